This design comes from an exercise in tuning for small area and a short achievable clock period on the open sky130 flow, not from production work. RTL that was checked went through simulation tests only; none was proved equivalent to the original. Runs are listed by start time; runs that overlapped did not see each other's results, and the first one shown may already differ from the original design. Some runs may be left out. An edit can pass the tests and still lose a function that they never use. The RTL of runs 1 to 7, 12 to 14, 18 to 20 and 23 was laid out without a check of its function. The clock port is modelled as an ideal driver, which makes a skipped or thinned clock tree look cheaper than it is; a real chip needs a root buffer or a tree. Power figures rest on the tool's default switching activity, not on a simulated workload.

$ cat design/flow/run.sh
#!/bin/bash
# synth_recipe.tcl (not shown) runs the flow's synth.tcl, then flattens the netlist and writes it again
# the make line also repeats each setting of config.mk as NAME=value (left out here)
make -C /OpenROAD-flow-scripts/flow DESIGN_CONFIG=/design/flow/config.mk WORK_HOME=/design/flow/orfs CLKGATE_MAP_FILE= SYNTH_SCRIPT=/design/flow/synth_recipe.tcl finish
$ cat design/flow/config.mk
export PLATFORM = sky130hd
export DESIGN_NAME = Convolution
export DESIGN_NICKNAME = Convolution
export VERILOG_FILES = /design/flow/design.v
export SDC_FILE = /design/flow/constraint.sdc
export NUM_CORES = 4
export LEC_CHECK = 0
export CAP_MARGIN = 20
export CORE_MARGIN = 2
export CORE_UTILIZATION = 40
export SLEW_MARGIN = 20
export SYNTH_HIERARCHICAL = 1
export SYNTH_MINIMUM_KEEP_SIZE = 0
$ cat design/flow/constraint.sdc
create_clock -name core_clock -period 5.5 [get_ports {clk}]
set_input_delay 1.1000 -clock core_clock [delete_from_list [all_inputs] [get_ports {clk}]]
set_output_delay 1.1000 -clock core_clock [all_outputs]
set_load 0.01 [all_outputs]
$ cat design/flow/design.v
module Convolution(
    input clk,
    input rst_n,
    input in_valid,
    input weight_valid,
    input [7:0] In_IFM_1,
    input [7:0] In_IFM_2,
    input [7:0] In_IFM_3,
    input [7:0] In_IFM_4,
    input [7:0] In_IFM_5,
    input [7:0] In_IFM_6,
    input [7:0] In_IFM_7,
    input [7:0] In_IFM_8,
    input [7:0] In_IFM_9,
    input [7:0] In_Weight_1,
    input [7:0] In_Weight_2,
    input [7:0] In_Weight_3,
    input [7:0] In_Weight_4,
    input [7:0] In_Weight_5,
    input [7:0] In_Weight_6,
    input [7:0] In_Weight_7,
    input [7:0] In_Weight_8,
    input [7:0] In_Weight_9,
    output reg out_valid,
    output reg [20:0] Out_OFM
);
reg [7:0] xn1, wn1;
reg [7:0] xn2, wn2;
reg [7:0] xn3, wn3;
reg [7:0] xn4, wn4;
reg [7:0] xn5, wn5;
reg [7:0] xn6, wn6;
reg [7:0] xn7, wn7;
reg [7:0] xn8, wn8;
reg [7:0] xn9, wn9;
always @(posedge clk) begin
    xn1 <= ~In_IFM_1;
    xn2 <= ~In_IFM_2;
    xn3 <= ~In_IFM_3;
    xn4 <= ~In_IFM_4;
    xn5 <= ~In_IFM_5;
    xn6 <= ~In_IFM_6;
    xn7 <= ~In_IFM_7;
    xn8 <= ~In_IFM_8;
    xn9 <= ~In_IFM_9;
    if (weight_valid) begin
        wn1 <= ~In_Weight_1;
        wn2 <= ~In_Weight_2;
        wn3 <= ~In_Weight_3;
        wn4 <= ~In_Weight_4;
        wn5 <= ~In_Weight_5;
        wn6 <= ~In_Weight_6;
        wn7 <= ~In_Weight_7;
        wn8 <= ~In_Weight_8;
        wn9 <= ~In_Weight_9;
    end
end
reg [4:0] vpipe;
always @(posedge clk or negedge rst_n) begin
    if (!rst_n) begin
        vpipe <= 0;
        out_valid <= 1'b0;
    end else begin
        vpipe <= {vpipe[3:0], in_valid};
        out_valid <= vpipe[4];
    end
end
reg r0_0;
reg r0_1;
reg r0_2;
reg r0_3;
reg r0_4;
reg r0_5;
reg r0_6;
reg r0_7;
reg r0_8;
reg r0_9;
reg r0_10;
reg r0_11;
reg r0_12;
reg r0_13;
reg r0_14;
reg r0_15;
reg r0_16;
reg r0_17;
reg r0_18;
reg r0_19;
reg r0_20;
reg r0_21;
reg r0_22;
reg r0_23;
reg r0_24;
reg r0_25;
reg r0_26;
reg r0_27;
reg r0_28;
reg r0_29;
reg r0_30;
reg r0_31;
reg r0_32;
reg r0_33;
reg r0_34;
reg r0_35;
reg r0_36;
reg r0_37;
reg r0_38;
reg r0_39;
reg r0_40;
reg r0_41;
reg r0_42;
reg r0_43;
reg r0_44;
reg r0_45;
reg r0_46;
reg r0_47;
reg r0_48;
reg r0_49;
reg r0_50;
reg r0_51;
reg r0_52;
reg r0_53;
reg r0_54;
reg r0_55;
reg r0_56;
reg r0_57;
reg r0_58;
reg r0_59;
reg r0_60;
reg r0_61;
reg r0_62;
reg r0_63;
reg r0_64;
reg r0_65;
reg r0_66;
reg r0_67;
reg r0_68;
reg r0_69;
reg r0_70;
reg r0_71;
reg r0_72;
reg r0_73;
reg r0_74;
reg r0_75;
reg r0_76;
reg r0_77;
reg r0_78;
reg r0_79;
reg r0_80;
reg r0_81;
reg r0_82;
reg r0_83;
reg r0_84;
reg r0_85;
reg r0_86;
reg r0_87;
reg r0_88;
reg r0_89;
reg r0_90;
reg r0_91;
reg r0_92;
reg r0_93;
reg r0_94;
reg r0_95;
reg r0_96;
reg r0_97;
reg r0_98;
reg r0_99;
reg r0_100;
reg r0_101;
reg r0_102;
reg r0_103;
reg r0_104;
reg r0_105;
reg r0_106;
reg r0_107;
reg r0_108;
reg r0_109;
reg r0_110;
reg r0_111;
reg r0_112;
reg r0_113;
reg r0_114;
reg r0_115;
reg r0_116;
reg r0_117;
reg r0_118;
reg r0_119;
reg r0_120;
reg r0_121;
reg r0_122;
reg r0_123;
reg r0_124;
reg r0_125;
reg r0_126;
reg r0_127;
reg r0_128;
reg r0_129;
reg r0_130;
reg r0_131;
reg r0_132;
reg r0_133;
reg r0_134;
reg r0_135;
reg r0_136;
reg r0_137;
reg r0_138;
reg r0_139;
reg r0_140;
reg r0_141;
reg r0_142;
reg r0_143;
reg r0_144;
reg r0_145;
reg r0_146;
reg r0_147;
reg r0_148;
reg r0_149;
reg r0_150;
reg r0_151;
reg r0_152;
reg r0_153;
reg r0_154;
reg r0_155;
reg r0_156;
reg r0_157;
reg r0_158;
reg r0_159;
reg r0_160;
reg r0_161;
reg r0_162;
reg r0_163;
reg r0_164;
reg r0_165;
reg r0_166;
reg r0_167;
reg r0_168;
reg r0_169;
reg r0_170;
reg r0_171;
reg r0_172;
reg r0_173;
reg r0_174;
reg r0_175;
reg r0_176;
reg r0_177;
reg r0_178;
reg r0_179;
reg r0_180;
reg r0_181;
reg r0_182;
reg r0_183;
reg r0_184;
reg r0_185;
reg r0_186;
reg r0_187;
reg r0_188;
reg r0_189;
reg r0_190;
reg r0_191;
reg r0_192;
reg r0_193;
reg r0_194;
reg r0_195;
reg r0_196;
reg r0_197;
reg r0_198;
reg r0_199;
reg r1_0;
reg r1_1;
reg r1_2;
reg r1_3;
reg r1_4;
reg r1_5;
reg r1_6;
reg r1_7;
reg r1_8;
reg r1_9;
reg r1_10;
reg r1_11;
reg r1_12;
reg r1_13;
reg r1_14;
reg r1_15;
reg r1_16;
reg r1_17;
reg r1_18;
reg r1_19;
reg r1_20;
reg r1_21;
reg r1_22;
reg r1_23;
reg r1_24;
reg r1_25;
reg r1_26;
reg r1_27;
reg r1_28;
reg r1_29;
reg r1_30;
reg r1_31;
reg r1_32;
reg r1_33;
reg r1_34;
reg r1_35;
reg r1_36;
reg r1_37;
reg r1_38;
reg r1_39;
reg r1_40;
reg r1_41;
reg r1_42;
reg r1_43;
reg r1_44;
reg r1_45;
reg r1_46;
reg r1_47;
reg r1_48;
reg r1_49;
reg r1_50;
reg r1_51;
reg r1_52;
reg r1_53;
reg r1_54;
reg r1_55;
reg r1_56;
reg r1_57;
reg r1_58;
reg r1_59;
reg r1_60;
reg r1_61;
reg r1_62;
reg r1_63;
reg r1_64;
reg r1_65;
reg r1_66;
reg r1_67;
reg r1_68;
reg r1_69;
reg r1_70;
reg r1_71;
reg r1_72;
reg r2_0;
reg r2_1;
reg r2_2;
reg r2_3;
reg r2_4;
reg r2_5;
reg r2_6;
reg r2_7;
reg r2_8;
reg r2_9;
reg r2_10;
reg r2_11;
reg r2_12;
reg r2_13;
reg r2_14;
reg r2_15;
reg r2_16;
reg r2_17;
reg r2_18;
reg r2_19;
reg r2_20;
reg r2_21;
reg r2_22;
reg r2_23;
reg r2_24;
reg r2_25;
reg r2_26;
reg r2_27;
reg r2_28;
reg r2_29;
reg r2_30;
reg r2_31;
reg r2_32;
reg r2_33;
reg r2_34;
reg r2_35;
reg r2_36;
reg r3_0;
reg r3_1;
reg r3_2;
reg r3_3;
reg r3_4;
reg r3_5;
reg r3_6;
reg r3_7;
reg r3_8;
reg r3_9;
reg r3_10;
reg r3_11;
reg r3_12;
reg r3_13;
reg r3_14;
reg r3_15;
reg r3_16;
reg r3_17;
reg r3_18;
reg r3_19;
reg r3_20;
reg r3_21;
reg r3_22;
reg r3_23;
reg r3_24;
reg r3_25;
reg r3_26;
wire n1, n2, n3, n4, n5, n6, n7, n8, n9, n10, n11, n12, n13, n14, n15, n16, n17, n18, n19, n20, n21, n22, n23, n24, n25, n26, n27, n28, n29, n30, n31, n32, n33, n34, n35, n36, n37, n38, n39, n40, n41, n42, n43, n44, n45, n46, n47, n48, n49, n50, n51, n52, n53, n54, n55, n56, n57, n58, n59, n60, n61, n62, n63, n64, n65, n66, n67, n68, n69, n70, n71, n72, n73, n74, n75, n76, n77, n78, n79, n80, n81, n82, n83, n84, n85, n86, n87, n88, n89, n90, n91, n92, n93, n94, n95, n96, n97, n98, n99, n100, n101, n102, n103, n104, n105, n106, n107, n108, n109, n110, n111, n112, n113, n114, n115, n116, n117, n118, n119, n120, n121, n122, n123, n124, n125, n126, n127, n128, n129, n130, n131, n132, n133, n134, n135, n136, n137, n138, n139, n140, n141, n142, n143, n144, n145, n146, n147, n148, n149, n150, n151, n152, n153, n154, n155, n156, n157, n158, n159, n160, n161, n162, n163, n164, n165, n166, n167, n168, n169, n170, n171, n172, n173, n174, n175, n176, n177, n178, n179, n180, n181, n182, n183, n184, n185, n186, n187, n188, n189, n190, n191, n192, n193, n194, n195, n196, n197, n198, n199, n200, n201, n202, n203, n204, n205, n206, n207, n208, n209, n210, n211, n212, n213, n214, n215, n216, n217, n218, n219, n220, n221, n222, n223, n224, n225, n226, n227, n228, n229, n230, n231, n232, n233, n234, n235, n236, n237, n238, n239, n240, n241, n242, n243, n244, n245, n246, n247, n248, n249, n250, n251, n252, n253, n254, n255, n256, n257, n258, n259, n260, n261, n262, n263, n264, n265, n266, n267, n268, n269, n270, n271, n272, n273, n274, n275, n276, n277, n278, n279, n280, n281, n282, n283, n284, n285, n286, n287, n288, n289, n290, n291, n292, n293, n294, n295, n296, n297, n298, n299, n300, n301, n302, n303, n304, n305, n306, n307, n308, n309, n310, n311, n312, n313, n314, n315, n316, n317, n318, n319, n320, n321, n322, n323, n324, n325, n326, n327, n328, n329, n330, n331, n332, n333, n334, n335, n336, n337, n338, n339, n340, n341, n342, n343, n344, n345, n346, n347, n348, n349, n350, n351, n352, n353, n354, n355, n356, n357, n358, n359, n360, n361, n362, n363, n364, n365, n366, n367, n368, n369, n370, n371, n372, n373, n374, n375, n376, n377, n378, n379, n380, n381, n382, n383, n384, n385, n386, n387, n388, n389, n390, n391, n392, n393, n394, n395, n396, n397, n398, n399, n400, n401, n402, n403, n404, n405, n406, n407, n408, n409, n410, n411, n412, n413, n414, n415, n416, n417, n418, n419, n420, n421, n422, n423, n424, n425, n426, n427, n428, n429, n430, n431, n432, n433, n434, n435, n436, n437, n438, n439, n440, n441, n442, n443, n444, n445, n446, n447, n448, n449, n450, n451, n452, n453, n454, n455, n456, n457, n458, n459, n460, n461, n462, n463, n464, n465, n466, n467, n468, n469, n470, n471, n472, n473, n474, n475, n476, n477, n478, n479, n480, n481, n482, n483, n484, n485, n486, n487, n488, n489, n490, n491, n492, n493, n494, n495, n496, n497, n498, n499, n500, n501, n502, n503, n504, n505, n506, n507, n508, n509, n510, n511, n512, n513, n514, n515, n516, n517, n518, n519, n520, n521, n522, n523, n524, n525, n526, n527, n528, n529, n530, n531, n532, n533, n534, n535, n536, n537, n538, n539, n540, n541, n542, n543, n544, n545, n546, n547, n548, n549, n550, n551, n552, n553, n554, n555, n556, n557, n558, n559, n560, n561, n562, n563, n564, n565, n566, n567, n568, n569, n570, n571, n572, n573, n574, n575, n576, n577, n578, n579, n580, n581, n582, n583, n584, n585, n586, n587, n588, n589, n590, n591, n592, n593, n594, n595, n596, n597, n598, n599, n600, n601, n602, n603, n604, n605, n606, n607, n608, n609, n610, n611, n612, n613, n614, n615, n616, n617, n618, n619, n620, n621, n622, n623, n624, n625, n626, n627, n628, n629, n630, n631, n632, n633, n634, n635, n636, n637, n638, n639, n640, n641, n642, n643, n644, n645, n646, n647, n648, n649, n650, n651, n652, n653, n654, n655, n656, n657, n658, n659, n660, n661, n662, n663, n664, n665, n666, n667, n668, n669, n670, n671, n672, n673, n674, n675, n676, n677, n678, n679, n680, n681, n682, n683, n684, n685, n686, n687, n688, n689, n690, n691, n692, n693, n694, n695, n696, n697, n698, n699, n700, n701, n702, n703, n704, n705, n706, n707, n708, n709, n710, n711, n712, n713, n714, n715, n716, n717, n718, n719, n720, n721, n722, n723, n724, n725, n726, n727, n728, n729, n730, n731, n732, n733, n734, n735, n736, n737, n738, n739, n740, n741, n742, n743, n744, n745, n746, n747, n748, n749, n750, n751, n752, n753, n754, n755, n756, n757, n758, n759, n760, n761, n762, n763, n764, n765, n766, n767, n768, n769, n770, n771, n772, n773, n774, n775, n776, n777, n778, n779, n780, n781, n782, n783, n784, n785, n786, n787, n788, n789, n790, n791, n792, n793, n794, n795, n796, n797, n798, n799, n800, n801, n802, n803, n804, n805, n806, n807, n808, n809, n810, n811, n812, n813, n814, n815, n816, n817, n818, n819, n820, n821, n822, n823, n824, n825, n826, n827, n828, n829, n830, n831, n832, n833, n834, n835, n836, n837, n838, n839, n840, n841, n842, n843, n844, n845, n846, n847, n848, n849, n850, n851, n852, n853, n854, n855, n856, n857, n858, n859, n860, n861, n862, n863, n864, n865, n866, n867, n868, n869, n870, n871, n872, n873, n874, n875, n876, n877, n878, n879, n880, n881, n882, n883, n884, n885, n886, n887, n888, n889, n890, n891, n892, n893, n894, n895, n896, n897, n898, n899, n900, n901, n902, n903, n904, n905, n906, n907, n908, n909, n910, n911, n912, n913, n914, n915, n916, n917, n918, n919, n920, n921, n922, n923, n924, n925, n926, n927, n928, n929, n930, n931, n932, n933, n934, n935, n936, n937, n938, n939, n940, n941, n942, n943, n944, n945, n946, n947, n948, n949, n950, n951, n952, n953, n954, n955, n956, n957, n958, n959, n960, n961, n962, n963, n964, n965, n966, n967, n968, n969, n970, n971, n972, n973, n974, n975, n976, n977, n978, n979, n980, n981, n982, n983, n984, n985, n986, n987, n988, n989, n990, n991, n992, n993, n994, n995, n996, n997, n998, n999, n1000, n1001, n1002, n1003, n1004, n1005, n1006, n1007, n1008, n1009, n1010, n1011, n1012, n1013, n1014, n1015, n1016, n1017, n1018, n1019, n1020, n1021, n1022, n1023, n1024, n1025, n1026, n1027, n1028, n1029, n1030, n1031, n1032, n1033, n1034, n1035, n1036, n1037, n1038, n1039, n1040, n1041, n1042, n1043, n1044, n1045, n1046, n1047, n1048, n1049, n1050, n1051, n1052, n1053, n1054, n1055, n1056, n1057, n1058, n1059, n1060, n1061, n1062, n1063, n1064, n1065, n1066, n1067, n1068, n1069, n1070, n1071, n1072, n1073, n1074, n1075, n1076, n1077, n1078, n1079, n1080, n1081, n1082, n1083, n1084, n1085, n1086, n1087, n1088, n1089, n1090, n1091, n1092, n1093, n1094, n1095, n1096, n1097, n1098, n1099, n1100, n1101, n1102, n1103, n1104, n1105, n1106, n1107, n1108, n1109, n1110, n1111, n1112, n1113, n1114, n1115, n1116, n1117, n1118, n1119, n1120, n1121, n1122, n1123, n1124, n1125, n1126, n1127, n1128, n1129, n1130, n1131, n1132, n1133, n1134, n1135, n1136, n1137, n1138, n1139, n1140, n1141, n1142, n1143, n1144, n1145, n1146, n1147, n1148, n1149, n1150, n1151, n1152, n1153, n1154, n1155, n1156, n1157, n1158, n1159, n1160, n1161, n1162, n1163, n1164, n1165, n1166, n1167, n1168, n1169, n1170, n1171, n1172, n1173, n1174, n1175, n1176, n1177, n1178, n1179, n1180, n1181, n1182, n1183, n1184, n1185, n1186, n1187, n1188, n1189, n1190, n1191, n1192, n1193, n1194, n1195, n1196, n1197, n1198, n1199, n1200, n1201, n1202, n1203, n1204, n1205, n1206, n1207, n1208, n1209, n1210, n1211, n1212, n1213, n1214, n1215, n1216, n1217, n1218, n1219, n1220, n1221, n1222, n1223, n1224, n1225, n1226, n1227, n1228, n1229, n1230, n1231, n1232, n1233, n1234, n1235, n1236, n1237, n1238, n1239, n1240, n1241, n1242, n1243, n1244, n1245, n1246, n1247, n1248, n1249, n1250, n1251, n1252, n1253, n1254, n1255, n1256, n1257, n1258, n1259, n1260, n1261, n1262, n1263, n1264, n1265, n1266, n1267, n1268, n1269, n1270, n1271, n1272, n1273, n1274, n1275, n1276, n1277, n1278, n1279, n1280, n1281, n1282, n1283, n1284, n1285, n1286, n1287, n1288, n1289, n1290, n1291, n1292, n1293, n1294, n1295, n1296, n1297, n1298, n1299, n1300, n1301, n1302, n1303, n1304, n1305, n1306, n1307, n1308, n1309, n1310, n1311, n1312, n1313, n1314, n1315, n1316, n1317, n1318, n1319, n1320, n1321, n1322, n1323, n1324, n1325, n1326, n1327, n1328, n1329, n1330, n1331, n1332, n1333, n1334, n1335, n1336, n1337, n1338, n1339, n1340, n1341, n1342, n1343, n1344, n1345, n1346, n1347, n1348, n1349, n1350, n1351, n1352, n1353, n1354, n1355, n1356, n1357, n1358, n1359, n1360, n1361, n1362, n1363, n1364, n1365, n1366, n1367, n1368, n1369, n1370, n1371, n1372, n1373, n1374, n1375, n1376, n1377, n1378, n1379, n1380, n1381, n1382, n1383, n1384, n1385, n1386, n1387, n1388, n1389, n1390, n1391, n1392, n1393, n1394, n1395, n1396, n1397, n1398, n1399, n1400, n1401, n1402, n1403, n1404, n1405, n1406, n1407, n1408, n1409, n1410, n1411, n1412, n1413, n1414, n1415, n1416, n1417, n1418, n1419, n1420, n1421, n1422, n1423, n1424, n1425, n1426, n1427, n1428, n1429, n1430, n1431, n1432, n1433, n1434, n1435, n1436, n1437, n1438, n1439, n1440, n1441, n1442, n1443, n1444, n1445, n1446, n1447, n1448, n1449, n1450, n1451, n1452, n1453, n1454, n1455, n1456, n1457, n1458, n1459, n1460, n1461, n1462, n1463, n1464, n1465, n1466, n1467, n1468, n1469, n1470, n1471, n1472, n1473, n1474, n1475, n1476, n1477, n1478, n1479, n1480, n1481, n1482, n1483, n1484, n1485, n1486, n1487, n1488, n1489, n1490, n1491, n1492, n1493, n1494, n1495, n1496, n1497, n1498, n1499, n1500, n1501, n1502, n1503, n1504, n1505, n1506, n1507, n1508, n1509, n1510, n1511, n1512, n1513, n1514, n1515, n1516, n1517, n1518, n1519, n1520, n1521, n1522, n1523, n1524, n1525, n1526, n1527, n1528, n1529, n1530, n1531, n1532, n1533, n1534, n1535, n1536, n1537, n1538, n1539, n1540, n1541, n1542, n1543, n1544, n1545, n1546, n1547, n1548, n1549, n1550, n1551, n1552, n1553, n1554, n1555, n1556, n1557, n1558, n1559, n1560, n1561, n1562, n1563, n1564, n1565, n1566, n1567, n1568, n1569, n1570, n1571, n1572, n1573, n1574, n1575, n1576, n1577, n1578, n1579, n1580, n1581, n1582, n1583, n1584, n1585, n1586, n1587, n1588, n1589, n1590, n1591, n1592, n1593, n1594, n1595, n1596, n1597, n1598, n1599, n1600, n1601, n1602, n1603, n1604, n1605, n1606, n1607, n1608, n1609, n1610, n1611, n1612, n1613, n1614, n1615, n1616, n1617, n1618, n1619, n1620, n1621, n1622, n1623, n1624, n1625, n1626, n1627, n1628, n1629, n1630, n1631, n1632, n1633, n1634, n1635, n1636, n1637, n1638, n1639, n1640, n1641, n1642, n1643, n1644, n1645, n1646, n1647, n1648, n1649, n1650, n1651, n1652, n1653, n1654, n1655, n1656, n1657, n1658, n1659, n1660, n1661, n1662, n1663, n1664, n1665, n1666, n1667, n1668, n1669, n1670, n1671, n1672, n1673, n1674;
assign n1 = ~(xn1[0] | wn1[0]);
assign n2 = ~(xn1[0] | wn1[1]);
assign n3 = ~(xn1[0] | wn1[2]);
assign n4 = ~(xn1[0] | wn1[3]);
assign n5 = ~(xn1[0] | wn1[4]);
assign n6 = ~(xn1[0] | wn1[5]);
assign n7 = ~(xn1[0] | wn1[6]);
assign n8 = ~(xn1[0] | wn1[7]);
assign n9 = ~(xn1[1] | wn1[0]);
assign n10 = ~(xn1[1] | wn1[1]);
assign n11 = ~(xn1[1] | wn1[2]);
assign n12 = ~(xn1[1] | wn1[3]);
assign n13 = ~(xn1[1] | wn1[4]);
assign n14 = ~(xn1[1] | wn1[5]);
assign n15 = ~(xn1[1] | wn1[6]);
assign n16 = ~(xn1[1] | wn1[7]);
assign n17 = ~(xn1[2] | wn1[0]);
assign n18 = ~(xn1[2] | wn1[1]);
assign n19 = ~(xn1[2] | wn1[2]);
assign n20 = ~(xn1[2] | wn1[3]);
assign n21 = ~(xn1[2] | wn1[4]);
assign n22 = ~(xn1[2] | wn1[5]);
assign n23 = ~(xn1[2] | wn1[6]);
assign n24 = ~(xn1[2] | wn1[7]);
assign n25 = ~(xn1[3] | wn1[0]);
assign n26 = ~(xn1[3] | wn1[1]);
assign n27 = ~(xn1[3] | wn1[2]);
assign n28 = ~(xn1[3] | wn1[3]);
assign n29 = ~(xn1[3] | wn1[4]);
assign n30 = ~(xn1[3] | wn1[5]);
assign n31 = ~(xn1[3] | wn1[6]);
assign n32 = ~(xn1[3] | wn1[7]);
assign n33 = ~(xn1[4] | wn1[0]);
assign n34 = ~(xn1[4] | wn1[1]);
assign n35 = ~(xn1[4] | wn1[2]);
assign n36 = ~(xn1[4] | wn1[3]);
assign n37 = ~(xn1[4] | wn1[4]);
assign n38 = ~(xn1[4] | wn1[5]);
assign n39 = ~(xn1[4] | wn1[6]);
assign n40 = ~(xn1[4] | wn1[7]);
assign n41 = ~(xn1[5] | wn1[0]);
assign n42 = ~(xn1[5] | wn1[1]);
assign n43 = ~(xn1[5] | wn1[2]);
assign n44 = ~(xn1[5] | wn1[3]);
assign n45 = ~(xn1[5] | wn1[4]);
assign n46 = ~(xn1[5] | wn1[5]);
assign n47 = ~(xn1[5] | wn1[6]);
assign n48 = ~(xn1[5] | wn1[7]);
assign n49 = ~(xn1[6] | wn1[0]);
assign n50 = ~(xn1[6] | wn1[1]);
assign n51 = ~(xn1[6] | wn1[2]);
assign n52 = ~(xn1[6] | wn1[3]);
assign n53 = ~(xn1[6] | wn1[4]);
assign n54 = ~(xn1[6] | wn1[5]);
assign n55 = ~(xn1[6] | wn1[6]);
assign n56 = ~(xn1[6] | wn1[7]);
assign n57 = ~(xn1[7] | wn1[0]);
assign n58 = ~(xn1[7] | wn1[1]);
assign n59 = ~(xn1[7] | wn1[2]);
assign n60 = ~(xn1[7] | wn1[3]);
assign n61 = ~(xn1[7] | wn1[4]);
assign n62 = ~(xn1[7] | wn1[5]);
assign n63 = ~(xn1[7] | wn1[6]);
assign n64 = ~(xn1[7] | wn1[7]);
assign n65 = ~(xn2[0] | wn2[0]);
assign n66 = ~(xn2[0] | wn2[1]);
assign n67 = ~(xn2[0] | wn2[2]);
assign n68 = ~(xn2[0] | wn2[3]);
assign n69 = ~(xn2[0] | wn2[4]);
assign n70 = ~(xn2[0] | wn2[5]);
assign n71 = ~(xn2[0] | wn2[6]);
assign n72 = ~(xn2[0] | wn2[7]);
assign n73 = ~(xn2[1] | wn2[0]);
assign n74 = ~(xn2[1] | wn2[1]);
assign n75 = ~(xn2[1] | wn2[2]);
assign n76 = ~(xn2[1] | wn2[3]);
assign n77 = ~(xn2[1] | wn2[4]);
assign n78 = ~(xn2[1] | wn2[5]);
assign n79 = ~(xn2[1] | wn2[6]);
assign n80 = ~(xn2[1] | wn2[7]);
assign n81 = ~(xn2[2] | wn2[0]);
assign n82 = ~(xn2[2] | wn2[1]);
assign n83 = ~(xn2[2] | wn2[2]);
assign n84 = ~(xn2[2] | wn2[3]);
assign n85 = ~(xn2[2] | wn2[4]);
assign n86 = ~(xn2[2] | wn2[5]);
assign n87 = ~(xn2[2] | wn2[6]);
assign n88 = ~(xn2[2] | wn2[7]);
assign n89 = ~(xn2[3] | wn2[0]);
assign n90 = ~(xn2[3] | wn2[1]);
assign n91 = ~(xn2[3] | wn2[2]);
assign n92 = ~(xn2[3] | wn2[3]);
assign n93 = ~(xn2[3] | wn2[4]);
assign n94 = ~(xn2[3] | wn2[5]);
assign n95 = ~(xn2[3] | wn2[6]);
assign n96 = ~(xn2[3] | wn2[7]);
assign n97 = ~(xn2[4] | wn2[0]);
assign n98 = ~(xn2[4] | wn2[1]);
assign n99 = ~(xn2[4] | wn2[2]);
assign n100 = ~(xn2[4] | wn2[3]);
assign n101 = ~(xn2[4] | wn2[4]);
assign n102 = ~(xn2[4] | wn2[5]);
assign n103 = ~(xn2[4] | wn2[6]);
assign n104 = ~(xn2[4] | wn2[7]);
assign n105 = ~(xn2[5] | wn2[0]);
assign n106 = ~(xn2[5] | wn2[1]);
assign n107 = ~(xn2[5] | wn2[2]);
assign n108 = ~(xn2[5] | wn2[3]);
assign n109 = ~(xn2[5] | wn2[4]);
assign n110 = ~(xn2[5] | wn2[5]);
assign n111 = ~(xn2[5] | wn2[6]);
assign n112 = ~(xn2[5] | wn2[7]);
assign n113 = ~(xn2[6] | wn2[0]);
assign n114 = ~(xn2[6] | wn2[1]);
assign n115 = ~(xn2[6] | wn2[2]);
assign n116 = ~(xn2[6] | wn2[3]);
assign n117 = ~(xn2[6] | wn2[4]);
assign n118 = ~(xn2[6] | wn2[5]);
assign n119 = ~(xn2[6] | wn2[6]);
assign n120 = ~(xn2[6] | wn2[7]);
assign n121 = ~(xn2[7] | wn2[0]);
assign n122 = ~(xn2[7] | wn2[1]);
assign n123 = ~(xn2[7] | wn2[2]);
assign n124 = ~(xn2[7] | wn2[3]);
assign n125 = ~(xn2[7] | wn2[4]);
assign n126 = ~(xn2[7] | wn2[5]);
assign n127 = ~(xn2[7] | wn2[6]);
assign n128 = ~(xn2[7] | wn2[7]);
assign n129 = ~(xn3[0] | wn3[0]);
assign n130 = ~(xn3[0] | wn3[1]);
assign n131 = ~(xn3[0] | wn3[2]);
assign n132 = ~(xn3[0] | wn3[3]);
assign n133 = ~(xn3[0] | wn3[4]);
assign n134 = ~(xn3[0] | wn3[5]);
assign n135 = ~(xn3[0] | wn3[6]);
assign n136 = ~(xn3[0] | wn3[7]);
assign n137 = ~(xn3[1] | wn3[0]);
assign n138 = ~(xn3[1] | wn3[1]);
assign n139 = ~(xn3[1] | wn3[2]);
assign n140 = ~(xn3[1] | wn3[3]);
assign n141 = ~(xn3[1] | wn3[4]);
assign n142 = ~(xn3[1] | wn3[5]);
assign n143 = ~(xn3[1] | wn3[6]);
assign n144 = ~(xn3[1] | wn3[7]);
assign n145 = ~(xn3[2] | wn3[0]);
assign n146 = ~(xn3[2] | wn3[1]);
assign n147 = ~(xn3[2] | wn3[2]);
assign n148 = ~(xn3[2] | wn3[3]);
assign n149 = ~(xn3[2] | wn3[4]);
assign n150 = ~(xn3[2] | wn3[5]);
assign n151 = ~(xn3[2] | wn3[6]);
assign n152 = ~(xn3[2] | wn3[7]);
assign n153 = ~(xn3[3] | wn3[0]);
assign n154 = ~(xn3[3] | wn3[1]);
assign n155 = ~(xn3[3] | wn3[2]);
assign n156 = ~(xn3[3] | wn3[3]);
assign n157 = ~(xn3[3] | wn3[4]);
assign n158 = ~(xn3[3] | wn3[5]);
assign n159 = ~(xn3[3] | wn3[6]);
assign n160 = ~(xn3[3] | wn3[7]);
assign n161 = ~(xn3[4] | wn3[0]);
assign n162 = ~(xn3[4] | wn3[1]);
assign n163 = ~(xn3[4] | wn3[2]);
assign n164 = ~(xn3[4] | wn3[3]);
assign n165 = ~(xn3[4] | wn3[4]);
assign n166 = ~(xn3[4] | wn3[5]);
assign n167 = ~(xn3[4] | wn3[6]);
assign n168 = ~(xn3[4] | wn3[7]);
assign n169 = ~(xn3[5] | wn3[0]);
assign n170 = ~(xn3[5] | wn3[1]);
assign n171 = ~(xn3[5] | wn3[2]);
assign n172 = ~(xn3[5] | wn3[3]);
assign n173 = ~(xn3[5] | wn3[4]);
assign n174 = ~(xn3[5] | wn3[5]);
assign n175 = ~(xn3[5] | wn3[6]);
assign n176 = ~(xn3[5] | wn3[7]);
assign n177 = ~(xn3[6] | wn3[0]);
assign n178 = ~(xn3[6] | wn3[1]);
assign n179 = ~(xn3[6] | wn3[2]);
assign n180 = ~(xn3[6] | wn3[3]);
assign n181 = ~(xn3[6] | wn3[4]);
assign n182 = ~(xn3[6] | wn3[5]);
assign n183 = ~(xn3[6] | wn3[6]);
assign n184 = ~(xn3[6] | wn3[7]);
assign n185 = ~(xn3[7] | wn3[0]);
assign n186 = ~(xn3[7] | wn3[1]);
assign n187 = ~(xn3[7] | wn3[2]);
assign n188 = ~(xn3[7] | wn3[3]);
assign n189 = ~(xn3[7] | wn3[4]);
assign n190 = ~(xn3[7] | wn3[5]);
assign n191 = ~(xn3[7] | wn3[6]);
assign n192 = ~(xn3[7] | wn3[7]);
assign n193 = ~(xn4[0] | wn4[0]);
assign n194 = ~(xn4[0] | wn4[1]);
assign n195 = ~(xn4[0] | wn4[2]);
assign n196 = ~(xn4[0] | wn4[3]);
assign n197 = ~(xn4[0] | wn4[4]);
assign n198 = ~(xn4[0] | wn4[5]);
assign n199 = ~(xn4[0] | wn4[6]);
assign n200 = ~(xn4[0] | wn4[7]);
assign n201 = ~(xn4[1] | wn4[0]);
assign n202 = ~(xn4[1] | wn4[1]);
assign n203 = ~(xn4[1] | wn4[2]);
assign n204 = ~(xn4[1] | wn4[3]);
assign n205 = ~(xn4[1] | wn4[4]);
assign n206 = ~(xn4[1] | wn4[5]);
assign n207 = ~(xn4[1] | wn4[6]);
assign n208 = ~(xn4[1] | wn4[7]);
assign n209 = ~(xn4[2] | wn4[0]);
assign n210 = ~(xn4[2] | wn4[1]);
assign n211 = ~(xn4[2] | wn4[2]);
assign n212 = ~(xn4[2] | wn4[3]);
assign n213 = ~(xn4[2] | wn4[4]);
assign n214 = ~(xn4[2] | wn4[5]);
assign n215 = ~(xn4[2] | wn4[6]);
assign n216 = ~(xn4[2] | wn4[7]);
assign n217 = ~(xn4[3] | wn4[0]);
assign n218 = ~(xn4[3] | wn4[1]);
assign n219 = ~(xn4[3] | wn4[2]);
assign n220 = ~(xn4[3] | wn4[3]);
assign n221 = ~(xn4[3] | wn4[4]);
assign n222 = ~(xn4[3] | wn4[5]);
assign n223 = ~(xn4[3] | wn4[6]);
assign n224 = ~(xn4[3] | wn4[7]);
assign n225 = ~(xn4[4] | wn4[0]);
assign n226 = ~(xn4[4] | wn4[1]);
assign n227 = ~(xn4[4] | wn4[2]);
assign n228 = ~(xn4[4] | wn4[3]);
assign n229 = ~(xn4[4] | wn4[4]);
assign n230 = ~(xn4[4] | wn4[5]);
assign n231 = ~(xn4[4] | wn4[6]);
assign n232 = ~(xn4[4] | wn4[7]);
assign n233 = ~(xn4[5] | wn4[0]);
assign n234 = ~(xn4[5] | wn4[1]);
assign n235 = ~(xn4[5] | wn4[2]);
assign n236 = ~(xn4[5] | wn4[3]);
assign n237 = ~(xn4[5] | wn4[4]);
assign n238 = ~(xn4[5] | wn4[5]);
assign n239 = ~(xn4[5] | wn4[6]);
assign n240 = ~(xn4[5] | wn4[7]);
assign n241 = ~(xn4[6] | wn4[0]);
assign n242 = ~(xn4[6] | wn4[1]);
assign n243 = ~(xn4[6] | wn4[2]);
assign n244 = ~(xn4[6] | wn4[3]);
assign n245 = ~(xn4[6] | wn4[4]);
assign n246 = ~(xn4[6] | wn4[5]);
assign n247 = ~(xn4[6] | wn4[6]);
assign n248 = ~(xn4[6] | wn4[7]);
assign n249 = ~(xn4[7] | wn4[0]);
assign n250 = ~(xn4[7] | wn4[1]);
assign n251 = ~(xn4[7] | wn4[2]);
assign n252 = ~(xn4[7] | wn4[3]);
assign n253 = ~(xn4[7] | wn4[4]);
assign n254 = ~(xn4[7] | wn4[5]);
assign n255 = ~(xn4[7] | wn4[6]);
assign n256 = ~(xn4[7] | wn4[7]);
assign n257 = ~(xn5[0] | wn5[0]);
assign n258 = ~(xn5[0] | wn5[1]);
assign n259 = ~(xn5[0] | wn5[2]);
assign n260 = ~(xn5[0] | wn5[3]);
assign n261 = ~(xn5[0] | wn5[4]);
assign n262 = ~(xn5[0] | wn5[5]);
assign n263 = ~(xn5[0] | wn5[6]);
assign n264 = ~(xn5[0] | wn5[7]);
assign n265 = ~(xn5[1] | wn5[0]);
assign n266 = ~(xn5[1] | wn5[1]);
assign n267 = ~(xn5[1] | wn5[2]);
assign n268 = ~(xn5[1] | wn5[3]);
assign n269 = ~(xn5[1] | wn5[4]);
assign n270 = ~(xn5[1] | wn5[5]);
assign n271 = ~(xn5[1] | wn5[6]);
assign n272 = ~(xn5[1] | wn5[7]);
assign n273 = ~(xn5[2] | wn5[0]);
assign n274 = ~(xn5[2] | wn5[1]);
assign n275 = ~(xn5[2] | wn5[2]);
assign n276 = ~(xn5[2] | wn5[3]);
assign n277 = ~(xn5[2] | wn5[4]);
assign n278 = ~(xn5[2] | wn5[5]);
assign n279 = ~(xn5[2] | wn5[6]);
assign n280 = ~(xn5[2] | wn5[7]);
assign n281 = ~(xn5[3] | wn5[0]);
assign n282 = ~(xn5[3] | wn5[1]);
assign n283 = ~(xn5[3] | wn5[2]);
assign n284 = ~(xn5[3] | wn5[3]);
assign n285 = ~(xn5[3] | wn5[4]);
assign n286 = ~(xn5[3] | wn5[5]);
assign n287 = ~(xn5[3] | wn5[6]);
assign n288 = ~(xn5[3] | wn5[7]);
assign n289 = ~(xn5[4] | wn5[0]);
assign n290 = ~(xn5[4] | wn5[1]);
assign n291 = ~(xn5[4] | wn5[2]);
assign n292 = ~(xn5[4] | wn5[3]);
assign n293 = ~(xn5[4] | wn5[4]);
assign n294 = ~(xn5[4] | wn5[5]);
assign n295 = ~(xn5[4] | wn5[6]);
assign n296 = ~(xn5[4] | wn5[7]);
assign n297 = ~(xn5[5] | wn5[0]);
assign n298 = ~(xn5[5] | wn5[1]);
assign n299 = ~(xn5[5] | wn5[2]);
assign n300 = ~(xn5[5] | wn5[3]);
assign n301 = ~(xn5[5] | wn5[4]);
assign n302 = ~(xn5[5] | wn5[5]);
assign n303 = ~(xn5[5] | wn5[6]);
assign n304 = ~(xn5[5] | wn5[7]);
assign n305 = ~(xn5[6] | wn5[0]);
assign n306 = ~(xn5[6] | wn5[1]);
assign n307 = ~(xn5[6] | wn5[2]);
assign n308 = ~(xn5[6] | wn5[3]);
assign n309 = ~(xn5[6] | wn5[4]);
assign n310 = ~(xn5[6] | wn5[5]);
assign n311 = ~(xn5[6] | wn5[6]);
assign n312 = ~(xn5[6] | wn5[7]);
assign n313 = ~(xn5[7] | wn5[0]);
assign n314 = ~(xn5[7] | wn5[1]);
assign n315 = ~(xn5[7] | wn5[2]);
assign n316 = ~(xn5[7] | wn5[3]);
assign n317 = ~(xn5[7] | wn5[4]);
assign n318 = ~(xn5[7] | wn5[5]);
assign n319 = ~(xn5[7] | wn5[6]);
assign n320 = ~(xn5[7] | wn5[7]);
assign n321 = ~(xn6[0] | wn6[0]);
assign n322 = ~(xn6[0] | wn6[1]);
assign n323 = ~(xn6[0] | wn6[2]);
assign n324 = ~(xn6[0] | wn6[3]);
assign n325 = ~(xn6[0] | wn6[4]);
assign n326 = ~(xn6[0] | wn6[5]);
assign n327 = ~(xn6[0] | wn6[6]);
assign n328 = ~(xn6[0] | wn6[7]);
assign n329 = ~(xn6[1] | wn6[0]);
assign n330 = ~(xn6[1] | wn6[1]);
assign n331 = ~(xn6[1] | wn6[2]);
assign n332 = ~(xn6[1] | wn6[3]);
assign n333 = ~(xn6[1] | wn6[4]);
assign n334 = ~(xn6[1] | wn6[5]);
assign n335 = ~(xn6[1] | wn6[6]);
assign n336 = ~(xn6[1] | wn6[7]);
assign n337 = ~(xn6[2] | wn6[0]);
assign n338 = ~(xn6[2] | wn6[1]);
assign n339 = ~(xn6[2] | wn6[2]);
assign n340 = ~(xn6[2] | wn6[3]);
assign n341 = ~(xn6[2] | wn6[4]);
assign n342 = ~(xn6[2] | wn6[5]);
assign n343 = ~(xn6[2] | wn6[6]);
assign n344 = ~(xn6[2] | wn6[7]);
assign n345 = ~(xn6[3] | wn6[0]);
assign n346 = ~(xn6[3] | wn6[1]);
assign n347 = ~(xn6[3] | wn6[2]);
assign n348 = ~(xn6[3] | wn6[3]);
assign n349 = ~(xn6[3] | wn6[4]);
assign n350 = ~(xn6[3] | wn6[5]);
assign n351 = ~(xn6[3] | wn6[6]);
assign n352 = ~(xn6[3] | wn6[7]);
assign n353 = ~(xn6[4] | wn6[0]);
assign n354 = ~(xn6[4] | wn6[1]);
assign n355 = ~(xn6[4] | wn6[2]);
assign n356 = ~(xn6[4] | wn6[3]);
assign n357 = ~(xn6[4] | wn6[4]);
assign n358 = ~(xn6[4] | wn6[5]);
assign n359 = ~(xn6[4] | wn6[6]);
assign n360 = ~(xn6[4] | wn6[7]);
assign n361 = ~(xn6[5] | wn6[0]);
assign n362 = ~(xn6[5] | wn6[1]);
assign n363 = ~(xn6[5] | wn6[2]);
assign n364 = ~(xn6[5] | wn6[3]);
assign n365 = ~(xn6[5] | wn6[4]);
assign n366 = ~(xn6[5] | wn6[5]);
assign n367 = ~(xn6[5] | wn6[6]);
assign n368 = ~(xn6[5] | wn6[7]);
assign n369 = ~(xn6[6] | wn6[0]);
assign n370 = ~(xn6[6] | wn6[1]);
assign n371 = ~(xn6[6] | wn6[2]);
assign n372 = ~(xn6[6] | wn6[3]);
assign n373 = ~(xn6[6] | wn6[4]);
assign n374 = ~(xn6[6] | wn6[5]);
assign n375 = ~(xn6[6] | wn6[6]);
assign n376 = ~(xn6[6] | wn6[7]);
assign n377 = ~(xn6[7] | wn6[0]);
assign n378 = ~(xn6[7] | wn6[1]);
assign n379 = ~(xn6[7] | wn6[2]);
assign n380 = ~(xn6[7] | wn6[3]);
assign n381 = ~(xn6[7] | wn6[4]);
assign n382 = ~(xn6[7] | wn6[5]);
assign n383 = ~(xn6[7] | wn6[6]);
assign n384 = ~(xn6[7] | wn6[7]);
assign n385 = ~(xn7[0] | wn7[0]);
assign n386 = ~(xn7[0] | wn7[1]);
assign n387 = ~(xn7[0] | wn7[2]);
assign n388 = ~(xn7[0] | wn7[3]);
assign n389 = ~(xn7[0] | wn7[4]);
assign n390 = ~(xn7[0] | wn7[5]);
assign n391 = ~(xn7[0] | wn7[6]);
assign n392 = ~(xn7[0] | wn7[7]);
assign n393 = ~(xn7[1] | wn7[0]);
assign n394 = ~(xn7[1] | wn7[1]);
assign n395 = ~(xn7[1] | wn7[2]);
assign n396 = ~(xn7[1] | wn7[3]);
assign n397 = ~(xn7[1] | wn7[4]);
assign n398 = ~(xn7[1] | wn7[5]);
assign n399 = ~(xn7[1] | wn7[6]);
assign n400 = ~(xn7[1] | wn7[7]);
assign n401 = ~(xn7[2] | wn7[0]);
assign n402 = ~(xn7[2] | wn7[1]);
assign n403 = ~(xn7[2] | wn7[2]);
assign n404 = ~(xn7[2] | wn7[3]);
assign n405 = ~(xn7[2] | wn7[4]);
assign n406 = ~(xn7[2] | wn7[5]);
assign n407 = ~(xn7[2] | wn7[6]);
assign n408 = ~(xn7[2] | wn7[7]);
assign n409 = ~(xn7[3] | wn7[0]);
assign n410 = ~(xn7[3] | wn7[1]);
assign n411 = ~(xn7[3] | wn7[2]);
assign n412 = ~(xn7[3] | wn7[3]);
assign n413 = ~(xn7[3] | wn7[4]);
assign n414 = ~(xn7[3] | wn7[5]);
assign n415 = ~(xn7[3] | wn7[6]);
assign n416 = ~(xn7[3] | wn7[7]);
assign n417 = ~(xn7[4] | wn7[0]);
assign n418 = ~(xn7[4] | wn7[1]);
assign n419 = ~(xn7[4] | wn7[2]);
assign n420 = ~(xn7[4] | wn7[3]);
assign n421 = ~(xn7[4] | wn7[4]);
assign n422 = ~(xn7[4] | wn7[5]);
assign n423 = ~(xn7[4] | wn7[6]);
assign n424 = ~(xn7[4] | wn7[7]);
assign n425 = ~(xn7[5] | wn7[0]);
assign n426 = ~(xn7[5] | wn7[1]);
assign n427 = ~(xn7[5] | wn7[2]);
assign n428 = ~(xn7[5] | wn7[3]);
assign n429 = ~(xn7[5] | wn7[4]);
assign n430 = ~(xn7[5] | wn7[5]);
assign n431 = ~(xn7[5] | wn7[6]);
assign n432 = ~(xn7[5] | wn7[7]);
assign n433 = ~(xn7[6] | wn7[0]);
assign n434 = ~(xn7[6] | wn7[1]);
assign n435 = ~(xn7[6] | wn7[2]);
assign n436 = ~(xn7[6] | wn7[3]);
assign n437 = ~(xn7[6] | wn7[4]);
assign n438 = ~(xn7[6] | wn7[5]);
assign n439 = ~(xn7[6] | wn7[6]);
assign n440 = ~(xn7[6] | wn7[7]);
assign n441 = ~(xn7[7] | wn7[0]);
assign n442 = ~(xn7[7] | wn7[1]);
assign n443 = ~(xn7[7] | wn7[2]);
assign n444 = ~(xn7[7] | wn7[3]);
assign n445 = ~(xn7[7] | wn7[4]);
assign n446 = ~(xn7[7] | wn7[5]);
assign n447 = ~(xn7[7] | wn7[6]);
assign n448 = ~(xn7[7] | wn7[7]);
assign n449 = ~(xn8[0] | wn8[0]);
assign n450 = ~(xn8[0] | wn8[1]);
assign n451 = ~(xn8[0] | wn8[2]);
assign n452 = ~(xn8[0] | wn8[3]);
assign n453 = ~(xn8[0] | wn8[4]);
assign n454 = ~(xn8[0] | wn8[5]);
assign n455 = ~(xn8[0] | wn8[6]);
assign n456 = ~(xn8[0] | wn8[7]);
assign n457 = ~(xn8[1] | wn8[0]);
assign n458 = ~(xn8[1] | wn8[1]);
assign n459 = ~(xn8[1] | wn8[2]);
assign n460 = ~(xn8[1] | wn8[3]);
assign n461 = ~(xn8[1] | wn8[4]);
assign n462 = ~(xn8[1] | wn8[5]);
assign n463 = ~(xn8[1] | wn8[6]);
assign n464 = ~(xn8[1] | wn8[7]);
assign n465 = ~(xn8[2] | wn8[0]);
assign n466 = ~(xn8[2] | wn8[1]);
assign n467 = ~(xn8[2] | wn8[2]);
assign n468 = ~(xn8[2] | wn8[3]);
assign n469 = ~(xn8[2] | wn8[4]);
assign n470 = ~(xn8[2] | wn8[5]);
assign n471 = ~(xn8[2] | wn8[6]);
assign n472 = ~(xn8[2] | wn8[7]);
assign n473 = ~(xn8[3] | wn8[0]);
assign n474 = ~(xn8[3] | wn8[1]);
assign n475 = ~(xn8[3] | wn8[2]);
assign n476 = ~(xn8[3] | wn8[3]);
assign n477 = ~(xn8[3] | wn8[4]);
assign n478 = ~(xn8[3] | wn8[5]);
assign n479 = ~(xn8[3] | wn8[6]);
assign n480 = ~(xn8[3] | wn8[7]);
assign n481 = ~(xn8[4] | wn8[0]);
assign n482 = ~(xn8[4] | wn8[1]);
assign n483 = ~(xn8[4] | wn8[2]);
assign n484 = ~(xn8[4] | wn8[3]);
assign n485 = ~(xn8[4] | wn8[4]);
assign n486 = ~(xn8[4] | wn8[5]);
assign n487 = ~(xn8[4] | wn8[6]);
assign n488 = ~(xn8[4] | wn8[7]);
assign n489 = ~(xn8[5] | wn8[0]);
assign n490 = ~(xn8[5] | wn8[1]);
assign n491 = ~(xn8[5] | wn8[2]);
assign n492 = ~(xn8[5] | wn8[3]);
assign n493 = ~(xn8[5] | wn8[4]);
assign n494 = ~(xn8[5] | wn8[5]);
assign n495 = ~(xn8[5] | wn8[6]);
assign n496 = ~(xn8[5] | wn8[7]);
assign n497 = ~(xn8[6] | wn8[0]);
assign n498 = ~(xn8[6] | wn8[1]);
assign n499 = ~(xn8[6] | wn8[2]);
assign n500 = ~(xn8[6] | wn8[3]);
assign n501 = ~(xn8[6] | wn8[4]);
assign n502 = ~(xn8[6] | wn8[5]);
assign n503 = ~(xn8[6] | wn8[6]);
assign n504 = ~(xn8[6] | wn8[7]);
assign n505 = ~(xn8[7] | wn8[0]);
assign n506 = ~(xn8[7] | wn8[1]);
assign n507 = ~(xn8[7] | wn8[2]);
assign n508 = ~(xn8[7] | wn8[3]);
assign n509 = ~(xn8[7] | wn8[4]);
assign n510 = ~(xn8[7] | wn8[5]);
assign n511 = ~(xn8[7] | wn8[6]);
assign n512 = ~(xn8[7] | wn8[7]);
assign n513 = ~(xn9[0] | wn9[0]);
assign n514 = ~(xn9[0] | wn9[1]);
assign n515 = ~(xn9[0] | wn9[2]);
assign n516 = ~(xn9[0] | wn9[3]);
assign n517 = ~(xn9[0] | wn9[4]);
assign n518 = ~(xn9[0] | wn9[5]);
assign n519 = ~(xn9[0] | wn9[6]);
assign n520 = ~(xn9[0] | wn9[7]);
assign n521 = ~(xn9[1] | wn9[0]);
assign n522 = ~(xn9[1] | wn9[1]);
assign n523 = ~(xn9[1] | wn9[2]);
assign n524 = ~(xn9[1] | wn9[3]);
assign n525 = ~(xn9[1] | wn9[4]);
assign n526 = ~(xn9[1] | wn9[5]);
assign n527 = ~(xn9[1] | wn9[6]);
assign n528 = ~(xn9[1] | wn9[7]);
assign n529 = ~(xn9[2] | wn9[0]);
assign n530 = ~(xn9[2] | wn9[1]);
assign n531 = ~(xn9[2] | wn9[2]);
assign n532 = ~(xn9[2] | wn9[3]);
assign n533 = ~(xn9[2] | wn9[4]);
assign n534 = ~(xn9[2] | wn9[5]);
assign n535 = ~(xn9[2] | wn9[6]);
assign n536 = ~(xn9[2] | wn9[7]);
assign n537 = ~(xn9[3] | wn9[0]);
assign n538 = ~(xn9[3] | wn9[1]);
assign n539 = ~(xn9[3] | wn9[2]);
assign n540 = ~(xn9[3] | wn9[3]);
assign n541 = ~(xn9[3] | wn9[4]);
assign n542 = ~(xn9[3] | wn9[5]);
assign n543 = ~(xn9[3] | wn9[6]);
assign n544 = ~(xn9[3] | wn9[7]);
assign n545 = ~(xn9[4] | wn9[0]);
assign n546 = ~(xn9[4] | wn9[1]);
assign n547 = ~(xn9[4] | wn9[2]);
assign n548 = ~(xn9[4] | wn9[3]);
assign n549 = ~(xn9[4] | wn9[4]);
assign n550 = ~(xn9[4] | wn9[5]);
assign n551 = ~(xn9[4] | wn9[6]);
assign n552 = ~(xn9[4] | wn9[7]);
assign n553 = ~(xn9[5] | wn9[0]);
assign n554 = ~(xn9[5] | wn9[1]);
assign n555 = ~(xn9[5] | wn9[2]);
assign n556 = ~(xn9[5] | wn9[3]);
assign n557 = ~(xn9[5] | wn9[4]);
assign n558 = ~(xn9[5] | wn9[5]);
assign n559 = ~(xn9[5] | wn9[6]);
assign n560 = ~(xn9[5] | wn9[7]);
assign n561 = ~(xn9[6] | wn9[0]);
assign n562 = ~(xn9[6] | wn9[1]);
assign n563 = ~(xn9[6] | wn9[2]);
assign n564 = ~(xn9[6] | wn9[3]);
assign n565 = ~(xn9[6] | wn9[4]);
assign n566 = ~(xn9[6] | wn9[5]);
assign n567 = ~(xn9[6] | wn9[6]);
assign n568 = ~(xn9[6] | wn9[7]);
assign n569 = ~(xn9[7] | wn9[0]);
assign n570 = ~(xn9[7] | wn9[1]);
assign n571 = ~(xn9[7] | wn9[2]);
assign n572 = ~(xn9[7] | wn9[3]);
assign n573 = ~(xn9[7] | wn9[4]);
assign n574 = ~(xn9[7] | wn9[5]);
assign n575 = ~(xn9[7] | wn9[6]);
assign n576 = ~(xn9[7] | wn9[7]);
fa un577 (.a(n1), .b(n129), .c(n193), .s(n577), .co(n578));
fa un579 (.a(n257), .b(n321), .c(n385), .s(n579), .co(n580));
fa un581 (.a(n449), .b(n513), .c(n65), .s(n581), .co(n582));
fa un583 (.a(n577), .b(n579), .c(n581), .s(n583), .co(n584));
fa un585 (.a(n130), .b(n137), .c(n194), .s(n585), .co(n586));
fa un587 (.a(n2), .b(n201), .c(n258), .s(n587), .co(n588));
fa un589 (.a(n265), .b(n322), .c(n329), .s(n589), .co(n590));
fa un591 (.a(n386), .b(n393), .c(n450), .s(n591), .co(n592));
fa un593 (.a(n457), .b(n514), .c(n521), .s(n593), .co(n594));
fa un595 (.a(n66), .b(n73), .c(n9), .s(n595), .co(n596));
fa un597 (.a(n578), .b(n580), .c(n582), .s(n597), .co(n598));
fa un599 (.a(n585), .b(n587), .c(n589), .s(n599), .co(n600));
fa un601 (.a(n591), .b(n593), .c(n595), .s(n601), .co(n602));
fa un603 (.a(n10), .b(n131), .c(n138), .s(n603), .co(n604));
fa un605 (.a(n145), .b(n17), .c(n195), .s(n605), .co(n606));
fa un607 (.a(n202), .b(n209), .c(n259), .s(n607), .co(n608));
fa un609 (.a(n266), .b(n273), .c(n3), .s(n609), .co(n610));
fa un611 (.a(n323), .b(n330), .c(n337), .s(n611), .co(n612));
fa un613 (.a(n387), .b(n394), .c(n401), .s(n613), .co(n614));
fa un615 (.a(n451), .b(n458), .c(n465), .s(n615), .co(n616));
fa un617 (.a(n515), .b(n522), .c(n529), .s(n617), .co(n618));
fa un619 (.a(n67), .b(n74), .c(n81), .s(n619), .co(n620));
fa un621 (.a(n586), .b(n588), .c(n590), .s(n621), .co(n622));
fa un623 (.a(n592), .b(n594), .c(n596), .s(n623), .co(n624));
fa un625 (.a(n603), .b(n605), .c(n607), .s(n625), .co(n626));
fa un627 (.a(n609), .b(n611), .c(n613), .s(n627), .co(n628));
fa un629 (.a(n615), .b(n617), .c(n619), .s(n629), .co(n630));
fa un631 (.a(n598), .b(n600), .c(n602), .s(n631), .co(n632));
fa un633 (.a(n11), .b(n132), .c(n139), .s(n633), .co(n634));
fa un635 (.a(n146), .b(n153), .c(n18), .s(n635), .co(n636));
fa un637 (.a(n196), .b(n203), .c(n210), .s(n637), .co(n638));
fa un639 (.a(n217), .b(n25), .c(n260), .s(n639), .co(n640));
fa un641 (.a(n267), .b(n274), .c(n281), .s(n641), .co(n642));
fa un643 (.a(n324), .b(n331), .c(n338), .s(n643), .co(n644));
fa un645 (.a(n345), .b(n388), .c(n395), .s(n645), .co(n646));
fa un647 (.a(n4), .b(n402), .c(n409), .s(n647), .co(n648));
fa un649 (.a(n452), .b(n459), .c(n466), .s(n649), .co(n650));
fa un651 (.a(n473), .b(n516), .c(n523), .s(n651), .co(n652));
fa un653 (.a(n530), .b(n537), .c(n68), .s(n653), .co(n654));
fa un655 (.a(n75), .b(n82), .c(n89), .s(n655), .co(n656));
fa un657 (.a(n604), .b(n606), .c(n608), .s(n657), .co(n658));
fa un659 (.a(n610), .b(n612), .c(n614), .s(n659), .co(n660));
fa un661 (.a(n616), .b(n618), .c(n620), .s(n661), .co(n662));
fa un663 (.a(n633), .b(n635), .c(n637), .s(n663), .co(n664));
fa un665 (.a(n639), .b(n641), .c(n643), .s(n665), .co(n666));
fa un667 (.a(n645), .b(n647), .c(n649), .s(n667), .co(n668));
fa un669 (.a(n651), .b(n653), .c(n655), .s(n669), .co(n670));
fa un671 (.a(n622), .b(n624), .c(n626), .s(n671), .co(n672));
fa un673 (.a(n628), .b(n630), .c(n657), .s(n673), .co(n674));
fa un675 (.a(n12), .b(n133), .c(n140), .s(n675), .co(n676));
fa un677 (.a(n147), .b(n154), .c(n161), .s(n677), .co(n678));
fa un679 (.a(n19), .b(n197), .c(n204), .s(n679), .co(n680));
fa un681 (.a(n211), .b(n218), .c(n225), .s(n681), .co(n682));
fa un683 (.a(n26), .b(n261), .c(n268), .s(n683), .co(n684));
fa un685 (.a(n275), .b(n282), .c(n289), .s(n685), .co(n686));
fa un687 (.a(n325), .b(n33), .c(n332), .s(n687), .co(n688));
fa un689 (.a(n339), .b(n346), .c(n353), .s(n689), .co(n690));
fa un691 (.a(n389), .b(n396), .c(n403), .s(n691), .co(n692));
fa un693 (.a(n410), .b(n417), .c(n453), .s(n693), .co(n694));
fa un695 (.a(n460), .b(n467), .c(n474), .s(n695), .co(n696));
fa un697 (.a(n481), .b(n5), .c(n517), .s(n697), .co(n698));
fa un699 (.a(n524), .b(n531), .c(n538), .s(n699), .co(n700));
fa un701 (.a(n545), .b(n69), .c(n76), .s(n701), .co(n702));
fa un703 (.a(n83), .b(n90), .c(n97), .s(n703), .co(n704));
fa un705 (.a(n634), .b(n636), .c(n638), .s(n705), .co(n706));
fa un707 (.a(n640), .b(n642), .c(n644), .s(n707), .co(n708));
fa un709 (.a(n646), .b(n648), .c(n650), .s(n709), .co(n710));
fa un711 (.a(n652), .b(n654), .c(n656), .s(n711), .co(n712));
fa un713 (.a(n675), .b(n677), .c(n679), .s(n713), .co(n714));
fa un715 (.a(n681), .b(n683), .c(n685), .s(n715), .co(n716));
fa un717 (.a(n687), .b(n689), .c(n691), .s(n717), .co(n718));
fa un719 (.a(n693), .b(n695), .c(n697), .s(n719), .co(n720));
fa un721 (.a(n699), .b(n701), .c(n703), .s(n721), .co(n722));
fa un723 (.a(n658), .b(n660), .c(n662), .s(n723), .co(n724));
fa un725 (.a(n664), .b(n666), .c(n668), .s(n725), .co(n726));
fa un727 (.a(n670), .b(n705), .c(n707), .s(n727), .co(n728));
fa un729 (.a(n105), .b(n13), .c(n134), .s(n729), .co(n730));
fa un731 (.a(n141), .b(n148), .c(n155), .s(n731), .co(n732));
fa un733 (.a(n162), .b(n169), .c(n198), .s(n733), .co(n734));
fa un735 (.a(n20), .b(n205), .c(n212), .s(n735), .co(n736));
fa un737 (.a(n219), .b(n226), .c(n233), .s(n737), .co(n738));
fa un739 (.a(n262), .b(n269), .c(n27), .s(n739), .co(n740));
fa un741 (.a(n276), .b(n283), .c(n290), .s(n741), .co(n742));
fa un743 (.a(n297), .b(n326), .c(n333), .s(n743), .co(n744));
fa un745 (.a(n34), .b(n340), .c(n347), .s(n745), .co(n746));
fa un747 (.a(n354), .b(n361), .c(n390), .s(n747), .co(n748));
fa un749 (.a(n397), .b(n404), .c(n41), .s(n749), .co(n750));
fa un751 (.a(n411), .b(n418), .c(n425), .s(n751), .co(n752));
fa un753 (.a(n454), .b(n461), .c(n468), .s(n753), .co(n754));
fa un755 (.a(n475), .b(n482), .c(n489), .s(n755), .co(n756));
fa un757 (.a(n518), .b(n525), .c(n532), .s(n757), .co(n758));
fa un759 (.a(n539), .b(n546), .c(n553), .s(n759), .co(n760));
fa un761 (.a(n6), .b(n70), .c(n77), .s(n761), .co(n762));
fa un763 (.a(n84), .b(n91), .c(n98), .s(n763), .co(n764));
fa un765 (.a(n676), .b(n678), .c(n680), .s(n765), .co(n766));
fa un767 (.a(n682), .b(n684), .c(n686), .s(n767), .co(n768));
fa un769 (.a(n688), .b(n690), .c(n692), .s(n769), .co(n770));
fa un771 (.a(n694), .b(n696), .c(n698), .s(n771), .co(n772));
fa un773 (.a(n700), .b(n702), .c(n704), .s(n773), .co(n774));
fa un775 (.a(n729), .b(n731), .c(n733), .s(n775), .co(n776));
fa un777 (.a(n735), .b(n737), .c(n739), .s(n777), .co(n778));
fa un779 (.a(n741), .b(n743), .c(n745), .s(n779), .co(n780));
fa un781 (.a(n747), .b(n749), .c(n751), .s(n781), .co(n782));
fa un783 (.a(n753), .b(n755), .c(n757), .s(n783), .co(n784));
fa un785 (.a(n759), .b(n761), .c(n763), .s(n785), .co(n786));
fa un787 (.a(n706), .b(n708), .c(n710), .s(n787), .co(n788));
fa un789 (.a(n712), .b(n714), .c(n716), .s(n789), .co(n790));
fa un791 (.a(n718), .b(n720), .c(n722), .s(n791), .co(n792));
fa un793 (.a(n765), .b(n767), .c(n769), .s(n793), .co(n794));
fa un795 (.a(n106), .b(n113), .c(n135), .s(n795), .co(n796));
fa un797 (.a(n14), .b(n142), .c(n149), .s(n797), .co(n798));
fa un799 (.a(n156), .b(n163), .c(n170), .s(n799), .co(n800));
fa un801 (.a(n177), .b(n199), .c(n206), .s(n801), .co(n802));
fa un803 (.a(n21), .b(n213), .c(n220), .s(n803), .co(n804));
fa un805 (.a(n227), .b(n234), .c(n241), .s(n805), .co(n806));
fa un807 (.a(n263), .b(n270), .c(n277), .s(n807), .co(n808));
fa un809 (.a(n28), .b(n284), .c(n291), .s(n809), .co(n810));
fa un811 (.a(n298), .b(n305), .c(n327), .s(n811), .co(n812));
fa un813 (.a(n334), .b(n341), .c(n348), .s(n813), .co(n814));
fa un815 (.a(n35), .b(n355), .c(n362), .s(n815), .co(n816));
fa un817 (.a(n369), .b(n391), .c(n398), .s(n817), .co(n818));
fa un819 (.a(n405), .b(n412), .c(n419), .s(n819), .co(n820));
fa un821 (.a(n42), .b(n426), .c(n433), .s(n821), .co(n822));
fa un823 (.a(n455), .b(n462), .c(n469), .s(n823), .co(n824));
fa un825 (.a(n476), .b(n483), .c(n49), .s(n825), .co(n826));
fa un827 (.a(n490), .b(n497), .c(n519), .s(n827), .co(n828));
fa un829 (.a(n526), .b(n533), .c(n540), .s(n829), .co(n830));
fa un831 (.a(n547), .b(n554), .c(n561), .s(n831), .co(n832));
fa un833 (.a(n7), .b(n71), .c(n78), .s(n833), .co(n834));
fa un835 (.a(n85), .b(n92), .c(n99), .s(n835), .co(n836));
fa un837 (.a(n730), .b(n732), .c(n734), .s(n837), .co(n838));
fa un839 (.a(n736), .b(n738), .c(n740), .s(n839), .co(n840));
fa un841 (.a(n742), .b(n744), .c(n746), .s(n841), .co(n842));
fa un843 (.a(n748), .b(n750), .c(n752), .s(n843), .co(n844));
fa un845 (.a(n754), .b(n756), .c(n758), .s(n845), .co(n846));
fa un847 (.a(n760), .b(n762), .c(n764), .s(n847), .co(n848));
fa un849 (.a(n795), .b(n797), .c(n799), .s(n849), .co(n850));
fa un851 (.a(n801), .b(n803), .c(n805), .s(n851), .co(n852));
fa un853 (.a(n807), .b(n809), .c(n811), .s(n853), .co(n854));
fa un855 (.a(n813), .b(n815), .c(n817), .s(n855), .co(n856));
fa un857 (.a(n819), .b(n821), .c(n823), .s(n857), .co(n858));
fa un859 (.a(n825), .b(n827), .c(n829), .s(n859), .co(n860));
fa un861 (.a(n831), .b(n833), .c(n835), .s(n861), .co(n862));
fa un863 (.a(n766), .b(n768), .c(n770), .s(n863), .co(n864));
fa un865 (.a(n772), .b(n774), .c(n776), .s(n865), .co(n866));
fa un867 (.a(n778), .b(n780), .c(n782), .s(n867), .co(n868));
fa un869 (.a(n784), .b(n786), .c(n837), .s(n869), .co(n870));
fa un871 (.a(n839), .b(n841), .c(n843), .s(n871), .co(n872));
fa un873 (.a(n100), .b(n107), .c(n114), .s(n873), .co(n874));
fa un875 (.a(n121), .b(n136), .c(n143), .s(n875), .co(n876));
fa un877 (.a(n15), .b(n150), .c(n157), .s(n877), .co(n878));
fa un879 (.a(n164), .b(n171), .c(n178), .s(n879), .co(n880));
fa un881 (.a(n185), .b(n200), .c(n207), .s(n881), .co(n882));
fa un883 (.a(n214), .b(n22), .c(n221), .s(n883), .co(n884));
fa un885 (.a(n228), .b(n235), .c(n242), .s(n885), .co(n886));
fa un887 (.a(n249), .b(n264), .c(n271), .s(n887), .co(n888));
fa un889 (.a(n278), .b(n285), .c(n29), .s(n889), .co(n890));
fa un891 (.a(n292), .b(n299), .c(n306), .s(n891), .co(n892));
fa un893 (.a(n313), .b(n328), .c(n335), .s(n893), .co(n894));
fa un895 (.a(n342), .b(n349), .c(n356), .s(n895), .co(n896));
fa un897 (.a(n36), .b(n363), .c(n370), .s(n897), .co(n898));
fa un899 (.a(n377), .b(n392), .c(n399), .s(n899), .co(n900));
fa un901 (.a(n406), .b(n413), .c(n420), .s(n901), .co(n902));
fa un903 (.a(n427), .b(n43), .c(n434), .s(n903), .co(n904));
fa un905 (.a(n441), .b(n456), .c(n463), .s(n905), .co(n906));
fa un907 (.a(n470), .b(n477), .c(n484), .s(n907), .co(n908));
fa un909 (.a(n491), .b(n498), .c(n50), .s(n909), .co(n910));
fa un911 (.a(n505), .b(n520), .c(n527), .s(n911), .co(n912));
fa un913 (.a(n534), .b(n541), .c(n548), .s(n913), .co(n914));
fa un915 (.a(n555), .b(n562), .c(n569), .s(n915), .co(n916));
fa un917 (.a(n57), .b(n72), .c(n79), .s(n917), .co(n918));
fa un919 (.a(n8), .b(n86), .c(n93), .s(n919), .co(n920));
fa un921 (.a(n796), .b(n798), .c(n800), .s(n921), .co(n922));
fa un923 (.a(n802), .b(n804), .c(n806), .s(n923), .co(n924));
fa un925 (.a(n808), .b(n810), .c(n812), .s(n925), .co(n926));
fa un927 (.a(n814), .b(n816), .c(n818), .s(n927), .co(n928));
fa un929 (.a(n820), .b(n822), .c(n824), .s(n929), .co(n930));
fa un931 (.a(n826), .b(n828), .c(n830), .s(n931), .co(n932));
fa un933 (.a(n832), .b(n834), .c(n836), .s(n933), .co(n934));
fa un935 (.a(n873), .b(n875), .c(n877), .s(n935), .co(n936));
fa un937 (.a(n879), .b(n881), .c(n883), .s(n937), .co(n938));
fa un939 (.a(n885), .b(n887), .c(n889), .s(n939), .co(n940));
fa un941 (.a(n891), .b(n893), .c(n895), .s(n941), .co(n942));
fa un943 (.a(n897), .b(n899), .c(n901), .s(n943), .co(n944));
fa un945 (.a(n903), .b(n905), .c(n907), .s(n945), .co(n946));
fa un947 (.a(n909), .b(n911), .c(n913), .s(n947), .co(n948));
fa un949 (.a(n915), .b(n917), .c(n919), .s(n949), .co(n950));
fa un951 (.a(n838), .b(n840), .c(n842), .s(n951), .co(n952));
fa un953 (.a(n844), .b(n846), .c(n848), .s(n953), .co(n954));
fa un955 (.a(n850), .b(n852), .c(n854), .s(n955), .co(n956));
fa un957 (.a(n856), .b(n858), .c(n860), .s(n957), .co(n958));
fa un959 (.a(n862), .b(n921), .c(n923), .s(n959), .co(n960));
fa un961 (.a(n925), .b(n927), .c(n929), .s(n961), .co(n962));
fa un963 (.a(n101), .b(n108), .c(n115), .s(n963), .co(n964));
fa un965 (.a(n122), .b(n144), .c(n151), .s(n965), .co(n966));
fa un967 (.a(n158), .b(n16), .c(n165), .s(n967), .co(n968));
fa un969 (.a(n172), .b(n179), .c(n186), .s(n969), .co(n970));
fa un971 (.a(n208), .b(n215), .c(n222), .s(n971), .co(n972));
fa un973 (.a(n229), .b(n23), .c(n236), .s(n973), .co(n974));
fa un975 (.a(n243), .b(n250), .c(n272), .s(n975), .co(n976));
fa un977 (.a(n279), .b(n286), .c(n293), .s(n977), .co(n978));
fa un979 (.a(n30), .b(n300), .c(n307), .s(n979), .co(n980));
fa un981 (.a(n314), .b(n336), .c(n343), .s(n981), .co(n982));
fa un983 (.a(n350), .b(n357), .c(n364), .s(n983), .co(n984));
fa un985 (.a(n37), .b(n371), .c(n378), .s(n985), .co(n986));
fa un987 (.a(n400), .b(n407), .c(n414), .s(n987), .co(n988));
fa un989 (.a(n421), .b(n428), .c(n435), .s(n989), .co(n990));
fa un991 (.a(n44), .b(n442), .c(n464), .s(n991), .co(n992));
fa un993 (.a(n471), .b(n478), .c(n485), .s(n993), .co(n994));
fa un995 (.a(n492), .b(n499), .c(n506), .s(n995), .co(n996));
fa un997 (.a(n51), .b(n528), .c(n535), .s(n997), .co(n998));
fa un999 (.a(n542), .b(n549), .c(n556), .s(n999), .co(n1000));
fa un1001 (.a(n563), .b(n570), .c(n58), .s(n1001), .co(n1002));
fa un1003 (.a(n80), .b(n87), .c(n94), .s(n1003), .co(n1004));
fa un1005 (.a(n874), .b(n876), .c(n878), .s(n1005), .co(n1006));
fa un1007 (.a(n880), .b(n882), .c(n884), .s(n1007), .co(n1008));
fa un1009 (.a(n886), .b(n888), .c(n890), .s(n1009), .co(n1010));
fa un1011 (.a(n892), .b(n894), .c(n896), .s(n1011), .co(n1012));
fa un1013 (.a(n898), .b(n900), .c(n902), .s(n1013), .co(n1014));
fa un1015 (.a(n904), .b(n906), .c(n908), .s(n1015), .co(n1016));
fa un1017 (.a(n910), .b(n912), .c(n914), .s(n1017), .co(n1018));
fa un1019 (.a(n916), .b(n918), .c(n920), .s(n1019), .co(n1020));
fa un1021 (.a(n1001), .b(n1003), .c(n963), .s(n1021), .co(n1022));
fa un1023 (.a(n965), .b(n967), .c(n969), .s(n1023), .co(n1024));
fa un1025 (.a(n971), .b(n973), .c(n975), .s(n1025), .co(n1026));
fa un1027 (.a(n977), .b(n979), .c(n981), .s(n1027), .co(n1028));
fa un1029 (.a(n983), .b(n985), .c(n987), .s(n1029), .co(n1030));
fa un1031 (.a(n989), .b(n991), .c(n993), .s(n1031), .co(n1032));
fa un1033 (.a(n995), .b(n997), .c(n999), .s(n1033), .co(n1034));
fa un1035 (.a(n922), .b(n924), .c(n926), .s(n1035), .co(n1036));
fa un1037 (.a(n928), .b(n930), .c(n932), .s(n1037), .co(n1038));
fa un1039 (.a(n934), .b(n936), .c(n938), .s(n1039), .co(n1040));
fa un1041 (.a(n940), .b(n942), .c(n944), .s(n1041), .co(n1042));
fa un1043 (.a(n946), .b(n948), .c(n950), .s(n1043), .co(n1044));
fa un1045 (.a(n1005), .b(n1007), .c(n1009), .s(n1045), .co(n1046));
fa un1047 (.a(n1011), .b(n1013), .c(n1015), .s(n1047), .co(n1048));
fa un1049 (.a(n102), .b(n109), .c(n116), .s(n1049), .co(n1050));
fa un1051 (.a(n123), .b(n152), .c(n159), .s(n1051), .co(n1052));
fa un1053 (.a(n166), .b(n173), .c(n180), .s(n1053), .co(n1054));
fa un1055 (.a(n187), .b(n216), .c(n223), .s(n1055), .co(n1056));
fa un1057 (.a(n230), .b(n237), .c(n24), .s(n1057), .co(n1058));
fa un1059 (.a(n244), .b(n251), .c(n280), .s(n1059), .co(n1060));
fa un1061 (.a(n287), .b(n294), .c(n301), .s(n1061), .co(n1062));
fa un1063 (.a(n308), .b(n31), .c(n315), .s(n1063), .co(n1064));
fa un1065 (.a(n344), .b(n351), .c(n358), .s(n1065), .co(n1066));
fa un1067 (.a(n365), .b(n372), .c(n379), .s(n1067), .co(n1068));
fa un1069 (.a(n38), .b(n408), .c(n415), .s(n1069), .co(n1070));
fa un1071 (.a(n422), .b(n429), .c(n436), .s(n1071), .co(n1072));
fa un1073 (.a(n443), .b(n45), .c(n472), .s(n1073), .co(n1074));
fa un1075 (.a(n479), .b(n486), .c(n493), .s(n1075), .co(n1076));
fa un1077 (.a(n500), .b(n507), .c(n52), .s(n1077), .co(n1078));
fa un1079 (.a(n536), .b(n543), .c(n550), .s(n1079), .co(n1080));
fa un1081 (.a(n557), .b(n564), .c(n571), .s(n1081), .co(n1082));
fa un1083 (.a(n59), .b(n88), .c(n95), .s(n1083), .co(n1084));
fa un1085 (.a(n1000), .b(n1002), .c(n1004), .s(n1085), .co(n1086));
fa un1087 (.a(n964), .b(n966), .c(n968), .s(n1087), .co(n1088));
fa un1089 (.a(n970), .b(n972), .c(n974), .s(n1089), .co(n1090));
fa un1091 (.a(n976), .b(n978), .c(n980), .s(n1091), .co(n1092));
fa un1093 (.a(n982), .b(n984), .c(n986), .s(n1093), .co(n1094));
fa un1095 (.a(n988), .b(n990), .c(n992), .s(n1095), .co(n1096));
fa un1097 (.a(n994), .b(n996), .c(n998), .s(n1097), .co(n1098));
fa un1099 (.a(n1049), .b(n1051), .c(n1053), .s(n1099), .co(n1100));
fa un1101 (.a(n1055), .b(n1057), .c(n1059), .s(n1101), .co(n1102));
fa un1103 (.a(n1061), .b(n1063), .c(n1065), .s(n1103), .co(n1104));
fa un1105 (.a(n1067), .b(n1069), .c(n1071), .s(n1105), .co(n1106));
fa un1107 (.a(n1073), .b(n1075), .c(n1077), .s(n1107), .co(n1108));
fa un1109 (.a(n1079), .b(n1081), .c(n1083), .s(n1109), .co(n1110));
fa un1111 (.a(n1006), .b(n1008), .c(n1010), .s(n1111), .co(n1112));
fa un1113 (.a(n1012), .b(n1014), .c(n1016), .s(n1113), .co(n1114));
fa un1115 (.a(n1018), .b(n1020), .c(n1022), .s(n1115), .co(n1116));
fa un1117 (.a(n1024), .b(n1026), .c(n1028), .s(n1117), .co(n1118));
fa un1119 (.a(n1030), .b(n1032), .c(n1034), .s(n1119), .co(n1120));
fa un1121 (.a(n1085), .b(n1087), .c(n1089), .s(n1121), .co(n1122));
fa un1123 (.a(n1091), .b(n1093), .c(n1095), .s(n1123), .co(n1124));
fa un1125 (.a(n103), .b(n110), .c(n117), .s(n1125), .co(n1126));
fa un1127 (.a(n124), .b(n160), .c(n167), .s(n1127), .co(n1128));
fa un1129 (.a(n174), .b(n181), .c(n188), .s(n1129), .co(n1130));
fa un1131 (.a(n224), .b(n231), .c(n238), .s(n1131), .co(n1132));
fa un1133 (.a(n245), .b(n252), .c(n288), .s(n1133), .co(n1134));
fa un1135 (.a(n295), .b(n302), .c(n309), .s(n1135), .co(n1136));
fa un1137 (.a(n316), .b(n32), .c(n352), .s(n1137), .co(n1138));
fa un1139 (.a(n359), .b(n366), .c(n373), .s(n1139), .co(n1140));
fa un1141 (.a(n380), .b(n39), .c(n416), .s(n1141), .co(n1142));
fa un1143 (.a(n423), .b(n430), .c(n437), .s(n1143), .co(n1144));
fa un1145 (.a(n444), .b(n46), .c(n480), .s(n1145), .co(n1146));
fa un1147 (.a(n487), .b(n494), .c(n501), .s(n1147), .co(n1148));
fa un1149 (.a(n508), .b(n53), .c(n544), .s(n1149), .co(n1150));
fa un1151 (.a(n551), .b(n558), .c(n565), .s(n1151), .co(n1152));
fa un1153 (.a(n572), .b(n60), .c(n96), .s(n1153), .co(n1154));
fa un1155 (.a(n1050), .b(n1052), .c(n1054), .s(n1155), .co(n1156));
fa un1157 (.a(n1056), .b(n1058), .c(n1060), .s(n1157), .co(n1158));
fa un1159 (.a(n1062), .b(n1064), .c(n1066), .s(n1159), .co(n1160));
fa un1161 (.a(n1068), .b(n1070), .c(n1072), .s(n1161), .co(n1162));
fa un1163 (.a(n1074), .b(n1076), .c(n1078), .s(n1163), .co(n1164));
fa un1165 (.a(n1080), .b(n1082), .c(n1084), .s(n1165), .co(n1166));
fa un1167 (.a(n1125), .b(n1127), .c(n1129), .s(n1167), .co(n1168));
fa un1169 (.a(n1131), .b(n1133), .c(n1135), .s(n1169), .co(n1170));
fa un1171 (.a(n1137), .b(n1139), .c(n1141), .s(n1171), .co(n1172));
fa un1173 (.a(n1143), .b(n1145), .c(n1147), .s(n1173), .co(n1174));
fa un1175 (.a(n1149), .b(n1151), .c(n1153), .s(n1175), .co(n1176));
fa un1177 (.a(n1086), .b(n1088), .c(n1090), .s(n1177), .co(n1178));
fa un1179 (.a(n1092), .b(n1094), .c(n1096), .s(n1179), .co(n1180));
fa un1181 (.a(n1098), .b(n1100), .c(n1102), .s(n1181), .co(n1182));
fa un1183 (.a(n1104), .b(n1106), .c(n1108), .s(n1183), .co(n1184));
fa un1185 (.a(n1110), .b(n1155), .c(n1157), .s(n1185), .co(n1186));
fa un1187 (.a(n1159), .b(n1161), .c(n1163), .s(n1187), .co(n1188));
fa un1189 (.a(n104), .b(n111), .c(n118), .s(n1189), .co(n1190));
fa un1191 (.a(n125), .b(n168), .c(n175), .s(n1191), .co(n1192));
fa un1193 (.a(n182), .b(n189), .c(n232), .s(n1193), .co(n1194));
fa un1195 (.a(n239), .b(n246), .c(n253), .s(n1195), .co(n1196));
fa un1197 (.a(n296), .b(n303), .c(n310), .s(n1197), .co(n1198));
fa un1199 (.a(n317), .b(n360), .c(n367), .s(n1199), .co(n1200));
fa un1201 (.a(n374), .b(n381), .c(n40), .s(n1201), .co(n1202));
fa un1203 (.a(n424), .b(n431), .c(n438), .s(n1203), .co(n1204));
fa un1205 (.a(n445), .b(n47), .c(n488), .s(n1205), .co(n1206));
fa un1207 (.a(n495), .b(n502), .c(n509), .s(n1207), .co(n1208));
fa un1209 (.a(n54), .b(n552), .c(n559), .s(n1209), .co(n1210));
fa un1211 (.a(n566), .b(n573), .c(n61), .s(n1211), .co(n1212));
fa un1213 (.a(n1126), .b(n1128), .c(n1130), .s(n1213), .co(n1214));
fa un1215 (.a(n1132), .b(n1134), .c(n1136), .s(n1215), .co(n1216));
fa un1217 (.a(n1138), .b(n1140), .c(n1142), .s(n1217), .co(n1218));
fa un1219 (.a(n1144), .b(n1146), .c(n1148), .s(n1219), .co(n1220));
fa un1221 (.a(n1150), .b(n1152), .c(n1154), .s(n1221), .co(n1222));
fa un1223 (.a(n1189), .b(n1191), .c(n1193), .s(n1223), .co(n1224));
fa un1225 (.a(n1195), .b(n1197), .c(n1199), .s(n1225), .co(n1226));
fa un1227 (.a(n1201), .b(n1203), .c(n1205), .s(n1227), .co(n1228));
fa un1229 (.a(n1207), .b(n1209), .c(n1211), .s(n1229), .co(n1230));
fa un1231 (.a(n1156), .b(n1158), .c(n1160), .s(n1231), .co(n1232));
fa un1233 (.a(n1162), .b(n1164), .c(n1166), .s(n1233), .co(n1234));
fa un1235 (.a(n1168), .b(n1170), .c(n1172), .s(n1235), .co(n1236));
fa un1237 (.a(n1174), .b(n1176), .c(n1213), .s(n1237), .co(n1238));
fa un1239 (.a(n1215), .b(n1217), .c(n1219), .s(n1239), .co(n1240));
fa un1241 (.a(n112), .b(n119), .c(n126), .s(n1241), .co(n1242));
fa un1243 (.a(n176), .b(n183), .c(n190), .s(n1243), .co(n1244));
fa un1245 (.a(n240), .b(n247), .c(n254), .s(n1245), .co(n1246));
fa un1247 (.a(n304), .b(n311), .c(n318), .s(n1247), .co(n1248));
fa un1249 (.a(n368), .b(n375), .c(n382), .s(n1249), .co(n1250));
fa un1251 (.a(n432), .b(n439), .c(n446), .s(n1251), .co(n1252));
fa un1253 (.a(n48), .b(n496), .c(n503), .s(n1253), .co(n1254));
fa un1255 (.a(n510), .b(n55), .c(n560), .s(n1255), .co(n1256));
fa un1257 (.a(n567), .b(n574), .c(n62), .s(n1257), .co(n1258));
fa un1259 (.a(n1190), .b(n1192), .c(n1194), .s(n1259), .co(n1260));
fa un1261 (.a(n1196), .b(n1198), .c(n1200), .s(n1261), .co(n1262));
fa un1263 (.a(n1202), .b(n1204), .c(n1206), .s(n1263), .co(n1264));
fa un1265 (.a(n1208), .b(n1210), .c(n1212), .s(n1265), .co(n1266));
fa un1267 (.a(n1241), .b(n1243), .c(n1245), .s(n1267), .co(n1268));
fa un1269 (.a(n1247), .b(n1249), .c(n1251), .s(n1269), .co(n1270));
fa un1271 (.a(n1253), .b(n1255), .c(n1257), .s(n1271), .co(n1272));
fa un1273 (.a(n1214), .b(n1216), .c(n1218), .s(n1273), .co(n1274));
fa un1275 (.a(n1220), .b(n1222), .c(n1224), .s(n1275), .co(n1276));
fa un1277 (.a(n1226), .b(n1228), .c(n1230), .s(n1277), .co(n1278));
fa un1279 (.a(n1259), .b(n1261), .c(n1263), .s(n1279), .co(n1280));
fa un1281 (.a(n120), .b(n127), .c(n184), .s(n1281), .co(n1282));
fa un1283 (.a(n191), .b(n248), .c(n255), .s(n1283), .co(n1284));
fa un1285 (.a(n312), .b(n319), .c(n376), .s(n1285), .co(n1286));
fa un1287 (.a(n383), .b(n440), .c(n447), .s(n1287), .co(n1288));
fa un1289 (.a(n504), .b(n511), .c(n56), .s(n1289), .co(n1290));
fa un1291 (.a(n568), .b(n575), .c(n63), .s(n1291), .co(n1292));
fa un1293 (.a(n1242), .b(n1244), .c(n1246), .s(n1293), .co(n1294));
fa un1295 (.a(n1248), .b(n1250), .c(n1252), .s(n1295), .co(n1296));
fa un1297 (.a(n1254), .b(n1256), .c(n1258), .s(n1297), .co(n1298));
fa un1299 (.a(n1281), .b(n1283), .c(n1285), .s(n1299), .co(n1300));
fa un1301 (.a(n1287), .b(n1289), .c(n1291), .s(n1301), .co(n1302));
fa un1303 (.a(n1260), .b(n1262), .c(n1264), .s(n1303), .co(n1304));
fa un1305 (.a(n1266), .b(n1268), .c(n1270), .s(n1305), .co(n1306));
fa un1307 (.a(n1272), .b(n1293), .c(n1295), .s(n1307), .co(n1308));
fa un1309 (.a(n128), .b(n192), .c(n256), .s(n1309), .co(n1310));
fa un1311 (.a(n320), .b(n384), .c(n448), .s(n1311), .co(n1312));
fa un1313 (.a(n512), .b(n576), .c(n64), .s(n1313), .co(n1314));
fa un1315 (.a(n1282), .b(n1284), .c(n1286), .s(n1315), .co(n1316));
fa un1317 (.a(n1288), .b(n1290), .c(n1292), .s(n1317), .co(n1318));
fa un1319 (.a(n1309), .b(n1311), .c(n1313), .s(n1319), .co(n1320));
fa un1321 (.a(n1294), .b(n1296), .c(n1298), .s(n1321), .co(n1322));
fa un1323 (.a(n1300), .b(n1302), .c(n1315), .s(n1323), .co(n1324));
fa un1325 (.a(n1310), .b(n1312), .c(n1314), .s(n1325), .co(n1326));
fa un1327 (.a(n1316), .b(n1318), .c(n1320), .s(n1327), .co(n1328));
fa un1329 (.a(r0_1), .b(r0_2), .c(r0_3), .s(n1329), .co(n1330));
fa un1331 (.a(r0_10), .b(r0_5), .c(r0_6), .s(n1331), .co(n1332));
fa un1333 (.a(r0_7), .b(r0_8), .c(r0_9), .s(n1333), .co(n1334));
fa un1335 (.a(n1330), .b(n1331), .c(n1333), .s(n1335), .co(n1336));
fa un1337 (.a(r0_11), .b(r0_12), .c(r0_13), .s(n1337), .co(n1338));
fa un1339 (.a(r0_14), .b(r0_15), .c(r0_16), .s(n1339), .co(n1340));
fa un1341 (.a(r0_17), .b(r0_18), .c(r0_19), .s(n1341), .co(n1342));
fa un1343 (.a(n1332), .b(n1334), .c(n1337), .s(n1343), .co(n1344));
fa un1345 (.a(n1339), .b(n1341), .c(n1336), .s(n1345), .co(n1346));
fa un1347 (.a(r0_20), .b(r0_21), .c(r0_22), .s(n1347), .co(n1348));
fa un1349 (.a(r0_23), .b(r0_24), .c(r0_25), .s(n1349), .co(n1350));
fa un1351 (.a(r0_26), .b(r0_27), .c(r0_28), .s(n1351), .co(n1352));
fa un1353 (.a(r0_29), .b(r0_30), .c(r0_31), .s(n1353), .co(n1354));
fa un1355 (.a(n1338), .b(n1340), .c(n1342), .s(n1355), .co(n1356));
fa un1357 (.a(n1347), .b(n1349), .c(n1351), .s(n1357), .co(n1358));
fa un1359 (.a(n1353), .b(n1344), .c(n1355), .s(n1359), .co(n1360));
fa un1361 (.a(r0_32), .b(r0_33), .c(r0_34), .s(n1361), .co(n1362));
fa un1363 (.a(r0_35), .b(r0_36), .c(r0_37), .s(n1363), .co(n1364));
fa un1365 (.a(r0_38), .b(r0_39), .c(r0_40), .s(n1365), .co(n1366));
fa un1367 (.a(r0_41), .b(r0_42), .c(r0_43), .s(n1367), .co(n1368));
fa un1369 (.a(r0_44), .b(r0_45), .c(r0_46), .s(n1369), .co(n1370));
fa un1371 (.a(n1348), .b(n1350), .c(n1352), .s(n1371), .co(n1372));
fa un1373 (.a(n1354), .b(n1361), .c(n1363), .s(n1373), .co(n1374));
fa un1375 (.a(n1365), .b(n1367), .c(n1369), .s(n1375), .co(n1376));
fa un1377 (.a(n1356), .b(n1358), .c(n1371), .s(n1377), .co(n1378));
fa un1379 (.a(r0_47), .b(r0_48), .c(r0_49), .s(n1379), .co(n1380));
fa un1381 (.a(r0_50), .b(r0_51), .c(r0_52), .s(n1381), .co(n1382));
fa un1383 (.a(r0_53), .b(r0_54), .c(r0_55), .s(n1383), .co(n1384));
fa un1385 (.a(r0_56), .b(r0_57), .c(r0_58), .s(n1385), .co(n1386));
fa un1387 (.a(r0_59), .b(r0_60), .c(r0_61), .s(n1387), .co(n1388));
fa un1389 (.a(r0_62), .b(r0_63), .c(r0_64), .s(n1389), .co(n1390));
fa un1391 (.a(n1362), .b(n1364), .c(n1366), .s(n1391), .co(n1392));
fa un1393 (.a(n1368), .b(n1370), .c(n1379), .s(n1393), .co(n1394));
fa un1395 (.a(n1381), .b(n1383), .c(n1385), .s(n1395), .co(n1396));
fa un1397 (.a(n1387), .b(n1389), .c(n1372), .s(n1397), .co(n1398));
fa un1399 (.a(n1374), .b(n1376), .c(n1391), .s(n1399), .co(n1400));
fa un1401 (.a(r0_65), .b(r0_66), .c(r0_67), .s(n1401), .co(n1402));
fa un1403 (.a(r0_68), .b(r0_69), .c(r0_70), .s(n1403), .co(n1404));
fa un1405 (.a(r0_71), .b(r0_72), .c(r0_73), .s(n1405), .co(n1406));
fa un1407 (.a(r0_74), .b(r0_75), .c(r0_76), .s(n1407), .co(n1408));
fa un1409 (.a(r0_77), .b(r0_78), .c(r0_79), .s(n1409), .co(n1410));
fa un1411 (.a(r0_80), .b(r0_81), .c(r0_82), .s(n1411), .co(n1412));
fa un1413 (.a(r0_83), .b(r0_84), .c(r0_85), .s(n1413), .co(n1414));
fa un1415 (.a(n1380), .b(n1382), .c(n1384), .s(n1415), .co(n1416));
fa un1417 (.a(n1386), .b(n1388), .c(n1390), .s(n1417), .co(n1418));
fa un1419 (.a(n1401), .b(n1403), .c(n1405), .s(n1419), .co(n1420));
fa un1421 (.a(n1407), .b(n1409), .c(n1411), .s(n1421), .co(n1422));
fa un1423 (.a(n1413), .b(n1392), .c(n1394), .s(n1423), .co(n1424));
fa un1425 (.a(n1396), .b(n1415), .c(n1417), .s(n1425), .co(n1426));
fa un1427 (.a(r0_100), .b(r0_101), .c(r0_102), .s(n1427), .co(n1428));
fa un1429 (.a(r0_103), .b(r0_104), .c(r0_105), .s(n1429), .co(n1430));
fa un1431 (.a(r0_106), .b(r0_107), .c(r0_86), .s(n1431), .co(n1432));
fa un1433 (.a(r0_87), .b(r0_88), .c(r0_89), .s(n1433), .co(n1434));
fa un1435 (.a(r0_90), .b(r0_91), .c(r0_92), .s(n1435), .co(n1436));
fa un1437 (.a(r0_93), .b(r0_94), .c(r0_95), .s(n1437), .co(n1438));
fa un1439 (.a(r0_96), .b(r0_97), .c(r0_98), .s(n1439), .co(n1440));
fa un1441 (.a(r0_99), .b(n1402), .c(n1404), .s(n1441), .co(n1442));
fa un1443 (.a(n1406), .b(n1408), .c(n1410), .s(n1443), .co(n1444));
fa un1445 (.a(n1412), .b(n1414), .c(n1427), .s(n1445), .co(n1446));
fa un1447 (.a(n1429), .b(n1431), .c(n1433), .s(n1447), .co(n1448));
fa un1449 (.a(n1435), .b(n1437), .c(n1439), .s(n1449), .co(n1450));
fa un1451 (.a(n1416), .b(n1418), .c(n1420), .s(n1451), .co(n1452));
fa un1453 (.a(n1422), .b(n1441), .c(n1443), .s(n1453), .co(n1454));
fa un1455 (.a(n1445), .b(n1447), .c(n1449), .s(n1455), .co(n1456));
fa un1457 (.a(r0_108), .b(r0_109), .c(r0_110), .s(n1457), .co(n1458));
fa un1459 (.a(r0_111), .b(r0_112), .c(r0_113), .s(n1459), .co(n1460));
fa un1461 (.a(r0_114), .b(r0_115), .c(r0_116), .s(n1461), .co(n1462));
fa un1463 (.a(r0_117), .b(r0_118), .c(r0_119), .s(n1463), .co(n1464));
fa un1465 (.a(r0_120), .b(r0_121), .c(r0_122), .s(n1465), .co(n1466));
fa un1467 (.a(r0_123), .b(r0_124), .c(r0_125), .s(n1467), .co(n1468));
fa un1469 (.a(r0_126), .b(r0_127), .c(r0_128), .s(n1469), .co(n1470));
fa un1471 (.a(n1428), .b(n1430), .c(n1432), .s(n1471), .co(n1472));
fa un1473 (.a(n1434), .b(n1436), .c(n1438), .s(n1473), .co(n1474));
fa un1475 (.a(n1440), .b(n1457), .c(n1459), .s(n1475), .co(n1476));
fa un1477 (.a(n1461), .b(n1463), .c(n1465), .s(n1477), .co(n1478));
fa un1479 (.a(n1467), .b(n1469), .c(n1442), .s(n1479), .co(n1480));
fa un1481 (.a(n1444), .b(n1446), .c(n1448), .s(n1481), .co(n1482));
fa un1483 (.a(n1450), .b(n1471), .c(n1473), .s(n1483), .co(n1484));
fa un1485 (.a(r0_129), .b(r0_130), .c(r0_131), .s(n1485), .co(n1486));
fa un1487 (.a(r0_132), .b(r0_133), .c(r0_134), .s(n1487), .co(n1488));
fa un1489 (.a(r0_135), .b(r0_136), .c(r0_137), .s(n1489), .co(n1490));
fa un1491 (.a(r0_138), .b(r0_139), .c(r0_140), .s(n1491), .co(n1492));
fa un1493 (.a(r0_141), .b(r0_142), .c(r0_143), .s(n1493), .co(n1494));
fa un1495 (.a(r0_144), .b(r0_145), .c(r0_146), .s(n1495), .co(n1496));
fa un1497 (.a(r0_147), .b(n1458), .c(n1460), .s(n1497), .co(n1498));
fa un1499 (.a(n1462), .b(n1464), .c(n1466), .s(n1499), .co(n1500));
fa un1501 (.a(n1468), .b(n1470), .c(n1485), .s(n1501), .co(n1502));
fa un1503 (.a(n1487), .b(n1489), .c(n1491), .s(n1503), .co(n1504));
fa un1505 (.a(n1493), .b(n1495), .c(n1472), .s(n1505), .co(n1506));
fa un1507 (.a(n1474), .b(n1476), .c(n1478), .s(n1507), .co(n1508));
fa un1509 (.a(n1497), .b(n1499), .c(n1501), .s(n1509), .co(n1510));
fa un1511 (.a(r0_148), .b(r0_149), .c(r0_150), .s(n1511), .co(n1512));
fa un1513 (.a(r0_151), .b(r0_152), .c(r0_153), .s(n1513), .co(n1514));
fa un1515 (.a(r0_154), .b(r0_155), .c(r0_156), .s(n1515), .co(n1516));
fa un1517 (.a(r0_157), .b(r0_158), .c(r0_159), .s(n1517), .co(n1518));
fa un1519 (.a(r0_160), .b(r0_161), .c(r0_162), .s(n1519), .co(n1520));
fa un1521 (.a(r0_163), .b(n1486), .c(n1488), .s(n1521), .co(n1522));
fa un1523 (.a(n1490), .b(n1492), .c(n1494), .s(n1523), .co(n1524));
fa un1525 (.a(n1496), .b(n1511), .c(n1513), .s(n1525), .co(n1526));
fa un1527 (.a(n1515), .b(n1517), .c(n1519), .s(n1527), .co(n1528));
fa un1529 (.a(n1498), .b(n1500), .c(n1502), .s(n1529), .co(n1530));
fa un1531 (.a(n1504), .b(n1521), .c(n1523), .s(n1531), .co(n1532));
fa un1533 (.a(r0_164), .b(r0_165), .c(r0_166), .s(n1533), .co(n1534));
fa un1535 (.a(r0_167), .b(r0_168), .c(r0_169), .s(n1535), .co(n1536));
fa un1537 (.a(r0_170), .b(r0_171), .c(r0_172), .s(n1537), .co(n1538));
fa un1539 (.a(r0_173), .b(r0_174), .c(r0_175), .s(n1539), .co(n1540));
fa un1541 (.a(r0_176), .b(n1512), .c(n1514), .s(n1541), .co(n1542));
fa un1543 (.a(n1516), .b(n1518), .c(n1520), .s(n1543), .co(n1544));
fa un1545 (.a(n1533), .b(n1535), .c(n1537), .s(n1545), .co(n1546));
fa un1547 (.a(n1539), .b(n1522), .c(n1524), .s(n1547), .co(n1548));
fa un1549 (.a(n1526), .b(n1528), .c(n1541), .s(n1549), .co(n1550));
fa un1551 (.a(r0_177), .b(r0_178), .c(r0_179), .s(n1551), .co(n1552));
fa un1553 (.a(r0_180), .b(r0_181), .c(r0_182), .s(n1553), .co(n1554));
fa un1555 (.a(r0_183), .b(r0_184), .c(r0_185), .s(n1555), .co(n1556));
fa un1557 (.a(r0_186), .b(n1534), .c(n1536), .s(n1557), .co(n1558));
fa un1559 (.a(n1538), .b(n1540), .c(n1551), .s(n1559), .co(n1560));
fa un1561 (.a(n1553), .b(n1555), .c(n1542), .s(n1561), .co(n1562));
fa un1563 (.a(n1544), .b(n1546), .c(n1557), .s(n1563), .co(n1564));
fa un1565 (.a(r0_187), .b(r0_188), .c(r0_189), .s(n1565), .co(n1566));
fa un1567 (.a(r0_190), .b(r0_191), .c(r0_192), .s(n1567), .co(n1568));
fa un1569 (.a(r0_193), .b(n1552), .c(n1554), .s(n1569), .co(n1570));
fa un1571 (.a(n1556), .b(n1565), .c(n1567), .s(n1571), .co(n1572));
fa un1573 (.a(n1558), .b(n1560), .c(n1569), .s(n1573), .co(n1574));
fa un1575 (.a(r0_194), .b(r0_195), .c(r0_196), .s(n1575), .co(n1576));
fa un1577 (.a(r0_197), .b(n1566), .c(n1568), .s(n1577), .co(n1578));
fa un1579 (.a(n1575), .b(n1570), .c(n1572), .s(n1579), .co(n1580));
fa un1581 (.a(r0_198), .b(r0_199), .c(n1576), .s(n1581), .co(n1582));
fa un1583 (.a(r1_6), .b(r1_7), .c(r1_8), .s(n1583), .co(n1584));
fa un1585 (.a(r1_10), .b(r1_11), .c(r1_12), .s(n1585), .co(n1586));
fa un1587 (.a(r1_9), .b(n1584), .c(n1585), .s(n1587), .co(n1588));
fa un1589 (.a(r1_13), .b(r1_14), .c(r1_15), .s(n1589), .co(n1590));
fa un1591 (.a(r1_16), .b(r1_17), .c(n1586), .s(n1591), .co(n1592));
fa un1593 (.a(n1589), .b(n1588), .c(n1591), .s(n1593), .co(n1594));
fa un1595 (.a(r1_18), .b(r1_19), .c(r1_20), .s(n1595), .co(n1596));
fa un1597 (.a(r1_21), .b(r1_22), .c(r1_23), .s(n1597), .co(n1598));
fa un1599 (.a(n1590), .b(n1595), .c(n1597), .s(n1599), .co(n1600));
fa un1601 (.a(r1_24), .b(r1_25), .c(r1_26), .s(n1601), .co(n1602));
fa un1603 (.a(r1_27), .b(r1_28), .c(n1596), .s(n1603), .co(n1604));
fa un1605 (.a(n1598), .b(n1601), .c(n1600), .s(n1605), .co(n1606));
fa un1607 (.a(r1_29), .b(r1_30), .c(r1_31), .s(n1607), .co(n1608));
fa un1609 (.a(r1_32), .b(r1_33), .c(r1_34), .s(n1609), .co(n1610));
fa un1611 (.a(r1_35), .b(r1_36), .c(n1602), .s(n1611), .co(n1612));
fa un1613 (.a(n1607), .b(n1609), .c(n1604), .s(n1613), .co(n1614));
fa un1615 (.a(r1_37), .b(r1_38), .c(r1_39), .s(n1615), .co(n1616));
fa un1617 (.a(r1_40), .b(r1_41), .c(r1_42), .s(n1617), .co(n1618));
fa un1619 (.a(r1_43), .b(n1608), .c(n1610), .s(n1619), .co(n1620));
fa un1621 (.a(n1615), .b(n1617), .c(n1612), .s(n1621), .co(n1622));
fa un1623 (.a(r1_44), .b(r1_45), .c(r1_46), .s(n1623), .co(n1624));
fa un1625 (.a(r1_47), .b(r1_48), .c(r1_49), .s(n1625), .co(n1626));
fa un1627 (.a(r1_50), .b(n1616), .c(n1618), .s(n1627), .co(n1628));
fa un1629 (.a(n1623), .b(n1625), .c(n1620), .s(n1629), .co(n1630));
fa un1631 (.a(r1_51), .b(r1_52), .c(r1_53), .s(n1631), .co(n1632));
fa un1633 (.a(r1_54), .b(r1_55), .c(r1_56), .s(n1633), .co(n1634));
fa un1635 (.a(n1624), .b(n1626), .c(n1631), .s(n1635), .co(n1636));
fa un1637 (.a(n1633), .b(n1628), .c(n1635), .s(n1637), .co(n1638));
fa un1639 (.a(r1_57), .b(r1_58), .c(r1_59), .s(n1639), .co(n1640));
fa un1641 (.a(r1_60), .b(r1_61), .c(n1632), .s(n1641), .co(n1642));
fa un1643 (.a(n1634), .b(n1639), .c(n1636), .s(n1643), .co(n1644));
fa un1645 (.a(r1_62), .b(r1_63), .c(r1_64), .s(n1645), .co(n1646));
fa un1647 (.a(r1_65), .b(n1640), .c(n1645), .s(n1647), .co(n1648));
fa un1649 (.a(r1_66), .b(r1_67), .c(r1_68), .s(n1649), .co(n1650));
fa un1651 (.a(n1646), .b(n1649), .c(n1648), .s(n1651), .co(n1652));
fa un1653 (.a(r1_69), .b(r1_70), .c(r1_71), .s(n1653), .co(n1654));
fa un1655 (.a(r2_10), .b(r2_11), .c(r2_9), .s(n1655), .co(n1656));
fa un1657 (.a(r2_12), .b(r2_13), .c(n1656), .s(n1657), .co(n1658));
fa un1659 (.a(r2_14), .b(r2_15), .c(r2_16), .s(n1659), .co(n1660));
fa un1661 (.a(r2_17), .b(r2_18), .c(r2_19), .s(n1661), .co(n1662));
fa un1663 (.a(r2_20), .b(r2_21), .c(r2_22), .s(n1663), .co(n1664));
fa un1665 (.a(r2_23), .b(r2_24), .c(n1664), .s(n1665), .co(n1666));
fa un1667 (.a(r2_25), .b(r2_26), .c(r2_27), .s(n1667), .co(n1668));
fa un1669 (.a(r2_28), .b(r2_29), .c(r2_30), .s(n1669), .co(n1670));
fa un1671 (.a(r2_32), .b(r2_33), .c(r2_34), .s(n1671), .co(n1672));
fa un1673 (.a(r2_35), .b(r2_36), .c(n1672), .s(n1673), .co(n1674));
always @(posedge clk) begin
    r0_0 <= n583;
    r0_1 <= n584;
    r0_2 <= n597;
    r0_3 <= n599;
    r0_4 <= n601;
    r0_5 <= n621;
    r0_6 <= n623;
    r0_7 <= n625;
    r0_8 <= n627;
    r0_9 <= n629;
    r0_10 <= n631;
    r0_11 <= n659;
    r0_12 <= n661;
    r0_13 <= n663;
    r0_14 <= n665;
    r0_15 <= n667;
    r0_16 <= n669;
    r0_17 <= n632;
    r0_18 <= n671;
    r0_19 <= n673;
    r0_20 <= n709;
    r0_21 <= n711;
    r0_22 <= n713;
    r0_23 <= n715;
    r0_24 <= n717;
    r0_25 <= n719;
    r0_26 <= n721;
    r0_27 <= n672;
    r0_28 <= n674;
    r0_29 <= n723;
    r0_30 <= n725;
    r0_31 <= n727;
    r0_32 <= n771;
    r0_33 <= n773;
    r0_34 <= n775;
    r0_35 <= n777;
    r0_36 <= n779;
    r0_37 <= n781;
    r0_38 <= n783;
    r0_39 <= n785;
    r0_40 <= n724;
    r0_41 <= n726;
    r0_42 <= n728;
    r0_43 <= n787;
    r0_44 <= n789;
    r0_45 <= n791;
    r0_46 <= n793;
    r0_47 <= n845;
    r0_48 <= n847;
    r0_49 <= n849;
    r0_50 <= n851;
    r0_51 <= n853;
    r0_52 <= n855;
    r0_53 <= n857;
    r0_54 <= n859;
    r0_55 <= n861;
    r0_56 <= n788;
    r0_57 <= n790;
    r0_58 <= n792;
    r0_59 <= n794;
    r0_60 <= n863;
    r0_61 <= n865;
    r0_62 <= n867;
    r0_63 <= n869;
    r0_64 <= n871;
    r0_65 <= n931;
    r0_66 <= n933;
    r0_67 <= n935;
    r0_68 <= n937;
    r0_69 <= n939;
    r0_70 <= n941;
    r0_71 <= n943;
    r0_72 <= n945;
    r0_73 <= n947;
    r0_74 <= n949;
    r0_75 <= n864;
    r0_76 <= n866;
    r0_77 <= n868;
    r0_78 <= n870;
    r0_79 <= n872;
    r0_80 <= n951;
    r0_81 <= n953;
    r0_82 <= n955;
    r0_83 <= n957;
    r0_84 <= n959;
    r0_85 <= n961;
    r0_86 <= n1017;
    r0_87 <= n1019;
    r0_88 <= n1021;
    r0_89 <= n1023;
    r0_90 <= n1025;
    r0_91 <= n1027;
    r0_92 <= n1029;
    r0_93 <= n1031;
    r0_94 <= n1033;
    r0_95 <= n952;
    r0_96 <= n954;
    r0_97 <= n956;
    r0_98 <= n958;
    r0_99 <= n1035;
    r0_100 <= n1037;
    r0_101 <= n960;
    r0_102 <= n962;
    r0_103 <= n1039;
    r0_104 <= n1041;
    r0_105 <= n1043;
    r0_106 <= n1045;
    r0_107 <= n1047;
    r0_108 <= n1097;
    r0_109 <= n1099;
    r0_110 <= n1101;
    r0_111 <= n1103;
    r0_112 <= n1105;
    r0_113 <= n1107;
    r0_114 <= n1109;
    r0_115 <= n1036;
    r0_116 <= n1038;
    r0_117 <= n1040;
    r0_118 <= n1042;
    r0_119 <= n1044;
    r0_120 <= n1046;
    r0_121 <= n1048;
    r0_122 <= n1111;
    r0_123 <= n1113;
    r0_124 <= n1115;
    r0_125 <= n1117;
    r0_126 <= n1119;
    r0_127 <= n1121;
    r0_128 <= n1123;
    r0_129 <= n1165;
    r0_130 <= n1167;
    r0_131 <= n1169;
    r0_132 <= n1171;
    r0_133 <= n1173;
    r0_134 <= n1175;
    r0_135 <= n1112;
    r0_136 <= n1114;
    r0_137 <= n1116;
    r0_138 <= n1118;
    r0_139 <= n1120;
    r0_140 <= n1122;
    r0_141 <= n1124;
    r0_142 <= n1177;
    r0_143 <= n1179;
    r0_144 <= n1181;
    r0_145 <= n1183;
    r0_146 <= n1185;
    r0_147 <= n1187;
    r0_148 <= n1221;
    r0_149 <= n1223;
    r0_150 <= n1225;
    r0_151 <= n1227;
    r0_152 <= n1229;
    r0_153 <= n1178;
    r0_154 <= n1180;
    r0_155 <= n1182;
    r0_156 <= n1184;
    r0_157 <= n1186;
    r0_158 <= n1188;
    r0_159 <= n1231;
    r0_160 <= n1233;
    r0_161 <= n1235;
    r0_162 <= n1237;
    r0_163 <= n1239;
    r0_164 <= n1265;
    r0_165 <= n1267;
    r0_166 <= n1269;
    r0_167 <= n1271;
    r0_168 <= n1232;
    r0_169 <= n1234;
    r0_170 <= n1236;
    r0_171 <= n1238;
    r0_172 <= n1240;
    r0_173 <= n1273;
    r0_174 <= n1275;
    r0_175 <= n1277;
    r0_176 <= n1279;
    r0_177 <= n1297;
    r0_178 <= n1299;
    r0_179 <= n1301;
    r0_180 <= n1274;
    r0_181 <= n1276;
    r0_182 <= n1278;
    r0_183 <= n1280;
    r0_184 <= n1303;
    r0_185 <= n1305;
    r0_186 <= n1307;
    r0_187 <= n1317;
    r0_188 <= n1319;
    r0_189 <= n1304;
    r0_190 <= n1306;
    r0_191 <= n1308;
    r0_192 <= n1321;
    r0_193 <= n1323;
    r0_194 <= n1325;
    r0_195 <= n1322;
    r0_196 <= n1324;
    r0_197 <= n1327;
    r0_198 <= n1326;
    r0_199 <= n1328;
    r1_0 <= r0_0;
    r1_1 <= r0_4;
    r1_2 <= n1329;
    r1_3 <= n1335;
    r1_4 <= n1343;
    r1_5 <= n1345;
    r1_6 <= n1357;
    r1_7 <= n1346;
    r1_8 <= n1359;
    r1_9 <= n1373;
    r1_10 <= n1375;
    r1_11 <= n1360;
    r1_12 <= n1377;
    r1_13 <= n1393;
    r1_14 <= n1395;
    r1_15 <= n1378;
    r1_16 <= n1397;
    r1_17 <= n1399;
    r1_18 <= n1419;
    r1_19 <= n1421;
    r1_20 <= n1398;
    r1_21 <= n1400;
    r1_22 <= n1423;
    r1_23 <= n1425;
    r1_24 <= n1424;
    r1_25 <= n1426;
    r1_26 <= n1451;
    r1_27 <= n1453;
    r1_28 <= n1455;
    r1_29 <= n1475;
    r1_30 <= n1477;
    r1_31 <= n1452;
    r1_32 <= n1454;
    r1_33 <= n1479;
    r1_34 <= n1456;
    r1_35 <= n1481;
    r1_36 <= n1483;
    r1_37 <= n1503;
    r1_38 <= n1480;
    r1_39 <= n1482;
    r1_40 <= n1484;
    r1_41 <= n1505;
    r1_42 <= n1507;
    r1_43 <= n1509;
    r1_44 <= n1525;
    r1_45 <= n1527;
    r1_46 <= n1506;
    r1_47 <= n1508;
    r1_48 <= n1510;
    r1_49 <= n1529;
    r1_50 <= n1531;
    r1_51 <= n1543;
    r1_52 <= n1545;
    r1_53 <= n1530;
    r1_54 <= n1532;
    r1_55 <= n1547;
    r1_56 <= n1549;
    r1_57 <= n1559;
    r1_58 <= n1548;
    r1_59 <= n1550;
    r1_60 <= n1561;
    r1_61 <= n1563;
    r1_62 <= n1571;
    r1_63 <= n1562;
    r1_64 <= n1564;
    r1_65 <= n1573;
    r1_66 <= n1577;
    r1_67 <= n1574;
    r1_68 <= n1579;
    r1_69 <= n1578;
    r1_70 <= n1581;
    r1_71 <= n1580;
    r1_72 <= n1582;
    r2_0 <= r1_0;
    r2_1 <= r1_1;
    r2_2 <= r1_2;
    r2_3 <= r1_3;
    r2_4 <= r1_4;
    r2_5 <= r1_5;
    r2_6 <= n1583;
    r2_7 <= n1587;
    r2_8 <= n1593;
    r2_9 <= n1592;
    r2_10 <= n1599;
    r2_11 <= n1594;
    r2_12 <= n1603;
    r2_13 <= n1605;
    r2_14 <= n1611;
    r2_15 <= n1606;
    r2_16 <= n1613;
    r2_17 <= n1619;
    r2_18 <= n1614;
    r2_19 <= n1621;
    r2_20 <= n1627;
    r2_21 <= n1622;
    r2_22 <= n1629;
    r2_23 <= n1630;
    r2_24 <= n1637;
    r2_25 <= n1641;
    r2_26 <= n1638;
    r2_27 <= n1643;
    r2_28 <= n1642;
    r2_29 <= n1647;
    r2_30 <= n1644;
    r2_31 <= n1651;
    r2_32 <= n1650;
    r2_33 <= n1653;
    r2_34 <= n1652;
    r2_35 <= r1_72;
    r2_36 <= n1654;
    r3_0 <= r2_0;
    r3_1 <= r2_1;
    r3_2 <= r2_2;
    r3_3 <= r2_3;
    r3_4 <= r2_4;
    r3_5 <= r2_5;
    r3_6 <= r2_6;
    r3_7 <= r2_7;
    r3_8 <= r2_8;
    r3_9 <= n1655;
    r3_10 <= n1657;
    r3_11 <= n1659;
    r3_12 <= n1658;
    r3_13 <= n1660;
    r3_14 <= n1661;
    r3_15 <= n1662;
    r3_16 <= n1663;
    r3_17 <= n1665;
    r3_18 <= n1667;
    r3_19 <= n1666;
    r3_20 <= n1668;
    r3_21 <= n1669;
    r3_22 <= r2_31;
    r3_23 <= n1670;
    r3_24 <= n1671;
    r3_25 <= n1673;
    r3_26 <= n1674;
end
wire [20:0] row_a = {1'b0, 1'b0, r3_26, r3_25, r3_24, r3_22, r3_20, r3_18, r3_17, r3_15, r3_13, r3_11, r3_10, r3_9, r3_8, r3_7, r3_6, r3_4, r3_3, r3_1, r3_0};
wire [20:0] row_b = {1'b0, 1'b0, 1'b0, 1'b0, 1'b0, r3_23, r3_21, r3_19, 1'b0, r3_16, r3_14, r3_12, 1'b0, 1'b0, 1'b0, 1'b0, 1'b0, r3_5, 1'b0, r3_2, 1'b0};
always @(posedge clk) Out_OFM <= row_a + row_b;
endmodule
module fa(input a, input b, input c, output s, output co);
assign s = a ^ b ^ c;
assign co = (a & b) | (a & c) | (b & c);
endmodule
==> flow_summary.toml, run 1 <==
[layout]
syn_to_final_growth_pct = 16.1
final_cells = 2968
regArea_um2 = 10900
top_register = "Out_OFM"
largest_reg_flops = 20
multiInputGateArea_um2 = 13700
fin_nets = 2782
n_antenna_cell = 0
nFillCells = 5599
drive_gt1_share_pct = 4.85

[setup_path]
critPathBufInv = 0
r2r_start = "xn9[4]"
worstPathMaxFanout = 8
cpMostUsedCell = "fa_1"
cp.required_ns = 6.00
worstPathCellList = "nor2_1 > fa_1 > fa_1 > fa_1"
crit_start = "xn9[4]"
crit_family = "adder cells"
slowest_stage = "dfxtp_1"
rrSetupSlack_ns = 2.66
max_stage_delay_ns = 0.91
cp.arrival_ns = 3.34
critPathKind = "register to register"
end_kind = "register"
cp-start-kind = "register"

[worst_hold_path]
holdCritPathClass = "register to register"
min_from = "r1_4"

[power_and_ir_drop]
p_leak_nw = 13.0
p_per_area_nw_per_um2 = 537
total_power_mw = 16.0
max-vdd-ir-drop_uv = 260

[sta]
slew_viol_final = 0
grt_setup_unrepaired = "no"
setup_tns_ns = 0
layout_min_cycle_time_ns = 2.84
whs_ns = 0.326
finalHoldViolations = 0
setup_viol = 0
max_freq_ghz = 0.352
slew_headroom_pct = 39.2
skew_ns = 0.0369
fin_ws_ns = 2.66
worst_pin_slew_ns = 0.910
fin_crit_sh_pct = 51.6

[die]
dieWidth_um = 257
die_y_um = 257
start_util_pct = 40.6
rows = 92
ioPinCount = 170
fp.coreArea_um2 = 63300
dieArea_um2 = 66300

[route]
ant_nets = 0
drt-met1-wl_um = 31400
wirelength_um = 77300
drtIter0Drc = 1429
wl_per_cell_um = 26.0
via_per_inst = 4.99
dr_wl_met2_um = 36900
wl_met3_um = 6410
vias = 14800
top_layer = "met5"
dr.pass1.iters = 6
post-route-drc-count = 0

[global_route]
antenna_found_initial = 4
grt_overflow = 0
grt_pass1_wl_um = 113000
track_usage_pct = 24.2
grt_pass1_vias = 16800
grt_max_degree = 50

[clock_network]
path_clk_slew_ns = 0.06
postCtsSetupBuffers = 0
cts-htree-levels = 2
cts_buffer_depth = 3
tritoncts = "built"
hold_buffers = 0
clk_latency_ns = 0.64
clock-root-buffer = "clkbuf_16"
cts_inserted_buffers = 56
postCtsResizedCells = 0
cts.sinks = 507

[synthesis]
synth_top_area_share_pct = 42.8
syn_area_um2 = 25700
syn_inst = 1994
synthesis.nets = 2700
async_flop_share_pct = 1.18
ys_ff_latch = 507
ys.flop_type = "dfxtp_1"
seq_area_frac_synth_pct = 42.4
synth_edf_count = 72
avgSynthCellArea_um2 = 12.9
yosysWarnings = 7
synth_area_leader_cell = "fa_1"
ys_types = 35
synthTopCellsByArea = "fa_1 (43%), dfxtp_1 (33%), nor2_1 (8.5%)"

[place]
pre_cts_ws_ns = 2.76
port_buffers = 168
dp_hpwl_um = 62800
place.gp.congestion = 0.975
dp.cells = 2864

[job]
maxCapViolCount = 0

[run_status]
status = "no timing/DRC/antenna violations"
## layout by cell type (no fill, tap or decap), drive strengths merged, types with 3 or more instances in the layout
cell           instances
a21oi                  5
ha                     9
o21ai                  3
a31oi                  4
inv                  152
nor2                 583
fa                   549
clkinvlp               5
dfrtp                  6
clkbuf                76
nand2                  5
xor2                   6
nand3                  5
buf                    3
xnor2                  8
edfxtp                72
clkdlybuf4s50        167
clkinv                12
dfxtp                429
bufinv                 6
## path summary, 6_finish.rpt
check	depth (start not counted)	end
max in group asynchronous	1	vpipe[3]
max	4	r0_127
min in group asynchronous	1	vpipe[1]
min reg2reg	0	r2_4
min	0	r2_4
max reg2reg	4	r0_127
## metrics by stage
stage	area (um^2)	util, %
after global placement	27900	44.0
after CTS	29800	47.1
final	29800	47.1
after detailed placement	27900	44.0
after floorplan	25700	-
after global routing	29800	47.1
## routing by layer
layer | GRT usage [%] | vias to the layer above
li1 | - | 6048
met1 | 31.8 | 7871
met2 | 39.9 | 712
met3 | 5.67 | 171
met4 | 7.72 | 4
met5 | 0 | -
## cell type report
type,instances,area share [%]
clock buffers,76,5.36
clock inverters,28,1.15
inverters,147,1.85
multi-input cells,1194,45.9
flip-flops and latches,507,36.5
well taps,846,3.55
repair buffers,170,5.68
## power breakdown
part	switching [mW]	internal, mW
registers	1.01	5.21
logic	3.10	2.78
clock network	1.60	2.33
## kinds of logic (layout without fill, tap and decap cells)
family                     Yosys count  count (layout)  share of synthesized area (%)
and+or+nand+nor                    601             601                           8.97
adders and majority gates          558             558                           43.2
DFF                                507             507                           42.4
buffers and inverters              293             421                           4.31
AOI/OAI and AO/OA                   20              20                          0.560
xor gates and xnor gates            14              14                          0.477
other                                1               1                         0.0146
## synthesized netlist by cell type (all sizes together) (2+ instances only)
cell / count
edfxtp: 72
a31oi: 4
buf: 2
dfrtp: 6
nor2: 583
xnor2: 8
xor2: 6
fa: 549
inv: 147
nand2: 5
clkbuf: 144
dfxtp: 429
nand3: 5
o21ai: 3
a21oi: 5
ha: 9
## modules after synthesis, one instance, submodules excluded
| module | area (um^2) | flops+latches |
|---|---|---|
| fa | 20.0 | 0 |
| Convolution | 14700 | 507 |
==> run 2, diff against run 1 <==
--- a/design/flow/config.mk
+++ b/design/flow/config.mk
@@ -9,4 +9,5 @@
 export CORE_MARGIN = 2
 export CORE_UTILIZATION = 40
+export SETUP_SLACK_MARGIN = 3.3
 export SLEW_MARGIN = 20
 export SYNTH_HIERARCHICAL = 1
==> flow_summary.toml, run 2 <==
[route]
wirelength_um = 79900
vias = 15300
post-route-drc-count = 0
wl_per_cell_um = 25.8
dr.pass1.iters = 8
ant_nets = 0
via_per_inst = 4.95
drtIter0Drc = 1201

[synthesis]
synthesis.nets = 2700
syn_inst = 1994
yosysWarnings = 7
yosys.cell_count.top_type = "nor2_1"
async_flop_share_pct = 1.18
synth_area_leader_cell = "fa_1"
synth_top_area_share_pct = 42.8
ys_types = 35
synthTopCellsByArea = "fa_1 (43%), dfxtp_1 (33%), nor2_1 (8.5%)"
ys_ff_latch = 507
synthTopCellsByCount = "nor2_1 (583), fa_1 (549), dfxtp_1 (429)"
seq_area_frac_synth_pct = 42.4
synth_edf_count = 72
syn_area_um2 = 25700
ys.flop_type = "dfxtp_1"
avgSynthCellArea_um2 = 12.9

[sta]
layout_min_cycle_time_ns = 2.35
setup_tns_ns = 0
slew_viol_final = 0
fin_crit_sh_pct = 42.8
grt_setup_unrepaired = "yes"
max_freq_ghz = 0.425
worst_pin_slew_ns = 0.744
setup_viol = 0
slew_headroom_pct = 50.4
finalHoldViolations = 0
skew_ns = 0.0359

[die]
dieWidth_um = 257
ioPinCount = 170
rows = 92
dieArea_um2 = 66300
die_y_um = 257
start_util_pct = 40.6
fp.coreArea_um2 = 63300

[global_route]
grt_pass1_vias = 17500
grt_pass1_wl_um = 117000
grt_overflow = 0
grt_max_degree = 50
track_usage_pct = 25.0
antenna_found_initial = 0

[clock_network]
cts-htree-levels = 2
cts.sinks = 507
cts_buffer_depth = 3
cts_inserted_buffers = 56
path_clk_slew_ns = 0.06
clk_latency_ns = 0.64
tritoncts = "built"
hold_buffers = 0
clock-root-buffer = "clkbuf_16"

[layout]
mostFrequentLayoutCells = "fa_1 (364), dfxtp_1 (354), nor2_1 (319)"
syn_to_final_growth_pct = 28.5
layout_commonest_cell = "fa_1"
fin_nets = 2915
largest_reg_flops = 20
drive_gt1_share_pct = 34.6
nFillCells = 5298
final_core_util_pct = 52.1
n_antenna_cell = 0
top_register = "Out_OFM"

[setup_path]
cp.required_ns = 6.07
r2r_start = "wn4[0]"
cp.arrival_ns = 2.92
critPathKind = "register to register"
reg2reg_to = "r0_44"
cp-start-kind = "register"
worst_r2r_path_depth = 5
rrSetupSlack_ns = 3.15
worstPathMaxFanout = 4
end_kind = "register"

[job]
maxCapViolCount = 0

[place]
dp_hpwl_um = 62800
port_buffers = 168
place.gp.congestion = 0.975

[worst_hold_path]
holdPathEnd = "r3_2"
min_from = "r2_2"
holdCritPathClass = "register to register"
whs_path_depth = 0

[run_status]
status = "no timing/DRC/antenna violations"

[power_and_ir_drop]
max-vdd-ir-drop_uv = 271
p_leak_nw = 13.7
p_per_area_nw_per_um2 = 498
## run 2: cell counts after synthesis
Identical to the previous run, type by type.
## run 2: worst max-delay path by stage
stage | start | to | slack [ns] | cells after the start
6_report | wn4[0] | r0_44 | 3.15 | 5
5_1_grt | wn3[0] | r0_44 | 3.14 | 5
2_1_floorplan | wn2[3] | r0_106 | 3.33 | 5
3_3_place_gp | xn9[4] | r0_127 | 2.81 | 4
4_1_cts | wn4[2] | r0_30 | 3.19 | 4
3_5_place_dp | xn9[4] | r0_127 | 2.76 | 4
## run 2: stage by stage
step | std cells | hold slack (ns) | total power [mW] | cell area (um^2) | worst slack (ns)
global route | 3101 | 0.327 | 17.7 | 33000 | 3.14
floorplan | 1994 | 0.310 | 9.41 | 25700 | 3.33
detailed placement | 2864 | 0.313 | 12.3 | 27900 | 2.76
global placement | 2864 | 0.312 | 12.2 | 27900 | 2.81
CTS | 3096 | 0.326 | 16.5 | 31900 | 3.19
finish | 3101 | 0.326 | 16.4 | 33000 | 3.15
## run 2: routing by layer
metal / up-vias / part of all wire, % / GRT usage, %
met5: - / 0 / 0
met4: 0 / 3.4 / 7.47
met3: 185 / 7.9 / 5.36
met2: 686 / 49 / 41.9
met1: 8134 / 40 / 32.7
li1: 6330 / - / -
## run 2: worst max-delay path, cell delays in order, from the launching register on
cell and delay, ns:
edfxtp_1 0.41, buf_4 0.18, nor2_1 0.17, fa_2 0.51, fa_2 0.45, fa_2 0.56
## run 2: power by group
part	internal, mW	switching, mW
Sequential	5.20	0.902
Clock	2.33	1.61
Combinational	3.02	3.38
## run 2: logic make-up after synthesis
kind of cell             Yosys count  share of synthesized area (%)
flip-flops                       507                           42.4
buffers and inverters            293                           4.31
other                              1                         0.0146
adder cells (fa/ha/maj)          558                           43.2
AND/OR/NAND/NOR                  601                           8.97
XOR/XNOR                          14                          0.477
AO/OA/AOI/OAI                     20                          0.560
## run 2: per-module statistics from Yosys (local to each module, per instance)
module,copies in the design,flops+latches
Convolution,1,507
fa,549,0
## run 2: area by class of cell
class,count,area (um^2),share of cell area [%]
repair buffers,303,3120,9.45
clock buffers,76,1600,4.84
flip-flops and latches,507,11100,33.7
well taps,846,1060,3.21
multi-input cells,1194,15200,46.1
inverters,147,552,1.67
clock inverters,28,343,1.04
## run 2: timing repair
action / in CTS / in global routing
pin swaps: 133 / 174
setup endpoints to repair: 135 / 97
setup buffers: 128 / 5
gates resized for setup: 452 / 356
==> run 3, diff against run 2 <==
--- a/design/flow/config.mk
+++ b/design/flow/config.mk
@@ -9,5 +9,5 @@
 export CORE_MARGIN = 2
 export CORE_UTILIZATION = 40
-export SETUP_SLACK_MARGIN = 3.3
+export SETUP_SLACK_MARGIN = 3.6
 export SLEW_MARGIN = 20
 export SYNTH_HIERARCHICAL = 1
==> flow_summary.toml, run 3 <==
[run_status]
status = "no timing/DRC/antenna violations"

[die]
dieArea_um2 = 66300
rows = 92
ioPinCount = 170
start_util_pct = 40.6
dieWidth_um = 257
fp.coreArea_um2 = 63300
die_y_um = 257

[route]
via_per_inst = 4.89
wirelength_um = 79000
ant_nets = 0
post-route-drc-count = 0
wl_per_cell_um = 25.4
vias = 15200
dr.pass1.iters = 5
drtIter0Drc = 965

[power_and_ir_drop]
p_leak_nw = 13.7
max-vdd-ir-drop_uv = 281
p_per_area_nw_per_um2 = 476
total_power_mw = 16.9

[synthesis]
synth_top_area_share_pct = 42.8
synthesis.nets = 2700
async_flop_share_pct = 1.18
synth_edf_count = 72
ys.flop_type = "dfxtp_1"
seq_area_frac_synth_pct = 42.4
ys_types = 35
yosysWarnings = 7
yosys.cell_count.top_type = "nor2_1"
syn_inst = 1994
synthTopCellsByCount = "nor2_1 (583), fa_1 (549), dfxtp_1 (429)"
ys_ff_latch = 507
synthTopCellsByArea = "fa_1 (43%), dfxtp_1 (33%), nor2_1 (8.5%)"
avgSynthCellArea_um2 = 12.9
syn_area_um2 = 25700
synth_area_leader_cell = "fa_1"

[setup_path]
end_kind = "register"
cp-start-kind = "register"
max_stage_delay_ns = 0.58
worstPathCellList = "buf_12 > buf_8 > nor2_4 > fa_2 > fa_2 > fa_2"
crit_start = "wn3[3]"
slowest_stage = "fa_2"
r2r_start = "wn3[3]"
critPathKind = "register to register"
cp.required_ns = 6.04
cpMostUsedCell = "fa_2"
cp.arrival_ns = 2.84
worstPathMaxFanout = 6

[clock_network]
hold_buffers = 0
tritoncts = "built"
path_clk_slew_ns = 0.06
cts-htree-levels = 2
cts_buffer_depth = 3
cts_inserted_buffers = 55
clock-root-buffer = "clkbuf_16"
clk_latency_ns = 0.62
cts.sinks = 507

[sta]
grt_setup_unrepaired = "yes"
slew_viol_final = 0
fin_crit_sh_pct = 41.9
finalHoldViolations = 0
slew_headroom_pct = 62.5
setup_viol = 0
setup_tns_ns = 0
max_freq_ghz = 0.434
skew_ns = 0.0194
layout_min_cycle_time_ns = 2.30
worst_pin_slew_ns = 0.557

[global_route]
track_usage_pct = 24.6
grt_overflow = 0
grt_pass1_wl_um = 116000
grt_max_degree = 38
grt_pass1_vias = 17400
antenna_found_initial = 3

[place]
port_buffers = 168
dp_hpwl_um = 63000
place.gp.congestion = 0.937

[layout]
largest_reg_flops = 20
n_antenna_cell = 0
syn_to_final_growth_pct = 37.8
nFillCells = 5040
drive_gt1_share_pct = 53.5
fin_nets = 2927
layout_commonest_cell = "fa_2"
top_register = "Out_OFM"
final_core_util_pct = 55.9
multiInputGateArea_um2 = 16900
mostFrequentLayoutCells = "fa_2 (353), dfxtp_1 (314), nor2_2 (263)"
regArea_um2 = 11200

[worst_hold_path]
holdCritPathClass = "register to register"
min_from = "r2_7"

[job]
maxCapViolCount = 0
## run 3: cell count changes in the layout (fill, tap and decap cells not counted), sizes merged
cell    before  now
clkinv      12   13
bufinv       6    8
inv        152  151
buf        157  170
clkbuf      76   71
## run 3: cells by family (layout without fill, tap and decap cells)
logic type,count (synthesis),after routing,share of synthesized area [%]
AOI/OAI and AO/OA,20,20,0.560
xor gates and xnor gates,14,14,0.477
adders and majority gates,558,558,43.2
buffers and inverters,293,564,4.31
DFF,507,507,42.4
other,1,1,0.0146
and+or+nand+nor,601,601,8.97
## run 3: final timing paths
check                      slack (ns)       end  cells after the start
min in group asynchronous        0.72  vpipe[1]                      1
max                              3.20     r0_44                      6
min reg2reg                      0.32      r3_7                      0
max reg2reg                      3.20     r0_44                      6
max in group asynchronous        4.58  vpipe[3]                      1
min                              0.32      r3_7                      0
## run 3: power by group
part	total (mW)	leakage (nW)	internal, mW	switching, mW
combinational	6.74	8.41	3.31	3.43
sequential	6.23	4.41	5.24	0.995
clock	3.89	0.917	2.32	1.57
## run 3: worst max-delay path: cells and delay by family, from the launching register on
| kind | cells | cell delay, ns |
|---|---|---|
| adders and majority gates | 3 | 1.44 |
| DFF | 1 | 0.42 |
| buffers and inverters | 2 | 0.29 |
| and+or+nand+nor | 1 | 0.08 |
## run 3: timing repair
item                                    CTS  global route
cloned                                    0             0
pin swaps                               230           159
gates resized for setup                 605           249
buffers inserted                        125            21
endpoints found under the setup margin  250           227
## run 3: metal layers
layer,part of all wire [%],vias to the layer above,global-route usage [%]
met4,2.5,0,5.59
li1,-,6360,-
met3,6.3,131,5.35
met2,50,512,41.7
met1,41,8207,32.4
met5,0,-,0
## run 3: stage by stage
stage	cell area (um^2)	hold WS, ns	worst slack [ns]	cells
after detailed placement	29300	0.312	2.78	2864
final	35400	0.325	3.20	3111
after CTS	34300	0.325	3.18	3090
after global routing	35400	0.332	3.17	3111
after global placement	29300	0.311	2.79	2864
after floorplan	28200	0.310	3.45	1994
## run 3: cell type report
type | count | area share [%]
Timing Repair Buffer | 316 | 10.6
Clock buffer | 71 | 4.26
Tap cell | 846 | 2.99
Multi-Input combinational cell | 1194 | 47.8
Clock inverter | 30 | 1.12
Sequential cell | 507 | 31.7
Inverter | 147 | 1.56
## run 3: per-module statistics from Yosys (local to each module, per instance)
module,cells inside,flip-flops and latches,times used,area (um^2)
fa,1,0,549,20.0
Convolution,1445,507,1,14700
==> run 4: too many edits to list; what changed since run 3 <==
design/flow/design.v: 1877 -> 1743 lines; modules unchanged: 1
  Convolution: edited, 1873 -> 1739 lines, shown in part
==> module Convolution as of run 4, first 86 of 1739 lines <==
module Convolution(
    input clk,
    input rst_n,
    input in_valid,
    input weight_valid,
    input [7:0] In_IFM_1,
    input [7:0] In_IFM_2,
    input [7:0] In_IFM_3,
    input [7:0] In_IFM_4,
    input [7:0] In_IFM_5,
    input [7:0] In_IFM_6,
    input [7:0] In_IFM_7,
    input [7:0] In_IFM_8,
    input [7:0] In_IFM_9,
    input [7:0] In_Weight_1,
    input [7:0] In_Weight_2,
    input [7:0] In_Weight_3,
    input [7:0] In_Weight_4,
    input [7:0] In_Weight_5,
    input [7:0] In_Weight_6,
    input [7:0] In_Weight_7,
    input [7:0] In_Weight_8,
    input [7:0] In_Weight_9,
    output reg out_valid,
    output reg [20:0] Out_OFM
);
reg [7:0] xn1, wn1;
reg [7:0] xn2, wn2;
reg [7:0] xn3, wn3;
reg [7:0] xn4, wn4;
reg [7:0] xn5, wn5;
reg [7:0] xn6, wn6;
reg [7:0] xn7, wn7;
reg [7:0] xn8, wn8;
reg [7:0] xn9, wn9;
always @(posedge clk) begin
    xn1 <= ~In_IFM_1;
    xn2 <= ~In_IFM_2;
    xn3 <= ~In_IFM_3;
    xn4 <= ~In_IFM_4;
    xn5 <= ~In_IFM_5;
    xn6 <= ~In_IFM_6;
    xn7 <= ~In_IFM_7;
    xn8 <= ~In_IFM_8;
    xn9 <= ~In_IFM_9;
    if (weight_valid) begin
        wn1 <= ~In_Weight_1;
        wn2 <= ~In_Weight_2;
        wn3 <= ~In_Weight_3;
        wn4 <= ~In_Weight_4;
        wn5 <= ~In_Weight_5;
        wn6 <= ~In_Weight_6;
        wn7 <= ~In_Weight_7;
        wn8 <= ~In_Weight_8;
        wn9 <= ~In_Weight_9;
    end
end
reg [3:0] vpipe;
always @(posedge clk or negedge rst_n) begin
    if (!rst_n) begin
        vpipe <= 0;
        out_valid <= 1'b0;
    end else begin
        vpipe <= {vpipe[2:0], in_valid};
        out_valid <= vpipe[3];
    end
end
reg r0_0;
reg r0_1;
reg r0_2;
reg r0_3;
reg r0_4;
reg r0_5;
reg r0_6;
reg r0_7;
reg r0_8;
reg r0_9;
reg r0_10;
reg r0_11;
reg r0_12;
reg r0_13;
reg r0_14;
reg r0_15;
reg r0_16;
reg r0_17;
reg r0_18;
--- a/design/flow/config.mk
+++ b/design/flow/config.mk
@@ -9,5 +9,5 @@
 export CORE_MARGIN = 2
 export CORE_UTILIZATION = 40
-export SETUP_SLACK_MARGIN = 3.6
+export SETUP_SLACK_MARGIN = 3.05
 export SLEW_MARGIN = 20
 export SYNTH_HIERARCHICAL = 1
==> flow_summary.toml, run 4 <==
[run_status]
status = "no timing/DRC/antenna violations"

[clock_network]
cts_buffer_depth = 3
clock-root-buffer = "clkbuf_16"
cts_inserted_buffers = 49
cts.sinks = 439
hold_buffers = 0
tritoncts = "built"
cts-htree-levels = 2
clk_latency_ns = 0.61
path_clk_slew_ns = 0.06

[layout]
top_register = "Out_OFM"
multiInputGateArea_um2 = 14000
fin_nets = 2819
syn_to_final_growth_pct = 21.3
layout_commonest_cell = "fa_1"
regArea_um2 = 9610
mostFrequentLayoutCells = "fa_1 (530), nor2_1 (512), dfxtp_1 (304)"
drive_gt1_share_pct = 15.2
nFillCells = 5272
largest_reg_flops = 20

[global_route]
grt_max_degree = 38
antenna_found_initial = 3
track_usage_pct = 25.0
grt_pass1_vias = 16900
grt_pass1_wl_um = 112000
grt_overflow = 0

[route]
post-route-drc-count = 0
vias = 14900
via_per_inst = 5.06
drtIter0Drc = 1365
ant_nets = 0
wl_per_cell_um = 25.8
dr.pass1.iters = 5
wirelength_um = 75600

[worst_hold_path]
holdCritPathClass = "register to register"

[synthesis]
syn_area_um2 = 24400
synth_top_area_share_pct = 45.0
synthesis.nets = 2652
synthTopCellsByArea = "fa_1 (45%), dfxtp_1 (30%), nor2_1 (9.0%)"
ys_types = 40
synthTopCellsByCount = "nor2_1 (583), fa_1 (549), dfxtp_1 (362)"
async_flop_share_pct = 1.14
ys.flop_type = "dfxtp_1"
yosysWarnings = 7
synth_area_leader_cell = "fa_1"
ys_ff_latch = 439
yosys.cell_count.top_type = "nor2_1"
syn_inst = 1946
seq_area_frac_synth_pct = 39.0
synth_edf_count = 72
avgSynthCellArea_um2 = 12.6

[sta]
setup_viol = 0
slew_viol_final = 0
fin_ws_ns = 3.01
worst_pin_slew_ns = 0.808
finalHoldViolations = 0
fin_crit_sh_pct = 45.4
grt_setup_unrepaired = "yes"
slew_headroom_pct = 46.2
skew_ns = 0.0255
layout_min_cycle_time_ns = 2.49
max_freq_ghz = 0.401
setup_tns_ns = 0

[die]
dieWidth_um = 251
rows = 90
dieArea_um2 = 63100
fp.coreArea_um2 = 60400
ioPinCount = 170
die_y_um = 251
start_util_pct = 40.5

[setup_path]
worstPathCellList = "nor2_2 > fa_1 > fa_1 > fa_1"
cp-start-kind = "register"
crit_family = "adder cells"
max_stage_delay_ns = 0.63
cpMostUsedCell = "fa_1"
critPathBufInv = 0
slowest_stage = "edfxtp_1"
end_kind = "register"
worstPathMaxFanout = 8
critPathKind = "register to register"
cp.required_ns = 5.96
cp.arrival_ns = 2.95

[place]
dp_hpwl_um = 61600
pre_cts_ws_ns = 2.75
port_buffers = 168
place.gp.congestion = 0.976

[power_and_ir_drop]
p_int_mw = 9.77
switchingPower_mw = 5.77
p_per_area_nw_per_um2 = 525
seq_power_share_pct = 33.8
p_leak_nw = 12.9
clkPwrFrac_pct = 23.0
p_sw_share_pct = 37.1
combinationalPowerShare_pct = 43.2
max-vdd-ir-drop_uv = 320

[job]
maxCapViolCount = 0
run 4: final timing paths:
path / endpoint / cells after the start / slack (ns) / from
setup reg to reg: r0_36 / 4 / 3.01 / wn5[0]
max in group asynchronous: vpipe[2] / 1 / 4.60 / rst_n
hold / removal: r2_5 / 0 / 0.32 / r1_5
min in group asynchronous: vpipe[1] / 1 / 0.71 / rst_n
setup / recovery: r0_36 / 4 / 3.01 / wn5[0]
hold reg to reg: r2_5 / 0 / 0.32 / r1_5
run 4: layout make-up:
cell class / instances / area share (%)
multi-input cells: 1214 / 47.4
flip-flops and latches: 439 / 32.4
repair buffers: 261 / 9.01
clock buffers: 63 / 4.48
well taps: 782 / 3.30
inverters: 148 / 1.87
clock inverters: 27 / 1.52
diodes: 1 / 0.00845
run 4: per-layer routing:
layer / share of wire [%] / GRT usage, % / vias to the layer above / wire (um)
met5: 0 / 0 / - / 0
met1: 39 / 32.1 / 7813 / 29300
met3: 9.6 / 6.19 / 190 / 7220
met4: 3.7 / 8.95 / 0 / 2800
met2: 48 / 41.2 / 770 / 36300
li1: - / - / 6090 / -
run 4: logic make-up (layout without fill, tap and decap cells):
group                    count (synthesis)  in the layout  synth area share, %
other                                    1              2               0.0154
adder cells (fa/ha/maj)                558            558                 45.5
flip-flops                             439            439                 39.0
AO/OA/AOI/OAI                           31             31                0.856
AND/OR/NAND/NOR                        611            611                 9.65
buffers and inverters                  293            499                 4.52
XOR/XNOR                                13             13                0.466
run 4: power groups by stage:
stage / logic [mW] / clock network (mW) / registers (mW)
2_1_floorplan: 4.05 / 0 / 5.01
6_report: 6.71 / 3.58 / 5.25
5_1_grt: 7.66 / 3.78 / 5.36
3_3_place_gp: 6.35 / 0 / 5.42
3_5_place_dp: 6.52 / 0 / 5.44
4_1_cts: 6.71 / 3.66 / 5.27
run 4: per-stage QoR:
stage	area (um^2)	hold WS, ns	power (mW)	cells	utilization (%)
after floorplan	24400	0.310	9.06	1946	-
after global placement	26500	0.310	11.8	2752	44.0
after detailed placement	26500	0.312	12.0	2752	44.0
after CTS	29200	0.323	15.6	2913	48.4
after global routing	29600	0.329	16.8	2934	49.1
final	29600	0.323	15.5	2935	49.1
run 4: timing repair:
action,4_1_cts,5_1_grt
gates resized for setup,85,97
setup buffers,71,21
setup endpoints to repair,146,60
pin swaps,19,46
run 4: modules after synthesis (local to each module, per instance):
module	flip-flops and latches	cell area [um^2]	copies in the design
Convolution	439	13400	1
fa	0	20.0	549
--- run 5: outline of the changes from run 4 ---
design/flow/design.v: 1743 -> 2023 lines; modules unchanged: 1
  Convolution: edited, 1739 -> 2019 lines, shown in part
==> module Convolution, changes in run 5, first 127 of 1923 lines <==
@@ -56,5 +56,5 @@
     end
 end
-reg [3:0] vpipe;
+reg [4:0] vpipe;
 always @(posedge clk or negedge rst_n) begin
     if (!rst_n) begin
@@ -62,6 +62,6 @@
         out_valid <= 1'b0;
     end else begin
-        vpipe <= {vpipe[2:0], in_valid};
-        out_valid <= vpipe[3];
+        vpipe <= {vpipe[3:0], in_valid};
+        out_valid <= vpipe[4];
     end
 end
@@ -242,4 +242,84 @@
 reg r0_174;
 reg r0_175;
+reg r0_176;
+reg r0_177;
+reg r0_178;
+reg r0_179;
+reg r0_180;
+reg r0_181;
+reg r0_182;
+reg r0_183;
+reg r0_184;
+reg r0_185;
+reg r0_186;
+reg r0_187;
+reg r0_188;
+reg r0_189;
+reg r0_190;
+reg r0_191;
+reg r0_192;
+reg r0_193;
+reg r0_194;
+reg r0_195;
+reg r0_196;
+reg r0_197;
+reg r0_198;
+reg r0_199;
+reg r0_200;
+reg r0_201;
+reg r0_202;
+reg r0_203;
+reg r0_204;
+reg r0_205;
+reg r0_206;
+reg r0_207;
+reg r0_208;
+reg r0_209;
+reg r0_210;
+reg r0_211;
+reg r0_212;
+reg r0_213;
+reg r0_214;
+reg r0_215;
+reg r0_216;
+reg r0_217;
+reg r0_218;
+reg r0_219;
+reg r0_220;
+reg r0_221;
+reg r0_222;
+reg r0_223;
+reg r0_224;
+reg r0_225;
+reg r0_226;
+reg r0_227;
+reg r0_228;
+reg r0_229;
+reg r0_230;
+reg r0_231;
+reg r0_232;
+reg r0_233;
+reg r0_234;
+reg r0_235;
+reg r0_236;
+reg r0_237;
+reg r0_238;
+reg r0_239;
+reg r0_240;
+reg r0_241;
+reg r0_242;
+reg r0_243;
+reg r0_244;
+reg r0_245;
+reg r0_246;
+reg r0_247;
+reg r0_248;
+reg r0_249;
+reg r0_250;
+reg r0_251;
+reg r0_252;
+reg r0_253;
+reg r0_254;
+reg r0_255;
 reg r1_0;
 reg r1_1;
@@ -305,4 +385,29 @@
 reg r1_61;
 reg r1_62;
+reg r1_63;
+reg r1_64;
+reg r1_65;
+reg r1_66;
+reg r1_67;
+reg r1_68;
+reg r1_69;
+reg r1_70;
+reg r1_71;
+reg r1_72;
+reg r1_73;
+reg r1_74;
+reg r1_75;
+reg r1_76;
+reg r1_77;
+reg r1_78;
+reg r1_79;
+reg r1_80;
+reg r1_81;
+reg r1_82;
+reg r1_83;
+reg r1_84;
+reg r1_85;
--- a/design/flow/config.mk
+++ b/design/flow/config.mk
@@ -9,5 +9,5 @@
 export CORE_MARGIN = 2
 export CORE_UTILIZATION = 40
-export SETUP_SLACK_MARGIN = 3.05
+export SETUP_SLACK_MARGIN = 3.25
 export SLEW_MARGIN = 20
 export SYNTH_HIERARCHICAL = 1
==> flow_summary.toml, run 5 <==
[place]
pre_cts_ws_ns = 3.14
place_area_um2 = 29400
dp.cells = 2958
port_buffers = 168
dp_hpwl_um = 60800
place.gp.congestion = 0.912

[route]
dr.pass1.iters = 5
post-route-drc-count = 0
wirelength_um = 74800
wl_per_cell_um = 24.3
drtIter0Drc = 1030
vias = 14900
via_per_inst = 4.84
ant_nets = 0

[layout]
drive_gt1_share_pct = 5.94
mostFrequentLayoutCells = "nor2_1 (581), fa_1 (549), dfxtp_1 (501)"
n_antenna_cell = 0
multiInputGateArea_um2 = 13700
syn_to_final_growth_pct = 16.0
nFillCells = 5871
fin_area_um2 = 31500
top_register = "Out_OFM"
fin_nets = 2859
largest_reg_flops = 20
layout_commonest_cell = "nor2_1"
regArea_um2 = 12400
final_cells = 3078

[global_route]
grt_overflow = 0
grt_max_degree = 73
grt_pass1_vias = 17400
track_usage_pct = 22.4
antenna_found_initial = 3
grt_pass1_wl_um = 112000

[setup_path]
end_kind = "output port"
cp-start-kind = "register"
crit_family = "flip-flops"
critPathKind = "register to output port"
critPathBufInv = 1
max_stage_delay_ns = 0.31
cp.required_ns = 4.40
cp.arrival_ns = 1.11
worstPathCellList = "clkdlybuf4s15_2"
slowest_stage = "dfxtp_1"
worstPathMaxFanout = 1

[sta]
layout_min_cycle_time_ns = 2.21
skew_ns = 0.0228
setup_viol = 0
fin_ws_ns = 3.29
setup_tns_ns = 0
fin_crit_sh_pct = 40.2
grt_setup_unrepaired = "no"
slew_viol_final = 0
slew_headroom_pct = 29.1
max_freq_ghz = 0.453
worst_pin_slew_ns = 1.06
finalHoldViolations = 0

[synthesis]
async_flop_share_pct = 1.03
synth_edf_count = 72
synthTopCellsByArea = "fa_1 (40%), dfxtp_1 (37%), nor2_1 (8.0%)"
avgSynthCellArea_um2 = 13.2
synthesis.nets = 2768
yosysWarnings = 7
synthTopCellsByCount = "nor2_1 (581), fa_1 (549), dfxtp_1 (502)"
synth_area_leader_cell = "fa_1"
syn_inst = 2062
synth_top_area_share_pct = 40.5
yosys.cell_count.top_type = "nor2_1"
syn_area_um2 = 27200
ys.flop_type = "dfxtp_1"
ys_ff_latch = 580
seq_area_frac_synth_pct = 45.5
ys_types = 35

[die]
start_util_pct = 40.4
rows = 95
fp.coreArea_um2 = 67200
die_y_um = 265
ioPinCount = 170
dieWidth_um = 265
dieArea_um2 = 70000

[power_and_ir_drop]
p_leak_nw = 13.7
p_per_area_nw_per_um2 = 543
max-vdd-ir-drop_uv = 237
total_power_mw = 17.1

[clock_network]
cts.sinks = 580
clk_latency_ns = 0.60
path_clk_slew_ns = 0.06
tritoncts = "built"
clock-root-buffer = "clkbuf_16"
cts-htree-levels = 3
postCtsSetupBuffers = 0
cts_inserted_buffers = 66
cts_buffer_depth = 3

[job]
maxCapViolCount = 0

[run_status]
status = "no timing/DRC/antenna violations"

[worst_hold_path]
holdCritPathClass = "register to register"
-- run 5: worst paths after layout --
check,startpoint,endpoint,slack [ns],depth (start not counted)
worst min register to register,r2_2,r3_2,0.32,0
min in group asynchronous,rst_n,vpipe[0],0.75,1
worst max register to register,wn1[5],r0_91,3.38,3
max in group asynchronous,rst_n,vpipe[4],4.54,1
worst max-delay path,Out_OFM[8],Out_OFM[8],3.29,1
worst min-delay path,r2_2,r3_2,0.32,0
-- run 5: Yosys stat by module (local to each module, per instance) --
module,flops+latches,cell area (um^2)
fa,0,20.0
Convolution,580,16200
-- run 5: worst register-to-register path: cells and delay by family (launching register included) --
kind | cells | cell delay, ns
adders and majority gates | 2 | 1.03
and+or+nand+nor | 1 | 0.16
DFF | 1 | 0.77
-- run 5: power breakdown --
part           switching (mW)  leakage, nW  internal [mW]
sequential               1.03         4.98           5.77
clock                    1.76         1.08           2.66
combinational            3.13         7.68           2.77
-- run 5: repair_timing --
action	in CTS	in global routing
gates resized for setup	75	5
hold buffers	0	0
cloned	0	0
hold endpoints to repair	0	0
setup endpoints to repair	21	4
-- run 5: cell families after synthesis --
| family | share of synthesized area (%) |
|---|---|
| AOI/OAI and AO/OA | 0.530 |
| DFF | 45.5 |
| other | 0.0138 |
| adders and majority gates | 40.9 |
| xor gates and xnor gates | 0.484 |
| buffers and inverters | 4.02 |
| and+or+nand+nor | 8.54 |
-- run 5: routing by layer --
metal / up-vias / share of wire [%] / GRT usage, %
met2: 605 / 49 / 37.3
met1: 7846 / 40 / 27.8
met3: 168 / 7.8 / 6.37
li1: 6275 / - / -
met4: 2 / 3.2 / 8.51
met5: - / 0.016 / 0
-- run 5: stage by stage --
| step | hold slack (ns) | utilization [%] |
|---|---|---|
| after detailed placement | 0.312 | 43.7 |
| after CTS | 0.322 | 46.9 |
| after global placement | 0.312 | 43.7 |
| after global routing | 0.327 | 46.9 |
| final | 0.324 | 46.9 |
| after floorplan | 0.310 | - |
-- run 5: layout make-up --
| type | count | share of cell area (%) |
|---|---|---|
| multi-input cells | 1192 | 43.5 |
| flip-flops and latches | 580 | 39.2 |
| clock buffers | 98 | 6.32 |
| repair buffers | 168 | 5.10 |
| well taps | 873 | 3.47 |
| inverters | 145 | 1.73 |
| clock inverters | 22 | 0.655 |
==> run 6, diff against run 5 <==
==> design/flow/flow/run.sh (new file) <==
#!/bin/bash
# Standard ORFS layout, with plain buf_1 cells as the port buffers (the resizer
# may upsize them) instead of the delay-buffer cells buffer_ports picks itself.
set -euo pipefail
bash standard.sh finish "BUFFER_PORTS_ARGS=-buffer_cell sky130_fd_sc_hd__buf_1" > orfs_flow.log 2>&1
==> design/flow/standard.sh (new file) <==
#!/bin/bash
# synth_recipe.tcl (not shown) runs the flow's synth.tcl, then flattens the netlist and writes it again
# the make line also repeats each setting of config.mk as NAME=value (left out here)
make -C /OpenROAD-flow-scripts/flow DESIGN_CONFIG=/design/flow/config.mk WORK_HOME=/design/flow/orfs CLKGATE_MAP_FILE= SYNTH_SCRIPT=/design/flow/synth_recipe.tcl "${@:-finish}"
removed: design/flow/run.sh
==> flow_summary.toml, run 6 <==
[die]
dieArea_um2 = 70000
fp.coreArea_um2 = 67200
rows = 95
start_util_pct = 40.4
dieWidth_um = 265
ioPinCount = 170
die_y_um = 265

[global_route]
grt_busiest_layer = "met2"
grt_pass1_vias = 17800
grt_max_degree = 43
antenna_found_initial = 2
met3_usage_pct = 3.77
track_usage_pct = 22.1
grt_pass1_wl_um = 112000
grt_util_met2_pct = 37.3
grt_overflow = 0
grt_use_met1_pct = 28.4

[worst_hold_path]
holdCritPathClass = "register to register"
min_from = "r1_5"

[sta]
slew_headroom_pct = 49.1
setup_tns_ns = 0
worst_pin_slew_ns = 0.763
layout_min_cycle_time_ns = 2.16
whs_ns = 0.324
slew_viol_final = 0
fin_crit_sh_pct = 39.3
max_freq_ghz = 0.462
setup_viol = 0
grt_setup_unrepaired = "no"
finalHoldViolations = 0
skew_ns = 0.0249

[power_and_ir_drop]
max-vdd-ir-drop_uv = 214
p_leak_nw = 13.2
p_per_area_nw_per_um2 = 554

[synthesis]
synth_top_area_share_pct = 40.5
ys_types = 35
syn_inst = 2062
synthTopCellsByArea = "fa_1 (40%), dfxtp_1 (37%), nor2_1 (8.0%)"
avgSynthCellArea_um2 = 13.2
yosys.cell_count.top_type = "nor2_1"
syn_area_um2 = 27200
synthTopCellsByCount = "nor2_1 (581), fa_1 (549), dfxtp_1 (502)"
synth_edf_count = 72
synth_area_leader_cell = "fa_1"
ys.flop_type = "dfxtp_1"
yosysWarnings = 7
synthesis.nets = 2768
ys_ff_latch = 580
async_flop_share_pct = 1.03
seq_area_frac_synth_pct = 45.5

[setup_path]
crit_start = "out_valid"
cp-start-kind = "register"
end_kind = "output port"
max_stage_delay_ns = 0.36
rrSetupSlack_ns = 3.34
critPathBufInv = 1
slowest_stage = "dfrtp_1"
r2r_start = "wn2[5]"
worstPathCellList = "buf_1"
critPathKind = "register to output port"
crit_family = "flip-flops"
worstPathMaxFanout = 1
cp.required_ns = 4.40
cp.arrival_ns = 1.06

[layout]
top_register = "Out_OFM"
drive_gt1_share_pct = 4.95
layout_commonest_cell = "nor2_1"
largest_reg_flops = 20
syn_to_final_growth_pct = 12.2
nFillCells = 5976
n_antenna_cell = 0
mostFrequentLayoutCells = "nor2_1 (581), fa_1 (549), dfxtp_1 (502)"
fin_nets = 2860

[place]
dp_hpwl_um = 59900
place.gp.congestion = 0.927
port_buffers = 168

[route]
wirelength_um = 74300
post-route-drc-count = 0
wl_per_cell_um = 24.2
via_per_inst = 4.95
dr.pass1.iters = 5
drtIter0Drc = 1129
ant_nets = 0
vias = 15200

[job]
maxCapViolCount = 0

[clock_network]
clk_latency_ns = 0.60
tritoncts = "built"
cts-htree-levels = 3
cts.sinks = 580
path_clk_slew_ns = 0.06
postCtsResizedCells = 0
clock-root-buffer = "clkbuf_16"
hold_buffers = 0
postCtsSetupBuffers = 0
cts_buffer_depth = 3
cts_inserted_buffers = 66

[run_status]
status = "no timing/DRC/antenna violations"
## run 6: worst reg2reg max path, cell delays in order (launching register included)
cell and delay (ns):
edfxtp_1 0.71, nor2_1 0.15, fa_1 0.70, fa_1 0.47
## run 6: routing by layer
| layer | share of wire [%] | up-vias |
|---|---|---|
| li1 | - | 6282 |
| met1 | 40 | 8011 |
| met2 | 49 | 737 |
| met3 | 7.0 | 203 |
| met4 | 3.8 | 0 |
| met5 | 0 | - |
## run 6: cell type report
type | count | area [um^2] | area share [%]
clock buffers | 93 | 1910 | 6.25
clock inverters | 24 | 223 | 0.731
inverters | 145 | 544 | 1.79
multi-input cells | 1192 | 13700 | 45.0
flip-flops and latches | 580 | 12400 | 40.6
well taps | 873 | 1090 | 3.58
repair buffers | 169 | 642 | 2.11
## run 6: per-stage QoR
step	total power, mW	setup WS [ns]	cell area (um^2)	cells	utilization (%)
after floorplan	10.1	3.61	27200	2062	-
after global placement	12.5	2.99	28300	2959	42.2
after detailed placement	12.7	2.94	28300	2959	42.2
after CTS	17.1	3.27	30500	3076	45.4
after global routing	18.2	3.28	30500	3076	45.4
final	16.9	3.34	30500	3076	45.4
## run 6: cell families (layout without fill, tap and decap cells)
kind of cell	count (synthesis)	count (layout)	share of synthesized area [%]
DFF	580	580	45.5
buffers and inverters	290	431	4.02
AOI/OAI and AO/OA	20	20	0.530
and+or+nand+nor	598	598	8.54
xor gates and xnor gates	15	15	0.484
other	1	1	0.0138
adders and majority gates	558	558	40.9
## run 6: modules after synthesis (local to each module, per instance)
| module | cells | flops+latches | times used |
|---|---|---|---|
| fa | 1 | 0 | 549 |
| Convolution | 1513 | 580 | 1 |
## run 6: worst paths after layout
path | depth (start not counted) | endpoint
worst max-delay path | 1 | out_valid
worst min-delay path | 0 | r2_5
worst max register to register | 3 | r0_169
worst min register to register | 0 | r2_5
max in group asynchronous | 1 | vpipe[2]
min in group asynchronous | 1 | out_valid
## run 6: where the power goes
group	switching (mW)	total, mW	internal (mW)
Clock	1.78	4.35	2.56
Sequential	1.04	6.80	5.76
Combinational	3.08	5.74	2.66
--- run 7: outline of the changes from run 6 ---
design/flow/design.v: 2023 -> 1801 lines; modules unchanged: 1
  Convolution: edited, 2019 -> 1797 lines, shown in part
==> module Convolution as of run 7, first 86 of 1797 lines <==
module Convolution(
    input clk,
    input rst_n,
    input in_valid,
    input weight_valid,
    input [7:0] In_IFM_1,
    input [7:0] In_IFM_2,
    input [7:0] In_IFM_3,
    input [7:0] In_IFM_4,
    input [7:0] In_IFM_5,
    input [7:0] In_IFM_6,
    input [7:0] In_IFM_7,
    input [7:0] In_IFM_8,
    input [7:0] In_IFM_9,
    input [7:0] In_Weight_1,
    input [7:0] In_Weight_2,
    input [7:0] In_Weight_3,
    input [7:0] In_Weight_4,
    input [7:0] In_Weight_5,
    input [7:0] In_Weight_6,
    input [7:0] In_Weight_7,
    input [7:0] In_Weight_8,
    input [7:0] In_Weight_9,
    output reg out_valid,
    output reg [20:0] Out_OFM
);
reg [7:0] xn1, wn1;
reg [7:0] xn2, wn2;
reg [7:0] xn3, wn3;
reg [7:0] xn4, wn4;
reg [7:0] xn5, wn5;
reg [7:0] xn6, wn6;
reg [7:0] xn7, wn7;
reg [7:0] xn8, wn8;
reg [7:0] xn9, wn9;
always @(posedge clk) begin
    xn1 <= ~In_IFM_1;
    xn2 <= ~In_IFM_2;
    xn3 <= ~In_IFM_3;
    xn4 <= ~In_IFM_4;
    xn5 <= ~In_IFM_5;
    xn6 <= ~In_IFM_6;
    xn7 <= ~In_IFM_7;
    xn8 <= ~In_IFM_8;
    xn9 <= ~In_IFM_9;
    if (weight_valid) begin
        wn1 <= ~In_Weight_1;
        wn2 <= ~In_Weight_2;
        wn3 <= ~In_Weight_3;
        wn4 <= ~In_Weight_4;
        wn5 <= ~In_Weight_5;
        wn6 <= ~In_Weight_6;
        wn7 <= ~In_Weight_7;
        wn8 <= ~In_Weight_8;
        wn9 <= ~In_Weight_9;
    end
end
reg [4:0] vpipe;
always @(posedge clk or negedge rst_n) begin
    if (!rst_n) begin
        vpipe <= 0;
        out_valid <= 1'b0;
    end else begin
        vpipe <= {vpipe[3:0], in_valid};
        out_valid <= vpipe[4];
    end
end
reg r0_0;
reg r0_1;
reg r0_2;
reg r0_3;
reg r0_4;
reg r0_5;
reg r0_6;
reg r0_7;
reg r0_8;
reg r0_9;
reg r0_10;
reg r0_11;
reg r0_12;
reg r0_13;
reg r0_14;
reg r0_15;
reg r0_16;
reg r0_17;
reg r0_18;
removed: design/flow/flow/run.sh
removed: design/flow/standard.sh
==> design/flow/run.sh (new file) <==
#!/bin/bash
# synth_recipe.tcl (not shown) runs the flow's synth.tcl, then flattens the netlist and writes it again
# the make line also repeats each setting of config.mk as NAME=value (left out here)
make -C /OpenROAD-flow-scripts/flow DESIGN_CONFIG=/design/flow/config.mk WORK_HOME=/design/flow/orfs CLKGATE_MAP_FILE= SYNTH_SCRIPT=/design/flow/synth_recipe.tcl finish
--- a/design/flow/config.mk
+++ b/design/flow/config.mk
@@ -9,5 +9,5 @@
 export CORE_MARGIN = 2
 export CORE_UTILIZATION = 40
-export SETUP_SLACK_MARGIN = 3.25
+export SETUP_SLACK_MARGIN = 3.3
 export SLEW_MARGIN = 20
 export SYNTH_HIERARCHICAL = 1
==> flow_summary.toml, run 7 <==
[power_and_ir_drop]
p_per_area_nw_per_um2 = 490
p_leak_nw = 13.3
max-vdd-ir-drop_uv = 283
total_power_mw = 16.2

[run_status]
status = "no timing/DRC/antenna violations"

[sta]
max_freq_ghz = 0.409
worst_pin_slew_ns = 0.739
whs_ns = 0.322
skew_ns = 0.0328
grt_setup_unrepaired = "yes"
slew_viol_final = 0
layout_min_cycle_time_ns = 2.45
setup_tns_ns = 0
slew_headroom_pct = 50.8
finalHoldViolations = 0
fin_ws_ns = 3.05
fin_crit_sh_pct = 44.5
setup_viol = 0

[global_route]
grt_pass1_wl_um = 116000
grt_max_degree = 48
grt_busiest_layer = "met2"
grt_util_met2_pct = 41.1
grt_overflow = 0
met3_usage_pct = 5.19
grt_pass1_vias = 17300
track_usage_pct = 25.5
antenna_found_initial = 2
grt_use_met1_pct = 34.5

[place]
dp_hpwl_um = 62300
place_area_um2 = 27200
port_buffers = 168
pre_cts_ws_ns = 2.78
dp.cells = 2838
place.gp.congestion = 0.994

[synthesis]
syn_area_um2 = 25000
synthTopCellsByArea = "fa_1 (44%), dfxtp_1 (31%), nor2_1 (8.7%)"
ys_ff_latch = 469
synth_edf_count = 72
ys_types = 40
async_flop_share_pct = 1.28
yosys.cell_count.top_type = "nor2_1"
synthTopCellsByCount = "nor2_1 (583), fa_1 (549), dfxtp_1 (391)"
syn_inst = 1975
avgSynthCellArea_um2 = 12.7
synthesis.nets = 2681
seq_area_frac_synth_pct = 40.5
synth_top_area_share_pct = 43.9
ys.flop_type = "dfxtp_1"
synth_area_leader_cell = "fa_1"
yosysWarnings = 7

[setup_path]
worstPathCellList = "buf_6 > buf_12 > nor2_4 > fa_2 > fa_2 > fa_2"
critPathBufInv = 2
worst_r2r_path_depth = 6
cp.required_ns = 5.99
crit_start = "wn1[4]"
slowest_stage = "fa_2"
endpoint = "r0_35"
path_depth = 6
cp.arrival_ns = 2.93
end_kind = "register"
crit_family = "adder cells"
cpMostUsedCell = "fa_2"
critPathKind = "register to register"
max_stage_delay_ns = 0.63
r2r_start = "wn1[4]"
rrSetupSlack_ns = 3.05
cp-start-kind = "register"
worstPathMaxFanout = 6
reg2reg_to = "r0_35"

[route]
wirelength_um = 78800
via_per_inst = 5.00
drtIter0Drc = 1004
dr.pass1.iters = 5
vias = 15300
post-route-drc-count = 0
wl_per_cell_um = 25.7
ant_nets = 0

[die]
start_util_pct = 40.5
die_y_um = 254
ioPinCount = 170
rows = 91
fp.coreArea_um2 = 61800
dieArea_um2 = 64600
dieWidth_um = 254

[layout]
n_antenna_cell = 0
final_cells = 3060
largest_reg_flops = 20
layout_commonest_cell = "fa_1"
final_core_util_pct = 53.3
drive_gt1_share_pct = 40.2
top_register = "Out_OFM"
mostFrequentLayoutCells = "fa_1 (343), dfxtp_1 (319), nor2_2 (226)"
syn_to_final_growth_pct = 31.7
fin_nets = 2890
fin_area_um2 = 33000

[clock_network]
path_clk_slew_ns = 0.07
clk_latency_ns = 0.61
cts_buffer_depth = 3
cts_inserted_buffers = 52
cts.sinks = 469
cts-htree-levels = 2
clock-root-buffer = "clkbuf_16"
tritoncts = "built"

[worst_hold_path]
holdCritPathClass = "register to register"

[job]
maxCapViolCount = 0
run 7: cell count changes in the layout (fill, tap and decap cells not counted), sizes merged, moves of 5 or more:
cell / before / now
clkdlybuf4s50: 0 / 146
dfxtp: 502 / 391
clkbuf: 94 / 67
buf: 168 / 154
bufinv: 3 / 9
a21oi: 4 / 9
run 7: final cells by class:
type / count / area [um^2]
Clock buffer: 67 / 1480
Clock inverter: 26 / 384
Fill cell: 5123 / 28900
Inverter: 147 / 552
Multi-Input combinational cell: 1214 / 16000
Sequential cell: 469 / 10400
Tap cell: 837 / 1050
Timing Repair Buffer: 300 / 3160
run 7: per-layer routing:
| layer | vias up | routed length, um |
|---|---|---|
| met5 | - | 0 |
| met4 | 0 | 3360 |
| met3 | 203 | 6930 |
| met2 | 765 | 36800 |
| met1 | 8038 | 31600 |
| li1 | 6286 | - |
run 7: logic make-up after synthesis:
kind of cell    Yosys count  synth area share (%)
simple gates            611                  9.42
fa+ha+maj               558                  44.4
flops                   469                  40.5
buf+inv                 292                  4.39
compound gates           31                 0.835
xor+xnor                 13                 0.455
other cells               1                0.0150
run 7: where the power goes:
part	switching (mW)	internal, mW	total [mW]
Combinational	3.58	3.17	6.75
Clock	1.45	2.32	3.77
Sequential	0.817	4.82	5.64
run 7: modules after synthesis (local to each module, per instance):
module,times used,cells inside,cell area (um^2)
Convolution,1,1426,14000
fa,549,1,20.0
run 7: worst min-delay path by stage:
| stage | start | to | slack, ns | depth (start not counted) |
|---|---|---|---|---|
| final | r2_0 | r3_0 | 0.32 | 0 |
| after CTS | r2_0 | r3_0 | 0.33 | 0 |
| after detailed placement | r1_5 | r2_5 | 0.31 | 0 |
| after global placement | r2_17 | r3_16 | 0.31 | 0 |
| after global routing | r2_14 | r3_13 | 0.33 | 0 |
| after floorplan | r3_0 | Out_OFM[0] | 0.31 | 0 |
run 7: worst register-to-register path, cell delays in order (launching register included):
cell and delay [ns]:
edfxtp_1 0.42, buf_6 0.15, buf_12 0.15, nor2_4 0.10, fa_2 0.44, fa_2 0.63
fa_2 0.45
run 7: repair_timing:
| item | 4_1_cts | 5_1_grt |
|---|---|---|
| endpoints found under the setup margin | 181 | 132 |
| resized for setup | 634 | 363 |
| buffers inserted | 116 | 13 |
| pin swaps | 200 | 207 |
| hold buffers | 0 | 0 |
==> run 8: too many edits to list; what changed since run 7 <==
design/flow/design.v: 1801 -> 2023 lines; modules unchanged: 1
  Convolution: edited, 1797 -> 2019 lines, shown in part
==> module Convolution, changes in run 8, first 99 of 3090 lines <==
@@ -35,23 +35,23 @@
 reg [7:0] xn9, wn9;
 always @(posedge clk) begin
-    xn1 <= ~In_IFM_1;
-    xn2 <= ~In_IFM_2;
-    xn3 <= ~In_IFM_3;
-    xn4 <= ~In_IFM_4;
-    xn5 <= ~In_IFM_5;
-    xn6 <= ~In_IFM_6;
-    xn7 <= ~In_IFM_7;
-    xn8 <= ~In_IFM_8;
-    xn9 <= ~In_IFM_9;
+    xn1 <= In_IFM_1;
+    xn2 <= In_IFM_2;
+    xn3 <= In_IFM_3;
+    xn4 <= In_IFM_4;
+    xn5 <= In_IFM_5;
+    xn6 <= In_IFM_6;
+    xn7 <= In_IFM_7;
+    xn8 <= In_IFM_8;
+    xn9 <= In_IFM_9;
     if (weight_valid) begin
-        wn1 <= ~In_Weight_1;
-        wn2 <= ~In_Weight_2;
-        wn3 <= ~In_Weight_3;
-        wn4 <= ~In_Weight_4;
-        wn5 <= ~In_Weight_5;
-        wn6 <= ~In_Weight_6;
-        wn7 <= ~In_Weight_7;
-        wn8 <= ~In_Weight_8;
-        wn9 <= ~In_Weight_9;
+        wn1 <= In_Weight_1;
+        wn2 <= In_Weight_2;
+        wn3 <= In_Weight_3;
+        wn4 <= In_Weight_4;
+        wn5 <= In_Weight_5;
+        wn6 <= In_Weight_6;
+        wn7 <= In_Weight_7;
+        wn8 <= In_Weight_8;
+        wn9 <= In_Weight_9;
     end
 end
@@ -242,4 +242,84 @@
 reg r0_174;
 reg r0_175;
+reg r0_176;
+reg r0_177;
+reg r0_178;
+reg r0_179;
+reg r0_180;
+reg r0_181;
+reg r0_182;
+reg r0_183;
+reg r0_184;
+reg r0_185;
+reg r0_186;
+reg r0_187;
+reg r0_188;
+reg r0_189;
+reg r0_190;
+reg r0_191;
+reg r0_192;
+reg r0_193;
+reg r0_194;
+reg r0_195;
+reg r0_196;
+reg r0_197;
+reg r0_198;
+reg r0_199;
+reg r0_200;
+reg r0_201;
+reg r0_202;
+reg r0_203;
+reg r0_204;
+reg r0_205;
+reg r0_206;
+reg r0_207;
+reg r0_208;
+reg r0_209;
+reg r0_210;
+reg r0_211;
+reg r0_212;
+reg r0_213;
+reg r0_214;
+reg r0_215;
+reg r0_216;
+reg r0_217;
+reg r0_218;
+reg r0_219;
+reg r0_220;
+reg r0_221;
+reg r0_222;
+reg r0_223;
+reg r0_224;
+reg r0_225;
+reg r0_226;
+reg r0_227;
+reg r0_228;
+reg r0_229;
removed: design/flow/run.sh
==> design/flow/flow/run.sh (new file) <==
#!/bin/bash
# Standard ORFS layout, with plain buf_1 cells as the port buffers (the resizer
# may upsize them) instead of the delay-buffer cells buffer_ports picks itself.
set -euo pipefail
bash standard.sh finish "BUFFER_PORTS_ARGS=-buffer_cell sky130_fd_sc_hd__buf_1" > orfs_flow.log 2>&1
==> design/flow/standard.sh (new file) <==
#!/bin/bash
# synth_recipe.tcl (not shown) runs the flow's synth.tcl, then flattens the netlist and writes it again
# the make line also repeats each setting of config.mk as NAME=value (left out here)
make -C /OpenROAD-flow-scripts/flow DESIGN_CONFIG=/design/flow/config.mk WORK_HOME=/design/flow/orfs CLKGATE_MAP_FILE= SYNTH_SCRIPT=/design/flow/synth_recipe.tcl "${@:-finish}"
--- a/design/flow/config.mk
+++ b/design/flow/config.mk
@@ -9,5 +9,5 @@
 export CORE_MARGIN = 2
 export CORE_UTILIZATION = 40
-export SETUP_SLACK_MARGIN = 3.3
+export SETUP_SLACK_MARGIN = 3.45
 export SLEW_MARGIN = 20
 export SYNTH_HIERARCHICAL = 1
==> flow_summary.toml, run 8 <==
[layout]
fin_nets = 2778
fin_area_um2 = 31000
drive_gt1_share_pct = 11.2
largest_reg_flops = 20
layout_commonest_cell = "nand2_1"
mostFrequentLayoutCells = "nand2_1 (580), fa_1 (543), dfxtp_1 (453)"
top_register = "Out_OFM"
final_cells = 2988
syn_to_final_growth_pct = 16.0

[synthesis]
synth_area_leader_cell = "fa_1"
yosysWarnings = 7
synthesis.nets = 2644
syn_area_um2 = 26700
seq_area_frac_synth_pct = 46.3
yosys.cell_count.top_type = "nand2_1"
syn_inst = 1938
ys_ff_latch = 580
synthTopCellsByArea = "fa_1 (41%), dfxtp_1 (38%), nand2_1 (8.2%)"
async_flop_share_pct = 1.03
synthTopCellsByCount = "nand2_1 (580), fa_1 (549), dfxtp_1 (502)"
synth_edf_count = 72
ys.flop_type = "dfxtp_1"
synth_top_area_share_pct = 41.2
avgSynthCellArea_um2 = 13.8
ys_types = 36

[global_route]
antenna_found_initial = 1
grt_max_degree = 51
grt_pass1_vias = 17100
grt_overflow = 0
track_usage_pct = 22.8
grt_use_met1_pct = 29.2
grt_busiest_layer = "met2"
met3_usage_pct = 5.81
grt_pass1_wl_um = 112000
grt_util_met2_pct = 37.7

[place]
dp_hpwl_um = 60700
place_area_um2 = 27900
port_buffers = 168
place.gp.congestion = 0.900
pre_cts_ws_ns = 2.98
dp.cells = 2826

[setup_path]
rrSetupSlack_ns = 3.43
reg2reg_to = "r1_20"
cp.required_ns = 4.40
worst_r2r_path_depth = 3
r2r_start = "r0_63"
crit_family = "flip-flops"
critPathBufInv = 1
cp.arrival_ns = 1.06
slowest_stage = "dfrtp_1"
max_stage_delay_ns = 0.36
path_depth = 1
worstPathMaxFanout = 1
cp-start-kind = "register"
worstPathCellList = "buf_1"
crit_start = "out_valid"
end_kind = "output port"
critPathKind = "register to output port"
endpoint = "out_valid"

[sta]
setup_viol = 0
finalHoldViolations = 0
skew_ns = 0.0238
slew_headroom_pct = 53.5
fin_ws_ns = 3.34
max_freq_ghz = 0.462
layout_min_cycle_time_ns = 2.16
slew_viol_final = 0
fin_crit_sh_pct = 39.3
grt_setup_unrepaired = "yes"
worst_pin_slew_ns = 0.697
setup_tns_ns = 0

[power_and_ir_drop]
p_sw_share_pct = 34.5
total_power_mw = 17.4
seq_power_share_pct = 38.8
switchingPower_mw = 5.99
p_per_area_nw_per_um2 = 561
p_int_mw = 11.4
max-vdd-ir-drop_uv = 283
combinationalPowerShare_pct = 34.8
clkPwrFrac_pct = 26.3
p_leak_nw = 11.3

[die]
die_y_um = 262
dieWidth_um = 262
fp.coreArea_um2 = 65900
start_util_pct = 40.5
dieArea_um2 = 68800
rows = 94
ioPinCount = 170

[route]
vias = 14900
drtIter0Drc = 951
dr.pass1.iters = 5
wirelength_um = 76200
post-route-drc-count = 0
ant_nets = 0
via_per_inst = 4.99
wl_per_cell_um = 25.5

[clock_network]
cts.sinks = 580
path_clk_slew_ns = 0.06
cts-htree-levels = 3
cts_inserted_buffers = 66
tritoncts = "built"
clock-root-buffer = "clkbuf_16"
hold_buffers = 0
clk_latency_ns = 0.61
cts_buffer_depth = 3

[worst_hold_path]
holdCritPathClass = "register to register"

[run_status]
status = "no timing/DRC/antenna violations"

[job]
maxCapViolCount = 0
run 8: changes by cell type after synthesis, moves of 3 or more:
cell and change:
nor2_1 -578, nand2_1 +573, inv_1 -127, dfxtp_1 +111, o21ai_0 -4, buf_1 +3
clkbuf_1 -3, nand3_1 -3, o2111ai_1 -3
run 8: final cells by class:
cell class                 count  area (um^2)
fill                        5801        34900
multi-input combinational   1193        13700
sequential                   580        12400
clock buffer                  92         2040
timing repair buffer         211         1350
tap                          864         1080
clock inverter                27          260
inverter                      20         75.1
antenna                        1         2.50
run 8: Yosys stat by module, one instance, submodules excluded:
module / cell area [um^2] / cells / flops+latches / times used
Convolution: 15700 / 1389 / 580 / 1
fa: 20.0 / 1 / 0 / 549
run 8: per-layer routing:
metal  up-vias  part of all wire [%]
met5         -                     0
met2       703                    48
met1      7905                    40
met4         0                   3.6
met3       184                   8.0
li1       6111                     -
run 8: power by group through the flow:
stage	clock, mW	sequential, mW	combinational [mW]
after CTS	4.66	6.77	6.03
after global routing	4.84	6.87	6.90
after global placement	0	6.87	5.70
after floorplan	0	6.38	3.68
final	4.57	6.74	6.05
after detailed placement	0	6.88	5.90
run 8: how the worst min path moves through the flow:
stage | depth (start not counted) | start | end | slack, ns
4_1_cts | 0 | r1_3 | r2_3 | 0.32
5_1_grt | 0 | r1_3 | r2_3 | 0.32
6_report | 0 | r1_3 | r2_3 | 0.32
2_1_floorplan | 0 | r0_0 | r1_0 | 0.31
3_5_place_dp | 0 | r0_0 | r1_0 | 0.31
3_3_place_gp | 0 | r1_0 | r2_0 | 0.31
run 8: repair_timing:
action / CTS / global route
setup buffers: 16 / 26
setup endpoints to repair: 75 / 87
pin swaps: 6 / 9
gates resized for setup: 52 / 38
run 8: cell families (layout without fill, tap and decap cells):
| family | count (synthesis) | after routing | share of synthesized area (%) |
|---|---|---|---|
| buffers and inverters | 165 | 350 | 2.33 |
| adders and majority gates | 558 | 558 | 41.6 |
| xor gates and xnor gates | 15 | 15 | 0.492 |
| AOI/OAI and AO/OA | 22 | 22 | 0.605 |
| other | 1 | 2 | 0.0141 |
| and+or+nand+nor | 597 | 597 | 8.63 |
| DFF | 580 | 580 | 46.3 |
run 8: per-stage QoR:
| step | utilization (%) | hold WS [ns] |
|---|---|---|
| 2_1_floorplan | - | 0.310 |
| 3_3_place_gp | 42.3 | 0.312 |
| 3_5_place_dp | 42.3 | 0.312 |
| 4_1_cts | 46.3 | 0.317 |
| 5_1_grt | 47.0 | 0.316 |
| 6_report | 47.0 | 0.321 |
==> run 9, diff against run 8 <==
--- a/design/flow/config.mk
+++ b/design/flow/config.mk
@@ -9,5 +9,5 @@
 export CORE_MARGIN = 2
 export CORE_UTILIZATION = 40
-export SETUP_SLACK_MARGIN = 3.45
+export SETUP_SLACK_MARGIN = 3.25
 export SLEW_MARGIN = 20
 export SYNTH_HIERARCHICAL = 1
==> flow_summary.toml, run 9 <==
[run_status]
status = "no timing/DRC/antenna violations"

[global_route]
grt_overflow = 0
track_usage_pct = 22.6
grt_pass1_vias = 16900
grt_pass1_wl_um = 112000
antenna_found_initial = 1
grt_max_degree = 51

[layout]
regArea_um2 = 12400
largest_reg_flops = 20
top_register = "Out_OFM"
mostFrequentLayoutCells = "nand2_1 (580), fa_1 (549), dfxtp_1 (502)"
nFillCells = 5876
layout_commonest_cell = "nand2_1"
multiInputGateArea_um2 = 13700
fin_nets = 2736
syn_to_final_growth_pct = 13.1
drive_gt1_share_pct = 5.86

[clock_network]
cts_inserted_buffers = 66
clk_latency_ns = 0.61
tritoncts = "built"
cts_buffer_depth = 3
cts.sinks = 580
path_clk_slew_ns = 0.06
clock-root-buffer = "clkbuf_16"
cts-htree-levels = 3

[sta]
setup_tns_ns = 0
skew_ns = 0.0255
slew_headroom_pct = 49.5
worst_pin_slew_ns = 0.756
grt_setup_unrepaired = "no"
max_freq_ghz = 0.458
slew_viol_final = 0
finalHoldViolations = 0
whs_ns = 0.321
fin_ws_ns = 3.32
fin_crit_sh_pct = 39.7
setup_viol = 0
layout_min_cycle_time_ns = 2.18

[route]
wl_met3_um = 6480
drtIter0Drc = 938
dr_wl_met2_um = 36500
dr.pass1.iters = 5
vias = 14700
wl_per_cell_um = 25.6
wirelength_um = 75500
via_per_inst = 4.98
top_layer = "met4"
drt-met1-wl_um = 29900
post-route-drc-count = 0
ant_nets = 0

[synthesis]
syn_inst = 1938
synth_edf_count = 72
avgSynthCellArea_um2 = 13.8
yosysWarnings = 7
ys_types = 36
synthTopCellsByArea = "fa_1 (41%), dfxtp_1 (38%), nand2_1 (8.2%)"
synthesis.nets = 2644
seq_area_frac_synth_pct = 46.3
yosys.cell_count.top_type = "nand2_1"
synth_area_leader_cell = "fa_1"
ys.flop_type = "dfxtp_1"
synthTopCellsByCount = "nand2_1 (580), fa_1 (549), dfxtp_1 (502)"
synth_top_area_share_pct = 41.2
ys_ff_latch = 580
async_flop_share_pct = 1.03
syn_area_um2 = 26700

[place]
port_buffers = 168
dp_hpwl_um = 60700
pre_cts_ws_ns = 2.98
place.gp.congestion = 0.900

[power_and_ir_drop]
p_per_area_nw_per_um2 = 569
max-vdd-ir-drop_uv = 288
p_leak_nw = 10.9

[setup_path]
cp.required_ns = 4.40
critPathKind = "register to output port"
cp.arrival_ns = 1.08
end_kind = "output port"
worstPathCellList = "buf_1"
critPathBufInv = 1
max_stage_delay_ns = 0.33
worstPathMaxFanout = 1
slowest_stage = "dfxtp_1"
r2r_start = "wn1[5]"
cp-start-kind = "register"
crit_family = "flip-flops"
crit_start = "Out_OFM[17]"

[die]
start_util_pct = 40.5
die_y_um = 262
rows = 94
ioPinCount = 170
fp.coreArea_um2 = 65900
dieWidth_um = 262
dieArea_um2 = 68800

[worst_hold_path]
min_from = "r1_3"
holdCritPathClass = "register to register"

[job]
maxCapViolCount = 0
## run 9: final cells by class
cell class | count | area share (%)
tap | 864 | 3.58
sequential | 580 | 41.0
clock inverter | 27 | 0.863
timing repair buffer | 169 | 2.14
multi-input combinational | 1193 | 45.4
clock buffer | 92 | 6.76
antenna | 1 | 0.00829
inverter | 20 | 0.249
## run 9: Yosys stat by module (local to each module, per instance)
module / cells inside / flops+latches / times used
Convolution: 1389 / 580 / 1
fa: 1 / 0 / 549
## run 9: cells by family (layout without fill, tap and decap cells)
kind of cell	after synthesis	count (layout)	share of synthesized area, %
and+or+nand+nor	597	597	8.63
xor gates and xnor gates	15	15	0.492
buffers and inverters	165	308	2.33
AOI/OAI and AO/OA	22	22	0.605
adders and majority gates	558	558	41.6
other	1	2	0.0141
DFF	580	580	46.3
## run 9: final timing paths
kind                          endpoint  slack, ns  depth (start not counted)
setup / recovery           Out_OFM[17]       3.32                          1
max in group asynchronous     vpipe[4]       4.92                          1
min in group asynchronous     vpipe[0]       0.36                          1
setup reg to reg                 r0_60       3.33                          3
hold reg to reg                   r2_3       0.32                          0
hold / removal                    r2_3       0.32                          0
## run 9: power breakdown
group / leakage (nW) / internal [mW] / total, mW / switching [mW]
sequential: 4.99 / 5.76 / 6.78 / 1.02
combinational: 4.81 / 2.67 / 5.82 / 3.15
clock: 1.12 / 2.78 / 4.56 / 1.78
## run 9: routing by layer
layer	vias to the layer above	track usage (%)
li1	6026	-
met1	7770	28.9
met2	698	37.4
met3	172	6.15
met4	0	7.46
met5	-	0
## run 9: per-stage QoR
step | std cells | area, um^2 | total power, mW | utilization [%]
finish | 2946 | 30200 | 17.2 | 45.8
global route | 2945 | 30200 | 18.4 | 45.8
CTS | 2945 | 30200 | 17.4 | 45.8
detailed placement | 2826 | 27900 | 12.8 | 42.3
global placement | 2826 | 27900 | 12.6 | 42.3
floorplan | 1938 | 26700 | 10.1 | -
## run 9: repair_timing
action,in CTS,in global routing
gates resized for setup,0,3
endpoints found under the setup margin,0,3
buffers inserted,0,0
hold buffers,0,0
==> run 10, diff against run 9 <==
--- a/design/flow/config.mk
+++ b/design/flow/config.mk
@@ -9,4 +9,6 @@
 export CORE_MARGIN = 2
 export CORE_UTILIZATION = 40
+export CTS_CLUSTER_DIAMETER = 60
+export CTS_CLUSTER_SIZE = 22
 export SETUP_SLACK_MARGIN = 3.25
 export SLEW_MARGIN = 20
==> flow_summary.toml, run 10 <==
[die]
rows = 94
die_y_um = 262
fp.coreArea_um2 = 65900
dieWidth_um = 262
dieArea_um2 = 68800
start_util_pct = 40.5
ioPinCount = 170

[clock_network]
cts-htree-levels = 2
cts_buffer_depth = 3
clk_latency_ns = 0.62
tritoncts = "built"
cts_inserted_buffers = 47
hold_buffers = 0
clock-root-buffer = "clkbuf_16"
cts.sinks = 580
path_clk_slew_ns = 0.08

[setup_path]
critPathBufInv = 1
end_kind = "output port"
max_stage_delay_ns = 0.37
crit_start = "out_valid"
rrSetupSlack_ns = 3.30
critPathKind = "register to output port"
cp-start-kind = "register"
worstPathMaxFanout = 1
worstPathCellList = "buf_1"
r2r_start = "wn8[3]"
cp.arrival_ns = 1.10
slowest_stage = "dfrtp_1"
crit_family = "flip-flops"
cp.required_ns = 4.40

[sta]
max_freq_ghz = 0.454
slew_viol_final = 0
layout_min_cycle_time_ns = 2.20
worst_pin_slew_ns = 0.776
skew_ns = 0.0295
slew_headroom_pct = 48.2
setup_tns_ns = 0
setup_viol = 0
fin_crit_sh_pct = 40.0
finalHoldViolations = 0
grt_setup_unrepaired = "no"

[global_route]
grt_max_degree = 51
track_usage_pct = 22.4
grt_pass1_vias = 16700
grt_pass1_wl_um = 110000
antenna_found_initial = 1
grt_overflow = 0

[route]
via_per_inst = 5.02
wirelength_um = 75300
ant_nets = 0
drtIter0Drc = 1019
wl_per_cell_um = 25.8
post-route-drc-count = 0
vias = 14600
dr.pass1.iters = 5

[layout]
layout_commonest_cell = "nand2_1"
syn_to_final_growth_pct = 10.9
multiInputGateArea_um2 = 13700
final_core_util_pct = 44.9
largest_reg_flops = 20
drive_gt1_share_pct = 4.78
mostFrequentLayoutCells = "nand2_1 (580), fa_1 (549), dfxtp_1 (502)"
n_antenna_cell = 0
regArea_um2 = 12400
top_register = "Out_OFM"
nFillCells = 5953
fin_nets = 2717

[synthesis]
syn_area_um2 = 26700
yosysWarnings = 7
avgSynthCellArea_um2 = 13.8
seq_area_frac_synth_pct = 46.3
yosys.cell_count.top_type = "nand2_1"
synthTopCellsByCount = "nand2_1 (580), fa_1 (549), dfxtp_1 (502)"
async_flop_share_pct = 1.03
synthesis.nets = 2644
ys.flop_type = "dfxtp_1"
synthTopCellsByArea = "fa_1 (41%), dfxtp_1 (38%), nand2_1 (8.2%)"
ys_types = 36
synth_top_area_share_pct = 41.2
synth_area_leader_cell = "fa_1"
syn_inst = 1938
ys_ff_latch = 580
synth_edf_count = 72

[place]
dp_hpwl_um = 60700
place.gp.congestion = 0.900
port_buffers = 168

[power_and_ir_drop]
p_per_area_nw_per_um2 = 553
p_leak_nw = 10.6
max-vdd-ir-drop_uv = 282

[job]
maxCapViolCount = 0

[worst_hold_path]
holdCritPathClass = "input port to async pin"

[run_status]
status = "no timing/DRC/antenna violations"
## run 10: cell counts after synthesis
Identical to the previous run, type by type.
## run 10: metrics by stage
step	cell area [um^2]	power, mW	worst slack, ns	cells	hold WS, ns
floorplan	26700	10.1	3.61	1938	0.310
global placement	27900	12.6	3.01	2826	0.312
detailed placement	27900	12.8	2.98	2826	0.312
CTS	29600	16.6	3.26	2914	0.305
global route	29600	17.6	3.25	2914	0.327
finish	29600	16.4	3.30	2914	0.327
## run 10: cells by family (layout without fill, tap and decap cells)
group | after synthesis | count (layout) | share of synthesized area, %
adders and majority gates | 558 | 558 | 41.6
xor gates and xnor gates | 15 | 15 | 0.492
AOI/OAI and AO/OA | 22 | 22 | 0.605
other | 1 | 1 | 0.0141
and+or+nand+nor | 597 | 597 | 8.63
buffers and inverters | 165 | 277 | 2.33
DFF | 580 | 580 | 46.3
## run 10: area by class of cell
class | count | share of cell area, %
clock inverter | 33 | 1.59
tap | 864 | 3.65
sequential | 580 | 41.8
clock buffer | 55 | 4.22
timing repair buffer | 169 | 2.19
inverter | 20 | 0.254
multi-input combinational | 1193 | 46.3
## run 10: layer usage
layer  track usage (%)  vias to the layer above  wire (um)
li1                  -                     5982          -
met1              28.3                     7781      29700
met2              36.6                      698      36000
met3              6.55                      173       6680
met4              8.40                        0       2960
met5                 0                        -          0
## run 10: Yosys stat by module, one instance, submodules excluded
module	flip-flops and latches	times used	cells	area, um^2
Convolution	580	1	1389	15700
fa	0	549	1	20.0
## run 10: worst paths after layout
check	to	cells after the start
max reg2reg	r0_210	3
min	out_valid	1
min in group core_clock	r2_37	0
max in group asynchronous	vpipe[2]	1
max	out_valid	1
min reg2reg	r2_37	0
## run 10: timing repair
action | in CTS | in global routing
setup endpoints to repair | 3 | 3
cloned | 0 | 0
resized for setup | 3 | 3
buffers inserted | 0 | 0
## run 10: worst reg2reg max path: cells and delay by family, from the launching register on
kind / cells / cell delay [ns]
adders and majority gates: 2 / 1.13
DFF: 1 / 0.80
and+or+nand+nor: 1 / 0.17
## run 10: power by group
part,internal (mW),total [mW],switching (mW),leakage (nW)
combinational,2.69,5.87,3.18,4.82
sequential,5.75,6.78,1.02,4.99
clock,1.90,3.73,1.83,0.836
==> run 11, diff against run 10 <==
--- a/design/flow/config.mk
+++ b/design/flow/config.mk
@@ -8,7 +8,8 @@
 export CAP_MARGIN = 20
 export CORE_MARGIN = 2
-export CORE_UTILIZATION = 40
+export CORE_UTILIZATION = 60
 export CTS_CLUSTER_DIAMETER = 60
 export CTS_CLUSTER_SIZE = 22
+export PLACE_DENSITY = 0.7
 export SETUP_SLACK_MARGIN = 3.25
 export SLEW_MARGIN = 20
==> flow_summary.toml, run 11 <==
[run_status]
status = "no timing/DRC/antenna violations"

[sta]
slew_headroom_pct = 51.8
fin_crit_sh_pct = 39.5
skew_ns = 0.0245
slew_viol_final = 0
worst_pin_slew_ns = 0.723
finalHoldViolations = 0
layout_min_cycle_time_ns = 2.17
setup_viol = 0
grt_setup_unrepaired = "no"
max_freq_ghz = 0.461
setup_tns_ns = 0

[synthesis]
ys_ff_latch = 580
seq_area_frac_synth_pct = 46.3
synth_area_leader_cell = "fa_1"
yosys.cell_count.top_type = "nand2_1"
ys.flop_type = "dfxtp_1"
synth_edf_count = 72
synthesis.nets = 2644
synth_top_area_share_pct = 41.2
async_flop_share_pct = 1.03
ys_types = 36
yosysWarnings = 7
synthTopCellsByArea = "fa_1 (41%), dfxtp_1 (38%), nand2_1 (8.2%)"
synthTopCellsByCount = "nand2_1 (580), fa_1 (549), dfxtp_1 (502)"
syn_inst = 1938
avgSynthCellArea_um2 = 13.8
syn_area_um2 = 26700

[layout]
mostFrequentLayoutCells = "nand2_1 (580), fa_1 (549), dfxtp_1 (502)"
fin_area_um2 = 28900
layout_commonest_cell = "nand2_1"
fin_nets = 2711
final_cells = 2625
drive_gt1_share_pct = 3.89
final_core_util_pct = 65.6
largest_reg_flops = 20
n_antenna_cell = 0
syn_to_final_growth_pct = 8.24
top_register = "Out_OFM"

[clock_network]
postCtsResizedCells = 0
cts.sinks = 580
tritoncts = "built"
cts-htree-levels = 2
path_clk_slew_ns = 0.08
hold_buffers = 0
clk_latency_ns = 0.60
cts_buffer_depth = 3
cts_inserted_buffers = 41
clock-root-buffer = "clkbuf_16"
postCtsSetupBuffers = 0

[setup_path]
crit_family = "adder cells"
max_stage_delay_ns = 0.71
cp.arrival_ns = 2.63
cp-start-kind = "register"
worstPathMaxFanout = 8
end_kind = "register"
slowest_stage = "dfxtp_1"
critPathBufInv = 0
critPathKind = "register to register"
cpMostUsedCell = "fa_1"
worstPathCellList = "nand2_1 > fa_1 > fa_1"
cp.required_ns = 5.96

[place]
dp.cells = 2554
place_area_um2 = 27500
place.gp.congestion = 0.941
port_buffers = 168
dp_hpwl_um = 55000

[job]
maxCapViolCount = 0

[power_and_ir_drop]
max-vdd-ir-drop_uv = 293
p_leak_nw = 10.5
p_per_area_nw_per_um2 = 542
total_power_mw = 15.7

[die]
dieArea_um2 = 46200
fp.coreArea_um2 = 44000
start_util_pct = 60.6
ioPinCount = 170
rows = 77
dieWidth_um = 215
die_y_um = 215

[global_route]
antenna_found_initial = 0
grt_overflow = 0
grt_pass1_wl_um = 102000
track_usage_pct = 31.2
grt_max_degree = 49
grt_pass1_vias = 16600

[route]
wirelength_um = 67900
post-route-drc-count = 0
vias = 14700
via_per_inst = 5.62
dr.pass1.iters = 5
wl_per_cell_um = 25.9
ant_nets = 0
drtIter0Drc = 1476

[worst_hold_path]
holdCritPathClass = "register to register"
[run 11: cell counts after synthesis]
No cell type changed its count.
[run 11: through the flow]
stage,setup slack (ns),hold slack (ns)
2_1_floorplan,3.61,0.310
3_3_place_gp,3.03,0.310
3_5_place_dp,2.99,0.312
4_1_cts,3.31,0.332
5_1_grt,3.27,0.337
6_report,3.33,0.329
[run 11: cells by family (layout without fill, tap and decap cells)]
logic type | Yosys count | after routing | synth area share (%)
compound gates | 22 | 22 | 0.605
xor+xnor | 15 | 15 | 0.492
fa+ha+maj | 558 | 558 | 41.6
buf+inv | 165 | 260 | 2.33
flops | 580 | 580 | 46.3
other cells | 1 | 1 | 0.0141
simple gates | 597 | 597 | 8.63
[run 11: layer usage]
metal	part of all wire, %	vias up	global-route usage, %	wire length, um
li1	-	5967	-	-
met1	38	7780	41.0	25600
met2	47	814	49.6	32100
met3	11	187	10.2	7680
met4	3.7	0	10.5	2500
met5	0	-	0	0
[run 11: Yosys stat by module (local to each module, per instance)]
module	flip-flops and latches	area (um^2)	times used
Convolution	580	15700	1
fa	0	20.0	549
[run 11: report_power, final]
part | internal, mW | switching (mW)
combinational | 2.62 | 3.05
clock | 1.56 | 1.63
sequential | 5.75 | 1.05
[run 11: path summary, 6_finish.rpt]
path / slack, ns / endpoint / cells after the start / from
worst max register to register: 3.33 / r0_169 / 3 / xn2[4]
max in group asynchronous: 4.88 / out_valid / 1 / rst_n
min in group asynchronous: 0.38 / vpipe[0] / 1 / rst_n
worst min-delay path: 0.33 / r3_8 / 0 / r2_8
worst max-delay path: 3.33 / r0_169 / 3 / xn2[4]
worst min register to register: 0.33 / r3_8 / 0 / r2_8
[run 11: cell type report]
cell class / instances / area (um^2)
clock buffer: 44 / 1060
clock inverter: 27 / 307
fill: 3226 / 15100
inverter: 20 / 75.1
multi-input combinational: 1193 / 13700
sequential: 580 / 12400
tap: 592 / 741
timing repair buffer: 169 / 642
## Run 12: large edit since run 11, in outline
design/flow/design.v: 2023 -> 1820 lines; modules unchanged: 1
  Convolution: edited, 2019 -> 1813 lines, shown in part
  wsel: new, 3 lines
==> module Convolution, changes in run 12, first 68 of 1926 lines <==
@@ -44,16 +44,32 @@
     xn8 <= In_IFM_8;
     xn9 <= In_IFM_9;
-    if (weight_valid) begin
-        wn1 <= In_Weight_1;
-        wn2 <= In_Weight_2;
-        wn3 <= In_Weight_3;
-        wn4 <= In_Weight_4;
-        wn5 <= In_Weight_5;
-        wn6 <= In_Weight_6;
-        wn7 <= In_Weight_7;
-        wn8 <= In_Weight_8;
-        wn9 <= In_Weight_9;
-    end
+    wn1 <= wn1_next;
+    wn2 <= wn2_next;
+    wn3 <= wn3_next;
+    wn4 <= wn4_next;
+    wn5 <= wn5_next;
+    wn6 <= wn6_next;
+    wn7 <= wn7_next;
+    wn8 <= wn8_next;
+    wn9 <= wn9_next;
 end
+wire [7:0] wn1_next;
+wsel uw1 (.sel(weight_valid), .a(In_Weight_1), .b(wn1), .y(wn1_next));
+wire [7:0] wn2_next;
+wsel uw2 (.sel(weight_valid), .a(In_Weight_2), .b(wn2), .y(wn2_next));
+wire [7:0] wn3_next;
+wsel uw3 (.sel(weight_valid), .a(In_Weight_3), .b(wn3), .y(wn3_next));
+wire [7:0] wn4_next;
+wsel uw4 (.sel(weight_valid), .a(In_Weight_4), .b(wn4), .y(wn4_next));
+wire [7:0] wn5_next;
+wsel uw5 (.sel(weight_valid), .a(In_Weight_5), .b(wn5), .y(wn5_next));
+wire [7:0] wn6_next;
+wsel uw6 (.sel(weight_valid), .a(In_Weight_6), .b(wn6), .y(wn6_next));
+wire [7:0] wn7_next;
+wsel uw7 (.sel(weight_valid), .a(In_Weight_7), .b(wn7), .y(wn7_next));
+wire [7:0] wn8_next;
+wsel uw8 (.sel(weight_valid), .a(In_Weight_8), .b(wn8), .y(wn8_next));
+wire [7:0] wn9_next;
+wsel uw9 (.sel(weight_valid), .a(In_Weight_9), .b(wn9), .y(wn9_next));
 reg [4:0] vpipe;
 always @(posedge clk or negedge rst_n) begin
@@ -242,84 +258,4 @@
 reg r0_174;
 reg r0_175;
-reg r0_176;
-reg r0_177;
-reg r0_178;
-reg r0_179;
-reg r0_180;
-reg r0_181;
-reg r0_182;
-reg r0_183;
-reg r0_184;
-reg r0_185;
-reg r0_186;
-reg r0_187;
-reg r0_188;
-reg r0_189;
-reg r0_190;
-reg r0_191;
-reg r0_192;
-reg r0_193;
-reg r0_194;
-reg r0_195;
-reg r0_196;
==> module wsel as of run 12 <==
module wsel(input sel, input [7:0] a, input [7:0] b, output [7:0] y);
assign y = sel ? a : b;
endmodule
--- a/design/flow/config.mk
+++ b/design/flow/config.mk
@@ -8,9 +8,8 @@
 export CAP_MARGIN = 20
 export CORE_MARGIN = 2
-export CORE_UTILIZATION = 60
+export CORE_UTILIZATION = 40
 export CTS_CLUSTER_DIAMETER = 60
 export CTS_CLUSTER_SIZE = 22
-export PLACE_DENSITY = 0.7
-export SETUP_SLACK_MARGIN = 3.25
+export SETUP_SLACK_MARGIN = 3.3
 export SLEW_MARGIN = 20
 export SYNTH_HIERARCHICAL = 1
==> flow_summary.toml, run 12 <==
[setup_path]
crit_start = "wn6[0]"
r2r_start = "wn6[0]"
reg2reg_to = "r0_2"
worstPathMaxFanout = 5
rrSetupSlack_ns = 3.19
cp-start-kind = "register"
cp.arrival_ns = 2.77
worst_r2r_path_depth = 6
end_kind = "register"
endpoint = "r0_2"
critPathKind = "register to register"
cp.required_ns = 5.96

[sta]
grt_setup_unrepaired = "yes"
slew_headroom_pct = 60.5
setup_viol = 0
setup_tns_ns = 0
layout_min_cycle_time_ns = 2.31
fin_ws_ns = 3.19
slew_viol_final = 0
max_freq_ghz = 0.432
fin_crit_sh_pct = 42.1
skew_ns = 0.0292
worst_pin_slew_ns = 0.592
finalHoldViolations = 0

[synthesis]
syn_area_um2 = 25000
synthTopCellsByArea = "fa_1 (44%), dfxtp_1 (37%), nand2_1 (8.7%)"
synthTopCellsByCount = "nand2_1 (578), fa_1 (549), dfxtp_1 (463)"
avgSynthCellArea_um2 = 13.0
ys_types = 39
ys.flop_type = "dfxtp_1"
yosys.cell_count.top_type = "nand2_1"
synth_top_area_share_pct = 44.0
syn_inst = 1913
synth_edf_count = 0
seq_area_frac_synth_pct = 37.7
yosysWarnings = 7
synth_area_leader_cell = "fa_1"
ys_ff_latch = 469
synthesis.nets = 2619
async_flop_share_pct = 1.28

[global_route]
grt_pass1_wl_um = 112000
track_usage_pct = 24.5
grt_pass1_vias = 16700
antenna_found_initial = 8
grt_max_degree = 49
grt_overflow = 0

[route]
via_per_inst = 5.12
wl_per_cell_um = 26.1
ant_nets = 0
vias = 15000
wirelength_um = 76700
drtIter0Drc = 1409
dr.pass1.iters = 5
post-route-drc-count = 0

[layout]
drive_gt1_share_pct = 26.0
fin_nets = 2769
fin_area_um2 = 29500
syn_to_final_growth_pct = 18.1
layout_commonest_cell = "nand2_1"
mostFrequentLayoutCells = "nand2_1 (558), fa_1 (439), dfxtp_1 (319)"
multiInputGateArea_um2 = 15200
n_antenna_cell = 0
largest_reg_flops = 20
nFillCells = 5461
top_register = "Out_OFM"
regArea_um2 = 9950

[clock_network]
cts_inserted_buffers = 43
clk_latency_ns = 0.60
clock-root-buffer = "clkbuf_16"
cts-htree-levels = 2
tritoncts = "built"
path_clk_slew_ns = 0.08
cts_buffer_depth = 3
hold_buffers = 0
cts.sinks = 469

[place]
port_buffers = 168
dp_hpwl_um = 59900
place.gp.congestion = 0.984
place_area_um2 = 26000
pre_cts_ws_ns = 2.53

[die]
fp.coreArea_um2 = 61700
dieArea_um2 = 64400
die_y_um = 254
ioPinCount = 170
start_util_pct = 40.4
dieWidth_um = 254
rows = 91

[run_status]
status = "no timing/DRC/antenna violations"

[power_and_ir_drop]
max-vdd-ir-drop_uv = 299
p_leak_nw = 10.8
p_per_area_nw_per_um2 = 534

[job]
maxCapViolCount = 0

[worst_hold_path]
holdCritPathClass = "register to register"
-- run 12: cell count changes in the layout (fill, tap and decap cells not counted), moves of 72 or more --
cell and delta:
dfxtp_1 -183, dfxtp_4 +142, fa_1 -110, fa_2 +110, edfxtp_1 -72, mux2_4 +72
-- run 12: layout make-up --
class                   instances  area share [%]
clock buffers                  46            3.83
well taps                     837            3.55
inverters                      19           0.242
flip-flops and latches        469            33.8
multi-input cells            1271            51.5
repair buffers                259            5.61
clock inverters                32            1.54
-- run 12: worst min path at each step --
stage	start	endpoint	slack [ns]	depth (start not counted)
floorplan	r0_0	r1_0	0.31	0
global route	r2_8	r3_8	0.33	0
finish	r2_8	r3_8	0.32	0
CTS	r2_8	r3_8	0.32	0
global placement	r2_0	r3_0	0.31	0
detailed placement	r1_1	r2_1	0.31	0
-- run 12: cell families (layout without fill, tap and decap cells) --
group	Yosys count	count (layout)	share of synthesized area, %
compound gates	23	23	0.652
flops	469	469	37.7
fa+ha+maj	558	558	44.5
mux	72	72	4.33
xor+xnor	15	15	0.526
other cells	1	1	0.0150
simple gates	602	602	9.36
buf+inv	173	356	2.89
-- run 12: timing repair --
item,CTS,global route
endpoints found under the setup margin,193,109
gates resized for setup,354,119
setup buffers,54,36
pin swaps,55,69
-- run 12: per-module statistics from Yosys, one instance, submodules excluded --
module | area, um^2 | cells inside
fa | 20.0 | 1
wsel | 131 | 9
Convolution | 12800 | 1283
-- run 12: routing by layer --
metal	up-vias	part of all wire (%)	wire length, um	GRT usage, %
met3	201	10	7650	6.67
met4	4	3.8	2910	7.88
met5	-	0.033	25	0
li1	6086	-	-	-
met2	900	47	36200	40.1
met1	7817	39	29900	31.8
-- run 12: report_power, final --
group	switching, mW	internal, mW	total, mW
Combinational	3.54	3.16	6.70
Clock	1.58	1.74	3.33
Sequential	0.937	4.78	5.72
Total	6.06	9.68	15.7
-- run 12: critical path, stage by stage, from the launching register on --
cell and delay (ns):
dfxtp_4 0.38, buf_12 0.13, buf_4 0.11, nand2_1 0.06, fa_1 0.51, fa_1 0.45, fa_1 0.53
-- run 12: stage by stage --
| step | cells | utilization, % | hold WS (ns) | power [mW] |
|---|---|---|---|---|
| after floorplan | 1913 | - | 0.310 | 9.52 |
| after global placement | 2765 | 42.1 | 0.310 | 12.0 |
| after detailed placement | 2765 | 42.1 | 0.312 | 12.3 |
| after CTS | 2897 | 46.7 | 0.321 | 15.8 |
| after global routing | 2933 | 47.8 | 0.326 | 17.1 |
| final | 2933 | 47.8 | 0.320 | 15.7 |
==> run 13, diff against run 12 <==
--- a/design/flow/design.v
+++ b/design/flow/design.v
@@ -72,5 +72,5 @@
 wire [7:0] wn9_next;
 wsel uw9 (.sel(weight_valid), .a(In_Weight_9), .b(wn9), .y(wn9_next));
-reg [4:0] vpipe;
+reg [3:0] vpipe;
 always @(posedge clk or negedge rst_n) begin
     if (!rst_n) begin
@@ -78,6 +78,6 @@
         out_valid <= 1'b0;
     end else begin
-        vpipe <= {vpipe[3:0], in_valid};
-        out_valid <= vpipe[4];
+        vpipe <= {vpipe[2:0], in_valid};
+        out_valid <= vpipe[3];
     end
 end
@@ -354,31 +354,4 @@
 reg r2_30;
 reg r2_31;
-reg r3_0;
-reg r3_1;
-reg r3_2;
-reg r3_3;
-reg r3_4;
-reg r3_5;
-reg r3_6;
-reg r3_7;
-reg r3_8;
-reg r3_9;
-reg r3_10;
-reg r3_11;
-reg r3_12;
-reg r3_13;
-reg r3_14;
-reg r3_15;
-reg r3_16;
-reg r3_17;
-reg r3_18;
-reg r3_19;
-reg r3_20;
-reg r3_21;
-reg r3_22;
-reg r3_23;
-reg r3_24;
-reg r3_25;
-reg r3_26;
 wire n1, n2, n3, n4, n5, n6, n7, n8, n9, n10, n11, n12, n13, n14, n15, n16, n17, n18, n19, n20, n21, n22, n23, n24, n25, n26, n27, n28, n29, n30, n31, n32, n33, n34, n35, n36, n37, n38, n39, n40, n41, n42, n43, n44, n45, n46, n47, n48, n49, n50, n51, n52, n53, n54, n55, n56, n57, n58, n59, n60, n61, n62, n63, n64, n65, n66, n67, n68, n69, n70, n71, n72, n73, n74, n75, n76, n77, n78, n79, n80, n81, n82, n83, n84, n85, n86, n87, n88, n89, n90, n91, n92, n93, n94, n95, n96, n97, n98, n99, n100, n101, n102, n103, n104, n105, n106, n107, n108, n109, n110, n111, n112, n113, n114, n115, n116, n117, n118, n119, n120, n121, n122, n123, n124, n125, n126, n127, n128, n129, n130, n131, n132, n133, n134, n135, n136, n137, n138, n139, n140, n141, n142, n143, n144, n145, n146, n147, n148, n149, n150, n151, n152, n153, n154, n155, n156, n157, n158, n159, n160, n161, n162, n163, n164, n165, n166, n167, n168, n169, n170, n171, n172, n173, n174, n175, n176, n177, n178, n179, n180, n181, n182, n183, n184, n185, n186, n187, n188, n189, n190, n191, n192, n193, n194, n195, n196, n197, n198, n199, n200, n201, n202, n203, n204, n205, n206, n207, n208, n209, n210, n211, n212, n213, n214, n215, n216, n217, n218, n219, n220, n221, n222, n223, n224, n225, n226, n227, n228, n229, n230, n231, n232, n233, n234, n235, n236, n237, n238, n239, n240, n241, n242, n243, n244, n245, n246, n247, n248, n249, n250, n251, n252, n253, n254, n255, n256, n257, n258, n259, n260, n261, n262, n263, n264, n265, n266, n267, n268, n269, n270, n271, n272, n273, n274, n275, n276, n277, n278, n279, n280, n281, n282, n283, n284, n285, n286, n287, n288, n289, n290, n291, n292, n293, n294, n295, n296, n297, n298, n299, n300, n301, n302, n303, n304, n305, n306, n307, n308, n309, n310, n311, n312, n313, n314, n315, n316, n317, n318, n319, n320, n321, n322, n323, n324, n325, n326, n327, n328, n329, n330, n331, n332, n333, n334, n335, n336, n337, n338, n339, n340, n341, n342, n343, n344, n345, n346, n347, n348, n349, n350, n351, n352, n353, n354, n355, n356, n357, n358, n359, n360, n361, n362, n363, n364, n365, n366, n367, n368, n369, n370, n371, n372, n373, n374, n375, n376, n377, n378, n379, n380, n381, n382, n383, n384, n385, n386, n387, n388, n389, n390, n391, n392, n393, n394, n395, n396, n397, n398, n399, n400, n401, n402, n403, n404, n405, n406, n407, n408, n409, n410, n411, n412, n413, n414, n415, n416, n417, n418, n419, n420, n421, n422, n423, n424, n425, n426, n427, n428, n429, n430, n431, n432, n433, n434, n435, n436, n437, n438, n439, n440, n441, n442, n443, n444, n445, n446, n447, n448, n449, n450, n451, n452, n453, n454, n455, n456, n457, n458, n459, n460, n461, n462, n463, n464, n465, n466, n467, n468, n469, n470, n471, n472, n473, n474, n475, n476, n477, n478, n479, n480, n481, n482, n483, n484, n485, n486, n487, n488, n489, n490, n491, n492, n493, n494, n495, n496, n497, n498, n499, n500, n501, n502, n503, n504, n505, n506, n507, n508, n509, n510, n511, n512, n513, n514, n515, n516, n517, n518, n519, n520, n521, n522, n523, n524, n525, n526, n527, n528, n529, n530, n531, n532, n533, n534, n535, n536, n537, n538, n539, n540, n541, n542, n543, n544, n545, n546, n547, n548, n549, n550, n551, n552, n553, n554, n555, n556, n557, n558, n559, n560, n561, n562, n563, n564, n565, n566, n567, n568, n569, n570, n571, n572, n573, n574, n575, n576, n577, n578, n579, n580, n581, n582, n583, n584, n585, n586, n587, n588, n589, n590, n591, n592, n593, n594, n595, n596, n597, n598, n599, n600, n601, n602, n603, n604, n605, n606, n607, n608, n609, n610, n611, n612, n613, n614, n615, n616, n617, n618, n619, n620, n621, n622, n623, n624, n625, n626, n627, n628, n629, n630, n631, n632, n633, n634, n635, n636, n637, n638, n639, n640, n641, n642, n643, n644, n645, n646, n647, n648, n649, n650, n651, n652, n653, n654, n655, n656, n657, n658, n659, n660, n661, n662, n663, n664, n665, n666, n667, n668, n669, n670, n671, n672, n673, n674, n675, n676, n677, n678, n679, n680, n681, n682, n683, n684, n685, n686, n687, n688, n689, n690, n691, n692, n693, n694, n695, n696, n697, n698, n699, n700, n701, n702, n703, n704, n705, n706, n707, n708, n709, n710, n711, n712, n713, n714, n715, n716, n717, n718, n719, n720, n721, n722, n723, n724, n725, n726, n727, n728, n729, n730, n731, n732, n733, n734, n735, n736, n737, n738, n739, n740, n741, n742, n743, n744, n745, n746, n747, n748, n749, n750, n751, n752, n753, n754, n755, n756, n757, n758, n759, n760, n761, n762, n763, n764, n765, n766, n767, n768, n769, n770, n771, n772, n773, n774, n775, n776, n777, n778, n779, n780, n781, n782, n783, n784, n785, n786, n787, n788, n789, n790, n791, n792, n793, n794, n795, n796, n797, n798, n799, n800, n801, n802, n803, n804, n805, n806, n807, n808, n809, n810, n811, n812, n813, n814, n815, n816, n817, n818, n819, n820, n821, n822, n823, n824, n825, n826, n827, n828, n829, n830, n831, n832, n833, n834, n835, n836, n837, n838, n839, n840, n841, n842, n843, n844, n845, n846, n847, n848, n849, n850, n851, n852, n853, n854, n855, n856, n857, n858, n859, n860, n861, n862, n863, n864, n865, n866, n867, n868, n869, n870, n871, n872, n873, n874, n875, n876, n877, n878, n879, n880, n881, n882, n883, n884, n885, n886, n887, n888, n889, n890, n891, n892, n893, n894, n895, n896, n897, n898, n899, n900, n901, n902, n903, n904, n905, n906, n907, n908, n909, n910, n911, n912, n913, n914, n915, n916, n917, n918, n919, n920, n921, n922, n923, n924, n925, n926, n927, n928, n929, n930, n931, n932, n933, n934, n935, n936, n937, n938, n939, n940, n941, n942, n943, n944, n945, n946, n947, n948, n949, n950, n951, n952, n953, n954, n955, n956, n957, n958, n959, n960, n961, n962, n963, n964, n965, n966, n967, n968, n969, n970, n971, n972, n973, n974, n975, n976, n977, n978, n979, n980, n981, n982, n983, n984, n985, n986, n987, n988, n989, n990, n991, n992, n993, n994, n995, n996, n997, n998, n999, n1000, n1001, n1002, n1003, n1004, n1005, n1006, n1007, n1008, n1009, n1010, n1011, n1012, n1013, n1014, n1015, n1016, n1017, n1018, n1019, n1020, n1021, n1022, n1023, n1024, n1025, n1026, n1027, n1028, n1029, n1030, n1031, n1032, n1033, n1034, n1035, n1036, n1037, n1038, n1039, n1040, n1041, n1042, n1043, n1044, n1045, n1046, n1047, n1048, n1049, n1050, n1051, n1052, n1053, n1054, n1055, n1056, n1057, n1058, n1059, n1060, n1061, n1062, n1063, n1064, n1065, n1066, n1067, n1068, n1069, n1070, n1071, n1072, n1073, n1074, n1075, n1076, n1077, n1078, n1079, n1080, n1081, n1082, n1083, n1084, n1085, n1086, n1087, n1088, n1089, n1090, n1091, n1092, n1093, n1094, n1095, n1096, n1097, n1098, n1099, n1100, n1101, n1102, n1103, n1104, n1105, n1106, n1107, n1108, n1109, n1110, n1111, n1112, n1113, n1114, n1115, n1116, n1117, n1118, n1119, n1120, n1121, n1122, n1123, n1124, n1125, n1126, n1127, n1128, n1129, n1130, n1131, n1132, n1133, n1134, n1135, n1136, n1137, n1138, n1139, n1140, n1141, n1142, n1143, n1144, n1145, n1146, n1147, n1148, n1149, n1150, n1151, n1152, n1153, n1154, n1155, n1156, n1157, n1158, n1159, n1160, n1161, n1162, n1163, n1164, n1165, n1166, n1167, n1168, n1169, n1170, n1171, n1172, n1173, n1174, n1175, n1176, n1177, n1178, n1179, n1180, n1181, n1182, n1183, n1184, n1185, n1186, n1187, n1188, n1189, n1190, n1191, n1192, n1193, n1194, n1195, n1196, n1197, n1198, n1199, n1200, n1201, n1202, n1203, n1204, n1205, n1206, n1207, n1208, n1209, n1210, n1211, n1212, n1213, n1214, n1215, n1216, n1217, n1218, n1219, n1220, n1221, n1222, n1223, n1224, n1225, n1226, n1227, n1228, n1229, n1230, n1231, n1232, n1233, n1234, n1235, n1236, n1237, n1238, n1239, n1240, n1241, n1242, n1243, n1244, n1245, n1246, n1247, n1248, n1249, n1250, n1251, n1252, n1253, n1254, n1255, n1256, n1257, n1258, n1259, n1260, n1261, n1262, n1263, n1264, n1265, n1266, n1267, n1268, n1269, n1270, n1271, n1272, n1273, n1274, n1275, n1276, n1277, n1278, n1279, n1280, n1281, n1282, n1283, n1284, n1285, n1286, n1287, n1288, n1289, n1290, n1291, n1292, n1293, n1294, n1295, n1296, n1297, n1298, n1299, n1300, n1301, n1302, n1303, n1304, n1305, n1306, n1307, n1308, n1309, n1310, n1311, n1312, n1313, n1314, n1315, n1316, n1317, n1318, n1319, n1320, n1321, n1322, n1323, n1324, n1325, n1326, n1327, n1328, n1329, n1330, n1331, n1332, n1333, n1334, n1335, n1336, n1337, n1338, n1339, n1340, n1341, n1342, n1343, n1344, n1345, n1346, n1347, n1348, n1349, n1350, n1351, n1352, n1353, n1354, n1355, n1356, n1357, n1358, n1359, n1360, n1361, n1362, n1363, n1364, n1365, n1366, n1367, n1368, n1369, n1370, n1371, n1372, n1373, n1374, n1375, n1376, n1377, n1378, n1379, n1380, n1381, n1382, n1383, n1384, n1385, n1386, n1387, n1388, n1389, n1390, n1391, n1392, n1393, n1394, n1395, n1396, n1397, n1398, n1399, n1400, n1401, n1402, n1403, n1404, n1405, n1406, n1407, n1408, n1409, n1410, n1411, n1412, n1413, n1414, n1415, n1416, n1417, n1418, n1419, n1420, n1421, n1422, n1423, n1424, n1425, n1426, n1427, n1428, n1429, n1430, n1431, n1432, n1433, n1434, n1435, n1436, n1437, n1438, n1439, n1440, n1441, n1442, n1443, n1444, n1445, n1446, n1447, n1448, n1449, n1450, n1451, n1452, n1453, n1454, n1455, n1456, n1457, n1458, n1459, n1460, n1461, n1462, n1463, n1464, n1465, n1466, n1467, n1468, n1469, n1470, n1471, n1472, n1473, n1474, n1475, n1476, n1477, n1478, n1479, n1480, n1481, n1482, n1483, n1484, n1485, n1486, n1487, n1488, n1489, n1490, n1491, n1492, n1493, n1494, n1495, n1496, n1497, n1498, n1499, n1500, n1501, n1502, n1503, n1504, n1505, n1506, n1507, n1508, n1509, n1510, n1511, n1512, n1513, n1514, n1515, n1516, n1517, n1518, n1519, n1520, n1521, n1522, n1523, n1524, n1525, n1526, n1527, n1528, n1529, n1530, n1531, n1532, n1533, n1534, n1535, n1536, n1537, n1538, n1539, n1540, n1541, n1542, n1543, n1544, n1545, n1546, n1547, n1548, n1549, n1550, n1551, n1552, n1553, n1554, n1555, n1556, n1557, n1558, n1559, n1560, n1561, n1562, n1563, n1564, n1565, n1566, n1567, n1568, n1569, n1570, n1571, n1572, n1573, n1574, n1575, n1576, n1577, n1578, n1579, n1580, n1581, n1582, n1583, n1584, n1585, n1586, n1587, n1588, n1589, n1590, n1591, n1592, n1593, n1594, n1595, n1596, n1597, n1598, n1599, n1600, n1601, n1602, n1603, n1604, n1605, n1606, n1607, n1608, n1609, n1610, n1611, n1612, n1613, n1614, n1615, n1616, n1617, n1618, n1619, n1620, n1621, n1622, n1623, n1624, n1625, n1626, n1627, n1628, n1629, n1630, n1631, n1632, n1633, n1634, n1635, n1636, n1637, n1638, n1639, n1640, n1641, n1642, n1643, n1644, n1645, n1646, n1647, n1648, n1649, n1650, n1651, n1652, n1653, n1654, n1655, n1656, n1657, n1658, n1659, n1660, n1661, n1662, n1663, n1664, n1665, n1666, n1667, n1668, n1669, n1670, n1671, n1672, n1673, n1674;
 assign n1 = ~(xn1[0] & wn1[0]);
@@ -1506,5 +1479,6 @@
 fa un1669 (.a(r2_21), .b(r2_22), .c(r2_23), .s(n1669), .co(n1670));
 fa un1671 (.a(r2_27), .b(r2_28), .c(r2_29), .s(n1671), .co(n1672));
-fa un1673 (.a(r2_30), .b(r2_31), .c(n1672), .s(n1673), .co(n1674));
+assign n1673 = ~(r2_30 ^ r2_31);
+assign n1674 = r2_30 | r2_31;
 always @(posedge clk) begin
     r0_0 <= n583;
@@ -1780,34 +1754,7 @@
     r2_30 <= r1_63;
     r2_31 <= n1664;
-    r3_0 <= r2_0;
-    r3_1 <= r2_1;
-    r3_2 <= r2_2;
-    r3_3 <= r2_3;
-    r3_4 <= r2_4;
-    r3_5 <= r2_5;
-    r3_6 <= r2_6;
-    r3_7 <= r2_7;
-    r3_8 <= r2_8;
-    r3_9 <= r2_9;
-    r3_10 <= n1665;
-    r3_11 <= r2_13;
-    r3_12 <= n1666;
-    r3_13 <= r2_14;
-    r3_14 <= r2_15;
-    r3_15 <= r2_16;
-    r3_16 <= r2_17;
-    r3_17 <= n1667;
-    r3_18 <= n1668;
-    r3_19 <= n1669;
-    r3_20 <= r2_24;
-    r3_21 <= n1670;
-    r3_22 <= r2_25;
-    r3_23 <= r2_26;
-    r3_24 <= n1671;
-    r3_25 <= n1673;
-    r3_26 <= n1674;
 end
-wire [20:0] row_a = {1'b1, 1'b1, r3_26, r3_25, r3_24, r3_22, r3_20, r3_18, r3_17, r3_15, r3_13, r3_11, r3_10, r3_9, r3_8, r3_7, r3_6, r3_4, r3_3, r3_1, r3_0};
-wire [20:0] row_b = {1'b1, 1'b1, 1'b1, 1'b1, 1'b1, r3_23, r3_21, r3_19, 1'b1, r3_16, r3_14, r3_12, 1'b1, 1'b1, 1'b1, 1'b1, 1'b1, r3_5, 1'b1, r3_2, 1'b1};
+wire [20:0] row_a = {1'b1, 1'b1, n1674, n1672, n1671, r2_25, n1670, n1668, n1667, r2_16, r2_14, n1666, n1665, r2_9, r2_8, r2_7, r2_6, r2_4, r2_3, r2_1, r2_0};
+wire [20:0] row_b = {1'b1, 1'b1, 1'b1, n1673, 1'b1, r2_26, r2_24, n1669, 1'b1, r2_17, r2_15, r2_13, 1'b1, 1'b1, 1'b1, 1'b1, 1'b1, r2_5, 1'b1, r2_2, 1'b1};
 always @(posedge clk) Out_OFM <= ~row_a + ~row_b;
 endmodule
--- a/design/flow/config.mk
+++ b/design/flow/config.mk
@@ -6,9 +6,11 @@
 export NUM_CORES = 4
 export LEC_CHECK = 0
+export ABC_CLOCK_PERIOD_IN_PS = 1500
 export CAP_MARGIN = 20
 export CORE_MARGIN = 2
-export CORE_UTILIZATION = 40
+export CORE_UTILIZATION = 60
 export CTS_CLUSTER_DIAMETER = 60
 export CTS_CLUSTER_SIZE = 22
+export PLACE_DENSITY = 0.7
 export SETUP_SLACK_MARGIN = 3.3
 export SLEW_MARGIN = 20
==> flow_summary.toml, run 13 <==
[setup_path]
worstPathMaxFanout = 8
rrSetupSlack_ns = 3.17
cp.arrival_ns = 2.84
slowest_stage = "fa_2"
cp.required_ns = 6.01
cp-start-kind = "register"
end_kind = "register"
worstPathCellList = "buf_12 > nand2_1 > fa_2 > fa_2 > fa_2"
r2r_start = "wn5[5]"
reg2reg_to = "r0_140"
worst_r2r_path_depth = 5
cpMostUsedCell = "fa_2"
max_stage_delay_ns = 0.58
critPathKind = "register to register"

[route]
post-route-drc-count = 0
dr.pass1.iters = 7
vias = 15400
wirelength_um = 75600
ant_nets = 0
wl_per_cell_um = 28.7
via_per_inst = 5.86
drtIter0Drc = 1763

[layout]
mostFrequentLayoutCells = "nand2_1 (522), fa_1 (399), dfxtp_1 (291)"
syn_to_final_growth_pct = 19.8
fin_nets = 2791
drive_gt1_share_pct = 30.7
top_register = "Out_OFM"
largest_reg_flops = 20
layout_commonest_cell = "nand2_1"
final_cells = 2634
nFillCells = 2523
n_antenna_cell = 0

[sta]
slew_headroom_pct = 62.9
layout_min_cycle_time_ns = 2.33
skew_ns = 0.0227
setup_viol = 0
slew_viol_final = 0
max_freq_ghz = 0.430
setup_tns_ns = 0
fin_crit_sh_pct = 42.3
worst_pin_slew_ns = 0.557
finalHoldViolations = 0
grt_setup_unrepaired = "yes"

[synthesis]
synth_area_leader_cell = "fa_1"
yosysWarnings = 7
ys_types = 39
syn_area_um2 = 24400
synth_edf_count = 0
synthTopCellsByCount = "nand2_1 (581), fa_1 (548), dfxtp_1 (436)"
async_flop_share_pct = 1.13
ys.flop_type = "dfxtp_1"
yosys.cell_count.top_type = "nand2_1"
ys_ff_latch = 441
syn_inst = 1889
synth_top_area_share_pct = 45.0
synthTopCellsByArea = "fa_1 (45%), dfxtp_1 (36%), nand2_1 (8.9%)"
synthesis.nets = 2596
seq_area_frac_synth_pct = 36.3
avgSynthCellArea_um2 = 12.9

[die]
rows = 73
dieArea_um2 = 42300
dieWidth_um = 206
die_y_um = 206
fp.coreArea_um2 = 39900
start_util_pct = 61.1
ioPinCount = 170

[worst_hold_path]
whs_path_depth = 0
holdPathEnd = "r2_4"
min_from = "r1_4"
holdCritPathClass = "register to register"

[clock_network]
clk_latency_ns = 0.59
cts_inserted_buffers = 36
clock-root-buffer = "clkbuf_16"
cts_buffer_depth = 3
cts.sinks = 441
path_clk_slew_ns = 0.08
cts-htree-levels = 2
tritoncts = "built"

[place]
dp.cells = 2430
place.gp.congestion = 0.984
port_buffers = 168
dp_hpwl_um = 55200

[global_route]
grt_pass1_wl_um = 108000
grt_overflow = 0
track_usage_pct = 36.9
grt_max_degree = 48
antenna_found_initial = 2
grt_pass1_vias = 16800

[power_and_ir_drop]
p_leak_nw = 10.8
p_per_area_nw_per_um2 = 529
max-vdd-ir-drop_uv = 310

[run_status]
status = "no timing/DRC/antenna violations"

[job]
maxCapViolCount = 0
run 13: cell types whose count changed in the layout (fill, tap and decap cells not counted), sizes merged, moves of 4 or more:
| cell | delta |
|---|---|
| a21oi | -4 |
| buf | +63 |
| clkbuf | -18 |
| clkinv | -7 |
| dfxtp | -27 |
| or3 | -4 |
run 13: worst max path at each step:
stage,from,to,slack [ns],cells past startpoint
final,wn5[5],r0_140,3.17,5
after global routing,wn5[5],r0_140,3.15,5
after CTS,xn6[6],r0_86,3.21,4
after detailed placement,weight_valid,wn9[7],2.56,3
after global placement,weight_valid,wn9[6],2.59,3
after floorplan,xn6[5],r0_107,3.29,5
run 13: worst max-delay path, delay by kind of cell, from the launching register on:
kind,cells,cell delay (ns)
fa+ha+maj,3,1.57
buf+inv,1,0.14
flops,1,0.47
simple gates,1,0.07
run 13: kinds of logic (layout without fill, tap and decap cells):
family | count (synthesis) | in the layout | share of synthesized area, %
AND/OR/NAND/NOR | 601 | 601 | 9.52
adder cells (fa/ha/maj) | 559 | 559 | 45.5
flip-flops | 441 | 441 | 36.3
buffers and inverters | 175 | 395 | 2.98
multiplexers | 72 | 72 | 4.43
AO/OA/AOI/OAI | 25 | 25 | 0.713
XOR/XNOR | 15 | 15 | 0.538
other | 1 | 1 | 0.0154
run 13: layer usage:
layer | wire [um] | global-route usage, % | part of all wire [%] | vias up
met5 | 0 | 0 | 0 | -
met4 | 4920 | 19.0 | 6.5 | 0
met3 | 8800 | 10.5 | 12 | 323
met2 | 34400 | 57.1 | 46 | 1124
met1 | 27500 | 47.8 | 36 | 7904
li1 | - | - | - | 6083
run 13: repair_timing:
item                       in CTS  in global routing
hold buffers                    0                  0
setup endpoints to repair     192                112
setup buffers                  92                 49
pin swaps                      94                136
gates resized for setup       411                198
run 13: final cells by class:
cell class | count | area, um^2 | share of cell area (%)
clock buffer | 39 | 932 | 3.19
clock inverter | 24 | 324 | 1.11
inverter | 21 | 78.8 | 0.270
multi-input combinational | 1273 | 15500 | 53.1
sequential | 441 | 9380 | 32.1
tap | 525 | 657 | 2.25
timing repair buffer | 311 | 2330 | 7.99
run 13: stage by stage:
stage | utilization, % | total power [mW] | hold WS, ns | setup slack (ns) | area [um^2]
detailed placement | 62.8 | 12.0 | 0.312 | 2.56 | 25100
global route | 73.2 | 16.6 | 0.341 | 3.15 | 29200
CTS | 70.6 | 15.2 | 0.332 | 3.21 | 28200
finish | 73.2 | 15.5 | 0.330 | 3.17 | 29200
floorplan | - | 9.37 | 0.310 | 3.29 | 24500
global placement | 62.8 | 11.7 | 0.310 | 2.59 | 25100
run 13: report_power, final:
part / total, mW / leakage (nW) / switching [mW] / internal (mW)
Clock: 2.77 / 0.601 / 1.40 / 1.37
Sequential: 5.33 / 3.77 / 0.858 / 4.48
Combinational: 7.35 / 6.42 / 3.85 / 3.50
Total: 15.5 / 10.8 / 6.10 / 9.35
run 13: Yosys stat by module (local to each module, per instance):
module / cells inside / cell area [um^2] / copies in the design / flip-flops and latches
Convolution: 1260 / 12200 / 1 / 441
fa: 1 / 20.0 / 548 / 0
wsel: 9 / 131 / 9 / 0
==> run 14, diff against run 13 <==
--- a/design/flow/design.v
+++ b/design/flow/design.v
@@ -44,33 +44,17 @@
     xn8 <= In_IFM_8;
     xn9 <= In_IFM_9;
-    wn1 <= wn1_next;
-    wn2 <= wn2_next;
-    wn3 <= wn3_next;
-    wn4 <= wn4_next;
-    wn5 <= wn5_next;
-    wn6 <= wn6_next;
-    wn7 <= wn7_next;
-    wn8 <= wn8_next;
-    wn9 <= wn9_next;
+    if (weight_valid) begin
+        wn1 <= In_Weight_1;
+        wn2 <= In_Weight_2;
+        wn3 <= In_Weight_3;
+        wn4 <= In_Weight_4;
+        wn5 <= In_Weight_5;
+        wn6 <= In_Weight_6;
+        wn7 <= In_Weight_7;
+        wn8 <= In_Weight_8;
+        wn9 <= In_Weight_9;
+    end
 end
-wire [7:0] wn1_next;
-wsel uw1 (.sel(weight_valid), .a(In_Weight_1), .b(wn1), .y(wn1_next));
-wire [7:0] wn2_next;
-wsel uw2 (.sel(weight_valid), .a(In_Weight_2), .b(wn2), .y(wn2_next));
-wire [7:0] wn3_next;
-wsel uw3 (.sel(weight_valid), .a(In_Weight_3), .b(wn3), .y(wn3_next));
-wire [7:0] wn4_next;
-wsel uw4 (.sel(weight_valid), .a(In_Weight_4), .b(wn4), .y(wn4_next));
-wire [7:0] wn5_next;
-wsel uw5 (.sel(weight_valid), .a(In_Weight_5), .b(wn5), .y(wn5_next));
-wire [7:0] wn6_next;
-wsel uw6 (.sel(weight_valid), .a(In_Weight_6), .b(wn6), .y(wn6_next));
-wire [7:0] wn7_next;
-wsel uw7 (.sel(weight_valid), .a(In_Weight_7), .b(wn7), .y(wn7_next));
-wire [7:0] wn8_next;
-wsel uw8 (.sel(weight_valid), .a(In_Weight_8), .b(wn8), .y(wn8_next));
-wire [7:0] wn9_next;
-wsel uw9 (.sel(weight_valid), .a(In_Weight_9), .b(wn9), .y(wn9_next));
-reg [3:0] vpipe;
+reg [4:0] vpipe;
 always @(posedge clk or negedge rst_n) begin
     if (!rst_n) begin
@@ -78,6 +62,6 @@
         out_valid <= 1'b0;
     end else begin
-        vpipe <= {vpipe[2:0], in_valid};
-        out_valid <= vpipe[3];
+        vpipe <= {vpipe[3:0], in_valid};
+        out_valid <= vpipe[4];
     end
 end
@@ -354,4 +338,31 @@
 reg r2_30;
 reg r2_31;
+reg r3_0;
+reg r3_1;
+reg r3_2;
+reg r3_3;
+reg r3_4;
+reg r3_5;
+reg r3_6;
+reg r3_7;
+reg r3_8;
+reg r3_9;
+reg r3_10;
+reg r3_11;
+reg r3_12;
+reg r3_13;
+reg r3_14;
+reg r3_15;
+reg r3_16;
+reg r3_17;
+reg r3_18;
+reg r3_19;
+reg r3_20;
+reg r3_21;
+reg r3_22;
+reg r3_23;
+reg r3_24;
+reg r3_25;
+reg r3_26;
 wire n1, n2, n3, n4, n5, n6, n7, n8, n9, n10, n11, n12, n13, n14, n15, n16, n17, n18, n19, n20, n21, n22, n23, n24, n25, n26, n27, n28, n29, n30, n31, n32, n33, n34, n35, n36, n37, n38, n39, n40, n41, n42, n43, n44, n45, n46, n47, n48, n49, n50, n51, n52, n53, n54, n55, n56, n57, n58, n59, n60, n61, n62, n63, n64, n65, n66, n67, n68, n69, n70, n71, n72, n73, n74, n75, n76, n77, n78, n79, n80, n81, n82, n83, n84, n85, n86, n87, n88, n89, n90, n91, n92, n93, n94, n95, n96, n97, n98, n99, n100, n101, n102, n103, n104, n105, n106, n107, n108, n109, n110, n111, n112, n113, n114, n115, n116, n117, n118, n119, n120, n121, n122, n123, n124, n125, n126, n127, n128, n129, n130, n131, n132, n133, n134, n135, n136, n137, n138, n139, n140, n141, n142, n143, n144, n145, n146, n147, n148, n149, n150, n151, n152, n153, n154, n155, n156, n157, n158, n159, n160, n161, n162, n163, n164, n165, n166, n167, n168, n169, n170, n171, n172, n173, n174, n175, n176, n177, n178, n179, n180, n181, n182, n183, n184, n185, n186, n187, n188, n189, n190, n191, n192, n193, n194, n195, n196, n197, n198, n199, n200, n201, n202, n203, n204, n205, n206, n207, n208, n209, n210, n211, n212, n213, n214, n215, n216, n217, n218, n219, n220, n221, n222, n223, n224, n225, n226, n227, n228, n229, n230, n231, n232, n233, n234, n235, n236, n237, n238, n239, n240, n241, n242, n243, n244, n245, n246, n247, n248, n249, n250, n251, n252, n253, n254, n255, n256, n257, n258, n259, n260, n261, n262, n263, n264, n265, n266, n267, n268, n269, n270, n271, n272, n273, n274, n275, n276, n277, n278, n279, n280, n281, n282, n283, n284, n285, n286, n287, n288, n289, n290, n291, n292, n293, n294, n295, n296, n297, n298, n299, n300, n301, n302, n303, n304, n305, n306, n307, n308, n309, n310, n311, n312, n313, n314, n315, n316, n317, n318, n319, n320, n321, n322, n323, n324, n325, n326, n327, n328, n329, n330, n331, n332, n333, n334, n335, n336, n337, n338, n339, n340, n341, n342, n343, n344, n345, n346, n347, n348, n349, n350, n351, n352, n353, n354, n355, n356, n357, n358, n359, n360, n361, n362, n363, n364, n365, n366, n367, n368, n369, n370, n371, n372, n373, n374, n375, n376, n377, n378, n379, n380, n381, n382, n383, n384, n385, n386, n387, n388, n389, n390, n391, n392, n393, n394, n395, n396, n397, n398, n399, n400, n401, n402, n403, n404, n405, n406, n407, n408, n409, n410, n411, n412, n413, n414, n415, n416, n417, n418, n419, n420, n421, n422, n423, n424, n425, n426, n427, n428, n429, n430, n431, n432, n433, n434, n435, n436, n437, n438, n439, n440, n441, n442, n443, n444, n445, n446, n447, n448, n449, n450, n451, n452, n453, n454, n455, n456, n457, n458, n459, n460, n461, n462, n463, n464, n465, n466, n467, n468, n469, n470, n471, n472, n473, n474, n475, n476, n477, n478, n479, n480, n481, n482, n483, n484, n485, n486, n487, n488, n489, n490, n491, n492, n493, n494, n495, n496, n497, n498, n499, n500, n501, n502, n503, n504, n505, n506, n507, n508, n509, n510, n511, n512, n513, n514, n515, n516, n517, n518, n519, n520, n521, n522, n523, n524, n525, n526, n527, n528, n529, n530, n531, n532, n533, n534, n535, n536, n537, n538, n539, n540, n541, n542, n543, n544, n545, n546, n547, n548, n549, n550, n551, n552, n553, n554, n555, n556, n557, n558, n559, n560, n561, n562, n563, n564, n565, n566, n567, n568, n569, n570, n571, n572, n573, n574, n575, n576, n577, n578, n579, n580, n581, n582, n583, n584, n585, n586, n587, n588, n589, n590, n591, n592, n593, n594, n595, n596, n597, n598, n599, n600, n601, n602, n603, n604, n605, n606, n607, n608, n609, n610, n611, n612, n613, n614, n615, n616, n617, n618, n619, n620, n621, n622, n623, n624, n625, n626, n627, n628, n629, n630, n631, n632, n633, n634, n635, n636, n637, n638, n639, n640, n641, n642, n643, n644, n645, n646, n647, n648, n649, n650, n651, n652, n653, n654, n655, n656, n657, n658, n659, n660, n661, n662, n663, n664, n665, n666, n667, n668, n669, n670, n671, n672, n673, n674, n675, n676, n677, n678, n679, n680, n681, n682, n683, n684, n685, n686, n687, n688, n689, n690, n691, n692, n693, n694, n695, n696, n697, n698, n699, n700, n701, n702, n703, n704, n705, n706, n707, n708, n709, n710, n711, n712, n713, n714, n715, n716, n717, n718, n719, n720, n721, n722, n723, n724, n725, n726, n727, n728, n729, n730, n731, n732, n733, n734, n735, n736, n737, n738, n739, n740, n741, n742, n743, n744, n745, n746, n747, n748, n749, n750, n751, n752, n753, n754, n755, n756, n757, n758, n759, n760, n761, n762, n763, n764, n765, n766, n767, n768, n769, n770, n771, n772, n773, n774, n775, n776, n777, n778, n779, n780, n781, n782, n783, n784, n785, n786, n787, n788, n789, n790, n791, n792, n793, n794, n795, n796, n797, n798, n799, n800, n801, n802, n803, n804, n805, n806, n807, n808, n809, n810, n811, n812, n813, n814, n815, n816, n817, n818, n819, n820, n821, n822, n823, n824, n825, n826, n827, n828, n829, n830, n831, n832, n833, n834, n835, n836, n837, n838, n839, n840, n841, n842, n843, n844, n845, n846, n847, n848, n849, n850, n851, n852, n853, n854, n855, n856, n857, n858, n859, n860, n861, n862, n863, n864, n865, n866, n867, n868, n869, n870, n871, n872, n873, n874, n875, n876, n877, n878, n879, n880, n881, n882, n883, n884, n885, n886, n887, n888, n889, n890, n891, n892, n893, n894, n895, n896, n897, n898, n899, n900, n901, n902, n903, n904, n905, n906, n907, n908, n909, n910, n911, n912, n913, n914, n915, n916, n917, n918, n919, n920, n921, n922, n923, n924, n925, n926, n927, n928, n929, n930, n931, n932, n933, n934, n935, n936, n937, n938, n939, n940, n941, n942, n943, n944, n945, n946, n947, n948, n949, n950, n951, n952, n953, n954, n955, n956, n957, n958, n959, n960, n961, n962, n963, n964, n965, n966, n967, n968, n969, n970, n971, n972, n973, n974, n975, n976, n977, n978, n979, n980, n981, n982, n983, n984, n985, n986, n987, n988, n989, n990, n991, n992, n993, n994, n995, n996, n997, n998, n999, n1000, n1001, n1002, n1003, n1004, n1005, n1006, n1007, n1008, n1009, n1010, n1011, n1012, n1013, n1014, n1015, n1016, n1017, n1018, n1019, n1020, n1021, n1022, n1023, n1024, n1025, n1026, n1027, n1028, n1029, n1030, n1031, n1032, n1033, n1034, n1035, n1036, n1037, n1038, n1039, n1040, n1041, n1042, n1043, n1044, n1045, n1046, n1047, n1048, n1049, n1050, n1051, n1052, n1053, n1054, n1055, n1056, n1057, n1058, n1059, n1060, n1061, n1062, n1063, n1064, n1065, n1066, n1067, n1068, n1069, n1070, n1071, n1072, n1073, n1074, n1075, n1076, n1077, n1078, n1079, n1080, n1081, n1082, n1083, n1084, n1085, n1086, n1087, n1088, n1089, n1090, n1091, n1092, n1093, n1094, n1095, n1096, n1097, n1098, n1099, n1100, n1101, n1102, n1103, n1104, n1105, n1106, n1107, n1108, n1109, n1110, n1111, n1112, n1113, n1114, n1115, n1116, n1117, n1118, n1119, n1120, n1121, n1122, n1123, n1124, n1125, n1126, n1127, n1128, n1129, n1130, n1131, n1132, n1133, n1134, n1135, n1136, n1137, n1138, n1139, n1140, n1141, n1142, n1143, n1144, n1145, n1146, n1147, n1148, n1149, n1150, n1151, n1152, n1153, n1154, n1155, n1156, n1157, n1158, n1159, n1160, n1161, n1162, n1163, n1164, n1165, n1166, n1167, n1168, n1169, n1170, n1171, n1172, n1173, n1174, n1175, n1176, n1177, n1178, n1179, n1180, n1181, n1182, n1183, n1184, n1185, n1186, n1187, n1188, n1189, n1190, n1191, n1192, n1193, n1194, n1195, n1196, n1197, n1198, n1199, n1200, n1201, n1202, n1203, n1204, n1205, n1206, n1207, n1208, n1209, n1210, n1211, n1212, n1213, n1214, n1215, n1216, n1217, n1218, n1219, n1220, n1221, n1222, n1223, n1224, n1225, n1226, n1227, n1228, n1229, n1230, n1231, n1232, n1233, n1234, n1235, n1236, n1237, n1238, n1239, n1240, n1241, n1242, n1243, n1244, n1245, n1246, n1247, n1248, n1249, n1250, n1251, n1252, n1253, n1254, n1255, n1256, n1257, n1258, n1259, n1260, n1261, n1262, n1263, n1264, n1265, n1266, n1267, n1268, n1269, n1270, n1271, n1272, n1273, n1274, n1275, n1276, n1277, n1278, n1279, n1280, n1281, n1282, n1283, n1284, n1285, n1286, n1287, n1288, n1289, n1290, n1291, n1292, n1293, n1294, n1295, n1296, n1297, n1298, n1299, n1300, n1301, n1302, n1303, n1304, n1305, n1306, n1307, n1308, n1309, n1310, n1311, n1312, n1313, n1314, n1315, n1316, n1317, n1318, n1319, n1320, n1321, n1322, n1323, n1324, n1325, n1326, n1327, n1328, n1329, n1330, n1331, n1332, n1333, n1334, n1335, n1336, n1337, n1338, n1339, n1340, n1341, n1342, n1343, n1344, n1345, n1346, n1347, n1348, n1349, n1350, n1351, n1352, n1353, n1354, n1355, n1356, n1357, n1358, n1359, n1360, n1361, n1362, n1363, n1364, n1365, n1366, n1367, n1368, n1369, n1370, n1371, n1372, n1373, n1374, n1375, n1376, n1377, n1378, n1379, n1380, n1381, n1382, n1383, n1384, n1385, n1386, n1387, n1388, n1389, n1390, n1391, n1392, n1393, n1394, n1395, n1396, n1397, n1398, n1399, n1400, n1401, n1402, n1403, n1404, n1405, n1406, n1407, n1408, n1409, n1410, n1411, n1412, n1413, n1414, n1415, n1416, n1417, n1418, n1419, n1420, n1421, n1422, n1423, n1424, n1425, n1426, n1427, n1428, n1429, n1430, n1431, n1432, n1433, n1434, n1435, n1436, n1437, n1438, n1439, n1440, n1441, n1442, n1443, n1444, n1445, n1446, n1447, n1448, n1449, n1450, n1451, n1452, n1453, n1454, n1455, n1456, n1457, n1458, n1459, n1460, n1461, n1462, n1463, n1464, n1465, n1466, n1467, n1468, n1469, n1470, n1471, n1472, n1473, n1474, n1475, n1476, n1477, n1478, n1479, n1480, n1481, n1482, n1483, n1484, n1485, n1486, n1487, n1488, n1489, n1490, n1491, n1492, n1493, n1494, n1495, n1496, n1497, n1498, n1499, n1500, n1501, n1502, n1503, n1504, n1505, n1506, n1507, n1508, n1509, n1510, n1511, n1512, n1513, n1514, n1515, n1516, n1517, n1518, n1519, n1520, n1521, n1522, n1523, n1524, n1525, n1526, n1527, n1528, n1529, n1530, n1531, n1532, n1533, n1534, n1535, n1536, n1537, n1538, n1539, n1540, n1541, n1542, n1543, n1544, n1545, n1546, n1547, n1548, n1549, n1550, n1551, n1552, n1553, n1554, n1555, n1556, n1557, n1558, n1559, n1560, n1561, n1562, n1563, n1564, n1565, n1566, n1567, n1568, n1569, n1570, n1571, n1572, n1573, n1574, n1575, n1576, n1577, n1578, n1579, n1580, n1581, n1582, n1583, n1584, n1585, n1586, n1587, n1588, n1589, n1590, n1591, n1592, n1593, n1594, n1595, n1596, n1597, n1598, n1599, n1600, n1601, n1602, n1603, n1604, n1605, n1606, n1607, n1608, n1609, n1610, n1611, n1612, n1613, n1614, n1615, n1616, n1617, n1618, n1619, n1620, n1621, n1622, n1623, n1624, n1625, n1626, n1627, n1628, n1629, n1630, n1631, n1632, n1633, n1634, n1635, n1636, n1637, n1638, n1639, n1640, n1641, n1642, n1643, n1644, n1645, n1646, n1647, n1648, n1649, n1650, n1651, n1652, n1653, n1654, n1655, n1656, n1657, n1658, n1659, n1660, n1661, n1662, n1663, n1664, n1665, n1666, n1667, n1668, n1669, n1670, n1671, n1672, n1673, n1674;
 assign n1 = ~(xn1[0] & wn1[0]);
@@ -1479,6 +1490,5 @@
 fa un1669 (.a(r2_21), .b(r2_22), .c(r2_23), .s(n1669), .co(n1670));
 fa un1671 (.a(r2_27), .b(r2_28), .c(r2_29), .s(n1671), .co(n1672));
-assign n1673 = ~(r2_30 ^ r2_31);
-assign n1674 = r2_30 | r2_31;
+fa un1673 (.a(r2_30), .b(r2_31), .c(n1672), .s(n1673), .co(n1674));
 always @(posedge clk) begin
     r0_0 <= n583;
@@ -1754,7 +1764,34 @@
     r2_30 <= r1_63;
     r2_31 <= n1664;
+    r3_0 <= r2_0;
+    r3_1 <= r2_1;
+    r3_2 <= r2_2;
+    r3_3 <= r2_3;
+    r3_4 <= r2_4;
+    r3_5 <= r2_5;
+    r3_6 <= r2_6;
+    r3_7 <= r2_7;
+    r3_8 <= r2_8;
+    r3_9 <= r2_9;
+    r3_10 <= n1665;
+    r3_11 <= r2_13;
+    r3_12 <= n1666;
+    r3_13 <= r2_14;
+    r3_14 <= r2_15;
+    r3_15 <= r2_16;
+    r3_16 <= r2_17;
+    r3_17 <= n1667;
+    r3_18 <= n1668;
+    r3_19 <= n1669;
+    r3_20 <= r2_24;
+    r3_21 <= n1670;
+    r3_22 <= r2_25;
+    r3_23 <= r2_26;
+    r3_24 <= n1671;
+    r3_25 <= n1673;
+    r3_26 <= n1674;
 end
-wire [20:0] row_a = {1'b1, 1'b1, n1674, n1672, n1671, r2_25, n1670, n1668, n1667, r2_16, r2_14, n1666, n1665, r2_9, r2_8, r2_7, r2_6, r2_4, r2_3, r2_1, r2_0};
-wire [20:0] row_b = {1'b1, 1'b1, 1'b1, n1673, 1'b1, r2_26, r2_24, n1669, 1'b1, r2_17, r2_15, r2_13, 1'b1, 1'b1, 1'b1, 1'b1, 1'b1, r2_5, 1'b1, r2_2, 1'b1};
+wire [20:0] row_a = {1'b1, 1'b1, r3_26, r3_25, r3_24, r3_22, r3_20, r3_18, r3_17, r3_15, r3_13, r3_11, r3_10, r3_9, r3_8, r3_7, r3_6, r3_4, r3_3, r3_1, r3_0};
+wire [20:0] row_b = {1'b1, 1'b1, 1'b1, 1'b1, 1'b1, r3_23, r3_21, r3_19, 1'b1, r3_16, r3_14, r3_12, 1'b1, 1'b1, 1'b1, 1'b1, 1'b1, r3_5, 1'b1, r3_2, 1'b1};
 always @(posedge clk) Out_OFM <= ~row_a + ~row_b;
 endmodule
@@ -1763,5 +1800,2 @@
 assign co = (a & b) | (a & c) | (b & c);
 endmodule
-module wsel(input sel, input [7:0] a, input [7:0] b, output [7:0] y);
-assign y = sel ? a : b;
-endmodule
==> design/flow/flow/run.sh (replaced) <==
#!/bin/bash
# Standard ORFS layout with three changes:
#  - plain buf_1 cells as the port buffers (the resizer may upsize them),
#  - clock tree synthesis without dummy loads,
#  - after clock tree synthesis, flow/early_clock.tcl gives the input
#    registers a clock branch of their own (useful skew for the paths from
#    them into the first pipeline stage).
set -euo pipefail
here=$(pwd)
export EARLY_GROUP_SIZE=24
export EARLY_BUF=sky130_fd_sc_hd__clkbuf_16
bash standard.sh finish \
  "BUFFER_PORTS_ARGS=-buffer_cell sky130_fd_sc_hd__buf_1" \
  "CTS_ARGS=-sink_clustering_enable -repair_clock_nets -sink_clustering_size 22 -sink_clustering_max_diameter 60 -dont_use_dummy_load" \
  "POST_CTS_TCL=$here/flow/early_clock.tcl" \
  "EARLY_GROUP_SIZE=$EARLY_GROUP_SIZE" "EARLY_BUF=$EARLY_BUF" \
  > orfs_flow.log 2>&1
==> design/flow/flow/early_clock.tcl (new file) <==
# POST_CTS hook: clock the input registers (xn*, wn*) from their own leaf
# buffers on the clock tree's root net, so their clock arrives earlier than
# the other registers'. The paths from these registers into the first
# pipeline stage gain that skew; the paths from the input ports into them
# lose it (they have ample slack).
set block [ord::get_db_block]
set root_buf [$block findInst clkbuf_0_clk]
set port_net [[$root_buf findITerm A] getNet]
puts "early_clock: clock port net [$port_net getName]"

set ffs {}
foreach inst [$block getInsts] {
  set n [$inst getName]
  if {[regexp {^(xn|wn)[0-9]+\\?\[} $n]} { lappend ffs $inst }
}
set nff [llength $ffs]
set k [expr {max(1, int(ceil($nff / double($::env(EARLY_GROUP_SIZE)))))}]
puts "early_clock: $nff registers in $k groups"

# k-means on register locations
set pts {}
foreach f $ffs { lappend pts [list {*}[$f getLocation]] }
set sorted [lsort -integer -index 0 $pts]
set cent {}
for {set i 0} {$i < $k} {incr i} {
  lappend cent [lindex $sorted [expr {int(($i + 0.5) * $nff / $k)}]]
}
for {set it 0} {$it < 20} {incr it} {
  set assign {}
  foreach p $pts {
    set best 0; set bd 1e30
    for {set i 0} {$i < $k} {incr i} {
      set c [lindex $cent $i]
      set d [expr {abs([lindex $p 0] - [lindex $c 0]) + abs([lindex $p 1] - [lindex $c 1])}]
      if {$d < $bd} { set bd $d; set best $i }
    }
    lappend assign $best
  }
  set newc {}
  for {set i 0} {$i < $k} {incr i} {
    set sx 0; set sy 0; set cnt 0
    foreach p $pts a $assign {
      if {$a == $i} { incr sx [lindex $p 0]; incr sy [lindex $p 1]; incr cnt }
    }
    if {$cnt > 0} { lappend newc [list [expr {$sx / $cnt}] [expr {$sy / $cnt}]] } else { lappend newc [lindex $cent $i] }
  }
  set cent $newc
}

set master [[ord::get_db] findMaster $::env(EARLY_BUF)]
# a root buffer of its own on the clock port net, so the main tree is not loaded
set eroot [odb::dbInst_create $block $master clkbuf_early_root]
set root_net [odb::dbNet_create $block clknet_early_root]
$root_net setSigType CLOCK
[$eroot findITerm A] connect $port_net
[$eroot findITerm X] connect $root_net
set sx 0; set sy 0
foreach c $cent { set sx [expr {$sx + [lindex $c 0]}]; set sy [expr {$sy + [lindex $c 1]}] }
$eroot setLocation [expr {int($sx / $k)}] [expr {int($sy / $k)}]
$eroot setPlacementStatus PLACED
set old_nets {}
for {set i 0} {$i < $k} {incr i} {
  set bname "clkbuf_early_$i"
  set buf [odb::dbInst_create $block $master $bname]
  set net [odb::dbNet_create $block "clknet_early_$i"]
  $net setSigType CLOCK
  [$buf findITerm A] connect $root_net
  [$buf findITerm X] connect $net
  set c [lindex $cent $i]
  $buf setLocation [expr {int([lindex $c 0])}] [expr {int([lindex $c 1])}]
  $buf setPlacementStatus PLACED
  set cnt 0
  foreach f $ffs a $assign {
    if {$a != $i} continue
    set it [$f findITerm CLK]
    set on [$it getNet]
    if {$on ne "NULL" && $on ne ""} { dict set old_nets [$on getName] 1 }
    $it disconnect
    $it connect $net
    incr cnt
  }
  puts "early_clock: $bname drives $cnt registers"
}

# drop clock buffers left without loads
foreach nn [dict keys $old_nets] {
  set net [$block findNet $nn]
  if {$net eq "NULL"} continue
  set loads 0
  set drv ""
  foreach it [$net getITerms] {
    if {[$it isOutputSignal]} { set drv [$it getInst] } else { incr loads }
  }
  if {$loads == 0 && $drv ne ""} {
    puts "early_clock: removing [$drv getName]"
    odb::dbInst_destroy $drv
    odb::dbNet_destroy $net
  }
}

detailed_placement
estimate_parasitics -placement
repair_timing_helper
detailed_placement
check_placement -verbose
report_clock_latency
--- a/design/flow/config.mk
+++ b/design/flow/config.mk
@@ -6,5 +6,4 @@
 export NUM_CORES = 4
 export LEC_CHECK = 0
-export ABC_CLOCK_PERIOD_IN_PS = 1500
 export CAP_MARGIN = 20
 export CORE_MARGIN = 2
@@ -13,5 +12,5 @@
 export CTS_CLUSTER_SIZE = 22
 export PLACE_DENSITY = 0.7
-export SETUP_SLACK_MARGIN = 3.3
+export SETUP_SLACK_MARGIN = 3.25
 export SLEW_MARGIN = 20
 export SYNTH_HIERARCHICAL = 1
==> flow_summary.toml, run 14 <==
[setup_path]
worstPathMaxFanout = 7
critPathKind = "register to register"
cp-start-kind = "register"
reg2reg_to = "r0_22"
cp.arrival_ns = 2.77
endpoint = "r0_22"
crit_start = "wn4[3]"
r2r_start = "wn4[3]"
rrSetupSlack_ns = 3.19
end_kind = "register"
worst_r2r_path_depth = 6
cp.required_ns = 5.96

[synthesis]
synth_top_area_share_pct = 44.7
synth_fa_ha_area_share_pct = 45.1
synthXorXnorAreaFrac_pct = 0.427
synthTopCellsByCount = "nand2_1 (583), fa_1 (549), dfxtp_1 (391)"
seq_area_frac_synth_pct = 41.2
synth_mux_area_share_pct = 0
synth-compound-area-share_pct = 0.722
synth-simple-area-share_pct = 9.87
synthTopCellsByArea = "fa_1 (45%), dfxtp_1 (32%), nand2_1 (8.9%)"
ys_types = 48
async_flop_share_pct = 1.28
synthesis.nets = 2557
avgSynthCellArea_um2 = 13.3
syn_area_um2 = 24600
synth_area_leader_cell = "fa_1"
ys_ff_latch = 469
syn_inst = 1851
yosys.cell_count.top_type = "nand2_1"
synth_top_family_by_area = "adder cells"
ys.flop_type = "dfxtp_1"
yosysWarnings = 7
synth_edf_count = 72

[place]
dp_hpwl_um = 56600
place_area_um2 = 25400
place.gp.congestion = 1.01
dp.cells = 2405
port_buffers = 168

[route]
drtIter0Drc = 1450
dr_wl_met2_um = 33700
via_per_inst = 5.79
wirelength_um = 71200
vias = 14800
wl_met3_um = 8100
drt-met1-wl_um = 25600
ant_nets = 0
wl_per_cell_um = 27.8
post-route-drc-count = 0
dr.pass1.iters = 6
top_layer = "met5"

[global_route]
grt_pass1_vias = 16500
grt_max_degree = 53
track_usage_pct = 36.0
antenna_found_initial = 3
grt_overflow = 0
grt_pass1_wl_um = 106000

[clock_network]
path_clk_slew_ns = 0.09
clk_latency_ns = 0.58
cts.sinks = 469

[layout]
layout_commonest_cell = "nand2_1"
multiInputGateArea_um2 = 14300
fin_area_um2 = 28600
syn_to_final_growth_pct = 16.2
mostFrequentLayoutCells = "nand2_1 (525), fa_1 (453), dfxtp_1 (320)"
top_register = "Out_OFM"
largest_reg_flops = 20
regArea_um2 = 10300
fin_nets = 2734
drive_gt1_share_pct = 19.2
nFillCells = 2692
final_core_util_pct = 70.3
final_cells = 2559

[job]
maxCapViolCount = 0

[power_and_ir_drop]
max-vdd-ir-drop_uv = 346
total_power_mw = 14.4
p_leak_nw = 10.3
p_per_area_nw_per_um2 = 505

[sta]
setup_tns_ns = 0
max_freq_ghz = 0.433
layout_min_cycle_time_ns = 2.31
fin_crit_sh_pct = 42.0
skew_ns = 0.204
setup_viol = 0
grt_setup_unrepaired = "yes"
finalHoldViolations = 0
worst_pin_slew_ns = 0.712
slew_headroom_pct = 52.5
slew_viol_final = 0

[die]
start_util_pct = 60.5
die_y_um = 207
rows = 74
fp.coreArea_um2 = 40600
ioPinCount = 170
dieWidth_um = 207
dieArea_um2 = 42700

[run_status]
status = "no timing/DRC/antenna violations"

[worst_hold_path]
holdCritPathClass = "register to register"
==> run 14: cell count changes after synthesis, sizes merged, moves of 4 or more <==
cell	change
a21o	-4
mux2	-72
dfxtp	-45
edfxtp	+72
or3	+4
buf	-9
==> run 14: kinds of logic (layout without fill, tap and decap cells) <==
group | Yosys count | after routing
AND/OR/NAND/NOR | 616 | 616
adder cells (fa/ha/maj) | 558 | 558
flip-flops | 469 | 469
buffers and inverters | 170 | 345
AO/OA/AOI/OAI | 25 | 25
XOR/XNOR | 12 | 12
other | 1 | 2
==> run 14: modules after synthesis, one instance, submodules excluded <==
module,cell area (um^2),cells inside,times used
fa,20.0,1,549
Convolution,13600,1302,1
==> run 14: final cells by class, without the clock buffers <==
| class | instances | share of cell area (%) |
|---|---|---|
| Buffer | 7 | 0.613 |
| Sequential cell | 469 | 36.2 |
| Inverter | 23 | 0.302 |
| Antenna cell | 1 | 0.00875 |
| Multi-Input combinational cell | 1212 | 50.0 |
| Tap cell | 532 | 2.33 |
| Timing Repair Buffer | 284 | 7.83 |
==> run 14: per-stage QoR <==
step	hold slack, ns	setup WS, ns
after detailed placement	0.312	2.72
after floorplan	0.310	3.27
final	0.305	3.19
after global routing	0.308	3.20
after global placement	0.310	2.77
==> run 14: how the worst min path moves through the flow <==
stage          start     to  slack (ns)  cells after the start
3_5_place_dp    r1_3   r2_3        0.31                      0
5_1_grt        r2_25  r3_22        0.31                      0
6_report       r2_25  r3_22        0.31                      0
3_3_place_gp   r2_13  r3_11        0.31                      0
2_1_floorplan   r0_0   r1_0        0.31                      0
==> run 14: where the power goes <==
part / leakage (nW) / internal [mW] / switching (mW)
sequential: 4.07 / 4.82 / 0.751
combinational: 5.74 / 3.01 / 3.49
clock: 0.468 / 1.22 / 1.15
==> run 14: critical path, cell delays in order, from the launching register on <==
cell	delay [ns]
edfxtp_1	0.44
buf_12	0.17
buf_4	0.14
nand2_1	0.07
fa_1	0.45
fa_2	0.64
fa_2	0.47
==> run 14: per-layer routing <==
metal,track usage [%],up-vias
li1,-,5926
met1,45.5,7679
met2,57.4,963
met3,11.4,234
met4,16.4,2
met5,0,-
==> run 15, diff against run 14 <==
==> design/flow/design.v: back to that of run 8 <==
==> design/flow/flow/run.sh (replaced) <==
#!/bin/bash
# Standard ORFS layout, with plain buf_1 cells as the port buffers (the resizer
# may upsize them) instead of the delay-buffer cells buffer_ports picks itself,
# and clock tree synthesis without dummy loads.
set -euo pipefail
bash standard.sh finish \
  "BUFFER_PORTS_ARGS=-buffer_cell sky130_fd_sc_hd__buf_1" \
  "CTS_ARGS=-sink_clustering_enable -repair_clock_nets -sink_clustering_size 22 -sink_clustering_max_diameter 60 -dont_use_dummy_load" \
  > orfs_flow.log 2>&1
removed: design/flow/flow/early_clock.tcl
==> flow_summary.toml, run 15 <==
[synthesis]
synth_mux_area_share_pct = 0
synthTopCellsByCount = "nand2_1 (580), fa_1 (549), dfxtp_1 (502)"
yosysWarnings = 7
avgSynthCellArea_um2 = 13.8
synth-compound-area-share_pct = 0.605
ys_ff_latch = 580
synthTopCellsByArea = "fa_1 (41%), dfxtp_1 (38%), nand2_1 (8.2%)"
async_flop_share_pct = 1.03
synth_edf_count = 72
ys_types = 36
synthesis.nets = 2644
seq_area_frac_synth_pct = 46.3
synth_top_area_share_pct = 41.2
yosys.cell_count.top_type = "nand2_1"
syn_inst = 1938
synth_area_leader_cell = "fa_1"
synth-simple-area-share_pct = 8.63
synth_fa_ha_area_share_pct = 41.6
syn_area_um2 = 26700
ys.flop_type = "dfxtp_1"
synthXorXnorAreaFrac_pct = 0.492
synth_top_family_by_area = "adder cells"

[sta]
slew_headroom_pct = 50.2
skew_ns = 0.0365
max_freq_ghz = 0.461
slew_viol_final = 0
finalHoldViolations = 0
worst_pin_slew_ns = 0.747
fin_crit_sh_pct = 39.5
setup_viol = 0
layout_min_cycle_time_ns = 2.17
grt_setup_unrepaired = "no"
whs_ns = 0.319
setup_tns_ns = 0

[global_route]
track_usage_pct = 31.2
grt_pass1_vias = 16500
grt_overflow = 0
antenna_found_initial = 0
grt_pass1_wl_um = 102000
grt_max_degree = 49

[route]
post-route-drc-count = 0
drtIter0Drc = 1486
wirelength_um = 68000
via_per_inst = 5.67
wl_per_cell_um = 26.2
vias = 14700
ant_nets = 0
dr.pass1.iters = 5

[clock_network]
cts_inserted_buffers = 41
cts.sinks = 580
cts_buffer_depth = 3
postCtsSetupBuffers = 0
cts-htree-levels = 2
clock-root-buffer = "clkbuf_16"
hold_buffers = 0
path_clk_slew_ns = 0.08
postCtsResizedCells = 0
clk_latency_ns = 0.59
tritoncts = "built"

[die]
ioPinCount = 170
start_util_pct = 60.6
fp.coreArea_um2 = 44000
dieArea_um2 = 46200
dieWidth_um = 215
rows = 77
die_y_um = 215

[layout]
n_antenna_cell = 0
mostFrequentLayoutCells = "nand2_1 (580), fa_1 (549), dfxtp_1 (502)"
fin_nets = 2711
final_core_util_pct = 64.8
top_register = "Out_OFM"
syn_to_final_growth_pct = 6.97
drive_gt1_share_pct = 2.50
layout_commonest_cell = "nand2_1"
fin_area_um2 = 28500
largest_reg_flops = 20

[setup_path]
cp-start-kind = "register"
end_kind = "register"
critPathKind = "register to register"
r2r_start = "wn1[5]"
cp.arrival_ns = 2.61
crit_start = "wn1[5]"
cp.required_ns = 5.94
worstPathMaxFanout = 8

[place]
place.gp.congestion = 0.941
port_buffers = 168
dp_hpwl_um = 55000
place_area_um2 = 27500

[power_and_ir_drop]
max-vdd-ir-drop_uv = 272
p_per_area_nw_per_um2 = 531
total_power_mw = 15.2
p_leak_nw = 10.3

[run_status]
status = "no timing/DRC/antenna violations"

[job]
maxCapViolCount = 0

[worst_hold_path]
holdCritPathClass = "register to register"
min_from = "r1_0"
run 15: worst max-delay path, stage by stage (launching register included):
cell	delay (ns)
edfxtp_1	0.84
nand2_1	0.18
fa_1	0.60
fa_1	0.42
run 15: area by class of cell:
| cell class | count | area, um^2 |
|---|---|---|
| Inverter | 20 | 75.1 |
| Fill cell | 3258 | 15500 |
| Timing Repair Buffer | 169 | 642 |
| Multi-Input combinational cell | 1193 | 13700 |
| Clock buffer | 41 | 1030 |
| Sequential cell | 580 | 12400 |
| Tap cell | 592 | 741 |
run 15: power breakdown:
part	total [mW]	internal, mW	leakage (nW)	switching, mW
Sequential	6.80	5.76	4.99	1.04
Clock	2.71	1.32	0.505	1.39
Combinational	5.64	2.62	4.81	3.02
run 15: modules after synthesis, one instance, submodules excluded:
module / flops+latches / cell area (um^2) / copies in the design / cells inside
Convolution: 580 / 15700 / 1 / 1389
fa: 0 / 20.0 / 549 / 1
run 15: per-layer routing:
| layer | track usage, % | share of wire (%) | vias up |
|---|---|---|---|
| met2 | 49.9 | 48 | 836 |
| met1 | 42.5 | 38 | 7779 |
| met3 | 7.90 | 11 | 183 |
| li1 | - | - | 5926 |
| met5 | 0 | 0 | - |
| met4 | 9.86 | 3.3 | 0 |
run 15: kinds of logic (layout without fill, tap and decap cells):
group / count (synthesis) / after routing
simple gates: 597 / 597
other cells: 1 / 1
xor+xnor: 15 / 15
buf+inv: 165 / 230
flops: 580 / 580
fa+ha+maj: 558 / 558
compound gates: 22 / 22
run 15: metrics by stage:
stage | worst slack (ns) | std cells
after floorplan | 3.61 | 1938
after global placement | 3.03 | 2554
after detailed placement | 2.99 | 2554
after CTS | 3.31 | 2595
after global routing | 3.27 | 2595
final | 3.33 | 2595
run 15: path summary, 6_finish.rpt:
check	end	slack, ns	cells after the start
max	r0_60	3.33	3
min	r2_0	0.32	0
max reg2reg	r0_60	3.33	3
min reg2reg	r2_0	0.32	0
max in group asynchronous	vpipe[2]	4.88	1
min in group asynchronous	vpipe[4]	0.39	1
==> run 16, diff against run 15 <==
--- a/design/flow/config.mk
+++ b/design/flow/config.mk
@@ -9,8 +9,6 @@
 export CORE_MARGIN = 2
 export CORE_UTILIZATION = 60
-export CTS_CLUSTER_DIAMETER = 60
-export CTS_CLUSTER_SIZE = 22
 export PLACE_DENSITY = 0.7
-export SETUP_SLACK_MARGIN = 3.25
+export SETUP_SLACK_MARGIN = 3.15
 export SLEW_MARGIN = 20
 export SYNTH_HIERARCHICAL = 1
==> flow_summary.toml, run 16 <==
[run_status]
status = "no timing/DRC/antenna violations"

[sta]
layout_min_cycle_time_ns = 2.17
setup_viol = 0
grt_setup_unrepaired = "no"
finalHoldViolations = 0
fin_ws_ns = 3.33
fin_crit_sh_pct = 39.5
skew_ns = 0.0365
setup_tns_ns = 0
worst_pin_slew_ns = 0.747
slew_headroom_pct = 50.2
max_freq_ghz = 0.461
slew_viol_final = 0

[global_route]
grt_pass1_vias = 16500
grt_overflow = 0
antenna_found_initial = 0
grt_pass1_wl_um = 102000
grt_max_degree = 49
track_usage_pct = 31.2

[die]
ioPinCount = 170
rows = 77
dieArea_um2 = 46200
dieWidth_um = 215
fp.coreArea_um2 = 44000
start_util_pct = 60.6
die_y_um = 215

[synthesis]
async_flop_share_pct = 1.03
synthTopCellsByCount = "nand2_1 (580), fa_1 (549), dfxtp_1 (502)"
yosysWarnings = 7
avgSynthCellArea_um2 = 13.8
syn_area_um2 = 26700
yosys.cell_count.top_type = "nand2_1"
ys_types = 36
synth_area_leader_cell = "fa_1"
synthesis.nets = 2644
syn_inst = 1938
synth_edf_count = 72
ys_ff_latch = 580
synth_top_area_share_pct = 41.2
ys.flop_type = "dfxtp_1"
seq_area_frac_synth_pct = 46.3
synthTopCellsByArea = "fa_1 (41%), dfxtp_1 (38%), nand2_1 (8.2%)"

[clock_network]
hold_buffers = 0
cts_buffer_depth = 3
tritoncts = "built"
postCtsResizedCells = 0
cts.sinks = 580
clock-root-buffer = "clkbuf_16"
postCtsSetupBuffers = 0
cts-htree-levels = 2
path_clk_slew_ns = 0.08
clk_latency_ns = 0.59
cts_inserted_buffers = 41

[layout]
nFillCells = 3258
fin_nets = 2711
final_cells = 2595
largest_reg_flops = 20
fin_area_um2 = 28500
drive_gt1_share_pct = 2.50
layout_commonest_cell = "nand2_1"
n_antenna_cell = 0
syn_to_final_growth_pct = 6.97
top_register = "Out_OFM"
final_core_util_pct = 64.8
mostFrequentLayoutCells = "nand2_1 (580), fa_1 (549), dfxtp_1 (502)"

[route]
wirelength_um = 68000
post-route-drc-count = 0
vias = 14700
via_per_inst = 5.67
dr.pass1.iters = 5
wl_per_cell_um = 26.2
ant_nets = 0
drtIter0Drc = 1486

[place]
dp.cells = 2554
place_area_um2 = 27500
place.gp.congestion = 0.941
pre_cts_ws_ns = 2.99
port_buffers = 168
dp_hpwl_um = 55000

[setup_path]
worstPathMaxFanout = 8
critPathKind = "register to register"
cp-start-kind = "register"
critPathBufInv = 0
worstPathCellList = "nand2_1 > fa_1 > fa_1"
slowest_stage = "edfxtp_1"
max_stage_delay_ns = 0.84
end_kind = "register"
crit_family = "adder cells"
cpMostUsedCell = "fa_1"
cp.required_ns = 5.94
cp.arrival_ns = 2.61

[power_and_ir_drop]
combinationalPowerShare_pct = 37.2
switchingPower_mw = 5.46
p_int_mw = 9.69
p_per_area_nw_per_um2 = 531
clkPwrFrac_pct = 17.9
seq_power_share_pct = 44.9
max-vdd-ir-drop_uv = 272
p_leak_nw = 10.3
p_sw_share_pct = 36.0

[worst_hold_path]
holdCritPathClass = "register to register"

[job]
maxCapViolCount = 0
-- run 16: worst paths after layout --
path	startpoint	end	slack [ns]	cells past startpoint
hold reg to reg	r1_0	r2_0	0.32	0
max in group asynchronous	rst_n	vpipe[2]	4.88	1
hold / removal	r1_0	r2_0	0.32	0
min in group asynchronous	rst_n	vpipe[4]	0.39	1
setup / recovery	wn1[5]	r0_60	3.33	3
setup reg to reg	wn1[5]	r0_60	3.33	3
-- run 16: modules after synthesis (local to each module, per instance) --
module / area (um^2) / flops+latches
Convolution: 15700 / 580
fa: 20.0 / 0
-- run 16: through the flow --
stage	hold slack, ns	total power, mW
floorplan	0.310	10.1
global placement	0.310	12.3
detailed placement	0.312	12.6
CTS	0.318	15.3
global route	0.333	16.4
finish	0.319	15.2
-- run 16: power by group through the flow --
stage | Combinational [mW] | Sequential [mW] | Clock, mW
2_1_floorplan | 3.68 | 6.38 | 0
3_3_place_gp | 5.47 | 6.85 | 0
3_5_place_dp | 5.70 | 6.88 | 0
4_1_cts | 5.72 | 6.79 | 2.77
5_1_grt | 6.56 | 6.93 | 2.92
6_report | 5.64 | 6.80 | 2.71
-- run 16: area by class of cell --
cell class,instances,area (um^2),area share [%]
multi-input combinational,1193,13700,48.0
sequential,580,12400,43.3
clock buffer,41,1030,3.59
tap,592,741,2.59
timing repair buffer,169,642,2.25
inverter,20,75.1,0.263
-- run 16: per-layer routing --
metal | vias up | share of wire [%] | track usage, %
met5 | - | 0 | 0
met4 | 0 | 3.3 | 9.86
met3 | 183 | 11 | 7.90
met2 | 836 | 48 | 49.9
met1 | 7779 | 38 | 42.5
li1 | 5926 | - | -
-- run 16: cell families after synthesis --
kind of cell	count (synthesis)	share of synthesized area (%)
other	1	0.0141
adders and majority gates	558	41.6
and+or+nand+nor	597	8.63
buffers and inverters	165	2.33
DFF	580	46.3
xor gates and xnor gates	15	0.492
AOI/OAI and AO/OA	22	0.605
==> run 17, diff against run 16 <==
--- a/design/flow/config.mk
+++ b/design/flow/config.mk
@@ -8,7 +8,7 @@
 export CAP_MARGIN = 20
 export CORE_MARGIN = 2
-export CORE_UTILIZATION = 60
-export PLACE_DENSITY = 0.7
-export SETUP_SLACK_MARGIN = 3.15
+export CORE_UTILIZATION = 70
+export PLACE_DENSITY = 0.8
+export SETUP_SLACK_MARGIN = 3.25
 export SLEW_MARGIN = 20
 export SYNTH_HIERARCHICAL = 1
==> flow_summary.toml, run 17 <==
[layout]
syn_to_final_growth_pct = 6.47
regArea_um2 = 12400
drive_gt1_share_pct = 2.59
fin_nets = 2712
nFillCells = 2352
top_register = "Out_OFM"
mostFrequentLayoutCells = "nand2_1 (580), fa_1 (549), dfxtp_1 (501)"
multiInputGateArea_um2 = 13700
layout_commonest_cell = "nand2_1"
n_antenna_cell = 0
largest_reg_flops = 20

[global_route]
grt_pass1_vias = 17000
antenna_found_initial = 1
grt_busiest_layer = "met2"
grt_max_degree = 73
met3_usage_pct = 13.5
grt_util_met2_pct = 60.1
grt_overflow = 0
grt_pass1_wl_um = 103000
grt_use_met1_pct = 46.5
track_usage_pct = 37.5

[route]
wl_per_cell_um = 27.4
via_per_inst = 5.98
drtIter0Drc = 1471
post-route-drc-count = 0
vias = 15000
wirelength_um = 69000
ant_nets = 0
dr.pass1.iters = 5

[die]
dieArea_um2 = 39700
dieWidth_um = 199
rows = 71
start_util_pct = 71.0
ioPinCount = 170
fp.coreArea_um2 = 37600
die_y_um = 199

[clock_network]
cts_buffer_depth = 3
hold_buffers = 0
clock-root-buffer = "clkbuf_16"
cts_inserted_buffers = 38
path_clk_slew_ns = 0.08
clk_latency_ns = 0.58
tritoncts = "built"
cts.sinks = 580
cts-htree-levels = 2

[setup_path]
cp.required_ns = 5.90
end_kind = "register"
cp-start-kind = "register"
worstPathMaxFanout = 8
critPathKind = "register to register"
cp.arrival_ns = 2.65

[power_and_ir_drop]
p_leak_nw = 10.3
max-vdd-ir-drop_uv = 281
p_per_area_nw_per_um2 = 536

[synthesis]
synthesis.nets = 2644
async_flop_share_pct = 1.03
yosysWarnings = 7
synth_area_leader_cell = "fa_1"
ys.flop_type = "dfxtp_1"
syn_area_um2 = 26700
seq_area_frac_synth_pct = 46.3
synthTopCellsByArea = "fa_1 (41%), dfxtp_1 (38%), nand2_1 (8.2%)"
syn_inst = 1938
synth_edf_count = 72
avgSynthCellArea_um2 = 13.8
ys_types = 36
ys_ff_latch = 580
synth_top_area_share_pct = 41.2
synthTopCellsByCount = "nand2_1 (580), fa_1 (549), dfxtp_1 (502)"
yosys.cell_count.top_type = "nand2_1"

[sta]
whs_ns = 0.330
skew_ns = 0.0453
slew_viol_final = 0
grt_setup_unrepaired = "no"
worst_pin_slew_ns = 1.03
slew_headroom_pct = 31.3
layout_min_cycle_time_ns = 2.24
finalHoldViolations = 0
max_freq_ghz = 0.446
setup_viol = 0
fin_crit_sh_pct = 40.8
setup_tns_ns = 0

[place]
dp_hpwl_um = 54000
port_buffers = 168
place.gp.congestion = 0.980

[job]
maxCapViolCount = 0

[run_status]
status = "no timing/DRC/antenna violations"

[worst_hold_path]
holdCritPathClass = "register to register"
[run 17: worst max-delay path, stage by stage (launching register included)]
cell and delay (ns):
dfxtp_1 0.78, nand2_1 0.18, fa_1 0.62, fa_1 0.49
[run 17: layout make-up]
cell class	instances	share of cell area, %
multi-input combinational	1193	48.2
sequential	580	43.5
clock buffer	38	3.35
timing repair buffer	173	2.41
tap	511	2.25
inverter	20	0.264
[run 17: report_power, final]
group	switching, mW	internal, mW
sequential	1.04	5.76
combinational	3.17	2.68
clock	1.36	1.23
total	5.57	9.67
[run 17: layer usage]
| metal | part of all wire (%) | routed length (um) |
|---|---|---|
| met1 | 33 | 23100 |
| met2 | 48 | 32900 |
| met3 | 14 | 9340 |
| met4 | 5.4 | 3700 |
| met5 | 0.017 | 12 |
[run 17: kinds of logic (layout without fill, tap and decap cells)]
group	count (synthesis)	count (layout)	synth area share, %
AO/OA/AOI/OAI	22	22	0.605
XOR/XNOR	15	15	0.492
adder cells (fa/ha/maj)	558	558	41.6
buffers and inverters	165	231	2.33
flip-flops	580	580	46.3
other	1	1	0.0141
AND/OR/NAND/NOR	597	597	8.63
[run 17: per-stage QoR]
stage	area, um^2	worst slack (ns)	total power [mW]	utilization (%)	std cells
final	28400	3.26	15.2	75.6	2515
after detailed placement	27400	3.08	12.6	73.0	2473
after global placement	27400	3.14	12.2	73.0	2473
after global routing	28400	3.27	16.3	75.6	2515
after floorplan	26700	3.61	10.1	-	1938
after CTS	28400	3.32	15.3	75.5	2511
[run 17: final timing paths]
check / startpoint / endpoint / slack (ns) / cells past startpoint
setup / recovery: xn8[4] / r0_59 / 3.26 / 3
hold / removal: r2_5 / r3_5 / 0.33 / 0
setup reg to reg: xn8[4] / r0_59 / 3.26 / 3
hold reg to reg: r2_5 / r3_5 / 0.33 / 0
max in group asynchronous: rst_n / vpipe[3] / 4.87 / 1
min in group asynchronous: rst_n / vpipe[1] / 0.40 / 1
[run 17: timing repair]
| item | CTS | global route |
|---|---|---|
| hold endpoints to repair | 0 | 0 |
| setup buffers | 0 | 4 |
| resized for setup | 0 | 1 |
| setup endpoints to repair | 0 | 2 |
[run 17: modules after synthesis, one instance, submodules excluded]
| module | cells inside | flip-flops and latches | times used | area, um^2 |
|---|---|---|---|---|
| Convolution | 1389 | 580 | 1 | 15700 |
| fa | 1 | 0 | 549 | 20.0 |
==> run 18: too many edits to list; what changed since run 17 <==
design/flow/design.v: 2023 -> 1525 lines; modules unchanged: 1
  Convolution: edited, 2019 -> 1518 lines, shown in part
  sel3: new, 3 lines
==> module Convolution, changes in run 18, first 115 of 2745 lines <==
@@ -34,4 +34,8 @@
 reg [7:0] xn8, wn8;
 reg [7:0] xn9, wn9;
+reg [8:0] sn1;   
+reg [8:0] sn2;   
+reg [8:0] sn3;   
+reg [8:0] sn4;   
 always @(posedge clk) begin
     xn1 <= In_IFM_1;
@@ -54,4 +58,8 @@
         wn8 <= In_Weight_8;
         wn9 <= In_Weight_9;
+        sn1 <= {1'b0, In_Weight_1} + {1'b0, In_Weight_2};
+        sn2 <= {1'b0, In_Weight_3} + {1'b0, In_Weight_4};
+        sn3 <= {1'b0, In_Weight_5} + {1'b0, In_Weight_6};
+        sn4 <= {1'b0, In_Weight_7} + {1'b0, In_Weight_8};
     end
 end
@@ -266,60 +274,4 @@
 reg r0_198;
 reg r0_199;
-reg r0_200;
-reg r0_201;
-reg r0_202;
-reg r0_203;
-reg r0_204;
-reg r0_205;
-reg r0_206;
-reg r0_207;
-reg r0_208;
-reg r0_209;
-reg r0_210;
-reg r0_211;
-reg r0_212;
-reg r0_213;
-reg r0_214;
-reg r0_215;
-reg r0_216;
-reg r0_217;
-reg r0_218;
-reg r0_219;
-reg r0_220;
-reg r0_221;
-reg r0_222;
-reg r0_223;
-reg r0_224;
-reg r0_225;
-reg r0_226;
-reg r0_227;
-reg r0_228;
-reg r0_229;
-reg r0_230;
-reg r0_231;
-reg r0_232;
-reg r0_233;
-reg r0_234;
-reg r0_235;
-reg r0_236;
-reg r0_237;
-reg r0_238;
-reg r0_239;
-reg r0_240;
-reg r0_241;
-reg r0_242;
-reg r0_243;
-reg r0_244;
-reg r0_245;
-reg r0_246;
-reg r0_247;
-reg r0_248;
-reg r0_249;
-reg r0_250;
-reg r0_251;
-reg r0_252;
-reg r0_253;
-reg r0_254;
-reg r0_255;
 reg r1_0;
 reg r1_1;
@@ -392,22 +344,4 @@
 reg r1_68;
 reg r1_69;
-reg r1_70;
-reg r1_71;
-reg r1_72;
-reg r1_73;
-reg r1_74;
-reg r1_75;
-reg r1_76;
-reg r1_77;
-reg r1_78;
-reg r1_79;
-reg r1_80;
-reg r1_81;
-reg r1_82;
-reg r1_83;
-reg r1_84;
-reg r1_85;
-reg r1_86;
-reg r1_87;
 reg r2_0;
 reg r2_1;
@@ -445,8 +379,4 @@
 reg r2_33;
 reg r2_34;
-reg r2_35;
-reg r2_36;
-reg r2_37;
-reg r2_38;
 reg r3_0;
 reg r3_1;
@@ -475,1476 +405,1050 @@
 reg r3_24;
 reg r3_25;
-reg r3_26;
==> module sel3 as of run 18 <==
module sel3(input a1, input a2, input b1, input b2, input c1, input c2, output y);
assign y = ~((a1 & a2) | (b1 & b2) | (c1 & c2));
endmodule
--- a/design/flow/config.mk
+++ b/design/flow/config.mk
@@ -8,6 +8,8 @@
 export CAP_MARGIN = 20
 export CORE_MARGIN = 2
-export CORE_UTILIZATION = 70
-export PLACE_DENSITY = 0.8
+export CORE_UTILIZATION = 60
+export CTS_CLUSTER_DIAMETER = 60
+export CTS_CLUSTER_SIZE = 22
+export PLACE_DENSITY = 0.7
 export SETUP_SLACK_MARGIN = 3.25
 export SLEW_MARGIN = 20
==> flow_summary.toml, run 18 <==
[sta]
slew_headroom_pct = 21.4
max_freq_ghz = 0.399
worst_pin_slew_ns = 1.18
setup_viol = 0
finalHoldViolations = 0
skew_ns = 0.0778
slew_viol_final = 0
layout_min_cycle_time_ns = 2.51
grt_setup_unrepaired = "yes"
fin_ws_ns = 2.99
setup_tns_ns = 0
fin_crit_sh_pct = 45.6

[global_route]
grt_max_degree = 48
antenna_found_initial = 0
track_usage_pct = 35.7
grt_overflow = 0
grt_pass1_vias = 16000
grt_pass1_wl_um = 105000

[synthesis]
ys_types = 42
ys.flop_type = "dfxtp_1"
yosysWarnings = 7
seq_area_frac_synth_pct = 50.0
async_flop_share_pct = 1.12
synthTopCellsByCount = "dfxtp_1 (423), fa_1 (331), a222oi_1 (256)"
yosys.cell_count.top_type = "dfxtp_1"
syn_area_um2 = 23700
synth_top_area_share_pct = 35.7
avgSynthCellArea_um2 = 15.2
ys_ff_latch = 537
synthTopCellsByArea = "dfxtp_1 (36%), fa_1 (28%), edfxtp_1 (14%)"
synthesis.nets = 2073
synth_area_leader_cell = "dfxtp_1"
syn_inst = 1555
synth_edf_count = 108

[route]
via_per_inst = 6.90
wirelength_um = 72300
post-route-drc-count = 0
ant_nets = 0
vias = 15800
drtIter0Drc = 4347
dr.pass1.iters = 17
wl_per_cell_um = 31.6

[setup_path]
rrSetupSlack_ns = 2.99
reg2reg_to = "r0_68"
r2r_start = "wn5[0]"
cp.required_ns = 5.96
worstPathMaxFanout = 5
end_kind = "register"
critPathKind = "register to register"
cp-start-kind = "register"
cp.arrival_ns = 2.97
worst_r2r_path_depth = 4

[power_and_ir_drop]
combinationalPowerShare_pct = 36.7
max-vdd-ir-drop_uv = 295
switchingPower_mw = 4.87
seq_power_share_pct = 45.5
clkPwrFrac_pct = 17.9
p_int_mw = 8.81
p_sw_share_pct = 35.6
total_power_mw = 13.7
p_leak_nw = 9.35
p_per_area_nw_per_um2 = 516

[layout]
fin_nets = 2289
layout_commonest_cell = "dfxtp_1"
mostFrequentLayoutCells = "dfxtp_1 (419), fa_1 (322), a222oi_1 (256)"
syn_to_final_growth_pct = 11.9
n_antenna_cell = 0
top_register = "Out_OFM"
drive_gt1_share_pct = 10.9
largest_reg_flops = 20
final_core_util_pct = 68.3
nFillCells = 2678
fin_area_um2 = 26500

[place]
place_area_um2 = 25000
pre_cts_ws_ns = 2.55
dp_hpwl_um = 54900
port_buffers = 168
place.gp.congestion = 1.01

[clock_network]
clock-root-buffer = "clkbuf_16"
cts_inserted_buffers = 37
hold_buffers = 0
cts_buffer_depth = 3
path_clk_slew_ns = 0.08
clk_latency_ns = 0.59
cts-htree-levels = 2
cts.sinks = 537
tritoncts = "built"

[die]
die_y_um = 203
rows = 72
start_util_pct = 61.1
fp.coreArea_um2 = 38800
ioPinCount = 170
dieArea_um2 = 41100
dieWidth_um = 203

[run_status]
status = "no timing/DRC/antenna violations"

[worst_hold_path]
whs_path_depth = 0
min_from = "r1_5"
holdPathEnd = "r2_5"
holdCritPathClass = "register to register"

[job]
maxCapViolCount = 0
[run 18: cell types whose count changed after synthesis, moves of 24 or more]
cell / change
nand2_1: -477
a222oi_1: +256
fa_1: -218
clkbuf_1: -121
dfxtp_1: -79
nor2b_1: +70
edfxtp_1: +36
and2_1: +32
ha_1: +30
nor2_1: +24
[run 18: cells by family after synthesis]
group           count (synthesis)  synth area share, %
compound gates                318                 12.5
xor+xnor                       32                 1.18
fa+ha+maj                     370                 30.0
buf+inv                        40                0.649
flops                         537                 50.0
other cells                     1               0.0158
simple gates                  257                 5.61
[run 18: area by class of cell]
cell class,count,area [um^2],area share [%]
Sequential cell,537,11900,44.8
Timing Repair Buffer,199,938,3.54
Clock buffer,37,926,3.49
Tap cell,518,648,2.44
Multi-Input combinational cell,978,12100,45.5
Inverter,18,67.6,0.255
[run 18: how the worst max path moves through the flow]
stage	start	end	slack, ns	depth (start not counted)
2_1_floorplan	In_Weight_1[0]	sn1[8]	2.91	7
3_3_place_gp	In_Weight_5[0]	sn3[8]	2.65	8
3_5_place_dp	In_Weight_6[0]	sn3[8]	2.55	8
4_1_cts	xn3[0]	r0_13	3.20	4
5_1_grt	xn3[0]	r0_13	3.14	5
6_report	wn5[0]	r0_68	2.99	4
[run 18: critical path: stages (launching register included)]
cell and delay, ns:
edfxtp_1 0.52, buf_6 0.18, a222oi_1 0.93, fa_2 0.40, fa_1 0.42
[run 18: power by group through the flow]
stage	clock [mW]	sequential, mW	combinational, mW
6_report	2.44	6.22	5.01
5_1_grt	2.61	6.32	5.65
2_1_floorplan	0	5.97	2.98
4_1_cts	2.47	6.20	4.99
3_5_place_dp	0	6.26	4.87
3_3_place_gp	0	6.23	4.68
[run 18: routing by layer]
layer  vias to the layer above  track usage (%)  part of all wire, %
met5                         -                0                    0
met4                         0             17.9                  6.2
met3                       259             7.82                   12
met2                      1246             54.4                   45
met1                      7931             49.0                   38
li1                       6355                -                    -
[run 18: modules after synthesis (local to each module, per instance)]
module / cells inside / flops+latches / copies in the design
fa: 1 / 0 / 326
sel3: 1 / 0 / 256
Convolution: 973 / 537 / 1
[run 18: timing repair]
action,in CTS,in global routing
buffers inserted,13,15
endpoints found under the setup margin,55,44
resized for setup,67,69
cloned,0,0
pin swaps,24,41
[run 18: stage by stage]
| step | std cells | hold slack (ns) |
|---|---|---|
| global placement | 2221 | 0.313 |
| floorplan | 1555 | 0.310 |
| finish | 2287 | 0.330 |
| global route | 2287 | 0.339 |
| detailed placement | 2221 | 0.312 |
| CTS | 2271 | 0.333 |
==> run 19, diff against run 18 <==
--- a/design/flow/config.mk
+++ b/design/flow/config.mk
@@ -6,10 +6,9 @@
 export NUM_CORES = 4
 export LEC_CHECK = 0
+export ABC_CLOCK_PERIOD_IN_PS = 1500
 export CAP_MARGIN = 20
 export CORE_MARGIN = 2
-export CORE_UTILIZATION = 60
-export CTS_CLUSTER_DIAMETER = 60
-export CTS_CLUSTER_SIZE = 22
-export PLACE_DENSITY = 0.7
+export CORE_UTILIZATION = 45
+export PLACE_DENSITY = 0.6
 export SETUP_SLACK_MARGIN = 3.25
 export SLEW_MARGIN = 20
==> flow_summary.toml, run 19 <==
[synthesis]
synth_top_family_by_area = "adder cells"
synth_mux_area_share_pct = 0
synth_area_leader_cell = "dfxtp_1"
synth_fa_ha_area_share_pct = 30.0
synthesis.nets = 2073
ys_types = 42
synth_edf_count = 108
ys.flop_type = "dfxtp_1"
seq_area_frac_synth_pct = 50.0
synth-compound-area-share_pct = 12.5
ys_ff_latch = 537
synth-simple-area-share_pct = 5.61
synthTopCellsByArea = "dfxtp_1 (36%), fa_1 (28%), edfxtp_1 (14%)"
syn_area_um2 = 23700
synthTopCellsByCount = "dfxtp_1 (423), fa_1 (331), a222oi_1 (256)"
synth_top_area_share_pct = 35.7
yosys.cell_count.top_type = "dfxtp_1"
async_flop_share_pct = 1.12
syn_inst = 1555
yosysWarnings = 7
synthXorXnorAreaFrac_pct = 1.18
avgSynthCellArea_um2 = 15.2

[setup_path]
cp.required_ns = 5.99
end_kind = "register"
max_stage_delay_ns = 1.05
worstPathCellList = "a222oi_1 > fa_2 > fa_1"
critPathKind = "register to register"
critPathBufInv = 0
cp-start-kind = "register"
cp.arrival_ns = 2.92
slowest_stage = "a222oi_1"
crit_family = "compound AO/OA/AOI/OAI gates"
worstPathMaxFanout = 2

[sta]
slew_viol_final = 0
grt_setup_unrepaired = "yes"
setup_viol = 0
finalHoldViolations = 0
skew_ns = 0.103
setup_tns_ns = 0
fin_crit_sh_pct = 44.2
slew_headroom_pct = 21.4
max_freq_ghz = 0.411
whs_ns = 0.319
worst_pin_slew_ns = 1.18
layout_min_cycle_time_ns = 2.43

[worst_hold_path]
holdCritPathClass = "register to register"

[clock_network]
cts.sinks = 537
cts_buffer_depth = 3
path_clk_slew_ns = 0.08
tritoncts = "built"
hold_buffers = 0
cts_inserted_buffers = 42
clock-root-buffer = "clkbuf_16"
cts-htree-levels = 2
clk_latency_ns = 0.62

[layout]
top_register = "Out_OFM"
largest_reg_flops = 20
syn_to_final_growth_pct = 13.9
mostFrequentLayoutCells = "dfxtp_1 (416), fa_1 (317), a222oi_1 (256)"
nFillCells = 4483
regArea_um2 = 11900
fin_nets = 2308
final_cells = 2476
multiInputGateArea_um2 = 12100
layout_commonest_cell = "dfxtp_1"
drive_gt1_share_pct = 12.4
fin_area_um2 = 27000
n_antenna_cell = 0

[route]
dr.pass1.iters = 17
via_per_inst = 6.23
drtIter0Drc = 3639
ant_nets = 0
wirelength_um = 74300
post-route-drc-count = 0
wl_per_cell_um = 30.0
vias = 15400

[global_route]
grt_pass1_vias = 15600
track_usage_pct = 27.6
grt_max_degree = 77
antenna_found_initial = 2
grt_pass1_wl_um = 107000
grt_overflow = 0

[power_and_ir_drop]
p_per_area_nw_per_um2 = 506
p_leak_nw = 9.50
max-vdd-ir-drop_uv = 252

[place]
port_buffers = 168
dp.cells = 2392
place_area_um2 = 25200
place.gp.congestion = 0.998
dp_hpwl_um = 57600

[die]
rows = 84
start_util_pct = 45.3
fp.coreArea_um2 = 52300
dieArea_um2 = 54500
ioPinCount = 170
die_y_um = 234
dieWidth_um = 234

[job]
maxCapViolCount = 0

[run_status]
status = "no timing/DRC/antenna violations"
[run 19: layout make-up]
class                           count  area share (%)
Clock buffer                       42            3.89
Inverter                           18           0.250
Multi-Input combinational cell    978            44.9
Sequential cell                   537            44.0
Tap cell                          688            3.19
Timing Repair Buffer              213            3.76
[run 19: modules after synthesis (local to each module, per instance)]
| module | cells inside | copies in the design |
|---|---|---|
| Convolution | 973 | 1 |
| fa | 1 | 326 |
| sel3 | 1 | 256 |
[run 19: report_power, final]
part / switching, mW / internal [mW] / total [mW]
sequential: 0.896 / 5.31 / 6.21
combinational: 2.59 / 2.23 / 4.82
clock: 1.29 / 1.34 / 2.64
total: 4.78 / 8.89 / 13.7
[run 19: metrics by stage]
stage | power (mW) | setup WS, ns | util, %
global route | 14.7 | 3.09 | 51.6
floorplan | 8.95 | 2.91 | -
global placement | 11.0 | 2.60 | 48.2
detailed placement | 11.1 | 2.54 | 48.2
finish | 13.7 | 3.07 | 51.6
CTS | 13.8 | 3.18 | 50.8
[run 19: worst paths after layout]
kind	startpoint	endpoint	slack, ns	cells after the start
hold / removal	r1_0	r2_0	0.32	0
min in group asynchronous	rst_n	vpipe[3]	0.40	1
setup / recovery	wn3[1]	r0_13	3.07	3
setup reg to reg	wn3[1]	r0_13	3.07	3
hold reg to reg	r1_0	r2_0	0.32	0
max in group asynchronous	rst_n	vpipe[0]	4.88	1
[run 19: metal layers]
layer / global-route usage, % / share of wire [%] / vias up
met5: 0 / 0 / -
met4: 10.2 / 4.1 / 0
met3: 6.47 / 9.9 / 184
met2: 43.7 / 46 / 961
met1: 37.1 / 40 / 7884
li1: - / - / 6395
[run 19: timing repair]
action                     4_1_cts  5_1_grt
buffers inserted                13       26
pin swaps                       25       37
resized for setup               71       79
setup endpoints to repair       87       40
[run 19: cells by family (layout without fill, tap and decap cells)]
| group | after synthesis | after routing |
|---|---|---|
| AO/OA/AOI/OAI | 318 | 318 |
| XOR/XNOR | 32 | 32 |
| adder cells (fa/ha/maj) | 370 | 370 |
| buffers and inverters | 40 | 273 |
| flip-flops | 537 | 537 |
| other | 1 | 1 |
| AND/OR/NAND/NOR | 257 | 257 |
==> run 20, diff against run 19 <==
--- a/design/flow/design.v
+++ b/design/flow/design.v
@@ -274,4 +274,33 @@
 reg r0_198;
 reg r0_199;
+reg r0_200;
+reg r0_201;
+reg r0_202;
+reg r0_203;
+reg r0_204;
+reg r0_205;
+reg r0_206;
+reg r0_207;
+reg r0_208;
+reg r0_209;
+reg r0_210;
+reg r0_211;
+reg r0_212;
+reg r0_213;
+reg r0_214;
+reg r0_215;
+reg r0_216;
+reg r0_217;
+reg r0_218;
+reg r0_219;
+reg r0_220;
+reg r0_221;
+reg r0_222;
+reg r0_223;
+reg r0_224;
+reg r0_225;
+reg r0_226;
+reg r0_227;
+reg r0_228;
 reg r1_0;
 reg r1_1;
@@ -344,4 +373,15 @@
 reg r1_68;
 reg r1_69;
+reg r1_70;
+reg r1_71;
+reg r1_72;
+reg r1_73;
+reg r1_74;
+reg r1_75;
+reg r1_76;
+reg r1_77;
+reg r1_78;
+reg r1_79;
+reg r1_80;
 reg r2_0;
 reg r2_1;
@@ -379,4 +419,7 @@
 reg r2_33;
 reg r2_34;
+reg r2_35;
+reg r2_36;
+reg r2_37;
 reg r3_0;
 reg r3_1;
@@ -863,321 +906,321 @@
 fa un463 (.a(n220), .b(n28), .c(n294), .s(n463), .co(n464));
 fa un465 (.a(n305), .b(n316), .c(n6), .s(n465), .co(n466));
-fa un467 (.a(n457), .b(n452), .c(n454), .s(n467), .co(n468));
-fa un469 (.a(n388), .b(n395), .c(n402), .s(n469), .co(n470));
-fa un471 (.a(n409), .b(n103), .c(n114), .s(n471), .co(n472));
-fa un473 (.a(n125), .b(n136), .c(n18), .s(n473), .co(n474));
-fa un475 (.a(n199), .b(n210), .c(n221), .s(n475), .co(n476));
-fa un477 (.a(n232), .b(n29), .c(n295), .s(n477), .co(n478));
-fa un479 (.a(n306), .b(n317), .c(n328), .s(n479), .co(n480));
-fa un481 (.a(n40), .b(n7), .c(n458), .s(n481), .co(n482));
-fa un483 (.a(n469), .b(n460), .c(n462), .s(n483), .co(n484));
-fa un485 (.a(n389), .b(n396), .c(n403), .s(n485), .co(n486));
-fa un487 (.a(n410), .b(n417), .c(n104), .s(n487), .co(n488));
-fa un489 (.a(n115), .b(n126), .c(n137), .s(n489), .co(n490));
-fa un491 (.a(n148), .b(n19), .c(n200), .s(n491), .co(n492));
-fa un493 (.a(n211), .b(n222), .c(n233), .s(n493), .co(n494));
-fa un495 (.a(n244), .b(n296), .c(n30), .s(n495), .co(n496));
-fa un497 (.a(n307), .b(n318), .c(n329), .s(n497), .co(n498));
-fa un499 (.a(n340), .b(n41), .c(n52), .s(n499), .co(n500));
-fa un501 (.a(n8), .b(n470), .c(n485), .s(n501), .co(n502));
-fa un503 (.a(n472), .b(n474), .c(n476), .s(n503), .co(n504));
-fa un505 (.a(n390), .b(n397), .c(n404), .s(n505), .co(n506));
-fa un507 (.a(n411), .b(n418), .c(n425), .s(n507), .co(n508));
-fa un509 (.a(n105), .b(n116), .c(n127), .s(n509), .co(n510));
-fa un511 (.a(n138), .b(n149), .c(n160), .s(n511), .co(n512));
-fa un513 (.a(n20), .b(n201), .c(n212), .s(n513), .co(n514));
-fa un515 (.a(n223), .b(n234), .c(n245), .s(n515), .co(n516));
-fa un517 (.a(n256), .b(n297), .c(n308), .s(n517), .co(n518));
-fa un519 (.a(n31), .b(n319), .c(n330), .s(n519), .co(n520));
-fa un521 (.a(n341), .b(n352), .c(n42), .s(n521), .co(n522));
-fa un523 (.a(n53), .b(n64), .c(n9), .s(n523), .co(n524));
-fa un525 (.a(n486), .b(n505), .c(n507), .s(n525), .co(n526));
-fa un527 (.a(n488), .b(n490), .c(n492), .s(n527), .co(n528));
-fa un529 (.a(n494), .b(n496), .c(n498), .s(n529), .co(n530));
-fa un531 (.a(n391), .b(n398), .c(n405), .s(n531), .co(n532));
-fa un533 (.a(n412), .b(n419), .c(n426), .s(n533), .co(n534));
-fa un535 (.a(n433), .b(n10), .c(n106), .s(n535), .co(n536));
-fa un537 (.a(n117), .b(n128), .c(n139), .s(n537), .co(n538));
-fa un539 (.a(n150), .b(n161), .c(n172), .s(n539), .co(n540));
-fa un541 (.a(n202), .b(n21), .c(n213), .s(n541), .co(n542));
-fa un543 (.a(n224), .b(n235), .c(n246), .s(n543), .co(n544));
-fa un545 (.a(n257), .b(n268), .c(n298), .s(n545), .co(n546));
-fa un547 (.a(n309), .b(n32), .c(n320), .s(n547), .co(n548));
-fa un549 (.a(n331), .b(n342), .c(n353), .s(n549), .co(n550));
-fa un551 (.a(n364), .b(n43), .c(n54), .s(n551), .co(n552));
-fa un553 (.a(n65), .b(n76), .c(n506), .s(n553), .co(n554));
-fa un555 (.a(n508), .b(n531), .c(n533), .s(n555), .co(n556));
-fa un557 (.a(n510), .b(n512), .c(n514), .s(n557), .co(n558));
-fa un559 (.a(n516), .b(n518), .c(n520), .s(n559), .co(n560));
-fa un561 (.a(n392), .b(n399), .c(n406), .s(n561), .co(n562));
-fa un563 (.a(n413), .b(n420), .c(n427), .s(n563), .co(n564));
-fa un565 (.a(n434), .b(n441), .c(n107), .s(n565), .co(n566));
-fa un567 (.a(n11), .b(n118), .c(n129), .s(n567), .co(n568));
-fa un569 (.a(n140), .b(n151), .c(n162), .s(n569), .co(n570));
-fa un571 (.a(n173), .b(n184), .c(n203), .s(n571), .co(n572));
-fa un573 (.a(n214), .b(n22), .c(n225), .s(n573), .co(n574));
-fa un575 (.a(n236), .b(n247), .c(n258), .s(n575), .co(n576));
-fa un577 (.a(n269), .b(n280), .c(n299), .s(n577), .co(n578));
-fa un579 (.a(n310), .b(n321), .c(n33), .s(n579), .co(n580));
-fa un581 (.a(n332), .b(n343), .c(n354), .s(n581), .co(n582));
-fa un583 (.a(n365), .b(n376), .c(n44), .s(n583), .co(n584));
-fa un585 (.a(n55), .b(n66), .c(n77), .s(n585), .co(n586));
-fa un587 (.a(n88), .b(n532), .c(n534), .s(n587), .co(n588));
-fa un589 (.a(n561), .b(n563), .c(n536), .s(n589), .co(n590));
-fa un591 (.a(n538), .b(n540), .c(n542), .s(n591), .co(n592));
-fa un593 (.a(n544), .b(n546), .c(n548), .s(n593), .co(n594));
-fa un595 (.a(n400), .b(n407), .c(n414), .s(n595), .co(n596));
-fa un597 (.a(n421), .b(n428), .c(n435), .s(n597), .co(n598));
-fa un599 (.a(n442), .b(n108), .c(n119), .s(n599), .co(n600));
-fa un601 (.a(n12), .b(n130), .c(n141), .s(n601), .co(n602));
-fa un603 (.a(n152), .b(n163), .c(n174), .s(n603), .co(n604));
-fa un605 (.a(n185), .b(n204), .c(n215), .s(n605), .co(n606));
-fa un607 (.a(n226), .b(n23), .c(n237), .s(n607), .co(n608));
-fa un609 (.a(n248), .b(n259), .c(n270), .s(n609), .co(n610));
-fa un611 (.a(n281), .b(n300), .c(n311), .s(n611), .co(n612));
-fa un613 (.a(n322), .b(n333), .c(n34), .s(n613), .co(n614));
-fa un615 (.a(n344), .b(n355), .c(n366), .s(n615), .co(n616));
-fa un617 (.a(n377), .b(n45), .c(n56), .s(n617), .co(n618));
-fa un619 (.a(n67), .b(n78), .c(n89), .s(n619), .co(n620));
-fa un621 (.a(n562), .b(n564), .c(n595), .s(n621), .co(n622));
-fa un623 (.a(n597), .b(n566), .c(n568), .s(n623), .co(n624));
-fa un625 (.a(n570), .b(n572), .c(n574), .s(n625), .co(n626));
-fa un627 (.a(n576), .b(n578), .c(n580), .s(n627), .co(n628));
-fa un629 (.a(n582), .b(n584), .c(n586), .s(n629), .co(n630));
-fa un631 (.a(n408), .b(n415), .c(n422), .s(n631), .co(n632));
-fa un633 (.a(n429), .b(n436), .c(n443), .s(n633), .co(n634));
-fa un635 (.a(n120), .b(n131), .c(n142), .s(n635), .co(n636));
-fa un637 (.a(n153), .b(n164), .c(n175), .s(n637), .co(n638));
-fa un639 (.a(n186), .b(n216), .c(n227), .s(n639), .co(n640));
-fa un641 (.a(n238), .b(n24), .c(n249), .s(n641), .co(n642));
-fa un643 (.a(n260), .b(n271), .c(n282), .s(n643), .co(n644));
-fa un645 (.a(n312), .b(n323), .c(n334), .s(n645), .co(n646));
-fa un647 (.a(n345), .b(n35), .c(n356), .s(n647), .co(n648));
-fa un649 (.a(n367), .b(n378), .c(n46), .s(n649), .co(n650));
-fa un651 (.a(n57), .b(n68), .c(n79), .s(n651), .co(n652));
-fa un653 (.a(n90), .b(n596), .c(n598), .s(n653), .co(n654));
-fa un655 (.a(n631), .b(n633), .c(n600), .s(n655), .co(n656));
-fa un657 (.a(n602), .b(n604), .c(n606), .s(n657), .co(n658));
-fa un659 (.a(n608), .b(n610), .c(n612), .s(n659), .co(n660));
-fa un661 (.a(n614), .b(n616), .c(n618), .s(n661), .co(n662));
-fa un663 (.a(n416), .b(n423), .c(n430), .s(n663), .co(n664));
-fa un665 (.a(n437), .b(n444), .c(n132), .s(n665), .co(n666));
-fa un667 (.a(n143), .b(n154), .c(n165), .s(n667), .co(n668));
-fa un669 (.a(n176), .b(n187), .c(n228), .s(n669), .co(n670));
-fa un671 (.a(n239), .b(n250), .c(n261), .s(n671), .co(n672));
-fa un673 (.a(n272), .b(n283), .c(n324), .s(n673), .co(n674));
-fa un675 (.a(n335), .b(n346), .c(n357), .s(n675), .co(n676));
-fa un677 (.a(n36), .b(n368), .c(n379), .s(n677), .co(n678));
-fa un679 (.a(n47), .b(n58), .c(n69), .s(n679), .co(n680));
-fa un681 (.a(n80), .b(n91), .c(n632), .s(n681), .co(n682));
-fa un683 (.a(n634), .b(n663), .c(n636), .s(n683), .co(n684));
-fa un685 (.a(n638), .b(n640), .c(n642), .s(n685), .co(n686));
-fa un687 (.a(n644), .b(n646), .c(n648), .s(n687), .co(n688));
-fa un689 (.a(n424), .b(n431), .c(n438), .s(n689), .co(n690));
-fa un691 (.a(n445), .b(n144), .c(n155), .s(n691), .co(n692));
-fa un693 (.a(n166), .b(n177), .c(n188), .s(n693), .co(n694));
-fa un695 (.a(n240), .b(n251), .c(n262), .s(n695), .co(n696));
-fa un697 (.a(n273), .b(n284), .c(n336), .s(n697), .co(n698));
-fa un699 (.a(n347), .b(n358), .c(n369), .s(n699), .co(n700));
-fa un701 (.a(n380), .b(n48), .c(n59), .s(n701), .co(n702));
-fa un703 (.a(n70), .b(n81), .c(n92), .s(n703), .co(n704));
-fa un705 (.a(n664), .b(n689), .c(n666), .s(n705), .co(n706));
-fa un707 (.a(n668), .b(n670), .c(n672), .s(n707), .co(n708));
-fa un709 (.a(n674), .b(n676), .c(n678), .s(n709), .co(n710));
-fa un711 (.a(n432), .b(n439), .c(n446), .s(n711), .co(n712));
-fa un713 (.a(n156), .b(n167), .c(n178), .s(n713), .co(n714));
-fa un715 (.a(n189), .b(n252), .c(n263), .s(n715), .co(n716));
-fa un717 (.a(n274), .b(n285), .c(n348), .s(n717), .co(n718));
-fa un719 (.a(n359), .b(n370), .c(n381), .s(n719), .co(n720));
-fa un721 (.a(n60), .b(n71), .c(n82), .s(n721), .co(n722));
-fa un723 (.a(n93), .b(n690), .c(n711), .s(n723), .co(n724));
-fa un725 (.a(n692), .b(n694), .c(n696), .s(n725), .co(n726));
-fa un727 (.a(n698), .b(n700), .c(n702), .s(n727), .co(n728));
-fa un729 (.a(n440), .b(n447), .c(n168), .s(n729), .co(n730));
-fa un731 (.a(n179), .b(n190), .c(n264), .s(n731), .co(n732));
-fa un733 (.a(n275), .b(n286), .c(n360), .s(n733), .co(n734));
-fa un735 (.a(n371), .b(n382), .c(n72), .s(n735), .co(n736));
-fa un737 (.a(n83), .b(n94), .c(n712), .s(n737), .co(n738));
-fa un739 (.a(n714), .b(n716), .c(n718), .s(n739), .co(n740));
-fa un741 (.a(n448), .b(n180), .c(n191), .s(n741), .co(n742));
-fa un743 (.a(n276), .b(n287), .c(n372), .s(n743), .co(n744));
-fa un745 (.a(n383), .b(n84), .c(n95), .s(n745), .co(n746));
-fa un747 (.a(n730), .b(n732), .c(n734), .s(n747), .co(n748));
-fa un749 (.a(n192), .b(n288), .c(n384), .s(n749), .co(n750));
-fa un751 (.a(n96), .b(n742), .c(n744), .s(n751), .co(n752));
-fa un753 (.a(r0_0), .b(r0_1), .c(r0_2), .s(n753), .co(n754));
-fa un755 (.a(r0_3), .b(r0_4), .c(r0_5), .s(n755), .co(n756));
-fa un757 (.a(r0_6), .b(r0_7), .c(n754), .s(n757), .co(n758));
-fa un759 (.a(r0_10), .b(r0_11), .c(r0_12), .s(n759), .co(n760));
-fa un761 (.a(r0_13), .b(r0_8), .c(r0_9), .s(n761), .co(n762));
-fa un763 (.a(n756), .b(n759), .c(n761), .s(n763), .co(n764));
-fa un765 (.a(r0_14), .b(r0_15), .c(r0_16), .s(n765), .co(n766));
-fa un767 (.a(r0_17), .b(r0_18), .c(r0_19), .s(n767), .co(n768));
-fa un769 (.a(r0_20), .b(r0_21), .c(r0_22), .s(n769), .co(n770));
-fa un771 (.a(r0_23), .b(n760), .c(n762), .s(n771), .co(n772));
-fa un773 (.a(n765), .b(n767), .c(n769), .s(n773), .co(n774));
-fa un775 (.a(n764), .b(n771), .c(n773), .s(n775), .co(n776));
-fa un777 (.a(r0_24), .b(r0_25), .c(r0_26), .s(n777), .co(n778));
-fa un779 (.a(r0_27), .b(r0_28), .c(r0_29), .s(n779), .co(n780));
-fa un781 (.a(r0_30), .b(r0_31), .c(r0_32), .s(n781), .co(n782));
-fa un783 (.a(r0_33), .b(r0_34), .c(r0_35), .s(n783), .co(n784));
-fa un785 (.a(r0_36), .b(n766), .c(n768), .s(n785), .co(n786));
-fa un787 (.a(n770), .b(n777), .c(n779), .s(n787), .co(n788));
-fa un789 (.a(n781), .b(n783), .c(n772), .s(n789), .co(n790));
-fa un791 (.a(n774), .b(n785), .c(n787), .s(n791), .co(n792));
-fa un793 (.a(r0_37), .b(r0_38), .c(r0_39), .s(n793), .co(n794));
-fa un795 (.a(r0_40), .b(r0_41), .c(r0_42), .s(n795), .co(n796));
-fa un797 (.a(r0_43), .b(r0_44), .c(r0_45), .s(n797), .co(n798));
-fa un799 (.a(r0_46), .b(r0_47), .c(r0_48), .s(n799), .co(n800));
-fa un801 (.a(r0_49), .b(r0_50), .c(n778), .s(n801), .co(n802));
-fa un803 (.a(n780), .b(n782), .c(n784), .s(n803), .co(n804));
-fa un805 (.a(n793), .b(n795), .c(n797), .s(n805), .co(n806));
-fa un807 (.a(n799), .b(n786), .c(n788), .s(n807), .co(n808));
-fa un809 (.a(n801), .b(n803), .c(n805), .s(n809), .co(n810));
-fa un811 (.a(r0_51), .b(r0_52), .c(r0_53), .s(n811), .co(n812));
-fa un813 (.a(r0_54), .b(r0_55), .c(r0_56), .s(n813), .co(n814));
-fa un815 (.a(r0_57), .b(r0_58), .c(r0_59), .s(n815), .co(n816));
-fa un817 (.a(r0_60), .b(r0_61), .c(r0_62), .s(n817), .co(n818));
-fa un819 (.a(r0_63), .b(r0_64), .c(r0_65), .s(n819), .co(n820));
-fa un821 (.a(r0_66), .b(r0_67), .c(r0_68), .s(n821), .co(n822));
-fa un823 (.a(n794), .b(n796), .c(n798), .s(n823), .co(n824));
-fa un825 (.a(n800), .b(n811), .c(n813), .s(n825), .co(n826));
-fa un827 (.a(n815), .b(n817), .c(n819), .s(n827), .co(n828));
-fa un829 (.a(n821), .b(n802), .c(n804), .s(n829), .co(n830));
-fa un831 (.a(n806), .b(n823), .c(n825), .s(n831), .co(n832));
-fa un833 (.a(r0_69), .b(r0_70), .c(r0_71), .s(n833), .co(n834));
-fa un835 (.a(r0_72), .b(r0_73), .c(r0_74), .s(n835), .co(n836));
-fa un837 (.a(r0_75), .b(r0_76), .c(r0_77), .s(n837), .co(n838));
-fa un839 (.a(r0_78), .b(r0_79), .c(r0_80), .s(n839), .co(n840));
-fa un841 (.a(r0_81), .b(r0_82), .c(r0_83), .s(n841), .co(n842));
-fa un843 (.a(r0_84), .b(r0_85), .c(r0_86), .s(n843), .co(n844));
-fa un845 (.a(r0_87), .b(r0_88), .c(r0_89), .s(n845), .co(n846));
-fa un847 (.a(n812), .b(n814), .c(n816), .s(n847), .co(n848));
-fa un849 (.a(n818), .b(n820), .c(n822), .s(n849), .co(n850));
-fa un851 (.a(n833), .b(n835), .c(n837), .s(n851), .co(n852));
-fa un853 (.a(n839), .b(n841), .c(n843), .s(n853), .co(n854));
-fa un855 (.a(n845), .b(n824), .c(n826), .s(n855), .co(n856));
-fa un857 (.a(n828), .b(n847), .c(n849), .s(n857), .co(n858));
-fa un859 (.a(r0_100), .b(r0_101), .c(r0_102), .s(n859), .co(n860));
-fa un861 (.a(r0_103), .b(r0_104), .c(r0_105), .s(n861), .co(n862));
-fa un863 (.a(r0_106), .b(r0_107), .c(r0_108), .s(n863), .co(n864));
-fa un865 (.a(r0_109), .b(r0_90), .c(r0_91), .s(n865), .co(n866));
-fa un867 (.a(r0_92), .b(r0_93), .c(r0_94), .s(n867), .co(n868));
-fa un869 (.a(r0_95), .b(r0_96), .c(r0_97), .s(n869), .co(n870));
-fa un871 (.a(r0_98), .b(r0_99), .c(n834), .s(n871), .co(n872));
-fa un873 (.a(n836), .b(n838), .c(n840), .s(n873), .co(n874));
-fa un875 (.a(n842), .b(n844), .c(n846), .s(n875), .co(n876));
-fa un877 (.a(n859), .b(n861), .c(n863), .s(n877), .co(n878));
-fa un879 (.a(n865), .b(n867), .c(n869), .s(n879), .co(n880));
-fa un881 (.a(n848), .b(n850), .c(n852), .s(n881), .co(n882));
-fa un883 (.a(n854), .b(n871), .c(n873), .s(n883), .co(n884));
-fa un885 (.a(n875), .b(n877), .c(n879), .s(n885), .co(n886));
-fa un887 (.a(r0_110), .b(r0_111), .c(r0_112), .s(n887), .co(n888));
-fa un889 (.a(r0_113), .b(r0_114), .c(r0_115), .s(n889), .co(n890));
-fa un891 (.a(r0_116), .b(r0_117), .c(r0_118), .s(n891), .co(n892));
-fa un893 (.a(r0_119), .b(r0_120), .c(r0_121), .s(n893), .co(n894));
-fa un895 (.a(r0_122), .b(r0_123), .c(r0_124), .s(n895), .co(n896));
-fa un897 (.a(r0_125), .b(r0_126), .c(r0_127), .s(n897), .co(n898));
-fa un899 (.a(r0_128), .b(r0_129), .c(n860), .s(n899), .co(n900));
-fa un901 (.a(n862), .b(n864), .c(n866), .s(n901), .co(n902));
-fa un903 (.a(n868), .b(n870), .c(n887), .s(n903), .co(n904));
-fa un905 (.a(n889), .b(n891), .c(n893), .s(n905), .co(n906));
-fa un907 (.a(n895), .b(n897), .c(n872), .s(n907), .co(n908));
-fa un909 (.a(n874), .b(n876), .c(n878), .s(n909), .co(n910));
-fa un911 (.a(n880), .b(n899), .c(n901), .s(n911), .co(n912));
-fa un913 (.a(r0_130), .b(r0_131), .c(r0_132), .s(n913), .co(n914));
-fa un915 (.a(r0_133), .b(r0_134), .c(r0_135), .s(n915), .co(n916));
-fa un917 (.a(r0_136), .b(r0_137), .c(r0_138), .s(n917), .co(n918));
-fa un919 (.a(r0_139), .b(r0_140), .c(r0_141), .s(n919), .co(n920));
-fa un921 (.a(r0_142), .b(r0_143), .c(r0_144), .s(n921), .co(n922));
-fa un923 (.a(r0_145), .b(r0_146), .c(r0_147), .s(n923), .co(n924));
-fa un925 (.a(r0_148), .b(n888), .c(n890), .s(n925), .co(n926));
-fa un927 (.a(n892), .b(n894), .c(n896), .s(n927), .co(n928));
-fa un929 (.a(n898), .b(n913), .c(n915), .s(n929), .co(n930));
-fa un931 (.a(n917), .b(n919), .c(n921), .s(n931), .co(n932));
-fa un933 (.a(n923), .b(n900), .c(n902), .s(n933), .co(n934));
-fa un935 (.a(n904), .b(n906), .c(n925), .s(n935), .co(n936));
-fa un937 (.a(n927), .b(n929), .c(n931), .s(n937), .co(n938));
-fa un939 (.a(r0_149), .b(r0_150), .c(r0_151), .s(n939), .co(n940));
-fa un941 (.a(r0_152), .b(r0_153), .c(r0_154), .s(n941), .co(n942));
-fa un943 (.a(r0_155), .b(r0_156), .c(r0_157), .s(n943), .co(n944));
-fa un945 (.a(r0_158), .b(r0_159), .c(r0_160), .s(n945), .co(n946));
-fa un947 (.a(r0_161), .b(r0_162), .c(r0_163), .s(n947), .co(n948));
-fa un949 (.a(n914), .b(n916), .c(n918), .s(n949), .co(n950));
-fa un951 (.a(n920), .b(n922), .c(n924), .s(n951), .co(n952));
-fa un953 (.a(n939), .b(n941), .c(n943), .s(n953), .co(n954));
-fa un955 (.a(n945), .b(n947), .c(n926), .s(n955), .co(n956));
-fa un957 (.a(n928), .b(n930), .c(n932), .s(n957), .co(n958));
-fa un959 (.a(n949), .b(n951), .c(n953), .s(n959), .co(n960));
-fa un961 (.a(r0_164), .b(r0_165), .c(r0_166), .s(n961), .co(n962));
-fa un963 (.a(r0_167), .b(r0_168), .c(r0_169), .s(n963), .co(n964));
-fa un965 (.a(r0_170), .b(r0_171), .c(r0_172), .s(n965), .co(n966));
-fa un967 (.a(r0_173), .b(r0_174), .c(r0_175), .s(n967), .co(n968));
-fa un969 (.a(n940), .b(n942), .c(n944), .s(n969), .co(n970));
-fa un971 (.a(n946), .b(n948), .c(n961), .s(n971), .co(n972));
-fa un973 (.a(n963), .b(n965), .c(n967), .s(n973), .co(n974));
-fa un975 (.a(n950), .b(n952), .c(n954), .s(n975), .co(n976));
-fa un977 (.a(n969), .b(n971), .c(n973), .s(n977), .co(n978));
-fa un979 (.a(r0_176), .b(r0_177), .c(r0_178), .s(n979), .co(n980));
-fa un981 (.a(r0_179), .b(r0_180), .c(r0_181), .s(n981), .co(n982));
-fa un983 (.a(r0_182), .b(r0_183), .c(r0_184), .s(n983), .co(n984));
-fa un985 (.a(r0_185), .b(r0_186), .c(n962), .s(n985), .co(n986));
-fa un987 (.a(n964), .b(n966), .c(n968), .s(n987), .co(n988));
-fa un989 (.a(n979), .b(n981), .c(n983), .s(n989), .co(n990));
-fa un991 (.a(n970), .b(n972), .c(n974), .s(n991), .co(n992));
-fa un993 (.a(n985), .b(n987), .c(n989), .s(n993), .co(n994));
-fa un995 (.a(r0_187), .b(r0_188), .c(r0_189), .s(n995), .co(n996));
-fa un997 (.a(r0_190), .b(r0_191), .c(r0_192), .s(n997), .co(n998));
-fa un999 (.a(r0_193), .b(n980), .c(n982), .s(n999), .co(n1000));
-fa un1001 (.a(n984), .b(n995), .c(n997), .s(n1001), .co(n1002));
-fa un1003 (.a(n986), .b(n988), .c(n990), .s(n1003), .co(n1004));
-fa un1005 (.a(r0_194), .b(r0_195), .c(r0_196), .s(n1005), .co(n1006));
-fa un1007 (.a(r0_197), .b(n996), .c(n998), .s(n1007), .co(n1008));
-fa un1009 (.a(n1005), .b(n1000), .c(n1002), .s(n1009), .co(n1010));
-fa un1011 (.a(r0_198), .b(r0_199), .c(n1006), .s(n1011), .co(n1012));
-fa un1013 (.a(r1_6), .b(r1_7), .c(r1_8), .s(n1013), .co(n1014));
-fa un1015 (.a(r1_10), .b(r1_11), .c(r1_12), .s(n1015), .co(n1016));
-fa un1017 (.a(r1_9), .b(n1014), .c(n1015), .s(n1017), .co(n1018));
-fa un1019 (.a(r1_13), .b(r1_14), .c(r1_15), .s(n1019), .co(n1020));
-fa un1021 (.a(r1_16), .b(r1_17), .c(n1016), .s(n1021), .co(n1022));
-fa un1023 (.a(n1019), .b(n1018), .c(n1021), .s(n1023), .co(n1024));
-fa un1025 (.a(r1_18), .b(r1_19), .c(r1_20), .s(n1025), .co(n1026));
-fa un1027 (.a(r1_21), .b(r1_22), .c(r1_23), .s(n1027), .co(n1028));
-fa un1029 (.a(n1020), .b(n1025), .c(n1027), .s(n1029), .co(n1030));
-fa un1031 (.a(r1_24), .b(r1_25), .c(r1_26), .s(n1031), .co(n1032));
-fa un1033 (.a(r1_27), .b(r1_28), .c(n1026), .s(n1033), .co(n1034));
-fa un1035 (.a(n1028), .b(n1031), .c(n1030), .s(n1035), .co(n1036));
-fa un1037 (.a(r1_29), .b(r1_30), .c(r1_31), .s(n1037), .co(n1038));
-fa un1039 (.a(r1_32), .b(r1_33), .c(r1_34), .s(n1039), .co(n1040));
-fa un1041 (.a(r1_35), .b(r1_36), .c(n1032), .s(n1041), .co(n1042));
-fa un1043 (.a(n1037), .b(n1039), .c(n1034), .s(n1043), .co(n1044));
-fa un1045 (.a(r1_37), .b(r1_38), .c(r1_39), .s(n1045), .co(n1046));
-fa un1047 (.a(r1_40), .b(r1_41), .c(r1_42), .s(n1047), .co(n1048));
-fa un1049 (.a(n1038), .b(n1040), .c(n1045), .s(n1049), .co(n1050));
-fa un1051 (.a(n1047), .b(n1042), .c(n1049), .s(n1051), .co(n1052));
-fa un1053 (.a(r1_43), .b(r1_44), .c(r1_45), .s(n1053), .co(n1054));
-fa un1055 (.a(r1_46), .b(r1_47), .c(r1_48), .s(n1055), .co(n1056));
-fa un1057 (.a(n1046), .b(n1048), .c(n1053), .s(n1057), .co(n1058));
-fa un1059 (.a(n1055), .b(n1050), .c(n1057), .s(n1059), .co(n1060));
-fa un1061 (.a(r1_49), .b(r1_50), .c(r1_51), .s(n1061), .co(n1062));
-fa un1063 (.a(r1_52), .b(r1_53), .c(n1054), .s(n1063), .co(n1064));
-fa un1065 (.a(n1056), .b(n1061), .c(n1058), .s(n1065), .co(n1066));
-fa un1067 (.a(r1_54), .b(r1_55), .c(r1_56), .s(n1067), .co(n1068));
-fa un1069 (.a(r1_57), .b(n1062), .c(n1067), .s(n1069), .co(n1070));
-fa un1071 (.a(r1_58), .b(r1_59), .c(r1_60), .s(n1071), .co(n1072));
-fa un1073 (.a(r1_61), .b(r1_62), .c(n1068), .s(n1073), .co(n1074));
-fa un1075 (.a(n1071), .b(n1070), .c(n1073), .s(n1075), .co(n1076));
-fa un1077 (.a(r1_63), .b(r1_64), .c(r1_65), .s(n1077), .co(n1078));
-fa un1079 (.a(n1072), .b(n1077), .c(n1074), .s(n1079), .co(n1080));
-fa un1081 (.a(r1_66), .b(r1_67), .c(r1_68), .s(n1081), .co(n1082));
-fa un1083 (.a(r2_10), .b(r2_11), .c(r2_9), .s(n1083), .co(n1084));
-fa un1085 (.a(r2_12), .b(r2_13), .c(n1084), .s(n1085), .co(n1086));
-fa un1087 (.a(r2_14), .b(r2_15), .c(r2_16), .s(n1087), .co(n1088));
-fa un1089 (.a(r2_17), .b(r2_18), .c(n1088), .s(n1089), .co(n1090));
-fa un1091 (.a(r2_19), .b(r2_20), .c(n1090), .s(n1091), .co(n1092));
-fa un1093 (.a(r2_21), .b(r2_22), .c(r2_23), .s(n1093), .co(n1094));
-fa un1095 (.a(r2_24), .b(r2_25), .c(r2_26), .s(n1095), .co(n1096));
-fa un1097 (.a(r2_30), .b(r2_31), .c(r2_32), .s(n1097), .co(n1098));
-fa un1099 (.a(r2_33), .b(r2_34), .c(n1098), .s(n1099), .co(n1100));
+fa un467 (.a(n388), .b(n395), .c(n402), .s(n467), .co(n468));
+fa un469 (.a(n409), .b(n103), .c(n114), .s(n469), .co(n470));
+fa un471 (.a(n125), .b(n136), .c(n18), .s(n471), .co(n472));
+fa un473 (.a(n199), .b(n210), .c(n221), .s(n473), .co(n474));
+fa un475 (.a(n232), .b(n29), .c(n295), .s(n475), .co(n476));
+fa un477 (.a(n306), .b(n317), .c(n328), .s(n477), .co(n478));
+fa un479 (.a(n40), .b(n7), .c(n458), .s(n479), .co(n480));
+fa un481 (.a(n389), .b(n396), .c(n403), .s(n481), .co(n482));
+fa un483 (.a(n410), .b(n417), .c(n104), .s(n483), .co(n484));
+fa un485 (.a(n115), .b(n126), .c(n137), .s(n485), .co(n486));
+fa un487 (.a(n148), .b(n19), .c(n200), .s(n487), .co(n488));
+fa un489 (.a(n211), .b(n222), .c(n233), .s(n489), .co(n490));
+fa un491 (.a(n244), .b(n296), .c(n30), .s(n491), .co(n492));
+fa un493 (.a(n307), .b(n318), .c(n329), .s(n493), .co(n494));
+fa un495 (.a(n340), .b(n41), .c(n52), .s(n495), .co(n496));
+fa un497 (.a(n8), .b(n468), .c(n481), .s(n497), .co(n498));
+fa un499 (.a(n390), .b(n397), .c(n404), .s(n499), .co(n500));
+fa un501 (.a(n411), .b(n418), .c(n425), .s(n501), .co(n502));
+fa un503 (.a(n105), .b(n116), .c(n127), .s(n503), .co(n504));
+fa un505 (.a(n138), .b(n149), .c(n160), .s(n505), .co(n506));
+fa un507 (.a(n20), .b(n201), .c(n212), .s(n507), .co(n508));
+fa un509 (.a(n223), .b(n234), .c(n245), .s(n509), .co(n510));
+fa un511 (.a(n256), .b(n297), .c(n308), .s(n511), .co(n512));
+fa un513 (.a(n31), .b(n319), .c(n330), .s(n513), .co(n514));
+fa un515 (.a(n341), .b(n352), .c(n42), .s(n515), .co(n516));
+fa un517 (.a(n53), .b(n64), .c(n9), .s(n517), .co(n518));
+fa un519 (.a(n482), .b(n499), .c(n501), .s(n519), .co(n520));
+fa un521 (.a(n391), .b(n398), .c(n405), .s(n521), .co(n522));
+fa un523 (.a(n412), .b(n419), .c(n426), .s(n523), .co(n524));
+fa un525 (.a(n433), .b(n10), .c(n106), .s(n525), .co(n526));
+fa un527 (.a(n117), .b(n128), .c(n139), .s(n527), .co(n528));
+fa un529 (.a(n150), .b(n161), .c(n172), .s(n529), .co(n530));
+fa un531 (.a(n202), .b(n21), .c(n213), .s(n531), .co(n532));
+fa un533 (.a(n224), .b(n235), .c(n246), .s(n533), .co(n534));
+fa un535 (.a(n257), .b(n268), .c(n298), .s(n535), .co(n536));
+fa un537 (.a(n309), .b(n32), .c(n320), .s(n537), .co(n538));
+fa un539 (.a(n331), .b(n342), .c(n353), .s(n539), .co(n540));
+fa un541 (.a(n364), .b(n43), .c(n54), .s(n541), .co(n542));
+fa un543 (.a(n65), .b(n76), .c(n500), .s(n543), .co(n544));
+fa un545 (.a(n502), .b(n521), .c(n523), .s(n545), .co(n546));
+fa un547 (.a(n392), .b(n399), .c(n406), .s(n547), .co(n548));
+fa un549 (.a(n413), .b(n420), .c(n427), .s(n549), .co(n550));
+fa un551 (.a(n434), .b(n441), .c(n107), .s(n551), .co(n552));
+fa un553 (.a(n11), .b(n118), .c(n129), .s(n553), .co(n554));
+fa un555 (.a(n140), .b(n151), .c(n162), .s(n555), .co(n556));
+fa un557 (.a(n173), .b(n184), .c(n203), .s(n557), .co(n558));
+fa un559 (.a(n214), .b(n22), .c(n225), .s(n559), .co(n560));
+fa un561 (.a(n236), .b(n247), .c(n258), .s(n561), .co(n562));
+fa un563 (.a(n269), .b(n280), .c(n299), .s(n563), .co(n564));
+fa un565 (.a(n310), .b(n321), .c(n33), .s(n565), .co(n566));
+fa un567 (.a(n332), .b(n343), .c(n354), .s(n567), .co(n568));
+fa un569 (.a(n365), .b(n376), .c(n44), .s(n569), .co(n570));
+fa un571 (.a(n55), .b(n66), .c(n77), .s(n571), .co(n572));
+fa un573 (.a(n88), .b(n522), .c(n524), .s(n573), .co(n574));
+fa un575 (.a(n400), .b(n407), .c(n414), .s(n575), .co(n576));
+fa un577 (.a(n421), .b(n428), .c(n435), .s(n577), .co(n578));
+fa un579 (.a(n442), .b(n108), .c(n119), .s(n579), .co(n580));
+fa un581 (.a(n12), .b(n130), .c(n141), .s(n581), .co(n582));
+fa un583 (.a(n152), .b(n163), .c(n174), .s(n583), .co(n584));
+fa un585 (.a(n185), .b(n204), .c(n215), .s(n585), .co(n586));
+fa un587 (.a(n226), .b(n23), .c(n237), .s(n587), .co(n588));
+fa un589 (.a(n248), .b(n259), .c(n270), .s(n589), .co(n590));
+fa un591 (.a(n281), .b(n300), .c(n311), .s(n591), .co(n592));
+fa un593 (.a(n322), .b(n333), .c(n34), .s(n593), .co(n594));
+fa un595 (.a(n344), .b(n355), .c(n366), .s(n595), .co(n596));
+fa un597 (.a(n377), .b(n45), .c(n56), .s(n597), .co(n598));
+fa un599 (.a(n67), .b(n78), .c(n89), .s(n599), .co(n600));
+fa un601 (.a(n548), .b(n550), .c(n575), .s(n601), .co(n602));
+fa un603 (.a(n408), .b(n415), .c(n422), .s(n603), .co(n604));
+fa un605 (.a(n429), .b(n436), .c(n443), .s(n605), .co(n606));
+fa un607 (.a(n120), .b(n131), .c(n142), .s(n607), .co(n608));
+fa un609 (.a(n153), .b(n164), .c(n175), .s(n609), .co(n610));
+fa un611 (.a(n186), .b(n216), .c(n227), .s(n611), .co(n612));
+fa un613 (.a(n238), .b(n24), .c(n249), .s(n613), .co(n614));
+fa un615 (.a(n260), .b(n271), .c(n282), .s(n615), .co(n616));
+fa un617 (.a(n312), .b(n323), .c(n334), .s(n617), .co(n618));
+fa un619 (.a(n345), .b(n35), .c(n356), .s(n619), .co(n620));
+fa un621 (.a(n367), .b(n378), .c(n46), .s(n621), .co(n622));
+fa un623 (.a(n57), .b(n68), .c(n79), .s(n623), .co(n624));
+fa un625 (.a(n90), .b(n576), .c(n578), .s(n625), .co(n626));
+fa un627 (.a(n416), .b(n423), .c(n430), .s(n627), .co(n628));
+fa un629 (.a(n437), .b(n444), .c(n132), .s(n629), .co(n630));
+fa un631 (.a(n143), .b(n154), .c(n165), .s(n631), .co(n632));
+fa un633 (.a(n176), .b(n187), .c(n228), .s(n633), .co(n634));
+fa un635 (.a(n239), .b(n250), .c(n261), .s(n635), .co(n636));
+fa un637 (.a(n272), .b(n283), .c(n324), .s(n637), .co(n638));
+fa un639 (.a(n335), .b(n346), .c(n357), .s(n639), .co(n640));
+fa un641 (.a(n36), .b(n368), .c(n379), .s(n641), .co(n642));
+fa un643 (.a(n47), .b(n58), .c(n69), .s(n643), .co(n644));
+fa un645 (.a(n80), .b(n91), .c(n604), .s(n645), .co(n646));
+fa un647 (.a(n424), .b(n431), .c(n438), .s(n647), .co(n648));
+fa un649 (.a(n445), .b(n144), .c(n155), .s(n649), .co(n650));
+fa un651 (.a(n166), .b(n177), .c(n188), .s(n651), .co(n652));
+fa un653 (.a(n240), .b(n251), .c(n262), .s(n653), .co(n654));
+fa un655 (.a(n273), .b(n284), .c(n336), .s(n655), .co(n656));
+fa un657 (.a(n347), .b(n358), .c(n369), .s(n657), .co(n658));
+fa un659 (.a(n380), .b(n48), .c(n59), .s(n659), .co(n660));
+fa un661 (.a(n70), .b(n81), .c(n92), .s(n661), .co(n662));
+fa un663 (.a(n432), .b(n439), .c(n446), .s(n663), .co(n664));
+fa un665 (.a(n156), .b(n167), .c(n178), .s(n665), .co(n666));
+fa un667 (.a(n189), .b(n252), .c(n263), .s(n667), .co(n668));
+fa un669 (.a(n274), .b(n285), .c(n348), .s(n669), .co(n670));
+fa un671 (.a(n359), .b(n370), .c(n381), .s(n671), .co(n672));
+fa un673 (.a(n60), .b(n71), .c(n82), .s(n673), .co(n674));
+fa un675 (.a(n93), .b(n648), .c(n663), .s(n675), .co(n676));
+fa un677 (.a(n440), .b(n447), .c(n168), .s(n677), .co(n678));
+fa un679 (.a(n179), .b(n190), .c(n264), .s(n679), .co(n680));
+fa un681 (.a(n275), .b(n286), .c(n360), .s(n681), .co(n682));
+fa un683 (.a(n371), .b(n382), .c(n72), .s(n683), .co(n684));
+fa un685 (.a(n83), .b(n94), .c(n664), .s(n685), .co(n686));
+fa un687 (.a(n448), .b(n180), .c(n191), .s(n687), .co(n688));
+fa un689 (.a(n276), .b(n287), .c(n372), .s(n689), .co(n690));
+fa un691 (.a(n383), .b(n84), .c(n95), .s(n691), .co(n692));
+fa un693 (.a(n192), .b(n288), .c(n384), .s(n693), .co(n694));
+fa un695 (.a(r0_0), .b(r0_1), .c(r0_2), .s(n695), .co(n696));
+fa un697 (.a(r0_3), .b(r0_4), .c(r0_5), .s(n697), .co(n698));
+fa un699 (.a(r0_6), .b(r0_7), .c(n696), .s(n699), .co(n700));
+fa un701 (.a(r0_10), .b(r0_11), .c(r0_12), .s(n701), .co(n702));
+fa un703 (.a(r0_13), .b(r0_14), .c(r0_15), .s(n703), .co(n704));
+fa un705 (.a(r0_8), .b(r0_9), .c(n698), .s(n705), .co(n706));
+fa un707 (.a(n701), .b(n703), .c(n700), .s(n707), .co(n708));
+fa un709 (.a(r0_16), .b(r0_17), .c(r0_18), .s(n709), .co(n710));
+fa un711 (.a(r0_19), .b(r0_20), .c(r0_21), .s(n711), .co(n712));
+fa un713 (.a(r0_22), .b(r0_23), .c(r0_24), .s(n713), .co(n714));
+fa un715 (.a(r0_25), .b(r0_26), .c(n702), .s(n715), .co(n716));
+fa un717 (.a(n704), .b(n709), .c(n711), .s(n717), .co(n718));
+fa un719 (.a(n713), .b(n706), .c(n715), .s(n719), .co(n720));
+fa un721 (.a(r0_27), .b(r0_28), .c(r0_29), .s(n721), .co(n722));
+fa un723 (.a(r0_30), .b(r0_31), .c(r0_32), .s(n723), .co(n724));
+fa un725 (.a(r0_33), .b(r0_34), .c(r0_35), .s(n725), .co(n726));
+fa un727 (.a(r0_36), .b(r0_37), .c(r0_38), .s(n727), .co(n728));
+fa un729 (.a(r0_39), .b(r0_40), .c(n710), .s(n729), .co(n730));
+fa un731 (.a(n712), .b(n714), .c(n721), .s(n731), .co(n732));
+fa un733 (.a(n723), .b(n725), .c(n727), .s(n733), .co(n734));
+fa un735 (.a(n716), .b(n718), .c(n729), .s(n735), .co(n736));
+fa un737 (.a(r0_41), .b(r0_42), .c(r0_43), .s(n737), .co(n738));
+fa un739 (.a(r0_44), .b(r0_45), .c(r0_46), .s(n739), .co(n740));
+fa un741 (.a(r0_47), .b(r0_48), .c(r0_49), .s(n741), .co(n742));
+fa un743 (.a(r0_50), .b(r0_51), .c(r0_52), .s(n743), .co(n744));
+fa un745 (.a(r0_53), .b(r0_54), .c(r0_55), .s(n745), .co(n746));
+fa un747 (.a(r0_56), .b(r0_57), .c(n722), .s(n747), .co(n748));
+fa un749 (.a(n724), .b(n726), .c(n728), .s(n749), .co(n750));
+fa un751 (.a(n737), .b(n739), .c(n741), .s(n751), .co(n752));
+fa un753 (.a(n743), .b(n745), .c(n730), .s(n753), .co(n754));
+fa un755 (.a(n732), .b(n734), .c(n747), .s(n755), .co(n756));
+fa un757 (.a(r0_58), .b(r0_59), .c(r0_60), .s(n757), .co(n758));
+fa un759 (.a(r0_61), .b(r0_62), .c(r0_63), .s(n759), .co(n760));
+fa un761 (.a(r0_64), .b(r0_65), .c(r0_66), .s(n761), .co(n762));
+fa un763 (.a(r0_67), .b(r0_68), .c(r0_69), .s(n763), .co(n764));
+fa un765 (.a(r0_70), .b(r0_71), .c(r0_72), .s(n765), .co(n766));
+fa un767 (.a(r0_73), .b(r0_74), .c(r0_75), .s(n767), .co(n768));
+fa un769 (.a(r0_76), .b(r0_77), .c(n738), .s(n769), .co(n770));
+fa un771 (.a(n740), .b(n742), .c(n744), .s(n771), .co(n772));
+fa un773 (.a(n746), .b(n757), .c(n759), .s(n773), .co(n774));
+fa un775 (.a(n761), .b(n763), .c(n765), .s(n775), .co(n776));
+fa un777 (.a(n767), .b(n748), .c(n750), .s(n777), .co(n778));
+fa un779 (.a(n752), .b(n769), .c(n771), .s(n779), .co(n780));
+fa un781 (.a(r0_100), .b(r0_101), .c(r0_102), .s(n781), .co(n782));
+fa un783 (.a(r0_78), .b(r0_79), .c(r0_80), .s(n783), .co(n784));
+fa un785 (.a(r0_81), .b(r0_82), .c(r0_83), .s(n785), .co(n786));
+fa un787 (.a(r0_84), .b(r0_85), .c(r0_86), .s(n787), .co(n788));
+fa un789 (.a(r0_87), .b(r0_88), .c(r0_89), .s(n789), .co(n790));
+fa un791 (.a(r0_90), .b(r0_91), .c(r0_92), .s(n791), .co(n792));
+fa un793 (.a(r0_93), .b(r0_94), .c(r0_95), .s(n793), .co(n794));
+fa un795 (.a(r0_96), .b(r0_97), .c(r0_98), .s(n795), .co(n796));
+fa un797 (.a(r0_99), .b(n758), .c(n760), .s(n797), .co(n798));
+fa un799 (.a(n762), .b(n764), .c(n766), .s(n799), .co(n800));
+fa un801 (.a(n768), .b(n781), .c(n783), .s(n801), .co(n802));
+fa un803 (.a(n785), .b(n787), .c(n789), .s(n803), .co(n804));
+fa un805 (.a(n791), .b(n793), .c(n795), .s(n805), .co(n806));
+fa un807 (.a(n770), .b(n772), .c(n774), .s(n807), .co(n808));
+fa un809 (.a(n776), .b(n797), .c(n799), .s(n809), .co(n810));
+fa un811 (.a(n801), .b(n803), .c(n805), .s(n811), .co(n812));
+fa un813 (.a(r0_103), .b(r0_104), .c(r0_105), .s(n813), .co(n814));
+fa un815 (.a(r0_106), .b(r0_107), .c(r0_108), .s(n815), .co(n816));
+fa un817 (.a(r0_109), .b(r0_110), .c(r0_111), .s(n817), .co(n818));
+fa un819 (.a(r0_112), .b(r0_113), .c(r0_114), .s(n819), .co(n820));
+fa un821 (.a(r0_115), .b(r0_116), .c(r0_117), .s(n821), .co(n822));
+fa un823 (.a(r0_118), .b(r0_119), .c(r0_120), .s(n823), .co(n824));
+fa un825 (.a(r0_121), .b(r0_122), .c(r0_123), .s(n825), .co(n826));
+fa un827 (.a(r0_124), .b(r0_125), .c(r0_126), .s(n827), .co(n828));
+fa un829 (.a(r0_127), .b(n782), .c(n784), .s(n829), .co(n830));
+fa un831 (.a(n786), .b(n788), .c(n790), .s(n831), .co(n832));
+fa un833 (.a(n792), .b(n794), .c(n796), .s(n833), .co(n834));
+fa un835 (.a(n813), .b(n815), .c(n817), .s(n835), .co(n836));
+fa un837 (.a(n819), .b(n821), .c(n823), .s(n837), .co(n838));
+fa un839 (.a(n825), .b(n827), .c(n798), .s(n839), .co(n840));
+fa un841 (.a(n800), .b(n802), .c(n804), .s(n841), .co(n842));
+fa un843 (.a(n806), .b(n829), .c(n831), .s(n843), .co(n844));
+fa un845 (.a(n833), .b(n835), .c(n837), .s(n845), .co(n846));
+fa un847 (.a(r0_128), .b(r0_129), .c(r0_130), .s(n847), .co(n848));
+fa un849 (.a(r0_131), .b(r0_132), .c(r0_133), .s(n849), .co(n850));
+fa un851 (.a(r0_134), .b(r0_135), .c(r0_136), .s(n851), .co(n852));
+fa un853 (.a(r0_137), .b(r0_138), .c(r0_139), .s(n853), .co(n854));
+fa un855 (.a(r0_140), .b(r0_141), .c(r0_142), .s(n855), .co(n856));
+fa un857 (.a(r0_143), .b(r0_144), .c(r0_145), .s(n857), .co(n858));
+fa un859 (.a(r0_146), .b(r0_147), .c(r0_148), .s(n859), .co(n860));
+fa un861 (.a(r0_149), .b(r0_150), .c(r0_151), .s(n861), .co(n862));
+fa un863 (.a(n814), .b(n816), .c(n818), .s(n863), .co(n864));
+fa un865 (.a(n820), .b(n822), .c(n824), .s(n865), .co(n866));
+fa un867 (.a(n826), .b(n828), .c(n847), .s(n867), .co(n868));
+fa un869 (.a(n849), .b(n851), .c(n853), .s(n869), .co(n870));
+fa un871 (.a(n855), .b(n857), .c(n859), .s(n871), .co(n872));
+fa un873 (.a(n861), .b(n830), .c(n832), .s(n873), .co(n874));
+fa un875 (.a(n834), .b(n836), .c(n838), .s(n875), .co(n876));
+fa un877 (.a(n863), .b(n865), .c(n867), .s(n877), .co(n878));
+fa un879 (.a(r0_152), .b(r0_153), .c(r0_154), .s(n879), .co(n880));
+fa un881 (.a(r0_155), .b(r0_156), .c(r0_157), .s(n881), .co(n882));
+fa un883 (.a(r0_158), .b(r0_159), .c(r0_160), .s(n883), .co(n884));
+fa un885 (.a(r0_161), .b(r0_162), .c(r0_163), .s(n885), .co(n886));
+fa un887 (.a(r0_164), .b(r0_165), .c(r0_166), .s(n887), .co(n888));
+fa un889 (.a(r0_167), .b(r0_168), .c(r0_169), .s(n889), .co(n890));
+fa un891 (.a(r0_170), .b(r0_171), .c(r0_172), .s(n891), .co(n892));
+fa un893 (.a(n848), .b(n850), .c(n852), .s(n893), .co(n894));
+fa un895 (.a(n854), .b(n856), .c(n858), .s(n895), .co(n896));
+fa un897 (.a(n860), .b(n862), .c(n879), .s(n897), .co(n898));
+fa un899 (.a(n881), .b(n883), .c(n885), .s(n899), .co(n900));
+fa un901 (.a(n887), .b(n889), .c(n891), .s(n901), .co(n902));
+fa un903 (.a(n864), .b(n866), .c(n868), .s(n903), .co(n904));
+fa un905 (.a(n870), .b(n872), .c(n893), .s(n905), .co(n906));
+fa un907 (.a(n895), .b(n897), .c(n899), .s(n907), .co(n908));
+fa un909 (.a(r0_173), .b(r0_174), .c(r0_175), .s(n909), .co(n910));
+fa un911 (.a(r0_176), .b(r0_177), .c(r0_178), .s(n911), .co(n912));
+fa un913 (.a(r0_179), .b(r0_180), .c(r0_181), .s(n913), .co(n914));
+fa un915 (.a(r0_182), .b(r0_183), .c(r0_184), .s(n915), .co(n916));
+fa un917 (.a(r0_185), .b(r0_186), .c(r0_187), .s(n917), .co(n918));
+fa un919 (.a(r0_188), .b(r0_189), .c(r0_190), .s(n919), .co(n920));
+fa un921 (.a(n880), .b(n882), .c(n884), .s(n921), .co(n922));
+fa un923 (.a(n886), .b(n888), .c(n890), .s(n923), .co(n924));
+fa un925 (.a(n892), .b(n909), .c(n911), .s(n925), .co(n926));
+fa un927 (.a(n913), .b(n915), .c(n917), .s(n927), .co(n928));
+fa un929 (.a(n919), .b(n894), .c(n896), .s(n929), .co(n930));
+fa un931 (.a(n898), .b(n900), .c(n902), .s(n931), .co(n932));
+fa un933 (.a(n921), .b(n923), .c(n925), .s(n933), .co(n934));
+fa un935 (.a(r0_191), .b(r0_192), .c(r0_193), .s(n935), .co(n936));
+fa un937 (.a(r0_194), .b(r0_195), .c(r0_196), .s(n937), .co(n938));
+fa un939 (.a(r0_197), .b(r0_198), .c(r0_199), .s(n939), .co(n940));
+fa un941 (.a(r0_200), .b(r0_201), .c(r0_202), .s(n941), .co(n942));
+fa un943 (.a(r0_203), .b(n910), .c(n912), .s(n943), .co(n944));
+fa un945 (.a(n914), .b(n916), .c(n918), .s(n945), .co(n946));
+fa un947 (.a(n920), .b(n935), .c(n937), .s(n947), .co(n948));
+fa un949 (.a(n939), .b(n941), .c(n922), .s(n949), .co(n950));
+fa un951 (.a(n924), .b(n926), .c(n928), .s(n951), .co(n952));
+fa un953 (.a(n943), .b(n945), .c(n947), .s(n953), .co(n954));
+fa un955 (.a(r0_204), .b(r0_205), .c(r0_206), .s(n955), .co(n956));
+fa un957 (.a(r0_207), .b(r0_208), .c(r0_209), .s(n957), .co(n958));
+fa un959 (.a(r0_210), .b(r0_211), .c(r0_212), .s(n959), .co(n960));
+fa un961 (.a(r0_213), .b(r0_214), .c(n936), .s(n961), .co(n962));
+fa un963 (.a(n938), .b(n940), .c(n942), .s(n963), .co(n964));
+fa un965 (.a(n955), .b(n957), .c(n959), .s(n965), .co(n966));
+fa un967 (.a(n944), .b(n946), .c(n948), .s(n967), .co(n968));
+fa un969 (.a(n961), .b(n963), .c(n965), .s(n969), .co(n970));
+fa un971 (.a(r0_215), .b(r0_216), .c(r0_217), .s(n971), .co(n972));
+fa un973 (.a(r0_218), .b(r0_219), .c(r0_220), .s(n973), .co(n974));
+fa un975 (.a(r0_221), .b(r0_222), .c(n956), .s(n975), .co(n976));
+fa un977 (.a(n958), .b(n960), .c(n971), .s(n977), .co(n978));
+fa un979 (.a(n973), .b(n962), .c(n964), .s(n979), .co(n980));
+fa un981 (.a(n966), .b(n975), .c(n977), .s(n981), .co(n982));
+fa un983 (.a(r0_223), .b(r0_224), .c(r0_225), .s(n983), .co(n984));
+fa un985 (.a(r0_226), .b(r0_227), .c(n972), .s(n985), .co(n986));
+fa un987 (.a(n974), .b(n983), .c(n976), .s(n987), .co(n988));
+fa un989 (.a(r0_228), .b(n984), .c(n986), .s(n989), .co(n990));
+fa un991 (.a(r1_5), .b(r1_6), .c(r1_7), .s(n991), .co(n992));
+fa un993 (.a(r1_10), .b(r1_11), .c(r1_8), .s(n993), .co(n994));
+fa un995 (.a(r1_9), .b(n992), .c(n993), .s(n995), .co(n996));
+fa un997 (.a(r1_12), .b(r1_13), .c(r1_14), .s(n997), .co(n998));
+fa un999 (.a(r1_15), .b(r1_16), .c(n994), .s(n999), .co(n1000));
+fa un1001 (.a(n997), .b(n996), .c(n999), .s(n1001), .co(n1002));
+fa un1003 (.a(r1_17), .b(r1_18), .c(r1_19), .s(n1003), .co(n1004));
+fa un1005 (.a(r1_20), .b(r1_21), .c(r1_22), .s(n1005), .co(n1006));
+fa un1007 (.a(n998), .b(n1003), .c(n1005), .s(n1007), .co(n1008));
+fa un1009 (.a(r1_23), .b(r1_24), .c(r1_25), .s(n1009), .co(n1010));
+fa un1011 (.a(r1_26), .b(r1_27), .c(n1004), .s(n1011), .co(n1012));
+fa un1013 (.a(n1006), .b(n1009), .c(n1008), .s(n1013), .co(n1014));
+fa un1015 (.a(r1_28), .b(r1_29), .c(r1_30), .s(n1015), .co(n1016));
+fa un1017 (.a(r1_31), .b(r1_32), .c(r1_33), .s(n1017), .co(n1018));
+fa un1019 (.a(r1_34), .b(n1010), .c(n1015), .s(n1019), .co(n1020));
+fa un1021 (.a(n1017), .b(n1012), .c(n1019), .s(n1021), .co(n1022));
+fa un1023 (.a(r1_35), .b(r1_36), .c(r1_37), .s(n1023), .co(n1024));
+fa un1025 (.a(r1_38), .b(r1_39), .c(r1_40), .s(n1025), .co(n1026));
+fa un1027 (.a(r1_41), .b(r1_42), .c(r1_43), .s(n1027), .co(n1028));
+fa un1029 (.a(n1016), .b(n1018), .c(n1023), .s(n1029), .co(n1030));
+fa un1031 (.a(n1025), .b(n1027), .c(n1020), .s(n1031), .co(n1032));
+fa un1033 (.a(r1_44), .b(r1_45), .c(r1_46), .s(n1033), .co(n1034));
+fa un1035 (.a(r1_47), .b(r1_48), .c(r1_49), .s(n1035), .co(n1036));
+fa un1037 (.a(r1_50), .b(n1024), .c(n1026), .s(n1037), .co(n1038));
+fa un1039 (.a(n1028), .b(n1033), .c(n1035), .s(n1039), .co(n1040));
+fa un1041 (.a(n1030), .b(n1037), .c(n1039), .s(n1041), .co(n1042));
+fa un1043 (.a(r1_51), .b(r1_52), .c(r1_53), .s(n1043), .co(n1044));
+fa un1045 (.a(r1_54), .b(r1_55), .c(r1_56), .s(n1045), .co(n1046));
+fa un1047 (.a(r1_57), .b(n1034), .c(n1036), .s(n1047), .co(n1048));
+fa un1049 (.a(n1043), .b(n1045), .c(n1038), .s(n1049), .co(n1050));
+fa un1051 (.a(r1_58), .b(r1_59), .c(r1_60), .s(n1051), .co(n1052));
+fa un1053 (.a(r1_61), .b(r1_62), .c(r1_63), .s(n1053), .co(n1054));
+fa un1055 (.a(n1044), .b(n1046), .c(n1051), .s(n1055), .co(n1056));
+fa un1057 (.a(n1053), .b(n1048), .c(n1055), .s(n1057), .co(n1058));
+fa un1059 (.a(r1_64), .b(r1_65), .c(r1_66), .s(n1059), .co(n1060));
+fa un1061 (.a(r1_67), .b(r1_68), .c(n1052), .s(n1061), .co(n1062));
+fa un1063 (.a(n1054), .b(n1059), .c(n1056), .s(n1063), .co(n1064));
+fa un1065 (.a(r1_69), .b(r1_70), .c(r1_71), .s(n1065), .co(n1066));
+fa un1067 (.a(r1_72), .b(n1060), .c(n1065), .s(n1067), .co(n1068));
+fa un1069 (.a(r1_73), .b(r1_74), .c(r1_75), .s(n1069), .co(n1070));
+fa un1071 (.a(r1_76), .b(r1_77), .c(n1066), .s(n1071), .co(n1072));
+fa un1073 (.a(n1069), .b(n1068), .c(n1071), .s(n1073), .co(n1074));
+fa un1075 (.a(r1_78), .b(r1_79), .c(n1070), .s(n1075), .co(n1076));
+fa un1077 (.a(r2_10), .b(r2_8), .c(r2_9), .s(n1077), .co(n1078));
+fa un1079 (.a(r2_11), .b(r2_12), .c(n1078), .s(n1079), .co(n1080));
+fa un1081 (.a(r2_13), .b(r2_14), .c(n1080), .s(n1081), .co(n1082));
+fa un1083 (.a(r2_15), .b(r2_16), .c(r2_17), .s(n1083), .co(n1084));
+fa un1085 (.a(r2_18), .b(r2_19), .c(n1084), .s(n1085), .co(n1086));
+fa un1087 (.a(r2_20), .b(r2_21), .c(r2_22), .s(n1087), .co(n1088));
+fa un1089 (.a(r2_23), .b(n1087), .c(n1086), .s(n1089), .co(n1090));
+fa un1091 (.a(r2_24), .b(r2_25), .c(n1088), .s(n1091), .co(n1092));
+fa un1093 (.a(r2_26), .b(r2_27), .c(r2_28), .s(n1093), .co(n1094));
+fa un1095 (.a(r2_29), .b(r2_30), .c(r2_31), .s(n1095), .co(n1096));
+fa un1097 (.a(r2_33), .b(r2_34), .c(r2_35), .s(n1097), .co(n1098));
+fa un1099 (.a(r2_36), .b(r2_37), .c(n1098), .s(n1099), .co(n1100));
 always @(posedge clk) begin
     r0_0 <= n292;
@@ -1189,266 +1232,306 @@
     r0_6 <= n453;
     r0_7 <= n455;
-    r0_8 <= n456;
-    r0_9 <= n459;
-    r0_10 <= n461;
-    r0_11 <= n463;
-    r0_12 <= n465;
-    r0_13 <= n467;
-    r0_14 <= n464;
-    r0_15 <= n466;
-    r0_16 <= n471;
-    r0_17 <= n473;
-    r0_18 <= n475;
-    r0_19 <= n477;
-    r0_20 <= n479;
-    r0_21 <= n481;
-    r0_22 <= n468;
-    r0_23 <= n483;
-    r0_24 <= n478;
-    r0_25 <= n480;
-    r0_26 <= n487;
-    r0_27 <= n489;
-    r0_28 <= n491;
-    r0_29 <= n493;
-    r0_30 <= n495;
-    r0_31 <= n497;
-    r0_32 <= n499;
-    r0_33 <= n482;
-    r0_34 <= n501;
-    r0_35 <= n484;
-    r0_36 <= n503;
-    r0_37 <= n500;
-    r0_38 <= n509;
-    r0_39 <= n511;
-    r0_40 <= n513;
-    r0_41 <= n515;
-    r0_42 <= n517;
-    r0_43 <= n519;
-    r0_44 <= n521;
-    r0_45 <= n523;
-    r0_46 <= n502;
-    r0_47 <= n525;
-    r0_48 <= n504;
-    r0_49 <= n527;
-    r0_50 <= n529;
-    r0_51 <= n522;
-    r0_52 <= n524;
-    r0_53 <= n535;
-    r0_54 <= n537;
-    r0_55 <= n539;
-    r0_56 <= n541;
-    r0_57 <= n543;
-    r0_58 <= n545;
-    r0_59 <= n547;
-    r0_60 <= n549;
-    r0_61 <= n551;
-    r0_62 <= n526;
-    r0_63 <= n553;
-    r0_64 <= n555;
-    r0_65 <= n528;
-    r0_66 <= n530;
-    r0_67 <= n557;
-    r0_68 <= n559;
-    r0_69 <= n550;
-    r0_70 <= n552;
-    r0_71 <= n565;
-    r0_72 <= n567;
-    r0_73 <= n569;
-    r0_74 <= n571;
-    r0_75 <= n573;
-    r0_76 <= n575;
-    r0_77 <= n577;
-    r0_78 <= n579;
-    r0_79 <= n581;
-    r0_80 <= n583;
-    r0_81 <= n585;
-    r0_82 <= n554;
-    r0_83 <= n556;
-    r0_84 <= n587;
-    r0_85 <= n558;
-    r0_86 <= n560;
-    r0_87 <= n589;
-    r0_88 <= n591;
-    r0_89 <= n593;
-    r0_90 <= n599;
-    r0_91 <= n601;
-    r0_92 <= n603;
-    r0_93 <= n605;
-    r0_94 <= n607;
-    r0_95 <= n609;
-    r0_96 <= n611;
-    r0_97 <= n613;
-    r0_98 <= n615;
-    r0_99 <= n617;
-    r0_100 <= n619;
-    r0_101 <= n588;
-    r0_102 <= n621;
-    r0_103 <= n590;
-    r0_104 <= n592;
-    r0_105 <= n594;
-    r0_106 <= n623;
-    r0_107 <= n625;
-    r0_108 <= n627;
-    r0_109 <= n629;
-    r0_110 <= n620;
-    r0_111 <= n635;
-    r0_112 <= n637;
-    r0_113 <= n639;
-    r0_114 <= n641;
-    r0_115 <= n643;
-    r0_116 <= n645;
-    r0_117 <= n647;
-    r0_118 <= n649;
-    r0_119 <= n651;
-    r0_120 <= n622;
-    r0_121 <= n653;
-    r0_122 <= n624;
-    r0_123 <= n626;
-    r0_124 <= n628;
-    r0_125 <= n630;
-    r0_126 <= n655;
-    r0_127 <= n657;
-    r0_128 <= n659;
-    r0_129 <= n661;
-    r0_130 <= n650;
-    r0_131 <= n652;
-    r0_132 <= n665;
-    r0_133 <= n667;
-    r0_134 <= n669;
-    r0_135 <= n671;
-    r0_136 <= n673;
-    r0_137 <= n675;
-    r0_138 <= n677;
-    r0_139 <= n679;
-    r0_140 <= n654;
-    r0_141 <= n681;
-    r0_142 <= n656;
-    r0_143 <= n658;
-    r0_144 <= n660;
-    r0_145 <= n662;
-    r0_146 <= n683;
-    r0_147 <= n685;
-    r0_148 <= n687;
-    r0_149 <= n680;
-    r0_150 <= n691;
-    r0_151 <= n693;
-    r0_152 <= n695;
-    r0_153 <= n697;
-    r0_154 <= n699;
-    r0_155 <= n701;
-    r0_156 <= n703;
-    r0_157 <= n682;
-    r0_158 <= n684;
-    r0_159 <= n686;
-    r0_160 <= n688;
-    r0_161 <= n705;
-    r0_162 <= n707;
-    r0_163 <= n709;
-    r0_164 <= n704;
-    r0_165 <= n713;
-    r0_166 <= n715;
-    r0_167 <= n717;
-    r0_168 <= n719;
-    r0_169 <= n721;
-    r0_170 <= n723;
-    r0_171 <= n706;
-    r0_172 <= n708;
-    r0_173 <= n710;
-    r0_174 <= n725;
-    r0_175 <= n727;
-    r0_176 <= n720;
-    r0_177 <= n722;
-    r0_178 <= n729;
-    r0_179 <= n731;
-    r0_180 <= n733;
-    r0_181 <= n735;
-    r0_182 <= n724;
-    r0_183 <= n737;
-    r0_184 <= n726;
-    r0_185 <= n728;
-    r0_186 <= n739;
-    r0_187 <= n736;
-    r0_188 <= n741;
-    r0_189 <= n743;
-    r0_190 <= n745;
-    r0_191 <= n738;
-    r0_192 <= n740;
-    r0_193 <= n747;
-    r0_194 <= n746;
-    r0_195 <= n749;
-    r0_196 <= n748;
-    r0_197 <= n751;
-    r0_198 <= n750;
-    r0_199 <= n752;
-    r1_0 <= n753;
-    r1_1 <= n755;
-    r1_2 <= n757;
-    r1_3 <= n758;
-    r1_4 <= n763;
-    r1_5 <= n775;
-    r1_6 <= n789;
-    r1_7 <= n776;
-    r1_8 <= n791;
-    r1_9 <= n790;
-    r1_10 <= n792;
-    r1_11 <= n807;
-    r1_12 <= n809;
-    r1_13 <= n827;
-    r1_14 <= n808;
-    r1_15 <= n829;
-    r1_16 <= n810;
-    r1_17 <= n831;
-    r1_18 <= n851;
-    r1_19 <= n853;
-    r1_20 <= n830;
-    r1_21 <= n832;
-    r1_22 <= n855;
-    r1_23 <= n857;
-    r1_24 <= n856;
-    r1_25 <= n858;
-    r1_26 <= n881;
-    r1_27 <= n883;
-    r1_28 <= n885;
-    r1_29 <= n903;
-    r1_30 <= n905;
-    r1_31 <= n882;
-    r1_32 <= n884;
-    r1_33 <= n907;
-    r1_34 <= n886;
-    r1_35 <= n909;
-    r1_36 <= n911;
-    r1_37 <= n908;
-    r1_38 <= n910;
-    r1_39 <= n912;
-    r1_40 <= n933;
-    r1_41 <= n935;
-    r1_42 <= n937;
-    r1_43 <= n934;
-    r1_44 <= n936;
-    r1_45 <= n955;
-    r1_46 <= n938;
-    r1_47 <= n957;
-    r1_48 <= n959;
-    r1_49 <= n956;
-    r1_50 <= n958;
-    r1_51 <= n960;
-    r1_52 <= n975;
-    r1_53 <= n977;
-    r1_54 <= n976;
-    r1_55 <= n978;
-    r1_56 <= n991;
-    r1_57 <= n993;
-    r1_58 <= n999;
-    r1_59 <= n1001;
-    r1_60 <= n992;
-    r1_61 <= n1003;
-    r1_62 <= n994;
-    r1_63 <= n1007;
-    r1_64 <= n1004;
-    r1_65 <= n1009;
-    r1_66 <= n1008;
-    r1_67 <= n1011;
-    r1_68 <= n1010;
-    r1_69 <= n1012;
+    r0_8 <= n457;
+    r0_9 <= n452;
+    r0_10 <= n454;
+    r0_11 <= n456;
+    r0_12 <= n459;
+    r0_13 <= n461;
+    r0_14 <= n463;
+    r0_15 <= n465;
+    r0_16 <= n467;
+    r0_17 <= n460;
+    r0_18 <= n462;
+    r0_19 <= n464;
+    r0_20 <= n466;
+    r0_21 <= n469;
+    r0_22 <= n471;
+    r0_23 <= n473;
+    r0_24 <= n475;
+    r0_25 <= n477;
+    r0_26 <= n479;
+    r0_27 <= n470;
+    r0_28 <= n472;
+    r0_29 <= n474;
+    r0_30 <= n476;
+    r0_31 <= n478;
+    r0_32 <= n483;
+    r0_33 <= n485;
+    r0_34 <= n487;
+    r0_35 <= n489;
+    r0_36 <= n491;
+    r0_37 <= n493;
+    r0_38 <= n495;
+    r0_39 <= n480;
+    r0_40 <= n497;
+    r0_41 <= n484;
+    r0_42 <= n486;
+    r0_43 <= n488;
+    r0_44 <= n490;
+    r0_45 <= n492;
+    r0_46 <= n494;
+    r0_47 <= n496;
+    r0_48 <= n503;
+    r0_49 <= n505;
+    r0_50 <= n507;
+    r0_51 <= n509;
+    r0_52 <= n511;
+    r0_53 <= n513;
+    r0_54 <= n515;
+    r0_55 <= n517;
+    r0_56 <= n498;
+    r0_57 <= n519;
+    r0_58 <= n504;
+    r0_59 <= n506;
+    r0_60 <= n508;
+    r0_61 <= n510;
+    r0_62 <= n512;
+    r0_63 <= n514;
+    r0_64 <= n516;
+    r0_65 <= n518;
+    r0_66 <= n525;
+    r0_67 <= n527;
+    r0_68 <= n529;
+    r0_69 <= n531;
+    r0_70 <= n533;
+    r0_71 <= n535;
+    r0_72 <= n537;
+    r0_73 <= n539;
+    r0_74 <= n541;
+    r0_75 <= n520;
+    r0_76 <= n543;
+    r0_77 <= n545;
+    r0_78 <= n547;
+    r0_79 <= n549;
+    r0_80 <= n526;
+    r0_81 <= n528;
+    r0_82 <= n530;
+    r0_83 <= n532;
+    r0_84 <= n534;
+    r0_85 <= n536;
+    r0_86 <= n538;
+    r0_87 <= n540;
+    r0_88 <= n542;
+    r0_89 <= n551;
+    r0_90 <= n553;
+    r0_91 <= n555;
+    r0_92 <= n557;
+    r0_93 <= n559;
+    r0_94 <= n561;
+    r0_95 <= n563;
+    r0_96 <= n565;
+    r0_97 <= n567;
+    r0_98 <= n569;
+    r0_99 <= n571;
+    r0_100 <= n544;
+    r0_101 <= n546;
+    r0_102 <= n573;
+    r0_103 <= n577;
+    r0_104 <= n552;
+    r0_105 <= n554;
+    r0_106 <= n556;
+    r0_107 <= n558;
+    r0_108 <= n560;
+    r0_109 <= n562;
+    r0_110 <= n564;
+    r0_111 <= n566;
+    r0_112 <= n568;
+    r0_113 <= n570;
+    r0_114 <= n572;
+    r0_115 <= n579;
+    r0_116 <= n581;
+    r0_117 <= n583;
+    r0_118 <= n585;
+    r0_119 <= n587;
+    r0_120 <= n589;
+    r0_121 <= n591;
+    r0_122 <= n593;
+    r0_123 <= n595;
+    r0_124 <= n597;
+    r0_125 <= n599;
+    r0_126 <= n574;
+    r0_127 <= n601;
+    r0_128 <= n603;
+    r0_129 <= n605;
+    r0_130 <= n580;
+    r0_131 <= n582;
+    r0_132 <= n584;
+    r0_133 <= n586;
+    r0_134 <= n588;
+    r0_135 <= n590;
+    r0_136 <= n592;
+    r0_137 <= n594;
+    r0_138 <= n596;
+    r0_139 <= n598;
+    r0_140 <= n600;
+    r0_141 <= n607;
+    r0_142 <= n609;
+    r0_143 <= n611;
+    r0_144 <= n613;
+    r0_145 <= n615;
+    r0_146 <= n617;
+    r0_147 <= n619;
+    r0_148 <= n621;
+    r0_149 <= n623;
+    r0_150 <= n602;
+    r0_151 <= n625;
+    r0_152 <= n606;
+    r0_153 <= n627;
+    r0_154 <= n608;
+    r0_155 <= n610;
+    r0_156 <= n612;
+    r0_157 <= n614;
+    r0_158 <= n616;
+    r0_159 <= n618;
+    r0_160 <= n620;
+    r0_161 <= n622;
+    r0_162 <= n624;
+    r0_163 <= n629;
+    r0_164 <= n631;
+    r0_165 <= n633;
+    r0_166 <= n635;
+    r0_167 <= n637;
+    r0_168 <= n639;
+    r0_169 <= n641;
+    r0_170 <= n643;
+    r0_171 <= n626;
+    r0_172 <= n645;
+    r0_173 <= n628;
+    r0_174 <= n647;
+    r0_175 <= n630;
+    r0_176 <= n632;
+    r0_177 <= n634;
+    r0_178 <= n636;
+    r0_179 <= n638;
+    r0_180 <= n640;
+    r0_181 <= n642;
+    r0_182 <= n644;
+    r0_183 <= n649;
+    r0_184 <= n651;
+    r0_185 <= n653;
+    r0_186 <= n655;
+    r0_187 <= n657;
+    r0_188 <= n659;
+    r0_189 <= n661;
+    r0_190 <= n646;
+    r0_191 <= n650;
+    r0_192 <= n652;
+    r0_193 <= n654;
+    r0_194 <= n656;
+    r0_195 <= n658;
+    r0_196 <= n660;
+    r0_197 <= n662;
+    r0_198 <= n665;
+    r0_199 <= n667;
+    r0_200 <= n669;
+    r0_201 <= n671;
+    r0_202 <= n673;
+    r0_203 <= n675;
+    r0_204 <= n666;
+    r0_205 <= n668;
+    r0_206 <= n670;
+    r0_207 <= n672;
+    r0_208 <= n674;
+    r0_209 <= n677;
+    r0_210 <= n679;
+    r0_211 <= n681;
+    r0_212 <= n683;
+    r0_213 <= n676;
+    r0_214 <= n685;
+    r0_215 <= n678;
+    r0_216 <= n680;
+    r0_217 <= n682;
+    r0_218 <= n684;
+    r0_219 <= n687;
+    r0_220 <= n689;
+    r0_221 <= n691;
+    r0_222 <= n686;
+    r0_223 <= n96;
+    r0_224 <= n688;
+    r0_225 <= n690;
+    r0_226 <= n692;
+    r0_227 <= n693;
+    r0_228 <= n694;
+    r1_0 <= n695;
+    r1_1 <= n697;
+    r1_2 <= n699;
+    r1_3 <= n705;
+    r1_4 <= n707;
+    r1_5 <= n717;
+    r1_6 <= n708;
+    r1_7 <= n719;
+    r1_8 <= n731;
+    r1_9 <= n733;
+    r1_10 <= n720;
+    r1_11 <= n735;
+    r1_12 <= n749;
+    r1_13 <= n751;
+    r1_14 <= n736;
+    r1_15 <= n753;
+    r1_16 <= n755;
+    r1_17 <= n773;
+    r1_18 <= n775;
+    r1_19 <= n754;
+    r1_20 <= n756;
+    r1_21 <= n777;
+    r1_22 <= n779;
+    r1_23 <= n778;
+    r1_24 <= n780;
+    r1_25 <= n807;
+    r1_26 <= n809;
+    r1_27 <= n811;
+    r1_28 <= n808;
+    r1_29 <= n810;
+    r1_30 <= n839;
+    r1_31 <= n812;
+    r1_32 <= n841;
+    r1_33 <= n843;
+    r1_34 <= n845;
+    r1_35 <= n869;
+    r1_36 <= n871;
+    r1_37 <= n840;
+    r1_38 <= n842;
+    r1_39 <= n844;
+    r1_40 <= n873;
+    r1_41 <= n846;
+    r1_42 <= n875;
+    r1_43 <= n877;
+    r1_44 <= n901;
+    r1_45 <= n874;
+    r1_46 <= n876;
+    r1_47 <= n878;
+    r1_48 <= n903;
+    r1_49 <= n905;
+    r1_50 <= n907;
+    r1_51 <= n927;
+    r1_52 <= n904;
+    r1_53 <= n906;
+    r1_54 <= n929;
+    r1_55 <= n908;
+    r1_56 <= n931;
+    r1_57 <= n933;
+    r1_58 <= n930;
+    r1_59 <= n932;
+    r1_60 <= n949;
+    r1_61 <= n934;
+    r1_62 <= n951;
+    r1_63 <= n953;
+    r1_64 <= n950;
+    r1_65 <= n952;
+    r1_66 <= n954;
+    r1_67 <= n967;
+    r1_68 <= n969;
+    r1_69 <= n968;
+    r1_70 <= n979;
+    r1_71 <= n970;
+    r1_72 <= n981;
+    r1_73 <= n978;
+    r1_74 <= n985;
+    r1_75 <= n980;
+    r1_76 <= n987;
+    r1_77 <= n982;
+    r1_78 <= n988;
+    r1_79 <= n989;
+    r1_80 <= n990;
     r2_0 <= r1_0;
     r2_1 <= r1_1;
@@ -1456,34 +1539,37 @@
     r2_3 <= r1_3;
     r2_4 <= r1_4;
-    r2_5 <= r1_5;
-    r2_6 <= n1013;
-    r2_7 <= n1017;
-    r2_8 <= n1023;
-    r2_9 <= n1022;
-    r2_10 <= n1029;
-    r2_11 <= n1024;
-    r2_12 <= n1033;
-    r2_13 <= n1035;
-    r2_14 <= n1041;
-    r2_15 <= n1036;
-    r2_16 <= n1043;
-    r2_17 <= n1044;
-    r2_18 <= n1051;
-    r2_19 <= n1052;
-    r2_20 <= n1059;
-    r2_21 <= n1063;
-    r2_22 <= n1060;
-    r2_23 <= n1065;
-    r2_24 <= n1064;
-    r2_25 <= n1069;
-    r2_26 <= n1066;
-    r2_27 <= n1075;
-    r2_28 <= n1076;
-    r2_29 <= n1079;
-    r2_30 <= n1078;
-    r2_31 <= n1081;
-    r2_32 <= n1080;
-    r2_33 <= r1_69;
-    r2_34 <= n1082;
+    r2_5 <= n991;
+    r2_6 <= n995;
+    r2_7 <= n1001;
+    r2_8 <= n1000;
+    r2_9 <= n1007;
+    r2_10 <= n1002;
+    r2_11 <= n1011;
+    r2_12 <= n1013;
+    r2_13 <= n1014;
+    r2_14 <= n1021;
+    r2_15 <= n1029;
+    r2_16 <= n1022;
+    r2_17 <= n1031;
+    r2_18 <= n1032;
+    r2_19 <= n1041;
+    r2_20 <= n1040;
+    r2_21 <= n1047;
+    r2_22 <= n1049;
+    r2_23 <= n1042;
+    r2_24 <= n1050;
+    r2_25 <= n1057;
+    r2_26 <= n1061;
+    r2_27 <= n1058;
+    r2_28 <= n1063;
+    r2_29 <= n1062;
+    r2_30 <= n1067;
+    r2_31 <= n1064;
+    r2_32 <= n1073;
+    r2_33 <= n1072;
+    r2_34 <= n1075;
+    r2_35 <= n1074;
+    r2_36 <= r1_80;
+    r2_37 <= n1076;
     r3_0 <= r2_0;
     r3_1 <= r2_1;
@@ -1494,19 +1580,19 @@
     r3_6 <= r2_6;
     r3_7 <= r2_7;
-    r3_8 <= r2_8;
-    r3_9 <= n1083;
-    r3_10 <= n1085;
-    r3_11 <= n1087;
-    r3_12 <= n1086;
-    r3_13 <= n1089;
-    r3_14 <= n1091;
-    r3_15 <= n1093;
-    r3_16 <= n1092;
-    r3_17 <= n1094;
-    r3_18 <= n1095;
-    r3_19 <= r2_27;
-    r3_20 <= n1096;
-    r3_21 <= r2_28;
-    r3_22 <= r2_29;
+    r3_8 <= n1077;
+    r3_9 <= n1079;
+    r3_10 <= n1081;
+    r3_11 <= n1083;
+    r3_12 <= n1082;
+    r3_13 <= n1085;
+    r3_14 <= n1089;
+    r3_15 <= n1091;
+    r3_16 <= n1090;
+    r3_17 <= n1093;
+    r3_18 <= n1092;
+    r3_19 <= n1094;
+    r3_20 <= n1095;
+    r3_21 <= r2_32;
+    r3_22 <= n1096;
     r3_23 <= n1097;
     r3_24 <= n1099;
--- a/design/flow/config.mk
+++ b/design/flow/config.mk
@@ -9,8 +9,8 @@
 export CAP_MARGIN = 20
 export CORE_MARGIN = 2
-export CORE_UTILIZATION = 45
-export PLACE_DENSITY = 0.6
+export CORE_UTILIZATION = 50
+export PLACE_DENSITY = 0.65
 export SETUP_SLACK_MARGIN = 3.25
-export SLEW_MARGIN = 20
+export SLEW_MARGIN = 60
 export SYNTH_HIERARCHICAL = 1
 export SYNTH_MINIMUM_KEEP_SIZE = 0
==> flow_summary.toml, run 20 <==
[worst_hold_path]
holdCritPathClass = "register to register"

[sta]
slew_viol_final = 0
setup_tns_ns = 0
finalHoldViolations = 0
fin_crit_sh_pct = 40.4
worst_pin_slew_ns = 0.625
fin_ws_ns = 3.28
slew_headroom_pct = 58.3
max_freq_ghz = 0.450
setup_viol = 0
layout_min_cycle_time_ns = 2.22
skew_ns = 0.0663
whs_ns = 0.324
grt_setup_unrepaired = "yes"

[setup_path]
cp-start-kind = "input port"
cp.required_ns = 5.80
crit_family = "compound AO/OA/AOI/OAI gates"
max_stage_delay_ns = 0.34
critPathKind = "input port to register"
cp.arrival_ns = 2.52
slowest_stage = "fa_2"
critPathBufInv = 1
worstPathCellList = "buf_8 > ha_4 > fa_2 > a21o_1 > a21oi_2 > nor2b_1 > o31ai_1 > a21oi_1"
worstPathMaxFanout = 2
end_kind = "register"

[layout]
fin_nets = 2386
nFillCells = 3912
top_register = "Out_OFM"
largest_reg_flops = 20
drive_gt1_share_pct = 9.00
layout_commonest_cell = "dfxtp_1"
mostFrequentLayoutCells = "dfxtp_1 (466), fa_1 (326), a222oi_1 (256)"
final_core_util_pct = 57.0
regArea_um2 = 12700
syn_to_final_growth_pct = 13.1
multiInputGateArea_um2 = 12000

[global_route]
grt_pass1_wl_um = 108000
grt_overflow = 0
grt_max_degree = 47
track_usage_pct = 29.7
grt_pass1_vias = 16500
antenna_found_initial = 5

[synthesis]
yosysWarnings = 7
ys_types = 42
synthTopCellsByArea = "dfxtp_1 (38%), fa_1 (27%), edfxtp_1 (13%)"
ys.flop_type = "dfxtp_1"
seq_area_frac_synth_pct = 51.8
async_flop_share_pct = 1.03
synthesis.nets = 2116
ys_ff_latch = 580
synth_top_area_share_pct = 38.0
synth_edf_count = 108
syn_inst = 1598
synth_area_leader_cell = "dfxtp_1"
avgSynthCellArea_um2 = 15.4
synthTopCellsByCount = "dfxtp_1 (466), fa_1 (331), a222oi_1 (256)"
yosys.cell_count.top_type = "dfxtp_1"
syn_area_um2 = 24600

[die]
rows = 81
die_y_um = 226
start_util_pct = 50.4
dieWidth_um = 226
dieArea_um2 = 50900
ioPinCount = 170
fp.coreArea_um2 = 48700

[power_and_ir_drop]
p_leak_nw = 9.81
switchingPower_mw = 4.84
p_sw_share_pct = 34.6
max-vdd-ir-drop_uv = 254
clkPwrFrac_pct = 19.2
p_per_area_nw_per_um2 = 503
p_int_mw = 9.15
seq_power_share_pct = 46.7
combinationalPowerShare_pct = 34.1

[route]
wl_per_cell_um = 29.1
wirelength_um = 73700
post-route-drc-count = 0
drtIter0Drc = 3475
vias = 15800
ant_nets = 0
via_per_inst = 6.24
dr.pass1.iters = 17

[clock_network]
clock-root-buffer = "clkbuf_16"
hold_buffers = 0
cts.sinks = 580
tritoncts = "built"
path_clk_slew_ns = 0.07
cts_buffer_depth = 3
clk_latency_ns = 0.60
cts-htree-levels = 2
cts_inserted_buffers = 41

[job]
maxCapViolCount = 0

[place]
dp_hpwl_um = 57600
place.gp.congestion = 0.981
pre_cts_ws_ns = 2.61
port_buffers = 168

[run_status]
status = "no timing/DRC/antenna violations"
run 20: cell types whose count changed after synthesis, sizes merged:
cell,delta
dfxtp,+43
run 20: final cells by class:
| class | count | area share [%] |
|---|---|---|
| tap | 664 | 2.99 |
| timing repair buffer | 249 | 4.16 |
| antenna | 3 | 0.0270 |
| multi-input combinational | 978 | 43.1 |
| inverter | 18 | 0.243 |
| clock buffer | 41 | 3.69 |
| sequential | 580 | 45.8 |
run 20: metal layers:
metal,GRT usage (%),routed length [um],up-vias
met3,6.93,7540,165
li1,-,-,6602
met5,0,8,-
met2,48.4,34900,964
met4,10.6,2890,2
met1,39.0,28400,8064
run 20: power by group through the flow:
stage	logic, mW	registers (mW)	clock network (mW)
2_1_floorplan	2.86	6.32	0
3_3_place_gp	4.57	6.58	0
3_5_place_dp	4.79	6.61	0
4_1_cts	4.81	6.52	2.74
5_1_grt	5.44	6.65	2.90
6_report	4.78	6.53	2.68
run 20: cell families (layout without fill, tap and decap cells):
| group | count (synthesis) | count (layout) | synth area share (%) |
|---|---|---|---|
| AO/OA/AOI/OAI | 318 | 318 | 12.1 |
| XOR/XNOR | 32 | 32 | 1.14 |
| adder cells (fa/ha/maj) | 370 | 370 | 29.0 |
| buffers and inverters | 40 | 308 | 0.626 |
| flip-flops | 580 | 580 | 51.8 |
| other | 1 | 4 | 0.0153 |
| AND/OR/NAND/NOR | 257 | 257 | 5.41 |
run 20: worst paths after layout:
kind,start,to,slack [ns],depth (start not counted)
max,In_Weight_5[0],sn3[8],3.28,8
min,r1_2,r2_2,0.32,0
max reg2reg,r3_1,Out_OFM[17],3.32,10
min reg2reg,r1_2,r2_2,0.32,0
max in group asynchronous,rst_n,vpipe[2],4.87,1
min in group asynchronous,rst_n,out_valid,0.41,1
run 20: per-module statistics from Yosys (local to each module, per instance):
module / flops+latches / times used / cells inside
fa: 0 / 326 / 1
sel3: 0 / 256 / 1
Convolution: 580 / 1 / 1016
run 20: worst reg2reg max path: stages, from the launching register on:
cell	delay, ns
dfxtp_1	0.32
inv_1	0.05
ha_1	0.20
inv_1	0.07
fa_2	0.25
nor4_4	0.06
buf_4	0.16
a211oi_2	0.21
nor2_2	0.09
or4b_1	0.47
nor3b_1	0.15
run 20: through the flow:
step	instances	power, mW	cell area, um^2
6_report	2533	14.0	27800
3_3_place_gp	2413	11.1	26100
5_1_grt	2530	15.0	27800
3_5_place_dp	2474	11.4	26500
4_1_cts	2516	14.1	27500
2_1_floorplan	1598	9.18	24700
run 20: timing repair:
action	in CTS	in global routing
endpoints found under the setup margin	7	11
gates resized for setup	3	15
buffers inserted	1	3
pin swaps	4	20
==> run 21, diff against run 20 <==
==> design/flow/design.v: back to that of run 8 <==
--- a/design/flow/flow/run.sh
+++ b/design/flow/flow/run.sh
@@ -6,4 +6,4 @@
 bash standard.sh finish \
   "BUFFER_PORTS_ARGS=-buffer_cell sky130_fd_sc_hd__buf_1" \
-  "CTS_ARGS=-sink_clustering_enable -repair_clock_nets -sink_clustering_size 22 -sink_clustering_max_diameter 60 -dont_use_dummy_load" \
+  "CTS_ARGS=-sink_clustering_enable -repair_clock_nets -sink_clustering_size 16 -sink_clustering_max_diameter 50 -dont_use_dummy_load -buf_list sky130_fd_sc_hd__clkbuf_8" \
   > orfs_flow.log 2>&1
==> design/flow/config.mk (replaced) <==
export PLATFORM = sky130hd
export DESIGN_NAME = Convolution
export DESIGN_NICKNAME = Convolution
export VERILOG_FILES = /design/flow/design.v
export SDC_FILE = /design/flow/constraint.sdc
export NUM_CORES = 4
export LEC_CHECK = 0
export CAP_MARGIN = 20
export CORE_MARGIN = 2
export CORE_UTILIZATION = 60
export PLACE_DENSITY = 0.7
export SETUP_SLACK_MARGIN = 3.25
export SLEW_MARGIN = 20
export SYNTH_HIERARCHICAL = 1
export SYNTH_MINIMUM_KEEP_SIZE = 0
==> flow_summary.toml, run 21 <==
[run_status]
status = "no timing/DRC/antenna violations"

[global_route]
grt_max_degree = 49
antenna_found_initial = 0
track_usage_pct = 31.0
grt_overflow = 0
grt_pass1_wl_um = 102000
grt_pass1_vias = 16600

[synthesis]
ys.flop_type = "dfxtp_1"
syn_inst = 1938
synthTopCellsByCount = "nand2_1 (580), fa_1 (549), dfxtp_1 (502)"
synth_top_area_share_pct = 41.2
syn_area_um2 = 26700
yosys.cell_count.top_type = "nand2_1"
yosysWarnings = 7
synthesis.nets = 2644
avgSynthCellArea_um2 = 13.8
ys_ff_latch = 580
synth_area_leader_cell = "fa_1"
synthTopCellsByArea = "fa_1 (41%), dfxtp_1 (38%), nand2_1 (8.2%)"
synth_edf_count = 72
async_flop_share_pct = 1.03
ys_types = 36
seq_area_frac_synth_pct = 46.3

[layout]
drive_gt1_share_pct = 3.88
largest_reg_flops = 20
multiInputGateArea_um2 = 13700
layout_commonest_cell = "nand2_1"
syn_to_final_growth_pct = 5.84
nFillCells = 3263
top_register = "Out_OFM"
final_cells = 2604
n_antenna_cell = 0
mostFrequentLayoutCells = "nand2_1 (580), fa_1 (549), dfxtp_1 (500)"
fin_nets = 2720
regArea_um2 = 12400

[setup_path]
cp.required_ns = 4.40
reg2reg_to = "r0_167"
slowest_stage = "dfrtp_1"
critPathBufInv = 1
crit_family = "flip-flops"
endpoint = "out_valid"
crit_start = "out_valid"
worst_r2r_path_depth = 3
cp-start-kind = "register"
cp.arrival_ns = 1.12
max_stage_delay_ns = 0.35
worstPathMaxFanout = 1
path_depth = 1
end_kind = "output port"
critPathKind = "register to output port"
r2r_start = "wn1[5]"
worstPathCellList = "clkbuf_2"
rrSetupSlack_ns = 3.34

[power_and_ir_drop]
p_leak_nw = 10.2
p_sw_share_pct = 37.0
p_int_mw = 9.20
switchingPower_mw = 5.40
seq_power_share_pct = 46.5
clkPwrFrac_pct = 14.8
p_per_area_nw_per_um2 = 517
max-vdd-ir-drop_uv = 250
combinationalPowerShare_pct = 38.7

[clock_network]
tritoncts = "built"
cts-htree-levels = 2
cts.sinks = 580
postCtsSetupBuffers = 0
cts_buffer_depth = 3
cts_inserted_buffers = 50
clock-root-buffer = "clkbuf_8"
clk_latency_ns = 0.69
path_clk_slew_ns = 0.08
hold_buffers = 0

[route]
post-route-drc-count = 0
drtIter0Drc = 1298
wl_per_cell_um = 25.9
wirelength_um = 67500
via_per_inst = 5.64
dr.pass1.iters = 6
vias = 14700
ant_nets = 0

[die]
dieWidth_um = 215
fp.coreArea_um2 = 44000
ioPinCount = 170
die_y_um = 215
rows = 77
dieArea_um2 = 46200
start_util_pct = 60.6

[sta]
layout_min_cycle_time_ns = 2.22
whs_ns = 0.289
setup_tns_ns = 0
grt_setup_unrepaired = "yes"
worst_pin_slew_ns = 0.716
setup_viol = 0
slew_headroom_pct = 52.2
slew_viol_final = 0
max_freq_ghz = 0.450
finalHoldViolations = 0
skew_ns = 0.0529
fin_crit_sh_pct = 40.4

[place]
place.gp.congestion = 0.941
dp.cells = 2554
dp_hpwl_um = 55000
port_buffers = 168

[job]
maxCapViolCount = 0

[worst_hold_path]
holdCritPathClass = "input port to async pin"
[run 21: cell count changes after synthesis, sizes merged, moves of 36 or more]
cell,previous run,this run
nand2,103,580
a222oi,256,0
nor2b,70,0
fa,331,549
edfxtp,108,72
clkbuf,20,141
dfxtp,466,502
[run 21: layer usage]
| layer | wire [um] | up-vias | track usage (%) | share of wire, % |
|---|---|---|---|---|
| met3 | 7310 | 194 | 9.09 | 11 |
| met2 | 31700 | 820 | 49.1 | 47 |
| met1 | 26100 | 7742 | 41.5 | 39 |
| met5 | 0 | - | 0 | 0 |
| li1 | - | 5930 | - | - |
| met4 | 2410 | 0 | 10.9 | 3.6 |
[run 21: cells by family (layout without fill, tap and decap cells)]
logic type	after synthesis	after routing	synth area share [%]
adder cells (fa/ha/maj)	558	558	41.6
other	1	1	0.0141
AO/OA/AOI/OAI	22	22	0.605
XOR/XNOR	15	15	0.492
buffers and inverters	165	239	2.33
AND/OR/NAND/NOR	597	597	8.63
flip-flops	580	580	46.3
[run 21: through the flow]
stage,area [um^2],power (mW),utilization (%),worst slack (ns)
finish,28200,14.6,64.2,3.28
global route,28200,15.9,64.2,3.24
CTS,28200,14.7,64.1,3.24
detailed placement,27500,12.6,62.5,2.99
global placement,27500,12.3,62.5,3.03
floorplan,26700,10.1,-,3.61
[run 21: timing repair]
item	4_1_cts	5_1_grt
resized for setup	13	8
pin swaps	0	0
endpoints found under the setup margin	12	8
[run 21: how the worst min path moves through the flow]
| stage | end | slack, ns | depth (start not counted) |
|---|---|---|---|
| after floorplan | r1_0 | 0.31 | 0 |
| after global placement | r2_5 | 0.31 | 0 |
| after detailed placement | r2_2 | 0.31 | 0 |
| after CTS | vpipe[3] | 0.27 | 1 |
| after global routing | vpipe[0] | 0.28 | 1 |
| final | vpipe[0] | 0.29 | 1 |
[run 21: Yosys stat by module (local to each module, per instance)]
| module | copies in the design | flops+latches | cell area (um^2) | cells |
|---|---|---|---|---|
| fa | 549 | 0 | 20.0 | 1 |
| Convolution | 1 | 580 | 15700 | 1389 |
[run 21: power groups by stage]
stage | Clock (mW) | Combinational [mW] | Sequential (mW)
after detailed placement | 0 | 5.70 | 6.88
after global routing | 2.35 | 6.58 | 6.93
after CTS | 2.20 | 5.71 | 6.79
final | 2.15 | 5.65 | 6.79
after global placement | 0 | 5.47 | 6.85
after floorplan | 0 | 3.68 | 6.38
[run 21: area by class of cell]
type / count / share of cell area (%)
multi-input cells: 1193 / 48.5
flip-flops and latches: 580 / 43.8
well taps: 592 / 2.62
clock buffers: 50 / 2.44
repair buffers: 169 / 2.39
inverters: 20 / 0.266
==> run 22, diff against run 21 <==
--- a/design/flow/flow/run.sh
+++ b/design/flow/flow/run.sh
@@ -2,5 +2,6 @@
 # Standard ORFS layout, with plain buf_1 cells as the port buffers (the resizer
 # may upsize them) instead of the delay-buffer cells buffer_ports picks itself,
-# and clock tree synthesis without dummy loads.
+# and clock tree synthesis without dummy loads, on clkbuf_8 cells in
+# smaller sink clusters.
 set -euo pipefail
 bash standard.sh finish \
==> flow_summary.toml, run 22 <==
[sta]
finalHoldViolations = 0
setup_viol = 0
fin_crit_sh_pct = 40.4
slew_viol_final = 0
skew_ns = 0.0529
max_freq_ghz = 0.450
worst_pin_slew_ns = 0.716
layout_min_cycle_time_ns = 2.22
fin_ws_ns = 3.28
setup_tns_ns = 0
slew_headroom_pct = 52.2
grt_setup_unrepaired = "yes"

[clock_network]
hold_buffers = 0
postCtsSetupBuffers = 0
cts-htree-levels = 2
path_clk_slew_ns = 0.08
clk_latency_ns = 0.69
cts_inserted_buffers = 50
clock-root-buffer = "clkbuf_8"
tritoncts = "built"
cts.sinks = 580
cts_buffer_depth = 3

[route]
post-route-drc-count = 0
wirelength_um = 67500
wl_per_cell_um = 25.9
dr.pass1.iters = 6
via_per_inst = 5.64
drtIter0Drc = 1298
vias = 14700
ant_nets = 0

[layout]
final_core_util_pct = 64.2
fin_nets = 2720
n_antenna_cell = 0
layout_commonest_cell = "nand2_1"
syn_to_final_growth_pct = 5.84
largest_reg_flops = 20
drive_gt1_share_pct = 3.88
mostFrequentLayoutCells = "nand2_1 (580), fa_1 (549), dfxtp_1 (500)"
top_register = "Out_OFM"

[synthesis]
avgSynthCellArea_um2 = 13.8
synthTopCellsByArea = "fa_1 (41%), dfxtp_1 (38%), nand2_1 (8.2%)"
yosysWarnings = 7
synth_top_area_share_pct = 41.2
syn_inst = 1938
synthTopCellsByCount = "nand2_1 (580), fa_1 (549), dfxtp_1 (502)"
ys.flop_type = "dfxtp_1"
synth_area_leader_cell = "fa_1"
ys_types = 36
synthesis.nets = 2644
seq_area_frac_synth_pct = 46.3
yosys.cell_count.top_type = "nand2_1"
synth_edf_count = 72
ys_ff_latch = 580
syn_area_um2 = 26700
async_flop_share_pct = 1.03

[setup_path]
worstPathMaxFanout = 1
cp-start-kind = "register"
max_stage_delay_ns = 0.35
critPathKind = "register to output port"
end_kind = "output port"
crit_family = "flip-flops"
critPathBufInv = 1
cp.required_ns = 4.40
cp.arrival_ns = 1.12
slowest_stage = "dfrtp_1"
worstPathCellList = "clkbuf_2"

[global_route]
grt_pass1_wl_um = 102000
antenna_found_initial = 0
grt_max_degree = 49
grt_pass1_vias = 16600
grt_overflow = 0
track_usage_pct = 31.0

[die]
die_y_um = 215
dieArea_um2 = 46200
dieWidth_um = 215
rows = 77
fp.coreArea_um2 = 44000
ioPinCount = 170
start_util_pct = 60.6

[power_and_ir_drop]
max-vdd-ir-drop_uv = 250
p_sw_share_pct = 37.0
clkPwrFrac_pct = 14.8
seq_power_share_pct = 46.5
combinationalPowerShare_pct = 38.7
p_int_mw = 9.20
p_per_area_nw_per_um2 = 517
p_leak_nw = 10.2
switchingPower_mw = 5.40

[place]
dp_hpwl_um = 55000
port_buffers = 168
place.gp.congestion = 0.941
pre_cts_ws_ns = 2.99

[worst_hold_path]
holdCritPathClass = "input port to async pin"

[job]
maxCapViolCount = 0

[run_status]
status = "no timing/DRC/antenna violations"
-- run 22: cell counts in the layout (fill, tap and decap cells not counted) --
No cell type changed its count.
-- run 22: metrics by stage --
| stage | instances | cell area [um^2] | hold WS [ns] | power (mW) |
|---|---|---|---|---|
| 6_report | 2604 | 28200 | 0.289 | 14.6 |
| 2_1_floorplan | 1938 | 26700 | 0.310 | 10.1 |
| 5_1_grt | 2604 | 28200 | 0.284 | 15.9 |
| 4_1_cts | 2604 | 28200 | 0.267 | 14.7 |
| 3_3_place_gp | 2554 | 27500 | 0.310 | 12.3 |
| 3_5_place_dp | 2554 | 27500 | 0.312 | 12.6 |
-- run 22: cells by family after synthesis --
logic type	count (synthesis)	synth area share, %
and+or+nand+nor	597	8.63
buffers and inverters	165	2.33
xor gates and xnor gates	15	0.492
AOI/OAI and AO/OA	22	0.605
adders and majority gates	558	41.6
DFF	580	46.3
other	1	0.0141
-- run 22: worst paths after layout --
kind	cells past startpoint	slack, ns	from	endpoint
worst max register to register	3	3.34	wn1[5]	r0_167
max in group asynchronous	1	4.95	rst_n	vpipe[1]
min in group core_clock	0	0.33	r2_6	r3_6
worst min-delay path	1	0.29	rst_n	vpipe[0]
worst max-delay path	1	3.28	out_valid	out_valid
worst min register to register	0	0.33	r2_6	r3_6
-- run 22: power groups by stage --
stage / Combinational, mW / Sequential [mW] / Clock (mW)
after global routing: 6.58 / 6.93 / 2.35
after detailed placement: 5.70 / 6.88 / 0
after CTS: 5.71 / 6.79 / 2.20
after floorplan: 3.68 / 6.38 / 0
after global placement: 5.47 / 6.85 / 0
final: 5.65 / 6.79 / 2.15
-- run 22: layout make-up --
class / instances / area, um^2
Clock buffer: 50 / 688
Fill cell: 3263 / 15800
Inverter: 20 / 75.1
Multi-Input combinational cell: 1193 / 13700
Sequential cell: 580 / 12400
Tap cell: 592 / 741
Timing Repair Buffer: 169 / 676
-- run 22: what timing repair did --
action / CTS / global route
cloned: 0 / 0
gates resized for setup: 13 / 8
setup endpoints to repair: 12 / 8
-- run 22: per-module statistics from Yosys (local to each module, per instance) --
module,cells inside,flops+latches
Convolution,1389,580
fa,1,0
-- run 22: metal layers --
layer	GRT usage, %	part of all wire, %	vias to the layer above
li1	-	-	5930
met1	41.5	39	7742
met2	49.1	47	820
met3	9.09	11	194
met4	10.9	3.6	0
met5	0	0	-
==> run 23: too many edits to list; what changed since run 22 <==
design/flow/design.v: 2023 -> 1676 lines; modules unchanged: 1
  Convolution: edited, 2019 -> 1612 lines, shown in part
  sel3: new, 3 lines
  kadd8: new, 57 lines
==> module Convolution, changes in run 23, first 80 of 2757 lines <==
@@ -34,4 +34,16 @@
 reg [7:0] xn8, wn8;
 reg [7:0] xn9, wn9;
+reg [8:0] sn1;   
+wire [8:0] ssum1;
+kadd8 us1 (.a(In_Weight_1), .b(In_Weight_2), .s(ssum1));
+reg [8:0] sn2;   
+wire [8:0] ssum2;
+kadd8 us2 (.a(In_Weight_3), .b(In_Weight_4), .s(ssum2));
+reg [8:0] sn3;   
+wire [8:0] ssum3;
+kadd8 us3 (.a(In_Weight_5), .b(In_Weight_6), .s(ssum3));
+reg [8:0] sn4;   
+wire [8:0] ssum4;
+kadd8 us4 (.a(In_Weight_7), .b(In_Weight_8), .s(ssum4));
 always @(posedge clk) begin
     xn1 <= In_IFM_1;
@@ -54,4 +66,8 @@
         wn8 <= In_Weight_8;
         wn9 <= In_Weight_9;
+        sn1 <= ssum1;
+        sn2 <= ssum2;
+        sn3 <= ssum3;
+        sn4 <= ssum4;
     end
 end
@@ -295,31 +311,4 @@
 reg r0_227;
 reg r0_228;
-reg r0_229;
-reg r0_230;
-reg r0_231;
-reg r0_232;
-reg r0_233;
-reg r0_234;
-reg r0_235;
-reg r0_236;
-reg r0_237;
-reg r0_238;
-reg r0_239;
-reg r0_240;
-reg r0_241;
-reg r0_242;
-reg r0_243;
-reg r0_244;
-reg r0_245;
-reg r0_246;
-reg r0_247;
-reg r0_248;
-reg r0_249;
-reg r0_250;
-reg r0_251;
-reg r0_252;
-reg r0_253;
-reg r0_254;
-reg r0_255;
 reg r1_0;
 reg r1_1;
@@ -403,11 +392,4 @@
 reg r1_79;
 reg r1_80;
-reg r1_81;
-reg r1_82;
-reg r1_83;
-reg r1_84;
-reg r1_85;
-reg r1_86;
-reg r1_87;
 reg r2_0;
 reg r2_1;
@@ -448,5 +430,4 @@
 reg r2_36;
 reg r2_37;
-reg r2_38;
 reg r3_0;
 reg r3_1;
@@ -475,1476 +456,1090 @@
 reg r3_24;
 reg r3_25;
-reg r3_26;
==> module sel3 as of run 23 <==
module sel3(input a1, input a2, input b1, input b2, input c1, input c2, output y);
assign y = ~((a1 & a2) | (b1 & b2) | (c1 & c2));
endmodule
==> module kadd8 as of run 23 <==
module kadd8(input [7:0] a, input [7:0] b, output [8:0] s);
wire [7:0] g0, p0;
wire [7:0] g1, p1;
wire [7:0] g2, p2;
wire [7:0] g3, p3;
assign g0 = a & b;
assign p0 = a ^ b;
assign g1[0] = g0[0];
assign p1[0] = p0[0];
assign g1[1] = g0[1] | (p0[1] & g0[0]);
assign p1[1] = p0[1] & p0[0];
assign g1[2] = g0[2] | (p0[2] & g0[1]);
assign p1[2] = p0[2] & p0[1];
assign g1[3] = g0[3] | (p0[3] & g0[2]);
assign p1[3] = p0[3] & p0[2];
assign g1[4] = g0[4] | (p0[4] & g0[3]);
assign p1[4] = p0[4] & p0[3];
assign g1[5] = g0[5] | (p0[5] & g0[4]);
assign p1[5] = p0[5] & p0[4];
assign g1[6] = g0[6] | (p0[6] & g0[5]);
assign p1[6] = p0[6] & p0[5];
assign g1[7] = g0[7] | (p0[7] & g0[6]);
assign p1[7] = p0[7] & p0[6];
assign g2[0] = g1[0];
assign p2[0] = p1[0];
assign g2[1] = g1[1];
assign p2[1] = p1[1];
assign g2[2] = g1[2] | (p1[2] & g1[0]);
assign p2[2] = p1[2] & p1[0];
assign g2[3] = g1[3] | (p1[3] & g1[1]);
assign p2[3] = p1[3] & p1[1];
assign g2[4] = g1[4] | (p1[4] & g1[2]);
assign p2[4] = p1[4] & p1[2];
assign g2[5] = g1[5] | (p1[5] & g1[3]);
assign p2[5] = p1[5] & p1[3];
assign g2[6] = g1[6] | (p1[6] & g1[4]);
assign p2[6] = p1[6] & p1[4];
assign g2[7] = g1[7] | (p1[7] & g1[5]);
assign p2[7] = p1[7] & p1[5];
assign g3[0] = g2[0];
assign p3[0] = p2[0];
assign g3[1] = g2[1];
assign p3[1] = p2[1];
assign g3[2] = g2[2];
assign p3[2] = p2[2];
assign g3[3] = g2[3];
assign p3[3] = p2[3];
assign g3[4] = g2[4] | (p2[4] & g2[0]);
assign p3[4] = p2[4] & p2[0];
assign g3[5] = g2[5] | (p2[5] & g2[1]);
assign p3[5] = p2[5] & p2[1];
assign g3[6] = g2[6] | (p2[6] & g2[2]);
assign p3[6] = p2[6] & p2[2];
assign g3[7] = g2[7] | (p2[7] & g2[3]);
assign p3[7] = p2[7] & p2[3];
assign s = {g3[7], p0 ^ {g3[6:0], 1'b0}};
endmodule
==> design/flow/config.mk (replaced) <==
export PLATFORM = sky130hd
export DESIGN_NAME = Convolution
export DESIGN_NICKNAME = Convolution
export VERILOG_FILES = /design/flow/design.v
export SDC_FILE = /design/flow/constraint.sdc
export NUM_CORES = 4
export LEC_CHECK = 0
export ABC_CLOCK_PERIOD_IN_PS = 1500
export CAP_MARGIN = 20
export CORE_MARGIN = 2
export CORE_UTILIZATION = 45
export PLACE_DENSITY = 0.6
export SETUP_SLACK_MARGIN = 3.35
export SLEW_MARGIN = 60
export SYNTH_HIERARCHICAL = 1
export SYNTH_MINIMUM_KEEP_SIZE = 0
==> flow_summary.toml, run 23 <==
[run_status]
status = "no timing/DRC/antenna violations"

[synthesis]
avgSynthCellArea_um2 = 15.3
synthTopCellsByCount = "dfxtp_1 (466), fa_1 (331), a222oi_1 (256)"
synth_top_area_share_pct = 37.7
syn_inst = 1623
syn_area_um2 = 24800
synth_mux_area_share_pct = 0
ys_types = 44
seq_area_frac_synth_pct = 51.3
ys.flop_type = "dfxtp_1"
synth_fa_ha_area_share_pct = 28.7
synthTopCellsByArea = "dfxtp_1 (38%), fa_1 (27%), edfxtp_1 (13%)"
synth-compound-area-share_pct = 12.1
synth_edf_count = 108
synthesis.nets = 2141
yosys.cell_count.top_type = "dfxtp_1"
synth_top_family_by_area = "adder cells"
synth_area_leader_cell = "dfxtp_1"
synth-simple-area-share_pct = 5.44
yosysWarnings = 7
synthXorXnorAreaFrac_pct = 1.38
ys_ff_latch = 580
async_flop_share_pct = 1.03

[die]
dieWidth_um = 239
rows = 86
ioPinCount = 170
fp.coreArea_um2 = 54800
die_y_um = 239
start_util_pct = 45.2
dieArea_um2 = 57000

[worst_hold_path]
holdCritPathClass = "input port to async pin"

[clock_network]
cts_buffer_depth = 3
hold_buffers = 0
clk_latency_ns = 0.71
postCtsSetupBuffers = 0
cts_inserted_buffers = 58
cts.sinks = 580
cts-htree-levels = 2
path_clk_slew_ns = 0.09
clock-root-buffer = "clkbuf_8"
tritoncts = "built"

[route]
wirelength_um = 75300
wl_per_cell_um = 28.9
via_per_inst = 6.06
dr.pass1.iters = 15
post-route-drc-count = 0
drtIter0Drc = 3289
ant_nets = 0
vias = 15800

[setup_path]
cp.arrival_ns = 1.17
crit_start = "out_valid"
end_kind = "output port"
max_stage_delay_ns = 0.37
cp.required_ns = 4.40
r2r_start = "xn4[1]"
rrSetupSlack_ns = 3.34
crit_family = "flip-flops"
critPathBufInv = 1
reg2reg_to = "r0_6"
path_depth = 1
cp-start-kind = "register"
worst_r2r_path_depth = 4
worstPathMaxFanout = 1
critPathKind = "register to output port"
slowest_stage = "dfrtp_1"
worstPathCellList = "buf_1"

[power_and_ir_drop]
p_int_mw = 8.76
p_leak_nw = 9.85
total_power_mw = 13.6
p_per_area_nw_per_um2 = 488
clkPwrFrac_pct = 16.9
switchingPower_mw = 4.79
seq_power_share_pct = 48.2
p_sw_share_pct = 35.4
combinationalPowerShare_pct = 34.9
max-vdd-ir-drop_uv = 211

[place]
place_area_um2 = 26700
dp.cells = 2534
place.gp.congestion = 0.958
port_buffers = 168
dp_hpwl_um = 59100

[sta]
slew_headroom_pct = 56.9
grt_setup_unrepaired = "yes"
setup_viol = 0
max_freq_ghz = 0.440
fin_crit_sh_pct = 41.3
setup_tns_ns = 0
slew_viol_final = 0
skew_ns = 0.0855
layout_min_cycle_time_ns = 2.27
finalHoldViolations = 0
worst_pin_slew_ns = 0.646

[global_route]
grt_pass1_wl_um = 110000
grt_pass1_vias = 16600
grt_overflow = 0
grt_max_degree = 60
track_usage_pct = 26.8
antenna_found_initial = 5

[layout]
fin_nets = 2420
largest_reg_flops = 20
multiInputGateArea_um2 = 12000
top_register = "Out_OFM"
layout_commonest_cell = "dfxtp_1"
mostFrequentLayoutCells = "dfxtp_1 (463), fa_1 (327), a222oi_1 (256)"
regArea_um2 = 12700
final_cells = 2607
nFillCells = 4639
syn_to_final_growth_pct = 12.0
drive_gt1_share_pct = 11.1
fin_area_um2 = 27700

[job]
maxCapViolCount = 0
-- run 23: Yosys stat by module, one instance, submodules excluded --
module       cells inside  cell area (um^2)  flops+latches
Convolution           877             14400            580
kadd8                  41               333              0
fa                      1              20.0              0
sel3                    1              10.0              0
-- run 23: timing repair --
action,CTS,global route
pin swaps,0,1
endpoints found under the setup margin,23,23
resized for setup,23,9
hold endpoints to repair,0,0
-- run 23: layout make-up --
cell class / count / area share [%]
flip-flops and latches: 580 / 45.9
multi-input cells: 979 / 43.4
repair buffers: 240 / 4.13
well taps: 704 / 3.17
clock buffers: 58 / 2.88
inverters: 43 / 0.582
diodes: 3 / 0.0271
-- run 23: power by group through the flow --
stage                     combinational (mW)  sequential (mW)  clock (mW)
after floorplan                         2.90             6.32           0
after global placement                  4.65             6.59           0
after detailed placement                4.77             6.62           0
after CTS                               4.79             6.52        2.37
after global routing                    5.42             6.65        2.51
final                                   4.73             6.53        2.29
-- run 23: worst max-delay path by stage --
stage	slack, ns	endpoint
after floorplan	3.13	sn1[6]
after global placement	2.85	wn7[0]
after detailed placement	2.84	sn3[6]
after CTS	3.16	out_valid
after global routing	3.15	out_valid
final	3.23	out_valid
-- run 23: cells by family (layout without fill, tap and decap cells) --
group	count (synthesis)	count (layout)
DFF	580	580
AOI/OAI and AO/OA	315	315
xor gates and xnor gates	39	39
adders and majority gates	370	370
other	1	4
and+or+nand+nor	254	254
buffers and inverters	64	341
-- run 23: layer usage --
metal / track usage, % / up-vias / wire [um]
met3: 5.24 / 175 / 6470
met5: 0 / - / 13
met1: 36.3 / 7978 / 30700
met2: 42.9 / 982 / 34700
li1: - / 6671 / -
met4: 10.3 / 2 / 3450
-- run 23: stage by stage --
stage               worst slack, ns  utilization, %  hold WS (ns)
floorplan                      3.13               -         0.310
global placement               2.85            48.0         0.313
detailed placement             2.84            48.7         0.315
CTS                            3.16            50.2         0.201
global route                   3.15            50.7         0.231
finish                         3.23            50.7         0.255
==> run 24, diff against run 23 <==
==> design/flow/design.v: back to that of run 8 <==
==> design/flow/config.mk (replaced) <==
export PLATFORM = sky130hd
export DESIGN_NAME = Convolution
export DESIGN_NICKNAME = Convolution
export VERILOG_FILES = /design/flow/design.v
export SDC_FILE = /design/flow/constraint.sdc
export NUM_CORES = 4
export LEC_CHECK = 0
export CAP_MARGIN = 20
export CORE_MARGIN = 2
export CORE_UTILIZATION = 55
export PLACE_DENSITY = 0.65
export SETUP_SLACK_MARGIN = 3.25
export SLEW_MARGIN = 20
export SYNTH_HIERARCHICAL = 1
export SYNTH_MINIMUM_KEEP_SIZE = 0
==> flow_summary.toml, run 24 <==
[die]
ioPinCount = 170
rows = 80
start_util_pct = 55.8
dieWidth_um = 224
fp.coreArea_um2 = 47800
dieArea_um2 = 50300
die_y_um = 224

[place]
dp_hpwl_um = 55600
port_buffers = 168
place_area_um2 = 27600
dp.cells = 2577
place.gp.congestion = 0.941
pre_cts_ws_ns = 2.98

[layout]
top_register = "Out_OFM"
layout_commonest_cell = "nand2_1"
final_core_util_pct = 59.3
largest_reg_flops = 20
n_antenna_cell = 0
syn_to_final_growth_pct = 6.28
fin_nets = 2726
mostFrequentLayoutCells = "nand2_1 (580), fa_1 (549), dfxtp_1 (501)"
drive_gt1_share_pct = 4.31
fin_area_um2 = 28400
final_cells = 2633

[setup_path]
worstPathCellList = "buf_2"
path_depth = 1
worstPathMaxFanout = 1
cp.required_ns = 4.40
slowest_stage = "dfxtp_1"
end_kind = "output port"
critPathBufInv = 1
cp-start-kind = "register"
critPathKind = "register to output port"
crit_family = "flip-flops"
cp.arrival_ns = 1.13
rrSetupSlack_ns = 3.29
max_stage_delay_ns = 0.31
worst_r2r_path_depth = 3

[sta]
fin_ws_ns = 3.27
finalHoldViolations = 0
setup_viol = 0
fin_crit_sh_pct = 40.5
skew_ns = 0.0651
setup_tns_ns = 0
max_freq_ghz = 0.449
slew_headroom_pct = 50.7
grt_setup_unrepaired = "yes"
layout_min_cycle_time_ns = 2.23
slew_viol_final = 0
worst_pin_slew_ns = 0.740
whs_ns = 0.305

[power_and_ir_drop]
p_per_area_nw_per_um2 = 521
p_leak_nw = 10.3
max-vdd-ir-drop_uv = 243
total_power_mw = 14.8

[route]
wirelength_um = 68800
ant_nets = 0
post-route-drc-count = 0
drtIter0Drc = 1262
vias = 14500
via_per_inst = 5.52
dr.pass1.iters = 5
wl_per_cell_um = 26.1

[clock_network]
cts-htree-levels = 2
path_clk_slew_ns = 0.09
clk_latency_ns = 0.70
clock-root-buffer = "clkbuf_8"
cts_buffer_depth = 3
cts_inserted_buffers = 55
cts.sinks = 580
tritoncts = "built"

[synthesis]
ys.flop_type = "dfxtp_1"
synth_top_area_share_pct = 41.2
yosysWarnings = 7
syn_inst = 1938
yosys.cell_count.top_type = "nand2_1"
ys_ff_latch = 580
synthTopCellsByArea = "fa_1 (41%), dfxtp_1 (38%), nand2_1 (8.2%)"
synth_area_leader_cell = "fa_1"
seq_area_frac_synth_pct = 46.3
synthTopCellsByCount = "nand2_1 (580), fa_1 (549), dfxtp_1 (502)"
synthesis.nets = 2644
async_flop_share_pct = 1.03
ys_types = 36
syn_area_um2 = 26700
avgSynthCellArea_um2 = 13.8
synth_edf_count = 72

[global_route]
grt_pass1_wl_um = 103000
grt_overflow = 0
grt_pass1_vias = 16600
grt_max_degree = 50
track_usage_pct = 29.0
antenna_found_initial = 2

[worst_hold_path]
holdCritPathClass = "input port to async pin"

[job]
maxCapViolCount = 0

[run_status]
status = "no timing/DRC/antenna violations"
## run 24: changes by cell type in the layout (fill, tap and decap cells not counted), sizes merged, moves of 36 or more
cell    change
nor2b      -74
a222oi    -256
buf        -54
dfxtp      +36
fa        +218
edfxtp     -36
nand2     +473
## run 24: cell families (layout without fill, tap and decap cells)
group                      Yosys count  count (layout)  synth area share, %
and+or+nand+nor                    597             597                 8.63
DFF                                580             580                 46.3
adders and majority gates          558             558                 41.6
buffers and inverters              165             245                 2.33
AOI/OAI and AO/OA                   22              22                0.605
xor gates and xnor gates            15              15                0.492
other                                1               1               0.0141
## run 24: what timing repair did
item / CTS / global route
hold buffers: 0 / 0
resized for setup: 18 / 5
setup endpoints to repair: 19 / 9
buffers inserted: 0 / 1
## run 24: routing by layer
metal	up-vias	part of all wire, %	track usage (%)
li1	5943	-	-
met1	7660	39	37.7
met2	744	46	45.9
met3	174	11	9.58
met4	2	3.8	11.2
met5	-	0.017	0
## run 24: cell type report
class | count | area (um^2)
fillers | 3814 | 19500
well taps | 615 | 769
clock buffers | 55 | 757
flip-flops and latches | 580 | 12400
repair buffers | 170 | 693
multi-input cells | 1193 | 13700
inverters | 20 | 75.1
## run 24: per-module statistics from Yosys (local to each module, per instance)
module	flops+latches	cells inside	copies in the design
Convolution	580	1389	1
fa	0	1	549
## run 24: path summary, 6_finish.rpt
kind | startpoint | to
max in group asynchronous | rst_n | vpipe[4]
hold / removal | rst_n | vpipe[0]
setup reg to reg | wn2[5] | r0_169
setup / recovery | Out_OFM[3] | Out_OFM[3]
hold reg to reg | r1_87 | r2_37
min in group core_clock | r1_87 | r2_37
## run 24: where the power goes
part	switching, mW	total (mW)	internal, mW
combinational	3.08	5.74	2.66
clock	1.37	2.25	0.886
sequential	1.02	6.78	5.76
==> run 25, diff against run 24 <==
--- a/design/flow/config.mk
+++ b/design/flow/config.mk
@@ -8,7 +8,7 @@
 export CAP_MARGIN = 20
 export CORE_MARGIN = 2
-export CORE_UTILIZATION = 55
-export PLACE_DENSITY = 0.65
-export SETUP_SLACK_MARGIN = 3.25
+export CORE_UTILIZATION = 60
+export PLACE_DENSITY = 0.7
+export SETUP_SLACK_MARGIN = 3.35
 export SLEW_MARGIN = 20
 export SYNTH_HIERARCHICAL = 1
==> flow_summary.toml, run 25 <==
[route]
dr.pass1.iters = 5
vias = 14700
via_per_inst = 5.63
ant_nets = 0
drt-met1-wl_um = 25700
wirelength_um = 67500
dr_wl_met2_um = 31900
wl_per_cell_um = 25.9
post-route-drc-count = 0
wl_met3_um = 7620
drtIter0Drc = 1308
top_layer = "met4"

[layout]
mostFrequentLayoutCells = "nand2_1 (580), fa_1 (549), dfxtp_1 (495)"
fin_area_um2 = 28400
drive_gt1_share_pct = 4.71
final_cells = 2610
syn_to_final_growth_pct = 6.29
nFillCells = 3248
layout_commonest_cell = "nand2_1"
n_antenna_cell = 0
top_register = "Out_OFM"
fin_nets = 2726
largest_reg_flops = 20

[setup_path]
slowest_stage = "dfrtp_1"
max_stage_delay_ns = 0.35
cp.required_ns = 4.40
crit_family = "flip-flops"
end_kind = "output port"
cp-start-kind = "register"
critPathBufInv = 1
cp.arrival_ns = 1.12
critPathKind = "register to output port"
worstPathMaxFanout = 1
worstPathCellList = "clkbuf_2"

[global_route]
grt_pass1_wl_um = 102000
grt_overflow = 0
grt_pass1_vias = 16600
antenna_found_initial = 0
grt_max_degree = 49
track_usage_pct = 31.0

[sta]
setup_viol = 0
fin_crit_sh_pct = 40.3
setup_tns_ns = 0
layout_min_cycle_time_ns = 2.22
grt_setup_unrepaired = "yes"
worst_pin_slew_ns = 0.673
fin_ws_ns = 3.28
slew_headroom_pct = 55.1
max_freq_ghz = 0.451
skew_ns = 0.0530
slew_viol_final = 0
finalHoldViolations = 0

[synthesis]
seq_area_frac_synth_pct = 46.3
synth_area_leader_cell = "fa_1"
async_flop_share_pct = 1.03
ys.flop_type = "dfxtp_1"
syn_area_um2 = 26700
yosys.cell_count.top_type = "nand2_1"
synth_top_area_share_pct = 41.2
ys_ff_latch = 580
yosysWarnings = 7
synthTopCellsByArea = "fa_1 (41%), dfxtp_1 (38%), nand2_1 (8.2%)"
avgSynthCellArea_um2 = 13.8
synthTopCellsByCount = "nand2_1 (580), fa_1 (549), dfxtp_1 (502)"
synth_edf_count = 72
synthesis.nets = 2644
ys_types = 36
syn_inst = 1938

[power_and_ir_drop]
p_sw_share_pct = 36.9
clkPwrFrac_pct = 14.7
combinationalPowerShare_pct = 38.9
seq_power_share_pct = 46.4
switchingPower_mw = 5.41
max-vdd-ir-drop_uv = 257
p_leak_nw = 10.3
p_int_mw = 9.23
p_per_area_nw_per_um2 = 516

[clock_network]
cts-htree-levels = 2
cts_buffer_depth = 3
cts_inserted_buffers = 50
path_clk_slew_ns = 0.08
clock-root-buffer = "clkbuf_8"
tritoncts = "built"
hold_buffers = 0
clk_latency_ns = 0.69
cts.sinks = 580

[die]
fp.coreArea_um2 = 44000
dieWidth_um = 215
start_util_pct = 60.6
rows = 77
die_y_um = 215
ioPinCount = 170
dieArea_um2 = 46200

[place]
port_buffers = 168
pre_cts_ws_ns = 2.99
dp_hpwl_um = 55000
dp.cells = 2554
place.gp.congestion = 0.941
place_area_um2 = 27500

[run_status]
status = "no timing/DRC/antenna violations"

[job]
maxCapViolCount = 0

[worst_hold_path]
holdCritPathClass = "input port to async pin"
==> run 25: cell counts after synthesis <==
No cell type changed its count.
==> run 25: path summary, 6_finish.rpt <==
path                                start  slack (ns)   endpoint  depth (start not counted)
worst max register to register     r0_113        3.38      r1_35                          3
worst min-delay path                rst_n        0.29   vpipe[0]                          1
worst min register to register       r2_6        0.33       r3_6                          0
worst max-delay path            out_valid        3.28  out_valid                          1
min in group core_clock              r2_6        0.33       r3_6                          0
max in group asynchronous           rst_n        4.95   vpipe[1]                          1
==> run 25: power by group through the flow <==
stage	Clock, mW	Sequential [mW]	Combinational [mW]
after floorplan	0	6.38	3.68
after global placement	0	6.85	5.47
after detailed placement	0	6.88	5.70
after CTS	2.20	6.79	5.73
after global routing	2.35	6.92	6.63
final	2.15	6.79	5.70
==> run 25: area by class of cell <==
| class | count | area, um^2 | area share [%] |
|---|---|---|---|
| Timing Repair Buffer | 175 | 782 | 2.76 |
| Sequential cell | 580 | 12400 | 43.6 |
| Tap cell | 592 | 741 | 2.61 |
| Clock buffer | 50 | 688 | 2.43 |
| Multi-Input combinational cell | 1193 | 13700 | 48.3 |
| Inverter | 20 | 75.1 | 0.265 |
==> run 25: what timing repair did <==
item,CTS,global route
setup endpoints to repair,23,30
resized for setup,26,9
setup buffers,0,6
pin swaps,0,0
endpoints found under the hold margin,0,0
cloned,0,0
==> run 25: cells by family (layout without fill, tap and decap cells) <==
| logic type | after synthesis | count (layout) | share of synthesized area, % |
|---|---|---|---|
| buffers and inverters | 165 | 245 | 2.33 |
| adders and majority gates | 558 | 558 | 41.6 |
| and+or+nand+nor | 597 | 597 | 8.63 |
| DFF | 580 | 580 | 46.3 |
| other | 1 | 1 | 0.0141 |
| xor gates and xnor gates | 15 | 15 | 0.492 |
| AOI/OAI and AO/OA | 22 | 22 | 0.605 |
==> run 25: modules after synthesis (local to each module, per instance) <==
| module | copies in the design | flip-flops and latches |
|---|---|---|
| Convolution | 1 | 580 |
| fa | 549 | 0 |
==> run 25: metal layers <==
layer / global-route usage, % / vias up
met5: 0 / -
met4: 10.9 / 0
met2: 49.1 / 851
li1: - / 5940
met1: 41.5 / 7726
met3: 9.09 / 179
==> run 25: stage by stage <==
step,hold slack [ns],power (mW),util [%]
finish,0.290,14.6,64.4
global route,0.284,15.9,64.4
CTS,0.267,14.7,64.2
detailed placement,0.312,12.6,62.5
global placement,0.310,12.3,62.5
floorplan,0.310,10.1,-
==> run 26, diff against run 25 <==
--- a/design/flow/config.mk
+++ b/design/flow/config.mk
@@ -6,9 +6,10 @@
 export NUM_CORES = 4
 export LEC_CHECK = 0
+export ABC_AREA = 1
 export CAP_MARGIN = 20
 export CORE_MARGIN = 2
 export CORE_UTILIZATION = 60
 export PLACE_DENSITY = 0.7
-export SETUP_SLACK_MARGIN = 3.35
+export SETUP_SLACK_MARGIN = 3.25
 export SLEW_MARGIN = 20
 export SYNTH_HIERARCHICAL = 1
==> flow_summary.toml, run 26 <==
[route]
vias = 15000
wirelength_um = 68900
post-route-drc-count = 0
ant_nets = 0
dr.pass1.iters = 7
dr_wl_met2_um = 32400
drtIter0Drc = 1479
wl_per_cell_um = 25.7
wl_met3_um = 7080
drt-met1-wl_um = 26700
top_layer = "met4"
via_per_inst = 5.61

[synthesis]
synthTopCellsByCount = "nand2_1 (621), fa_1 (549), dfxtp_1 (502)"
async_flop_share_pct = 1.03
ys.flop_type = "dfxtp_1"
ys_types = 29
syn_area_um2 = 26900
avgSynthCellArea_um2 = 13.4
yosys.cell_count.top_type = "nand2_1"
synthTopCellsByArea = "fa_1 (41%), dfxtp_1 (37%), nand2_1 (8.7%)"
synth_top_area_share_pct = 40.9
syn_inst = 2012
synth_edf_count = 72
yosysWarnings = 7
synthesis.nets = 2718
synth_area_leader_cell = "fa_1"
seq_area_frac_synth_pct = 46.0
ys_ff_latch = 580

[clock_network]
clk_latency_ns = 0.68
path_clk_slew_ns = 0.08
cts_buffer_depth = 3
cts-htree-levels = 2
cts.sinks = 580
cts_inserted_buffers = 51
hold_buffers = 0
tritoncts = "built"
clock-root-buffer = "clkbuf_8"

[place]
place.gp.congestion = 0.966
dp.cells = 2628
port_buffers = 168
pre_cts_ws_ns = 3.08
dp_hpwl_um = 55600

[worst_hold_path]
holdCritPathClass = "input port to async pin"

[die]
die_y_um = 216
dieWidth_um = 216
ioPinCount = 170
dieArea_um2 = 46500
rows = 77
fp.coreArea_um2 = 44200
start_util_pct = 60.8

[global_route]
grt_overflow = 0
antenna_found_initial = 1
grt_pass1_vias = 16900
track_usage_pct = 31.5
grt_max_degree = 73
grt_pass1_wl_um = 104000

[sta]
worst_pin_slew_ns = 1.03
setup_viol = 0
layout_min_cycle_time_ns = 2.23
setup_tns_ns = 0
slew_viol_final = 0
fin_crit_sh_pct = 40.6
grt_setup_unrepaired = "yes"
fin_ws_ns = 3.27
skew_ns = 0.0574
finalHoldViolations = 0
slew_headroom_pct = 31.1
whs_ns = 0.299
max_freq_ghz = 0.448

[job]
maxCapViolCount = 0

[setup_path]
slowest_stage = "dfrtp_1"
end_kind = "output port"
worstPathMaxFanout = 1
critPathBufInv = 1
cp.arrival_ns = 1.13
worst_r2r_path_depth = 3
critPathKind = "register to output port"
cp.required_ns = 4.40
crit_family = "flip-flops"
path_depth = 1
worstPathCellList = "clkbuf_2"
max_stage_delay_ns = 0.36
cp-start-kind = "register"

[layout]
mostFrequentLayoutCells = "nand2_1 (621), fa_1 (549), dfxtp_1 (501)"
final_cells = 2680
syn_to_final_growth_pct = 5.82
final_core_util_pct = 64.4
fin_nets = 2795
top_register = "Out_OFM"
largest_reg_flops = 20
layout_commonest_cell = "nand2_1"
drive_gt1_share_pct = 4.31

[power_and_ir_drop]
p_leak_nw = 10.5
p_per_area_nw_per_um2 = 519
max-vdd-ir-drop_uv = 258

[run_status]
status = "no timing/DRC/antenna violations"
## run 26: cell count changes in the layout (fill, tap and decap cells not counted), moves of 4 or more
cell,change
inv_1,+22
dfxtp_1,+6
buf_6,-4
dfxtp_2,-6
xnor2_1,-10
nand2_1,+41
nand3_1,+9
buf_1,+5
nor2_2,+4
nand2_2,+7
## run 26: cell families after synthesis
logic type	Yosys count	synth area share [%]
AND/OR/NAND/NOR	663	9.58
adder cells (fa/ha/maj)	558	41.3
XOR/XNOR	7	0.228
buffers and inverters	190	2.67
flip-flops	580	46.0
other	1	0.0139
AO/OA/AOI/OAI	13	0.270
## run 26: area by class of cell
cell class / count / area [um^2]
Clock buffer: 51 / 702
Multi-Input combinational cell: 1242 / 13800
Antenna cell: 1 / 2.50
Tap cell: 592 / 741
Fill cell: 3304 / 15800
Sequential cell: 580 / 12400
Inverter: 45 / 169
Timing Repair Buffer: 169 / 668
## run 26: Yosys stat by module (local to each module, per instance)
module | flops+latches | cells | copies in the design | cell area (um^2)
Convolution | 580 | 1463 | 1 | 15900
fa | 0 | 1 | 549 | 20.0
## run 26: what timing repair did
action                                  in CTS  in global routing
gates resized for setup                     15                  3
endpoints found under the setup margin      16                  5
setup buffers                                0                  0
## run 26: stage by stage
stage	power [mW]	area (um^2)
global route	16.0	28500
CTS	14.9	28500
finish	14.8	28500
global placement	12.5	27700
floorplan	10.1	26900
detailed placement	12.8	27700
## run 26: worst paths after layout
path / startpoint / end / slack, ns
max: out_valid / out_valid / 3.27
min: rst_n / vpipe[3] / 0.30
max reg2reg: xn2[4] / r0_169 / 3.35
min reg2reg: r1_87 / r2_37 / 0.33
max in group asynchronous: rst_n / vpipe[0] / 4.97
min in group core_clock: r1_87 / r2_37 / 0.33
## run 26: routing by layer
layer	up-vias	GRT usage, %
met3	214	7.36
met2	912	49.8
li1	6126	-
met4	0	12.6
met1	7783	42.7
met5	-	0
## run 26: worst reg2reg max path: stages, from the launching register on
cell and delay, ns:
dfxtp_1 0.70, nand2_1 0.17, fa_1 0.70, fa_1 0.45
## run 26: power breakdown
| group | internal [mW] | switching [mW] |
|---|---|---|
| registers | 5.75 | 1.01 |
| clock network | 0.825 | 1.34 |
| logic | 2.65 | 3.18 |
==> run 27, diff against run 26 <==
--- a/design/flow/flow/run.sh
+++ b/design/flow/flow/run.sh
@@ -7,4 +7,4 @@
 bash standard.sh finish \
   "BUFFER_PORTS_ARGS=-buffer_cell sky130_fd_sc_hd__buf_1" \
-  "CTS_ARGS=-sink_clustering_enable -repair_clock_nets -sink_clustering_size 16 -sink_clustering_max_diameter 50 -dont_use_dummy_load -buf_list sky130_fd_sc_hd__clkbuf_8" \
+  "CTS_ARGS=-sink_clustering_enable -repair_clock_nets -sink_clustering_size 12 -sink_clustering_max_diameter 40 -dont_use_dummy_load -buf_list sky130_fd_sc_hd__clkbuf_8" \
   > orfs_flow.log 2>&1
--- a/design/flow/config.mk
+++ b/design/flow/config.mk
@@ -6,5 +6,4 @@
 export NUM_CORES = 4
 export LEC_CHECK = 0
-export ABC_AREA = 1
 export CAP_MARGIN = 20
 export CORE_MARGIN = 2
==> flow_summary.toml, run 27 <==
[worst_hold_path]
holdCritPathClass = "register to register"

[synthesis]
synth_edf_count = 72
ys_ff_latch = 580
synth_top_area_share_pct = 41.2
synth-compound-area-share_pct = 0.605
seq_area_frac_synth_pct = 46.3
ys_types = 36
synth_mux_area_share_pct = 0
synthTopCellsByCount = "nand2_1 (580), fa_1 (549), dfxtp_1 (502)"
ys.flop_type = "dfxtp_1"
synth_fa_ha_area_share_pct = 41.6
synth-simple-area-share_pct = 8.63
async_flop_share_pct = 1.03
synthXorXnorAreaFrac_pct = 0.492
yosysWarnings = 7
synthTopCellsByArea = "fa_1 (41%), dfxtp_1 (38%), nand2_1 (8.2%)"
avgSynthCellArea_um2 = 13.8
synthesis.nets = 2644
yosys.cell_count.top_type = "nand2_1"
synth_area_leader_cell = "fa_1"
syn_inst = 1938
syn_area_um2 = 26700
synth_top_family_by_area = "adder cells"

[die]
die_y_um = 215
ioPinCount = 170
rows = 77
dieWidth_um = 215
start_util_pct = 60.6
fp.coreArea_um2 = 44000
dieArea_um2 = 46200

[global_route]
grt_overflow = 0
grt_pass1_vias = 16900
antenna_found_initial = 1
grt_pass1_wl_um = 103000
grt_max_degree = 49
track_usage_pct = 31.2

[place]
port_buffers = 168
dp_hpwl_um = 55000
place.gp.congestion = 0.941

[clock_network]
hold_buffers = 0
clk_latency_ns = 0.66
cts.sinks = 580
cts-htree-levels = 3
path_clk_slew_ns = 0.07
cts_inserted_buffers = 79
cts_buffer_depth = 3
clock-root-buffer = "clkbuf_8"
tritoncts = "built"

[setup_path]
critPathKind = "register to output port"
critPathBufInv = 1
end_kind = "output port"
worstPathMaxFanout = 1
max_stage_delay_ns = 0.35
crit_family = "flip-flops"
slowest_stage = "dfrtp_1"
cp-start-kind = "register"
cp.required_ns = 4.40
worstPathCellList = "clkbuf_2"
cp.arrival_ns = 1.11

[job]
maxCapViolCount = 0

[power_and_ir_drop]
seq_power_share_pct = 44.9
p_leak_nw = 10.4
p_per_area_nw_per_um2 = 529
p_sw_share_pct = 36.3
switchingPower_mw = 5.50
clkPwrFrac_pct = 17.8
p_int_mw = 9.65
combinationalPowerShare_pct = 37.2
max-vdd-ir-drop_uv = 250

[sta]
fin_crit_sh_pct = 40.2
setup_tns_ns = 0
setup_viol = 0
finalHoldViolations = 0
whs_ns = 0.309
grt_setup_unrepaired = "no"
slew_viol_final = 0
layout_min_cycle_time_ns = 2.21
slew_headroom_pct = 52.7
worst_pin_slew_ns = 0.710
max_freq_ghz = 0.453
skew_ns = 0.0649

[layout]
top_register = "Out_OFM"
syn_to_final_growth_pct = 7.24
drive_gt1_share_pct = 4.75
mostFrequentLayoutCells = "nand2_1 (580), fa_1 (549), dfxtp_1 (502)"
nFillCells = 3242
n_antenna_cell = 0
fin_nets = 2749
layout_commonest_cell = "nand2_1"
largest_reg_flops = 20

[route]
vias = 14900
wirelength_um = 67800
via_per_inst = 5.67
wl_per_cell_um = 25.7
drtIter0Drc = 1409
dr.pass1.iters = 5
ant_nets = 0
post-route-drc-count = 0

[run_status]
status = "no timing/DRC/antenna violations"
## run 27: area by class of cell
cell class / instances / area [um^2] / area share [%]
Multi-Input combinational cell: 1193 / 13700 / 47.9
Sequential cell: 580 / 12400 / 43.2
Clock buffer: 79 / 1090 / 3.80
Tap cell: 592 / 741 / 2.59
Timing Repair Buffer: 169 / 653 / 2.28
Inverter: 20 / 75.1 / 0.262
## run 27: kinds of logic after synthesis
kind of cell	count (synthesis)
AO/OA/AOI/OAI	22
XOR/XNOR	15
adder cells (fa/ha/maj)	558
buffers and inverters	165
flip-flops	580
other	1
AND/OR/NAND/NOR	597
## run 27: path summary, 6_finish.rpt
path	startpoint	end	slack, ns	cells after the start
setup / recovery	out_valid	out_valid	3.29	1
hold / removal	r1_1	r2_1	0.31	0
setup reg to reg	xn2[4]	r0_169	3.33	3
hold reg to reg	r1_1	r2_1	0.31	0
max in group asynchronous	rst_n	vpipe[1]	4.95	1
min in group asynchronous	rst_n	vpipe[4]	0.32	1
## run 27: routing by layer
metal | GRT usage (%) | up-vias | wire length [um]
met5 | 0 | - | 0
met4 | 11.8 | 0 | 2510
met3 | 8.44 | 216 | 7380
met2 | 49.3 | 905 | 31900
met1 | 42.1 | 7809 | 26000
li1 | - | 5995 | -
## run 27: power groups by stage
stage	Sequential, mW	Clock, mW	Combinational (mW)
after floorplan	6.38	0	3.68
after CTS	6.79	2.76	5.71
after global routing	6.93	2.94	6.57
final	6.81	2.70	5.64
after detailed placement	6.88	0	5.70
after global placement	6.85	0	5.47
## run 27: modules after synthesis (local to each module, per instance)
module / copies in the design / area, um^2
fa: 549 / 20.0
Convolution: 1 / 15700
## run 27: per-stage QoR
step           cells  cell area, um^2  util, %  worst slack [ns]  total power, mW
2_1_floorplan   1938            26700        -              3.61             10.1
3_3_place_gp    2554            27500     62.5              3.03             12.3
3_5_place_dp    2554            27500     62.5              2.99             12.6
4_1_cts         2633            28600     65.0              3.24             15.3
5_1_grt         2633            28600     65.0              3.25             16.4
6_report        2633            28600     65.0              3.29             15.1
## run 27: timing repair
action                     CTS  global route
buffers inserted             0             0
setup endpoints to repair    6             4
gates resized for setup      5             4
pin swaps                    0             0

port drivers added, routing unchanged:
The results above use ideal ports. As a check the final layouts listed here were re-extracted and re-timed, cells and wires unchanged.
Step 1: set_driving_cell puts a clkbuf_16 on clk and a buf_2 on each other input, an assumption about the parent block.
Step 2 also shifts input and output timing later by t, the mid clock arrival at the registers, as if the neighbouring blocks saw the same clock.
Slacks: no drivers / after step 1 / after step 2; pairs: no drivers / after step 1.
run | shift t [ns] | setup slack, ns | pins driven straight from the clock port
run 1 | 0.686 | 2.660 / 2.660 / 2.660 | 1
run 2 | 0.686 | 3.147 / 3.147 / 2.905 | 1
run 3 | 0.666 | 3.198 / 3.198 / 3.149 | 1
run 4 | 0.657 | 3.005 / 3.005 / 3.000 | 1
run 5 | 0.649 | 3.290 / 3.233 / 3.131 | 1
run 6 | 0.651 | 3.338 / 3.278 / 2.970 | 1
run 7 | 0.660 | 3.053 / 3.053 / 2.932 | 1
run 8 | 0.651 | 3.337 / 3.281 / 2.932 | 1
run 9 | 0.651 | 3.319 / 3.264 / 2.955 | 1
run 10 | 0.668 | 3.298 / 3.237 / 2.968 | 1
run 11 | 0.639 | 3.330 / 3.299 / 3.004 | 1
run 12 | 0.649 | 3.185 / 3.185 / 2.846 | 1
run 13 | 0.633 | 3.175 / 3.175 / 2.832 | 1
run 14 | 0.552 | 3.188 / 3.188 / 2.871 | 2
run 15 | 0.636 | 3.329 / 3.292 / 2.997 | 1
run 16 | 0.636 | 3.329 / 3.292 / 2.997 | 1
run 17 | 0.618 | 3.256 / 3.256 / 3.067 | 1
run 18 | 0.605 | 2.994 / 2.994 / 2.654 | 1
run 19 | 0.629 | 3.069 / 3.069 / 2.700 | 1
run 20 | 0.631 | 3.280 / 3.299 / 2.668 | 1
run 21 | 0.718 | 3.280 / 3.226 / 2.993 | 1
run 22 | 0.718 | 3.280 / 3.226 / 2.993 | 1
run 23 | 0.718 | 3.227 / 3.171 / 2.806 | 1
run 24 | 0.725 | 3.272 / 3.218 / 2.991 | 1
run 25 | 0.717 | 3.281 / 3.227 / 3.012 | 1
run 26 | 0.709 | 3.268 / 3.213 / 3.066 | 1
run 27 | 0.687 | 3.291 / 3.236 / 3.001 | 1
After both steps setup and hold are still met in every run listed. For run 20, which loses most, drivers alone change the setup slack by +0.019 ns; drivers and shift together by -0.612 ns.
